From an optimization exercise on the open Yosys and OpenROAD flow, aimed at small area and a short achievable clock period; shortcuts taken in it are not production practice.
At most, simulation tests tie the RTL to the original design; equivalence was not proved.
Runs are listed by start time; runs that overlapped did not see each other's results, and the first one shown may already differ from the original design.
The series may have gaps, and a smaller design here may also do less where the tests do not look.
Only the layout flow was run in runs 3 to 9, 25, 29, 30, 32, 36 and 37; the RTL was not checked for function there.

$ cat flow/design.v
module add(
input [15:0] dataA,
input [15:0] dataB,
input [1:0] bitnum,
output [15:0] sum
);
wire [3:0] d0,d1,d2,d3,d4,d5,d6,d7;
wire [4:0] c0,c1,c2,c3;
assign d0 = dataA[3:0];
assign d1 = dataA[7:4];
assign d2 = dataA[11:8];
assign d3 = dataA[15:12];
assign d4 = dataB[3:0];
assign d5 = dataB[7:4];
assign d6 = dataB[11:8];
assign d7 = dataB[15:12];
assign c0[4:0]= d0 + d4;
assign c1[4:0]= (bitnum==2'b00)? (d1+ d5)       : (d1+ d5+ c0[4]);
assign c2[4:0]= (bitnum==2'b10)? (d2+ d6+ c1[4]): (d2+ d6);
assign c3[4:0]= (bitnum==2'b00)? (d3+ d7)       : (d3+ d7+ c2[4]);
assign sum={c3[3:0],c2[3:0],c1[3:0],c0[3:0]};
endmodule
module sub(
input [15:0] dataA,
input [15:0] dataB,
input [1:0] bitnum,
output [15:0] sub
);
wire [4:0] c0,c1,c2,c3;
wire [3:0] d0,d1,d2,d3,d4,d5,d6,d7;
wire [15:0] negB;
assign negB = ~dataB;
assign d0 = dataA[3:0];
assign d1 = dataA[7:4];
assign d2 = dataA[11:8];
assign d3 = dataA[15:12];
assign d4 = negB[3:0];
assign d5 = negB[7:4];
assign d6 = negB[11:8];
assign d7 = negB[15:12];
assign c0[4:0]= d0 + d4 +2'b01;
assign c1[4:0]= (bitnum==2'b00)? (d1+ d5 +2'b01):(d1+ d5 + c0[4]);
assign c2[4:0]= (bitnum==2'b10)? (d2+ d6 +c1[4]):(d2+ d6 +2'b01);
assign c3[4:0]= (bitnum==2'b00)? (d3+ d7 +2'b01):(d3+ d7 + c2[4]);
assign sub = {c3[3:0],c2[3:0],c1[3:0],c0[3:0]};
endmodule
module multi(
input [15:0] A,
input [15:0] B,
input [15:0] dataC,
input [1:0] bitnum,
input select,
output [15:0] multi_H,
output [15:0] multi_L
);
wire [15:0] m0,m1,m2,m3,m4,m5,m6,m7,m8,m9,m10,m11,m12,m13,m14,m15;
wire [31:0] c0,c1,c2;
assign m0 = B[0]? A : 0;
assign m1 = B[1]? A : 0;
assign m2 = B[2]? A : 0;
assign m3 = B[3]? A : 0;
assign m4 = B[4]? A : 0;
assign m5 = B[5]? A : 0;
assign m6 = B[6]? A : 0;
assign m7 = B[7]? A : 0;
assign m8 = B[8]? A : 0;
assign m9 = B[9]? A : 0;
assign m10 = B[10]? A : 0;
assign m11 = B[11]? A : 0;
assign m12 = B[12]? A : 0;
assign m13 = B[13]? A : 0;
assign m14 = B[14]? A : 0;
assign m15 = B[15]? A : 0;
assign c0[7:0]  = {m0[3]  ,m0[3]  ,m0[3]  ,m0[3:0]}   + {m1[3],  m1[3],  m1[3:0],   1'b0}+ {m2[3],  m2[3:0],   2'b0}+ {B[3]? (~m3[3:0]+1):m3[3:0],      3'b0}+ {select? (dataC[3]?4'hf:4'b0):4'b0,select?dataC[3:0]:4'b0};
assign c0[15:8] = {m4[7]  ,m4[7]  ,m4[7]  ,m4[7:4]}   + {m5[7],  m5[7],  m5[7:4],   1'b0}+ {m6[7],  m6[7:4],   2'b0}+ {B[7]? (~m7[7:4]+1):m7[7:4],      3'b0}+ {select? (dataC[7]?4'hf:4'b0):4'b0,select?dataC[7:4]:4'b0};
assign c0[23:16]= {m8[11] ,m8[11] ,m8[11] ,m8[11:8]}  + {m9[11], m9[11], m9[11:8],  1'b0}+ {m10[11],m10[11:8], 2'b0}+ {B[11]?(~m11[11:8]+1):m11[11:8],  3'b0}+ {select? (dataC[11]?4'hf:4'b0):4'b0,select?dataC[11:8]:4'b0};
assign c0[31:24]= {m12[15],m12[15],m12[15],m12[15:12]}+ {m13[15],m13[15],m13[15:12],1'b0}+ {m14[15],m14[15:12],2'b0}+ {B[15]?(~m15[15:12]+1):m15[15:12],3'b0}+ {select? (dataC[15]?4'hf:4'b0):4'b0,select?dataC[15:12]:4'b0};
assign c1[15:0] = {m0[7]?7'h7f:7'h0,m0[7:0]}   +{m1[7]?6'h3F:6'h0,m1[7:0],1'b0}   + {m2[7]?5'h1f:5'h0,m2[7:0],2'b00}    + {m3[7]?4'hf:4'h0,m3[7:0],3'b0}+
				   {m4[7]?3'h7:3'h0, m4[7:0],4'b0}     +{m5[7]?2'h3:2'h0,m5[7:0],5'b0}     +{m6[7],m6[7:0],6'b0}     +{B[7]?(~m7[7:0]+1):m7[7:0],7'b0}      +{select? (dataC[7]?8'hff:8'b0):8'b0,select?dataC[7:0]:8'b0};
assign c1[31:16]= {m8[15]?7'h7f:7'h0,m8[15:8]} +{m9[15]?6'h3F:6'h0,m9[15:8],1'b0} + {m10[15]?5'h1f:5'h0,m10[15:8],2'b00}+ {m11[15]?4'hf:4'h0,m11[15:8],3'b0}+
				   {m12[15]?3'h7:3'h0, m12[15:8],4'b0} +{m13[15]?2'h3:2'h0,m13[15:8],5'b0} +{m14[15],m14[15:8],6'b0} +{B[15]?(~m15[15:8]+1):m15[15:8],7'b0} +{select? (dataC[15]?8'hff:8'b0):8'b0,select?dataC[15:8]:8'b0};
assign c2 = {m0[15]? 15'h7fff:15'h0,m0}       +{m1[15]? 14'h3fff:14'h0, m1,1'b0}  +{m2[15]? 13'h1fff:13'h0,m2 ,2'b0} +{m3[15]? 12'hfff:12'h0,m3,3'b0}
	       +{m4[15]? 11'h7ff :11'h0,m4 ,4'b0} +{m5[15]? 10'h3ff :10'h0, m5,5'b0}  +{m6[15]?  9'h1ff : 9'h0,m6 ,6'b0} +{m7[15]?  8'hff :8'h0, m7,7'b0}
           +{m8[15]?  7'h7f  : 7'h0,m8 ,8'b0} +{m9[15]?  6'h3f  : 6'h0, m9,9'b0}  +{m10[15]? 5'h1f  : 5'h0,m10,10'b0}+{m11[15]? 4'hf  :4'h0, m11,11'b0}
           +{m12[15]? 3'h7   : 3'h0,m12,12'b0}+{m13[15]? 2'h3   : 2'h0, m13,13'b0}+{m14[15]? 1'h1   : 1'h0,m14,14'b0}+{B[15]?(~m15+1):m15,15'b0}+{select? (dataC[15]?16'hffff:16'b0):16'b0,select?dataC:16'b0};
assign multi_H=bitnum[1]? c2[31:16]:(bitnum[0]? c1[31:16]:c0[31:16]);
assign multi_L=bitnum[1]? c2[15:0]:(bitnum[0]? c1[15:0]:c0[15:0]);
endmodule
module am_shifter(
input [15:0] datain,
input right,
input [1:0] bitnum,
output [15:0]dataout
);
wire [14:0]	right_temp = datain[15:1];
wire [14:0] left_temp = datain[14:0];
wire [15:0] data_temp = (right==1'b1)? {datain[15], right_temp} : {left_temp, 1'b0};
assign  dataout[3:0] = {(bitnum == 2'b00)? {(right==1'b1)?datain[3]:data_temp[3], data_temp[2:0]} :{data_temp[3:0]}};
assign  dataout[7:4] = {(bitnum == 2'b10)? {data_temp[7]} : {(right==1'b1)?datain[7]:
                         data_temp[7]},data_temp[6:5],(bitnum == 2'b00)? {right&data_temp[4]} : {data_temp[4]} };
assign  dataout[11:8] = {(bitnum == 2'b00)? {(right==1'b1)?datain[11]:data_temp[11]} :
                          data_temp[11],data_temp[10:9],(bitnum == 2'b10)? {data_temp[8]} : {right&data_temp[8]} };
assign  dataout[15:12]= {data_temp[15:13],(bitnum == 2'b00)? {right&data_temp[12]} : {data_temp[12]} };
endmodule
module lg_shifter(
input [15:0]datain,
input right,
input [1:0] bitnum,
output [15:0]dataout
);
wire [14:0]	right_temp = datain[15:1];
wire [14:0] left_temp = datain[14:0];
wire [15:0] data_temp = (right==1'b1)? {1'b0, right_temp} : {left_temp, 1'b0};
assign  dataout[3:0] = {(bitnum == 2'b00)? {(!right)&data_temp[3], data_temp[2:0]} : {data_temp[3:0]}};
assign  dataout[7:4] = {(bitnum == 2'b10)? {data_temp[7]} : {(!right)&data_temp[7]},
                        data_temp[6:5], (bitnum == 2'b00)? {right&data_temp[4]} : {data_temp[4]} };
assign  dataout[11:8] = {(bitnum == 2'b00)? {(!right)&data_temp[11]} : data_temp[11],
                        data_temp[10:9],(bitnum == 2'b10)? {data_temp[8]} : {right&data_temp[8]} };
assign  dataout[15:12]= {data_temp[15:13], (bitnum == 2'b00)? {right&data_temp[12]} : {data_temp[12]} };
endmodule										  
module AND(
input [15:0] dataA, dataB,
output [15:0] out
);
assign out[0]=dataA[0]&dataB[0];
assign out[1]=dataA[1]&dataB[1];
assign out[2]=dataA[2]&dataB[2];
assign out[3]=dataA[3]&dataB[3];
assign out[4]=dataA[4]&dataB[4];
assign out[5]=dataA[5]&dataB[5];
assign out[6]=dataA[6]&dataB[6];
assign out[7]=dataA[7]&dataB[7];
assign out[8]=dataA[8]&dataB[8];
assign out[9]=dataA[9]&dataB[9];
assign out[10]=dataA[10]&dataB[10];
assign out[11]=dataA[11]&dataB[11];
assign out[12]=dataA[12]&dataB[12];
assign out[13]=dataA[13]&dataB[13];
assign out[14]=dataA[14]&dataB[14];
assign out[15]=dataA[15]&dataB[15];
endmodule
module OR(
input [15:0] dataA, dataB,
output [15:0] out
);
assign out[0]=dataA[0]|dataB[0];
assign out[1]=dataA[1]|dataB[1];
assign out[2]=dataA[2]|dataB[2];
assign out[3]=dataA[3]|dataB[3];
assign out[4]=dataA[4]|dataB[4];
assign out[5]=dataA[5]|dataB[5];
assign out[6]=dataA[6]|dataB[6];
assign out[7]=dataA[7]|dataB[7];
assign out[8]=dataA[8]|dataB[8];
assign out[9]=dataA[9]|dataB[9];
assign out[10]=dataA[10]|dataB[10];
assign out[11]=dataA[11]|dataB[11];
assign out[12]=dataA[12]|dataB[12];
assign out[13]=dataA[13]|dataB[13];
assign out[14]=dataA[14]|dataB[14];
assign out[15]=dataA[15]|dataB[15];
endmodule
module XOR(
input [15:0] dataA, dataB,
output [15:0] out
);
assign out[0]=(dataA[0]==dataB[0])?1'b0:1'b1;
assign out[1]=(dataA[1]==dataB[1])?1'b0:1'b1;
assign out[2]=(dataA[2]==dataB[2])?1'b0:1'b1;
assign out[3]=(dataA[3]==dataB[3])?1'b0:1'b1;
assign out[4]=(dataA[4]==dataB[4])?1'b0:1'b1;
assign out[5]=(dataA[5]==dataB[5])?1'b0:1'b1;
assign out[6]=(dataA[6]==dataB[6])?1'b0:1'b1;
assign out[7]=(dataA[7]==dataB[7])?1'b0:1'b1;
assign out[8]=(dataA[8]==dataB[8])?1'b0:1'b1;
assign out[9]=(dataA[9]==dataB[9])?1'b0:1'b1;
assign out[10]=(dataA[10]==dataB[10])?1'b0:1'b1;
assign out[11]=(dataA[11]==dataB[11])?1'b0:1'b1;
assign out[12]=(dataA[12]==dataB[12])?1'b0:1'b1;
assign out[13]=(dataA[13]==dataB[13])?1'b0:1'b1;
assign out[14]=(dataA[14]==dataB[14])?1'b0:1'b1;
assign out[15]=(dataA[15]==dataB[15])?1'b0:1'b1;
endmodule
module NOT(
input [15:0] dataA,
output [15:0] out
);
assign out[0]=!dataA[0];
assign out[1]=!dataA[1];
assign out[2]=!dataA[2];
assign out[3]=!dataA[3];
assign out[4]=!dataA[4];
assign out[5]=!dataA[5];
assign out[6]=!dataA[6];
assign out[7]=!dataA[7];
assign out[8]=!dataA[8];
assign out[9]=!dataA[9];
assign out[10]=!dataA[10];
assign out[11]=!dataA[11];
assign out[12]=!dataA[12];
assign out[13]=!dataA[13];
assign out[14]=!dataA[14];
assign out[15]=!dataA[15];
endmodule
module SIMD(
input [11:0] instruction,
input clk,
input rst,
output [31:0] outputvalue
);
reg [15:0] register[0:15];
reg [11:0]command;  
reg [1:0]bitwidth;  
reg add_en,sub_en,mux_en,shiftlg_en,mac_en,shiftam_en,and_en,or_en,xor_en,not_en;  
reg [3:0]fa,fb,fc;  
reg [15:0]execute_H,execute,mux_H;  
reg [3:0]wbnum,wb;
wire [15:0] add_out,sub_out,mux_out_H,mux_out_L,and_out,or_out,xor_out,not_out,shifam_out,shiflg_out;  
always @(posedge clk)
begin
  if(rst) begin
            command<=12'b0;
            bitwidth<=2'b0;
            add_en<=0; sub_en<=0; mux_en<=0; mac_en<=0; shiftlg_en<=0; shiftam_en<=0; and_en<=0; or_en<=0; xor_en<=0; not_en<=0;
            fa<=4'b0; fb<=4'b0; fc<=4'b0;
            execute<=16'b0;
            wbnum<=4'b0;
            register[0]<=16'b0;  
            register[1]<=16'b0001_1000_1000_0100;   
            register[2]<=16'b1110_0110_0110_1100;
            register[3]<=16'b0;
            register[4]<=16'b0010_0111_0100_1100;
            register[5]<=16'b1101_1000_1000_0101;
            register[6]<=16'b0;
            register[7]<=16'b0;
            register[8]<=16'b0001_0110_0100_1010;
            register[9]<=16'b1111_1010_1010_0100;
            register[10]<=16'b0;
            register[11]<=16'b0;
            register[12]<=16'b0;
            register[13]<=16'b0001_1000_1000_0100;
            register[14]<=16'b0;
            register[15]<=16'b0;
          end
  else begin
        command<=instruction;
        bitwidth<=command[7:6];
        add_en<=((command[11:8]==4'd0)? 1'b1:1'b0);
        sub_en<=((command[11:8]==4'd1)? 1'b1:1'b0);
        mux_en<=((command[11:8]==4'd2)? 1'b1:1'b0);
        mac_en<=((command[11:8]==4'd3)? 1'b1:1'b0);
        shiftlg_en<=((command[11:8]==4'd4)? 1'b1:1'b0);
        shiftam_en<=((command[11:8]==4'd6)? 1'b1:1'b0);
        and_en<=((command[11:8]==4'd8)? 1'b1:1'b0);
        or_en<=((command[11:8]==4'd9)? 1'b1:1'b0);
        xor_en<=((command[11:8]==4'd10)? 1'b1:1'b0);
        not_en<=((command[11:8]==4'd11)? 1'b1:1'b0);
        fa<={command[7:6],command[1:0]};
        fb<={command[7:6],command[3:2]};
        fc<={command[7:6],command[5:4]};
        execute <= add_en? add_out:(sub_en? sub_out:(mux_en? mux_out_L:(mac_en? mux_out_L:(shiftlg_en? shiflg_out:(
                  shiftam_en? shifam_out:(and_en? and_out:(or_en? or_out:(xor_en? xor_out:(not_en? not_out:0)))))))));
        execute_H <=(mux_en|mac_en)? mux_out_H:16'b0;
        wbnum <= fc;
        register[wbnum] <=execute;
        mux_H<=execute_H;
        wb<=wbnum;
  end
end
add    a(.dataA(register[fa]),.dataB(register[fb]),.bitnum(bitwidth),.sum(add_out));
sub    b(.dataA(register[fa]),.dataB(register[fb]),.bitnum(bitwidth),.sub(sub_out));
multi mu(.A(register[fa]),.B(register[fb]),.dataC(register[fc]),.select(mac_en),.bitnum(bitwidth),.multi_H(mux_out_H),.multi_L(mux_out_L));
AND   an(.dataA(register[{fb[1:0],fa[1:0]}]),.dataB(register[fc]),.out(and_out));
OR     o(.dataA(register[{fb[1:0],fa[1:0]}]),.dataB(register[fc]),.out(or_out));
XOR   xo(.dataA(register[{fb[1:0],fa[1:0]}]),.dataB(register[fc]),.out(xor_out));
NOT   no(.dataA(register[{fb[1:0],fa[1:0]}]),.out(not_out));
am_shifter am(.datain(register[fa]),.right(fb[0]),.bitnum(bitwidth),.dataout(shifam_out));
lg_shifter lg(.datain(register[fa]),.right(fb[0]),.bitnum(bitwidth),.dataout(shiflg_out));
assign outputvalue = {mux_H,register[wb]};
endmodule
$ cat flow/constraint.sdc
create_clock -name core_clock -period 10.0 [get_ports {clk}]
set_input_delay 2.0000 -clock core_clock [delete_from_list [all_inputs] [get_ports {clk}]]
set_output_delay 2.0000 -clock core_clock [all_outputs]
set_load 0.01 [all_outputs]
$ cat flow/config.mk
export PLATFORM = sky130hd
export DESIGN_NAME = SIMD
export DESIGN_NICKNAME = SIMD
export VERILOG_FILES = /design/flow/design.v
export SDC_FILE = /design/flow/constraint.sdc
export NUM_CORES = 4
export LEC_CHECK = 0
export CAP_MARGIN = 20
export CORE_MARGIN = 2
export CORE_UTILIZATION = 40
export SLEW_MARGIN = 20
$ cat flow/run.sh
#!/bin/bash
# synth_recipe.tcl (not shown) runs the flow's synth.tcl, then flattens the netlist and writes it again
# the make line also repeats each setting of config.mk as NAME=value (left out here)
make -C /OpenROAD-flow-scripts/flow DESIGN_CONFIG=/design/flow/config.mk WORK_HOME=/design/flow/orfs CLKGATE_MAP_FILE= SYNTH_SCRIPT=/design/flow/synth_recipe.tcl finish
==> results.txt, run 1 <==
----------------------------------------------------
[Clock tree]
  Post-CTS Hold Buffers ... 0
  TritonCTS clock tree ... yes
  CTS H-tree lvls ... 2
  # resized after CTS ... 0
  CTS clock-pin slew for the worst setup and hold paths ... around 80 ps
  Clock tree sinks ... about 350
  Setup bufs post-CTS ... 0
  Cts bufs inserted ... 42
  Root buf cell ... clkbuf_16
  Clock network latency to the later pin of the worst-skew pair ... around 630 ps
  Buffers from clock root to sink, at most ... 3

[Min path]
  Endpoint of the worst hold path ... mux_H[3]$_DFFE_PN_
  Worst Min Path Start ... execute_H[3]$_SDFFCE_PN0N_
  Worst hold path cell count ... 0
  Hold Crit Class ... reg2reg

[Cells and area]
  Number of filler instances in the final layout ... 9174
  Antenna diodes ... 0
  Post-layout net count ... between 4000 and 5000
  Final core utilization ... between 40% and 50%
  Area of all placed cells without fillers ... 43400 um^2
  FF/Latch Area ... a little under 10000 um^2
  Growth of design area from synthesis to finish ... 9.27%
  Fraction of final layout cells with drive strength greater than 1 ... 16.5%
  Multi-input logic area ... approximately 27000 um^2

[Drt]
  Routed wire length ... 128000 um
  Avg WL per Cell ... between 20 and 30 um
  Drc violations ... 0
  Starting DRC count in detailed routing ... approximately 3400
  Post-route antenna net violation count ... 0
  Via density per instance ... 5.89
  Number of vias in the routed layout ... 28168
  DRT Pass-1 Iters ... 6

[Placed design]
  DPL Wire Length ... approximately 94000 um
  Dpl ws ... 776 ps
  Count of buffers inserted at the top-level ports ... 45
  Gpl congestion ... around 0.94
  Total cell area at the placement stage ... roughly 42000 um^2

[Global route]
  GRT overflow ... 0
  Met3 Track Usage GR ... 5.77%
  Pin count of the biggest net entering global routing ... 65
  Via count of the first global-routing pass ... about 29000
  Global-route wire length before repair ... 192000 um
  Overall Global Routing Usage ... between 20% and 30%
  Met2 capacity usage during global routing ... between 40% and 50%
  Global routing usage on met1 ... about a third
  Number of antenna violations at the first check in global routing ... 2
  GR peak layer ... met2

[Synthesis]
  Post-synth ARST share ... 0%
  Total nets after synthesis ... ~4100
  Gate Count Post-Synth ... 3466
  Number of warning messages in the yosys log ... 1
  Post-synth cell types ... 78
  Synth Flop Type ... edfxtp_1
  Post-Synthesis Mean Instance Area ... 11.4 um^2
  Sequential element share of the synthesized area ... 24.8%
  Netlist area before placement ... roughly 40000 um^2
  Post-synthesis sequential element count ... between 300 and 400
  Number of enable flip-flop cells after synthesis ... between 200 and 300

[Timing]
  Final Hold Viols ... 0
  Headroom to the max-slew limit ... about a fifth
  Final Critical Period ... 9200 ps
  Worst Tran Pin Value ... about 1200 ps
  Skew final ... around 47 ps
  Peak clock frequency supported by timing ... about 110 MHz
  Final setup vio count ... 0
  Final total negative setup slack ... 0 ps
  Final worst slack ... between 800 and 900 ps
  Pins over their slew limit ... 0
  Fraction of the cycle the final worst path needs ... approximately 90%
  Setup repair after global routing missed its margin ... no

[Worst setup path]
  Required arrival time at the worst endpoint ... 10420 ps
  R2r setup slk ... approximately 800 ps
  Cell depth of the worst flop-to-flop path ... 27
  Capture instance of the worst register-to-register path ... execute_H[14]$_SDFFCE_PN0N_
  Critical path class ... reg2reg
  Crit Path Max Fanout ... 41
  Origin of the critical flop-to-flop path ... fb[0]$_SDFF_PP0_
  Critical Path End Type ... register
  Kind of start point of the critical path ... register
  Crit path arrival time ... 9620 ps

[Die]
  Initial cell density of the core ... between 40% and 50%
  Rows ... around 120
  Floorplan die height ... 319 um
  Die X ... ~320 um
  Full die area ... approximately 100000 um^2
  Floorplan core area ... 98400 um^2
  Number of primary I/O pins ... 46

[Flow run]
  Number of max-capacitance violations reported ... 0

[Outcome]
  Run status ... finished clean

----------------------------------------------------
critical path: stages, from the launching register on:
cell	delay (ps)
dfxtp_4	890
buf_4	440
mux4_2	540
mux2_2	290
o21ai_2	500
clkinv_1	490
nand2_1	210
fa_1	490
fa_1	480
fa_1	500
inv_1	50
fa_1	470
inv_1	50
fa_1	480
inv_1	50
fa_1	430
ha_1	330
nand2_1	70
nand2_1	50
a21oi_1	220
o221ai_1	170
a2111oi_0	450
nor3_1	240
a311oi_1	340
buf_4	190
nor2b_1	60
o21ba_2	190
o41ai_1	310
layout make-up:
type	instances	area share (%)
clock inverter	26	0.805
clock buffer	52	2.58
tap	1287	3.71
timing repair buffer	150	2.96
sequential	346	22.8
inverter	541	4.69
multi-input combinational	2379	62.5
cells in the final DEF, fill, tap and decap left out, types with 98 or more instances in the layout:
master and instances:
inv_1 527, fa_1 451, mux4_2 316, edfxtp_1 292, nand2_1 244, nor2_1 227, and2_1 223, ha_1 192
xnor2_1 122, buf_4 101, a21oi_1 98
metal layers:
metal	routed length [um]	share of wire, %
met1	49700	39
met2	59400	46
met3	13200	10
met4	5730	4.5
met5	0	0
registers in the layout, indices dropped and copies added, names as in the netlist, named ones only:
signal	cells
register	256
execute	16
execute_H	16
mux_H	16
command	12
wb	4
wbnum	4
bitwidth	2
fb	2
fc	2
add_en	1
and_en	1
mac_en	1
mux_en	1
not_en	1
or_en	1
shiftam_en	1
shiftlg_en	1
sub_en	1
xor_en	1
worst max path at each step:
| stage | from | end | slack, ps |
|---|---|---|---|
| 2_1_floorplan | fb[0]$_SDFF_PP0_ | execute_H[14]$_SDFFCE_PN0N_ | 1540 |
| 4_1_cts | fb[0]$_SDFF_PP0_ | execute_H[14]$_SDFFCE_PN0N_ | 780 |
| 3_5_place_dp | fb[0]$_SDFF_PP0_ | execute_H[14]$_SDFFCE_PN0N_ | 780 |
| 3_3_place_gp | fb[0]$_SDFF_PP0_ | execute_H[14]$_SDFFCE_PN0N_ | 850 |
| 5_1_grt | fb[0]$_SDFF_PP0_ | execute_H[14]$_SDFFCE_PN0N_ | 230 |
| 6_report | fb[0]$_SDFF_PP0_ | execute_H[14]$_SDFFCE_PN0N_ | 800 |
cell families (layout without fill, tap and decap cells):
logic type	count (synthesis)	in the layout	share of synthesized area, %
flip-flops	346	346	24.8
AND/OR/NAND/NOR	897	897	11.0
adder cells (fa/ha/maj)	643	643	28.8
buffers and inverters	741	769	7.29
XOR/XNOR	150	150	3.31
multiplexers	357	357	19.0
AO/OA/AOI/OAI	332	332	5.77
synth_stat cells, types with 45 or more instances:
library cell / count / area, um^2
mux4_2: 316 / 7120
and2_1: 223 / 1400
xnor2_1: 122 / 1070
nand2_1: 248 / 931
a211oi_1: 45 / 338
nor2_1: 239 / 897
ha_1: 192 / 2400
fa_1: 451 / 9030
clkbuf_1: 128 / 480
edfxtp_1: 292 / 8770
inv_1: 528 / 1980
o21ai_0: 52 / 260
a21oi_1: 98 / 490
dfxtp_1: 54 / 1080
through the flow:
step	std cells	hold slack, ps
after floorplan	3466	400
after global placement	4703	402
after detailed placement	4703	408
after CTS	4781	422
after global routing	4781	422
final	4781	419
Power of run 1 is not shown: the default activity estimate is doubtful for this run.
==> run 2, diff against run 1 <==
==> flow/design.v (replaced) <==
module simd_addsub(
input  [15:0] a,
input  [15:0] b,
input  [1:0]  w,
input         sub,
output [15:0] s
);
wire [15:0] y = sub ? ~b : b;
wire p1 = (w != 2'd0);
wire p2 = (w == 2'd2);
wire [20:0] fx = {a[15:12], p1 | sub, a[11:8], p2 | sub, a[7:4], p1 | sub, a[3:0], sub};
wire [20:0] fy = {y[15:12], ~p1 & sub, y[11:8], ~p2 & sub, y[7:4], ~p1 & sub, y[3:0], sub};
wire [20:0] fs = fx + fy;
assign s = {fs[19:16], fs[14:11], fs[9:6], fs[4:1]};
endmodule
module simd_mul(
  input  [15:0] a,
  input  [15:0] b,
  input  [15:0] c,
  input         m4, m8, m16,
  output [31:0] p
);
  wire nm4 = ~m4, nm8 = ~m8, nm16 = ~m16;
  wire t0 = b[0] & nm4;
  wire t1 = b[0] & m16;
  wire t2 = b[1] & nm4;
  wire t3 = b[1] & m16;
  wire t4 = b[2] & nm4;
  wire t5 = b[2] & m16;
  wire t6 = b[3] & nm4;
  wire t7 = b[3] & m16;
  wire t8 = b[4] & nm4;
  wire t9 = b[4] & m16;
  wire t10 = b[5] & nm4;
  wire t11 = b[5] & m16;
  wire t12 = b[6] & nm4;
  wire t13 = b[6] & m16;
  wire t14 = b[7] & nm4;
  wire t15 = b[7] & m16;
  wire t16 = b[8] & nm4;
  wire t17 = b[8] & m16;
  wire t18 = b[9] & nm4;
  wire t19 = b[9] & m16;
  wire t20 = b[10] & nm4;
  wire t21 = b[10] & m16;
  wire t22 = b[11] & nm4;
  wire t23 = b[11] & m16;
  wire t24 = b[12] & nm4;
  wire t25 = b[12] & m16;
  wire t26 = b[13] & nm4;
  wire t27 = b[13] & m16;
  wire t28 = b[14] & nm4;
  wire t29 = b[14] & m16;
  wire t30 = b[15] & nm4;
  wire t31 = b[15] & m16;
  wire t32 = a[0] & b[0];
  wire t33 = a[0] & b[1];
  wire t34 = a[0] & b[2];
  wire t35 = (a[0] & b[3]) ^ m4;
  wire t36 = a[0] & t8;
  wire t37 = a[0] & t10;
  wire t38 = a[0] & t12;
  wire t39 = (a[0] & t14) ^ m8;
  wire t40 = a[0] & t17;
  wire t41 = a[0] & t19;
  wire t42 = a[0] & t21;
  wire t43 = a[0] & t23;
  wire t44 = a[0] & t25;
  wire t45 = a[0] & t27;
  wire t46 = a[0] & t29;
  wire t47 = (a[0] & t31) ^ m16;
  wire t48 = a[1] & b[0];
  wire t49 = a[1] & b[1];
  wire t50 = a[1] & b[2];
  wire t51 = (a[1] & b[3]) ^ m4;
  wire t52 = a[1] & t8;
  wire t53 = a[1] & t10;
  wire t54 = a[1] & t12;
  wire t55 = (a[1] & t14) ^ m8;
  wire t56 = a[1] & t17;
  wire t57 = a[1] & t19;
  wire t58 = a[1] & t21;
  wire t59 = a[1] & t23;
  wire t60 = a[1] & t25;
  wire t61 = a[1] & t27;
  wire t62 = a[1] & t29;
  wire t63 = (a[1] & t31) ^ m16;
  wire t64 = a[2] & b[0];
  wire t65 = a[2] & b[1];
  wire t66 = a[2] & b[2];
  wire t67 = (a[2] & b[3]) ^ m4;
  wire t68 = a[2] & t8;
  wire t69 = a[2] & t10;
  wire t70 = a[2] & t12;
  wire t71 = (a[2] & t14) ^ m8;
  wire t72 = a[2] & t17;
  wire t73 = a[2] & t19;
  wire t74 = a[2] & t21;
  wire t75 = a[2] & t23;
  wire t76 = a[2] & t25;
  wire t77 = a[2] & t27;
  wire t78 = a[2] & t29;
  wire t79 = (a[2] & t31) ^ m16;
  wire t80 = (a[3] & b[0]) ^ m4;
  wire t81 = (a[3] & b[1]) ^ m4;
  wire t82 = (a[3] & b[2]) ^ m4;
  wire t83 = a[3] & b[3];
  wire t84 = a[3] & t8;
  wire t85 = a[3] & t10;
  wire t86 = a[3] & t12;
  wire t87 = (a[3] & t14) ^ m8;
  wire t88 = a[3] & t17;
  wire t89 = a[3] & t19;
  wire t90 = a[3] & t21;
  wire t91 = a[3] & t23;
  wire t92 = a[3] & t25;
  wire t93 = a[3] & t27;
  wire t94 = a[3] & t29;
  wire t95 = (a[3] & t31) ^ m16;
  wire t96 = a[4] & t0;
  wire t97 = a[4] & t2;
  wire t98 = a[4] & t4;
  wire t99 = a[4] & t6;
  wire t100 = a[4] & b[4];
  wire t101 = a[4] & b[5];
  wire t102 = a[4] & b[6];
  wire t103 = (a[4] & b[7]) ^ nm16;
  wire t104 = a[4] & t17;
  wire t105 = a[4] & t19;
  wire t106 = a[4] & t21;
  wire t107 = a[4] & t23;
  wire t108 = a[4] & t25;
  wire t109 = a[4] & t27;
  wire t110 = a[4] & t29;
  wire t111 = (a[4] & t31) ^ m16;
  wire t112 = a[5] & t0;
  wire t113 = a[5] & t2;
  wire t114 = a[5] & t4;
  wire t115 = a[5] & t6;
  wire t116 = a[5] & b[4];
  wire t117 = a[5] & b[5];
  wire t118 = a[5] & b[6];
  wire t119 = (a[5] & b[7]) ^ nm16;
  wire t120 = a[5] & t17;
  wire t121 = a[5] & t19;
  wire t122 = a[5] & t21;
  wire t123 = a[5] & t23;
  wire t124 = a[5] & t25;
  wire t125 = a[5] & t27;
  wire t126 = a[5] & t29;
  wire t127 = (a[5] & t31) ^ m16;
  wire t128 = a[6] & t0;
  wire t129 = a[6] & t2;
  wire t130 = a[6] & t4;
  wire t131 = a[6] & t6;
  wire t132 = a[6] & b[4];
  wire t133 = a[6] & b[5];
  wire t134 = a[6] & b[6];
  wire t135 = (a[6] & b[7]) ^ nm16;
  wire t136 = a[6] & t17;
  wire t137 = a[6] & t19;
  wire t138 = a[6] & t21;
  wire t139 = a[6] & t23;
  wire t140 = a[6] & t25;
  wire t141 = a[6] & t27;
  wire t142 = a[6] & t29;
  wire t143 = (a[6] & t31) ^ m16;
  wire t144 = (a[7] & t0) ^ m8;
  wire t145 = (a[7] & t2) ^ m8;
  wire t146 = (a[7] & t4) ^ m8;
  wire t147 = (a[7] & t6) ^ m8;
  wire t148 = (a[7] & b[4]) ^ nm16;
  wire t149 = (a[7] & b[5]) ^ nm16;
  wire t150 = (a[7] & b[6]) ^ nm16;
  wire t151 = a[7] & b[7];
  wire t152 = a[7] & t17;
  wire t153 = a[7] & t19;
  wire t154 = a[7] & t21;
  wire t155 = a[7] & t23;
  wire t156 = a[7] & t25;
  wire t157 = a[7] & t27;
  wire t158 = a[7] & t29;
  wire t159 = (a[7] & t31) ^ m16;
  wire t160 = a[8] & t1;
  wire t161 = a[8] & t3;
  wire t162 = a[8] & t5;
  wire t163 = a[8] & t7;
  wire t164 = a[8] & t9;
  wire t165 = a[8] & t11;
  wire t166 = a[8] & t13;
  wire t167 = a[8] & t15;
  wire t168 = a[8] & b[8];
  wire t169 = a[8] & b[9];
  wire t170 = a[8] & b[10];
  wire t171 = (a[8] & b[11]) ^ m4;
  wire t172 = a[8] & t24;
  wire t173 = a[8] & t26;
  wire t174 = a[8] & t28;
  wire t175 = (a[8] & t30) ^ nm4;
  wire t176 = a[9] & t1;
  wire t177 = a[9] & t3;
  wire t178 = a[9] & t5;
  wire t179 = a[9] & t7;
  wire t180 = a[9] & t9;
  wire t181 = a[9] & t11;
  wire t182 = a[9] & t13;
  wire t183 = a[9] & t15;
  wire t184 = a[9] & b[8];
  wire t185 = a[9] & b[9];
  wire t186 = a[9] & b[10];
  wire t187 = (a[9] & b[11]) ^ m4;
  wire t188 = a[9] & t24;
  wire t189 = a[9] & t26;
  wire t190 = a[9] & t28;
  wire t191 = (a[9] & t30) ^ nm4;
  wire t192 = a[10] & t1;
  wire t193 = a[10] & t3;
  wire t194 = a[10] & t5;
  wire t195 = a[10] & t7;
  wire t196 = a[10] & t9;
  wire t197 = a[10] & t11;
  wire t198 = a[10] & t13;
  wire t199 = a[10] & t15;
  wire t200 = a[10] & b[8];
  wire t201 = a[10] & b[9];
  wire t202 = a[10] & b[10];
  wire t203 = (a[10] & b[11]) ^ m4;
  wire t204 = a[10] & t24;
  wire t205 = a[10] & t26;
  wire t206 = a[10] & t28;
  wire t207 = (a[10] & t30) ^ nm4;
  wire t208 = a[11] & t1;
  wire t209 = a[11] & t3;
  wire t210 = a[11] & t5;
  wire t211 = a[11] & t7;
  wire t212 = a[11] & t9;
  wire t213 = a[11] & t11;
  wire t214 = a[11] & t13;
  wire t215 = a[11] & t15;
  wire t216 = (a[11] & b[8]) ^ m4;
  wire t217 = (a[11] & b[9]) ^ m4;
  wire t218 = (a[11] & b[10]) ^ m4;
  wire t219 = a[11] & b[11];
  wire t220 = a[11] & t24;
  wire t221 = a[11] & t26;
  wire t222 = a[11] & t28;
  wire t223 = (a[11] & t30) ^ nm4;
  wire t224 = a[12] & t1;
  wire t225 = a[12] & t3;
  wire t226 = a[12] & t5;
  wire t227 = a[12] & t7;
  wire t228 = a[12] & t9;
  wire t229 = a[12] & t11;
  wire t230 = a[12] & t13;
  wire t231 = a[12] & t15;
  wire t232 = a[12] & t16;
  wire t233 = a[12] & t18;
  wire t234 = a[12] & t20;
  wire t235 = a[12] & t22;
  wire t236 = a[12] & b[12];
  wire t237 = a[12] & b[13];
  wire t238 = a[12] & b[14];
  wire t239 = ~(a[12] & b[15]);
  wire t240 = a[13] & t1;
  wire t241 = a[13] & t3;
  wire t242 = a[13] & t5;
  wire t243 = a[13] & t7;
  wire t244 = a[13] & t9;
  wire t245 = a[13] & t11;
  wire t246 = a[13] & t13;
  wire t247 = a[13] & t15;
  wire t248 = a[13] & t16;
  wire t249 = a[13] & t18;
  wire t250 = a[13] & t20;
  wire t251 = a[13] & t22;
  wire t252 = a[13] & b[12];
  wire t253 = a[13] & b[13];
  wire t254 = a[13] & b[14];
  wire t255 = ~(a[13] & b[15]);
  wire t256 = a[14] & t1;
  wire t257 = a[14] & t3;
  wire t258 = a[14] & t5;
  wire t259 = a[14] & t7;
  wire t260 = a[14] & t9;
  wire t261 = a[14] & t11;
  wire t262 = a[14] & t13;
  wire t263 = a[14] & t15;
  wire t264 = a[14] & t16;
  wire t265 = a[14] & t18;
  wire t266 = a[14] & t20;
  wire t267 = a[14] & t22;
  wire t268 = a[14] & b[12];
  wire t269 = a[14] & b[13];
  wire t270 = a[14] & b[14];
  wire t271 = ~(a[14] & b[15]);
  wire t272 = (a[15] & t1) ^ m16;
  wire t273 = (a[15] & t3) ^ m16;
  wire t274 = (a[15] & t5) ^ m16;
  wire t275 = (a[15] & t7) ^ m16;
  wire t276 = (a[15] & t9) ^ m16;
  wire t277 = (a[15] & t11) ^ m16;
  wire t278 = (a[15] & t13) ^ m16;
  wire t279 = (a[15] & t15) ^ m16;
  wire t280 = (a[15] & t16) ^ nm4;
  wire t281 = (a[15] & t18) ^ nm4;
  wire t282 = (a[15] & t20) ^ nm4;
  wire t283 = (a[15] & t22) ^ nm4;
  wire t284 = ~(a[15] & b[12]);
  wire t285 = ~(a[15] & b[13]);
  wire t286 = ~(a[15] & b[14]);
  wire t287 = a[15] & b[15];
  wire t288 = ^b[3:0];
  wire t289 = ^b[7:4];
  wire t290 = ^b[11:8];
  wire t291 = ^b[15:12];
  wire t292 = t288 ^ t289;
  wire t293 = t290 ^ t291;
  wire t294 = t292 ^ t293;
  wire t295 = (m4 & (c[0])) | (m8 & (c[0])) | (m16 & (c[0]));
  wire t296 = (m4 & (c[1])) | (m8 & (c[1])) | (m16 & (c[1]));
  wire t297 = (m4 & (c[2])) | (m8 & (c[2])) | (m16 & (c[2]));
  wire t298 = (m4 & (c[3])) | (m8 & (c[3])) | (m16 & (c[3]));
  wire t299 = (m4 & (~c[3])) | (m8 & (c[4])) | (m16 & (c[4]));
  wire t300 = (m8 & (c[5])) | (m16 & (c[5]));
  wire t301 = (m8 & (c[6])) | (m16 & (c[6]));
  wire t302 = (m4 & (~(a[3] & t288))) | (m8 & (c[7])) | (m16 & (c[7]));
  wire t303 = (m4 & (c[4])) | (m8 & (~c[7])) | (m16 & (c[8]));
  wire t304 = (m4 & (c[5])) | (m16 & (c[9]));
  wire t305 = (m4 & (c[6])) | (m16 & (c[10]));
  wire t306 = (m4 & (c[7])) | (m16 & (c[11]));
  wire t307 = (m4 & (~c[7])) | (m16 & (c[12]));
  wire t308 = (m16 & (c[13]));
  wire t309 = (m16 & (c[14]));
  wire t310 = (m4 & (~(a[7] & t289))) | (m8 & (~(a[7] & t292))) | (m16 & (c[15]));
  wire t311 = (m4 & (c[8])) | (m8 & (c[8])) | (m16 & (~c[15]));
  wire t312 = (m4 & (c[9])) | (m8 & (c[9]));
  wire t313 = (m4 & (c[10])) | (m8 & (c[10]));
  wire t314 = (m4 & (c[11])) | (m8 & (c[11]));
  wire t315 = (m4 & (~c[11])) | (m8 & (c[12]));
  wire t316 = (m8 & (c[13]));
  wire t317 = (m8 & (c[14]));
  wire t318 = (m4 & (~(a[11] & t290))) | (m8 & (c[15]));
  wire t319 = (m4 & (c[12])) | (m8 & (~c[15]));
  wire t320 = (m4 & (c[13]));
  wire t321 = (m4 & (c[14]));
  wire t322 = (m4 & (c[15]));
  wire t323 = (m4 & (~c[15]));
  wire t324 = (m4 & (~(a[15] & t291))) | (m8 & (~(a[15] & t293))) | (m16 & (~(a[15] & t294)));
  wire t325 = t33 ^ t48 ^ t296;
  wire t326 = (t33 & t48) | (t33 & t296) | (t48 & t296);
  wire t327 = t34 ^ t49 ^ t64;
  wire t328 = (t34 & t49) | (t34 & t64) | (t49 & t64);
  wire t329 = t297 ^ t327 ^ t326;
  wire t330 = (t297 & t327) | (t297 & t326) | (t327 & t326);
  wire t331 = t50 ^ t65 ^ t35;
  wire t332 = (t50 & t65) | (t50 & t35) | (t65 & t35);
  wire t333 = t80 ^ t298 ^ t328;
  wire t334 = (t80 & t298) | (t80 & t328) | (t298 & t328);
  wire t335 = t331 ^ t333 ^ t330;
  wire t336 = (t331 & t333) | (t331 & t330) | (t333 & t330);
  wire t337 = t36 ^ t66 ^ t96;
  wire t338 = (t36 & t66) | (t36 & t96) | (t66 & t96);
  wire t339 = t51 ^ t81 ^ t299;
  wire t340 = (t51 & t81) | (t51 & t299) | (t81 & t299);
  wire t341 = t337 ^ t332 ^ t339;
  wire t342 = (t337 & t332) | (t337 & t339) | (t332 & t339);
  wire t343 = t334 ^ t341 ^ t336;
  wire t344 = (t334 & t341) | (t334 & t336) | (t341 & t336);
  wire t345 = t37 ^ t52 ^ t97;
  wire t346 = (t37 & t52) | (t37 & t97) | (t52 & t97);
  wire t347 = t112 ^ t67 ^ t82;
  wire t348 = (t112 & t67) | (t112 & t82) | (t67 & t82);
  wire t349 = t300 ^ t338 ^ t345;
  wire t350 = (t300 & t338) | (t300 & t345) | (t338 & t345);
  wire t351 = t340 ^ t347 ^ t349;
  wire t352 = (t340 & t347) | (t340 & t349) | (t347 & t349);
  wire t353 = t342 ^ t351 ^ t344;
  wire t354 = (t342 & t351) | (t342 & t344) | (t351 & t344);
  wire t355 = t38 ^ t53 ^ t68;
  wire t356 = (t38 & t53) | (t38 & t68) | (t53 & t68);
  wire t357 = t83 ^ t98 ^ t113;
  wire t358 = (t83 & t98) | (t83 & t113) | (t98 & t113);
  wire t359 = t128 ^ t301 ^ t346;
  wire t360 = (t128 & t301) | (t128 & t346) | (t301 & t346);
  wire t361 = t355 ^ t357 ^ t348;
  wire t362 = (t355 & t357) | (t355 & t348) | (t357 & t348);
  wire t363 = t350 ^ t359 ^ t361;
  wire t364 = (t350 & t359) | (t350 & t361) | (t359 & t361);
  wire t365 = t352 ^ t363 ^ t354;
  wire t366 = (t352 & t363) | (t352 & t354) | (t363 & t354);
  wire t367 = t54 ^ t69 ^ t84;
  wire t368 = (t54 & t69) | (t54 & t84) | (t69 & t84);
  wire t369 = t368 & nm4;
  wire t370 = t99 ^ t114 ^ t129;
  wire t371 = (t99 & t114) | (t99 & t129) | (t114 & t129);
  wire t372 = t371 & nm4;
  wire t373 = t39 ^ t144 ^ t356;
  wire t374 = (t39 & t144) | (t39 & t356) | (t144 & t356);
  wire t375 = t374 & nm4;
  wire t376 = t358 ^ t367 ^ t370;
  wire t377 = (t358 & t367) | (t358 & t370) | (t367 & t370);
  wire t378 = t377 & nm4;
  wire t379 = t302 ^ t360 ^ t373;
  wire t380 = (t302 & t360) | (t302 & t373) | (t360 & t373);
  wire t381 = t380 & nm4;
  wire t382 = t376 ^ t362 ^ t379;
  wire t383 = (t376 & t362) | (t376 & t379) | (t362 & t379);
  wire t384 = t383 & nm4;
  wire t385 = t364 ^ t382 ^ t366;
  wire t386 = (t364 & t382) | (t364 & t366) | (t382 & t366);
  wire t387 = t386 & nm4;
  wire t388 = t40 ^ t70 ^ t85;
  wire t389 = (t40 & t70) | (t40 & t85) | (t70 & t85);
  wire t390 = t100 ^ t115 ^ t130;
  wire t391 = (t100 & t115) | (t100 & t130) | (t115 & t130);
  wire t392 = t160 ^ t55 ^ t145;
  wire t393 = (t160 & t55) | (t160 & t145) | (t55 & t145);
  wire t394 = t303 ^ t388 ^ t390;
  wire t395 = (t303 & t388) | (t303 & t390) | (t388 & t390);
  wire t396 = t369 ^ t372 ^ t392;
  wire t397 = (t369 & t372) | (t369 & t392) | (t372 & t392);
  wire t398 = t394 ^ t375 ^ t378;
  wire t399 = (t394 & t375) | (t394 & t378) | (t375 & t378);
  wire t400 = t396 ^ t381 ^ t398;
  wire t401 = (t396 & t381) | (t396 & t398) | (t381 & t398);
  wire t402 = t384 ^ t400 ^ t387;
  wire t403 = (t384 & t400) | (t384 & t387) | (t400 & t387);
  wire t404 = t41 ^ t56 ^ t86;
  wire t405 = (t41 & t56) | (t41 & t86) | (t56 & t86);
  wire t406 = t101 ^ t116 ^ t131;
  wire t407 = (t101 & t116) | (t101 & t131) | (t116 & t131);
  wire t408 = t161 ^ t176 ^ t71;
  wire t409 = (t161 & t176) | (t161 & t71) | (t176 & t71);
  wire t410 = t146 ^ t304 ^ t389;
  wire t411 = (t146 & t304) | (t146 & t389) | (t304 & t389);
  wire t412 = t391 ^ t404 ^ t406;
  wire t413 = (t391 & t404) | (t391 & t406) | (t404 & t406);
  wire t414 = t393 ^ t408 ^ t395;
  wire t415 = (t393 & t408) | (t393 & t395) | (t408 & t395);
  wire t416 = t410 ^ t412 ^ t397;
  wire t417 = (t410 & t412) | (t410 & t397) | (t412 & t397);
  wire t418 = t414 ^ t399 ^ t416;
  wire t419 = (t414 & t399) | (t414 & t416) | (t399 & t416);
  wire t420 = t401 ^ t418 ^ t403;
  wire t421 = (t401 & t418) | (t401 & t403) | (t418 & t403);
  wire t422 = t42 ^ t57 ^ t72;
  wire t423 = (t42 & t57) | (t42 & t72) | (t57 & t72);
  wire t424 = t102 ^ t117 ^ t132;
  wire t425 = (t102 & t117) | (t102 & t132) | (t117 & t132);
  wire t426 = t162 ^ t177 ^ t192;
  wire t427 = (t162 & t177) | (t162 & t192) | (t177 & t192);
  wire t428 = t87 ^ t147 ^ t305;
  wire t429 = (t87 & t147) | (t87 & t305) | (t147 & t305);
  wire t430 = t405 ^ t407 ^ t422;
  wire t431 = (t405 & t407) | (t405 & t422) | (t407 & t422);
  wire t432 = t424 ^ t426 ^ t409;
  wire t433 = (t424 & t426) | (t424 & t409) | (t426 & t409);
  wire t434 = t428 ^ t411 ^ t413;
  wire t435 = (t428 & t411) | (t428 & t413) | (t411 & t413);
  wire t436 = t430 ^ t432 ^ t415;
  wire t437 = (t430 & t432) | (t430 & t415) | (t432 & t415);
  wire t438 = t434 ^ t417 ^ t436;
  wire t439 = (t434 & t417) | (t434 & t436) | (t417 & t436);
  wire t440 = t419 ^ t438 ^ t421;
  wire t441 = (t419 & t438) | (t419 & t421) | (t438 & t421);
  wire t442 = t43 ^ t58 ^ t73;
  wire t443 = (t43 & t58) | (t43 & t73) | (t58 & t73);
  wire t444 = t88 ^ t118 ^ t133;
  wire t445 = (t88 & t118) | (t88 & t133) | (t118 & t133);
  wire t446 = t163 ^ t178 ^ t193;
  wire t447 = (t163 & t178) | (t163 & t193) | (t178 & t193);
  wire t448 = t208 ^ t103 ^ t148;
  wire t449 = (t208 & t103) | (t208 & t148) | (t103 & t148);
  wire t450 = t306 ^ t423 ^ t425;
  wire t451 = (t306 & t423) | (t306 & t425) | (t423 & t425);
  wire t452 = t427 ^ t442 ^ t444;
  wire t453 = (t427 & t442) | (t427 & t444) | (t442 & t444);
  wire t454 = t446 ^ t429 ^ t448;
  wire t455 = (t446 & t429) | (t446 & t448) | (t429 & t448);
  wire t456 = t431 ^ t450 ^ t452;
  wire t457 = (t431 & t450) | (t431 & t452) | (t450 & t452);
  wire t458 = t433 ^ t454 ^ t435;
  wire t459 = (t433 & t454) | (t433 & t435) | (t454 & t435);
  wire t460 = t456 ^ t437 ^ t458;
  wire t461 = (t456 & t437) | (t456 & t458) | (t437 & t458);
  wire t462 = t439 ^ t460 ^ t441;
  wire t463 = (t439 & t460) | (t439 & t441) | (t460 & t441);
  wire t464 = t44 ^ t59 ^ t74;
  wire t465 = (t44 & t59) | (t44 & t74) | (t59 & t74);
  wire t466 = t89 ^ t104 ^ t134;
  wire t467 = (t89 & t104) | (t89 & t134) | (t104 & t134);
  wire t468 = t164 ^ t179 ^ t194;
  wire t469 = (t164 & t179) | (t164 & t194) | (t179 & t194);
  wire t470 = t209 ^ t224 ^ t119;
  wire t471 = (t209 & t224) | (t209 & t119) | (t224 & t119);
  wire t472 = t149 ^ t307 ^ t443;
  wire t473 = (t149 & t307) | (t149 & t443) | (t307 & t443);
  wire t474 = t445 ^ t447 ^ t464;
  wire t475 = (t445 & t447) | (t445 & t464) | (t447 & t464);
  wire t476 = t466 ^ t468 ^ t449;
  wire t477 = (t466 & t468) | (t466 & t449) | (t468 & t449);
  wire t478 = t470 ^ t451 ^ t453;
  wire t479 = (t470 & t451) | (t470 & t453) | (t451 & t453);
  wire t480 = t472 ^ t474 ^ t455;
  wire t481 = (t472 & t474) | (t472 & t455) | (t474 & t455);
  wire t482 = t476 ^ t457 ^ t478;
  wire t483 = (t476 & t457) | (t476 & t478) | (t457 & t478);
  wire t484 = t480 ^ t459 ^ t482;
  wire t485 = (t480 & t459) | (t480 & t482) | (t459 & t482);
  wire t486 = t461 ^ t484 ^ t463;
  wire t487 = (t461 & t484) | (t461 & t463) | (t484 & t463);
  wire t488 = t45 ^ t60 ^ t75;
  wire t489 = (t45 & t60) | (t45 & t75) | (t60 & t75);
  wire t490 = t90 ^ t105 ^ t120;
  wire t491 = (t90 & t105) | (t90 & t120) | (t105 & t120);
  wire t492 = t165 ^ t180 ^ t195;
  wire t493 = (t165 & t180) | (t165 & t195) | (t180 & t195);
  wire t494 = t210 ^ t225 ^ t240;
  wire t495 = (t210 & t225) | (t210 & t240) | (t225 & t240);
  wire t496 = t135 ^ t150 ^ t308;
  wire t497 = (t135 & t150) | (t135 & t308) | (t150 & t308);
  wire t498 = t465 ^ t467 ^ t469;
  wire t499 = (t465 & t467) | (t465 & t469) | (t467 & t469);
  wire t500 = t488 ^ t490 ^ t492;
  wire t501 = (t488 & t490) | (t488 & t492) | (t490 & t492);
  wire t502 = t494 ^ t471 ^ t496;
  wire t503 = (t494 & t471) | (t494 & t496) | (t471 & t496);
  wire t504 = t473 ^ t475 ^ t498;
  wire t505 = (t473 & t475) | (t473 & t498) | (t475 & t498);
  wire t506 = t500 ^ t477 ^ t502;
  wire t507 = (t500 & t477) | (t500 & t502) | (t477 & t502);
  wire t508 = t479 ^ t504 ^ t481;
  wire t509 = (t479 & t504) | (t479 & t481) | (t504 & t481);
  wire t510 = t506 ^ t483 ^ t508;
  wire t511 = (t506 & t483) | (t506 & t508) | (t483 & t508);
  wire t512 = t485 ^ t510 ^ t487;
  wire t513 = (t485 & t510) | (t485 & t487) | (t510 & t487);
  wire t514 = t46 ^ t61 ^ t76;
  wire t515 = (t46 & t61) | (t46 & t76) | (t61 & t76);
  wire t516 = t91 ^ t106 ^ t121;
  wire t517 = (t91 & t106) | (t91 & t121) | (t106 & t121);
  wire t518 = t136 ^ t151 ^ t166;
  wire t519 = (t136 & t151) | (t136 & t166) | (t151 & t166);
  wire t520 = t181 ^ t196 ^ t211;
  wire t521 = (t181 & t196) | (t181 & t211) | (t196 & t211);
  wire t522 = t226 ^ t241 ^ t256;
  wire t523 = (t226 & t241) | (t226 & t256) | (t241 & t256);
  wire t524 = t309 ^ t489 ^ t491;
  wire t525 = (t309 & t489) | (t309 & t491) | (t489 & t491);
  wire t526 = t493 ^ t495 ^ t514;
  wire t527 = (t493 & t495) | (t493 & t514) | (t495 & t514);
  wire t528 = t516 ^ t518 ^ t520;
  wire t529 = (t516 & t518) | (t516 & t520) | (t518 & t520);
  wire t530 = t522 ^ t497 ^ t499;
  wire t531 = (t522 & t497) | (t522 & t499) | (t497 & t499);
  wire t532 = t501 ^ t524 ^ t526;
  wire t533 = (t501 & t524) | (t501 & t526) | (t524 & t526);
  wire t534 = t528 ^ t503 ^ t505;
  wire t535 = (t528 & t503) | (t528 & t505) | (t503 & t505);
  wire t536 = t530 ^ t532 ^ t507;
  wire t537 = (t530 & t532) | (t530 & t507) | (t532 & t507);
  wire t538 = t534 ^ t509 ^ t536;
  wire t539 = (t534 & t509) | (t534 & t536) | (t509 & t536);
  wire t540 = t511 ^ t538 ^ t513;
  wire t541 = (t511 & t538) | (t511 & t513) | (t538 & t513);
  wire t542 = t62 ^ t77 ^ t92;
  wire t543 = (t62 & t77) | (t62 & t92) | (t77 & t92);
  wire t544 = t543 & m16;
  wire t545 = t107 ^ t122 ^ t137;
  wire t546 = (t107 & t122) | (t107 & t137) | (t122 & t137);
  wire t547 = t546 & m16;
  wire t548 = t152 ^ t167 ^ t182;
  wire t549 = (t152 & t167) | (t152 & t182) | (t167 & t182);
  wire t550 = t549 & m16;
  wire t551 = t197 ^ t212 ^ t227;
  wire t552 = (t197 & t212) | (t197 & t227) | (t212 & t227);
  wire t553 = t552 & m16;
  wire t554 = t242 ^ t257 ^ t47;
  wire t555 = (t242 & t257) | (t242 & t47) | (t257 & t47);
  wire t556 = t555 & m16;
  wire t557 = t272 ^ t515 ^ t517;
  wire t558 = (t272 & t515) | (t272 & t517) | (t515 & t517);
  wire t559 = t558 & m16;
  wire t560 = t519 ^ t521 ^ t523;
  wire t561 = (t519 & t521) | (t519 & t523) | (t521 & t523);
  wire t562 = t561 & m16;
  wire t563 = t542 ^ t545 ^ t548;
  wire t564 = (t542 & t545) | (t542 & t548) | (t545 & t548);
  wire t565 = t564 & m16;
  wire t566 = t551 ^ t554 ^ t310;
  wire t567 = (t551 & t554) | (t551 & t310) | (t554 & t310);
  wire t568 = t567 & m16;
  wire t569 = t525 ^ t527 ^ t529;
  wire t570 = (t525 & t527) | (t525 & t529) | (t527 & t529);
  wire t571 = t570 & m16;
  wire t572 = t557 ^ t560 ^ t563;
  wire t573 = (t557 & t560) | (t557 & t563) | (t560 & t563);
  wire t574 = t573 & m16;
  wire t575 = t531 ^ t533 ^ t566;
  wire t576 = (t531 & t533) | (t531 & t566) | (t533 & t566);
  wire t577 = t576 & m16;
  wire t578 = t569 ^ t572 ^ t535;
  wire t579 = (t569 & t572) | (t569 & t535) | (t572 & t535);
  wire t580 = t579 & m16;
  wire t581 = t575 ^ t537 ^ t578;
  wire t582 = (t575 & t537) | (t575 & t578) | (t537 & t578);
  wire t583 = t582 & m16;
  wire t584 = t539 ^ t581 ^ t541;
  wire t585 = (t539 & t581) | (t539 & t541) | (t581 & t541);
  wire t586 = t585 & m16;
  wire t587 = t78 ^ t93 ^ t108;
  wire t588 = (t78 & t93) | (t78 & t108) | (t93 & t108);
  wire t589 = t123 ^ t138 ^ t153;
  wire t590 = (t123 & t138) | (t123 & t153) | (t138 & t153);
  wire t591 = t168 ^ t183 ^ t198;
  wire t592 = (t168 & t183) | (t168 & t198) | (t183 & t198);
  wire t593 = t213 ^ t228 ^ t243;
  wire t594 = (t213 & t228) | (t213 & t243) | (t228 & t243);
  wire t595 = t258 ^ t63 ^ t273;
  wire t596 = (t258 & t63) | (t258 & t273) | (t63 & t273);
  wire t597 = t311 ^ t587 ^ t589;
  wire t598 = (t311 & t587) | (t311 & t589) | (t587 & t589);
  wire t599 = t591 ^ t593 ^ t544;
  wire t600 = (t591 & t593) | (t591 & t544) | (t593 & t544);
  wire t601 = t547 ^ t550 ^ t553;
  wire t602 = (t547 & t550) | (t547 & t553) | (t550 & t553);
  wire t603 = t595 ^ t556 ^ t597;
  wire t604 = (t595 & t556) | (t595 & t597) | (t556 & t597);
  wire t605 = t559 ^ t562 ^ t565;
  wire t606 = (t559 & t562) | (t559 & t565) | (t562 & t565);
  wire t607 = t599 ^ t601 ^ t603;
  wire t608 = (t599 & t601) | (t599 & t603) | (t601 & t603);
  wire t609 = t568 ^ t571 ^ t574;
  wire t610 = (t568 & t571) | (t568 & t574) | (t571 & t574);
  wire t611 = t605 ^ t607 ^ t577;
  wire t612 = (t605 & t607) | (t605 & t577) | (t607 & t577);
  wire t613 = t609 ^ t580 ^ t611;
  wire t614 = (t609 & t580) | (t609 & t611) | (t580 & t611);
  wire t615 = t583 ^ t613 ^ t586;
  wire t616 = (t583 & t613) | (t583 & t586) | (t613 & t586);
  wire t617 = t94 ^ t109 ^ t124;
  wire t618 = (t94 & t109) | (t94 & t124) | (t109 & t124);
  wire t619 = t139 ^ t154 ^ t169;
  wire t620 = (t139 & t154) | (t139 & t169) | (t154 & t169);
  wire t621 = t184 ^ t199 ^ t214;
  wire t622 = (t184 & t199) | (t184 & t214) | (t199 & t214);
  wire t623 = t229 ^ t244 ^ t259;
  wire t624 = (t229 & t244) | (t229 & t259) | (t244 & t259);
  wire t625 = t79 ^ t274 ^ t312;
  wire t626 = (t79 & t274) | (t79 & t312) | (t274 & t312);
  wire t627 = t588 ^ t590 ^ t592;
  wire t628 = (t588 & t590) | (t588 & t592) | (t590 & t592);
  wire t629 = t594 ^ t617 ^ t619;
  wire t630 = (t594 & t617) | (t594 & t619) | (t617 & t619);
  wire t631 = t621 ^ t623 ^ t596;
  wire t632 = (t621 & t623) | (t621 & t596) | (t623 & t596);
  wire t633 = t625 ^ t598 ^ t627;
  wire t634 = (t625 & t598) | (t625 & t627) | (t598 & t627);
  wire t635 = t629 ^ t600 ^ t602;
  wire t636 = (t629 & t600) | (t629 & t602) | (t600 & t602);
  wire t637 = t631 ^ t604 ^ t633;
  wire t638 = (t631 & t604) | (t631 & t633) | (t604 & t633);
  wire t639 = t606 ^ t635 ^ t608;
  wire t640 = (t606 & t635) | (t606 & t608) | (t635 & t608);
  wire t641 = t637 ^ t610 ^ t639;
  wire t642 = (t637 & t610) | (t637 & t639) | (t610 & t639);
  wire t643 = t612 ^ t641 ^ t614;
  wire t644 = (t612 & t641) | (t612 & t614) | (t641 & t614);
  wire t645 = t110 ^ t125 ^ t140;
  wire t646 = (t110 & t125) | (t110 & t140) | (t125 & t140);
  wire t647 = t155 ^ t170 ^ t185;
  wire t648 = (t155 & t170) | (t155 & t185) | (t170 & t185);
  wire t649 = t200 ^ t215 ^ t230;
  wire t650 = (t200 & t215) | (t200 & t230) | (t215 & t230);
  wire t651 = t245 ^ t260 ^ t95;
  wire t652 = (t245 & t260) | (t245 & t95) | (t260 & t95);
  wire t653 = t275 ^ t313 ^ t618;
  wire t654 = (t275 & t313) | (t275 & t618) | (t313 & t618);
  wire t655 = t620 ^ t622 ^ t624;
  wire t656 = (t620 & t622) | (t620 & t624) | (t622 & t624);
  wire t657 = t645 ^ t647 ^ t649;
  wire t658 = (t645 & t647) | (t645 & t649) | (t647 & t649);
  wire t659 = t626 ^ t651 ^ t628;
  wire t660 = (t626 & t651) | (t626 & t628) | (t651 & t628);
  wire t661 = t630 ^ t653 ^ t655;
  wire t662 = (t630 & t653) | (t630 & t655) | (t653 & t655);
  wire t663 = t657 ^ t632 ^ t634;
  wire t664 = (t657 & t632) | (t657 & t634) | (t632 & t634);
  wire t665 = t659 ^ t661 ^ t636;
  wire t666 = (t659 & t661) | (t659 & t636) | (t661 & t636);
  wire t667 = t638 ^ t663 ^ t665;
  wire t668 = (t638 & t663) | (t638 & t665) | (t663 & t665);
  wire t669 = t640 ^ t667 ^ t642;
  wire t670 = (t640 & t667) | (t640 & t642) | (t667 & t642);
  wire t671 = t126 ^ t141 ^ t156;
  wire t672 = (t126 & t141) | (t126 & t156) | (t141 & t156);
  wire t673 = t186 ^ t201 ^ t231;
  wire t674 = (t186 & t201) | (t186 & t231) | (t201 & t231);
  wire t675 = t246 ^ t261 ^ t111;
  wire t676 = (t246 & t261) | (t246 & t111) | (t261 & t111);
  wire t677 = t171 ^ t216 ^ t276;
  wire t678 = (t171 & t216) | (t171 & t276) | (t216 & t276);
  wire t679 = t314 ^ t646 ^ t648;
  wire t680 = (t314 & t646) | (t314 & t648) | (t646 & t648);
  wire t681 = t650 ^ t671 ^ t673;
  wire t682 = (t650 & t671) | (t650 & t673) | (t671 & t673);
  wire t683 = t652 ^ t675 ^ t677;
  wire t684 = (t652 & t675) | (t652 & t677) | (t675 & t677);
  wire t685 = t654 ^ t656 ^ t658;
  wire t686 = (t654 & t656) | (t654 & t658) | (t656 & t658);
  wire t687 = t679 ^ t681 ^ t683;
  wire t688 = (t679 & t681) | (t679 & t683) | (t681 & t683);
  wire t689 = t660 ^ t662 ^ t685;
  wire t690 = (t660 & t662) | (t660 & t685) | (t662 & t685);
  wire t691 = t687 ^ t664 ^ t689;
  wire t692 = (t687 & t664) | (t687 & t689) | (t664 & t689);
  wire t693 = t666 ^ t691 ^ t668;
  wire t694 = (t666 & t691) | (t666 & t668) | (t691 & t668);
  wire t695 = t142 ^ t157 ^ t172;
  wire t696 = (t142 & t157) | (t142 & t172) | (t157 & t172);
  wire t697 = t202 ^ t232 ^ t247;
  wire t698 = (t202 & t232) | (t202 & t247) | (t232 & t247);
  wire t699 = t262 ^ t127 ^ t187;
  wire t700 = (t262 & t127) | (t262 & t187) | (t127 & t187);
  wire t701 = t217 ^ t277 ^ t315;
  wire t702 = (t217 & t277) | (t217 & t315) | (t277 & t315);
  wire t703 = t672 ^ t674 ^ t695;
  wire t704 = (t672 & t674) | (t672 & t695) | (t674 & t695);
  wire t705 = t697 ^ t676 ^ t678;
  wire t706 = (t697 & t676) | (t697 & t678) | (t676 & t678);
  wire t707 = t699 ^ t701 ^ t680;
  wire t708 = (t699 & t701) | (t699 & t680) | (t701 & t680);
  wire t709 = t682 ^ t703 ^ t684;
  wire t710 = (t682 & t703) | (t682 & t684) | (t703 & t684);
  wire t711 = t705 ^ t686 ^ t707;
  wire t712 = (t705 & t686) | (t705 & t707) | (t686 & t707);
  wire t713 = t688 ^ t709 ^ t690;
  wire t714 = (t688 & t709) | (t688 & t690) | (t709 & t690);
  wire t715 = t711 ^ t692 ^ t713;
  wire t716 = (t711 & t692) | (t711 & t713) | (t692 & t713);
  wire t717 = t158 ^ t173 ^ t188;
  wire t718 = (t158 & t173) | (t158 & t188) | (t173 & t188);
  wire t719 = t233 ^ t248 ^ t263;
  wire t720 = (t233 & t248) | (t233 & t263) | (t248 & t263);
  wire t721 = t143 ^ t203 ^ t218;
  wire t722 = (t143 & t203) | (t143 & t218) | (t203 & t218);
  wire t723 = t278 ^ t316 ^ t696;
  wire t724 = (t278 & t316) | (t278 & t696) | (t316 & t696);
  wire t725 = t698 ^ t717 ^ t719;
  wire t726 = (t698 & t717) | (t698 & t719) | (t717 & t719);
  wire t727 = t700 ^ t702 ^ t721;
  wire t728 = (t700 & t702) | (t700 & t721) | (t702 & t721);
  wire t729 = t704 ^ t723 ^ t725;
  wire t730 = (t704 & t723) | (t704 & t725) | (t723 & t725);
  wire t731 = t706 ^ t727 ^ t708;
  wire t732 = (t706 & t727) | (t706 & t708) | (t727 & t708);
  wire t733 = t729 ^ t710 ^ t712;
  wire t734 = (t729 & t710) | (t729 & t712) | (t710 & t712);
  wire t735 = t731 ^ t714 ^ t733;
  wire t736 = (t731 & t714) | (t731 & t733) | (t714 & t733);
  wire t737 = t174 ^ t189 ^ t204;
  wire t738 = (t174 & t189) | (t174 & t204) | (t189 & t204);
  wire t739 = t219 ^ t234 ^ t249;
  wire t740 = (t219 & t234) | (t219 & t249) | (t234 & t249);
  wire t741 = t264 ^ t159 ^ t279;
  wire t742 = (t264 & t159) | (t264 & t279) | (t159 & t279);
  wire t743 = t317 ^ t718 ^ t720;
  wire t744 = (t317 & t718) | (t317 & t720) | (t718 & t720);
  wire t745 = t737 ^ t739 ^ t722;
  wire t746 = (t737 & t739) | (t737 & t722) | (t739 & t722);
  wire t747 = t741 ^ t724 ^ t726;
  wire t748 = (t741 & t724) | (t741 & t726) | (t724 & t726);
  wire t749 = t743 ^ t728 ^ t745;
  wire t750 = (t743 & t728) | (t743 & t745) | (t728 & t745);
  wire t751 = t730 ^ t747 ^ t749;
  wire t752 = (t730 & t747) | (t730 & t749) | (t747 & t749);
  wire t753 = t732 ^ t751 ^ t734;
  wire t754 = (t732 & t751) | (t732 & t734) | (t751 & t734);
  wire t755 = t190 ^ t205 ^ t220;
  wire t756 = (t190 & t205) | (t190 & t220) | (t205 & t220);
  wire t757 = t756 & nm4;
  wire t758 = t235 ^ t250 ^ t265;
  wire t759 = (t235 & t250) | (t235 & t265) | (t250 & t265);
  wire t760 = t759 & nm4;
  wire t761 = t175 ^ t280 ^ t738;
  wire t762 = (t175 & t280) | (t175 & t738) | (t280 & t738);
  wire t763 = t762 & nm4;
  wire t764 = t740 ^ t755 ^ t758;
  wire t765 = (t740 & t755) | (t740 & t758) | (t755 & t758);
  wire t766 = t765 & nm4;
  wire t767 = t742 ^ t318 ^ t744;
  wire t768 = (t742 & t318) | (t742 & t744) | (t318 & t744);
  wire t769 = t768 & nm4;
  wire t770 = t761 ^ t764 ^ t746;
  wire t771 = (t761 & t764) | (t761 & t746) | (t764 & t746);
  wire t772 = t771 & nm4;
  wire t773 = t748 ^ t767 ^ t750;
  wire t774 = (t748 & t767) | (t748 & t750) | (t767 & t750);
  wire t775 = t774 & nm4;
  wire t776 = t770 ^ t752 ^ t773;
  wire t777 = (t770 & t752) | (t770 & t773) | (t752 & t773);
  wire t778 = t777 & nm4;
  wire t779 = t206 ^ t221 ^ t236;
  wire t780 = (t206 & t221) | (t206 & t236) | (t221 & t236);
  wire t781 = t251 ^ t266 ^ t191;
  wire t782 = (t251 & t266) | (t251 & t191) | (t266 & t191);
  wire t783 = t281 ^ t319 ^ t779;
  wire t784 = (t281 & t319) | (t281 & t779) | (t319 & t779);
  wire t785 = t757 ^ t760 ^ t781;
  wire t786 = (t757 & t760) | (t757 & t781) | (t760 & t781);
  wire t787 = t783 ^ t763 ^ t766;
  wire t788 = (t783 & t763) | (t783 & t766) | (t763 & t766);
  wire t789 = t785 ^ t769 ^ t787;
  wire t790 = (t785 & t769) | (t785 & t787) | (t769 & t787);
  wire t791 = t772 ^ t789 ^ t775;
  wire t792 = (t772 & t789) | (t772 & t775) | (t789 & t775);
  wire t793 = t222 ^ t237 ^ t252;
  wire t794 = (t222 & t237) | (t222 & t252) | (t237 & t252);
  wire t795 = t267 ^ t207 ^ t282;
  wire t796 = (t267 & t207) | (t267 & t282) | (t207 & t282);
  wire t797 = t320 ^ t780 ^ t793;
  wire t798 = (t320 & t780) | (t320 & t793) | (t780 & t793);
  wire t799 = t782 ^ t795 ^ t784;
  wire t800 = (t782 & t795) | (t782 & t784) | (t795 & t784);
  wire t801 = t797 ^ t786 ^ t799;
  wire t802 = (t797 & t786) | (t797 & t799) | (t786 & t799);
  wire t803 = t788 ^ t801 ^ t790;
  wire t804 = (t788 & t801) | (t788 & t790) | (t801 & t790);
  wire t805 = t238 ^ t253 ^ t268;
  wire t806 = (t238 & t253) | (t238 & t268) | (t253 & t268);
  wire t807 = t223 ^ t283 ^ t321;
  wire t808 = (t223 & t283) | (t223 & t321) | (t283 & t321);
  wire t809 = t794 ^ t805 ^ t796;
  wire t810 = (t794 & t805) | (t794 & t796) | (t805 & t796);
  wire t811 = t807 ^ t798 ^ t809;
  wire t812 = (t807 & t798) | (t807 & t809) | (t798 & t809);
  wire t813 = t800 ^ t811 ^ t802;
  wire t814 = (t800 & t811) | (t800 & t802) | (t811 & t802);
  wire t815 = t239 ^ t254 ^ t269;
  wire t816 = (t239 & t254) | (t239 & t269) | (t254 & t269);
  wire t817 = t284 ^ t322 ^ t806;
  wire t818 = (t284 & t322) | (t284 & t806) | (t322 & t806);
  wire t819 = t815 ^ t808 ^ t817;
  wire t820 = (t815 & t808) | (t815 & t817) | (t808 & t817);
  wire t821 = t810 ^ t819 ^ t812;
  wire t822 = (t810 & t819) | (t810 & t812) | (t819 & t812);
  wire t823 = t255 ^ t270 ^ t285;
  wire t824 = (t255 & t270) | (t255 & t285) | (t270 & t285);
  wire t825 = t323 ^ t816 ^ t823;
  wire t826 = (t323 & t816) | (t323 & t823) | (t816 & t823);
  wire t827 = t818 ^ t825 ^ t820;
  wire t828 = (t818 & t825) | (t818 & t820) | (t825 & t820);
  wire t829 = t271 ^ t286 ^ t824;
  wire t830 = (t271 & t286) | (t271 & t824) | (t286 & t824);
  wire t831 = t826 ^ t829 ^ t828;
  wire t832 = (t826 & t829) | (t826 & t828) | (t829 & t828);
  wire t833 = t287 ^ t830 ^ t832;
  wire t834 = (t287 & t830) | (t287 & t832) | (t830 & t832);
  wire [34:0] fx = {t324, t833, t831, t822, t814, t804, t792, t778, nm4, t754, t736, t716, t694, t670, t644, t616, t615, m16, t584, t540, t512, t486, t462, t440, t420, t402, nm4, t385, t365, t353, t343, t335, t329, t325, t32};
  wire [34:0] fy = {t834, 1'b0, 1'b0, t827, t821, t813, t803, t791, 1'b0, t776, t753, t735, t715, t693, t669, t643, 1'b0, 1'b0, 1'b0, 1'b0, 1'b0, 1'b0, 1'b0, 1'b0, 1'b0, 1'b0, 1'b0, 1'b0, 1'b0, 1'b0, 1'b0, 1'b0, 1'b0, 1'b0, t295};
  wire [34:0] fs = fx + fy;
  assign p = {fs[34:27], fs[25:18], fs[16:9], fs[7:0]};
endmodule
module simd_shift(
input  [15:0] d,
input  [1:0]  w,
input         right,
input         arith,
output [15:0] q
);
wire s4 = (w == 2'd0);
wire s16 = (w == 2'd2);
wire [15:0] tops = {1'b1, 3'b0, s4, 3'b0, ~s16, 3'b0, s4, 3'b0};
wire [15:0] bots = {3'b0, s4, 3'b0, ~s16, 3'b0, s4, 3'b0, 1'b1};
wire [15:0] rsh = ({1'b0, d[15:1]} & ~tops) | (d & tops & {16{arith}});
wire [15:0] lsh = {d[14:0], 1'b0} & ~bots;
assign q = right ? rsh : lsh;
endmodule
module SIMD(
input [11:0] instruction,
input clk,
input rst,
output [31:0] outputvalue
);
reg  [11:0] cmd;             
reg  [255:0] rf;             
reg  [15:0] ra, rb, rc;      
reg  e_as, e_sub, e_mul, e_mac, e_sh, e_arith, e_and, e_or, e_xor, e_not;
reg  [1:0] e_w;
reg  e_m4, e_m8, e_m16, e_right;
reg  [3:0] e_dst;
reg  [15:0] res_l, res_h, out_l, out_h;
wire [3:0] op = cmd[11:8];
wire [1:0] w  = cmd[7:6];
wire [1:0] fc = cmd[5:4];
wire [1:0] fb = cmd[3:2];
wire [1:0] fa = cmd[1:0];
wire is_logic = (op[3:2] == 2'b10);
wire [3:0] addr_a = is_logic ? {fb, fa} : {w, fa};
wire [15:0] bank0 = rf[16*{w,2'd0} +: 16];
wire [15:0] bank1 = rf[16*{w,2'd1} +: 16];
wire [15:0] bank2 = rf[16*{w,2'd2} +: 16];
wire [15:0] bank3 = rf[16*{w,2'd3} +: 16];
wire [15:0] rd_a = rf[16*addr_a +: 16];
wire [15:0] rd_b = fb[1] ? (fb[0] ? bank3 : bank2) : (fb[0] ? bank1 : bank0);
wire [15:0] rd_c = fc[1] ? (fc[0] ? bank3 : bank2) : (fc[0] ? bank1 : bank0);
always @(posedge clk) begin
  ra <= rd_a;
  rb <= rd_b;
  rc <= rd_c;
  e_w <= w;
  e_m4 <= (w == 2'd0);
  e_m8 <= (w == 2'd1);
  e_m16 <= w[1];
  e_right <= fb[0];
  if (rst) begin
    cmd <= 12'd0;
    {e_as, e_sub, e_mul, e_mac, e_sh, e_arith, e_and, e_or, e_xor, e_not} <= 10'd0;
    e_dst <= 4'd0;
  end else begin
    cmd <= instruction;
    e_as    <= (op[3:1] == 3'd0);
    e_sub   <= (op == 4'd1);
    e_mul   <= (op[3:1] == 3'd1);
    e_mac   <= (op == 4'd3);
    e_sh    <= (op == 4'd4) | (op == 4'd6);
    e_arith <= (op == 4'd6);
    e_and   <= (op == 4'd8);
    e_or    <= (op == 4'd9);
    e_xor   <= (op == 4'd10);
    e_not   <= (op == 4'd11);
    e_dst   <= {w, fc};
  end
end
wire [31:0] prod;
simd_mul mu(.a(ra), .b(rb), .c(e_mac ? rc : 16'd0), .m4(e_m4), .m8(e_m8), .m16(e_m16), .p(prod));
wire [15:0] as_out;
simd_addsub as(.a(ra), .b(rb), .w(e_w), .sub(e_sub), .s(as_out));
wire [15:0] sh_out;
simd_shift sh(.d(ra), .w(e_w), .right(e_right), .arith(e_arith), .q(sh_out));
wire [15:0] res = ({16{e_mul}} & prod[15:0])
                | ({16{e_as}}  & as_out)
                | ({16{e_sh}}  & sh_out)
                | ({16{e_and}} & (ra & rc))
                | ({16{e_or}}  & (ra | rc))
                | ({16{e_xor}} & (ra ^ rc))
                | ({16{e_not}} & ~ra);
integer i;
always @(posedge clk) begin
  res_l <= res;
  res_h <= {16{e_mul}} & prod[31:16];
  out_l <= res_l;
  out_h <= res_h;
  for (i = 0; i < 16; i = i + 1) begin
    if (rst)
      rf[16*i +: 16] <= rf_init(i);
    else if (e_dst == i)
      rf[16*i +: 16] <= res;
  end
end
function [15:0] rf_init(input integer r);
  case (r)
    1:  rf_init = 16'b0001_1000_1000_0100;
    2:  rf_init = 16'b1110_0110_0110_1100;
    4:  rf_init = 16'b0010_0111_0100_1100;
    5:  rf_init = 16'b1101_1000_1000_0101;
    8:  rf_init = 16'b0001_0110_0100_1010;
    9:  rf_init = 16'b1111_1010_1010_0100;
    13: rf_init = 16'b0001_1000_1000_0100;
    default: rf_init = 16'b0;
  endcase
endfunction
assign outputvalue = {out_h, out_l};
endmodule
==> run 2 against run 1 <==
Sequential share of layout area grew 3.1 points. Global-route usage shrank 1.0 points. Non-clock buffer count shrank 20. Synthesized cell count shrank 17%. Cell area shrank 29%. Count of clock-buffer cells in the layout grew 13. Worst setup slack lost 300 ps. Core utilization grew 0.44 points. First-iteration DRC count shrank 33%. Clock skew shrank 16 ps. Critical path depth grew 5. Critical path type unchanged.
==> results.txt, run 2 <==
----------------------------------------------------
[Synthesis]
  Number of enable flip-flop cells after synthesis ... 0 (-100%)
  Most repeated cell in the gate-level netlist after synthesis ... dfxtp_1
  Gate Count Post-Synth ... 2862 (-17%)
  Synth Flop Type ... dfxtp_1
  Area share of the largest cell type after synthesis ... 28.5% (+5.8 points)
  Netlist area before placement ... 28000 um^2 (-29%)
  Post-Synthesis Mean Instance Area ... 9.78 um^2 (-15%)
  Post-synthesis sequential element count ... 399 (+15%)
  Ranking of synthesized cells by area ... dfxtp_1 29%, fa_1 17%, mux4_2 13%, a211oi_1 5.3%, nor2_1 4.3%
  Post-synth cell types ... 79 (+1.3%)
  Post-synth top cells ... 399 x dfxtp_1, 318 x nor2_1, 264 x inv_1
  Number of warning messages in the yosys log ... 1 (unchanged)
  Sequential element share of the synthesized area ... 28.5% (+3.7 points)
  Total nets after synthesis ... 3177 (-23%)
  Post-synth top area cell ... dfxtp_1
  Post-synth ARST share ... 0% (unchanged)

[Global route]
  Pin count of the biggest net entering global routing ... 104 (+60%)
  Overall Global Routing Usage ... 24.5% (-1.0 points)
  GRT overflow ... 0 (unchanged)
  Global-route wire length before repair ... 135000 um (-30%)
  Via count of the first global-routing pass ... 22319 (-23%)
  Number of antenna violations at the first check in global routing ... 6 (+4)

[Clock tree]
  TritonCTS clock tree ... yes
  Cts bufs inserted ... 46 (+9.5%)
  Clock network latency to the later pin of the worst-skew pair ... 600 ps (-30 ps)
  Root buf cell ... clkbuf_16
  Post-CTS Hold Buffers ... 0 (unchanged)
  CTS H-tree lvls ... 2 (unchanged)
  CTS clock-pin slew for the worst setup and hold paths ... 60 ps (-20 ps)
  Buffers from clock root to sink, at most ... 3 (unchanged)
  Clock tree sinks ... 399 (+15%)

[Timing]
  Fraction of the cycle the final worst path needs ... 95.0% (+3.0 points)
  Worst Tran Pin Value ... 1140 ps (-48.8 ps)
  Skew final ... 30.7 ps (-16.4 ps)
  Final Critical Period ... 9500 ps (+304 ps)
  Pins over their slew limit ... 0 (unchanged)
  Peak clock frequency supported by timing ... 105 MHz (-3.2%)
  Final setup vio count ... 0 (unchanged)
  Final Hold Viols ... 0 (unchanged)
  Setup repair after global routing missed its margin ... no
  Headroom to the max-slew limit ... 24.0% (+3.3 points)
  Final total negative setup slack ... 0 ps (unchanged)

[Min path]
  Hold Crit Class ... reg2reg
  Worst hold path cell count ... 0 (unchanged)

[Cells and area]
  Most frequent standard cell in the layout excluding fill and tap cells ... dfxtp_1
  Area of all placed cells without fillers ... 31000 um^2 (-29%)
  Post-layout net count ... 3101 (-25%)
  Flip-flop count of the largest register, all copies and words added ... 256 (unchanged)
  Final non-filler cell total ... 3760 (-21%)
  Commonest cells after routing, fill and taps aside ... 391 x dfxtp_1, 309 x nor2_1, 264 x inv_1
  Fraction of final layout cells with drive strength greater than 1 ... 14.1% (-2.5 points)
  Growth of design area from synthesis to finish ... 10.7%
  Final core utilization ... 44.5% (+0.44 points)
  Largest reg by FF count ... rf

[Worst setup path]
  R2r setup slk ... 500 ps (-300 ps)
  First element of the critical path ... e_w[1]$_DFF_P_
  Critical path class ... reg2reg
  Capture instance of the worst register-to-register path ... res_h[11]$_DFF_P_
  Termination of the worst setup path ... res_h[11]$_DFF_P_
  Critical Path End Type ... register
  Origin of the critical flop-to-flop path ... e_w[1]$_DFF_P_
  Required arrival time at the worst endpoint ... 10500 ps (+80 ps)
  Master of the slowest instance on the critical path ... fa_1
  Worst stage delay on the critical path ... 470 ps (-420 ps)
  Crit Path Max Fanout ... 9 (-78%)
  Most used cell along the critical path ... fa_1
  Kind of start point of the critical path ... register
  Cell depth of the worst flop-to-flop path ... 32 (+19%)
  Crit path arrival time ... 10000 ps (+380 ps)

[Placed design]
  Count of buffers inserted at the top-level ports ... 45 (unchanged)
  DPL Wire Length ... 59400 um (-37%)
  Total cell area at the placement stage ... 29400 um^2 (-30%)
  Cell count after placement ... 3678 (-22%)
  Gpl congestion ... 0.923 (-1.4%)

[Die]
  Floorplan die height ... 269 um (-16%)
  Full die area ... 72100 um^2 (-29%)
  Initial cell density of the core ... 40.2% (-0.13 points)
  Number of primary I/O pins ... 46 (unchanged)
  Rows ... 97 (-16%)
  Floorplan core area ... 69700 um^2 (-29%)
  Die X ... 269 um (-16%)

[Flow run]
  Number of max-capacitance violations reported ... 0 (unchanged)

[Drt]
  Number of vias in the routed layout ... 21809 (-23%)
  Drc violations ... 0 (unchanged)
  Avg WL per Cell ... 23.2 um (-13%)
  Post-route antenna net violation count ... 0 (unchanged)
  Starting DRC count in detailed routing ... 2231 (-33%)
  Via density per instance ... 5.80 (-1.6%)
  DRT Pass-1 Iters ... 7 (+1)
  Routed wire length ... 87100 um (-32%)

[Outcome]
  Run status ... finished clean

----------------------------------------------------
[run 2: cell types whose count changed after synthesis, sizes merged, moves of 85 or more]
cell	delta
dfxtp	+345
clkbuf	+90
edfxtp	-292
and2	-125
mux4	-156
a211oi	+160
and3	+85
ha	-131
inv	-270
fa	-211
[run 2: metrics by stage]
step                      worst slack, ps  hold WS [ps]
after global routing                 12.4           327
after detailed placement              150           313
final                                 498           324
after floorplan                       263           310
after CTS                             160           326
after global placement                244           311
[run 2: routing by layer]
metal / GRT usage (%) / wire (um)
met1: 32.0 / 35800
met2: 40.8 / 41500
met3: 4.06 / 6660
met4: 9.22 / 3240
met5: 0 / 23
[run 2: worst min path at each step]
| stage | start | endpoint | slack, ps |
|---|---|---|---|
| floorplan | res_h[0]$_DFF_P_ | out_h[0]$_DFF_P_ | 310 |
| global placement | res_l[13]$_DFF_P_ | out_l[13]$_DFF_P_ | 310 |
| detailed placement | res_l[15]$_DFF_P_ | out_l[15]$_DFF_P_ | 310 |
| CTS | res_l[15]$_DFF_P_ | out_l[15]$_DFF_P_ | 330 |
| global route | res_l[15]$_DFF_P_ | out_l[15]$_DFF_P_ | 330 |
| finish | res_l[15]$_DFF_P_ | out_l[15]$_DFF_P_ | 320 |
[run 2: critical path: cells and delay by family (launching register included)]
kind	cells	cell delay, ps
DFF	1	370
adders and majority gates	17	6480
and+or+nand+nor	4	540
AOI/OAI and AO/OA	8	1790
buffers and inverters	3	230
[run 2: timing repair]
action	4_1_cts	5_1_grt
setup buffers	0	0
endpoints found under the setup margin	0	8
resized for setup	0	7
[run 2: kinds of logic (layout without fill, tap and decap cells)]
family	count (synthesis)	count (layout)	synth area share, %
xor+xnor	91	91	2.85
flops	399	399	28.5
other cells	0	1	0
mux	170	170	13.2
buf+inv	519	476	7.13
fa+ha+maj	301	301	19.9
compound gates	493	493	13.3
simple gates	889	889	15.1
[run 2: cell type report]
cell class / count / area (um^2)
antenna: 1 / 2.50
clock buffer: 65 / 1380
clock inverter: 16 / 220
fill: 6649 / 38700
inverter: 265 / 995
multi-input combinational: 1944 / 18100
sequential: 399 / 8010
tap: 940 / 1180
timing repair buffer: 130 / 1090
Power of run 2 is not shown: the default activity estimate is doubtful for this run.
==> run 3, diff against run 2 <==
--- a/flow/design.v
+++ b/flow/design.v
@@ -347,16 +347,16 @@
   wire t323 = (m4 & (~c[15]));
   wire t324 = (m4 & (~(a[15] & t291))) | (m8 & (~(a[15] & t293))) | (m16 & (~(a[15] & t294)));
-  wire t325 = t33 ^ t48 ^ t296;
-  wire t326 = (t33 & t48) | (t33 & t296) | (t48 & t296);
+  wire t325 = t33 ^ t48;
+  wire t326 = t33 & t48;
   wire t327 = t34 ^ t49 ^ t64;
   wire t328 = (t34 & t49) | (t34 & t64) | (t49 & t64);
-  wire t329 = t297 ^ t327 ^ t326;
-  wire t330 = (t297 & t327) | (t297 & t326) | (t327 & t326);
+  wire t329 = t297 ^ t326;
+  wire t330 = t297 & t326;
   wire t331 = t50 ^ t65 ^ t35;
   wire t332 = (t50 & t65) | (t50 & t35) | (t65 & t35);
   wire t333 = t80 ^ t298 ^ t328;
   wire t334 = (t80 & t298) | (t80 & t328) | (t298 & t328);
-  wire t335 = t331 ^ t333 ^ t330;
-  wire t336 = (t331 & t333) | (t331 & t330) | (t333 & t330);
+  wire t335 = t330 ^ t331;
+  wire t336 = t330 & t331;
   wire t337 = t36 ^ t66 ^ t96;
   wire t338 = (t36 & t66) | (t36 & t96) | (t66 & t96);
@@ -365,6 +365,6 @@
   wire t341 = t337 ^ t332 ^ t339;
   wire t342 = (t337 & t332) | (t337 & t339) | (t332 & t339);
-  wire t343 = t334 ^ t341 ^ t336;
-  wire t344 = (t334 & t341) | (t334 & t336) | (t341 & t336);
+  wire t343 = t334 ^ t336;
+  wire t344 = t334 & t336;
   wire t345 = t37 ^ t52 ^ t97;
   wire t346 = (t37 & t52) | (t37 & t97) | (t52 & t97);
@@ -375,6 +375,6 @@
   wire t351 = t340 ^ t347 ^ t349;
   wire t352 = (t340 & t347) | (t340 & t349) | (t347 & t349);
-  wire t353 = t342 ^ t351 ^ t344;
-  wire t354 = (t342 & t351) | (t342 & t344) | (t351 & t344);
+  wire t353 = t342 ^ t344;
+  wire t354 = t342 & t344;
   wire t355 = t38 ^ t53 ^ t68;
   wire t356 = (t38 & t53) | (t38 & t68) | (t53 & t68);
@@ -387,6 +387,6 @@
   wire t363 = t350 ^ t359 ^ t361;
   wire t364 = (t350 & t359) | (t350 & t361) | (t359 & t361);
-  wire t365 = t352 ^ t363 ^ t354;
-  wire t366 = (t352 & t363) | (t352 & t354) | (t363 & t354);
+  wire t365 = t352 ^ t354;
+  wire t366 = t352 & t354;
   wire t367 = t54 ^ t69 ^ t84;
   wire t368 = (t54 & t69) | (t54 & t84) | (t69 & t84);
@@ -407,6 +407,6 @@
   wire t383 = (t376 & t362) | (t376 & t379) | (t362 & t379);
   wire t384 = t383 & nm4;
-  wire t385 = t364 ^ t382 ^ t366;
-  wire t386 = (t364 & t382) | (t364 & t366) | (t382 & t366);
+  wire t385 = t364 ^ t366;
+  wire t386 = t364 & t366;
   wire t387 = t386 & nm4;
   wire t388 = t40 ^ t70 ^ t85;
@@ -424,6 +424,6 @@
   wire t400 = t396 ^ t381 ^ t398;
   wire t401 = (t396 & t381) | (t396 & t398) | (t381 & t398);
-  wire t402 = t384 ^ t400 ^ t387;
-  wire t403 = (t384 & t400) | (t384 & t387) | (t400 & t387);
+  wire t402 = t384 ^ t387;
+  wire t403 = t384 & t387;
   wire t404 = t41 ^ t56 ^ t86;
   wire t405 = (t41 & t56) | (t41 & t86) | (t56 & t86);
@@ -442,6 +442,6 @@
   wire t418 = t414 ^ t399 ^ t416;
   wire t419 = (t414 & t399) | (t414 & t416) | (t399 & t416);
-  wire t420 = t401 ^ t418 ^ t403;
-  wire t421 = (t401 & t418) | (t401 & t403) | (t418 & t403);
+  wire t420 = t401 ^ t418;
+  wire t421 = t401 & t418;
   wire t422 = t42 ^ t57 ^ t72;
   wire t423 = (t42 & t57) | (t42 & t72) | (t57 & t72);
@@ -462,6 +462,6 @@
   wire t438 = t434 ^ t417 ^ t436;
   wire t439 = (t434 & t417) | (t434 & t436) | (t417 & t436);
-  wire t440 = t419 ^ t438 ^ t421;
-  wire t441 = (t419 & t438) | (t419 & t421) | (t438 & t421);
+  wire t440 = t419 ^ t421;
+  wire t441 = t419 & t421;
   wire t442 = t43 ^ t58 ^ t73;
   wire t443 = (t43 & t58) | (t43 & t73) | (t58 & t73);
@@ -484,6 +484,6 @@
   wire t460 = t456 ^ t437 ^ t458;
   wire t461 = (t456 & t437) | (t456 & t458) | (t437 & t458);
-  wire t462 = t439 ^ t460 ^ t441;
-  wire t463 = (t439 & t460) | (t439 & t441) | (t460 & t441);
+  wire t462 = t439 ^ t460;
+  wire t463 = t439 & t460;
   wire t464 = t44 ^ t59 ^ t74;
   wire t465 = (t44 & t59) | (t44 & t74) | (t59 & t74);
@@ -508,6 +508,6 @@
   wire t484 = t480 ^ t459 ^ t482;
   wire t485 = (t480 & t459) | (t480 & t482) | (t459 & t482);
-  wire t486 = t461 ^ t484 ^ t463;
-  wire t487 = (t461 & t484) | (t461 & t463) | (t484 & t463);
+  wire t486 = t461 ^ t484;
+  wire t487 = t461 & t484;
   wire t488 = t45 ^ t60 ^ t75;
   wire t489 = (t45 & t60) | (t45 & t75) | (t60 & t75);
@@ -534,6 +534,6 @@
   wire t510 = t506 ^ t483 ^ t508;
   wire t511 = (t506 & t483) | (t506 & t508) | (t483 & t508);
-  wire t512 = t485 ^ t510 ^ t487;
-  wire t513 = (t485 & t510) | (t485 & t487) | (t510 & t487);
+  wire t512 = t485 ^ t487;
+  wire t513 = t485 & t487;
   wire t514 = t46 ^ t61 ^ t76;
   wire t515 = (t46 & t61) | (t46 & t76) | (t61 & t76);
@@ -562,6 +562,6 @@
   wire t538 = t534 ^ t509 ^ t536;
   wire t539 = (t534 & t509) | (t534 & t536) | (t509 & t536);
-  wire t540 = t511 ^ t538 ^ t513;
-  wire t541 = (t511 & t538) | (t511 & t513) | (t538 & t513);
+  wire t540 = t511 ^ t538;
+  wire t541 = t511 & t538;
   wire t542 = t62 ^ t77 ^ t92;
   wire t543 = (t62 & t77) | (t62 & t92) | (t77 & t92);
@@ -606,6 +606,6 @@
   wire t582 = (t575 & t537) | (t575 & t578) | (t537 & t578);
   wire t583 = t582 & m16;
-  wire t584 = t539 ^ t581 ^ t541;
-  wire t585 = (t539 & t581) | (t539 & t541) | (t581 & t541);
+  wire t584 = t539 ^ t541;
+  wire t585 = t539 & t541;
   wire t586 = t585 & m16;
   wire t587 = t78 ^ t93 ^ t108;
@@ -637,6 +637,6 @@
   wire t613 = t609 ^ t580 ^ t611;
   wire t614 = (t609 & t580) | (t609 & t611) | (t580 & t611);
-  wire t615 = t583 ^ t613 ^ t586;
-  wire t616 = (t583 & t613) | (t583 & t586) | (t613 & t586);
+  wire t615 = t583 ^ t613;
+  wire t616 = t583 & t613;
   wire t617 = t94 ^ t109 ^ t124;
   wire t618 = (t94 & t109) | (t94 & t124) | (t109 & t124);
@@ -853,10 +853,10 @@
   wire t829 = t271 ^ t286 ^ t824;
   wire t830 = (t271 & t286) | (t271 & t824) | (t286 & t824);
-  wire t831 = t826 ^ t829 ^ t828;
-  wire t832 = (t826 & t829) | (t826 & t828) | (t829 & t828);
-  wire t833 = t287 ^ t830 ^ t832;
-  wire t834 = (t287 & t830) | (t287 & t832) | (t830 & t832);
-  wire [34:0] fx = {t324, t833, t831, t822, t814, t804, t792, t778, nm4, t754, t736, t716, t694, t670, t644, t616, t615, m16, t584, t540, t512, t486, t462, t440, t420, t402, nm4, t385, t365, t353, t343, t335, t329, t325, t32};
-  wire [34:0] fy = {t834, 1'b0, 1'b0, t827, t821, t813, t803, t791, 1'b0, t776, t753, t735, t715, t693, t669, t643, 1'b0, 1'b0, 1'b0, 1'b0, 1'b0, 1'b0, 1'b0, 1'b0, 1'b0, 1'b0, 1'b0, 1'b0, 1'b0, 1'b0, 1'b0, 1'b0, 1'b0, 1'b0, t295};
+  wire t831 = t826 ^ t829;
+  wire t832 = t826 & t829;
+  wire t833 = t287 ^ t830;
+  wire t834 = t287 & t830;
+  wire [34:0] fx = {t324, t832, t828, t822, t814, t804, t792, t778, nm4, t754, t736, t716, t694, t670, t644, t616, t586, m16, t581, t513, t510, t463, t441, t438, t403, t400, nm4, t382, t363, t351, t341, t333, t327, t296, t32};
+  wire [34:0] fy = {t834, t833, t831, t827, t821, t813, t803, t791, 1'b0, t776, t753, t735, t715, t693, t669, t643, t615, 1'b0, t584, t540, t512, t486, t462, t440, t420, t402, 1'b0, t385, t365, t353, t343, t335, t329, t325, t295};
   wire [34:0] fs = fx + fy;
   assign p = {fs[34:27], fs[25:18], fs[16:9], fs[7:0]};
@@ -946,4 +946,6 @@
                 | ({16{e_xor}} & (ra ^ rc))
                 | ({16{e_not}} & ~ra);
+wire [15:0] wd0 = res & ~{16{rst}};
+wire [15:0] wd1 = res | {16{rst}};
 integer i;
 always @(posedge clk) begin
@@ -952,10 +954,7 @@
   out_l <= res_l;
   out_h <= res_h;
-  for (i = 0; i < 16; i = i + 1) begin
-    if (rst)
-      rf[16*i +: 16] <= rf_init(i);
-    else if (e_dst == i)
-      rf[16*i +: 16] <= res;
-  end
+  for (i = 0; i < 16; i = i + 1)
+    if (rst | (e_dst == i))
+      rf[16*i +: 16] <= (wd1 & rf_init(i)) | (wd0 & ~rf_init(i));
 end
 function [15:0] rf_init(input integer r);
==> run 3 against run 2 <==
Final cell count down 13%. Sequential cell count unchanged. Critical path depth down 13. Worst hold slack worse by 2.3 ps. Critical endpoint is now rf[14]$_DFFE_PP_. Largest cell class unchanged. Highest routed layer is now met4.
==> results.txt, run 3 <==
----------------------------------------------------
[Outcome]
  Run status ... finished clean

[Flow run]
  Number of max-capacitance violations reported ... 0 (unchanged)

[Timing]
  Peak clock frequency supported by timing ... 132 MHz (+25%)
  Pins over their slew limit ... 0 (unchanged)
  Worst Tran Pin Value ... 1170 ps (+34.1 ps)
  Fraction of the cycle the final worst path needs ... 75.8% (-19 points)
  Final setup vio count ... 0 (unchanged)
  Setup repair after global routing missed its margin ... no
  Final total negative setup slack ... 0 ps (unchanged)
  Skew final ... 26.5 ps (-4.16 ps)
  Hold_ws ... 321 ps (-2.32 ps)
  Headroom to the max-slew limit ... 21.7% (-2.3 points)
  Final Critical Period ... 7580 ps (-1920 ps)
  Final Hold Viols ... 0 (unchanged)

[Cells and area]
  Flip-flop count of the largest register, all copies and words added ... 256 (unchanged)
  Fraction of final layout cells with drive strength greater than 1 ... 14.0% (-0.037 points)
  Area of all placed cells without fillers ... 30400 um^2 (-1.8%)
  Largest reg by FF count ... rf
  Post-layout net count ... 2628 (-15%)
  Most frequent standard cell in the layout excluding fill and tap cells ... edfxtp_1
  Growth of design area from synthesis to finish ... 9.82%
  Commonest cells after routing, fill and taps aside ... 256 x edfxtp_1, 252 x inv_1, 223 x fa_1

[Synthesis]
  Share of synthesized cell area in full adder, half adder and majority cells ... 20.4% (+0.56 points)
  Parity-gate share of the synthesized area counting xor and xnor cells ... 2.72% (-0.13 points)
  Post-Synthesis Mean Instance Area ... 12.0 um^2 (+23%)
  Post-synth cell types ... 81 (+2.5%)
  Area fraction in compound gates after synthesis ... 7.86% (-5.4 points)
  Synth Flop Type ... edfxtp_1
  Ranking of synthesized cells by area ... edfxtp_1 28%, fa_1 16%, mux4_2 13%, dfxtp_1 10%, ha_1 4.3%
  Post-synthesis sequential element count ... 399 (unchanged)
  Area share of the largest cell type after synthesis ... 27.7% (-0.79 points)
  Total nets after synthesis ... 2644 (-17%)
  Number of enable flip-flop cells after synthesis ... 256 (+256)
  Most repeated cell in the gate-level netlist after synthesis ... edfxtp_1
  Post-synth ARST share ... 0% (unchanged)
  Portion of netlist area occupied by mux cells ... 13.6% (+0.38 points)
  Sequential element share of the synthesized area ... 38.1% (+9.5 points)
  Simple-Gate Fraction of Synth Area ... 11.5% (-3.6 points)
  Combinational family with the most area after synthesis ... adder cells
  Number of warning messages in the yosys log ... 1 (unchanged)
  Post-synth top cells ... 256 x edfxtp_1, 252 x inv_1, 223 x fa_1
  Post-synth top area cell ... edfxtp_1
  Netlist area before placement ... 27700 um^2 (-1.0%)
  Gate Count Post-Synth ... 2311 (-19%)

[Die]
  Rows ... 96 (-1.0%)
  Die X ... 267 um (-0.50%)
  Floorplan core area ... 68600 um^2 (-1.5%)
  Number of primary I/O pins ... 46 (unchanged)
  Floorplan die height ... 267 um (-0.50%)
  Initial cell density of the core ... 40.4% (+0.22 points)
  Full die area ... 71400 um^2 (-1.0%)

[Clock tree]
  Setup bufs post-CTS ... 0 (unchanged)
  Root buf cell ... clkbuf_16
  CTS H-tree lvls ... 2 (unchanged)
  # resized after CTS ... 0 (unchanged)
  CTS clock-pin slew for the worst setup and hold paths ... 60 ps (about the same)
  Post-CTS Hold Buffers ... 0 (unchanged)
  Buffers from clock root to sink, at most ... 3 (unchanged)
  Clock network latency to the later pin of the worst-skew pair ... 570 ps (-30 ps)
  TritonCTS clock tree ... yes
  Cts bufs inserted ... 42 (-8.7%)
  Clock tree sinks ... 399 (unchanged)

[Worst setup path]
  Worst stage delay on the critical path ... 910 ps (+440 ps)
  Critical path class ... reg2reg
  Cell chain of the critical path ... buf_4 -> nand3_1 -> fa_1 -> inv_1 -> fa_1 -> inv_1 -> fa_1 -> fa_1 -> inv_1 -> ha_1 -> ha_1 -> ha_1 -> a21oi_1 -> nand2_1 -> a2111oi_4 -> o311ai_0 -> o41ai_1 -> a211oi_1 -> nor2_1
  Kind of start point of the critical path ... register
  Crit path arrival time ... 7820 ps (-2180 ps)
  Crit path buf inv count ... 4 (+1)
  Master of the slowest instance on the critical path ... dfxtp_4
  Family with the most delay on the worst path ... adder cells
  Most used cell along the critical path ... fa_1
  Required arrival time at the worst endpoint ... 10250 ps (-250 ps)
  Crit Path Max Fanout ... 89 (+80)
  Critical Path End Type ... register

[Placed design]
  Count of buffers inserted at the top-level ports ... 45 (unchanged)
  Gpl congestion ... 0.928 (+0.50%)
  DPL Wire Length ... 52900 um (-11%)
  Total cell area at the placement stage ... 29100 um^2 (-0.89%)

[Min path]
  Hold Crit Class ... reg2reg

[Global route]
  Via count of the first global-routing pass ... 19763 (-11%)
  Global-route wire length before repair ... 119000 um (-12%)
  Pin count of the biggest net entering global routing ... 90 (-13%)
  GRT overflow ... 0 (unchanged)
  Overall Global Routing Usage ... 22.3% (-2.1 points)
  Number of antenna violations at the first check in global routing ... 1 (-5)

[Drt]
  Drc violations ... 0 (unchanged)
  DRT Pass-1 Iters ... 5 (-2)
  Avg WL per Cell ... 24.0 um (+3.4%)
  Number of vias in the routed layout ... 18703 (-14%)
  Post-route antenna net violation count ... 0 (unchanged)
  Via density per instance ... 5.74 (-1.1%)
  Routed wire length ... 78100 um (-10%)
  Starting DRC count in detailed routing ... 1692 (-24%)

----------------------------------------------------
## run 3: stage by stage
stage,worst slack (ps),utilization (%),instances
after global routing,2000,44.4,3259
final,2420,44.4,3260
after detailed placement,2630,42.5,3182
after global placement,2710,42.5,3182
after CTS,2570,44.4,3259
after floorplan,3150,-,2311
## run 3: final cells by class
cell class | instances | area [um^2]
antenna | 1 | 2.50
clock buffer | 52 | 1130
clock inverter | 25 | 180
fill | 6208 | 38100
inverter | 253 | 950
multi-input combinational | 1499 | 15600
sequential | 399 | 10600
tap | 931 | 1160
timing repair buffer | 100 | 858
## run 3: cell families after synthesis
| family | Yosys count |
|---|---|
| DFF | 399 |
| AOI/OAI and AO/OA | 295 |
| and+or+nand+nor | 623 |
| xor gates and xnor gates | 86 |
| adders and majority gates | 319 |
| buffers and inverters | 413 |
| muxes | 176 |
## run 3: path summary, 6_finish.rpt
check,startpoint,endpoint,slack [ps],depth (start not counted)
worst max-delay path,e_w[1]$_DFF_P_,rf[14]$_DFFE_PP_,2420,19
worst min-delay path,res_h[11]$_DFF_P_,out_h[11]$_DFF_P_,320,0
worst max register to register,e_w[1]$_DFF_P_,rf[14]$_DFFE_PP_,2420,19
worst min register to register,res_h[11]$_DFF_P_,out_h[11]$_DFF_P_,320,0
## run 3: worst register-to-register path, delay by kind of cell, from the launching register on
kind	cells	cell delay [ps]
adder cells (fa/ha/maj)	7	2900
AO/OA/AOI/OAI	5	1520
AND/OR/NAND/NOR	3	1040
buffers and inverters	4	910
flip-flops	1	910
## run 3: per-layer routing
| metal | global-route usage, % | part of all wire [%] |
|---|---|---|
| met5 | 0 | 0 |
| met4 | 9.20 | 4.3 |
| met3 | 3.79 | 7.8 |
| met2 | 38.0 | 49 |
| met1 | 28.2 | 39 |
Power of run 3 is not shown: the default activity estimate is doubtful for this run.
==> run 4, diff against run 3 <==
--- a/flow/config.mk
+++ b/flow/config.mk
@@ -6,4 +6,5 @@
 export NUM_CORES = 4
 export LEC_CHECK = 0
+export ABC_CLOCK_PERIOD_IN_PS = 5000
 export CAP_MARGIN = 20
 export CORE_MARGIN = 2
==> run 4 against run 3 <==
Register-to-register slack is essentially flat. Synthesized cell count is the same. Global-route usage is the same. Critical path type unchanged. Sequential share of layout area is the same. Count of clock-buffer cells in the layout is the same. Cell area is the same.
==> results.txt, run 4 <==
----------------------------------------------------
[Outcome]
  Run status ... finished clean

[Placed design]
  DPL Wire Length ... 52900 um (unchanged)
  Gpl congestion ... 0.928 (unchanged)
  Count of buffers inserted at the top-level ports ... 45 (unchanged)

[Timing]
  Pins over their slew limit ... 0 (unchanged)
  Final Critical Period ... 7580 ps (unchanged)
  Skew final ... 26.5 ps (unchanged)
  Final setup vio count ... 0 (unchanged)
  Peak clock frequency supported by timing ... 132 MHz (unchanged)
  Final Hold Viols ... 0 (unchanged)
  Fraction of the cycle the final worst path needs ... 75.8% (unchanged)
  Hold_ws ... 321 ps (unchanged)
  Final total negative setup slack ... 0 ps (unchanged)
  Worst Tran Pin Value ... 1170 ps (unchanged)
  Setup repair after global routing missed its margin ... no
  Headroom to the max-slew limit ... 21.7% (unchanged)

[Global route]
  Pin count of the biggest net entering global routing ... 90 (unchanged)
  Global-route wire length before repair ... 119000 um (unchanged)
  GRT overflow ... 0 (unchanged)
  Via count of the first global-routing pass ... 19763 (unchanged)
  Number of antenna violations at the first check in global routing ... 1 (unchanged)
  Overall Global Routing Usage ... 22.3% (unchanged)

[Synthesis]
  Total nets after synthesis ... 2644 (unchanged)
  Post-synthesis sequential element count ... 399 (unchanged)
  Sequential element share of the synthesized area ... 38.1% (unchanged)
  Most repeated cell in the gate-level netlist after synthesis ... edfxtp_1
  Number of enable flip-flop cells after synthesis ... 256 (unchanged)
  Gate Count Post-Synth ... 2311 (unchanged)
  Netlist area before placement ... 27700 um^2 (unchanged)
  Post-synth cell types ... 81 (unchanged)
  Post-synth top area cell ... edfxtp_1
  Post-synth ARST share ... 0% (unchanged)
  Area share of the largest cell type after synthesis ... 27.7% (unchanged)
  Post-Synthesis Mean Instance Area ... 12.0 um^2 (unchanged)
  Post-synth top cells ... 256 x edfxtp_1, 252 x inv_1, 223 x fa_1
  Synth Flop Type ... edfxtp_1
  Ranking of synthesized cells by area ... edfxtp_1 28%, fa_1 16%, mux4_2 13%, dfxtp_1 10%, ha_1 4.3%
  Number of warning messages in the yosys log ... 1 (unchanged)

[Cells and area]
  Growth of design area from synthesis to finish ... 9.82% (unchanged)
  Commonest cells after routing, fill and taps aside ... 256 x edfxtp_1, 252 x inv_1, 223 x fa_1
  Most frequent standard cell in the layout excluding fill and tap cells ... edfxtp_1
  Largest reg by FF count ... rf
  Flip-flop count of the largest register, all copies and words added ... 256 (unchanged)
  Post-layout net count ... 2628 (unchanged)
  Fraction of final layout cells with drive strength greater than 1 ... 14.0% (unchanged)

[Die]
  Rows ... 96 (unchanged)
  Number of primary I/O pins ... 46 (unchanged)
  Die X ... 267 um (unchanged)
  Initial cell density of the core ... 40.4% (unchanged)
  Floorplan core area ... 68600 um^2 (unchanged)
  Full die area ... 71400 um^2 (unchanged)
  Floorplan die height ... 267 um (unchanged)

[Drt]
  Post-route antenna net violation count ... 0 (unchanged)
  Via density per instance ... 5.74 (unchanged)
  Avg WL per Cell ... 24.0 um (unchanged)
  DRT Pass-1 Iters ... 5 (unchanged)
  Number of vias in the routed layout ... 18703 (unchanged)
  Routed wire length ... 78100 um (unchanged)
  Starting DRC count in detailed routing ... 1692 (unchanged)
  Drc violations ... 0 (unchanged)

[Worst setup path]
  Critical Path End Type ... register
  Crit Path Max Fanout ... 89 (unchanged)
  Crit path arrival time ... 7820 ps (about the same)
  Critical path class ... reg2reg
  Kind of start point of the critical path ... register
  Required arrival time at the worst endpoint ... 10250 ps (about the same)

[Clock tree]
  TritonCTS clock tree ... yes
  Setup bufs post-CTS ... 0 (unchanged)
  Post-CTS Hold Buffers ... 0 (unchanged)
  Clock tree sinks ... 399 (unchanged)
  CTS clock-pin slew for the worst setup and hold paths ... 60 ps (about the same)
  CTS H-tree lvls ... 2 (unchanged)
  # resized after CTS ... 0 (unchanged)
  Clock network latency to the later pin of the worst-skew pair ... 570 ps (about the same)
  Root buf cell ... clkbuf_16
  Cts bufs inserted ... 42 (unchanged)
  Buffers from clock root to sink, at most ... 3 (unchanged)

[Flow run]
  Number of max-capacitance violations reported ... 0 (unchanged)

[Min path]
  Hold Crit Class ... reg2reg

----------------------------------------------------
## run 4: cell counts in the layout (fill, tap and decap cells not counted)
No cell type changed its count.
## run 4: final cells by class
cell class,instances,area [um^2]
Timing Repair Buffer,100,858
Antenna cell,1,2.50
Multi-Input combinational cell,1499,15600
Fill cell,6208,38100
Clock inverter,25,180
Sequential cell,399,10600
Clock buffer,52,1130
Tap cell,931,1160
Inverter,253,950
## run 4: worst paths after layout
check	depth (start not counted)	slack (ps)	start	endpoint
setup / recovery	19	2420	e_w[1]$_DFF_P_	rf[14]$_DFFE_PP_
hold / removal	0	320	res_h[11]$_DFF_P_	out_h[11]$_DFF_P_
setup reg to reg	19	2420	e_w[1]$_DFF_P_	rf[14]$_DFFE_PP_
hold reg to reg	0	320	res_h[11]$_DFF_P_	out_h[11]$_DFF_P_
## run 4: cells by family (layout without fill, tap and decap cells)
| group | Yosys count | in the layout | share of synthesized area [%] |
|---|---|---|---|
| mux | 176 | 176 | 13.6 |
| xor+xnor | 86 | 86 | 2.72 |
| buf+inv | 413 | 430 | 5.78 |
| fa+ha+maj | 319 | 319 | 20.4 |
| compound gates | 295 | 295 | 7.86 |
| simple gates | 623 | 623 | 11.5 |
| flops | 399 | 399 | 38.1 |
| other cells | 0 | 1 | 0 |
## run 4: critical path: stages (launching register included)
cell	delay (ps)
dfxtp_4	910
buf_4	690
nand3_1	210
fa_1	590
inv_1	60
fa_1	520
inv_1	60
fa_1	480
fa_1	490
inv_1	50
ha_1	180
ha_1	270
ha_1	370
a21oi_1	210
nand2_1	170
a2111oi_4	630
o311ai_0	240
o41ai_1	180
a211oi_1	260
nor2_1	650
## run 4: routing by layer
layer  GRT usage, %  share of wire [%]
met1           28.2                 39
met2           38.0                 49
met3           3.79                7.8
met4           9.20                4.3
met5              0                  0
## run 4: stage by stage
| stage | setup slack [ps] | instances | utilization, % | area [um^2] |
|---|---|---|---|---|
| 4_1_cts | 2570 | 3259 | 44.4 | 30400 |
| 5_1_grt | 2000 | 3259 | 44.4 | 30400 |
| 2_1_floorplan | 3150 | 2311 | - | 27700 |
| 3_3_place_gp | 2710 | 3182 | 42.5 | 29100 |
| 3_5_place_dp | 2630 | 3182 | 42.5 | 29100 |
| 6_report | 2420 | 3260 | 44.4 | 30400 |
Power of run 4 is not shown: the default activity estimate is doubtful for this run.
==> run 5, diff against run 4 <==
--- a/flow/config.mk
+++ b/flow/config.mk
@@ -6,7 +6,7 @@
 export NUM_CORES = 4
 export LEC_CHECK = 0
-export ABC_CLOCK_PERIOD_IN_PS = 5000
 export CAP_MARGIN = 20
 export CORE_MARGIN = 2
 export CORE_UTILIZATION = 40
+export SETUP_SLACK_MARGIN = 3
 export SLEW_MARGIN = 20
==> run 5 against run 4 <==
Final cell count hardly changed. Sequential share of layout area is 0.12 points lower. Fmax is 12% higher. Via count is 0.27% higher. Wire length is 1.0% higher.
==> results.txt, run 5 <==
----------------------------------------------------
[Clock tree]
  CTS clock-pin slew for the worst setup and hold paths ... 60 ps (about the same)
  Cts bufs inserted ... 42 (unchanged)
  Root buf cell ... clkbuf_16
  Clock network latency to the later pin of the worst-skew pair ... 570 ps (about the same)
  Clock tree sinks ... 399 (unchanged)
  CTS H-tree lvls ... 2 (unchanged)
  TritonCTS clock tree ... yes
  Buffers from clock root to sink, at most ... 3 (unchanged)

[Worst setup path]
  Origin of the critical flop-to-flop path ... rb[10]$_DFF_P_
  Crit Path Max Fanout ... 18 (-80%)
  Worst stage delay on the critical path ... 550 ps (-360 ps)
  Critical path class ... reg2reg
  Master of the slowest instance on the critical path ... fa_1
  Cell chain of the critical path ... buf_4 -> and3_1 -> fa_1 -> fa_1 -> fa_1 -> inv_1 -> fa_1 -> fa_1 -> inv_1 -> fa_1 -> inv_1 -> fa_1 -> inv_1 -> ha_1 -> nand4_1 -> or4_1 -> o221ai_2 -> a21oi_1 -> o311ai_1 -> mux2i_1
  Required arrival time at the worst endpoint ... 10490 ps (+240 ps)
  First element of the critical path ... rb[10]$_DFF_P_
  Family with the most delay on the worst path ... adder cells
  Critical Path End Type ... register
  Crit path buf inv count ... 5 (+1)
  Most used cell along the critical path ... fa_1
  Kind of start point of the critical path ... register
  Crit path arrival time ... 7250 ps (-570 ps)

[Cells and area]
  Fraction of final layout cells with drive strength greater than 1 ... 14.4% (+0.37 points)
  Commonest cells after routing, fill and taps aside ... 256 x edfxtp_1, 252 x inv_1, 223 x fa_1
  Number of filler instances in the final layout ... 6200 (-0.13%)
  Final non-filler cell total ... 3263 (+0.092%)
  Largest reg by FF count ... rf
  Most frequent standard cell in the layout excluding fill and tap cells ... edfxtp_1
  Flip-flop count of the largest register, all copies and words added ... 256 (unchanged)
  Growth of design area from synthesis to finish ... 10.2%
  Post-layout net count ... 2631 (+0.11%)

[Timing]
  Final Hold Viols ... 0 (unchanged)
  Final Critical Period ... 6760 ps (-816 ps)
  Final setup vio count ... 0 (unchanged)
  Hold_ws ... 322 ps (+0.397 ps)
  Worst Tran Pin Value ... 1190 ps (+20.5 ps)
  Fraction of the cycle the final worst path needs ... 67.6% (-8.2 points)
  Setup repair after global routing missed its margin ... no
  Final total negative setup slack ... 0 ps (unchanged)
  Headroom to the max-slew limit ... 20.3% (-1.4 points)
  Skew final ... 26.1 ps (-0.449 ps)
  Peak clock frequency supported by timing ... 148 MHz (+12%)
  Pins over their slew limit ... 0 (unchanged)

[Drt]
  Post-route antenna net violation count ... 0 (unchanged)
  Drc violations ... 0 (unchanged)
  Starting DRC count in detailed routing ... 1642 (-3.0%)
  Avg WL per Cell ... 24.2 um (+0.95%)
  Routed wire length ... 78900 um (+1.0%)
  Via density per instance ... 5.75 (+0.18%)
  Number of vias in the routed layout ... 18753 (+0.27%)
  DRT Pass-1 Iters ... 7 (+2)

[Die]
  Floorplan core area ... 68600 um^2 (unchanged)
  Rows ... 96 (unchanged)
  Floorplan die height ... 267 um (unchanged)
  Initial cell density of the core ... 40.4% (unchanged)
  Full die area ... 71400 um^2 (unchanged)
  Die X ... 267 um (unchanged)
  Number of primary I/O pins ... 46 (unchanged)

[Synthesis]
  Post-Synthesis Mean Instance Area ... 12.0 um^2 (unchanged)
  Number of enable flip-flop cells after synthesis ... 256 (unchanged)
  Post-synthesis sequential element count ... 399 (unchanged)
  Number of warning messages in the yosys log ... 1 (unchanged)
  Post-synth top area cell ... edfxtp_1
  Post-synth top cells ... 256 x edfxtp_1, 252 x inv_1, 223 x fa_1
  Post-synth cell types ... 81 (unchanged)
  Area share of the largest cell type after synthesis ... 27.7% (unchanged)
  Sequential element share of the synthesized area ... 38.1% (unchanged)
  Netlist area before placement ... 27700 um^2 (unchanged)
  Gate Count Post-Synth ... 2311 (unchanged)
  Post-synth ARST share ... 0% (unchanged)
  Ranking of synthesized cells by area ... edfxtp_1 28%, fa_1 16%, mux4_2 13%, dfxtp_1 10%, ha_1 4.3%
  Total nets after synthesis ... 2644 (unchanged)
  Most repeated cell in the gate-level netlist after synthesis ... edfxtp_1
  Synth Flop Type ... edfxtp_1

[Global route]
  Overall Global Routing Usage ... 22.4% (+0.093 points)
  Pin count of the biggest net entering global routing ... 82 (-8.9%)
  GRT overflow ... 0 (unchanged)
  Global-route wire length before repair ... 120000 um (+0.35%)
  Via count of the first global-routing pass ... 19800 (+0.19%)
  Number of antenna violations at the first check in global routing ... 1 (unchanged)

[Min path]
  Worst Min Path Start ... res_h[11]$_DFF_P_
  Hold Crit Class ... reg2reg

[Placed design]
  Count of buffers inserted at the top-level ports ... 45 (unchanged)
  DPL Wire Length ... 52900 um (unchanged)
  Gpl congestion ... 0.928 (unchanged)
  Cell count after placement ... 3182 (unchanged)

[Flow run]
  Number of max-capacitance violations reported ... 0 (unchanged)

[Outcome]
  Run status ... finished clean

----------------------------------------------------
run 5: cell counts after synthesis:
Identical to the previous run, type by type.
run 5: path summary, 6_finish.rpt:
check | slack, ps | to | cells past startpoint
setup / recovery | 3240 | res_h[12]$_DFF_P_ | 20
hold / removal | 320 | out_h[11]$_DFF_P_ | 0
setup reg to reg | 3240 | res_h[12]$_DFF_P_ | 20
hold reg to reg | 320 | out_h[11]$_DFF_P_ | 0
run 5: layout make-up:
type | count | area, um^2 | area share (%)
Tap cell | 931 | 1160 | 3.81
Timing Repair Buffer | 103 | 950 | 3.11
Inverter | 253 | 950 | 3.11
Clock buffer | 52 | 1130 | 3.69
Multi-Input combinational cell | 1499 | 15600 | 51.1
Antenna cell | 1 | 2.50 | 0.00819
Sequential cell | 399 | 10600 | 34.6
Clock inverter | 25 | 180 | 0.590
run 5: routing by layer:
metal	wire length [um]	up-vias	global-route usage, %
met4	3300	0	9.25
met3	6330	206	3.81
met1	30800	9568	28.4
met2	38500	861	38.1
met5	0	-	0
li1	-	8118	-
run 5: stage by stage:
stage	setup slack, ps	area [um^2]	utilization [%]
detailed placement	2630	29100	42.5
CTS	3100	30500	44.4
global route	3010	30600	44.5
finish	3240	30600	44.5
global placement	2710	29100	42.5
floorplan	3150	27700	-
run 5: worst reg2reg max path, stage by stage (launching register included):
cell and delay, ps:
dfxtp_1 300, buf_4 320, and3_1 260, fa_1 450
fa_1 520, fa_1 540, inv_1 50, fa_1 440
fa_1 550, inv_1 60, fa_1 540, inv_1 60
fa_1 510, inv_1 40, ha_1 380, nand4_1 170
or4_1 520, o221ai_2 270, a21oi_1 150, o311ai_1 360
mux2i_1 210
run 5: what timing repair did:
action | in CTS | in global routing
resized for setup | 3 | 13
pin swaps | 0 | 0
buffers inserted | 1 | 2
hold buffers | 0 | 0
endpoints found under the setup margin | 83 | 66
run 5: logic make-up (layout without fill, tap and decap cells):
group	after synthesis	in the layout	share of synthesized area, %
and+or+nand+nor	623	623	11.5
buffers and inverters	413	433	5.78
DFF	399	399	38.1
adders and majority gates	319	319	20.4
AOI/OAI and AO/OA	295	295	7.86
muxes	176	176	13.6
xor gates and xnor gates	86	86	2.72
other	0	1	0
Power of run 5 is not shown: the default activity estimate is doubtful for this run.
==> run 6: too many edits to list; what changed since run 5 <==
flow/design.v: 973 -> 678 lines; modules unchanged: 3
  simd_mul: edited, 848 -> 553 lines, not shown
--- a/flow/config.mk
+++ b/flow/config.mk
@@ -9,4 +9,3 @@
 export CORE_MARGIN = 2
 export CORE_UTILIZATION = 40
-export SETUP_SLACK_MARGIN = 3
 export SLEW_MARGIN = 20
==> run 6 against run 5 <==
Still clean on timing, DRC and antenna. Fmax decreased by 13%. Non-clock buffer count grew 6. Count of clock-buffer cells in the layout grew 7. Final cell count down 5.4%. First-iteration DRC count rose by 26%. Register-to-register slack worse by 1000 ps. Largest cell class unchanged. Highest routed layer unchanged.
==> results.txt, run 6 <==
----------------------------------------------------
[Drt]
  Via density per instance ... 6.01 (+4.6%)
  Routed wire length ... 78200 um (-0.90%)
  Drc violations ... 0 (unchanged)
  DRT Pass-1 Iters ... 6 (-1)
  Starting DRC count in detailed routing ... 2076 (+26%)
  Avg WL per Cell ... 25.3 um (+4.7%)
  Post-route antenna net violation count ... 0 (unchanged)
  Number of vias in the routed layout ... 18549 (-1.1%)

[Clock tree]
  Clock tree sinks ... 399 (unchanged)
  Buffers from clock root to sink, at most ... 3 (unchanged)
  CTS H-tree lvls ... 2 (unchanged)
  Clock network latency to the later pin of the worst-skew pair ... 600 ps (+30 ps)
  TritonCTS clock tree ... yes
  # resized after CTS ... 0 (-3)
  CTS clock-pin slew for the worst setup and hold paths ... 60 ps (about the same)
  Root buf cell ... clkbuf_16
  Post-CTS Hold Buffers ... 0 (unchanged)
  Cts bufs inserted ... 44 (+4.8%)
  Setup bufs post-CTS ... 0 (-1)

[Worst setup path]
  Crit path arrival time ... 8060 ps (+810 ps)
  Critical path class ... reg2reg
  Cell chain of the critical path ... inv_2 -> ha_1 -> mux2_2 -> a22oi_1 -> xnor2_1 -> nand2b_1 -> fa_1 -> or2_2 -> fa_1 -> inv_1 -> fa_1 -> ha_1 -> ha_1 -> nand2b_1 -> a2111oi_0 -> nor4_1 -> a21oi_1 -> xor2_1 -> a211o_1 -> nor2b_1
  WP depth ... 20 (unchanged)
  Crit path buf inv count ... 2 (-3)
  Cell depth of the worst flop-to-flop path ... 20 (unchanged)
  Required arrival time at the worst endpoint ... 10300 ps (-190 ps)
  Master of the slowest instance on the critical path ... dfxtp_1
  Kind of start point of the critical path ... register
  Worst stage delay on the critical path ... 940 ps (+390 ps)
  Crit Path Max Fanout ... 18 (unchanged)
  Critical Path End Type ... register
  Family with the most delay on the worst path ... adder cells

[Timing]
  Fraction of the cycle the final worst path needs ... 77.6% (+10 points)
  Pins over their slew limit ... 0 (unchanged)
  Peak clock frequency supported by timing ... 129 MHz (-13%)
  Final Critical Period ... 7760 ps (+1000 ps)
  Final Hold Viols ... 0 (unchanged)
  Headroom to the max-slew limit ... 22.8% (+2.4 points)
  Final total negative setup slack ... 0 ps (unchanged)
  Final setup vio count ... 0 (unchanged)
  Skew final ... 37.3 ps (+11.2 ps)
  Setup repair after global routing missed its margin ... no
  Worst Tran Pin Value ... 1160 ps (-36.3 ps)

[Synthesis]
  Netlist area before placement ... 26300 um^2 (-5.1%)
  Number of enable flip-flop cells after synthesis ... 256 (unchanged)
  Area share of the largest cell type after synthesis ... 29.2% (+1.5 points)
  Ranking of synthesized cells by area ... edfxtp_1 29%, mux4_2 14%, dfxtp_1 11%, fa_1 8.9%, ha_1 5.4%
  Post-synth ARST share ... 0% (unchanged)
  Total nets after synthesis ... 2452 (-7.3%)
  Number of warning messages in the yosys log ... 1 (unchanged)
  Gate Count Post-Synth ... 2208 (-4.5%)
  Post-synth top cells ... 256 x edfxtp_1, 179 x nand2_1, 160 x mux4_2
  Synth Flop Type ... edfxtp_1
  Post-synthesis sequential element count ... 399 (unchanged)
  Most repeated cell in the gate-level netlist after synthesis ... edfxtp_1
  Post-synth top area cell ... edfxtp_1
  Post-synth cell types ... 73 (-9.9%)
  Post-Synthesis Mean Instance Area ... 11.9 um^2 (-0.67%)
  Sequential element share of the synthesized area ... 40.1% (+2.0 points)

[Cells and area]
  Final core utilization ... 44.8% (+0.22 points)
  Largest reg by FF count ... rf
  Flip-flop count of the largest register, all copies and words added ... 256 (unchanged)
  Commonest cells after routing, fill and taps aside ... 256 x edfxtp_1, 179 x nand2_1, 160 x mux4_2
  Fraction of final layout cells with drive strength greater than 1 ... 15.3% (+0.93 points)
  Antenna diodes ... 0 (-1)
  Growth of design area from synthesis to finish ... 11.3%
  Post-layout net count ... 2431 (-7.6%)
  Area of all placed cells without fillers ... 29300 um^2 (-4.2%)
  Number of filler instances in the final layout ... 5983 (-3.5%)
  Most frequent standard cell in the layout excluding fill and tap cells ... edfxtp_1

[Global route]
  Global-route wire length before repair ... 117000 um (-2.1%)
  Via count of the first global-routing pass ... 18790 (-5.1%)
  GRT overflow ... 0 (unchanged)
  Overall Global Routing Usage ... 23.1% (+0.63 points)
  Pin count of the biggest net entering global routing ... 71 (-13%)
  Number of antenna violations at the first check in global routing ... 2 (+1)

[Die]
  Floorplan core area ... 65400 um^2 (-4.7%)
  Initial cell density of the core ... 40.2% (-0.19 points)
  Floorplan die height ... 260 um (-2.5%)
  Rows ... 94 (-2.1%)
  Number of primary I/O pins ... 46 (unchanged)
  Die X ... 260 um (-2.5%)
  Full die area ... 67800 um^2 (-5.0%)

[Placed design]
  Total cell area at the placement stage ... 27700 um^2 (-5.0%)
  DPL Wire Length ... 52900 um (about the same)
  Count of buffers inserted at the top-level ports ... 45 (unchanged)
  Gpl congestion ... 0.932 (+0.45%)

[Min path]
  Hold Crit Class ... reg2reg
  Worst hold path cell count ... 0 (unchanged)

[Flow run]
  Number of max-capacitance violations reported ... 0 (unchanged)

[Outcome]
  Run status ... finished clean

----------------------------------------------------
-- run 6: cell count changes after synthesis, sizes merged, moves of 15 or more --
| cell | previous run | this run |
|---|---|---|
| a21oi | 48 | 65 |
| inv | 253 | 143 |
| xnor2 | 45 | 155 |
| a22oi | 7 | 123 |
| and2 | 100 | 30 |
| ha | 96 | 113 |
| nand2b | 24 | 54 |
| and3 | 82 | 13 |
| clkbuf | 113 | 133 |
| fa | 223 | 117 |
| a21o | 37 | 22 |
| nand3 | 59 | 31 |
-- run 6: cell type report --
| type | instances | area (um^2) | share of cell area [%] |
|---|---|---|---|
| Timing Repair Buffer | 109 | 926 | 3.16 |
| Sequential cell | 399 | 10600 | 36.1 |
| Inverter | 144 | 541 | 1.85 |
| Clock buffer | 59 | 1280 | 4.37 |
| Multi-Input combinational cell | 1489 | 14600 | 49.7 |
| Tap cell | 864 | 1080 | 3.69 |
| Clock inverter | 23 | 333 | 1.14 |
-- run 6: path summary, 6_finish.rpt --
path / slack [ps] / endpoint / startpoint
setup / recovery: 2240 / rf[14]$_DFFE_PP_ / rb[3]$_DFF_P_
hold / removal: 320 / out_l[3]$_DFF_P_ / res_l[3]$_DFF_P_
setup reg to reg: 2240 / rf[14]$_DFFE_PP_ / rb[3]$_DFF_P_
hold reg to reg: 320 / out_l[3]$_DFF_P_ / res_l[3]$_DFF_P_
-- run 6: kinds of logic (layout without fill, tap and decap cells) --
kind of cell,Yosys count,count (layout),synth area share (%)
XOR/XNOR,196,196,6.53
buffers and inverters,320,335,4.66
multiplexers,177,177,14.4
adder cells (fa/ha/maj),230,230,14.3
AND/OR/NAND/NOR,459,459,8.49
AO/OA/AOI/OAI,427,427,11.5
flip-flops,399,399,40.1
-- run 6: metal layers --
metal	GRT usage (%)	up-vias	part of all wire, %
met5	0	-	0
met4	10.3	0	4.3
met3	2.95	182	7.9
met2	37.1	910	47
met1	31.3	9394	41
li1	-	8063	-
-- run 6: stage by stage --
step                      hold slack (ps)  cells  setup WS (ps)
after floorplan                       310   2208           3730
after global placement                311   3005           2590
after detailed placement              312   3005           2360
after CTS                             324   3087           2330
after global routing                  331   3087           2070
final                                 323   3087           2240
-- run 6: worst reg2reg max path: stages, from the launching register on --
cell and delay (ps):
dfxtp_1 940, inv_2 260, ha_1 280, mux2_2 400
a22oi_1 250, xnor2_1 140, nand2b_1 90, fa_1 360
or2_2 300, fa_1 530, inv_1 60, fa_1 540
ha_1 230, ha_1 310, nand2b_1 100, a2111oi_0 810
nor4_1 290, a21oi_1 440, xor2_1 250, a211o_1 270
nor2b_1 640
Power of run 6 is not shown: default switching activity piles up to over one toggle a cycle in this logic, so the estimate is an artifact.
==> run 7, diff against run 6 <==
--- a/flow/config.mk
+++ b/flow/config.mk
@@ -9,3 +9,4 @@
 export CORE_MARGIN = 2
 export CORE_UTILIZATION = 40
+export SETUP_SLACK_MARGIN = 5
 export SLEW_MARGIN = 20
==> run 7 against run 6 <==
Count of clock-buffer cells in the layout rose by 1. Worst hold slack improved by 1.1 ps. Via count rose by 4.6%. Highest routed layer is now met5. Non-clock buffer count rose by 131. Critical endpoint is now rf[47]$_DFFE_PP_. Synthesized cell count did not move. Still clean. Fmax rose by 31%. Critical path type unchanged. Critical path depth rose by 4. Global-route usage rose by 0.35 points. Largest cell class unchanged. Core utilization rose by 4.1 points. First-iteration DRC count fell by 5.1%. Register-to-register slack improved by 1800 ps. Clock skew fell by 14 ps.
==> results.txt, run 7 <==
----------------------------------------------------
[Cells and area]
  Flip-flop count of the largest register, all copies and words added ... 256 (unchanged)
  Commonest cells after routing, fill and taps aside ... 256 x edfxtp_1, 173 x nand2_1, 160 x mux4_2
  Multi-input logic area ... 16000 um^2 (+10%)
  Area of all placed cells without fillers ... 32000 um^2 (+9.3%)
  Fraction of final layout cells with drive strength greater than 1 ... 29.2% (+14 points)
  Number of filler instances in the final layout ... 5697 (-4.8%)
  Antenna diodes ... 0 (unchanged)
  Largest reg by FF count ... rf
  FF/Latch Area ... 10600 um^2 (+0.49%)
  Post-layout net count ... 2568 (+5.6%)
  Final core utilization ... 48.9% (+4.1 points)
  Growth of design area from synthesis to finish ... 21.6%
  Most frequent standard cell in the layout excluding fill and tap cells ... edfxtp_1

[Placed design]
  DPL Wire Length ... 52100 um (-1.4%)
  Total cell area at the placement stage ... 28000 um^2 (+1.3%)
  Count of buffers inserted at the top-level ports ... 45 (unchanged)
  Gpl congestion ... 0.892 (-4.3%)

[Synthesis]
  Post-synth ARST share ... 0% (unchanged)
  Number of warning messages in the yosys log ... 1 (unchanged)
  Post-synth cell types ... 73 (unchanged)
  Post-synth top area cell ... edfxtp_1
  Netlist area before placement ... 26300 um^2 (unchanged)
  Total nets after synthesis ... 2452 (unchanged)
  Post-synth top cells ... 256 x edfxtp_1, 179 x nand2_1, 160 x mux4_2
  Synth Flop Type ... edfxtp_1
  Parity-gate share of the synthesized area counting xor and xnor cells ... 6.53% (unchanged)
  Sequential element share of the synthesized area ... 40.1% (unchanged)
  Number of enable flip-flop cells after synthesis ... 256 (unchanged)
  Simple-Gate Fraction of Synth Area ... 8.49% (unchanged)
  Post-synthesis sequential element count ... 399 (unchanged)
  Area share of the largest cell type after synthesis ... 29.2% (unchanged)
  Post-Synthesis Mean Instance Area ... 11.9 um^2 (unchanged)
  Ranking of synthesized cells by area ... edfxtp_1 29%, mux4_2 14%, dfxtp_1 11%, fa_1 8.9%, ha_1 5.4%
  Gate Count Post-Synth ... 2208 (unchanged)
  Portion of netlist area occupied by mux cells ... 14.4% (unchanged)
  Most repeated cell in the gate-level netlist after synthesis ... edfxtp_1
  Share of synthesized cell area in full adder, half adder and majority cells ... 14.3% (unchanged)
  Area fraction in compound gates after synthesis ... 11.5% (unchanged)
  Combinational family with the most area after synthesis ... multiplexers

[Global route]
  Via count of the first global-routing pass ... 19286 (+2.6%)
  Global-route wire length before repair ... 119000 um (+2.1%)
  Number of antenna violations at the first check in global routing ... 1 (-1)
  Overall Global Routing Usage ... 23.4% (+0.35 points)
  GRT overflow ... 0 (unchanged)
  Pin count of the biggest net entering global routing ... 71 (unchanged)

[Die]
  Die X ... 260 um (unchanged)
  Floorplan core area ... 65400 um^2 (unchanged)
  Rows ... 94 (unchanged)
  Floorplan die height ... 260 um (unchanged)
  Number of primary I/O pins ... 46 (unchanged)
  Initial cell density of the core ... 40.2% (unchanged)
  Full die area ... 67800 um^2 (unchanged)

[Worst setup path]
  Kind of start point of the critical path ... register
  Cell depth of the worst flop-to-flop path ... 24 (+20%)
  Critical path class ... reg2reg
  Required arrival time at the worst endpoint ... 10300 ps (about the same)
  Origin of the critical flop-to-flop path ... e_m4$_DFF_P_
  Crit path arrival time ... 6240 ps (-1820 ps)
  Crit Path Max Fanout ... 6 (-12)
  R2r setup slk ... 4060 ps (+1820 ps)
  Critical Path End Type ... register
  Capture instance of the worst register-to-register path ... rf[47]$_DFFE_PP_

[Timing]
  Pins over their slew limit ... 0 (unchanged)
  Hold_ws ... 324 ps (+1.10 ps)
  Final setup vio count ... 0 (unchanged)
  Worst Tran Pin Value ... 1130 ps (-27.7 ps)
  Final Critical Period ... 5940 ps (-1820 ps)
  Final Hold Viols ... 0 (unchanged)
  Peak clock frequency supported by timing ... 168 MHz (+31%)
  Final total negative setup slack ... 0 ps (unchanged)
  Skew final ... 23.0 ps (-14.3 ps)
  Headroom to the max-slew limit ... 24.6% (+1.8 points)
  Fraction of the cycle the final worst path needs ... 59.4% (-18 points)
  Setup repair after global routing missed its margin ... yes

[Drt]
  Drc violations ... 0 (unchanged)
  Routed wire length ... 80700 um (+3.2%)
  Via density per instance ... 6.02 (+0.24%)
  Post-route antenna net violation count ... 0 (unchanged)
  Starting DRC count in detailed routing ... 1971 (-5.1%)
  Avg WL per Cell ... 25.1 um (-1.0%)
  Number of vias in the routed layout ... 19395 (+4.6%)
  DRT Pass-1 Iters ... 6 (unchanged)

[Min path]
  Hold Crit Class ... reg2reg
  Worst hold path cell count ... 0 (unchanged)
  Worst Min Path Start ... res_l[2]$_DFF_P_
  Endpoint of the worst hold path ... out_l[2]$_DFF_P_

[Outcome]
  Run status ... finished clean

[Flow run]
  Number of max-capacitance violations reported ... 0 (unchanged)

[Clock tree]
  Post-CTS Hold Buffers ... 0 (unchanged)
  Cts bufs inserted ... 42 (-4.5%)
  Buffers from clock root to sink, at most ... 3 (unchanged)
  TritonCTS clock tree ... yes
  Clock network latency to the later pin of the worst-skew pair ... 580 ps (-20 ps)
  CTS H-tree lvls ... 2 (unchanged)
  CTS clock-pin slew for the worst setup and hold paths ... 60 ps (about the same)
  Root buf cell ... clkbuf_16
  Clock tree sinks ... 399 (unchanged)

----------------------------------------------------
## run 7: cell count changes in the layout (fill, tap and decap cells not counted), sizes merged
| cell | change |
|---|---|
| bufinv | -5 |
| bufbuf | +3 |
| nor2 | +5 |
| clkinv | -1 |
| inv | +2 |
| clkinvlp | -3 |
| clkbuf | +3 |
| buf | +126 |
| nor2b | +3 |
## run 7: critical path: stages, from the launching register on
cell and delay (ps):
dfxtp_4 350, buf_12 140, nand2b_4 140, buf_4 150, xnor2_4 240, buf_12 160, buf_4 110, o21ai_0 90
nor2_1 220, a21oi_2 80, xnor2_2 290, fa_1 480, fa_1 560, inv_1 50, fa_2 570, ha_4 210
ha_4 240, nand2_4 150, nor2_2 80, a211oi_4 290, nand3b_1 200, xor2_2 260, a21oi_2 190, o311ai_4 140
or2_1 280
## run 7: area by class of cell
cell class / instances / share of cell area (%)
clock inverters: 16 / 0.446
clock buffers: 60 / 3.88
repair buffers: 240 / 7.10
multi-input cells: 1497 / 50.2
inverters: 144 / 1.84
well taps: 864 / 3.38
flip-flops and latches: 399 / 33.2
## run 7: kinds of logic after synthesis
family	after synthesis
and+or+nand+nor	459
AOI/OAI and AO/OA	427
DFF	399
buffers and inverters	320
adders and majority gates	230
xor gates and xnor gates	196
muxes	177
## run 7: how the worst max path moves through the flow
stage | start | to | slack [ps] | cells past startpoint
after floorplan | rb[5]$_DFF_P_ | res_h[15]$_DFF_P_ | 4410 | 23
after global placement | rb[11]$_DFF_P_ | rf[63]$_DFFE_PP_ | 3080 | 20
after global routing | e_m4$_DFF_P_ | rf[47]$_DFFE_PP_ | 3980 | 24
after detailed placement | rb[11]$_DFF_P_ | rf[207]$_DFFE_PP_ | 2950 | 20
final | e_m4$_DFF_P_ | rf[47]$_DFFE_PP_ | 4060 | 24
after CTS | rb[5]$_DFF_P_ | res_h[15]$_DFF_P_ | 4130 | 24
## run 7: metrics by stage
stage	setup WS [ps]	std cells
after floorplan	4410	2208
after global placement	3080	2994
after detailed placement	2950	2994
after CTS	4130	3166
after global routing	3980	3220
final	4060	3220
## run 7: per-layer routing
layer / share of wire [%] / vias to the layer above / GRT usage (%)
li1: - / 8342 / -
met1: 39 / 9932 / 30.6
met2: 49 / 915 / 39.4
met3: 7.9 / 204 / 3.49
met4: 3.8 / 2 / 8.75
met5: 0.012 / - / 0
## run 7: timing repair
action / CTS / global route
resized for setup: 133 / 123
setup endpoints to repair: 216 / 199
gates cloned: 5 / 7
pin swaps: 71 / 103
buffers inserted: 91 / 47
Power of run 7 is left out for the same reason.
--- run 8: outline of the changes from run 7 ---
flow/design.v: 678 -> 700 lines; modules unchanged: 2
  simd_booth_enc: new, 38 lines, not shown
  simd_mul: edited, 553 -> 529 lines, shown in part
  SIMD: edited, 95 -> 103 lines, not shown
==> module simd_mul as of run 8, first 40 of 529 lines <==
module simd_mul(
  input  [15:0] a,
  input  [7:0]  one, two, neg,
  input  [15:0] c,
  input  [3:0]  q,
  input         m4, m8, m16,
  output [31:0] p
);
  wire nm4 = ~m4, nm8 = ~m8, nm16 = ~m16;
  wire t0 = (one[0] & a[0]) ^ neg[0];
  wire t1 = ((one[0] & a[1]) | (two[0] & a[0])) ^ neg[0];
  wire t2 = ((one[0] & a[2]) | (two[0] & a[1])) ^ neg[0];
  wire t3 = ((one[0] & a[3]) | (two[0] & a[2])) ^ neg[0];
  wire t4 = (m4 & (~(((one[0] | two[0]) & a[3]) ^ neg[0]))) | (nm4 & (((one[0] & a[4]) | (two[0] & a[3])) ^ neg[0]));
  wire t5 = one[0] & nm4;
  wire t6 = two[0] & nm4;
  wire t7 = neg[0] & nm4;
  wire t8 = ((t5 & a[5]) | (t6 & a[4])) ^ t7;
  wire t9 = ((t5 & a[6]) | (t6 & a[5])) ^ t7;
  wire t10 = ((t5 & a[7]) | (t6 & a[6])) ^ t7;
  wire t11 = (m8 & (~(((one[0] | two[0]) & a[7]) ^ neg[0]))) | (m16 & (((one[0] & a[8]) | (two[0] & a[7])) ^ neg[0]));
  wire t12 = one[0] & m16;
  wire t13 = two[0] & m16;
  wire t14 = neg[0] & m16;
  wire t15 = ((t12 & a[9]) | (t13 & a[8])) ^ t14;
  wire t16 = ((t12 & a[10]) | (t13 & a[9])) ^ t14;
  wire t17 = ((t12 & a[11]) | (t13 & a[10])) ^ t14;
  wire t18 = ((t12 & a[12]) | (t13 & a[11])) ^ t14;
  wire t19 = ((t12 & a[13]) | (t13 & a[12])) ^ t14;
  wire t20 = ((t12 & a[14]) | (t13 & a[13])) ^ t14;
  wire t21 = ((t12 & a[15]) | (t13 & a[14])) ^ t14;
  wire t22 = m16 & ~(((t12 | t13) & a[15]) ^ t14);
  wire t23 = (one[1] & a[0]) ^ neg[1];
  wire t24 = ((one[1] & a[1]) | (two[1] & a[0])) ^ neg[1];
  wire t25 = ((one[1] & a[2]) | (two[1] & a[1])) ^ neg[1];
  wire t26 = ((one[1] & a[3]) | (two[1] & a[2])) ^ neg[1];
  wire t27 = (m4 & (~(((one[1] | two[1]) & a[3]) ^ neg[1]))) | (nm4 & (((one[1] & a[4]) | (two[1] & a[3])) ^ neg[1]));
  wire t28 = one[1] & nm4;
  wire t29 = two[1] & nm4;
  wire t30 = neg[1] & nm4;
==> run 8 against run 7 <==
Synthesized area rose by 2.8%. Wire length up 6.1%. Cell area up 0.99%. Final cell count rose by 2.0%. Via count up 2.5%. Global-route usage rose by 0.60 points.
==> results.txt, run 8 <==
----------------------------------------------------
[Outcome]
  Run status ... finished clean

[Die]
  Floorplan core area ... 67000 um^2 (+2.5%)
  Die X ... 264 um (+1.4%)
  Full die area ... 69700 um^2 (+2.8%)
  Floorplan die height ... 264 um (+1.4%)
  Initial cell density of the core ... 40.3% (+0.12 points)
  Number of primary I/O pins ... 46 (unchanged)
  Rows ... 95 (+1.1%)

[Synthesis]
  Post-synthesis sequential element count ... 416 (+4.3%)
  Gate Count Post-Synth ... 2291 (+3.8%)
  Synth Flop Type ... edfxtp_1
  Number of enable flip-flop cells after synthesis ... 256 (unchanged)
  Number of warning messages in the yosys log ... 1 (unchanged)
  Sequential element share of the synthesized area ... 40.3% (+0.16 points)
  Netlist area before placement ... 27000 um^2 (+2.8%)
  Post-synth top area cell ... edfxtp_1
  Ranking of synthesized cells by area ... edfxtp_1 28%, mux4_2 13%, dfxtp_1 12%, fa_1 8.7%, ha_1 5.2%
  Post-synth top cells ... 256 x edfxtp_1, 178 x nand2_1, 160 x dfxtp_1
  Area share of the largest cell type after synthesis ... 28.4% (-0.80 points)
  Total nets after synthesis ... 2534 (+3.3%)
  Most repeated cell in the gate-level netlist after synthesis ... edfxtp_1
  Post-synth cell types ... 74 (+1.4%)
  Post-Synthesis Mean Instance Area ... 11.8 um^2 (-0.90%)
  Post-synth ARST share ... 0% (unchanged)

[Clock tree]
  CTS H-tree lvls ... 2 (unchanged)
  CTS clock-pin slew for the worst setup and hold paths ... 60 ps (about the same)
  Cts bufs inserted ... 45 (+7.1%)
  TritonCTS clock tree ... yes
  Root buf cell ... clkbuf_16
  Post-CTS Hold Buffers ... 0 (unchanged)
  Clock tree sinks ... 416 (+4.3%)
  Buffers from clock root to sink, at most ... 3 (unchanged)
  Clock network latency to the later pin of the worst-skew pair ... 590 ps (about the same)

[Global route]
  Number of antenna violations at the first check in global routing ... 0 (-1)
  Global-route wire length before repair ... 127000 um (+6.3%)
  Overall Global Routing Usage ... 24.0% (+0.60 points)
  Via count of the first global-routing pass ... 20226 (+4.9%)
  Pin count of the biggest net entering global routing ... 69 (-2.8%)
  GRT overflow ... 0 (unchanged)

[Cells and area]
  Post-layout net count ... 2619 (+2.0%)
  Antenna diodes ... 0 (unchanged)
  Fraction of final layout cells with drive strength greater than 1 ... 26.2% (-3.0 points)
  Flip-flop count of the largest register, all copies and words added ... 256 (unchanged)
  Final non-filler cell total ... 3286 (+2.0%)
  Commonest cells after routing, fill and taps aside ... 256 x edfxtp_1, 169 x nand2_1, 157 x mux4_2
  Most frequent standard cell in the layout excluding fill and tap cells ... edfxtp_1
  Growth of design area from synthesis to finish ... 19.4%
  Largest reg by FF count ... rf

[Drt]
  Routed wire length ... 85600 um (+6.1%)
  Post-route antenna net violation count ... 0 (unchanged)
  Avg WL per Cell ... 26.1 um (+3.9%)
  Number of vias in the routed layout ... 19871 (+2.5%)
  Via density per instance ... 6.05 (+0.40%)
  DRT Pass-1 Iters ... 9 (+3)
  Starting DRC count in detailed routing ... 2196 (+11%)
  Drc violations ... 0 (unchanged)

[Timing]
  Setup repair after global routing missed its margin ... yes
  Final Critical Period ... 5130 ps (-808 ps)
  Headroom to the max-slew limit ... 32.8% (+8.2 points)
  Worst Tran Pin Value ... 1010 ps (-123 ps)
  Peak clock frequency supported by timing ... 195 MHz (+16%)
  Skew final ... 30.3 ps (+7.30 ps)
  Final worst slack ... 4870 ps (+808 ps)
  Final total negative setup slack ... 0 ps (unchanged)
  Hold_ws ... 323 ps (-1.12 ps)
  Final Hold Viols ... 0 (unchanged)
  Fraction of the cycle the final worst path needs ... 51.3% (-8.1 points)
  Pins over their slew limit ... 0 (unchanged)
  Final setup vio count ... 0 (unchanged)

[Worst setup path]
  Origin of the critical flop-to-flop path ... ra[5]$_DFF_P_
  Cell chain of the critical path ... buf_12 -> a22oi_2 -> xnor2_1 -> nand2_1 -> fa_2 -> fa_1 -> fa_2 -> fa_2 -> nor2_2 -> fa_1 -> ha_4 -> and2_4 -> or3_1 -> o211ai_1 -> o21a_1 -> and2_4 -> o311ai_4 -> o31ai_2 -> mux2i_1
  Termination of the worst setup path ... res_h[13]$_DFF_P_
  First element of the critical path ... ra[5]$_DFF_P_
  Cell depth of the worst flop-to-flop path ... 19 (-21%)
  Crit Path Max Fanout ... 7 (+1)
  Master of the slowest instance on the critical path ... fa_1
  Most used cell along the critical path ... fa_2
  Worst stage delay on the critical path ... 580 ps (about the same)
  Kind of start point of the critical path ... register
  Required arrival time at the worst endpoint ... 10500 ps (+200 ps)
  Capture instance of the worst register-to-register path ... res_h[13]$_DFF_P_
  R2r setup slk ... 4870 ps (+810 ps)
  Crit path arrival time ... 5640 ps (-600 ps)
  Critical path class ... reg2reg
  Critical Path End Type ... register

[Placed design]
  Dpl ws ... 3380 ps (+424 ps)
  Cell count after placement ... 3080 (+2.9%)
  DPL Wire Length ... 56900 um (+9.2%)
  Count of buffers inserted at the top-level ports ... 45 (unchanged)
  Gpl congestion ... 0.965 (+8.3%)

[Min path]
  Worst Min Path Start ... res_l[10]$_DFF_P_
  Hold Crit Class ... reg2reg

[Flow run]
  Number of max-capacitance violations reported ... 0 (unchanged)

----------------------------------------------------
## run 8: changes by cell type after synthesis, sizes merged, moves of 12 or more
cell	change
mux2i	+28
nand2b	-18
dfxtp	+17
nor2b	+20
a21oi	+19
nor2	+37
o221ai	+12
xor2	+15
a31oi	-17
## run 8: routing by layer
metal,GRT usage [%],routed length (um),vias up
met5,0,0,-
met2,40.9,42100,1067
li1,-,-,8486
met1,29.7,32300,10043
met3,3.73,6640,275
met4,11.9,4600,0
## run 8: worst min-delay path by stage
stage / to / slack (ps) / cells past startpoint
floorplan: out_h[0]$_DFF_P_ / 310 / 0
global placement: out_h[2]$_DFF_P_ / 310 / 0
detailed placement: out_l[13]$_DFF_P_ / 310 / 0
CTS: out_l[2]$_DFF_P_ / 320 / 0
global route: out_l[2]$_DFF_P_ / 330 / 0
finish: out_l[10]$_DFF_P_ / 320 / 0
## run 8: logic make-up (layout without fill, tap and decap cells)
logic type	count (synthesis)	in the layout	share of synthesized area, %
AND/OR/NAND/NOR	478	483	8.43
AO/OA/AOI/OAI	419	419	10.7
flip-flops	416	416	40.3
buffers and inverters	336	453	4.87
adder cells (fa/ha/maj)	229	229	13.8
multiplexers	208	208	15.3
XOR/XNOR	205	205	6.64
## run 8: area by class of cell
| class | count | area (um^2) |
|---|---|---|
| Multi-Input combinational cell | 1544 | 15900 |
| Clock buffer | 48 | 1150 |
| Timing Repair Buffer | 223 | 2230 |
| Inverter | 146 | 552 |
| Tap cell | 873 | 1090 |
| Sequential cell | 416 | 11000 |
| Clock inverter | 36 | 357 |
| Fill cell | 5874 | 34700 |
## run 8: through the flow
stage                     area (um^2)  utilization [%]
final                           32300             48.2
after global routing            32300             48.2
after CTS                       31400             46.9
after detailed placement        28400             42.4
after global placement          28400             42.4
after floorplan                 27400                -
## run 8: critical path: cells and delay by family (launching register included)
kind                     cells  cell delay, ps
XOR/XNOR                     1             140
multiplexers                 1             210
adder cells (fa/ha/maj)      6            2500
buffers and inverters        1             150
AND/OR/NAND/NOR              5             880
flip-flops                   1             380
AO/OA/AOI/OAI                5             790
## run 8: what timing repair did
item	CTS	global route
pin swaps	56	52
setup endpoints to repair	173	161
buffers inserted	72	42
cloned	6	2
gates resized for setup	193	97
Power of run 8 is left out for the same reason.
--- run 9: outline of the changes from run 8 ---
flow/design.v: 700 -> 672 lines; modules unchanged: 3
  simd_mul: edited, 529 -> 500 lines, shown in part
  SIMD: edited, 103 -> 104 lines, not shown
==> module simd_mul, changes in run 9, first 35 of 685 lines <==
@@ -2,6 +2,6 @@
   input  [15:0] a,
   input  [7:0]  one, two, neg,
-  input  [15:0] c,
-  input  [3:0]  q,
+  input  [31:0] x,
+  input         en,
   input         m4, m8, m16,
   output [31:0] p
@@ -12,5 +12,5 @@
   wire t2 = ((one[0] & a[2]) | (two[0] & a[1])) ^ neg[0];
   wire t3 = ((one[0] & a[3]) | (two[0] & a[2])) ^ neg[0];
-  wire t4 = (m4 & (~(((one[0] | two[0]) & a[3]) ^ neg[0]))) | (nm4 & (((one[0] & a[4]) | (two[0] & a[3])) ^ neg[0]));
+  wire t4 = (m4 & (en & ~(((one[0] | two[0]) & a[3]) ^ neg[0]))) | (nm4 & (((one[0] & a[4]) | (two[0] & a[3])) ^ neg[0]));
   wire t5 = one[0] & nm4;
   wire t6 = two[0] & nm4;
@@ -19,5 +19,5 @@
   wire t9 = ((t5 & a[6]) | (t6 & a[5])) ^ t7;
   wire t10 = ((t5 & a[7]) | (t6 & a[6])) ^ t7;
-  wire t11 = (m8 & (~(((one[0] | two[0]) & a[7]) ^ neg[0]))) | (m16 & (((one[0] & a[8]) | (two[0] & a[7])) ^ neg[0]));
+  wire t11 = (m8 & (en & ~(((one[0] | two[0]) & a[7]) ^ neg[0]))) | (m16 & (((one[0] & a[8]) | (two[0] & a[7])) ^ neg[0]));
   wire t12 = one[0] & m16;
   wire t13 = two[0] & m16;
@@ -30,10 +30,10 @@
   wire t20 = ((t12 & a[14]) | (t13 & a[13])) ^ t14;
   wire t21 = ((t12 & a[15]) | (t13 & a[14])) ^ t14;
-  wire t22 = m16 & ~(((t12 | t13) & a[15]) ^ t14);
+  wire t22 = m16 & en & ~(((t12 | t13) & a[15]) ^ t14);
   wire t23 = (one[1] & a[0]) ^ neg[1];
   wire t24 = ((one[1] & a[1]) | (two[1] & a[0])) ^ neg[1];
   wire t25 = ((one[1] & a[2]) | (two[1] & a[1])) ^ neg[1];
   wire t26 = ((one[1] & a[3]) | (two[1] & a[2])) ^ neg[1];
-  wire t27 = (m4 & (~(((one[1] | two[1]) & a[3]) ^ neg[1]))) | (nm4 & (((one[1] & a[4]) | (two[1] & a[3])) ^ neg[1]));
+  wire t27 = (m4 & (en & ~(((one[1] | two[1]) & a[3]) ^ neg[1]))) | (nm4 & (((one[1] & a[4]) | (two[1] & a[3])) ^ neg[1]));
   wire t28 = one[1] & nm4;
==> run 9 against run 8 <==
Global-route usage shrank 0.61 points. Count of clock-buffer cells in the layout rose by 9. Sequential cell count down 4. Worst hold slack worse by 12 ps. Cell area fell by 2.1%. Core utilization decreased by 0.19 points. Wire length down 3.7%. Non-clock buffer count shrank 6. Fmax down 4.0%. Synthesized area down 1.4%. Worst setup slack lost 220 ps. Critical path type unchanged. Largest cell class unchanged.
==> results.txt, run 9 <==
----------------------------------------------------
[Min path]
  Hold Crit Class ... reg2reg

[Timing]
  Final setup vio count ... 0 (unchanged)
  Fraction of the cycle the final worst path needs ... 53.5% (+2.2 points)
  Final Hold Viols ... 0 (unchanged)
  Final total negative setup slack ... 0 ps (unchanged)
  Worst Tran Pin Value ... 1090 ps (+78.9 ps)
  Pins over their slew limit ... 0 (unchanged)
  Skew final ... 52.5 ps (+22.1 ps)
  Setup repair after global routing missed its margin ... yes
  Headroom to the max-slew limit ... 27.6% (-5.3 points)
  Final Critical Period ... 5350 ps (+216 ps)
  Peak clock frequency supported by timing ... 187 MHz (-4.0%)

[Die]
  Number of primary I/O pins ... 46 (unchanged)
  Floorplan die height ... 262 um (-0.67%)
  Die X ... 262 um (-0.67%)
  Initial cell density of the core ... 40.5% (+0.16 points)
  Floorplan core area ... 65900 um^2 (-1.8%)
  Full die area ... 68800 um^2 (-1.3%)
  Rows ... 94 (-1.1%)

[Worst setup path]
  Crit path arrival time ... 5840 ps (+200 ps)
  Required arrival time at the worst endpoint ... 10490 ps (about the same)
  Critical Path End Type ... register
  Kind of start point of the critical path ... register
  Crit Path Max Fanout ... 6 (-1)
  Critical path class ... reg2reg

[Global route]
  Pin count of the biggest net entering global routing ... 53 (-23%)
  Global-route wire length before repair ... 122000 um (-3.6%)
  Overall Global Routing Usage ... 23.4% (-0.61 points)
  Via count of the first global-routing pass ... 19206 (-5.0%)
  Number of antenna violations at the first check in global routing ... 1 (+1)
  GRT overflow ... 0 (unchanged)

[Clock tree]
  TritonCTS clock tree ... yes
  Root buf cell ... clkbuf_16
  Clock tree sinks ... 412 (-0.96%)
  CTS H-tree lvls ... 2 (unchanged)
  Clock network latency to the later pin of the worst-skew pair ... 610 ps (+20 ps)
  Cts bufs inserted ... 45 (unchanged)
  Buffers from clock root to sink, at most ... 3 (unchanged)
  CTS clock-pin slew for the worst setup and hold paths ... 60 ps (about the same)

[Drt]
  Starting DRC count in detailed routing ... 2214 (+0.82%)
  Routed wire length ... 82400 um (-3.7%)
  Via density per instance ... 5.95 (-1.7%)
  Drc violations ... 0 (unchanged)
  Number of vias in the routed layout ... 19042 (-4.2%)
  Post-route antenna net violation count ... 0 (unchanged)
  DRT Pass-1 Iters ... 7 (-2)
  Avg WL per Cell ... 25.7 um (-1.2%)

[Cells and area]
  Number of filler instances in the final layout ... 5803 (-1.2%)
  Commonest cells after routing, fill and taps aside ... 256 x edfxtp_1, 166 x mux4_2, 159 x inv_1
  Top Registers ... rf x256, e_x x31
  Final core utilization ... 48.0% (-0.19 points)
  Flip-flop count of the largest register, all copies and words added ... 256 (unchanged)
  Final non-filler cell total ... 3203 (-2.5%)
  Growth of design area from synthesis to finish ... 18.5%
  Post-layout net count ... 2546 (-2.8%)
  Fraction of final layout cells with drive strength greater than 1 ... 26.0% (-0.20 points)
  Largest reg by FF count ... rf
  Antenna diodes ... 0 (unchanged)
  Most frequent standard cell in the layout excluding fill and tap cells ... edfxtp_1
  Area of all placed cells without fillers ... 31600 um^2 (-2.1%)

[Synthesis]
  Post-synth top area cell ... edfxtp_1
  Synth Flop Type ... edfxtp_1
  Post-Synthesis Mean Instance Area ... 12.1 um^2 (+2.3%)
  Number of enable flip-flop cells after synthesis ... 256 (unchanged)
  Post-synth ARST share ... 0% (unchanged)
  Total nets after synthesis ... 2453 (-3.2%)
  Ranking of synthesized cells by area ... edfxtp_1 29%, mux4_2 14%, dfxtp_1 12%, fa_1 8.9%, ha_1 5.2%
  Most repeated cell in the gate-level netlist after synthesis ... edfxtp_1
  Post-synth top cells ... 256 x edfxtp_1, 166 x inv_1, 166 x mux4_2
  Gate Count Post-Synth ... 2210 (-3.5%)
  Netlist area before placement ... 26700 um^2 (-1.4%)
  Sequential element share of the synthesized area ... 40.5% (+0.25 points)
  Area share of the largest cell type after synthesis ... 28.8% (+0.39 points)
  Post-synthesis sequential element count ... 412 (-0.96%)
  Number of warning messages in the yosys log ... 1 (unchanged)
  Post-synth cell types ... 72 (-2.7%)

[Placed design]
  Cell count after placement ... 3000 (-2.6%)
  DPL Wire Length ... 54100 um (-5.0%)
  Total cell area at the placement stage ... 28100 um^2 (-1.1%)
  Count of buffers inserted at the top-level ports ... 45 (unchanged)
  Gpl congestion ... 0.926 (-4.1%)

[Outcome]
  Run status ... finished clean

[Flow run]
  Number of max-capacitance violations reported ... 0 (unchanged)

----------------------------------------------------
[run 9: cell types whose count changed in the layout (fill, tap and decap cells not counted), sizes merged, moves of 12 or more]
cell	previous run	this run
nand2	178	135
xor2	56	81
inv	148	172
nand2b	36	16
xnor2	149	129
and2	31	18
a31o	1	13
[run 9: worst max-delay path: stages (launching register included)]
cell and delay (ps):
dfxtp_4 380, o21ai_2 150, xnor2_1 150, nor2_1 80
fa_2 530, inv_2 40, fa_2 390, fa_1 500
fa_1 460, fa_1 520, inv_2 50, ha_4 250
a21o_1 200, a21oi_2 180, o21ai_2 90, a21oi_2 200
buf_4 150, buf_6 80, buf_6 80, buf_6 80
buf_6 80, buf_6 80, buf_6 80, buf_6 80
buf_6 80, buf_6 80, nand2b_4 40, xor2_1 130
[run 9: per-stage QoR]
step	setup slack (ps)	hold WS, ps
floorplan	4760	310
global placement	3780	311
detailed placement	3710	312
CTS	4730	306
global route	4540	316
finish	4650	311
[run 9: timing repair]
item                                    in CTS  in global routing
gates cloned                                 6                  1
endpoints found under the hold margin        0                  0
hold buffers                                 0                  0
pin swaps                                   64                 39
endpoints found under the setup margin     151                132
buffers inserted                            81                 32
resized for setup                          198                 39
[run 9: cells by family after synthesis]
kind of cell,count (synthesis),share of synthesized area [%]
buffers and inverters,343,5.21
AOI/OAI and AO/OA,409,10.6
adders and majority gates,229,14.1
xor gates and xnor gates,210,6.89
DFF,412,40.5
and+or+nand+nor,398,7.00
muxes,209,15.7
[run 9: final timing paths]
check	cells past startpoint	from	endpoint	slack, ps
worst max-delay path	27	e_one[0]$_DFF_P_	res_h[4]$_DFF_P_	4650
worst min-delay path	0	res_l[8]$_DFF_P_	out_l[8]$_DFF_P_	310
worst max register to register	27	e_one[0]$_DFF_P_	res_h[4]$_DFF_P_	4650
worst min register to register	0	res_l[8]$_DFF_P_	out_l[8]$_DFF_P_	310
[run 9: layout make-up]
cell class | instances | area [um^2] | share of cell area, %
clock buffers | 57 | 1240 | 3.94
clock inverters | 26 | 315 | 0.997
inverters | 168 | 636 | 2.01
multi-input cells | 1458 | 15300 | 48.5
flip-flops and latches | 412 | 10900 | 34.6
well taps | 864 | 1080 | 3.42
repair buffers | 217 | 2060 | 6.52
repair inverters | 1 | 5.00 | 0.0158
[run 9: layer usage]
metal  wire, um  vias up  GRT usage (%)
met5          0        -              0
met4       4330        0           11.6
met3       6210      214           3.43
met2      39900      955           38.9
met1      32000     9663           29.9
li1           -     8210              -
Power of run 9 is not shown: the default activity estimate is doubtful for this run.
==> run 10, diff against run 9 <==
--- a/flow/design.v
+++ b/flow/design.v
@@ -58,5 +58,7 @@
   input         en,
   input         m4, m8, m16,
-  output [31:0] p
+  output [15:0] pl,
+  output [15:0] hx, hy,
+  output        hc
 );
   wire nm4 = ~m4, nm8 = ~m8, nm16 = ~m16;
@@ -547,8 +549,11 @@
   wire t366 = x[30] ^ t183;
   wire t367 = x[30] & t183;
-  wire [34:0] fx = {x[31], fc365, t364, fc361, fc359, fc356, fc353, t349, nm4, fc341, fc336, fc331, fc325, fc319, fc312, fc305, t297, m16, t280, t271, t263, t255, fs253, t241, t235, t229, nm4, fs225, fs218, fs213, fs209, fs205, fs202, t199, t0};
-  wire [34:0] fy = {t367, t366, fs365, t363, fs361, fs359, fs356, fs353, 1'b0, fs348, fs341, fs336, fs331, fs325, fs319, fs312, fs305, 1'b0, t295, t279, t270, t262, t254, t247, t240, t234, 1'b0, t227, t219, t214, t210, t206, t203, t200, t198};
-  wire [34:0] fs = fx + fy;
-  assign p = {fs[34:27], fs[25:18], fs[16:9], fs[7:0]};
+  wire [17:0] fx = {1'b0, t280, t271, t263, t255, fs253, t241, t235, t229, nm4, fs225, fs218, fs213, fs209, fs205, fs202, t199, t0};
+  wire [17:0] fy = {1'b0, t295, t279, t270, t262, t254, t247, t240, t234, 1'b0, t227, t219, t214, t210, t206, t203, t200, t198};
+  wire [17:0] fs = fx + fy;
+  assign pl = {fs[16:9], fs[7:0]};
+  assign hc = fs[17] & m16;
+  assign hx = {x[31], fc365, t364, fc361, fc359, fc356, fc353, t349, fc341, fc336, fc331, fc325, fc319, fc312, fc305, t297};
+  assign hy = {t367, t366, fs365, t363, fs361, fs359, fs356, fs353, fs348, fs341, fs336, fs331, fs325, fs319, fs312, fs305};
 endmodule
 module simd_shift(
@@ -581,5 +586,7 @@
 reg  e_mul, e_m4, e_m8, e_m16;
 reg  [3:0] e_dst;
-reg  [15:0] res_l, res_h, out_l, out_h;
+reg  [15:0] res_l, out_l, out_h;
+reg  [15:0] w_hx, w_hy;      
+reg  w_hc, w_k24;            
 wire [3:0] op = cmd[11:8];
 wire [1:0] w  = cmd[7:6];
@@ -641,8 +648,9 @@
   cmd <= instruction;
 end
-wire [31:0] prod;
+wire [15:0] res, hx, hy;
+wire hc;
 simd_mul mu(.a(ra), .one(e_one), .two(e_two), .neg(e_neg), .x(e_x), .en(e_mul),
-            .m4(e_m4), .m8(e_m8), .m16(e_m16), .p(prod));
-wire [15:0] res = prod[15:0];
+            .m4(e_m4), .m8(e_m8), .m16(e_m16), .pl(res), .hx(hx), .hy(hy), .hc(hc));
+wire [17:0] hs = {w_hx[15:8], w_k24, w_hx[7:0], w_hc} + {w_hy[15:8], 1'b0, w_hy[7:0], w_hc};
 wire [15:0] wd0 = res & ~{16{rst}};
 wire [15:0] wd1 = res | {16{rst}};
@@ -650,7 +658,10 @@
 always @(posedge clk) begin
   res_l <= res;
-  res_h <= prod[31:16];
+  w_hx <= hx;
+  w_hy <= hy;
+  w_hc <= hc;
+  w_k24 <= ~e_m4;
   out_l <= res_l;
-  out_h <= res_h;
+  out_h <= {hs[17:10], hs[8:1]};
   for (i = 0; i < 16; i = i + 1)
     if (rst | (e_dst == i))
==> run 10 against run 9 <==
Via count decreased by 2.2%. Final cell count decreased by 1.3%. Non-clock buffer count decreased by 81. Fmax increased by 9.6%. Still clean. Wire length decreased by 2.2%. Sequential cell count increased by 17.
==> results.txt, run 10 <==
----------------------------------------------------
[Cells and area]
  Most frequent standard cell in the layout excluding fill and tap cells ... edfxtp_1
  Commonest cells after routing, fill and taps aside ... 256 x edfxtp_1, 162 x inv_1, 161 x mux4_2
  Top Registers ... rf x256, e_x x31
  Growth of design area from synthesis to finish ... 13.2%
  Post-layout net count ... 2495 (-2.0%)
  Antenna diodes ... 0 (unchanged)
  Area of all placed cells without fillers ... 30800 um^2 (-2.7%)
  Flip-flop count of the largest register, all copies and words added ... 256 (unchanged)
  Number of filler instances in the final layout ... 5944 (+2.4%)
  Fraction of final layout cells with drive strength greater than 1 ... 20.0% (-6.0 points)
  Largest reg by FF count ... rf

[Drt]
  Routed wire length ... 80600 um (-2.2%)
  Via density per instance ... 5.89 (-0.91%)
  DRT Pass-1 Iters ... 7 (unchanged)
  Drc violations ... 0 (unchanged)
  Starting DRC count in detailed routing ... 1853 (-16%)
  Post-route antenna net violation count ... 0 (unchanged)
  Number of vias in the routed layout ... 18627 (-2.2%)
  Avg WL per Cell ... 25.5 um (-0.96%)

[Synthesis]
  Post-synth ARST share ... 0% (unchanged)
  Area share of the largest cell type after synthesis ... 28.3% (-0.52 points)
  Netlist area before placement ... 27200 um^2 (+1.8%)
  Most repeated cell in the gate-level netlist after synthesis ... edfxtp_1
  Sequential element share of the synthesized area ... 41.0% (+0.52 points)
  Post-synth top area cell ... edfxtp_1
  Number of warning messages in the yosys log ... 1 (unchanged)
  Synth Flop Type ... edfxtp_1
  Post-synthesis sequential element count ... 429 (+4.1%)
  Post-synth cell types ... 82 (+14%)
  Number of enable flip-flop cells after synthesis ... 256 (unchanged)
  Gate Count Post-Synth ... 2236 (+1.2%)
  Post-synth top cells ... 256 x edfxtp_1, 173 x dfxtp_1, 162 x inv_1
  Total nets after synthesis ... 2480 (+1.1%)
  Ranking of synthesized cells by area ... edfxtp_1 28%, mux4_2 13%, dfxtp_1 13%, fa_1 8.8%, ha_1 5.1%
  Post-Synthesis Mean Instance Area ... 12.2 um^2 (+0.65%)

[Clock tree]
  Clock network latency to the later pin of the worst-skew pair ... 610 ps (about the same)
  Post-CTS Hold Buffers ... 0 (unchanged)
  Buffers from clock root to sink, at most ... 3 (unchanged)
  Root buf cell ... clkbuf_16
  Clock tree sinks ... 429 (+4.1%)
  CTS H-tree lvls ... 2 (unchanged)
  CTS clock-pin slew for the worst setup and hold paths ... 60 ps (about the same)
  Cts bufs inserted ... 47 (+4.4%)
  TritonCTS clock tree ... yes

[Worst setup path]
  Kind of start point of the critical path ... register
  Crit path buf inv count ... 1 (-11)
  Cell chain of the critical path ... a22oi_2 -> xnor2_1 -> nand2_1 -> fa_2 -> fa_2 -> fa_1 -> fa_1 -> inv_1 -> ha_1 -> ha_1 -> nand2_1 -> or2_2 -> nor3_4 -> o41a_1 -> a31oi_4 -> or2_2
  Family with the most delay on the worst path ... adder cells
  Crit path arrival time ... 5220 ps (-620 ps)
  Master of the slowest instance on the critical path ... fa_1
  Worst stage delay on the critical path ... 550 ps (+20 ps)
  Required arrival time at the worst endpoint ... 10340 ps (-150 ps)
  Crit Path Max Fanout ... 14 (+8)
  Critical path class ... reg2reg
  Critical Path End Type ... register

[Die]
  Floorplan core area ... 67200 um^2 (+2.0%)
  Full die area ... 70000 um^2 (+1.8%)
  Rows ... 95 (+1.1%)
  Initial cell density of the core ... 40.5% (-0.051 points)
  Floorplan die height ... 265 um (+0.90%)
  Number of primary I/O pins ... 46 (unchanged)
  Die X ... 265 um (+0.90%)

[Timing]
  Peak clock frequency supported by timing ... 205 MHz (+9.6%)
  Setup repair after global routing missed its margin ... no
  Worst Tran Pin Value ... 1120 ps (+37.7 ps)
  Skew final ... 38.2 ps (-14.3 ps)
  Final setup vio count ... 0 (unchanged)
  Pins over their slew limit ... 0 (unchanged)
  Fraction of the cycle the final worst path needs ... 48.8% (-4.7 points)
  Hold_ws ... 318 ps (+6.67 ps)
  Final Critical Period ... 4880 ps (-470 ps)
  Final Hold Viols ... 0 (unchanged)
  Final total negative setup slack ... 0 ps (unchanged)
  Headroom to the max-slew limit ... 24.4% (-3.2 points)

[Placed design]
  Gpl congestion ... 0.967 (+4.4%)
  DPL Wire Length ... 55900 um (+3.4%)
  Total cell area at the placement stage ... 28400 um^2 (+1.0%)
  Count of buffers inserted at the top-level ports ... 45 (unchanged)

[Min path]
  Hold Crit Class ... reg2reg

[Global route]
  Via count of the first global-routing pass ... 18987 (-1.1%)
  Pin count of the biggest net entering global routing ... 88 (+66%)
  Number of antenna violations at the first check in global routing ... 3 (+2)
  Overall Global Routing Usage ... 23.0% (-0.39 points)
  GRT overflow ... 0 (unchanged)
  Global-route wire length before repair ... 122000 um (-0.45%)

[Flow run]
  Number of max-capacitance violations reported ... 0 (unchanged)

[Outcome]
  Run status ... finished clean

----------------------------------------------------
[run 10: cell families after synthesis]
group	after synthesis	synth area share, %
adders and majority gates	230	13.9
and+or+nand+nor	403	7.14
AOI/OAI and AO/OA	402	10.3
buffers and inverters	346	5.31
DFF	429	41.0
xor gates and xnor gates	202	6.51
muxes	224	15.8
[run 10: cell type report]
| cell class | count | area, um^2 | share of cell area, % |
|---|---|---|---|
| flip-flops and latches | 429 | 11200 | 36.6 |
| inverters | 174 | 656 | 2.13 |
| clock inverters | 27 | 339 | 1.10 |
| repair buffers | 136 | 1280 | 4.18 |
| well taps | 873 | 1090 | 3.55 |
| clock buffers | 60 | 1310 | 4.25 |
| multi-input cells | 1463 | 14800 | 48.2 |
[run 10: through the flow]
step	setup WS [ps]	std cells	util, %
global placement	4450	3043	42.3
CTS	5000	3135	45.1
global route	4960	3162	45.8
detailed placement	4290	3043	42.3
finish	5120	3162	45.8
floorplan	4990	2236	-
[run 10: worst reg2reg max path, stage by stage (launching register included)]
cell and delay, ps:
dfxtp_4 410, a22oi_2 220, xnor2_1 130, nand2_1 100, fa_2 420, fa_2 410
fa_1 490, fa_1 550, inv_1 50, ha_1 270, ha_1 320, nand2_1 80
or2_2 320, nor3_4 220, o41a_1 260, a31oi_4 80, or2_2 330
[run 10: routing by layer]
metal	vias up	global-route usage, %	part of all wire (%)
met5	-	0	0.016
met1	9497	29.3	40
met4	2	9.49	4.5
li1	8150	-	-
met3	191	3.86	7.0
met2	787	39.0	49
[run 10: path summary, 6_finish.rpt]
check	slack (ps)	end	startpoint	depth (start not counted)
worst min-delay path	320	out_l[9]$_DFF_P_	res_l[9]$_DFF_P_	0
worst max-delay path	5120	rf[158]$_DFFE_PP_	e_two[4]$_DFF_P_	16
worst max register to register	5120	rf[158]$_DFFE_PP_	e_two[4]$_DFF_P_	16
worst min register to register	320	out_l[9]$_DFF_P_	res_l[9]$_DFF_P_	0
[run 10: what timing repair did]
action | 4_1_cts | 5_1_grt
resized for setup | 57 | 61
buffers inserted | 3 | 26
setup endpoints to repair | 117 | 125
cloned | 2 | 1
pin swaps | 3 | 8
Power of run 10 is not shown: the default activity estimate is doubtful for this run.
==> run 11, diff against run 10 <==
--- a/flow/config.mk
+++ b/flow/config.mk
@@ -11,2 +11,3 @@
 export SETUP_SLACK_MARGIN = 5
 export SLEW_MARGIN = 20
+export TNS_END_PERCENT = 5
==> run 11 against run 10 <==
Still clean on timing, DRC and antenna. Die area unchanged. Synthesized area unchanged. Worst setup slack worse by 130 ps. First-iteration DRC count down 3.5%. Synthesized cell count unchanged. Fmax down 2.6%. Critical path depth up 1. Global-route usage down 0.22 points. Clock skew down 11 ps. Worst hold slack better by 5.9 ps. Final cell count down 0.66%. Via count down 1.7%. Largest cell class unchanged.
==> results.txt, run 11 <==
----------------------------------------------------
[Synthesis]
  Post-synth top cells ... 256 x edfxtp_1, 173 x dfxtp_1, 162 x inv_1
  Post-synth top area cell ... edfxtp_1
  Post-synthesis sequential element count ... 429 (unchanged)
  Synth Flop Type ... edfxtp_1
  Sequential element share of the synthesized area ... 41.0% (unchanged)
  Number of warning messages in the yosys log ... 1 (unchanged)
  Netlist area before placement ... 27200 um^2 (unchanged)
  Total nets after synthesis ... 2480 (unchanged)
  Post-synth cell types ... 82 (unchanged)
  Gate Count Post-Synth ... 2236 (unchanged)
  Most repeated cell in the gate-level netlist after synthesis ... edfxtp_1
  Number of enable flip-flop cells after synthesis ... 256 (unchanged)
  Post-synth ARST share ... 0% (unchanged)
  Area share of the largest cell type after synthesis ... 28.3% (unchanged)
  Ranking of synthesized cells by area ... edfxtp_1 28%, mux4_2 13%, dfxtp_1 13%, fa_1 8.8%, ha_1 5.1%
  Post-Synthesis Mean Instance Area ... 12.2 um^2 (unchanged)

[Drt]
  Drc violations ... 0 (unchanged)
  Number of vias in the routed layout ... 18317 (-1.7%)
  Avg WL per Cell ... 25.3 um (-0.70%)
  DRT Pass-1 Iters ... 5 (-2)
  Via density per instance ... 5.83 (-1.0%)
  Starting DRC count in detailed routing ... 1788 (-3.5%)
  Routed wire length ... 79500 um (-1.4%)
  Post-route antenna net violation count ... 0 (unchanged)

[Worst setup path]
  Crit path arrival time ... 5430 ps (+210 ps)
  Critical path class ... reg2reg
  Required arrival time at the worst endpoint ... 10430 ps (+90 ps)
  Crit Path Max Fanout ... 18 (+4)
  Kind of start point of the critical path ... register
  Critical Path End Type ... register

[Timing]
  Headroom to the max-slew limit ... 19.7% (-4.7 points)
  Final Hold Viols ... 0 (unchanged)
  Pins over their slew limit ... 0 (unchanged)
  Final setup vio count ... 0 (unchanged)
  Worst Tran Pin Value ... 1200 ps (+77.7 ps)
  Final Critical Period ... 5010 ps (+128 ps)
  Fraction of the cycle the final worst path needs ... 50.1% (+1.3 points)
  Peak clock frequency supported by timing ... 200 MHz (-2.6%)
  Final total negative setup slack ... 0 ps (unchanged)
  Setup repair after global routing missed its margin ... yes
  Skew final ... 27.1 ps (-11.1 ps)
  Final worst slack ... 4990 ps (-128 ps)

[Die]
  Number of primary I/O pins ... 46 (unchanged)
  Full die area ... 70000 um^2 (unchanged)
  Floorplan die height ... 265 um (unchanged)
  Initial cell density of the core ... 40.5% (unchanged)
  Rows ... 95 (unchanged)
  Die X ... 265 um (unchanged)
  Floorplan core area ... 67200 um^2 (unchanged)

[Global route]
  GR peak layer ... met2
  Global routing usage on met1 ... 28.1% (-1.2 points)
  Met3 Track Usage GR ... 4.14% (+0.29 points)
  Met2 capacity usage during global routing ... 38.8% (-0.19 points)
  Overall Global Routing Usage ... 22.8% (-0.22 points)
  GRT overflow ... 0 (unchanged)
  Via count of the first global-routing pass ... 18819 (-0.88%)
  Global-route wire length before repair ... 120000 um (-1.3%)
  Number of antenna violations at the first check in global routing ... 1 (-2)
  Pin count of the biggest net entering global routing ... 88 (unchanged)

[Cells and area]
  Commonest cells after routing, fill and taps aside ... 256 x edfxtp_1, 162 x inv_1, 161 x mux4_2
  Most frequent standard cell in the layout excluding fill and tap cells ... edfxtp_1
  Antenna diodes ... 0 (unchanged)
  Largest reg by FF count ... rf
  Fraction of final layout cells with drive strength greater than 1 ... 18.0% (-1.9 points)
  Growth of design area from synthesis to finish ... 11.9%
  Top Registers ... rf x256, e_x x31
  Post-layout net count ... 2472 (-0.92%)
  Flip-flop count of the largest register, all copies and words added ... 256 (unchanged)
  Number of filler instances in the final layout ... 5959 (+0.25%)

[Placed design]
  Dpl ws ... 4070 ps (-218 ps)
  Count of buffers inserted at the top-level ports ... 45 (unchanged)
  DPL Wire Length ... 55800 um (-0.21%)
  Gpl congestion ... 0.969 (+0.29%)

[Clock tree]
  CTS H-tree lvls ... 2 (unchanged)
  Cts bufs inserted ... 49 (+4.3%)
  CTS clock-pin slew for the worst setup and hold paths ... 60 ps (about the same)
  Post-CTS Hold Buffers ... 0 (unchanged)
  Buffers from clock root to sink, at most ... 3 (unchanged)
  Clock tree sinks ... 429 (unchanged)
  Clock network latency to the later pin of the worst-skew pair ... 620 ps (about the same)
  Root buf cell ... clkbuf_16
  TritonCTS clock tree ... yes

[Outcome]
  Run status ... finished clean

[Min path]
  Hold Crit Class ... reg2reg

[Flow run]
  Number of max-capacitance violations reported ... 0 (unchanged)

----------------------------------------------------
## run 11: kinds of logic (layout without fill, tap and decap cells)
family	Yosys count	in the layout	share of synthesized area, %
flip-flops	429	429	41.0
AO/OA/AOI/OAI	402	402	10.3
XOR/XNOR	202	202	6.51
AND/OR/NAND/NOR	403	405	7.14
multiplexers	224	224	15.8
buffers and inverters	346	376	5.31
adder cells (fa/ha/maj)	230	230	13.9
## run 11: cell type report
type,count,area [um^2],area share [%]
Sequential cell,429,11200,37.0
Inverter,174,653,2.15
Timing Repair Buffer,111,1030,3.38
Clock buffer,69,1380,4.55
Multi-Input combinational cell,1463,14700,48.5
Tap cell,873,1090,3.59
Clock inverter,22,268,0.881
## run 11: path summary, 6_finish.rpt
kind | from | to | slack, ps | depth (start not counted)
worst min register to register | res_l[11]$_DFF_P_ | out_l[11]$_DFF_P_ | 320 | 0
worst max register to register | e_one[5]$_DFF_P_ | rf[222]$_DFFE_PP_ | 4990 | 17
worst max-delay path | e_one[5]$_DFF_P_ | rf[222]$_DFFE_PP_ | 4990 | 17
worst min-delay path | res_l[11]$_DFF_P_ | out_l[11]$_DFF_P_ | 320 | 0
## run 11: critical path, stage by stage, from the launching register on
cell     delay (ps)
dfxtp_1         350
buf_12          170
nand2_1          80
xnor2_1         140
nand2_1          90
fa_1            460
fa_1            440
fa_1            480
fa_1            560
inv_1            50
ha_1            280
ha_1            340
nand2_1         130
or2_4           160
nor3_4           50
o41a_1          480
a31oi_4         260
nor2b_4         300
## run 11: metrics by stage
stage | area, um^2 | util [%] | hold slack, ps | cells
floorplan | 27200 | - | 310 | 2236
global placement | 28400 | 42.3 | 311 | 3044
detailed placement | 28400 | 42.3 | 312 | 3044
CTS | 30200 | 45.0 | 324 | 3139
global route | 30400 | 45.3 | 326 | 3141
finish | 30400 | 45.3 | 324 | 3141
## run 11: repair_timing
action | 4_1_cts | 5_1_grt
buffers inserted | 2 | 2
pin swaps | 1 | 3
resized for setup | 41 | 37
cloned | 2 | 0
setup endpoints to repair | 127 | 126
## run 11: routing by layer
layer	vias up	part of all wire (%)	wire, um
li1	8078	-	-
met1	9246	39	31000
met2	790	49	39100
met3	203	6.8	5430
met4	0	5.1	4030
met5	-	0	0
Power of run 11 is not shown: the default activity estimate is doubtful for this run.
==> run 12, diff against run 11 <==
--- a/flow/config.mk
+++ b/flow/config.mk
@@ -8,6 +8,5 @@
 export CAP_MARGIN = 20
 export CORE_MARGIN = 2
-export CORE_UTILIZATION = 40
+export CORE_UTILIZATION = 60
 export SETUP_SLACK_MARGIN = 5
 export SLEW_MARGIN = 20
-export TNS_END_PERCENT = 5
==> run 12 against run 11 <==
Still clean on timing, DRC and antenna. Worst setup slack improved by 120 ps. Sequential cell count unchanged. Via count increased by 1.5%. Sequential share of layout area increased by 0.30 points. Count of clock-buffer cells in the layout decreased by 11. Critical path type unchanged. Largest cell class unchanged. Highest routed layer unchanged.
==> results.txt, run 12 <==
----------------------------------------------------
[Outcome]
  Run status ... finished clean

[Timing]
  Final Critical Period ... 4890 ps (-121 ps)
  Setup repair after global routing missed its margin ... no
  Peak clock frequency supported by timing ... 205 MHz (+2.5%)
  Final total negative setup slack ... 0 ps (unchanged)
  Final setup vio count ... 0 (unchanged)
  Worst Tran Pin Value ... 1160 ps (-38.1 ps)
  Pins over their slew limit ... 0 (unchanged)
  Fraction of the cycle the final worst path needs ... 48.9% (-1.2 points)
  Final worst slack ... 5110 ps (+121 ps)
  Skew final ... 25.8 ps (-1.29 ps)
  Headroom to the max-slew limit ... 21.7% (+2.0 points)
  Final Hold Viols ... 0 (unchanged)

[Placed design]
  Total cell area at the placement stage ... 28000 um^2 (-1.3%)
  Count of buffers inserted at the top-level ports ... 45 (unchanged)
  Gpl congestion ... 0.992 (+2.4%)
  Dpl ws ... 3960 ps (-112 ps)
  DPL Wire Length ... 54300 um (-2.7%)

[Clock tree]
  Buffers from clock root to sink, at most ... 3 (unchanged)
  Root buf cell ... clkbuf_16
  TritonCTS clock tree ... yes
  Clock network latency to the later pin of the worst-skew pair ... 610 ps (about the same)
  Clock tree sinks ... 429 (unchanged)
  CTS clock-pin slew for the worst setup and hold paths ... 60 ps (about the same)
  CTS H-tree lvls ... 2 (unchanged)
  Cts bufs inserted ... 45 (-8.2%)

[Synthesis]
  Ranking of synthesized cells by area ... edfxtp_1 28%, mux4_2 13%, dfxtp_1 13%, fa_1 8.8%, ha_1 5.1%
  Netlist area before placement ... 27200 um^2 (unchanged)
  Area share of the largest cell type after synthesis ... 28.3% (unchanged)
  Post-synth top area cell ... edfxtp_1
  Number of warning messages in the yosys log ... 1 (unchanged)
  Total nets after synthesis ... 2480 (unchanged)
  Post-synth ARST share ... 0% (unchanged)
  Most repeated cell in the gate-level netlist after synthesis ... edfxtp_1
  Gate Count Post-Synth ... 2236 (unchanged)
  Number of enable flip-flop cells after synthesis ... 256 (unchanged)
  Sequential element share of the synthesized area ... 41.0% (unchanged)
  Post-synth top cells ... 256 x edfxtp_1, 173 x dfxtp_1, 162 x inv_1
  Post-Synthesis Mean Instance Area ... 12.2 um^2 (unchanged)
  Post-synthesis sequential element count ... 429 (unchanged)
  Post-synth cell types ... 82 (unchanged)
  Synth Flop Type ... edfxtp_1

[Die]
  Die X ... 217 um (-18%)
  Full die area ... 47000 um^2 (-33%)
  Rows ... 77 (-19%)
  Initial cell density of the core ... 61.2% (+21 points)
  Floorplan die height ... 217 um (-18%)
  Floorplan core area ... 44400 um^2 (-34%)
  Number of primary I/O pins ... 46 (unchanged)

[Drt]
  DRT Pass-1 Iters ... 8 (+3)
  Avg WL per Cell ... 27.3 um (+7.8%)
  Via density per instance ... 6.48 (+11%)
  Drc violations ... 0 (unchanged)
  Post-route antenna net violation count ... 0 (unchanged)
  Starting DRC count in detailed routing ... 2004 (+12%)
  Routed wire length ... 78200 um (-1.6%)
  Number of vias in the routed layout ... 18588 (+1.5%)

[Global route]
  Global-route wire length before repair ... 116000 um (-3.2%)
  Pin count of the biggest net entering global routing ... 54 (-39%)
  Overall Global Routing Usage ... 33.5% (+11 points)
  Number of antenna violations at the first check in global routing ... 2 (+1)
  GRT overflow ... 0 (unchanged)
  Via count of the first global-routing pass ... 18446 (-2.0%)

[Worst setup path]
  Critical path class ... reg2reg
  Capture instance of the worst register-to-register path ... rf[63]$_DFFE_PP_
  Origin of the critical flop-to-flop path ... ra[12]$_DFF_P_
  Kind of start point of the critical path ... register
  Termination of the worst setup path ... rf[63]$_DFFE_PP_
  Crit Path Max Fanout ... 16 (-2)
  Crit path arrival time ... 5340 ps (-90 ps)
  First element of the critical path ... ra[12]$_DFF_P_
  R2r setup slk ... 5110 ps (+120 ps)
  Cell depth of the worst flop-to-flop path ... 16 (-1)
  Required arrival time at the worst endpoint ... 10450 ps (+20 ps)
  Critical Path End Type ... register

[Cells and area]
  Area of all placed cells without fillers ... 30200 um^2 (-0.65%)
  Commonest cells after routing, fill and taps aside ... 256 x edfxtp_1, 162 x inv_1, 161 x mux4_2
  Largest reg by FF count ... rf
  Most frequent standard cell in the layout excluding fill and tap cells ... edfxtp_1
  Antenna diodes ... 0 (unchanged)
  Top Registers ... rf x256, e_x x31
  Fraction of final layout cells with drive strength greater than 1 ... 19.5% (+1.4 points)
  Growth of design area from synthesis to finish ... 11.1%
  Post-layout net count ... 2482 (+0.40%)
  Flip-flop count of the largest register, all copies and words added ... 256 (unchanged)

[Min path]
  Hold Crit Class ... reg2reg
  Worst hold path cell count ... 0 (unchanged)

[Flow run]
  Number of max-capacitance violations reported ... 0 (unchanged)

----------------------------------------------------
-- run 12: cell counts after synthesis --
Identical to the previous run, type by type.
-- run 12: area by class of cell --
type,count,area (um^2)
Multi-Input combinational cell,1463,14800
Fill cell,3230,14200
Timing Repair Buffer,125,1160
Inverter,174,661
Clock inverter,26,304
Clock buffer,58,1220
Tap cell,592,741
Sequential cell,429,11300
-- run 12: cells by family (layout without fill, tap and decap cells) --
group,after synthesis,count (layout),share of synthesized area [%]
simple gates,403,405,7.14
xor+xnor,202,202,6.51
buf+inv,346,383,5.31
compound gates,402,402,10.3
flops,429,429,41.0
mux,224,224,15.8
fa+ha+maj,230,230,13.9
-- run 12: worst min path at each step --
stage / from / slack (ps) / to
6_report: res_l[4]$_DFF_P_ / 330 / out_l[4]$_DFF_P_
5_1_grt: res_l[4]$_DFF_P_ / 330 / out_l[4]$_DFF_P_
4_1_cts: res_l[4]$_DFF_P_ / 330 / out_l[4]$_DFF_P_
3_5_place_dp: res_l[7]$_DFF_P_ / 310 / out_l[7]$_DFF_P_
3_3_place_gp: res_l[7]$_DFF_P_ / 310 / out_l[7]$_DFF_P_
2_1_floorplan: res_l[0]$_DFF_P_ / 310 / out_l[0]$_DFF_P_
-- run 12: worst max-delay path, cell delays in order, from the launching register on --
cell and delay (ps):
dfxtp_4 420, a22oi_1 250, xnor2_1 150, nand2_1 90
fa_1 450, fa_1 530, fa_1 550, inv_1 50
fa_1 490, ha_1 360, ha_4 320, nor2_1 50
nor2_1 160, nor2_1 110, or3_4 410, a21oi_4 190
buf_12 160
-- run 12: timing repair --
item,CTS,global route
hold buffers,0,0
gates cloned,1,1
pin swaps,2,3
gates resized for setup,47,66
setup endpoints to repair,133,107
buffers inserted,1,20
-- run 12: through the flow --
stage	std cells	util (%)	hold WS, ps
after global routing	2867	68.0	332
final	2867	68.0	326
after floorplan	2236	-	310
after global placement	2758	63.1	310
after detailed placement	2759	63.1	312
after CTS	2845	66.9	326
-- run 12: metal layers --
metal	global-route usage [%]	wire (um)	up-vias
met5	0	0	-
met4	14.8	3860	0
met3	6.97	7240	192
met2	54.4	37400	1014
met1	43.8	29700	9279
li1	-	-	8103
Power of run 12 is not shown: the default activity estimate is doubtful for this run.
--- run 13: outline of the changes from run 12 ---
flow/design.v: 683 -> 665 lines; modules unchanged: 3
  simd_mul: edited, 505 -> 455 lines, not shown
  SIMD: edited, 110 -> 142 lines, not shown
--- a/flow/config.mk
+++ b/flow/config.mk
@@ -8,5 +8,5 @@
 export CAP_MARGIN = 20
 export CORE_MARGIN = 2
-export CORE_UTILIZATION = 60
+export CORE_UTILIZATION = 40
 export SETUP_SLACK_MARGIN = 5
 export SLEW_MARGIN = 20
==> run 13 against run 12 <==
Final cell count increased by 27%. Sequential cell count increased by 27. Critical path depth increased by 2. Synthesized area increased by 1.1%. First-iteration DRC count increased by 48%. Register-to-register slack improved by 60 ps. Clock skew increased by 24 ps. Sequential share of layout area increased by 0.12 points. Non-clock buffer count increased by 44.
==> results.txt, run 13 <==
----------------------------------------------------
[Cells and area]
  Fraction of final layout cells with drive strength greater than 1 ... 12.2% (-7.3 points)
  Post-layout net count ... 2969 (+20%)
  Largest reg by FF count ... rf
  Commonest cells after routing, fill and taps aside ... 331 x a22oi_1, 256 x edfxtp_1, 240 x nand2_1
  Number of filler instances in the final layout ... 6262 (+94%)
  Multi-input logic area ... 14600 um^2 (-1.8%)
  Antenna diodes ... 0 (unchanged)
  Growth of design area from synthesis to finish ... 14.6%
  Top Registers ... rf x256, e_x x32
  FF/Latch Area ... 11800 um^2 (+4.7%)
  Flip-flop count of the largest register, all copies and words added ... 256 (unchanged)
  Most frequent standard cell in the layout excluding fill and tap cells ... a22oi_1

[Drt]
  Starting DRC count in detailed routing ... 2959 (+48%)
  Number of vias in the routed layout ... 22675 (+22%)
  Via density per instance ... 6.21 (-4.2%)
  Drc violations ... 0 (unchanged)
  Avg WL per Cell ... 26.6 um (-2.6%)
  Routed wire length ... 97000 um (+24%)
  DRT Pass-1 Iters ... 9 (+1)
  Post-route antenna net violation count ... 0 (unchanged)

[Flow run]
  Number of max-capacitance violations reported ... 0 (unchanged)

[Placed design]
  Count of buffers inserted at the top-level ports ... 45 (unchanged)
  DPL Wire Length ... 64800 um (+19%)
  Gpl congestion ... 0.933 (-6.0%)

[Global route]
  Global-route wire length before repair ... 142000 um (+22%)
  Overall Global Routing Usage ... 26.8% (-6.7 points)
  Number of antenna violations at the first check in global routing ... 1 (-1)
  GRT overflow ... 0 (unchanged)
  Via count of the first global-routing pass ... 21928 (+19%)
  Pin count of the biggest net entering global routing ... 83 (+54%)

[Synthesis]
  Number of warning messages in the yosys log ... 2 (+1)
  Number of enable flip-flop cells after synthesis ... 256 (unchanged)
  Sequential element share of the synthesized area ... 42.5% (+1.5 points)
  Most repeated cell in the gate-level netlist after synthesis ... a22oi_1
  Area share of the largest cell type after synthesis ... 28.0% (-0.32 points)
  Post-synth top area cell ... edfxtp_1
  Netlist area before placement ... 27500 um^2 (+1.1%)
  Post-synth cell types ... 77 (-6.1%)
  Post-Synthesis Mean Instance Area ... 10.2 um^2 (-16%)
  Total nets after synthesis ... 2947 (+19%)
  Post-synthesis sequential element count ... 456 (+6.3%)
  Synth Flop Type ... edfxtp_1
  Post-synth ARST share ... 0% (unchanged)
  Gate Count Post-Synth ... 2704 (+21%)
  Ranking of synthesized cells by area ... edfxtp_1 28%, dfxtp_1 15%, a22oi_1 9.3%, fa_1 7.7%, ha_1 5.6%
  Post-synth top cells ... 339 x a22oi_1, 256 x edfxtp_1, 242 x nand2_1

[Worst setup path]
  Kind of start point of the critical path ... primary input
  Crit path buf inv count ... 4 (+2)
  Cell chain of the critical path ... buf_4 -> buf_12 -> nor3_4 -> nand2_4 -> buf_12 -> clkinvlp_4 -> nand2_2 -> nor2_1 -> ha_1 -> nand2_1 -> a41oi_2 -> o2111ai_4 -> o311ai_4 -> a31oi_4 -> o32a_1 -> o21bai_2 -> nor2b_2 -> mux2i_1
  Crit path arrival time ... 5460 ps (+120 ps)
  R2r setup slk ... 5170 ps (+60 ps)
  Required arrival time at the worst endpoint ... 10540 ps (+90 ps)
  Worst stage delay on the critical path ... 410 ps (-140 ps)
  Most used cell along the critical path ... buf_12
  Crit Path Max Fanout ... 14 (-2)
  Critical Path End Type ... register
  Critical path class ... in2reg
  Family with the most delay on the worst path ... compound AO/OA/AOI/OAI gates
  Master of the slowest instance on the critical path ... o311ai_4

[Clock tree]
  Cts bufs inserted ... 51 (+13%)
  CTS clock-pin slew for the worst setup and hold paths ... 60 ps (about the same)
  Clock tree sinks ... 456 (+6.3%)
  Root buf cell ... clkbuf_16
  Buffers from clock root to sink, at most ... 3 (unchanged)
  CTS H-tree lvls ... 2 (unchanged)
  Post-CTS Hold Buffers ... 0 (unchanged)
  Clock network latency to the later pin of the worst-skew pair ... 650 ps (+40 ps)
  TritonCTS clock tree ... yes

[Timing]
  Final setup vio count ... 0 (unchanged)
  Skew final ... 50.3 ps (+24.5 ps)
  Peak clock frequency supported by timing ... 203 MHz (-0.68%)
  Final total negative setup slack ... 0 ps (unchanged)
  Headroom to the max-slew limit ... 16.4% (-5.3 points)
  Fraction of the cycle the final worst path needs ... 49.2% (+0.33 points)
  Setup repair after global routing missed its margin ... yes
  Pins over their slew limit ... 0 (unchanged)
  Worst Tran Pin Value ... 1250 ps (+88.2 ps)
  Final Critical Period ... 4920 ps (+33.4 ps)
  Final Hold Viols ... 0 (unchanged)

[Outcome]
  Run status ... finished clean

[Die]
  Floorplan core area ... 68300 um^2 (+54%)
  Rows ... 96 (+25%)
  Die X ... 266 um (+23%)
  Number of primary I/O pins ... 46 (unchanged)
  Floorplan die height ... 266 um (+23%)
  Initial cell density of the core ... 40.2% (-21 points)
  Full die area ... 70800 um^2 (+51%)

[Min path]
  Hold Crit Class ... reg2reg

----------------------------------------------------
-- run 13: cell types whose count changed in the layout (fill, tap and decap cells not counted), sizes merged, moves of 18 or more --
cell    before  now
nor2        97  159
a21oi       77  105
mux4       161    0
dfxtp      173  200
buf         80  120
mux2i       60   22
xor2        51   69
a22oi      120  342
a22o         7   47
a221oi       5   41
nand2      132  242
-- run 13: layout make-up --
cell class,instances,share of cell area [%]
Multi-Input combinational cell,1869,46.3
Sequential cell,456,37.4
Timing Repair Buffer,169,4.91
Clock buffer,61,4.43
Tap cell,882,3.50
Inverter,178,2.14
Clock inverter,35,1.31
Timing Repair inverter,1,0.0159
-- run 13: worst paths after layout --
check,start,endpoint,cells past startpoint
setup / recovery,rst,e_x[22]$_SDFF_PN0_,18
hold / removal,res_l[7]$_DFF_P_,out_l[7]$_DFF_P_,0
setup reg to reg,e_one[1]$_DFF_P_,rf[47]$_DFFE_PP_,14
hold reg to reg,res_l[7]$_DFF_P_,out_l[7]$_DFF_P_,0
-- run 13: cells by family after synthesis --
logic type / count (synthesis) / share of synthesized area (%)
mux: 24 / 0.897
buf+inv: 379 / 5.38
xor+xnor: 227 / 7.24
fa+ha+maj: 229 / 13.3
simple gates: 623 / 10.4
flops: 456 / 42.5
compound gates: 765 / 20.2
other cells: 1 / 0.0136
-- run 13: worst register-to-register path: cells and delay by family (launching register included) --
| family | cells | cell delay, ps |
|---|---|---|
| xor+xnor | 1 | 220 |
| buf+inv | 2 | 240 |
| fa+ha+maj | 5 | 2320 |
| flops | 1 | 360 |
| compound gates | 3 | 920 |
| simple gates | 3 | 530 |
-- run 13: layer usage --
layer | global-route usage, % | wire, um | vias up
met4 | 10.7 | 4370 | 0
met3 | 6.98 | 11800 | 293
met2 | 41.1 | 42700 | 1512
met1 | 36.1 | 38300 | 11056
li1 | - | - | 9814
met5 | 0 | 0 | -
-- run 13: through the flow --
step / hold WS [ps] / setup slack [ps] / utilization [%] / cell area (um^2) / instances
finish: 327 / 5080 / 46.1 / 31500 / 3651
global route: 332 / 4910 / 46.1 / 31500 / 3651
detailed placement: 312 / 3150 / 42.1 / 28800 / 3500
global placement: 310 / 3320 / 42.1 / 28800 / 3500
floorplan: 310 / 4990 / - / 27500 / 2704
CTS: 327 / 4930 / 45.4 / 31000 / 3615
-- run 13: timing repair --
| item | CTS | global route |
|---|---|---|
| endpoints found under the setup margin | 127 | 104 |
| cloned | 4 | 1 |
| endpoints found under the hold margin | 0 | 0 |
| pin swaps | 10 | 12 |
| gates resized for setup | 79 | 40 |
| buffers inserted | 15 | 35 |
Power of run 13 is not shown: the default activity estimate is doubtful for this run.
==> run 14, diff against run 13 <==
==> flow/design.v: back to that of run 10 <==
==> flow/flow/run.sh (new file) <==
#!/bin/bash
set -euo pipefail
bash standard.sh SETUP_SLACK_MARGIN=7 finish > make_finish.log 2>&1
==> flow/standard.sh (new file) <==
#!/bin/bash
# synth_recipe.tcl (not shown) runs the flow's synth.tcl, then flattens the netlist and writes it again
# the make line also repeats each setting of config.mk as NAME=value (left out here)
make -C /OpenROAD-flow-scripts/flow DESIGN_CONFIG=/design/flow/config.mk WORK_HOME=/design/flow/orfs CLKGATE_MAP_FILE= SYNTH_SCRIPT=/design/flow/synth_recipe.tcl "${@:-finish}"
--- a/flow/config.mk
+++ b/flow/config.mk
@@ -9,4 +9,3 @@
 export CORE_MARGIN = 2
 export CORE_UTILIZATION = 40
-export SETUP_SLACK_MARGIN = 5
 export SLEW_MARGIN = 20
removed: flow/run.sh
==> run 14 against run 13 <==
Still clean. Synthesized cell count is 17% lower. Via count is 13% lower. Global-route usage is 2.5 points lower. Die area is 1.1% lower. Sequential cell count is 27 lower. Sequential share of layout area is 4.8 points lower. Register-to-register slack better by 230 ps. Final cell count is 9.0% lower. Count of clock-buffer cells in the layout is 4 lower.
==> results.txt, run 14 <==
----------------------------------------------------
[Worst setup path]
  Crit Path Max Fanout ... 12 (-2)
  Cell depth of the worst flop-to-flop path ... 19 (+5)
  Crit path arrival time ... 5080 ps (-380 ps)
  Master of the slowest instance on the critical path ... fa_2
  Worst stage delay on the critical path ... 550 ps (+140 ps)
  Kind of start point of the critical path ... register
  R2r setup slk ... 5400 ps (+230 ps)
  Crit path buf inv count ... 4 (unchanged)
  Origin of the critical flop-to-flop path ... e_one[0]$_DFF_P_
  Termination of the worst setup path ... rf[63]$_DFFE_PP_
  WP depth ... 19 (+1)
  Cell chain of the critical path ... buf_6 -> a22oi_2 -> xnor2_1 -> and2_1 -> fa_2 -> inv_2 -> fa_2 -> fa_1 -> inv_1 -> ha_2 -> ha_4 -> ha_4 -> nand2_4 -> or2_4 -> a21oi_4 -> nor3_2 -> or3_4 -> a21oi_4 -> buf_12
  Family with the most delay on the worst path ... adder cells
  Critical path class ... reg2reg
  First element of the critical path ... e_one[0]$_DFF_P_
  Required arrival time at the worst endpoint ... 10480 ps (-60 ps)
  Capture instance of the worst register-to-register path ... rf[63]$_DFFE_PP_
  Critical Path End Type ... register

[Clock tree]
  Clock tree sinks ... 429 (-5.9%)
  Buffers from clock root to sink, at most ... 3 (unchanged)
  TritonCTS clock tree ... yes
  Root buf cell ... clkbuf_16
  Cts bufs inserted ... 46 (-9.8%)
  Post-CTS Hold Buffers ... 0 (unchanged)
  Clock network latency to the later pin of the worst-skew pair ... 630 ps (-20 ps)
  CTS H-tree lvls ... 2 (unchanged)
  CTS clock-pin slew for the worst setup and hold paths ... 70 ps (about the same)

[Timing]
  Final worst slack ... 5400 ps (+320 ps)
  Setup repair after global routing missed its margin ... yes
  Skew final ... 19.5 ps (-30.7 ps)
  Worst Tran Pin Value ... 1190 ps (-59.7 ps)
  Final total negative setup slack ... 0 ps (unchanged)
  Headroom to the max-slew limit ... 18.2% (+1.8 points)
  Final setup vio count ... 0 (unchanged)
  Pins over their slew limit ... 0 (unchanged)
  Final Critical Period ... 4600 ps (-320 ps)
  Peak clock frequency supported by timing ... 217 MHz (+7.0%)
  Fraction of the cycle the final worst path needs ... 46.0% (-3.2 points)
  Final Hold Viols ... 0 (unchanged)

[Global route]
  Number of antenna violations at the first check in global routing ... 1 (unchanged)
  Via count of the first global-routing pass ... 20001 (-8.8%)
  Met3 Track Usage GR ... 4.19% (-2.8 points)
  Met2 capacity usage during global routing ... 41.0% (-0.053 points)
  Pin count of the biggest net entering global routing ... 65 (-22%)
  GRT overflow ... 0 (unchanged)
  Global-route wire length before repair ... 127000 um (-10%)
  Overall Global Routing Usage ... 24.3% (-2.5 points)
  Global routing usage on met1 ... 30.2% (-5.9 points)
  GR peak layer ... met2

[Placed design]
  Dpl ws ... 4700 ps (+1550 ps)
  DPL Wire Length ... 53700 um (-17%)
  Count of buffers inserted at the top-level ports ... 45 (unchanged)
  Total cell area at the placement stage ... 29000 um^2 (+0.93%)
  Gpl congestion ... 0.918 (-1.6%)
  Cell count after placement ... 3033 (-13%)

[Min path]
  Hold Crit Class ... reg2reg
  Worst hold path cell count ... 0 (unchanged)

[Cells and area]
  Most frequent standard cell in the layout excluding fill and tap cells ... edfxtp_1
  Post-layout net count ... 2652 (-11%)
  Final non-filler cell total ... 3321 (-9.0%)
  Top Registers ... rf x256, e_x x31
  Flip-flop count of the largest register, all copies and words added ... 256 (unchanged)
  Commonest cells after routing, fill and taps aside ... 256 x edfxtp_1, 161 x mux4_2, 138 x inv_1
  Area of all placed cells without fillers ... 34500 um^2 (+9.5%)
  Number of filler instances in the final layout ... 5581 (-11%)
  Fraction of final layout cells with drive strength greater than 1 ... 38.0% (+26 points)
  Growth of design area from synthesis to finish ... 27.0%
  Largest reg by FF count ... rf

[Drt]
  Routed wire length ... 87600 um (-9.7%)
  Drc violations ... 0 (unchanged)
  Avg WL per Cell ... 26.4 um (-0.74%)
  Starting DRC count in detailed routing ... 2181 (-26%)
  DRT Pass-1 Iters ... 6 (-3)
  Via density per instance ... 5.95 (-4.1%)
  Post-route antenna net violation count ... 0 (unchanged)
  Number of vias in the routed layout ... 19775 (-13%)

[Die]
  Initial cell density of the core ... 40.5% (+0.25 points)
  Floorplan core area ... 67200 um^2 (-1.7%)
  Rows ... 95 (-1.0%)
  Floorplan die height ... 265 um (-0.56%)
  Number of primary I/O pins ... 46 (unchanged)
  Full die area ... 70000 um^2 (-1.1%)
  Die X ... 265 um (-0.56%)

[Synthesis]
  Number of warning messages in the yosys log ... 1 (-1)
  Post-synth cell types ... 82 (+6.5%)
  Number of enable flip-flop cells after synthesis ... 256 (unchanged)
  Post-synth top cells ... 256 x edfxtp_1, 173 x dfxtp_1, 162 x inv_1
  Netlist area before placement ... 27200 um^2 (-1.1%)
  Area share of the largest cell type after synthesis ... 28.3% (+0.32 points)
  Post-Synthesis Mean Instance Area ... 12.2 um^2 (+20%)
  Post-synthesis sequential element count ... 429 (-5.9%)
  Synth Flop Type ... edfxtp_1
  Gate Count Post-Synth ... 2236 (-17%)
  Sequential element share of the synthesized area ... 41.0% (-1.5 points)
  Post-synth ARST share ... 0% (unchanged)
  Total nets after synthesis ... 2480 (-16%)
  Most repeated cell in the gate-level netlist after synthesis ... edfxtp_1
  Ranking of synthesized cells by area ... edfxtp_1 28%, mux4_2 13%, dfxtp_1 13%, fa_1 8.8%, ha_1 5.1%
  Post-synth top area cell ... edfxtp_1

[Outcome]
  Run status ... finished clean

[Flow run]
  Number of max-capacitance violations reported ... 0 (unchanged)

----------------------------------------------------
## run 14: cell type report
cell class	count	area, um^2	share of cell area, %
sequential	429	11300	32.6
clock inverter	28	350	1.02
antenna	3	7.51	0.0218
timing repair buffer	292	3170	9.19
multi-input combinational	1465	16700	48.5
tap	873	1090	3.17
clock buffer	57	1230	3.58
inverter	174	668	1.94
## run 14: per-layer routing
layer / vias to the layer above / part of all wire, %
li1: 8459 / -
met1: 9995 / 38
met2: 1063 / 48
met3: 258 / 8.1
met4: 0 / 5.4
met5: - / 0
## run 14: per-stage QoR
step | util [%] | hold WS (ps)
CTS | 49.4 | 326
finish | 51.4 | 322
floorplan | - | 310
detailed placement | 43.2 | 312
global route | 51.4 | 334
global placement | 43.2 | 313
## run 14: how the worst min path moves through the flow
stage / from / endpoint / slack [ps]
floorplan: res_l[0]$_DFF_P_ / out_l[0]$_DFF_P_ / 310
global placement: res_l[15]$_DFF_P_ / out_l[15]$_DFF_P_ / 310
detailed placement: res_l[3]$_DFF_P_ / out_l[3]$_DFF_P_ / 310
CTS: res_l[3]$_DFF_P_ / out_l[3]$_DFF_P_ / 330
global route: res_l[9]$_DFF_P_ / out_l[9]$_DFF_P_ / 330
finish: res_l[6]$_DFF_P_ / out_l[6]$_DFF_P_ / 320
## run 14: logic make-up after synthesis
kind of cell / synth area share, %
xor gates and xnor gates: 6.51
muxes: 15.8
AOI/OAI and AO/OA: 10.3
buffers and inverters: 5.31
adders and majority gates: 13.9
and+or+nand+nor: 7.14
DFF: 41.0
## run 14: repair_timing
action	CTS	global route
pin swaps	106	78
endpoints found under the setup margin	622	320
setup buffers	122	59
gates cloned	13	6
endpoints found under the hold margin	0	0
gates resized for setup	458	147
Power of run 14 is not shown: the default activity estimate is doubtful for this run.
==> run 15, diff against run 14 <==
--- a/flow/design.v
+++ b/flow/design.v
@@ -597,12 +597,33 @@
 wire nop = rst | rst_d;
 wire mul = ~nop & (op[3:1] == 3'd1);
-wire [3:0] addr_a = is_logic ? {fb, fa} : {w, fa};
-wire [15:0] bank0 = rf[16*{w,2'd0} +: 16];
-wire [15:0] bank1 = rf[16*{w,2'd1} +: 16];
-wire [15:0] bank2 = rf[16*{w,2'd2} +: 16];
-wire [15:0] bank3 = rf[16*{w,2'd3} +: 16];
-wire [15:0] rd_a = rf[16*addr_a +: 16];
-wire [15:0] rd_b = fb[1] ? (fb[0] ? bank3 : bank2) : (fb[0] ? bank1 : bank0);
-wire [15:0] rd_c = fc[1] ? (fc[0] ? bank3 : bank2) : (fc[0] ? bank1 : bank0);
+reg  [15:0] sel_a;
+reg  [3:0]  sel_w, sel_b, sel_c;
+wire [11:0] ins = instruction;
+wire [3:0] ins_a = (ins[11:10] == 2'b10) ? {ins[3:2], ins[1:0]} : {ins[7:6], ins[1:0]};
+always @(posedge clk) begin
+  sel_a <= 16'd1 << ins_a;
+  sel_w <= 4'd1 << ins[7:6];
+  sel_b <= 4'd1 << ins[3:2];
+  sel_c <= 4'd1 << ins[5:4];
+end
+reg [15:0] rd_a, rd_b, rd_c;
+reg [15:0] bank [0:3];
+integer r, k;
+always @* begin
+  rd_a = 16'd0;
+  for (r = 0; r < 16; r = r + 1)
+    rd_a = rd_a | ({16{sel_a[r]}} & rf[16*r +: 16]);
+  for (k = 0; k < 4; k = k + 1) begin
+    bank[k] = 16'd0;
+    for (r = 0; r < 4; r = r + 1)
+      bank[k] = bank[k] | ({16{sel_w[r]}} & rf[16*(4*r+k) +: 16]);
+  end
+  rd_b = 16'd0;
+  rd_c = 16'd0;
+  for (k = 0; k < 4; k = k + 1) begin
+    rd_b = rd_b | ({16{sel_b[k]}} & bank[k]);
+    rd_c = rd_c | ({16{sel_c[k]}} & bank[k]);
+  end
+end
 wire [15:0] as_out;
 simd_addsub as(.a(rd_a), .b(rd_b), .w(w), .sub(op == 4'd1), .s(as_out));
==> flow/run.sh (new file) <==
#!/bin/bash
# synth_recipe.tcl (not shown) runs the flow's synth.tcl, then flattens the netlist and writes it again
# the make line also repeats each setting of config.mk as NAME=value (left out here)
make -C /OpenROAD-flow-scripts/flow DESIGN_CONFIG=/design/flow/config.mk WORK_HOME=/design/flow/orfs CLKGATE_MAP_FILE= SYNTH_SCRIPT=/design/flow/synth_recipe.tcl finish
--- a/flow/config.mk
+++ b/flow/config.mk
@@ -9,3 +9,4 @@
 export CORE_MARGIN = 2
 export CORE_UTILIZATION = 40
+export SETUP_SLACK_MARGIN = 5
 export SLEW_MARGIN = 20
removed: flow/flow/run.sh
removed: flow/standard.sh
==> run 15 against run 14 <==
Final cell count increased by 4.0%. Synthesized area fell by 1.6%. Wire length is 3.7% higher. Sequential cell count rose by 25. Non-clock buffer count decreased by 143. Sequential share of layout area up 6.0 points. Worst hold slack improved by 2.4 ps. First-iteration DRC count increased by 35%. Still clean. Global-route usage up 1.1 points. Clock skew rose by 19 ps. Cell area is 12% lower. Via count up 8.6%. Critical endpoint is now rf[107]$_DFFE_PP_.
==> results.txt, run 15 <==
----------------------------------------------------
[Outcome]
  Run status ... finished clean

[Cells and area]
  Growth of design area from synthesis to finish ... 13.9%
  Post-layout net count ... 2789 (+5.2%)
  Area of all placed cells without fillers ... 30500 um^2 (-12%)
  Most frequent standard cell in the layout excluding fill and tap cells ... a22oi_1
  Commonest cells after routing, fill and taps aside ... 317 x a22oi_1, 256 x edfxtp_1, 221 x nand2_1
  Top Registers ... rf x256, e_x x31
  Largest reg by FF count ... rf
  Flip-flop count of the largest register, all copies and words added ... 256 (unchanged)
  Fraction of final layout cells with drive strength greater than 1 ... 11.6% (-26 points)

[Worst setup path]
  Critical path class ... reg2reg
  Crit Path Max Fanout ... 14 (+2)
  R2r setup slk ... 5020 ps (-380 ps)
  Crit path arrival time ... 5290 ps (+210 ps)
  Kind of start point of the critical path ... register
  Origin of the critical flop-to-flop path ... e_mul$_DFF_P_
  Capture instance of the worst register-to-register path ... rf[107]$_DFFE_PP_
  Cell depth of the worst flop-to-flop path ... 15 (-4)
  Required arrival time at the worst endpoint ... 10310 ps (-170 ps)
  First element of the critical path ... e_mul$_DFF_P_
  Critical Path End Type ... register

[Timing]
  Final worst slack ... 5020 ps (-381 ps)
  Worst Tran Pin Value ... 1260 ps (+66.3 ps)
  Hold_ws ... 324 ps (+2.43 ps)
  Setup repair after global routing missed its margin ... yes
  Headroom to the max-slew limit ... 16.0% (-2.3 points)
  Final setup vio count ... 0 (unchanged)
  Pins over their slew limit ... 0 (unchanged)
  Skew final ... 38.6 ps (+19.1 ps)
  Peak clock frequency supported by timing ... 201 MHz (-7.7%)
  Fraction of the cycle the final worst path needs ... 49.8% (+3.8 points)
  Final Hold Viols ... 0 (unchanged)
  Final Critical Period ... 4980 ps (+381 ps)
  Final total negative setup slack ... 0 ps (unchanged)

[Die]
  Rows ... 94 (-1.1%)
  Die X ... 263 um (-0.77%)
  Floorplan core area ... 66000 um^2 (-1.8%)
  Floorplan die height ... 263 um (-0.77%)
  Full die area ... 68900 um^2 (-1.5%)
  Number of primary I/O pins ... 46 (unchanged)
  Initial cell density of the core ... 40.5% (+0.079 points)

[Clock tree]
  CTS H-tree lvls ... 2 (unchanged)
  Buffers from clock root to sink, at most ... 3 (unchanged)
  Cts bufs inserted ... 48 (+4.3%)
  Root buf cell ... clkbuf_16
  Clock tree sinks ... 454 (+5.8%)
  TritonCTS clock tree ... yes
  Clock network latency to the later pin of the worst-skew pair ... 630 ps (about the same)
  CTS clock-pin slew for the worst setup and hold paths ... 60 ps (about the same)

[Drt]
  Drc violations ... 0 (unchanged)
  Starting DRC count in detailed routing ... 2944 (+35%)
  DRT Pass-1 Iters ... 7 (+1)
  Post-route antenna net violation count ... 0 (unchanged)
  Routed wire length ... 90900 um (+3.7%)
  Via density per instance ... 6.22 (+4.4%)
  Avg WL per Cell ... 26.3 um (-0.24%)
  Number of vias in the routed layout ... 21474 (+8.6%)

[Synthesis]
  Sequential element share of the synthesized area ... 43.6% (+2.5 points)
  Post-synth top cells ... 331 x a22oi_1, 256 x edfxtp_1, 221 x nand2_1
  Number of warning messages in the yosys log ... 2 (+1)
  Post-synth ARST share ... 0% (unchanged)
  Ranking of synthesized cells by area ... edfxtp_1 29%, dfxtp_1 15%, a22oi_1 9.3%, fa_1 9.0%, ha_1 5.1%
  Netlist area before placement ... 26700 um^2 (-1.6%)
  Most repeated cell in the gate-level netlist after synthesis ... a22oi_1
  Synth Flop Type ... edfxtp_1
  Gate Count Post-Synth ... 2547 (+14%)
  Post-synth cell types ... 76 (-7.3%)
  Total nets after synthesis ... 2791 (+13%)
  Area share of the largest cell type after synthesis ... 28.7% (+0.45 points)
  Post-Synthesis Mean Instance Area ... 10.5 um^2 (-14%)
  Number of enable flip-flop cells after synthesis ... 256 (unchanged)
  Post-synth top area cell ... edfxtp_1
  Post-synthesis sequential element count ... 454 (+5.8%)

[Global route]
  Via count of the first global-routing pass ... 20509 (+2.5%)
  Number of antenna violations at the first check in global routing ... 4 (+3)
  Overall Global Routing Usage ... 25.4% (+1.1 points)
  GRT overflow ... 0 (unchanged)
  Pin count of the biggest net entering global routing ... 65 (unchanged)
  Global-route wire length before repair ... 133000 um (+4.3%)

[Placed design]
  DPL Wire Length ... 58900 um (+9.5%)
  Dpl ws ... 3960 ps (-735 ps)
  Count of buffers inserted at the top-level ports ... 45 (unchanged)
  Gpl congestion ... 0.937 (+2.0%)
  Total cell area at the placement stage ... 28000 um^2 (-3.5%)

[Min path]
  Endpoint of the worst hold path ... w_hx[15]$_DFF_P_
  Hold Crit Class ... reg2reg
  Worst hold path cell count ... 0 (unchanged)
  Worst Min Path Start ... e_x[31]$_SDFF_PN0_

[Flow run]
  Number of max-capacitance violations reported ... 0 (unchanged)

----------------------------------------------------
## run 15: metrics by stage
stage	utilization, %	cells
final	46.2	3453
after global routing	46.2	3449
after CTS	45.3	3415
after detailed placement	42.5	3319
after global placement	42.4	3318
after floorplan	-	2547
## run 15: area by class of cell
cell class	instances	area, um^2
fillers	5947	35500
multi-input cells	1716	14000
flip-flops and latches	454	11800
clock buffers	65	1380
repair buffers	149	1350
well taps	864	1080
inverters	175	661
clock inverters	25	265
diodes	4	10.0
repair inverters	1	5.00
## run 15: logic make-up after synthesis
group | Yosys count | synth area share (%)
adders and majority gates | 230 | 14.1
muxes | 29 | 1.09
and+or+nand+nor | 540 | 9.39
AOI/OAI and AO/OA | 715 | 19.9
buffers and inverters | 379 | 5.39
DFF | 454 | 43.6
xor gates and xnor gates | 200 | 6.55
## run 15: worst max-delay path: stages, from the launching register on
cell and delay [ps]:
dfxtp_1 750, o2111ai_1 240, o211ai_1 140, o21ai_0 200
fa_1 550, inv_1 50, fa_1 460, ha_1 300
ha_2 330, o211a_1 170, and3_1 200, o31a_1 200
nor2_1 70, xnor2_1 210, buf_4 210, nor2b_1 610
## run 15: timing repair
item | CTS | global route
resized for setup | 57 | 67
setup endpoints to repair | 137 | 128
cloned | 4 | 1
buffers inserted | 2 | 33
hold buffers | 0 | 0
pin swaps | 2 | 22
## run 15: routing by layer
metal  GRT usage, %  wire length (um)  vias up
li1               -                 -     9243
met1           35.0             36800    10524
met2           38.2             39400     1426
met3           5.18              9970      279
met4           12.2              4750        2
met5              0                17        -
## run 15: worst max-delay path by stage
stage,end,slack (ps),cells after the start
detailed placement,rf[190]$_DFFE_PP_,3960,18
floorplan,rf[111]$_DFFE_PP_,5010,16
global route,rf[107]$_DFFE_PP_,4800,17
global placement,rf[190]$_DFFE_PP_,4120,16
CTS,rf[46]$_DFFE_PP_,4940,17
finish,rf[107]$_DFFE_PP_,5020,15
Power of run 15 is not shown: the default activity estimate is doubtful for this run.
==> run 16, diff against run 15 <==
--- a/flow/design.v
+++ b/flow/design.v
@@ -597,33 +597,12 @@
 wire nop = rst | rst_d;
 wire mul = ~nop & (op[3:1] == 3'd1);
-reg  [15:0] sel_a;
-reg  [3:0]  sel_w, sel_b, sel_c;
-wire [11:0] ins = instruction;
-wire [3:0] ins_a = (ins[11:10] == 2'b10) ? {ins[3:2], ins[1:0]} : {ins[7:6], ins[1:0]};
-always @(posedge clk) begin
-  sel_a <= 16'd1 << ins_a;
-  sel_w <= 4'd1 << ins[7:6];
-  sel_b <= 4'd1 << ins[3:2];
-  sel_c <= 4'd1 << ins[5:4];
-end
-reg [15:0] rd_a, rd_b, rd_c;
-reg [15:0] bank [0:3];
-integer r, k;
-always @* begin
-  rd_a = 16'd0;
-  for (r = 0; r < 16; r = r + 1)
-    rd_a = rd_a | ({16{sel_a[r]}} & rf[16*r +: 16]);
-  for (k = 0; k < 4; k = k + 1) begin
-    bank[k] = 16'd0;
-    for (r = 0; r < 4; r = r + 1)
-      bank[k] = bank[k] | ({16{sel_w[r]}} & rf[16*(4*r+k) +: 16]);
-  end
-  rd_b = 16'd0;
-  rd_c = 16'd0;
-  for (k = 0; k < 4; k = k + 1) begin
-    rd_b = rd_b | ({16{sel_b[k]}} & bank[k]);
-    rd_c = rd_c | ({16{sel_c[k]}} & bank[k]);
-  end
-end
+wire [3:0] addr_a = is_logic ? {fb, fa} : {w, fa};
+wire [15:0] bank0 = rf[16*{w,2'd0} +: 16];
+wire [15:0] bank1 = rf[16*{w,2'd1} +: 16];
+wire [15:0] bank2 = rf[16*{w,2'd2} +: 16];
+wire [15:0] bank3 = rf[16*{w,2'd3} +: 16];
+wire [15:0] rd_a = rf[16*addr_a +: 16];
+wire [15:0] rd_b = fb[1] ? (fb[0] ? bank3 : bank2) : (fb[0] ? bank1 : bank0);
+wire [15:0] rd_c = fc[1] ? (fc[0] ? bank3 : bank2) : (fc[0] ? bank1 : bank0);
 wire [15:0] as_out;
 simd_addsub as(.a(rd_a), .b(rd_b), .w(w), .sub(op == 4'd1), .s(as_out));
--- a/flow/config.mk
+++ b/flow/config.mk
@@ -9,4 +9,4 @@
 export CORE_MARGIN = 2
 export CORE_UTILIZATION = 40
-export SETUP_SLACK_MARGIN = 5
+export SETUP_SLACK_MARGIN = 4
 export SLEW_MARGIN = 20
==> run 16 against run 15 <==
Synthesized cell count is 12% lower. Critical path type unchanged. Still clean. Largest cell class unchanged. Via count is 15% lower. Fmax is 14% lower. Cell area is 0.68% lower. Non-clock buffer count is 44 lower. Critical path depth stayed put. Count of clock-buffer cells in the layout is 3 lower. Global-route usage is 2.7 points lower. Synthesized area is 1.6% higher.
==> results.txt, run 16 <==
----------------------------------------------------
[Cells and area]
  Final core utilization ... 45.1% (-1.1 points)
  Commonest cells after routing, fill and taps aside ... 256 x edfxtp_1, 166 x dfxtp_1, 163 x inv_1
  Fraction of final layout cells with drive strength greater than 1 ... 16.7% (+5.1 points)
  Top Registers ... rf x256, e_x x31
  Most frequent standard cell in the layout excluding fill and tap cells ... edfxtp_1
  Growth of design area from synthesis to finish ... 11.4%
  Flip-flop count of the largest register, all copies and words added ... 256 (unchanged)
  Area of all placed cells without fillers ... 30300 um^2 (-0.68%)
  Largest reg by FF count ... rf
  Number of filler instances in the final layout ... 6031 (+1.4%)
  Post-layout net count ... 2464 (-12%)

[Clock tree]
  Setup bufs post-CTS ... 0 (-2)
  Buffers from clock root to sink, at most ... 3 (unchanged)
  Root buf cell ... clkbuf_16
  Clock tree sinks ... 429 (-5.5%)
  CTS clock-pin slew for the worst setup and hold paths ... 60 ps (about the same)
  Clock network latency to the later pin of the worst-skew pair ... 620 ps (about the same)
  Cts bufs inserted ... 49 (+2.1%)
  CTS H-tree lvls ... 2 (unchanged)
  TritonCTS clock tree ... yes

[Global route]
  Number of antenna violations at the first check in global routing ... 2 (-2)
  GRT overflow ... 0 (unchanged)
  Via count of the first global-routing pass ... 19049 (-7.1%)
  Pin count of the biggest net entering global routing ... 88 (+35%)
  Global-route wire length before repair ... 120000 um (-9.8%)
  Overall Global Routing Usage ... 22.7% (-2.7 points)

[Placed design]
  DPL Wire Length ... 56400 um (-4.2%)
  Dpl ws ... 4090 ps (+121 ps)
  Gpl congestion ... 0.962 (+2.7%)
  Total cell area at the placement stage ... 28400 um^2 (+1.3%)
  Count of buffers inserted at the top-level ports ... 45 (unchanged)

[Worst setup path]
  Worst stage delay on the critical path ... 780 ps (+30 ps)
  Crit path arrival time ... 6120 ps (+830 ps)
  Critical path class ... reg2reg
  Crit Path Max Fanout ... 17 (+3)
  Kind of start point of the critical path ... register
  Critical Path End Type ... register
  Master of the slowest instance on the critical path ... dfxtp_1
  Most used cell along the critical path ... fa_1
  Required arrival time at the worst endpoint ... 10350 ps (+40 ps)
  Cell chain of the critical path ... a22oi_1 -> xor2_1 -> fa_1 -> fa_1 -> fa_1 -> fa_1 -> inv_1 -> ha_1 -> ha_1 -> nand2_1 -> or2_2 -> nor3_1 -> o31ai_1 -> a31oi_1 -> nor2b_2

[Timing]
  Pins over their slew limit ... 0 (unchanged)
  Setup repair after global routing missed its margin ... yes
  Final worst slack ... 4230 ps (-788 ps)
  Final Critical Period ... 5770 ps (+788 ps)
  Fraction of the cycle the final worst path needs ... 57.7% (+7.9 points)
  Final total negative setup slack ... 0 ps (unchanged)
  Final Hold Viols ... 0 (unchanged)
  Skew final ... 37.6 ps (-0.995 ps)
  Headroom to the max-slew limit ... 29.8% (+14 points)
  Peak clock frequency supported by timing ... 173 MHz (-14%)
  Final setup vio count ... 0 (unchanged)
  Worst Tran Pin Value ... 1050 ps (-208 ps)

[Drt]
  DRT Pass-1 Iters ... 6 (-1)
  Routed wire length ... 78600 um (-13%)
  Avg WL per Cell ... 25.1 um (-4.7%)
  Number of vias in the routed layout ... 18278 (-15%)
  Post-route antenna net violation count ... 0 (unchanged)
  Total met3 wirelength after detailed routing ... 5340 um (-46%)
  Routed met2 length ... 39000 um (-0.94%)
  Highest Signal Layer ... met4
  Detailed-routing wirelength on met1 ... 30700 um (-16%)
  Via density per instance ... 5.83 (-6.2%)
  Starting DRC count in detailed routing ... 1893 (-36%)
  Drc violations ... 0 (unchanged)

[Die]
  Initial cell density of the core ... 40.5% (-0.079 points)
  Rows ... 95 (+1.1%)
  Floorplan die height ... 265 um (+0.78%)
  Full die area ... 70000 um^2 (+1.6%)
  Number of primary I/O pins ... 46 (unchanged)
  Die X ... 265 um (+0.78%)
  Floorplan core area ... 67200 um^2 (+1.8%)

[Synthesis]
  Sequential element share of the synthesized area ... 41.0% (-2.5 points)
  Most repeated cell in the gate-level netlist after synthesis ... edfxtp_1
  Share of synthesized cell area in full adder, half adder and majority cells ... 13.9% (-0.22 points)
  Netlist area before placement ... 27200 um^2 (+1.6%)
  Post-synth top cells ... 256 x edfxtp_1, 173 x dfxtp_1, 162 x inv_1
  Simple-Gate Fraction of Synth Area ... 7.14% (-2.3 points)
  Post-synth ARST share ... 0% (unchanged)
  Total nets after synthesis ... 2480 (-11%)
  Post-synth cell types ... 82 (+7.9%)
  Parity-gate share of the synthesized area counting xor and xnor cells ... 6.51% (-0.038 points)
  Gate Count Post-Synth ... 2236 (-12%)
  Area share of the largest cell type after synthesis ... 28.3% (-0.45 points)
  Synth Flop Type ... edfxtp_1
  Post-synthesis sequential element count ... 429 (-5.5%)
  Number of enable flip-flop cells after synthesis ... 256 (unchanged)
  Ranking of synthesized cells by area ... edfxtp_1 28%, mux4_2 13%, dfxtp_1 13%, fa_1 8.8%, ha_1 5.1%
  Number of warning messages in the yosys log ... 1 (-1)
  Area fraction in compound gates after synthesis ... 10.3% (-9.6 points)
  Portion of netlist area occupied by mux cells ... 15.8% (+15 points)
  Post-synth top area cell ... edfxtp_1
  Combinational family with the most area after synthesis ... multiplexers
  Post-Synthesis Mean Instance Area ... 12.2 um^2 (+16%)

[Flow run]
  Number of max-capacitance violations reported ... 0 (unchanged)

[Outcome]
  Run status ... finished clean

[Min path]
  Hold Crit Class ... reg2reg

----------------------------------------------------
==> run 16: cell count changes after synthesis, sizes merged, moves of 23 or more <==
| cell | delta |
|---|---|
| mux4 | +161 |
| a221oi | -51 |
| buf | +27 |
| nor2 | -23 |
| clkbuf | -59 |
| a22o | -48 |
| dfxtp | -25 |
| nand2 | -90 |
| a22oi | -215 |
| mux2i | +32 |
==> run 16: critical path, delay by kind of cell, from the launching register on <==
family                   cells  cell delay (ps)
adder cells (fa/ha/maj)      6             2550
AND/OR/NAND/NOR              4             1210
flip-flops                   1              780
AO/OA/AOI/OAI                3              700
XOR/XNOR                     1              200
buffers and inverters        1               50
==> run 16: kinds of logic (layout without fill, tap and decap cells) <==
family / Yosys count / after routing
compound gates: 402 / 402
xor+xnor: 202 / 202
fa+ha+maj: 230 / 230
buf+inv: 346 / 370
flops: 429 / 429
mux: 224 / 224
other cells: 0 / 1
simple gates: 403 / 403
==> run 16: what timing repair did <==
item                                    4_1_cts  5_1_grt
gates resized for setup                       0        4
hold buffers                                  0        0
endpoints found under the setup margin        0       50
endpoints found under the hold margin         0        0
==> run 16: final cells by class <==
class                      count  area (um^2)  area share [%]
antenna                        1         2.50         0.00827
clock buffer                  62         1490            4.91
multi-input combinational   1461        14600            48.2
sequential                   429        11200            36.9
inverter                     174          653            2.16
timing repair buffer         105          893            2.95
tap                          873         1090            3.61
clock inverter                29          379            1.25
==> run 16: path summary, 6_finish.rpt <==
path | from | to | slack [ps] | depth (start not counted)
min | res_l[0]$_DFF_P_ | out_l[0]$_DFF_P_ | 330 | 0
max reg2reg | e_two[2]$_DFF_P_ | rf[222]$_DFFE_PP_ | 4230 | 15
max | e_two[2]$_DFF_P_ | rf[222]$_DFFE_PP_ | 4230 | 15
min reg2reg | res_l[0]$_DFF_P_ | out_l[0]$_DFF_P_ | 330 | 0
==> run 16: per-stage QoR <==
stage	hold slack, ps	std cells
6_report	325	3134
5_1_grt	329	3133
4_1_cts	327	3133
3_5_place_dp	312	3042
3_3_place_gp	311	3041
2_1_floorplan	310	2236
==> run 16: per-layer routing <==
metal | vias up | track usage [%]
met4 | 0 | 9.78
met1 | 9226 | 28.0
met5 | - | 0
met2 | 787 | 39.4
met3 | 198 | 3.60
li1 | 8067 | -
Power of run 16 is not shown: the default activity estimate is doubtful for this run.
==> run 17, diff against run 16 <==
--- a/flow/config.mk
+++ b/flow/config.mk
@@ -9,4 +9,5 @@
 export CORE_MARGIN = 2
 export CORE_UTILIZATION = 40
-export SETUP_SLACK_MARGIN = 4
+export CTS_BUF_LIST = sky130_fd_sc_hd__clkbuf_4 sky130_fd_sc_hd__clkbuf_8
+export SETUP_SLACK_MARGIN = 5
 export SLEW_MARGIN = 20
==> run 17 against run 16 <==
Still clean. Worst setup slack better by 890 ps. Register-to-register slack better by 890 ps. Worst hold slack worse by 1.5 ps. Fmax up 18%. Global-route usage up 0.57 points. Wire length up 2.6%. Non-clock buffer count up 19. Final cell count up 2.2%. Die area unchanged. Synthesized area unchanged. Largest cell class unchanged.
==> results.txt, run 17 <==
----------------------------------------------------
[Synthesis]
  Synth Flop Type ... edfxtp_1
  Area share of the largest cell type after synthesis ... 28.3% (unchanged)
  Number of enable flip-flop cells after synthesis ... 256 (unchanged)
  Post-synth top cells ... 256 x edfxtp_1, 173 x dfxtp_1, 162 x inv_1
  Number of warning messages in the yosys log ... 1 (unchanged)
  Post-synth cell types ... 82 (unchanged)
  Gate Count Post-Synth ... 2236 (unchanged)
  Sequential element share of the synthesized area ... 41.0% (unchanged)
  Ranking of synthesized cells by area ... edfxtp_1 28%, mux4_2 13%, dfxtp_1 13%, fa_1 8.8%, ha_1 5.1%
  Post-Synthesis Mean Instance Area ... 12.2 um^2 (unchanged)
  Most repeated cell in the gate-level netlist after synthesis ... edfxtp_1
  Total nets after synthesis ... 2480 (unchanged)
  Post-synth top area cell ... edfxtp_1
  Post-synth ARST share ... 0% (unchanged)
  Netlist area before placement ... 27200 um^2 (unchanged)
  Post-synthesis sequential element count ... 429 (unchanged)

[Placed design]
  Cell count after placement ... 3043 (+0.033%)
  Count of buffers inserted at the top-level ports ... 45 (unchanged)
  Gpl congestion ... 0.967 (+0.45%)
  DPL Wire Length ... 55900 um (-0.91%)

[Clock tree]
  Clock tree sinks ... 429 (unchanged)
  Cts bufs inserted ... 76 (+55%)
  Buffers from clock root to sink, at most ... 3 (unchanged)
  CTS clock-pin slew for the worst setup and hold paths ... 70 ps (about the same)
  Clock network latency to the later pin of the worst-skew pair ... 710 ps (+90 ps)
  Post-CTS Hold Buffers ... 0 (unchanged)
  Root buf cell ... clkbuf_8
  CTS H-tree lvls ... 3 (+1)
  TritonCTS clock tree ... yes

[Cells and area]
  Post-layout net count ... 2511 (+1.9%)
  Fraction of final layout cells with drive strength greater than 1 ... 21.4% (+4.7 points)
  Largest reg by FF count ... rf
  Flip-flop count of the largest register, all copies and words added ... 256 (unchanged)
  Number of filler instances in the final layout ... 5968 (-1.0%)
  Most frequent standard cell in the layout excluding fill and tap cells ... edfxtp_1
  Commonest cells after routing, fill and taps aside ... 256 x edfxtp_1, 162 x inv_1, 161 x mux4_2
  Final non-filler cell total ... 3203 (+2.2%)
  Growth of design area from synthesis to finish ... 12.9%
  Top Registers ... rf x256, e_x x31

[Die]
  Floorplan die height ... 265 um (unchanged)
  Floorplan core area ... 67200 um^2 (unchanged)
  Initial cell density of the core ... 40.5% (unchanged)
  Full die area ... 70000 um^2 (unchanged)
  Rows ... 95 (unchanged)
  Number of primary I/O pins ... 46 (unchanged)
  Die X ... 265 um (unchanged)

[Drt]
  DRT Pass-1 Iters ... 5 (-1)
  Starting DRC count in detailed routing ... 1795 (-5.2%)
  Drc violations ... 0 (unchanged)
  Routed wire length ... 80700 um (+2.6%)
  Avg WL per Cell ... 25.2 um (+0.35%)
  Post-route antenna net violation count ... 0 (unchanged)
  Number of vias in the routed layout ... 18804 (+2.9%)
  Via density per instance ... 5.87 (+0.66%)

[Global route]
  Pin count of the biggest net entering global routing ... 88 (unchanged)
  GRT overflow ... 0 (unchanged)
  Met2 capacity usage during global routing ... 39.1% (-0.30 points)
  Overall Global Routing Usage ... 23.2% (+0.57 points)
  Via count of the first global-routing pass ... 19214 (+0.87%)
  Number of antenna violations at the first check in global routing ... 5 (+3)
  GR peak layer ... met2
  Global routing usage on met1 ... 28.9% (+0.91 points)
  Global-route wire length before repair ... 123000 um (+2.4%)
  Met3 Track Usage GR ... 4.46% (+0.85 points)

[Worst setup path]
  Required arrival time at the worst endpoint ... 10500 ps (+150 ps)
  Family with the most delay on the worst path ... adder cells
  Cell chain of the critical path ... a22oi_2 -> xnor2_1 -> nand2_1 -> fa_2 -> fa_2 -> fa_1 -> fa_1 -> inv_1 -> ha_1 -> ha_4 -> nand2_1 -> or2_2 -> a21oi_4 -> nor3_4 -> or3_4 -> a21oi_4
  Master of the slowest instance on the critical path ... fa_1
  First element of the critical path ... ra[1]$_DFF_P_
  Kind of start point of the critical path ... register
  Crit path arrival time ... 5380 ps (-740 ps)
  Critical Path End Type ... register
  Origin of the critical flop-to-flop path ... ra[1]$_DFF_P_
  Crit path buf inv count ... 1 (unchanged)
  Worst stage delay on the critical path ... 550 ps (-230 ps)
  Critical path class ... reg2reg
  Crit Path Max Fanout ... 16 (-1)

[Timing]
  Skew final ... 45.6 ps (+7.99 ps)
  Pins over their slew limit ... 0 (unchanged)
  Worst Tran Pin Value ... 1100 ps (+44.9 ps)
  Final Critical Period ... 4880 ps (-892 ps)
  Final setup vio count ... 0 (unchanged)
  Headroom to the max-slew limit ... 26.3% (-3.5 points)
  Final Hold Viols ... 0 (unchanged)
  Final total negative setup slack ... 0 ps (unchanged)
  Fraction of the cycle the final worst path needs ... 48.8% (-8.9 points)
  Peak clock frequency supported by timing ... 205 MHz (+18%)
  Setup repair after global routing missed its margin ... yes

[Min path]
  Hold Crit Class ... reg2reg
  Worst Min Path Start ... res_l[3]$_DFF_P_

[Outcome]
  Run status ... finished clean

[Flow run]
  Number of max-capacitance violations reported ... 0 (unchanged)

----------------------------------------------------
[run 17: worst paths after layout]
path              slack (ps)  cells past startpoint                end
setup / recovery        5120                     16  rf[207]$_DFFE_PP_
hold / removal           320                      0   out_l[3]$_DFF_P_
hold reg to reg          320                      0   out_l[3]$_DFF_P_
setup reg to reg        5120                     16  rf[207]$_DFFE_PP_
[run 17: timing repair]
item,in CTS,in global routing
cloned,1,0
setup buffers,4,14
pin swaps,2,7
endpoints found under the setup margin,112,120
gates resized for setup,51,61
[run 17: layout make-up]
| cell class | instances | area, um^2 | area share, % |
|---|---|---|---|
| well taps | 873 | 1090 | 3.56 |
| clock inverters | 35 | 362 | 1.18 |
| inverters | 174 | 656 | 2.14 |
| diodes | 1 | 2.50 | 0.00816 |
| multi-input cells | 1462 | 14800 | 48.4 |
| flip-flops and latches | 429 | 11200 | 36.7 |
| clock buffers | 105 | 1320 | 4.30 |
| repair buffers | 124 | 1150 | 3.76 |
[run 17: logic make-up after synthesis]
logic type,share of synthesized area [%]
XOR/XNOR,6.51
AND/OR/NAND/NOR,7.14
flip-flops,41.0
adder cells (fa/ha/maj),13.9
buffers and inverters,5.31
AO/OA/AOI/OAI,10.3
multiplexers,15.8
[run 17: worst reg2reg max path: cells and delay by family (launching register included)]
family | cells | cell delay [ps]
DFF | 1 | 410
buffers and inverters | 1 | 50
AOI/OAI and AO/OA | 3 | 590
and+or+nand+nor | 5 | 1030
xor gates and xnor gates | 1 | 130
adders and majority gates | 6 | 2480
[run 17: metrics by stage]
step                      setup slack (ps)  hold WS, ps  instance area (um^2)  util (%)
after detailed placement              4290          312                 28400      42.3
after CTS                             5000          321                 30300      45.1
after global placement                4450          312                 28400      42.3
after global routing                  4960          324                 30700      45.7
after floorplan                       4990          310                 27200         -
final                                 5120          324                 30700      45.7
[run 17: routing by layer]
| metal | routed length [um] | up-vias | part of all wire (%) |
|---|---|---|---|
| met3 | 5930 | 235 | 7.3 |
| met2 | 39300 | 859 | 49 |
| met5 | 29 | - | 0.036 |
| met4 | 4120 | 4 | 5.1 |
| li1 | - | 8179 | - |
| met1 | 31300 | 9527 | 39 |
Power of run 17 is not shown: the default activity estimate is doubtful for this run.
==> run 18, diff against run 17 <==
--- a/flow/config.mk
+++ b/flow/config.mk
@@ -9,5 +9,5 @@
 export CORE_MARGIN = 2
 export CORE_UTILIZATION = 40
-export CTS_BUF_LIST = sky130_fd_sc_hd__clkbuf_4 sky130_fd_sc_hd__clkbuf_8
+export CTS_CLUSTER_SIZE = 30
 export SETUP_SLACK_MARGIN = 5
 export SLEW_MARGIN = 20
==> run 18 against run 17 <==
Via count shrank 0.94%. Synthesized area is the same. Worst setup slack got worse by 2.3 ps. Still clean. Final cell count is 1.3% lower. Non-clock buffer count grew 12. Clock skew down 7.4 ps. Register-to-register slack about the same. Worst hold slack worse by 6.2 ps. First-iteration DRC count rose by 3.2%.
==> results.txt, run 18 <==
----------------------------------------------------
[Outcome]
  Run status ... finished clean

[Synthesis]
  Simple-Gate Fraction of Synth Area ... 7.14% (unchanged)
  Area fraction in compound gates after synthesis ... 10.3% (unchanged)
  Post-synth cell types ... 82 (unchanged)
  Combinational family with the most area after synthesis ... multiplexers
  Share of synthesized cell area in full adder, half adder and majority cells ... 13.9% (unchanged)
  Ranking of synthesized cells by area ... edfxtp_1 28%, mux4_2 13%, dfxtp_1 13%, fa_1 8.8%, ha_1 5.1%
  Area share of the largest cell type after synthesis ... 28.3% (unchanged)
  Gate Count Post-Synth ... 2236 (unchanged)
  Post-synthesis sequential element count ... 429 (unchanged)
  Number of enable flip-flop cells after synthesis ... 256 (unchanged)
  Post-synth top area cell ... edfxtp_1
  Parity-gate share of the synthesized area counting xor and xnor cells ... 6.51% (unchanged)
  Portion of netlist area occupied by mux cells ... 15.8% (unchanged)
  Post-Synthesis Mean Instance Area ... 12.2 um^2 (unchanged)
  Netlist area before placement ... 27200 um^2 (unchanged)
  Synth Flop Type ... edfxtp_1
  Total nets after synthesis ... 2480 (unchanged)
  Most repeated cell in the gate-level netlist after synthesis ... edfxtp_1
  Post-synth top cells ... 256 x edfxtp_1, 173 x dfxtp_1, 162 x inv_1
  Post-synth ARST share ... 0% (unchanged)
  Sequential element share of the synthesized area ... 41.0% (unchanged)
  Number of warning messages in the yosys log ... 1 (unchanged)

[Worst setup path]
  Kind of start point of the critical path ... register
  Worst stage delay on the critical path ... 550 ps (about the same)
  Master of the slowest instance on the critical path ... fa_1
  Required arrival time at the worst endpoint ... 10340 ps (-160 ps)
  Capture instance of the worst register-to-register path ... rf[158]$_DFFE_PP_
  Origin of the critical flop-to-flop path ... e_two[4]$_DFF_P_
  Critical Path End Type ... register
  Critical path class ... reg2reg
  Cell depth of the worst flop-to-flop path ... 16 (unchanged)
  Cell chain of the critical path ... a22oi_2 -> xnor2_1 -> nand2_1 -> fa_2 -> fa_2 -> fa_1 -> fa_1 -> inv_1 -> ha_1 -> ha_1 -> nand2_1 -> or2_2 -> nor3_4 -> o41a_1 -> a31oi_4 -> or2_2
  Crit Path Max Fanout ... 14 (-2)
  Crit path arrival time ... 5220 ps (-160 ps)
  R2r setup slk ... 5120 ps (about the same)

[Global route]
  GRT overflow ... 0 (unchanged)
  Overall Global Routing Usage ... 23.0% (-0.24 points)
  Pin count of the biggest net entering global routing ... 88 (unchanged)
  Number of antenna violations at the first check in global routing ... 3 (-2)
  Via count of the first global-routing pass ... 18987 (-1.2%)
  Global-route wire length before repair ... 122000 um (-0.59%)

[Die]
  Full die area ... 70000 um^2 (unchanged)
  Number of primary I/O pins ... 46 (unchanged)
  Die X ... 265 um (unchanged)
  Floorplan core area ... 67200 um^2 (unchanged)
  Rows ... 95 (unchanged)
  Initial cell density of the core ... 40.5% (unchanged)
  Floorplan die height ... 265 um (unchanged)

[Drt]
  Post-route antenna net violation count ... 0 (unchanged)
  Via density per instance ... 5.89 (+0.34%)
  Starting DRC count in detailed routing ... 1853 (+3.2%)
  DRT Pass-1 Iters ... 7 (+2)
  Avg WL per Cell ... 25.5 um (+1.2%)
  Routed wire length ... 80600 um (about the same)
  Drc violations ... 0 (unchanged)
  Number of vias in the routed layout ... 18627 (-0.94%)

[Cells and area]
  Flip-flop count of the largest register, all copies and words added ... 256 (unchanged)
  Final core utilization ... 45.8% (+0.14 points)
  Growth of design area from synthesis to finish ... 13.2%
  Most frequent standard cell in the layout excluding fill and tap cells ... edfxtp_1
  Fraction of final layout cells with drive strength greater than 1 ... 20.0% (-1.4 points)
  Top Registers ... rf x256, e_x x31
  Commonest cells after routing, fill and taps aside ... 256 x edfxtp_1, 162 x inv_1, 161 x mux4_2
  FF/Latch Area ... 11200 um^2 (unchanged)
  Antenna diodes ... 0 (-1)
  Number of filler instances in the final layout ... 5944 (-0.40%)
  Largest reg by FF count ... rf
  Post-layout net count ... 2495 (-0.64%)
  Area of all placed cells without fillers ... 30800 um^2 (+0.31%)
  Multi-input logic area ... 14800 um^2 (about the same)

[Timing]
  Final setup vio count ... 0 (unchanged)
  Peak clock frequency supported by timing ... 205 MHz (about the same)
  Skew final ... 38.2 ps (-7.44 ps)
  Final Hold Viols ... 0 (unchanged)
  Worst Tran Pin Value ... 1120 ps (+28.7 ps)
  Pins over their slew limit ... 0 (unchanged)
  Hold_ws ... 318 ps (-6.22 ps)
  Headroom to the max-slew limit ... 24.4% (-1.9 points)
  Setup repair after global routing missed its margin ... no
  Final Critical Period ... 4880 ps (+2.25 ps)
  Fraction of the cycle the final worst path needs ... 48.8% (about the same)
  Final total negative setup slack ... 0 ps (unchanged)

[Clock tree]
  Cts bufs inserted ... 47 (-38%)
  CTS H-tree lvls ... 2 (-1)
  Root buf cell ... clkbuf_16
  Post-CTS Hold Buffers ... 0 (unchanged)
  Clock network latency to the later pin of the worst-skew pair ... 610 ps (-100 ps)
  Buffers from clock root to sink, at most ... 3 (unchanged)
  TritonCTS clock tree ... yes
  Clock tree sinks ... 429 (unchanged)
  CTS clock-pin slew for the worst setup and hold paths ... 60 ps (about the same)

[Placed design]
  Gpl congestion ... 0.967 (unchanged)
  Count of buffers inserted at the top-level ports ... 45 (unchanged)
  DPL Wire Length ... 55900 um (unchanged)
  Total cell area at the placement stage ... 28400 um^2 (unchanged)

[Min path]
  Worst Min Path Start ... res_l[9]$_DFF_P_
  Endpoint of the worst hold path ... out_l[9]$_DFF_P_
  Worst hold path cell count ... 0 (unchanged)
  Hold Crit Class ... reg2reg

[Flow run]
  Number of max-capacitance violations reported ... 0 (unchanged)

----------------------------------------------------
run 18: cell counts after synthesis:
Identical to the previous run, type by type.
run 18: layout make-up:
type / instances / share of cell area [%]
Clock buffer: 60 / 4.25
Clock inverter: 27 / 1.10
Inverter: 174 / 2.13
Multi-Input combinational cell: 1463 / 48.2
Sequential cell: 429 / 36.6
Tap cell: 873 / 3.55
Timing Repair Buffer: 136 / 4.18
run 18: worst max path at each step:
stage / startpoint / endpoint / slack, ps / depth (start not counted)
global placement: e_neg[0]$_DFF_P_ / rf[111]$_DFFE_PP_ / 4450 / 16
floorplan: ra[0]$_DFF_P_ / rf[110]$_DFFE_PP_ / 4990 / 18
global route: ra[10]$_DFF_P_ / rf[62]$_DFFE_PP_ / 4960 / 19
CTS: e_one[5]$_DFF_P_ / rf[207]$_DFFE_PP_ / 5000 / 17
finish: e_two[4]$_DFF_P_ / rf[158]$_DFFE_PP_ / 5120 / 16
detailed placement: e_neg[0]$_DFF_P_ / rf[254]$_DFFE_PP_ / 4290 / 16
run 18: cells by family after synthesis:
kind of cell    after synthesis
compound gates              402
xor+xnor                    202
fa+ha+maj                   230
buf+inv                     346
flops                       429
mux                         224
simple gates                403
run 18: through the flow:
step / setup WS [ps] / std cells
floorplan: 4990 / 2236
global placement: 4450 / 3043
detailed placement: 4290 / 3043
CTS: 5000 / 3135
global route: 4960 / 3162
finish: 5120 / 3162
run 18: per-layer routing:
metal	vias up	GRT usage (%)	share of wire (%)
li1	8150	-	-
met1	9497	29.3	40
met2	787	39.0	49
met3	191	3.86	7.0
met4	2	9.49	4.5
met5	-	0	0.016
run 18: worst max-delay path, delay by kind of cell (launching register included):
family,cells,cell delay (ps)
and+or+nand+nor,5,1050
DFF,1,410
adders and majority gates,6,2450
buffers and inverters,1,50
xor gates and xnor gates,1,130
AOI/OAI and AO/OA,3,550
run 18: timing repair:
item,in CTS,in global routing
gates cloned,2,1
resized for setup,57,61
endpoints found under the setup margin,117,125
pin swaps,3,8
setup buffers,3,26
Power of run 18 is not shown: the default activity estimate is doubtful for this run.
==> run 19, diff against run 18 <==
--- a/flow/config.mk
+++ b/flow/config.mk
@@ -8,6 +8,7 @@
 export CAP_MARGIN = 20
 export CORE_MARGIN = 2
-export CORE_UTILIZATION = 40
-export CTS_CLUSTER_SIZE = 30
+export CORE_UTILIZATION = 60
+export CTS_BUF_LIST = sky130_fd_sc_hd__clkbuf_8 sky130_fd_sc_hd__clkbuf_16
+export CTS_CLUSTER_SIZE = 40
 export SETUP_SLACK_MARGIN = 5
 export SLEW_MARGIN = 20
==> run 19 against run 18 <==
Die area decreased by 33%. Highest routed layer is now met4. Synthesized area unchanged. Still clean on timing, DRC and antenna. Sequential cell count unchanged. Clock skew decreased by 7.1 ps. Wire length decreased by 3.5%. Final cell count decreased by 9.6%. Register-to-register slack about the same. Cell area decreased by 2.1%. Global-route usage increased by 10 points. Count of clock-buffer cells in the layout decreased by 12.
==> results.txt, run 19 <==
----------------------------------------------------
[Outcome]
  Run status ... finished clean

[Die]
  Number of primary I/O pins ... 46 (unchanged)
  Floorplan die height ... 217 um (-18%)
  Rows ... 77 (-19%)
  Floorplan core area ... 44400 um^2 (-34%)
  Initial cell density of the core ... 61.2% (+21 points)
  Full die area ... 47000 um^2 (-33%)
  Die X ... 217 um (-18%)

[Drt]
  Avg WL per Cell ... 27.2 um (+6.7%)
  DRT Pass-1 Iters ... 5 (-2)
  Via density per instance ... 6.49 (+10%)
  Post-route antenna net violation count ... 0 (unchanged)
  Routed wire length ... 77800 um (-3.5%)
  Number of vias in the routed layout ... 18556 (-0.38%)
  Starting DRC count in detailed routing ... 1853 (unchanged)
  Drc violations ... 0 (unchanged)

[Worst setup path]
  Crit Path Max Fanout ... 16 (+2)
  Kind of start point of the critical path ... register
  Critical path class ... reg2reg
  Required arrival time at the worst endpoint ... 10340 ps (about the same)
  Crit path arrival time ... 5220 ps (about the same)
  Critical Path End Type ... register

[Timing]
  Setup repair after global routing missed its margin ... yes
  Skew final ... 31.1 ps (-7.08 ps)
  Worst Tran Pin Value ... 1210 ps (+85.7 ps)
  Final Hold Viols ... 0 (unchanged)
  Headroom to the max-slew limit ... 19.3% (-5.0 points)
  Fraction of the cycle the final worst path needs ... 48.8% (about the same)
  Final Critical Period ... 4880 ps (+2.29 ps)
  Final setup vio count ... 0 (unchanged)
  Pins over their slew limit ... 0 (unchanged)
  Final total negative setup slack ... 0 ps (unchanged)
  Peak clock frequency supported by timing ... 205 MHz (about the same)

[Synthesis]
  Area share of the largest cell type after synthesis ... 28.3% (unchanged)
  Post-synth ARST share ... 0% (unchanged)
  Post-synthesis sequential element count ... 429 (unchanged)
  Netlist area before placement ... 27200 um^2 (unchanged)
  Post-synth top area cell ... edfxtp_1
  Total nets after synthesis ... 2480 (unchanged)
  Ranking of synthesized cells by area ... edfxtp_1 28%, mux4_2 13%, dfxtp_1 13%, fa_1 8.8%, ha_1 5.1%
  Post-synth top cells ... 256 x edfxtp_1, 173 x dfxtp_1, 162 x inv_1
  Synth Flop Type ... edfxtp_1
  Gate Count Post-Synth ... 2236 (unchanged)
  Most repeated cell in the gate-level netlist after synthesis ... edfxtp_1
  Number of enable flip-flop cells after synthesis ... 256 (unchanged)
  Sequential element share of the synthesized area ... 41.0% (unchanged)
  Post-Synthesis Mean Instance Area ... 12.2 um^2 (unchanged)
  Post-synth cell types ... 82 (unchanged)
  Number of warning messages in the yosys log ... 1 (unchanged)

[Global route]
  Overall Global Routing Usage ... 33.4% (+10 points)
  Number of antenna violations at the first check in global routing ... 0 (-3)
  Via count of the first global-routing pass ... 18427 (-2.9%)
  GRT overflow ... 0 (unchanged)
  Pin count of the biggest net entering global routing ... 54 (-39%)
  Global-route wire length before repair ... 116000 um (-4.5%)

[Cells and area]
  Multi-input logic area ... 14800 um^2 (about the same)
  FF/Latch Area ... 11300 um^2 (about the same)
  Largest reg by FF count ... rf
  Top Registers ... rf x256, e_x x31
  Most frequent standard cell in the layout excluding fill and tap cells ... edfxtp_1
  Antenna diodes ... 0 (unchanged)
  Number of filler instances in the final layout ... 3225 (-46%)
  Commonest cells after routing, fill and taps aside ... 256 x edfxtp_1, 171 x inv_1, 161 x mux4_2
  Post-layout net count ... 2475 (-0.80%)
  Fraction of final layout cells with drive strength greater than 1 ... 19.1% (-0.82 points)
  Final non-filler cell total ... 2859 (-9.6%)
  Flip-flop count of the largest register, all copies and words added ... 256 (unchanged)
  Growth of design area from synthesis to finish ... 10.9%

[Clock tree]
  Clock tree sinks ... 429 (unchanged)
  CTS H-tree lvls ... 2 (unchanged)
  CTS clock-pin slew for the worst setup and hold paths ... 60 ps (about the same)
  TritonCTS clock tree ... yes
  Clock network latency to the later pin of the worst-skew pair ... 610 ps (about the same)
  Buffers from clock root to sink, at most ... 3 (unchanged)
  Cts bufs inserted ... 45 (-4.3%)
  Root buf cell ... clkbuf_16

[Placed design]
  DPL Wire Length ... 54300 um (-2.9%)
  Count of buffers inserted at the top-level ports ... 45 (unchanged)
  Gpl congestion ... 0.992 (+2.7%)
  Cell count after placement ... 2759 (-9.3%)

[Min path]
  Hold Crit Class ... reg2reg

[Flow run]
  Number of max-capacitance violations reported ... 0 (unchanged)

----------------------------------------------------
==> run 19: cell counts after synthesis <==
No cell type changed its count.
==> run 19: final timing paths <==
path                         start          endpoint  slack, ps  depth (start not counted)
setup / recovery    ra[13]$_DFF_P_  rf[63]$_DFFE_PP_       5120                         17
hold / removal    res_l[1]$_DFF_P_  out_l[1]$_DFF_P_        330                          0
setup reg to reg    ra[13]$_DFF_P_  rf[63]$_DFFE_PP_       5120                         17
hold reg to reg   res_l[1]$_DFF_P_  out_l[1]$_DFF_P_        330                          0
==> run 19: critical path: stages (launching register included) <==
cell and delay, ps:
dfxtp_1 310, buf_4 230, a22oi_1 140, xnor2_1 140, and2_1 170, fa_1 510
inv_1 70, fa_1 380, fa_1 480, fa_1 570, inv_1 50, ha_1 270
ha_2 220, or3_4 410, nor3_4 230, or3_4 190, a21oi_4 60, buf_12 190
==> run 19: what timing repair did <==
item | CTS | global route
gates cloned | 1 | 1
endpoints found under the setup margin | 133 | 108
setup buffers | 1 | 14
resized for setup | 47 | 64
pin swaps | 2 | 5
hold buffers | 0 | 0
==> run 19: kinds of logic after synthesis <==
family,Yosys count,synth area share [%]
compound gates,402,10.3
xor+xnor,202,6.51
fa+ha+maj,230,13.9
buf+inv,346,5.31
flops,429,41.0
mux,224,15.8
simple gates,403,7.14
==> run 19: final cells by class <==
type / instances / share of cell area, %
tap: 592 / 2.46
clock buffer: 48 / 3.91
sequential: 429 / 37.3
clock inverter: 35 / 1.13
inverter: 174 / 2.19
timing repair buffer: 118 / 3.68
multi-input combinational: 1463 / 49.3
==> run 19: layer usage <==
metal,global-route usage [%],vias up,wire length [um]
met5,0,-,0
li1,-,8097,-
met2,54.5,961,37300
met3,6.53,202,6990
met1,44.0,9296,29700
met4,14.4,0,3830
==> run 19: stage by stage <==
stage	area, um^2	hold WS, ps	worst slack (ps)	utilization (%)
after floorplan	27200	310	4990	-
after global placement	28000	310	4100	63.1
after detailed placement	28000	312	3960	63.1
after CTS	29700	326	4900	66.9
after global routing	30100	332	4940	67.8
final	30100	326	5120	67.8
Power of run 19 is not shown: the default activity estimate is doubtful for this run.
==> run 20, diff against run 19 <==
--- a/flow/config.mk
+++ b/flow/config.mk
@@ -9,6 +9,6 @@
 export CORE_MARGIN = 2
 export CORE_UTILIZATION = 60
-export CTS_BUF_LIST = sky130_fd_sc_hd__clkbuf_8 sky130_fd_sc_hd__clkbuf_16
-export CTS_CLUSTER_SIZE = 40
+export CTS_CLUSTER_DIAMETER = 150
+export CTS_CLUSTER_SIZE = 20
 export SETUP_SLACK_MARGIN = 5
 export SLEW_MARGIN = 20
==> run 20 against run 19 <==
Wire length decreased by 1.0%. Global-route usage decreased by 0.39 points. Via count increased by 0.19%. Fmax decreased by 1.8%. Critical path depth unchanged. Sequential cell count unchanged. Core utilization decreased by 2.1 points. Synthesized cell count unchanged. Final cell count decreased by 1.6%. Critical endpoint is now rf[31]$_DFFE_PP_. Highest routed layer is now met5.
==> results.txt, run 20 <==
----------------------------------------------------
[Drt]
  Via density per instance ... 6.61 (+1.8%)
  Starting DRC count in detailed routing ... 2073 (+12%)
  DRT Pass-1 Iters ... 6 (+1)
  Avg WL per Cell ... 27.4 um (+0.60%)
  Routed wire length ... 77000 um (-1.0%)
  Post-route antenna net violation count ... 0 (unchanged)
  Number of vias in the routed layout ... 18592 (+0.19%)
  Drc violations ... 0 (unchanged)

[Worst setup path]
  Crit path arrival time ... 5310 ps (+90 ps)
  Critical path class ... reg2reg
  Cell chain of the critical path ... buf_4 -> a22oi_1 -> xnor2_1 -> and2_1 -> fa_1 -> inv_1 -> fa_1 -> fa_1 -> fa_1 -> inv_1 -> ha_1 -> ha_1 -> or3_1 -> nor3_4 -> or3_4 -> a21oi_4 -> buf_12
  Most used cell along the critical path ... fa_1
  Kind of start point of the critical path ... register
  Required arrival time at the worst endpoint ... 10340 ps (about the same)
  Critical Path End Type ... register
  Crit path buf inv count ... 4 (unchanged)
  R2r setup slk ... 5030 ps (-90 ps)
  Crit Path Max Fanout ... 16 (unchanged)
  Family with the most delay on the worst path ... adder cells
  First element of the critical path ... ra[13]$_DFF_P_
  Master of the slowest instance on the critical path ... fa_1
  Capture instance of the worst register-to-register path ... rf[31]$_DFFE_PP_
  Cell depth of the worst flop-to-flop path ... 17 (unchanged)
  WP depth ... 17 (unchanged)
  Origin of the critical flop-to-flop path ... ra[13]$_DFF_P_
  Worst stage delay on the critical path ... 570 ps (about the same)
  Termination of the worst setup path ... rf[31]$_DFFE_PP_

[Timing]
  Skew final ... 36.7 ps (+5.56 ps)
  Final setup vio count ... 0 (unchanged)
  Fraction of the cycle the final worst path needs ... 49.7% (+0.87 points)
  Pins over their slew limit ... 0 (unchanged)
  Final Critical Period ... 4970 ps (+87.1 ps)
  Peak clock frequency supported by timing ... 201 MHz (-1.8%)
  Headroom to the max-slew limit ... 19.5% (+0.14 points)
  Worst Tran Pin Value ... 1200 ps (-13.1 ps)
  Setup repair after global routing missed its margin ... yes
  Final Hold Viols ... 0 (unchanged)
  Final total negative setup slack ... 0 ps (unchanged)

[Global route]
  Number of antenna violations at the first check in global routing ... 5 (+5)
  GRT overflow ... 0 (unchanged)
  Met2 capacity usage during global routing ... 54.3% (-0.15 points)
  Pin count of the biggest net entering global routing ... 54 (unchanged)
  Via count of the first global-routing pass ... 18208 (-1.2%)
  GR peak layer ... met2
  Overall Global Routing Usage ... 33.0% (-0.39 points)
  Met3 Track Usage GR ... 5.26% (-1.3 points)
  Global routing usage on met1 ... 44.5% (+0.49 points)
  Global-route wire length before repair ... 116000 um (-0.48%)

[Synthesis]
  Ranking of synthesized cells by area ... edfxtp_1 28%, mux4_2 13%, dfxtp_1 13%, fa_1 8.8%, ha_1 5.1%
  Synth Flop Type ... edfxtp_1
  Post-synthesis sequential element count ... 429 (unchanged)
  Post-Synthesis Mean Instance Area ... 12.2 um^2 (unchanged)
  Number of enable flip-flop cells after synthesis ... 256 (unchanged)
  Post-synth top cells ... 256 x edfxtp_1, 173 x dfxtp_1, 162 x inv_1
  Netlist area before placement ... 27200 um^2 (unchanged)
  Post-synth ARST share ... 0% (unchanged)
  Post-synth top area cell ... edfxtp_1
  Gate Count Post-Synth ... 2236 (unchanged)
  Sequential element share of the synthesized area ... 41.0% (unchanged)
  Post-synth cell types ... 82 (unchanged)
  Total nets after synthesis ... 2480 (unchanged)
  Area share of the largest cell type after synthesis ... 28.3% (unchanged)
  Most repeated cell in the gate-level netlist after synthesis ... edfxtp_1
  Number of warning messages in the yosys log ... 1 (unchanged)

[Outcome]
  Run status ... finished clean

[Cells and area]
  Largest reg by FF count ... rf
  Flip-flop count of the largest register, all copies and words added ... 256 (unchanged)
  Antenna diodes ... 0 (unchanged)
  Top Registers ... rf x256, e_x x31
  Post-layout net count ... 2449 (-1.1%)
  Commonest cells after routing, fill and taps aside ... 256 x edfxtp_1, 162 x inv_1, 161 x mux4_2
  Growth of design area from synthesis to finish ... 7.44%
  Number of filler instances in the final layout ... 3346 (+3.8%)
  Most frequent standard cell in the layout excluding fill and tap cells ... edfxtp_1
  Fraction of final layout cells with drive strength greater than 1 ... 17.1% (-2.1 points)

[Clock tree]
  Cts bufs inserted ... 25 (-44%)
  Root buf cell ... clkbuf_16
  Clock network latency to the later pin of the worst-skew pair ... 610 ps (about the same)
  CTS clock-pin slew for the worst setup and hold paths ... 90 ps (+30 ps)
  Clock tree sinks ... 429 (unchanged)
  CTS H-tree lvls ... 1 (-1)
  Buffers from clock root to sink, at most ... 3 (unchanged)
  TritonCTS clock tree ... yes
  Post-CTS Hold Buffers ... 0 (unchanged)

[Placed design]
  Count of buffers inserted at the top-level ports ... 45 (unchanged)
  DPL Wire Length ... 54300 um (unchanged)
  Gpl congestion ... 0.992 (unchanged)

[Die]
  Floorplan core area ... 44400 um^2 (unchanged)
  Full die area ... 47000 um^2 (unchanged)
  Initial cell density of the core ... 61.2% (unchanged)
  Rows ... 77 (unchanged)
  Floorplan die height ... 217 um (unchanged)
  Die X ... 217 um (unchanged)
  Number of primary I/O pins ... 46 (unchanged)

[Flow run]
  Number of max-capacitance violations reported ... 0 (unchanged)

[Min path]
  Hold Crit Class ... reg2reg

----------------------------------------------------
==> run 20: cell types whose count changed in the layout (fill, tap and decap cells not counted), sizes merged <==
| cell | delta |
|---|---|
| nor2b | -1 |
| clkbuf | -7 |
| buf | -6 |
| bufinv | -4 |
| inv | -12 |
| clkinv | -14 |
| clkinvlp | -2 |
==> run 20: per-stage QoR <==
stage                     setup WS [ps]  util (%)  cell area (um^2)  cells  hold WS (ps)
after floorplan                    4990         -             27200   2236           310
after global placement             4100      63.1             28000   2758           310
after detailed placement           3960      63.1             28000   2759           312
after CTS                          4930      65.1             28900   2804           330
after global routing               4930      65.7             29200   2813           336
final                              5030      65.7             29200   2813           330
==> run 20: layout make-up <==
type,instances,area (um^2),area share [%]
clock buffers,40,682,2.34
flip-flops and latches,429,11300,38.6
multi-input cells,1462,14800,50.6
clock inverters,3,36.3,0.124
repair buffers,113,1050,3.59
well taps,592,741,2.54
inverters,174,661,2.26
==> run 20: worst min-delay path by stage <==
stage / startpoint / endpoint / slack (ps) / depth (start not counted)
final: res_l[7]$_DFF_P_ / out_l[7]$_DFF_P_ / 330 / 0
after global routing: res_l[7]$_DFF_P_ / out_l[7]$_DFF_P_ / 340 / 0
after CTS: res_l[7]$_DFF_P_ / out_l[7]$_DFF_P_ / 330 / 0
after global placement: res_l[7]$_DFF_P_ / out_l[7]$_DFF_P_ / 310 / 0
after floorplan: res_l[0]$_DFF_P_ / out_l[0]$_DFF_P_ / 310 / 0
after detailed placement: res_l[7]$_DFF_P_ / out_l[7]$_DFF_P_ / 310 / 0
==> run 20: metal layers <==
layer,vias to the layer above,share of wire (%)
met3,181,9.3
met2,994,48
met4,4,4.9
li1,8020,-
met1,9393,38
met5,-,0.040
==> run 20: cell families after synthesis <==
group           after synthesis  synth area share, %
flops                       429                 41.0
simple gates                403                 7.14
compound gates              402                 10.3
buf+inv                     346                 5.31
fa+ha+maj                   230                 13.9
mux                         224                 15.8
xor+xnor                    202                 6.51
==> run 20: timing repair <==
item | CTS | global route
pin swaps | 2 | 4
setup endpoints to repair | 133 | 106
resized for setup | 48 | 56
cloned | 1 | 0
buffers inserted | 1 | 8
Power of run 20 is not shown: the default activity estimate is doubtful for this run.
==> run 21, diff against run 20 <==
--- a/flow/config.mk
+++ b/flow/config.mk
@@ -10,5 +10,5 @@
 export CORE_UTILIZATION = 60
 export CTS_CLUSTER_DIAMETER = 150
-export CTS_CLUSTER_SIZE = 20
+export CTS_CLUSTER_SIZE = 26
 export SETUP_SLACK_MARGIN = 5
 export SLEW_MARGIN = 20
==> run 21 against run 20 <==
Cell area down 0.18%. Die area did not move. Critical path depth is 1 lower. Sequential share of layout area up 0.076 points. Wire length rose by 0.59%. Register-to-register slack about the same. Critical path type unchanged.
==> results.txt, run 21 <==
----------------------------------------------------
[Outcome]
  Run status ... finished clean

[Cells and area]
  Largest reg by FF count ... rf
  Flip-flop count of the largest register, all copies and words added ... 256 (unchanged)
  Growth of design area from synthesis to finish ... 7.25%
  Number of filler instances in the final layout ... 3353 (+0.21%)
  Final non-filler cell total ... 2814 (+0.036%)
  Commonest cells after routing, fill and taps aside ... 256 x edfxtp_1, 162 x inv_1, 161 x mux4_2
  Area of all placed cells without fillers ... 29100 um^2 (-0.18%)
  Post-layout net count ... 2453 (+0.16%)
  Multi-input logic area ... 14800 um^2 (+0.19%)
  Fraction of final layout cells with drive strength greater than 1 ... 17.3% (+0.22 points)
  Antenna diodes ... 0 (unchanged)
  Most frequent standard cell in the layout excluding fill and tap cells ... edfxtp_1
  Top Registers ... rf x256, e_x x31
  FF/Latch Area ... 11300 um^2 (about the same)

[Clock tree]
  CTS clock-pin slew for the worst setup and hold paths ... 100 ps (about the same)
  Clock tree sinks ... 429 (unchanged)
  TritonCTS clock tree ... yes
  Cts bufs inserted ... 20 (-20%)
  Clock network latency to the later pin of the worst-skew pair ... 590 ps (-20 ps)
  Buffers from clock root to sink, at most ... 3 (unchanged)
  Post-CTS Hold Buffers ... 0 (unchanged)
  Root buf cell ... clkbuf_16
  CTS H-tree lvls ... 1 (unchanged)

[Worst setup path]
  First element of the critical path ... ra[8]$_DFF_P_
  Master of the slowest instance on the critical path ... fa_1
  Required arrival time at the worst endpoint ... 10320 ps (-20 ps)
  Cell chain of the critical path ... buf_6 -> a22oi_1 -> xnor2_1 -> nand2_1 -> fa_1 -> fa_1 -> fa_1 -> fa_1 -> inv_1 -> ha_1 -> ha_1 -> or3_1 -> nor3_4 -> or3_4 -> a21oi_4 -> buf_12
  Kind of start point of the critical path ... register
  Crit Path Max Fanout ... 18 (+2)
  Critical path class ... reg2reg
  Origin of the critical flop-to-flop path ... ra[8]$_DFF_P_
  Termination of the worst setup path ... rf[79]$_DFFE_PP_
  Family with the most delay on the worst path ... adder cells
  WP depth ... 16 (-1)
  Crit path arrival time ... 5280 ps (-30 ps)
  Crit path buf inv count ... 3 (-1)
  Worst stage delay on the critical path ... 570 ps (about the same)
  Critical Path End Type ... register
  Capture instance of the worst register-to-register path ... rf[79]$_DFFE_PP_
  Cell depth of the worst flop-to-flop path ... 16 (-1)
  Most used cell along the critical path ... fa_1
  R2r setup slk ... 5050 ps (about the same)

[Placed design]
  Count of buffers inserted at the top-level ports ... 45 (unchanged)
  Gpl congestion ... 0.992 (unchanged)
  Total cell area at the placement stage ... 28000 um^2 (unchanged)
  Cell count after placement ... 2759 (unchanged)
  DPL Wire Length ... 54300 um (unchanged)

[Die]
  Floorplan die height ... 217 um (unchanged)
  Die X ... 217 um (unchanged)
  Full die area ... 47000 um^2 (unchanged)
  Initial cell density of the core ... 61.2% (unchanged)
  Floorplan core area ... 44400 um^2 (unchanged)
  Rows ... 77 (unchanged)
  Number of primary I/O pins ... 46 (unchanged)

[Global route]
  Via count of the first global-routing pass ... 18202 (-0.033%)
  Pin count of the biggest net entering global routing ... 54 (unchanged)
  Overall Global Routing Usage ... 32.9% (-0.077 points)
  Number of antenna violations at the first check in global routing ... 2 (-3)
  Global-route wire length before repair ... 116000 um (-0.16%)
  GRT overflow ... 0 (unchanged)

[Synthesis]
  Most repeated cell in the gate-level netlist after synthesis ... edfxtp_1
  Post-synth top area cell ... edfxtp_1
  Post-Synthesis Mean Instance Area ... 12.2 um^2 (unchanged)
  Total nets after synthesis ... 2480 (unchanged)
  Post-synthesis sequential element count ... 429 (unchanged)
  Post-synth ARST share ... 0% (unchanged)
  Sequential element share of the synthesized area ... 41.0% (unchanged)
  Netlist area before placement ... 27200 um^2 (unchanged)
  Post-synth top cells ... 256 x edfxtp_1, 173 x dfxtp_1, 162 x inv_1
  Ranking of synthesized cells by area ... edfxtp_1 28%, mux4_2 13%, dfxtp_1 13%, fa_1 8.8%, ha_1 5.1%
  Number of enable flip-flop cells after synthesis ... 256 (unchanged)
  Synth Flop Type ... edfxtp_1
  Number of warning messages in the yosys log ... 1 (unchanged)
  Gate Count Post-Synth ... 2236 (unchanged)
  Area share of the largest cell type after synthesis ... 28.3% (unchanged)
  Post-synth cell types ... 82 (unchanged)

[Drt]
  Drc violations ... 0 (unchanged)
  DRT Pass-1 Iters ... 6 (unchanged)
  Routed wire length ... 77400 um (+0.59%)
  Starting DRC count in detailed routing ... 1923 (-7.2%)
  Via density per instance ... 6.58 (-0.42%)
  Avg WL per Cell ... 27.5 um (+0.55%)
  Post-route antenna net violation count ... 0 (unchanged)
  Number of vias in the routed layout ... 18521 (-0.38%)

[Flow run]
  Number of max-capacitance violations reported ... 0 (unchanged)

[Timing]
  Final Hold Viols ... 0 (unchanged)
  Final setup vio count ... 0 (unchanged)
  Pins over their slew limit ... 0 (unchanged)
  Skew final ... 40.7 ps (+4.01 ps)
  Headroom to the max-slew limit ... 20.1% (+0.60 points)
  Fraction of the cycle the final worst path needs ... 49.5% (-0.15 points)
  Peak clock frequency supported by timing ... 202 MHz (+0.29%)
  Final total negative setup slack ... 0 ps (unchanged)
  Final Critical Period ... 4950 ps (-14.6 ps)
  Setup repair after global routing missed its margin ... yes
  Worst Tran Pin Value ... 1190 ps (-8.88 ps)

[Min path]
  Hold Crit Class ... reg2reg
  Worst Min Path Start ... e_x[31]$_SDFF_PN0_

----------------------------------------------------
[run 21: cells by family after synthesis]
family	Yosys count	share of synthesized area, %
buffers and inverters	346	5.31
flip-flops	429	41.0
adder cells (fa/ha/maj)	230	13.9
AND/OR/NAND/NOR	403	7.14
multiplexers	224	15.8
XOR/XNOR	202	6.51
AO/OA/AOI/OAI	402	10.3
[run 21: area by class of cell]
type | instances | share of cell area [%]
clock inverters | 3 | 0.107
flip-flops and latches | 429 | 38.6
repair buffers | 121 | 3.80
inverters | 174 | 2.27
clock buffers | 32 | 1.87
multi-input cells | 1463 | 50.8
well taps | 592 | 2.54
[run 21: worst register-to-register path: cells and delay by family (launching register included)]
| family | cells | cell delay [ps] |
|---|---|---|
| xor gates and xnor gates | 1 | 160 |
| DFF | 1 | 320 |
| adders and majority gates | 6 | 2590 |
| and+or+nand+nor | 4 | 920 |
| AOI/OAI and AO/OA | 2 | 330 |
| buffers and inverters | 3 | 410 |
[run 21: routing by layer]
layer | global-route usage [%] | up-vias | routed length (um)
li1 | - | 8021 | -
met1 | 44.0 | 9354 | 29600
met2 | 54.6 | 964 | 37400
met3 | 5.35 | 182 | 6910
met4 | 12.6 | 0 | 3480
met5 | 0 | - | 0
[run 21: worst min-delay path by stage]
stage | end | slack (ps) | depth (start not counted)
final | w_hx[15]$_DFF_P_ | 340 | 0
after global routing | out_l[7]$_DFF_P_ | 340 | 0
after CTS | out_l[7]$_DFF_P_ | 340 | 0
after detailed placement | out_l[7]$_DFF_P_ | 310 | 0
after global placement | out_l[7]$_DFF_P_ | 310 | 0
after floorplan | out_l[0]$_DFF_P_ | 310 | 0
[run 21: metrics by stage]
step / util, % / hold slack [ps] / setup WS, ps
2_1_floorplan: - / 310 / 4990
3_3_place_gp: 63.1 / 310 / 4100
3_5_place_dp: 63.1 / 312 / 3960
4_1_cts: 64.8 / 336 / 4940
5_1_grt: 65.6 / 343 / 4920
6_report: 65.6 / 337 / 5050
[run 21: what timing repair did]
action                                  in CTS  in global routing
pin swaps                                    2                  3
endpoints found under the setup margin     133                106
cloned                                       1                  1
resized for setup                           49                 51
buffers inserted                             1                 17
Power of run 21 is not shown: the default activity estimate is doubtful for this run.
==> run 22, diff against run 21 <==
--- a/flow/design.v
+++ b/flow/design.v
@@ -597,12 +597,33 @@
 wire nop = rst | rst_d;
 wire mul = ~nop & (op[3:1] == 3'd1);
-wire [3:0] addr_a = is_logic ? {fb, fa} : {w, fa};
-wire [15:0] bank0 = rf[16*{w,2'd0} +: 16];
-wire [15:0] bank1 = rf[16*{w,2'd1} +: 16];
-wire [15:0] bank2 = rf[16*{w,2'd2} +: 16];
-wire [15:0] bank3 = rf[16*{w,2'd3} +: 16];
-wire [15:0] rd_a = rf[16*addr_a +: 16];
-wire [15:0] rd_b = fb[1] ? (fb[0] ? bank3 : bank2) : (fb[0] ? bank1 : bank0);
-wire [15:0] rd_c = fc[1] ? (fc[0] ? bank3 : bank2) : (fc[0] ? bank1 : bank0);
+reg  [15:0] sel_a;
+reg  [3:0]  sel_w, sel_b, sel_c;
+wire [11:0] ins = instruction;
+wire [3:0] ins_a = (ins[11:10] == 2'b10) ? {ins[3:2], ins[1:0]} : {ins[7:6], ins[1:0]};
+always @(posedge clk) begin
+  sel_a <= 16'd1 << ins_a;
+  sel_w <= 4'd1 << ins[7:6];
+  sel_b <= 4'd1 << ins[3:2];
+  sel_c <= 4'd1 << ins[5:4];
+end
+reg [15:0] rd_a, rd_b, rd_c;
+reg [15:0] bank [0:3];
+integer r, k;
+always @* begin
+  rd_a = 16'd0;
+  for (r = 0; r < 16; r = r + 1)
+    rd_a = rd_a | ({16{sel_a[r]}} & rf[16*r +: 16]);
+  for (k = 0; k < 4; k = k + 1) begin
+    bank[k] = 16'd0;
+    for (r = 0; r < 4; r = r + 1)
+      bank[k] = bank[k] | ({16{sel_w[r]}} & rf[16*(4*r+k) +: 16]);
+  end
+  rd_b = 16'd0;
+  rd_c = 16'd0;
+  for (k = 0; k < 4; k = k + 1) begin
+    rd_b = rd_b | ({16{sel_b[k]}} & bank[k]);
+    rd_c = rd_c | ({16{sel_c[k]}} & bank[k]);
+  end
+end
 wire [15:0] as_out;
 simd_addsub as(.a(rd_a), .b(rd_b), .w(w), .sub(op == 4'd1), .s(as_out));
--- a/flow/config.mk
+++ b/flow/config.mk
@@ -10,5 +10,5 @@
 export CORE_UTILIZATION = 60
 export CTS_CLUSTER_DIAMETER = 150
-export CTS_CLUSTER_SIZE = 26
+export CTS_CLUSTER_SIZE = 20
 export SETUP_SLACK_MARGIN = 5
 export SLEW_MARGIN = 20
==> run 22 against run 21 <==
Wire length up 17%. Core utilization up 0.66 points. Non-clock buffer count up 27. Worst hold slack worse by 6.2 ps. Register-to-register slack worse by 140 ps. First-iteration DRC count up 84%. Sequential share of layout area up 1.6 points. Critical path depth down 3. Fmax down 2.7%. Cell area up 0.35%. Via count up 16%. Count of clock-buffer cells in the layout up 10. Critical path type unchanged.
==> results.txt, run 22 <==
----------------------------------------------------
[Synthesis]
  Sequential element share of the synthesized area ... 43.6% (+2.5 points)
  Post-synth top area cell ... edfxtp_1
  Post-synth top cells ... 331 x a22oi_1, 256 x edfxtp_1, 221 x nand2_1
  Post-synthesis sequential element count ... 454 (+5.8%)
  Most repeated cell in the gate-level netlist after synthesis ... a22oi_1
  Gate Count Post-Synth ... 2547 (+14%)
  Post-synth cell types ... 76 (-7.3%)
  Number of enable flip-flop cells after synthesis ... 256 (unchanged)
  Total nets after synthesis ... 2791 (+13%)
  Area share of the largest cell type after synthesis ... 28.7% (+0.45 points)
  Post-Synthesis Mean Instance Area ... 10.5 um^2 (-14%)
  Netlist area before placement ... 26700 um^2 (-1.6%)
  Synth Flop Type ... edfxtp_1
  Number of warning messages in the yosys log ... 2 (+1)
  Ranking of synthesized cells by area ... edfxtp_1 29%, dfxtp_1 15%, a22oi_1 9.3%, fa_1 9.0%, ha_1 5.1%
  Post-synth ARST share ... 0% (unchanged)

[Clock tree]
  Buffers from clock root to sink, at most ... 3 (unchanged)
  Root buf cell ... clkbuf_16
  TritonCTS clock tree ... yes
  Clock tree sinks ... 454 (+5.8%)
  Clock network latency to the later pin of the worst-skew pair ... 620 ps (+30 ps)
  CTS H-tree lvls ... 1 (unchanged)
  Cts bufs inserted ... 26 (+30%)
  CTS clock-pin slew for the worst setup and hold paths ... 90 ps (about the same)

[Min path]
  Hold Crit Class ... reg2reg

[Global route]
  Overall Global Routing Usage ... 38.4% (+5.5 points)
  Number of antenna violations at the first check in global routing ... 3 (+1)
  GRT overflow ... 0 (unchanged)
  Global routing usage on met1 ... 54.1% (+10 points)
  Via count of the first global-routing pass ... 20477 (+12%)
  Met2 capacity usage during global routing ... 55.6% (+1.0 points)
  GR peak layer ... met2
  Met3 Track Usage GR ... 9.47% (+4.1 points)
  Global-route wire length before repair ... 133000 um (+15%)
  Pin count of the biggest net entering global routing ... 71 (+31%)

[Worst setup path]
  Crit Path Max Fanout ... 15 (-3)
  Cell chain of the critical path ... nand2_1 -> a2bb2oi_1 -> fa_1 -> fa_1 -> inv_1 -> ha_1 -> a21o_1 -> nor3_1 -> o21ai_0 -> a31oi_1 -> nor2_1 -> xnor2_1 -> nor2_2
  Crit path buf inv count ... 1 (-2)
  Most used cell along the critical path ... fa_1
  Critical Path End Type ... register
  Critical path class ... reg2reg
  Termination of the worst setup path ... rf[248]$_DFFE_PP_
  Worst stage delay on the critical path ... 740 ps (+170 ps)
  Crit path arrival time ... 5360 ps (+80 ps)
  Capture instance of the worst register-to-register path ... rf[248]$_DFFE_PP_
  Kind of start point of the critical path ... register
  Required arrival time at the worst endpoint ... 10270 ps (-50 ps)
  WP depth ... 13 (-3)
  Cell depth of the worst flop-to-flop path ... 13 (-3)
  Family with the most delay on the worst path ... adder cells
  First element of the critical path ... e_mul$_DFF_P_
  Master of the slowest instance on the critical path ... dfxtp_1
  Origin of the critical flop-to-flop path ... e_mul$_DFF_P_
  R2r setup slk ... 4910 ps (-140 ps)

[Timing]
  Fraction of the cycle the final worst path needs ... 50.9% (+1.4 points)
  Worst Tran Pin Value ... 1170 ps (-17.8 ps)
  Final Critical Period ... 5090 ps (+140 ps)
  Final total negative setup slack ... 0 ps (unchanged)
  Final setup vio count ... 0 (unchanged)
  Setup repair after global routing missed its margin ... yes
  Skew final ... 41.4 ps (+0.713 ps)
  Final Hold Viols ... 0 (unchanged)
  Final worst slack ... 4910 ps (-140 ps)
  Peak clock frequency supported by timing ... 196 MHz (-2.7%)
  Pins over their slew limit ... 0 (unchanged)
  Headroom to the max-slew limit ... 22.0% (+1.9 points)

[Cells and area]
  Growth of design area from synthesis to finish ... 9.33%
  Flip-flop count of the largest register, all copies and words added ... 256 (unchanged)
  Commonest cells after routing, fill and taps aside ... 315 x a22oi_1, 256 x edfxtp_1, 221 x nand2_1
  Multi-input logic area ... 14000 um^2 (-5.7%)
  FF/Latch Area ... 11800 um^2 (+4.4%)
  Fraction of final layout cells with drive strength greater than 1 ... 9.96% (-7.3 points)
  Post-layout net count ... 2767 (+13%)
  Top Registers ... rf x256, e_x x31
  Final core utilization ... 66.3% (+0.66 points)
  Number of filler instances in the final layout ... 3545 (+5.7%)
  Most frequent standard cell in the layout excluding fill and tap cells ... a22oi_1
  Largest reg by FF count ... rf

[Placed design]
  Gpl congestion ... 0.949 (-4.4%)
  Count of buffers inserted at the top-level ports ... 45 (unchanged)
  Dpl ws ... 4000 ps (+46.6 ps)
  DPL Wire Length ... 61200 um (+13%)

[Die]
  Die X ... 215 um (-0.77%)
  Rows ... 77 (unchanged)
  Initial cell density of the core ... 60.6% (-0.56 points)
  Full die area ... 46300 um^2 (-1.5%)
  Floorplan core area ... 44100 um^2 (-0.65%)
  Floorplan die height ... 215 um (-0.77%)
  Number of primary I/O pins ... 46 (unchanged)

[Drt]
  Number of vias in the routed layout ... 21402 (+16%)
  Routed wire length ... 90600 um (+17%)
  DRT Pass-1 Iters ... 6 (unchanged)
  Via density per instance ... 6.83 (+3.8%)
  Starting DRC count in detailed routing ... 3535 (+84%)
  Post-route antenna net violation count ... 0 (unchanged)
  Avg WL per Cell ... 28.9 um (+5.1%)
  Drc violations ... 0 (unchanged)

[Flow run]
  Number of max-capacitance violations reported ... 0 (unchanged)

[Outcome]
  Run status ... finished clean

----------------------------------------------------
==> run 22: cell types whose count changed in the layout (fill, tap and decap cells not counted), sizes merged, moves of 21 or more <==
cell	delta
buf	+21
nand2	+90
dfxtp	+25
nor2	+23
a221oi	+51
a22oi	+215
a22o	+48
mux4	-161
mux2i	-32
==> run 22: metal layers <==
metal  vias to the layer above  share of wire, %
li1                       9156                 -
met1                     10389                39
met2                      1547                42
met3                       308                13
met4                         2               6.1
met5                         -             0.014
==> run 22: metrics by stage <==
step / cell area [um^2] / hold slack [ps] / instances
5_1_grt: 29200 / 338 / 3131
3_5_place_dp: 27600 / 312 / 3042
2_1_floorplan: 26800 / 310 / 2547
4_1_cts: 28600 / 332 / 3090
3_3_place_gp: 27600 / 310 / 3042
6_report: 29200 / 330 / 3134
==> run 22: worst min path at each step <==
stage	cells after the start	end	slack (ps)	from
after CTS	0	w_hx[15]$_DFF_P_	330	e_x[31]$_SDFF_PN0_
after detailed placement	0	out_l[0]$_DFF_P_	310	res_l[0]$_DFF_P_
final	0	out_l[6]$_DFF_P_	330	res_l[6]$_DFF_P_
after global routing	0	out_l[8]$_DFF_P_	340	res_l[8]$_DFF_P_
after global placement	0	out_l[6]$_DFF_P_	310	res_l[6]$_DFF_P_
after floorplan	0	out_l[0]$_DFF_P_	310	res_l[0]$_DFF_P_
==> run 22: timing repair <==
action | in CTS | in global routing
buffers inserted | 1 | 36
gates cloned | 3 | 3
hold buffers | 0 | 0
pin swaps | 3 | 29
resized for setup | 60 | 73
endpoints found under the setup margin | 141 | 104
==> run 22: logic make-up after synthesis <==
logic type      Yosys count  share of synthesized area [%]
compound gates          715                           19.9
simple gates            540                           9.39
flops                   454                           43.6
buf+inv                 379                           5.39
fa+ha+maj               230                           14.1
xor+xnor                200                           6.55
mux                      29                           1.09
==> run 22: area by class of cell <==
type / instances / area share [%]
antenna: 3 / 0.0257
clock buffer: 42 / 2.43
clock inverter: 2 / 0.0856
inverter: 175 / 2.30
multi-input combinational: 1717 / 47.7
sequential: 454 / 40.2
tap: 592 / 2.53
timing repair buffer: 148 / 4.69
timing repair inverter: 1 / 0.0171
==> run 22: worst register-to-register path: cells and delay by family, from the launching register on <==
kind,cells,cell delay (ps)
buffers and inverters,1,40
AO/OA/AOI/OAI,4,1080
AND/OR/NAND/NOR,4,840
XOR/XNOR,1,720
flip-flops,1,740
adder cells (fa/ha/maj),3,1350
Power of run 22 is not shown: the default activity estimate is doubtful for this run.
==> run 23, diff against run 22 <==
==> flow/flow/run.sh (new file) <==
#!/bin/bash
set -euo pipefail
bash standard.sh SETUP_SLACK_MARGIN=6.0 finish > make_finish.log 2>&1
==> flow/standard.sh (new file) <==
#!/bin/bash
# synth_recipe.tcl (not shown) runs the flow's synth.tcl, then flattens the netlist and writes it again
# the make line also repeats each setting of config.mk as NAME=value (left out here)
make -C /OpenROAD-flow-scripts/flow DESIGN_CONFIG=/design/flow/config.mk WORK_HOME=/design/flow/orfs CLKGATE_MAP_FILE= SYNTH_SCRIPT=/design/flow/synth_recipe.tcl "${@:-finish}"
--- a/flow/config.mk
+++ b/flow/config.mk
@@ -11,4 +11,3 @@
 export CTS_CLUSTER_DIAMETER = 150
 export CTS_CLUSTER_SIZE = 20
-export SETUP_SLACK_MARGIN = 5
 export SLEW_MARGIN = 20
removed: flow/run.sh
==> run 23 against run 22 <==
Synthesized area unchanged. Final cell count rose by 1.3%. First-iteration DRC count fell by 0.68%. Fmax up 6.3%. Worst hold slack gained 0.99 ps. Clock skew fell by 24 ps. Sequential cell count is the same. Worst setup slack improved by 300 ps. Wire length increased by 2.3%. Die area is the same. Critical endpoint is now rf[94]$_DFFE_PP_. Largest cell class unchanged.
==> results.txt, run 23 <==
----------------------------------------------------
[Global route]
  Number of antenna violations at the first check in global routing ... 8 (+5)
  Global-route wire length before repair ... 135000 um (+1.9%)
  GRT overflow ... 0 (unchanged)
  Overall Global Routing Usage ... 39.3% (+0.89 points)
  Via count of the first global-routing pass ... 20831 (+1.7%)
  Pin count of the biggest net entering global routing ... 69 (-2.8%)

[Outcome]
  Run status ... finished clean

[Min path]
  Hold Crit Class ... reg2reg

[Timing]
  Headroom to the max-slew limit ... 20.1% (-1.9 points)
  Final setup vio count ... 0 (unchanged)
  Worst Tran Pin Value ... 1200 ps (+28.3 ps)
  Peak clock frequency supported by timing ... 209 MHz (+6.3%)
  Final Critical Period ... 4790 ps (-301 ps)
  Fraction of the cycle the final worst path needs ... 47.9% (-3.0 points)
  Final total negative setup slack ... 0 ps (unchanged)
  Skew final ... 17.3 ps (-24.1 ps)
  Final Hold Viols ... 0 (unchanged)
  Setup repair after global routing missed its margin ... yes
  Pins over their slew limit ... 0 (unchanged)

[Drt]
  Routed wire length ... 92700 um (+2.3%)
  Avg WL per Cell ... 29.2 um (+0.94%)
  Starting DRC count in detailed routing ... 3511 (-0.68%)
  Post-route antenna net violation count ... 0 (unchanged)
  Number of vias in the routed layout ... 21849 (+2.1%)
  Via density per instance ... 6.88 (+0.77%)
  DRT Pass-1 Iters ... 6 (unchanged)
  Drc violations ... 0 (unchanged)

[Cells and area]
  Post-layout net count ... 2804 (+1.3%)
  Commonest cells after routing, fill and taps aside ... 301 x a22oi_1, 256 x edfxtp_1, 216 x nand2_1
  Flip-flop count of the largest register, all copies and words added ... 256 (unchanged)
  Top Registers ... rf x256, e_x x31
  Most frequent standard cell in the layout excluding fill and tap cells ... a22oi_1
  Growth of design area from synthesis to finish ... 13.1%
  Largest reg by FF count ... rf
  Fraction of final layout cells with drive strength greater than 1 ... 15.2% (+5.2 points)

[Worst setup path]
  Crit path arrival time ... 5150 ps (-210 ps)
  Critical path class ... reg2reg
  Kind of start point of the critical path ... register
  Critical Path End Type ... register
  Crit Path Max Fanout ... 6 (-9)
  Required arrival time at the worst endpoint ... 10360 ps (+90 ps)

[Synthesis]
  Synth Flop Type ... edfxtp_1
  Netlist area before placement ... 26700 um^2 (unchanged)
  Post-synth cell types ... 76 (unchanged)
  Number of warning messages in the yosys log ... 2 (unchanged)
  Most repeated cell in the gate-level netlist after synthesis ... a22oi_1
  Gate Count Post-Synth ... 2547 (unchanged)
  Post-Synthesis Mean Instance Area ... 10.5 um^2 (unchanged)
  Ranking of synthesized cells by area ... edfxtp_1 29%, dfxtp_1 15%, a22oi_1 9.3%, fa_1 9.0%, ha_1 5.1%
  Post-synth top area cell ... edfxtp_1
  Area share of the largest cell type after synthesis ... 28.7% (unchanged)
  Post-synthesis sequential element count ... 454 (unchanged)
  Total nets after synthesis ... 2791 (unchanged)
  Post-synth top cells ... 331 x a22oi_1, 256 x edfxtp_1, 221 x nand2_1
  Post-synth ARST share ... 0% (unchanged)
  Number of enable flip-flop cells after synthesis ... 256 (unchanged)
  Sequential element share of the synthesized area ... 43.6% (unchanged)

[Die]
  Full die area ... 46300 um^2 (unchanged)
  Rows ... 77 (unchanged)
  Floorplan die height ... 215 um (unchanged)
  Floorplan core area ... 44100 um^2 (unchanged)
  Initial cell density of the core ... 60.6% (unchanged)
  Number of primary I/O pins ... 46 (unchanged)
  Die X ... 215 um (unchanged)

[Placed design]
  DPL Wire Length ... 60700 um (-0.75%)
  Count of buffers inserted at the top-level ports ... 45 (unchanged)
  Gpl congestion ... 0.948 (-0.16%)

[Clock tree]
  TritonCTS clock tree ... yes
  CTS clock-pin slew for the worst setup and hold paths ... 90 ps (about the same)
  Clock network latency to the later pin of the worst-skew pair ... 600 ps (-20 ps)
  Buffers from clock root to sink, at most ... 3 (unchanged)
  CTS H-tree lvls ... 1 (unchanged)
  Post-CTS Hold Buffers ... 0 (unchanged)
  Cts bufs inserted ... 26 (unchanged)
  Root buf cell ... clkbuf_16
  Clock tree sinks ... 454 (unchanged)

[Flow run]
  Number of max-capacitance violations reported ... 0 (unchanged)

----------------------------------------------------
[run 23: cell counts after synthesis]
No cell type changed its count.
[run 23: final timing paths]
path / from / endpoint / slack (ps) / cells after the start
setup / recovery: e_one[0]$_DFF_P_ / rf[94]$_DFFE_PP_ / 5210 / 18
hold / removal: res_l[3]$_DFF_P_ / out_l[3]$_DFF_P_ / 330 / 0
setup reg to reg: e_one[0]$_DFF_P_ / rf[94]$_DFFE_PP_ / 5210 / 18
hold reg to reg: res_l[3]$_DFF_P_ / out_l[3]$_DFF_P_ / 330 / 0
[run 23: area by class of cell]
class	instances	area, um^2
repair inverters	1	5.00
well taps	592	741
multi-input cells	1718	14600
fillers	3401	13900
inverters	175	676
diodes	7	17.5
clock inverters	2	25.0
flip-flops and latches	454	11800
clock buffers	42	711
repair buffers	184	1750
[run 23: timing repair]
item	in CTS	in global routing
cloned	3	3
setup endpoints to repair	209	201
resized for setup	131	92
setup buffers	44	28
pin swaps	27	45
[run 23: critical path, stage by stage, from the launching register on]
cell and delay (ps):
dfxtp_4 400, a22oi_2 190, xor2_1 170, nor2_1 80
fa_1 530, inv_2 40, fa_1 460, fa_1 530
inv_2 50, ha_4 260, ha_4 190, a21o_1 180
a21o_1 200, or3_4 350, a21oi_4 140, o41ai_2 90
a21oi_2 260, xnor2_4 160, or2_4 260
[run 23: logic make-up after synthesis]
logic type / Yosys count / share of synthesized area (%)
compound gates: 715 / 19.9
simple gates: 540 / 9.39
flops: 454 / 43.6
buf+inv: 379 / 5.39
fa+ha+maj: 230 / 14.1
xor+xnor: 200 / 6.55
mux: 29 / 1.09
[run 23: layer usage]
| layer | vias to the layer above | track usage, % | share of wire [%] |
|---|---|---|---|
| met1 | 10557 | 54.2 | 38 |
| met5 | - | 0 | 0.042 |
| met2 | 1685 | 56.9 | 42 |
| met4 | 6 | 19.3 | 6.3 |
| li1 | 9255 | - | - |
| met3 | 346 | 11.5 | 14 |
[run 23: stage by stage]
step	area (um^2)	utilization, %	hold WS [ps]	setup slack, ps	instances
global route	30300	68.6	342	5070	3175
floorplan	27300	-	310	5380	2547
CTS	29500	67.0	334	5280	3136
detailed placement	27900	63.3	312	4370	3045
global placement	27900	63.3	311	4440	3045
finish	30300	68.6	331	5210	3175
Power of run 23 is not shown: the default activity estimate is doubtful for this run.
==> run 24, diff against run 23 <==
==> flow/flow/run.sh (replaced) <==
#!/bin/bash
set -euo pipefail
bash standard.sh SETUP_SLACK_MARGIN=5.5 finish > make_finish.log 2>&1
==> run 24 against run 23 <==
Sequential share of layout area increased by 0.77 points. Fmax increased by 0.15%. Via count rose by 0.27%. Non-clock buffer count fell by 18. Still clean on timing, DRC and antenna. Cell area shrank 2.0%. Wire length is 0.24% higher. Worst setup slack better by 7.2 ps. Count of clock-buffer cells in the layout increased by 1. Synthesized area did not move. Critical path type unchanged. Die area unchanged. First-iteration DRC count grew 1.8%. Final cell count fell by 0.72%. Critical endpoint is now rf[46]$_DFFE_PP_.
==> results.txt, run 24 <==
----------------------------------------------------
[Clock tree]
  Root buf cell ... clkbuf_16
  Buffers from clock root to sink, at most ... 3 (unchanged)
  Clock network latency to the later pin of the worst-skew pair ... 620 ps (+20 ps)
  Clock tree sinks ... 454 (unchanged)
  CTS H-tree lvls ... 1 (unchanged)
  Cts bufs inserted ... 26 (unchanged)
  TritonCTS clock tree ... yes
  CTS clock-pin slew for the worst setup and hold paths ... 90 ps (about the same)

[Worst setup path]
  Origin of the critical flop-to-flop path ... e_one[1]$_DFF_P_
  Kind of start point of the critical path ... register
  R2r setup slk ... 5210 ps (about the same)
  Capture instance of the worst register-to-register path ... rf[46]$_DFFE_PP_
  Critical Path End Type ... register
  Crit path arrival time ... 5130 ps (-20 ps)
  Crit Path Max Fanout ... 11 (+5)
  Required arrival time at the worst endpoint ... 10350 ps (about the same)
  Critical path class ... reg2reg
  Cell depth of the worst flop-to-flop path ... 19 (+1)

[Synthesis]
  Post-Synthesis Mean Instance Area ... 10.5 um^2 (unchanged)
  Sequential element share of the synthesized area ... 43.6% (unchanged)
  Post-synth top area cell ... edfxtp_1
  Post-synth ARST share ... 0% (unchanged)
  Ranking of synthesized cells by area ... edfxtp_1 29%, dfxtp_1 15%, a22oi_1 9.3%, fa_1 9.0%, ha_1 5.1%
  Number of warning messages in the yosys log ... 2 (unchanged)
  Post-synth top cells ... 331 x a22oi_1, 256 x edfxtp_1, 221 x nand2_1
  Area share of the largest cell type after synthesis ... 28.7% (unchanged)
  Total nets after synthesis ... 2791 (unchanged)
  Synth Flop Type ... edfxtp_1
  Post-synth cell types ... 76 (unchanged)
  Post-synthesis sequential element count ... 454 (unchanged)
  Number of enable flip-flop cells after synthesis ... 256 (unchanged)
  Gate Count Post-Synth ... 2547 (unchanged)
  Netlist area before placement ... 26700 um^2 (unchanged)
  Most repeated cell in the gate-level netlist after synthesis ... a22oi_1

[Cells and area]
  Growth of design area from synthesis to finish ... 10.9%
  Flip-flop count of the largest register, all copies and words added ... 256 (unchanged)
  Top Registers ... rf x256, e_x x31
  Number of filler instances in the final layout ... 3471 (+2.1%)
  Post-layout net count ... 2785 (-0.68%)
  Multi-input logic area ... 14100 um^2 (-3.0%)
  FF/Latch Area ... 11700 um^2 (about the same)
  Most frequent standard cell in the layout excluding fill and tap cells ... a22oi_1
  Fraction of final layout cells with drive strength greater than 1 ... 11.8% (-3.3 points)
  Commonest cells after routing, fill and taps aside ... 312 x a22oi_1, 256 x edfxtp_1, 220 x nand2_1
  Largest reg by FF count ... rf

[Placed design]
  Count of buffers inserted at the top-level ports ... 45 (unchanged)
  DPL Wire Length ... 61800 um (+1.7%)
  Gpl congestion ... 0.948 (about the same)

[Timing]
  Fraction of the cycle the final worst path needs ... 47.9% (-0.072 points)
  Pins over their slew limit ... 0 (unchanged)
  Peak clock frequency supported by timing ... 209 MHz (+0.15%)
  Final setup vio count ... 0 (unchanged)
  Final total negative setup slack ... 0 ps (unchanged)
  Final Critical Period ... 4790 ps (-7.24 ps)
  Worst Tran Pin Value ... 1160 ps (-42.6 ps)
  Skew final ... 46.0 ps (+28.7 ps)
  Headroom to the max-slew limit ... 23.0% (+2.8 points)
  Hold_ws ... 334 ps (+3.03 ps)
  Setup repair after global routing missed its margin ... yes
  Final Hold Viols ... 0 (unchanged)

[Global route]
  Met2 capacity usage during global routing ... 58.2% (+1.4 points)
  Number of antenna violations at the first check in global routing ... 3 (-5)
  GR peak layer ... met2
  GRT overflow ... 0 (unchanged)
  Global-route wire length before repair ... 136000 um (+0.46%)
  Via count of the first global-routing pass ... 20858 (+0.13%)
  Pin count of the biggest net entering global routing ... 65 (-5.8%)
  Global routing usage on met1 ... 55.9% (+1.7 points)
  Met3 Track Usage GR ... 8.49% (-3.0 points)
  Overall Global Routing Usage ... 39.5% (+0.19 points)

[Flow run]
  Number of max-capacitance violations reported ... 0 (unchanged)

[Min path]
  Hold Crit Class ... reg2reg
  Endpoint of the worst hold path ... out_l[2]$_DFF_P_
  Worst Min Path Start ... res_l[2]$_DFF_P_
  Worst hold path cell count ... 0 (unchanged)

[Outcome]
  Run status ... finished clean

[Die]
  Floorplan die height ... 215 um (unchanged)
  Die X ... 215 um (unchanged)
  Number of primary I/O pins ... 46 (unchanged)
  Rows ... 77 (unchanged)
  Initial cell density of the core ... 60.6% (unchanged)
  Full die area ... 46300 um^2 (unchanged)
  Floorplan core area ... 44100 um^2 (unchanged)

[Drt]
  Post-route antenna net violation count ... 0 (unchanged)
  Drc violations ... 0 (unchanged)
  Starting DRC count in detailed routing ... 3573 (+1.8%)
  Via density per instance ... 6.95 (+1.0%)
  Avg WL per Cell ... 29.5 um (+0.98%)
  Routed wire length ... 92900 um (+0.24%)
  Number of vias in the routed layout ... 21908 (+0.27%)
  DRT Pass-1 Iters ... 6 (unchanged)

----------------------------------------------------
==> run 24: changes by cell type in the layout (fill, tap and decap cells not counted), sizes merged <==
cell / change
clkbuf: +1
inv: +1
buf: -20
diode: -5
bufbuf: +2
nor2b: -1
clkinv: -1
==> run 24: kinds of logic (layout without fill, tap and decap cells) <==
kind of cell               after synthesis  count (layout)  synth area share, %
buffers and inverters                  379             387                 5.39
xor gates and xnor gates               200             200                 6.55
AOI/OAI and AO/OA                      715             715                 19.9
other                                    0               2                    0
DFF                                    454             454                 43.6
adders and majority gates              230             230                 14.1
and+or+nand+nor                        540             543                 9.39
muxes                                   29              29                 1.09
==> run 24: metal layers <==
metal | vias up | part of all wire, %
met3 | 363 | 14
met4 | 4 | 6.2
met5 | - | 0.034
met2 | 1732 | 42
met1 | 10612 | 38
li1 | 9197 | -
==> run 24: area by class of cell <==
type                    instances  area share [%]
diodes                          2          0.0169
clock buffers                  43            2.41
clock inverters                 2          0.0844
inverters                     175            2.25
multi-input cells            1717            47.7
flip-flops and latches        454            39.6
well taps                     592            2.50
repair buffers                166            5.41
repair inverters                1          0.0169
==> run 24: worst max path at each step <==
| stage | cells past startpoint | startpoint | endpoint | slack, ps |
|---|---|---|---|---|
| after global routing | 19 | e_one[4]$_DFF_P_ | rf[46]$_DFFE_PP_ | 5090 |
| after CTS | 19 | e_one[4]$_DFF_P_ | rf[46]$_DFFE_PP_ | 5320 |
| final | 19 | e_one[1]$_DFF_P_ | rf[46]$_DFFE_PP_ | 5210 |
| after detailed placement | 16 | e_m16$_DFF_P_ | rf[238]$_DFFE_PP_ | 4400 |
| after floorplan | 20 | e_two[0]$_DFF_P_ | rf[158]$_DFFE_PP_ | 5380 |
| after global placement | 18 | e_m16$_DFF_P_ | rf[174]$_DFFE_PP_ | 4500 |
==> run 24: critical path, stage by stage, from the launching register on <==
cell and delay, ps:
dfxtp_4 410, a22oi_1 220, xor2_1 170, nor2_1 70
fa_1 510, inv_1 60, fa_1 480, fa_1 500
inv_2 50, ha_4 260, ha_4 190, a21o_1 170
a21o_1 180, or3_1 330, a21oi_2 150, o41ai_2 110
a21oi_1 150, buf_4 170, xnor2_4 110, or2_4 250
==> run 24: timing repair <==
item | 4_1_cts | 5_1_grt
endpoints found under the setup margin | 168 | 145
hold buffers | 0 | 0
setup buffers | 34 | 20
pin swaps | 20 | 14
resized for setup | 112 | 30
cloned | 6 | 0
==> run 24: metrics by stage <==
stage | std cells | setup WS, ps | cell area (um^2) | utilization, %
6_report | 3152 | 5210 | 29600 | 67.2
5_1_grt | 3150 | 5090 | 29600 | 67.2
4_1_cts | 3129 | 5320 | 29300 | 66.5
3_5_place_dp | 3044 | 4400 | 27800 | 63.1
3_3_place_gp | 3043 | 4500 | 27800 | 63.1
2_1_floorplan | 2547 | 5380 | 27200 | -
Power of run 24 is not shown: the default activity estimate is doubtful for this run.
==> run 25, diff against run 24 <==
--- a/flow/design.v
+++ b/flow/design.v
@@ -549,9 +549,310 @@
   wire t366 = x[30] ^ t183;
   wire t367 = x[30] & t183;
-  wire [17:0] fx = {1'b0, t280, t271, t263, t255, fs253, t241, t235, t229, nm4, fs225, fs218, fs213, fs209, fs205, fs202, t199, t0};
-  wire [17:0] fy = {1'b0, t295, t279, t270, t262, t254, t247, t240, t234, 1'b0, t227, t219, t214, t210, t206, t203, t200, t198};
-  wire [17:0] fs = fx + fy;
-  assign pl = {fs[16:9], fs[7:0]};
-  assign hc = fs[17] & m16;
+  wire t368 = t0 & t198;
+  wire t369 = t0 ^ t198;
+  wire t370 = t199 & t200;
+  wire t371 = t199 ^ t200;
+  wire t372 = fs202 & t203;
+  wire t373 = fs202 ^ t203;
+  wire t374 = fs205 & t206;
+  wire t375 = fs205 ^ t206;
+  wire t376 = fs209 & t210;
+  wire t377 = fs209 ^ t210;
+  wire t378 = fs213 & t214;
+  wire t379 = fs213 ^ t214;
+  wire t380 = fs218 & t219;
+  wire t381 = fs218 ^ t219;
+  wire t382 = fs225 & t227;
+  wire t383 = fs225 ^ t227;
+  wire t384 = t229 & t234;
+  wire t385 = t229 ^ t234;
+  wire t386 = t235 & t240;
+  wire t387 = t235 ^ t240;
+  wire t388 = t241 & t247;
+  wire t389 = t241 ^ t247;
+  wire t390 = fs253 & t254;
+  wire t391 = fs253 ^ t254;
+  wire t392 = t255 & t262;
+  wire t393 = t255 ^ t262;
+  wire t394 = t263 & t270;
+  wire t395 = t263 ^ t270;
+  wire t396 = t271 & t279;
+  wire t397 = t271 ^ t279;
+  wire t398 = t280 & t295;
+  wire t399 = t280 ^ t295;
+  wire t400 = t371 ^ t368;
+  wire t401 = t370 | (t371 & t368);
+  wire t402 = t373 ^ t401;
+  wire t403 = t372 | (t373 & t370);
+  wire t404 = t373 & t371;
+  wire t405 = t372 | (t373 & t401);
+  wire t406 = t375 ^ t405;
+  wire t407 = t374 | (t375 & t372);
+  wire t408 = t375 & t373;
+  wire t409 = t374 | (t375 & t403);
+  wire t410 = t375 & t404;
+  wire t411 = t374 | (t375 & t405);
+  wire t412 = t377 ^ t411;
+  wire t413 = t376 | (t377 & t374);
+  wire t414 = t377 & t375;
+  wire t415 = t376 | (t377 & t407);
+  wire t416 = t377 & t408;
+  wire t417 = t376 | (t377 & t409);
+  wire t418 = t377 & t410;
+  wire t419 = t376 | (t377 & t411);
+  wire t420 = t379 ^ t419;
+  wire t421 = t378 | (t379 & t376);
+  wire t422 = t379 & t377;
+  wire t423 = t378 | (t379 & t413);
+  wire t424 = t379 & t414;
+  wire t425 = t378 | (t379 & t415);
+  wire t426 = t379 & t416;
+  wire t427 = t378 | (t379 & t417);
+  wire t428 = t379 & t418;
+  wire t429 = t378 | (t379 & t419);
+  wire t430 = t381 ^ t429;
+  wire t431 = t380 | (t381 & t378);
+  wire t432 = t381 & t379;
+  wire t433 = t380 | (t381 & t421);
+  wire t434 = t381 & t422;
+  wire t435 = t380 | (t381 & t423);
+  wire t436 = t381 & t424;
+  wire t437 = t380 | (t381 & t425);
+  wire t438 = t381 & t426;
+  wire t439 = t380 | (t381 & t427);
+  wire t440 = t381 & t428;
+  wire t441 = t380 | (t381 & t429);
+  wire t442 = t383 ^ t441;
+  wire t443 = t382 | (t383 & t380);
+  wire t444 = t383 & t381;
+  wire t445 = t382 | (t383 & t431);
+  wire t446 = t383 & t432;
+  wire t447 = t382 | (t383 & t433);
+  wire t448 = t383 & t434;
+  wire t449 = t382 | (t383 & t435);
+  wire t450 = t383 & t436;
+  wire t451 = t382 | (t383 & t437);
+  wire t452 = t383 & t438;
+  wire t453 = t382 | (t383 & t439);
+  wire t454 = t383 & t440;
+  wire t455 = t382 | (t383 & t441);
+  wire t456 = nm4 ^ t455;
+  wire t457 = 1'b0 | (nm4 & t382);
+  wire t458 = nm4 & t383;
+  wire t459 = t457 | (t458 & t380);
+  wire t460 = t458 & t381;
+  wire t461 = t457 | (t458 & t431);
+  wire t462 = t458 & t432;
+  wire t463 = t457 | (t458 & t433);
+  wire t464 = t458 & t434;
+  wire t465 = t457 | (t458 & t435);
+  wire t466 = t458 & t436;
+  wire t467 = t457 | (t458 & t437);
+  wire t468 = t458 & t438;
+  wire t469 = t457 | (t458 & t439);
+  wire t470 = t458 & t440;
+  wire t471 = t457 | (t458 & t441);
+  wire t472 = t385 ^ t471;
+  wire t473 = t384 | (t385 & 1'b0);
+  wire t474 = t385 & nm4;
+  wire t475 = t384 | (t385 & t457);
+  wire t476 = t385 & t458;
+  wire t477 = t475 | (t476 & t380);
+  wire t478 = t476 & t381;
+  wire t479 = t475 | (t476 & t431);
+  wire t480 = t476 & t432;
+  wire t481 = t475 | (t476 & t433);
+  wire t482 = t476 & t434;
+  wire t483 = t475 | (t476 & t435);
+  wire t484 = t476 & t436;
+  wire t485 = t475 | (t476 & t437);
+  wire t486 = t476 & t438;
+  wire t487 = t475 | (t476 & t439);
+  wire t488 = t476 & t440;
+  wire t489 = t475 | (t476 & t441);
+  wire t490 = t387 ^ t489;
+  wire t491 = t386 | (t387 & t384);
+  wire t492 = t387 & t385;
+  wire t493 = t491 | (t492 & 1'b0);
+  wire t494 = t492 & nm4;
+  wire t495 = t491 | (t492 & t457);
+  wire t496 = t492 & t458;
+  wire t497 = t491 | (t492 & t459);
+  wire t498 = t492 & t460;
+  wire t499 = t491 | (t492 & t461);
+  wire t500 = t492 & t462;
+  wire t501 = t491 | (t492 & t463);
+  wire t502 = t492 & t464;
+  wire t503 = t491 | (t492 & t465);
+  wire t504 = t492 & t466;
+  wire t505 = t491 | (t492 & t467);
+  wire t506 = t492 & t468;
+  wire t507 = t491 | (t492 & t469);
+  wire t508 = t492 & t470;
+  wire t509 = t491 | (t492 & t471);
+  wire t510 = t389 ^ t509;
+  wire t511 = t388 | (t389 & t386);
+  wire t512 = t389 & t387;
+  wire t513 = t511 | (t512 & t384);
+  wire t514 = t512 & t385;
+  wire t515 = t511 | (t512 & t473);
+  wire t516 = t512 & t474;
+  wire t517 = t511 | (t512 & t475);
+  wire t518 = t512 & t476;
+  wire t519 = t517 | (t518 & t380);
+  wire t520 = t518 & t381;
+  wire t521 = t517 | (t518 & t431);
+  wire t522 = t518 & t432;
+  wire t523 = t517 | (t518 & t433);
+  wire t524 = t518 & t434;
+  wire t525 = t517 | (t518 & t435);
+  wire t526 = t518 & t436;
+  wire t527 = t517 | (t518 & t437);
+  wire t528 = t518 & t438;
+  wire t529 = t517 | (t518 & t439);
+  wire t530 = t518 & t440;
+  wire t531 = t517 | (t518 & t441);
+  wire t532 = t391 ^ t531;
+  wire t533 = t390 | (t391 & t388);
+  wire t534 = t391 & t389;
+  wire t535 = t390 | (t391 & t511);
+  wire t536 = t391 & t512;
+  wire t537 = t535 | (t536 & t384);
+  wire t538 = t536 & t385;
+  wire t539 = t535 | (t536 & t473);
+  wire t540 = t536 & t474;
+  wire t541 = t535 | (t536 & t475);
+  wire t542 = t536 & t476;
+  wire t543 = t535 | (t536 & t477);
+  wire t544 = t536 & t478;
+  wire t545 = t535 | (t536 & t479);
+  wire t546 = t536 & t480;
+  wire t547 = t535 | (t536 & t481);
+  wire t548 = t536 & t482;
+  wire t549 = t535 | (t536 & t483);
+  wire t550 = t536 & t484;
+  wire t551 = t535 | (t536 & t485);
+  wire t552 = t536 & t486;
+  wire t553 = t535 | (t536 & t487);
+  wire t554 = t536 & t488;
+  wire t555 = t535 | (t536 & t489);
+  wire t556 = t393 ^ t555;
+  wire t557 = t392 | (t393 & t390);
+  wire t558 = t393 & t391;
+  wire t559 = t557 | (t558 & t388);
+  wire t560 = t558 & t389;
+  wire t561 = t557 | (t558 & t511);
+  wire t562 = t558 & t512;
+  wire t563 = t557 | (t558 & t513);
+  wire t564 = t558 & t514;
+  wire t565 = t557 | (t558 & t515);
+  wire t566 = t558 & t516;
+  wire t567 = t557 | (t558 & t517);
+  wire t568 = t558 & t518;
+  wire t569 = t567 | (t568 & t380);
+  wire t570 = t568 & t381;
+  wire t571 = t567 | (t568 & t431);
+  wire t572 = t568 & t432;
+  wire t573 = t567 | (t568 & t433);
+  wire t574 = t568 & t434;
+  wire t575 = t567 | (t568 & t435);
+  wire t576 = t568 & t436;
+  wire t577 = t567 | (t568 & t437);
+  wire t578 = t568 & t438;
+  wire t579 = t567 | (t568 & t439);
+  wire t580 = t568 & t440;
+  wire t581 = t567 | (t568 & t441);
+  wire t582 = t395 ^ t581;
+  wire t583 = t394 | (t395 & t392);
+  wire t584 = t395 & t393;
+  wire t585 = t583 | (t584 & t390);
+  wire t586 = t584 & t391;
+  wire t587 = t583 | (t584 & t533);
+  wire t588 = t584 & t534;
+  wire t589 = t583 | (t584 & t535);
+  wire t590 = t584 & t536;
+  wire t591 = t589 | (t590 & t384);
+  wire t592 = t590 & t385;
+  wire t593 = t589 | (t590 & t473);
+  wire t594 = t590 & t474;
+  wire t595 = t589 | (t590 & t475);
+  wire t596 = t590 & t476;
+  wire t597 = t589 | (t590 & t477);
+  wire t598 = t590 & t478;
+  wire t599 = t589 | (t590 & t479);
+  wire t600 = t590 & t480;
+  wire t601 = t589 | (t590 & t481);
+  wire t602 = t590 & t482;
+  wire t603 = t589 | (t590 & t483);
+  wire t604 = t590 & t484;
+  wire t605 = t589 | (t590 & t485);
+  wire t606 = t590 & t486;
+  wire t607 = t589 | (t590 & t487);
+  wire t608 = t590 & t488;
+  wire t609 = t589 | (t590 & t489);
+  wire t610 = t397 ^ t609;
+  wire t611 = t396 | (t397 & t394);
+  wire t612 = t397 & t395;
+  wire t613 = t611 | (t612 & t392);
+  wire t614 = t612 & t393;
+  wire t615 = t611 | (t612 & t557);
+  wire t616 = t612 & t558;
+  wire t617 = t615 | (t616 & t388);
+  wire t618 = t616 & t389;
+  wire t619 = t615 | (t616 & t511);
+  wire t620 = t616 & t512;
+  wire t621 = t615 | (t616 & t513);
+  wire t622 = t616 & t514;
+  wire t623 = t615 | (t616 & t515);
+  wire t624 = t616 & t516;
+  wire t625 = t615 | (t616 & t517);
+  wire t626 = t616 & t518;
+  wire t627 = t615 | (t616 & t519);
+  wire t628 = t616 & t520;
+  wire t629 = t615 | (t616 & t521);
+  wire t630 = t616 & t522;
+  wire t631 = t615 | (t616 & t523);
+  wire t632 = t616 & t524;
+  wire t633 = t615 | (t616 & t525);
+  wire t634 = t616 & t526;
+  wire t635 = t615 | (t616 & t527);
+  wire t636 = t616 & t528;
+  wire t637 = t615 | (t616 & t529);
+  wire t638 = t616 & t530;
+  wire t639 = t615 | (t616 & t531);
+  wire t640 = t399 ^ t639;
+  wire t641 = t398 | (t399 & t396);
+  wire t642 = t399 & t397;
+  wire t643 = t641 | (t642 & t394);
+  wire t644 = t642 & t395;
+  wire t645 = t641 | (t642 & t583);
+  wire t646 = t642 & t584;
+  wire t647 = t645 | (t646 & t390);
+  wire t648 = t646 & t391;
+  wire t649 = t645 | (t646 & t533);
+  wire t650 = t646 & t534;
+  wire t651 = t645 | (t646 & t535);
+  wire t652 = t646 & t536;
+  wire t653 = t645 | (t646 & t537);
+  wire t654 = t646 & t538;
+  wire t655 = t645 | (t646 & t539);
+  wire t656 = t646 & t540;
+  wire t657 = t645 | (t646 & t541);
+  wire t658 = t646 & t542;
+  wire t659 = t645 | (t646 & t543);
+  wire t660 = t646 & t544;
+  wire t661 = t645 | (t646 & t545);
+  wire t662 = t646 & t546;
+  wire t663 = t645 | (t646 & t547);
+  wire t664 = t646 & t548;
+  wire t665 = t645 | (t646 & t549);
+  wire t666 = t646 & t550;
+  wire t667 = t645 | (t646 & t551);
+  wire t668 = t646 & t552;
+  wire t669 = t645 | (t646 & t553);
+  wire t670 = t646 & t554;
+  wire t671 = t645 | (t646 & t555);
+  assign pl = {t640, t610, t582, t556, t532, t510, t490, t472, t442, t430, t420, t412, t406, t402, t400, t369};
+  assign hc = t671 & m16;
   assign hx = {x[31], fc365, t364, fc361, fc359, fc356, fc353, t349, fc341, fc336, fc331, fc325, fc319, fc312, fc305, t297};
   assign hy = {t367, t366, fs365, t363, fs361, fs359, fs356, fs353, fs348, fs341, fs336, fs331, fs325, fs319, fs312, fs305};
==> run 25 against run 24 <==
Final cell count fell by 1.8%. Largest cell class unchanged. Count of clock-buffer cells in the layout fell by 2. Synthesized area fell by 1.1%. Die area fell by 1.0%. Still clean. Fmax fell by 6.8%. Critical endpoint is now rf[79]$_DFFE_PP_. Register-to-register slack got worse by 350 ps. Core utilization rose by 0.098 points. Worst setup slack got worse by 350 ps. Worst hold slack got worse by 2.4 ps. Sequential share of layout area rose by 0.64 points. Sequential cell count did not move. Highest routed layer is now met4. Critical path type unchanged.
==> results.txt, run 25 <==
----------------------------------------------------
[Die]
  Rows ... 76 (-1.3%)
  Full die area ... 45800 um^2 (-1.0%)
  Die X ... 214 um (-0.52%)
  Floorplan die height ... 214 um (-0.52%)
  Initial cell density of the core ... 61.2% (+0.55 points)
  Number of primary I/O pins ... 46 (unchanged)
  Floorplan core area ... 43300 um^2 (-1.9%)

[Worst setup path]
  Master of the slowest instance on the critical path ... fa_2
  Kind of start point of the critical path ... register
  Cell chain of the critical path ... buf_12 -> nor3_4 -> nor2b_1 -> ha_1 -> ha_1 -> inv_1 -> fa_2 -> fa_2 -> fa_2 -> fa_2 -> fa_2 -> fa_2 -> nor2b_4 -> o211a_1 -> o21a_1 -> o21a_1 -> o21a_2 -> o21ai_2 -> a21oi_2 -> xor2_2 -> nor2b_4
  Most used cell along the critical path ... fa_2
  Family with the most delay on the worst path ... adder cells
  Critical Path End Type ... register
  Worst stage delay on the critical path ... 380 ps (-130 ps)
  Capture instance of the worst register-to-register path ... rf[79]$_DFFE_PP_
  Crit path buf inv count ... 2 (-1)
  Crit path arrival time ... 5570 ps (+440 ps)
  Required arrival time at the worst endpoint ... 10440 ps (+90 ps)
  Cell depth of the worst flop-to-flop path ... 21 (+2)
  Crit Path Max Fanout ... 7 (-4)
  R2r setup slk ... 4870 ps (-350 ps)
  Critical path class ... reg2reg
  Origin of the critical flop-to-flop path ... e_m16$_DFF_P_

[Cells and area]
  Growth of design area from synthesis to finish ... 10.0%
  Multi-input logic area ... 13700 um^2 (-3.3%)
  Flip-flop count of the largest register, all copies and words added ... 256 (unchanged)
  Number of filler instances in the final layout ... 3345 (-3.6%)
  Commonest cells after routing, fill and taps aside ... 352 x a22oi_1, 256 x edfxtp_1, 220 x nand2_1
  Post-layout net count ... 2736 (-1.8%)
  Fraction of final layout cells with drive strength greater than 1 ... 10.7% (-1.1 points)
  Most frequent standard cell in the layout excluding fill and tap cells ... a22oi_1
  Top Registers ... rf x256, e_x x31
  FF/Latch Area ... 11700 um^2 (-0.22%)
  Largest reg by FF count ... rf

[Min path]
  Worst hold path cell count ... 0 (unchanged)
  Worst Min Path Start ... res_l[6]$_DFF_P_
  Endpoint of the worst hold path ... out_l[6]$_DFF_P_
  Hold Crit Class ... reg2reg

[Global route]
  Via count of the first global-routing pass ... 20411 (-2.1%)
  GRT overflow ... 0 (unchanged)
  Overall Global Routing Usage ... 37.4% (-2.1 points)
  Global-route wire length before repair ... 129000 um (-5.1%)
  Pin count of the biggest net entering global routing ... 65 (unchanged)
  Number of antenna violations at the first check in global routing ... 0 (-3)

[Timing]
  Peak clock frequency supported by timing ... 195 MHz (-6.8%)
  Fraction of the cycle the final worst path needs ... 51.3% (+3.5 points)
  Pins over their slew limit ... 0 (unchanged)
  Skew final ... 40.5 ps (-5.52 ps)
  Final Critical Period ... 5130 ps (+348 ps)
  Final total negative setup slack ... 0 ps (unchanged)
  Setup repair after global routing missed its margin ... yes
  Worst Tran Pin Value ... 1180 ps (+19.4 ps)
  Headroom to the max-slew limit ... 21.7% (-1.3 points)
  Final setup vio count ... 0 (unchanged)
  Final Hold Viols ... 0 (unchanged)

[Placed design]
  DPL Wire Length ... 57200 um (-7.3%)
  Gpl congestion ... 0.975 (+2.8%)
  Count of buffers inserted at the top-level ports ... 45 (unchanged)

[Clock tree]
  Clock network latency to the later pin of the worst-skew pair ... 640 ps (+20 ps)
  CTS H-tree lvls ... 1 (unchanged)
  Clock tree sinks ... 454 (unchanged)
  Root buf cell ... clkbuf_16
  Buffers from clock root to sink, at most ... 3 (unchanged)
  Cts bufs inserted ... 26 (unchanged)
  TritonCTS clock tree ... yes
  CTS clock-pin slew for the worst setup and hold paths ... 90 ps (about the same)

[Synthesis]
  Area fraction in compound gates after synthesis ... 18.9% (-1.0 points)
  Post-synthesis sequential element count ... 454 (unchanged)
  Portion of netlist area occupied by mux cells ... 1.25% (+0.16 points)
  Area share of the largest cell type after synthesis ... 29.1% (+0.31 points)
  Netlist area before placement ... 26500 um^2 (-1.1%)
  Sequential element share of the synthesized area ... 44.0% (+0.47 points)
  Total nets after synthesis ... 2746 (-1.6%)
  Number of warning messages in the yosys log ... 2 (unchanged)
  Post-synth cell types ... 77 (+1.3%)
  Post-synth ARST share ... 0% (unchanged)
  Share of synthesized cell area in full adder, half adder and majority cells ... 14.4% (+0.25 points)
  Parity-gate share of the synthesized area counting xor and xnor cells ... 6.65% (+0.10 points)
  Number of enable flip-flop cells after synthesis ... 256 (unchanged)
  Gate Count Post-Synth ... 2503 (-1.7%)
  Most repeated cell in the gate-level netlist after synthesis ... a22oi_1
  Synth Flop Type ... edfxtp_1
  Post-synth top cells ... 358 x a22oi_1, 256 x edfxtp_1, 220 x nand2_1
  Simple-Gate Fraction of Synth Area ... 9.24% (-0.15 points)
  Combinational family with the most area after synthesis ... compound AO/OA/AOI/OAI gates
  Post-synth top area cell ... edfxtp_1
  Ranking of synthesized cells by area ... edfxtp_1 29%, dfxtp_1 15%, a22oi_1 10%, fa_1 9.5%, ha_1 4.9%
  Post-Synthesis Mean Instance Area ... 10.6 um^2 (+0.68%)

[Drt]
  Number of vias in the routed layout ... 21006 (-4.1%)
  Starting DRC count in detailed routing ... 2871 (-20%)
  Routed wire length ... 87500 um (-5.8%)
  Drc violations ... 0 (unchanged)
  Post-route antenna net violation count ... 0 (unchanged)
  Via density per instance ... 6.79 (-2.3%)
  DRT Pass-1 Iters ... 7 (+1)
  Avg WL per Cell ... 28.3 um (-4.0%)

[Outcome]
  Run status ... finished clean

[Flow run]
  Number of max-capacitance violations reported ... 0 (unchanged)

----------------------------------------------------
==> run 25: cell types whose count changed after synthesis, sizes merged, moves of 9 or more <==
cell / previous run / this run
mux2i: 28 / 18
a221oi: 56 / 43
a22oi: 335 / 358
buf: 27 / 39
and3: 18 / 7
clkbuf: 177 / 168
==> run 25: final cells by class <==
| cell class | instances | share of cell area [%] |
|---|---|---|
| Inverter | 179 | 2.32 |
| Clock buffer | 41 | 2.54 |
| Antenna cell | 2 | 0.0172 |
| Tap cell | 585 | 2.51 |
| Timing Repair Buffer | 165 | 5.31 |
| Sequential cell | 454 | 40.3 |
| Multi-Input combinational cell | 1667 | 46.9 |
| Clock inverter | 1 | 0.103 |
==> run 25: repair_timing <==
action | CTS | global route
cloned | 7 | 2
hold buffers | 0 | 0
buffers inserted | 15 | 26
endpoints found under the setup margin | 168 | 165
resized for setup | 56 | 47
pin swaps | 10 | 13
==> run 25: logic make-up after synthesis <==
family | count (synthesis)
AOI/OAI and AO/OA | 680
and+or+nand+nor | 528
DFF | 454
buffers and inverters | 386
adders and majority gates | 229
xor gates and xnor gates | 201
muxes | 25
==> run 25: worst max-delay path by stage <==
stage	start	to	slack, ps	depth (start not counted)
5_1_grt	e_m16$_DFF_P_	rf[79]$_DFFE_PP_	4700	21
3_3_place_gp	e_neg[0]$_DFF_P_	rf[125]$_DFFE_PP_	4280	18
6_report	e_m16$_DFF_P_	rf[79]$_DFFE_PP_	4870	21
2_1_floorplan	e_two[1]$_DFF_P_	rf[110]$_DFFE_PP_	5070	20
4_1_cts	e_m16$_DFF_P_	rf[79]$_DFFE_PP_	4920	21
3_5_place_dp	e_neg[0]$_DFF_P_	rf[15]$_DFFE_PP_	4160	17
==> run 25: through the flow <==
| step | utilization (%) | cell area [um^2] | hold WS [ps] | instances | setup slack (ps) |
|---|---|---|---|---|---|
| detailed placement | 63.5 | 27500 | 315 | 3000 | 4160 |
| finish | 67.3 | 29100 | 332 | 3094 | 4870 |
| global route | 67.3 | 29100 | 336 | 3092 | 4700 |
| floorplan | - | 26600 | 310 | 2503 | 5070 |
| CTS | 66.3 | 28700 | 333 | 3064 | 4920 |
| global placement | 63.5 | 27500 | 310 | 2999 | 4280 |
==> run 25: worst reg2reg max path: stages, from the launching register on <==
cell	delay, ps
dfxtp_4	370
buf_12	130
nor3_4	180
nor2b_1	70
ha_1	270
ha_1	130
inv_1	50
fa_2	330
fa_2	350
fa_2	360
fa_2	350
fa_2	350
fa_2	380
nor2b_4	130
o211a_1	160
o21a_1	130
o21a_1	150
o21a_2	180
o21ai_2	70
a21oi_2	210
xor2_2	310
nor2b_4	300
==> run 25: layer usage <==
metal	track usage, %	vias to the layer above	routed length [um]
met1	46.2	10156	30900
met4	23.1	0	6790
met5	0	-	0
li1	-	8935	-
met3	6.52	426	9180
met2	61.6	1489	40600
Power of run 25 is not shown: the default activity estimate is doubtful for this run.
==> run 26, diff against run 25 <==
==> flow/design.v: back to that of run 15 <==
--- a/flow/config.mk
+++ b/flow/config.mk
@@ -8,5 +8,5 @@
 export CAP_MARGIN = 20
 export CORE_MARGIN = 2
-export CORE_UTILIZATION = 60
+export CORE_UTILIZATION = 70
 export CTS_CLUSTER_DIAMETER = 150
 export CTS_CLUSTER_SIZE = 20
==> run 26 against run 25 <==
Still clean. Cell area rose by 0.77%. Critical path depth shrank 4. Critical path type unchanged. Worst setup slack improved by 310 ps.
==> results.txt, run 26 <==
----------------------------------------------------
[Outcome]
  Run status ... finished clean

[Placed design]
  Count of buffers inserted at the top-level ports ... 45 (unchanged)
  Gpl congestion ... 0.993 (+1.9%)
  Cell count after placement ... 2956 (-1.5%)
  DPL Wire Length ... 58900 um (+2.9%)
  Total cell area at the placement stage ... 27700 um^2 (+0.71%)

[Worst setup path]
  Cell chain of the critical path ... buf_6 -> xnor2_1 -> nand2_1 -> fa_1 -> fa_1 -> fa_1 -> inv_2 -> ha_4 -> ha_4 -> a21o_1 -> a21o_1 -> or3_1 -> a21oi_2 -> o41ai_2 -> a21oi_2 -> xnor2_4 -> nor2b_4
  Master of the slowest instance on the critical path ... fa_1
  Crit path arrival time ... 5230 ps (-340 ps)
  Origin of the critical flop-to-flop path ... e_neg[4]$_DFF_P_
  Worst stage delay on the critical path ... 570 ps (+190 ps)
  Kind of start point of the critical path ... register
  Capture instance of the worst register-to-register path ... rf[222]$_DFFE_PP_
  Crit Path Max Fanout ... 20 (+13)
  Critical Path End Type ... register
  First element of the critical path ... e_neg[4]$_DFF_P_
  Critical path class ... reg2reg
  Most used cell along the critical path ... fa_1
  Required arrival time at the worst endpoint ... 10400 ps (-40 ps)
  Cell depth of the worst flop-to-flop path ... 17 (-19%)
  R2r setup slk ... 5170 ps (+310 ps)

[Timing]
  Headroom to the max-slew limit ... 17.9% (-3.8 points)
  Final setup vio count ... 0 (unchanged)
  Pins over their slew limit ... 0 (unchanged)
  Worst Tran Pin Value ... 1230 ps (+56.6 ps)
  Final Hold Viols ... 0 (unchanged)
  Skew final ... 43.5 ps (+2.95 ps)
  Final Critical Period ... 4830 ps (-307 ps)
  Setup repair after global routing missed its margin ... yes
  Fraction of the cycle the final worst path needs ... 48.3% (-3.1 points)
  Final total negative setup slack ... 0 ps (unchanged)
  Peak clock frequency supported by timing ... 207 MHz (+6.4%)
  Hold_ws ... 331 ps (-1.25 ps)

[Cells and area]
  Flip-flop count of the largest register, all copies and words added ... 256 (unchanged)
  Fraction of final layout cells with drive strength greater than 1 ... 11.1% (+0.39 points)
  Post-layout net count ... 2765 (+1.1%)
  Number of filler instances in the final layout ... 2460 (-26%)
  Area of all placed cells without fillers ... 29300 um^2 (+0.77%)
  Final non-filler cell total ... 3051 (-1.4%)
  Largest reg by FF count ... rf
  Top Registers ... rf x256, e_x x31
  Growth of design area from synthesis to finish ... 9.70%
  Commonest cells after routing, fill and taps aside ... 313 x a22oi_1, 256 x edfxtp_1, 220 x nand2_1
  Most frequent standard cell in the layout excluding fill and tap cells ... a22oi_1

[Synthesis]
  Post-synth top cells ... 331 x a22oi_1, 256 x edfxtp_1, 221 x nand2_1
  Post-synth ARST share ... 0% (unchanged)
  Netlist area before placement ... 26700 um^2 (+1.1%)
  Number of warning messages in the yosys log ... 2 (unchanged)
  Gate Count Post-Synth ... 2547 (+1.8%)
  Synth Flop Type ... edfxtp_1
  Area share of the largest cell type after synthesis ... 28.7% (-0.31 points)
  Total nets after synthesis ... 2791 (+1.6%)
  Number of enable flip-flop cells after synthesis ... 256 (unchanged)
  Sequential element share of the synthesized area ... 43.6% (-0.47 points)
  Post-Synthesis Mean Instance Area ... 10.5 um^2 (-0.67%)
  Post-synthesis sequential element count ... 454 (unchanged)
  Ranking of synthesized cells by area ... edfxtp_1 29%, dfxtp_1 15%, a22oi_1 9.3%, fa_1 9.0%, ha_1 5.1%
  Post-synth top area cell ... edfxtp_1
  Most repeated cell in the gate-level netlist after synthesis ... a22oi_1
  Post-synth cell types ... 76 (-1.3%)

[Min path]
  Endpoint of the worst hold path ... out_l[1]$_DFF_P_
  Hold Crit Class ... reg2reg
  Worst hold path cell count ... 0 (unchanged)
  Worst Min Path Start ... res_l[1]$_DFF_P_

[Drt]
  Detailed-routing wirelength on met1 ... 30800 um (-0.42%)
  Drc violations ... 0 (unchanged)
  Starting DRC count in detailed routing ... 4435 (+54%)
  Highest Signal Layer ... met5
  Post-route antenna net violation count ... 0 (unchanged)
  Routed wire length ... 89700 um (+2.5%)
  Total met3 wirelength after detailed routing ... 15500 um (+68%)
  Avg WL per Cell ... 29.4 um (+4.0%)
  Via density per instance ... 7.26 (+7.0%)
  DRT Pass-1 Iters ... 8 (+1)
  Number of vias in the routed layout ... 22158 (+5.5%)
  Routed met2 length ... 36800 um (-9.6%)

[Clock tree]
  Cts bufs inserted ... 26 (unchanged)
  Root buf cell ... clkbuf_16
  CTS clock-pin slew for the worst setup and hold paths ... 80 ps (about the same)
  Clock network latency to the later pin of the worst-skew pair ... 620 ps (-20 ps)
  CTS H-tree lvls ... 1 (unchanged)
  TritonCTS clock tree ... yes
  Post-CTS Hold Buffers ... 0 (unchanged)
  Clock tree sinks ... 454 (unchanged)
  Buffers from clock root to sink, at most ... 3 (unchanged)

[Global route]
  Overall Global Routing Usage ... 45.1% (+7.6 points)
  GRT overflow ... 0 (unchanged)
  Global-route wire length before repair ... 130000 um (+1.1%)
  Via count of the first global-routing pass ... 20782 (+1.8%)
  Pin count of the biggest net entering global routing ... 65 (unchanged)
  Number of antenna violations at the first check in global routing ... 3 (+3)

[Die]
  Initial cell density of the core ... 71.0% (+9.8 points)
  Rows ... 71 (-6.6%)
  Floorplan core area ... 37700 um^2 (-13%)
  Full die area ... 39800 um^2 (-13%)
  Number of primary I/O pins ... 46 (unchanged)
  Die X ... 199 um (-6.8%)
  Floorplan die height ... 199 um (-6.8%)

[Flow run]
  Number of max-capacitance violations reported ... 0 (unchanged)

----------------------------------------------------
## run 26: how the worst max path moves through the flow
stage	depth (start not counted)	endpoint
floorplan	20	rf[158]$_DFFE_PP_
global placement	16	rf[127]$_DFFE_PP_
detailed placement	16	rf[175]$_DFFE_PP_
CTS	16	rf[222]$_DFFE_PP_
global route	18	rf[222]$_DFFE_PP_
finish	17	rf[222]$_DFFE_PP_
## run 26: layer usage
layer,up-vias,GRT usage (%)
met4,10,26.6
met5,-,0
met3,492,16.6
met2,2087,63.9
li1,9157,-
met1,10412,59.5
## run 26: critical path, delay by kind of cell, from the launching register on
kind / cells / cell delay [ps]
xor+xnor: 2 / 370
fa+ha+maj: 5 / 1960
compound gates: 5 / 890
simple gates: 3 / 730
flops: 1 / 330
buf+inv: 2 / 320
## run 26: stage by stage
| step | util, % | setup WS, ps |
|---|---|---|
| global placement | 73.5 | 4460 |
| floorplan | - | 5380 |
| CTS | 77.2 | 5230 |
| global route | 77.9 | 5030 |
| finish | 77.9 | 5170 |
| detailed placement | 73.5 | 4390 |
## run 26: what timing repair did
item / 4_1_cts / 5_1_grt
buffers inserted: 26 / 13
gates cloned: 5 / 2
gates resized for setup: 109 / 20
pin swaps: 31 / 13
endpoints found under the setup margin: 149 / 144
## run 26: area by class of cell
type | count | area (um^2) | area share, %
inverters | 175 | 662 | 2.26
well taps | 511 | 639 | 2.18
flip-flops and latches | 454 | 11800 | 40.0
repair buffers | 145 | 1370 | 4.65
diodes | 3 | 7.51 | 0.0256
clock buffers | 42 | 711 | 2.42
multi-input cells | 1718 | 14200 | 48.3
clock inverters | 2 | 25.0 | 0.0853
repair inverters | 1 | 5.00 | 0.0171
## run 26: kinds of logic after synthesis
| kind of cell | Yosys count | share of synthesized area (%) |
|---|---|---|
| compound gates | 715 | 19.9 |
| xor+xnor | 200 | 6.55 |
| fa+ha+maj | 230 | 14.1 |
| buf+inv | 379 | 5.39 |
| flops | 454 | 43.6 |
| mux | 29 | 1.09 |
| simple gates | 540 | 9.39 |
Power of run 26 is not shown: the default activity estimate is doubtful for this run.
==> run 27, diff against run 26 <==
==> flow/flow/run.sh (replaced) <==
#!/bin/bash
set -euo pipefail
bash standard.sh SETUP_SLACK_MARGIN=5.25 finish > make_finish.log 2>&1
==> run 27 against run 26 <==
Fmax decreased by 2.7%. Critical endpoint is now rf[15]$_DFFE_PP_. Still clean. Sequential share of layout area shrank 0.18 points. First-iteration DRC count is 8.8% lower. Critical path type unchanged. Non-clock buffer count rose by 11. Synthesized cell count unchanged.
==> results.txt, run 27 <==
----------------------------------------------------
[Worst setup path]
  Master of the slowest instance on the critical path ... fa_1
  Cell depth of the worst flop-to-flop path ... 17 (unchanged)
  Worst stage delay on the critical path ... 530 ps (-40 ps)
  Critical path class ... reg2reg
  R2r setup slk ... 5040 ps (-130 ps)
  Cell chain of the critical path ... a22oi_2 -> xor2_2 -> nor2_2 -> fa_1 -> inv_1 -> fa_1 -> fa_1 -> inv_2 -> ha_4 -> ha_4 -> a21o_1 -> a21o_1 -> buf_4 -> or3_4 -> o21a_4 -> o311ai_4 -> nor2b_4
  Required arrival time at the worst endpoint ... 10420 ps (+20 ps)
  Most used cell along the critical path ... fa_1
  Kind of start point of the critical path ... register
  Critical Path End Type ... register
  Crit path arrival time ... 5390 ps (+160 ps)
  Crit Path Max Fanout ... 7 (-65%)
  Origin of the critical flop-to-flop path ... ra[6]$_DFF_P_
  Capture instance of the worst register-to-register path ... rf[15]$_DFFE_PP_

[Cells and area]
  Growth of design area from synthesis to finish ... 10.2%
  Most frequent standard cell in the layout excluding fill and tap cells ... a22oi_1
  Area of all placed cells without fillers ... 29500 um^2 (+0.43%)
  Top Registers ... rf x256, e_x x31
  Largest reg by FF count ... rf
  Commonest cells after routing, fill and taps aside ... 316 x a22oi_1, 256 x edfxtp_1, 220 x nand2_1
  Fraction of final layout cells with drive strength greater than 1 ... 11.6% (+0.46 points)
  Flip-flop count of the largest register, all copies and words added ... 256 (unchanged)
  Post-layout net count ... 2775 (+0.36%)

[Global route]
  GRT overflow ... 0 (unchanged)
  Pin count of the biggest net entering global routing ... 65 (unchanged)
  Number of antenna violations at the first check in global routing ... 3 (unchanged)
  Global-route wire length before repair ... 133000 um (+1.7%)
  Overall Global Routing Usage ... 45.5% (+0.45 points)
  Via count of the first global-routing pass ... 21380 (+2.9%)

[Timing]
  Pins over their slew limit ... 0 (unchanged)
  Final Hold Viols ... 0 (unchanged)
  Worst Tran Pin Value ... 1200 ps (-27.6 ps)
  Final Critical Period ... 4960 ps (+135 ps)
  Fraction of the cycle the final worst path needs ... 49.6% (+1.3 points)
  Setup repair after global routing missed its margin ... yes
  Peak clock frequency supported by timing ... 202 MHz (-2.7%)
  Headroom to the max-slew limit ... 19.7% (+1.8 points)
  Final setup vio count ... 0 (unchanged)
  Final total negative setup slack ... 0 ps (unchanged)
  Skew final ... 17.8 ps (-25.7 ps)

[Synthesis]
  Post-synth cell types ... 76 (unchanged)
  Number of warning messages in the yosys log ... 2 (unchanged)
  Gate Count Post-Synth ... 2547 (unchanged)
  Synth Flop Type ... edfxtp_1
  Number of enable flip-flop cells after synthesis ... 256 (unchanged)
  Post-synth top cells ... 331 x a22oi_1, 256 x edfxtp_1, 221 x nand2_1
  Total nets after synthesis ... 2791 (unchanged)
  Post-synth top area cell ... edfxtp_1
  Post-synthesis sequential element count ... 454 (unchanged)
  Netlist area before placement ... 26700 um^2 (unchanged)
  Ranking of synthesized cells by area ... edfxtp_1 29%, dfxtp_1 15%, a22oi_1 9.3%, fa_1 9.0%, ha_1 5.1%
  Post-synth ARST share ... 0% (unchanged)
  Sequential element share of the synthesized area ... 43.6% (unchanged)
  Most repeated cell in the gate-level netlist after synthesis ... a22oi_1
  Area share of the largest cell type after synthesis ... 28.7% (unchanged)
  Post-Synthesis Mean Instance Area ... 10.5 um^2 (unchanged)

[Drt]
  Highest Signal Layer ... met5
  Detailed-routing wirelength on met1 ... 31400 um (+2.1%)
  Routed met2 length ... 37400 um (+1.7%)
  Starting DRC count in detailed routing ... 4044 (-8.8%)
  Avg WL per Cell ... 29.6 um (+0.49%)
  DRT Pass-1 Iters ... 9 (+1)
  Number of vias in the routed layout ... 22257 (+0.45%)
  Routed wire length ... 90600 um (+0.99%)
  Drc violations ... 0 (unchanged)
  Total met3 wirelength after detailed routing ... 15100 um (-2.3%)
  Via density per instance ... 7.26 (about the same)
  Post-route antenna net violation count ... 0 (unchanged)

[Min path]
  Worst hold path cell count ... 0 (unchanged)
  Hold Crit Class ... reg2reg
  Endpoint of the worst hold path ... out_l[5]$_DFF_P_
  Worst Min Path Start ... res_l[5]$_DFF_P_

[Die]
  Floorplan die height ... 199 um (unchanged)
  Initial cell density of the core ... 71.0% (unchanged)
  Full die area ... 39800 um^2 (unchanged)
  Rows ... 71 (unchanged)
  Floorplan core area ... 37700 um^2 (unchanged)
  Die X ... 199 um (unchanged)
  Number of primary I/O pins ... 46 (unchanged)

[Placed design]
  DPL Wire Length ... 58500 um (-0.61%)
  Total cell area at the placement stage ... 27600 um^2 (-0.42%)
  Gpl congestion ... 0.979 (-1.4%)
  Count of buffers inserted at the top-level ports ... 45 (unchanged)

[Clock tree]
  Clock network latency to the later pin of the worst-skew pair ... 600 ps (-20 ps)
  Buffers from clock root to sink, at most ... 3 (unchanged)
  Root buf cell ... clkbuf_16
  CTS clock-pin slew for the worst setup and hold paths ... 90 ps (about the same)
  TritonCTS clock tree ... yes
  CTS H-tree lvls ... 1 (unchanged)
  Cts bufs inserted ... 26 (unchanged)
  Clock tree sinks ... 454 (unchanged)

[Flow run]
  Number of max-capacitance violations reported ... 0 (unchanged)

[Outcome]
  Run status ... finished clean

----------------------------------------------------
==> run 27: cell count changes in the layout (fill, tap and decap cells not counted), sizes merged <==
cell | previous run | this run
buf | 97 | 109
diode | 3 | 7
bufinv | 0 | 1
clkbuf | 44 | 43
clkinv | 3 | 2
inv | 173 | 174
nor2b | 41 | 40
==> run 27: metrics by stage <==
step	cells	util (%)	setup slack [ps]	hold WS, ps
after floorplan	2547	-	5260	310
after global placement	2960	73.1	4190	311
after detailed placement	2961	73.2	4020	314
after CTS	3051	77.5	5200	330
after global routing	3059	78.2	4990	332
final	3066	78.2	5040	329
==> run 27: cells by family (layout without fill, tap and decap cells) <==
| logic type | count (synthesis) | after routing | synth area share, % |
|---|---|---|---|
| buffers and inverters | 379 | 377 | 5.39 |
| adder cells (fa/ha/maj) | 230 | 230 | 14.1 |
| AO/OA/AOI/OAI | 715 | 715 | 19.9 |
| AND/OR/NAND/NOR | 540 | 543 | 9.39 |
| other | 0 | 7 | 0 |
| XOR/XNOR | 200 | 200 | 6.55 |
| flip-flops | 454 | 454 | 43.6 |
| multiplexers | 29 | 29 | 1.09 |
==> run 27: critical path, delay by kind of cell (launching register included) <==
| family | cells | cell delay [ps] |
|---|---|---|
| AO/OA/AOI/OAI | 5 | 1260 |
| XOR/XNOR | 1 | 200 |
| adder cells (fa/ha/maj) | 5 | 1950 |
| buffers and inverters | 3 | 270 |
| flip-flops | 1 | 380 |
| AND/OR/NAND/NOR | 3 | 720 |
==> run 27: worst max-delay path by stage <==
| stage | end | from | depth (start not counted) |
|---|---|---|---|
| after floorplan | rf[159]$_DFFE_PP_ | e_m16$_DFF_P_ | 16 |
| after global placement | rf[207]$_DFFE_PP_ | e_m16$_DFF_P_ | 15 |
| after detailed placement | rf[127]$_DFFE_PP_ | e_m16$_DFF_P_ | 15 |
| after CTS | rf[90]$_DFFE_PP_ | e_two[1]$_DFF_P_ | 17 |
| after global routing | rf[15]$_DFFE_PP_ | e_one[4]$_DFF_P_ | 16 |
| final | rf[15]$_DFFE_PP_ | ra[6]$_DFF_P_ | 17 |
==> run 27: cell type report <==
cell class,instances,area [um^2]
diodes,7,17.5
clock buffers,42,711
clock inverters,3,50.0
fillers,2441,8200
inverters,175,673
multi-input cells,1717,14200
flip-flops and latches,454,11700
well taps,511,639
repair buffers,156,1450
repair inverters,1,5.00
==> run 27: timing repair <==
| item | in CTS | in global routing |
|---|---|---|
| buffers inserted | 40 | 5 |
| resized for setup | 126 | 41 |
| endpoints found under the setup margin | 158 | 137 |
| pin swaps | 13 | 19 |
| endpoints found under the hold margin | 0 | 0 |
| cloned | 5 | 2 |
| hold buffers | 0 | 0 |
==> run 27: layer usage <==
metal  track usage (%)  up-vias
met1              60.5    10513
met3              15.3      468
met5                 0        -
met2              65.5     2103
li1                  -     9171
met4              26.2        2
Power of run 27 is not shown: the default activity estimate is doubtful for this run.
==> run 28, diff against run 27 <==
==> flow/flow/run.sh (replaced) <==
#!/bin/bash
set -euo pipefail
bash standard.sh SETUP_SLACK_MARGIN=5.75 finish > make_finish.log 2>&1
==> run 28 against run 27 <==
Global-route usage shrank 0.64 points. Via count shrank 0.45%. First-iteration DRC count grew 1.4%. Worst setup slack gained 83 ps. Synthesized cell count is the same. Wire length shrank 1.3%. Fmax grew 1.7%. Die area is the same. Register-to-register slack gained 80 ps. Core utilization grew 0.51 points. Count of clock-buffer cells in the layout grew 2. Critical endpoint is now rf[94]$_DFFE_PP_.
==> results.txt, run 28 <==
----------------------------------------------------
[Die]
  Initial cell density of the core ... 71.0% (unchanged)
  Floorplan die height ... 199 um (unchanged)
  Number of primary I/O pins ... 46 (unchanged)
  Rows ... 71 (unchanged)
  Full die area ... 39800 um^2 (unchanged)
  Floorplan core area ... 37700 um^2 (unchanged)
  Die X ... 199 um (unchanged)

[Worst setup path]
  Critical path class ... reg2reg
  Crit path arrival time ... 5230 ps (-160 ps)
  Cell chain of the critical path ... buf_8 -> a22oi_2 -> xnor2_1 -> nand2_1 -> fa_1 -> fa_1 -> fa_1 -> inv_2 -> ha_4 -> ha_4 -> a21o_1 -> a21o_1 -> or3_4 -> a21oi_4 -> o41ai_2 -> a21oi_2 -> xnor2_4 -> or2_4
  Kind of start point of the critical path ... register
  Master of the slowest instance on the critical path ... fa_1
  Crit Path Max Fanout ... 18 (+11)
  Worst stage delay on the critical path ... 510 ps (-20 ps)
  Critical Path End Type ... register
  Most used cell along the critical path ... fa_1
  Required arrival time at the worst endpoint ... 10360 ps (-60 ps)

[Cells and area]
  Number of filler instances in the final layout ... 2392 (-2.0%)
  Most frequent standard cell in the layout excluding fill and tap cells ... a22oi_1
  Flip-flop count of the largest register, all copies and words added ... 256 (unchanged)
  Growth of design area from synthesis to finish ... 10.9%
  FF/Latch Area ... 11700 um^2 (about the same)
  Final core utilization ... 78.7% (+0.51 points)
  Largest reg by FF count ... rf
  Top Registers ... rf x256, e_x x31
  Multi-input logic area ... 14400 um^2 (+1.3%)
  Post-layout net count ... 2788 (+0.47%)
  Fraction of final layout cells with drive strength greater than 1 ... 12.6% (+0.99 points)
  Final non-filler cell total ... 3075 (+0.29%)
  Commonest cells after routing, fill and taps aside ... 310 x a22oi_1, 256 x edfxtp_1, 219 x nand2_1

[Clock tree]
  Post-CTS Hold Buffers ... 0 (unchanged)
  TritonCTS clock tree ... yes
  CTS H-tree lvls ... 1 (unchanged)
  Cts bufs inserted ... 26 (unchanged)
  Clock tree sinks ... 454 (unchanged)
  Buffers from clock root to sink, at most ... 3 (unchanged)
  Clock network latency to the later pin of the worst-skew pair ... 610 ps (about the same)
  Root buf cell ... clkbuf_16
  CTS clock-pin slew for the worst setup and hold paths ... 90 ps (about the same)

[Outcome]
  Run status ... finished clean

[Synthesis]
  Area share of the largest cell type after synthesis ... 28.7% (unchanged)
  Synth Flop Type ... edfxtp_1
  Share of synthesized cell area in full adder, half adder and majority cells ... 14.1% (unchanged)
  Post-synthesis sequential element count ... 454 (unchanged)
  Ranking of synthesized cells by area ... edfxtp_1 29%, dfxtp_1 15%, a22oi_1 9.3%, fa_1 9.0%, ha_1 5.1%
  Most repeated cell in the gate-level netlist after synthesis ... a22oi_1
  Parity-gate share of the synthesized area counting xor and xnor cells ... 6.55% (unchanged)
  Number of enable flip-flop cells after synthesis ... 256 (unchanged)
  Total nets after synthesis ... 2791 (unchanged)
  Portion of netlist area occupied by mux cells ... 1.09% (unchanged)
  Gate Count Post-Synth ... 2547 (unchanged)
  Number of warning messages in the yosys log ... 2 (unchanged)
  Simple-Gate Fraction of Synth Area ... 9.39% (unchanged)
  Post-synth cell types ... 76 (unchanged)
  Post-synth top cells ... 331 x a22oi_1, 256 x edfxtp_1, 221 x nand2_1
  Post-synth ARST share ... 0% (unchanged)
  Post-synth top area cell ... edfxtp_1
  Sequential element share of the synthesized area ... 43.6% (unchanged)
  Combinational family with the most area after synthesis ... compound AO/OA/AOI/OAI gates
  Area fraction in compound gates after synthesis ... 19.9% (unchanged)
  Post-Synthesis Mean Instance Area ... 10.5 um^2 (unchanged)
  Netlist area before placement ... 26700 um^2 (unchanged)

[Timing]
  Worst Tran Pin Value ... 1250 ps (+47.7 ps)
  Skew final ... 36.8 ps (+19.1 ps)
  Pins over their slew limit ... 0 (unchanged)
  Final setup vio count ... 0 (unchanged)
  Peak clock frequency supported by timing ... 205 MHz (+1.7%)
  Final total negative setup slack ... 0 ps (unchanged)
  Final Critical Period ... 4880 ps (-83.0 ps)
  Headroom to the max-slew limit ... 16.5% (-3.2 points)
  Final Hold Viols ... 0 (unchanged)
  Setup repair after global routing missed its margin ... yes
  Hold_ws ... 330 ps (+0.316 ps)
  Fraction of the cycle the final worst path needs ... 48.8% (-0.83 points)

[Global route]
  Number of antenna violations at the first check in global routing ... 5 (+2)
  Pin count of the biggest net entering global routing ... 65 (unchanged)
  GRT overflow ... 0 (unchanged)
  Overall Global Routing Usage ... 44.9% (-0.64 points)
  Global-route wire length before repair ... 130000 um (-1.8%)
  Via count of the first global-routing pass ... 21019 (-1.7%)

[Drt]
  Drc violations ... 0 (unchanged)
  Via density per instance ... 7.21 (-0.75%)
  Routed wire length ... 89500 um (-1.3%)
  Starting DRC count in detailed routing ... 4100 (+1.4%)
  DRT Pass-1 Iters ... 7 (-2)
  Post-route antenna net violation count ... 0 (unchanged)
  Number of vias in the routed layout ... 22156 (-0.45%)
  Avg WL per Cell ... 29.1 um (-1.6%)

[Placed design]
  Count of buffers inserted at the top-level ports ... 45 (unchanged)
  DPL Wire Length ... 59400 um (+1.6%)
  Cell count after placement ... 2962 (+0.034%)
  Gpl congestion ... 1.02 (+4.1%)

[Flow run]
  Number of max-capacitance violations reported ... 0 (unchanged)

[Min path]
  Hold Crit Class ... reg2reg

----------------------------------------------------
==> run 28: layout make-up <==
class,count,share of cell area [%]
inverter,175,2.27
multi-input combinational,1722,48.4
timing repair inverter,1,0.0169
timing repair buffer,164,5.01
tap,511,2.16
antenna,2,0.0169
clock buffer,44,2.42
clock inverter,2,0.0844
sequential,454,39.6
==> run 28: kinds of logic (layout without fill, tap and decap cells) <==
kind of cell / Yosys count / in the layout
other: 0 / 2
flip-flops: 454 / 454
XOR/XNOR: 200 / 200
AO/OA/AOI/OAI: 715 / 715
AND/OR/NAND/NOR: 540 / 548
multiplexers: 29 / 29
adder cells (fa/ha/maj): 230 / 230
buffers and inverters: 379 / 386
==> run 28: metrics by stage <==
stage | instance area, um^2 | setup slack [ps]
2_1_floorplan | 27200 | 5380
3_3_place_gp | 27800 | 4370
3_5_place_dp | 27800 | 4260
4_1_cts | 29400 | 5200
5_1_grt | 29700 | 4950
6_report | 29700 | 5120
==> run 28: timing repair <==
action | CTS | global route
cloned | 8 | 3
setup endpoints to repair | 185 | 185
setup buffers | 47 | 7
resized for setup | 116 | 35
pin swaps | 35 | 11
==> run 28: final timing paths <==
path              depth (start not counted)  slack (ps)             start          endpoint
setup / recovery                         18        5120  e_one[3]$_DFF_P_  rf[94]$_DFFE_PP_
hold / removal                            0         330  res_l[3]$_DFF_P_  out_l[3]$_DFF_P_
setup reg to reg                         18        5120  e_one[3]$_DFF_P_  rf[94]$_DFFE_PP_
hold reg to reg                           0         330  res_l[3]$_DFF_P_  out_l[3]$_DFF_P_
==> run 28: per-layer routing <==
metal | vias up | part of all wire [%] | wire (um) | GRT usage (%)
li1 | 9209 | - | - | -
met1 | 10421 | 35 | 30900 | 59.7
met2 | 2065 | 42 | 37600 | 65.9
met3 | 457 | 17 | 14900 | 14.1
met4 | 4 | 6.8 | 6060 | 24.5
met5 | - | 0.036 | 32 | 0
==> run 28: critical path, delay by kind of cell (launching register included) <==
family | cells | cell delay (ps)
adder cells (fa/ha/maj) | 5 | 1930
buffers and inverters | 2 | 210
AND/OR/NAND/NOR | 3 | 730
XOR/XNOR | 2 | 310
flip-flops | 1 | 330
AO/OA/AOI/OAI | 6 | 1150
Power of run 28 is not shown: the default activity estimate is doubtful for this run.
==> run 29, diff against run 28 <==
--- a/flow/design.v
+++ b/flow/design.v
@@ -56,5 +56,4 @@
   input  [7:0]  one, two, neg,
   input  [31:0] x,
-  input         en,
   input         m4, m8, m16,
   output [15:0] pl,
@@ -67,5 +66,5 @@
   wire t2 = ((one[0] & a[2]) | (two[0] & a[1])) ^ neg[0];
   wire t3 = ((one[0] & a[3]) | (two[0] & a[2])) ^ neg[0];
-  wire t4 = (m4 & (en & ~(((one[0] | two[0]) & a[3]) ^ neg[0]))) | (nm4 & (((one[0] & a[4]) | (two[0] & a[3])) ^ neg[0]));
+  wire t4 = (m4 & (~(((one[0] | two[0]) & a[3]) ^ neg[0]))) | (nm4 & (((one[0] & a[4]) | (two[0] & a[3])) ^ neg[0]));
   wire t5 = one[0] & nm4;
   wire t6 = two[0] & nm4;
@@ -74,5 +73,5 @@
   wire t9 = ((t5 & a[6]) | (t6 & a[5])) ^ t7;
   wire t10 = ((t5 & a[7]) | (t6 & a[6])) ^ t7;
-  wire t11 = (m8 & (en & ~(((one[0] | two[0]) & a[7]) ^ neg[0]))) | (m16 & (((one[0] & a[8]) | (two[0] & a[7])) ^ neg[0]));
+  wire t11 = (m8 & (~(((one[0] | two[0]) & a[7]) ^ neg[0]))) | (m16 & (((one[0] & a[8]) | (two[0] & a[7])) ^ neg[0]));
   wire t12 = one[0] & m16;
   wire t13 = two[0] & m16;
@@ -85,10 +84,10 @@
   wire t20 = ((t12 & a[14]) | (t13 & a[13])) ^ t14;
   wire t21 = ((t12 & a[15]) | (t13 & a[14])) ^ t14;
-  wire t22 = m16 & en & ~(((t12 | t13) & a[15]) ^ t14);
+  wire t22 = m16 & ~(((t12 | t13) & a[15]) ^ t14);
   wire t23 = (one[1] & a[0]) ^ neg[1];
   wire t24 = ((one[1] & a[1]) | (two[1] & a[0])) ^ neg[1];
   wire t25 = ((one[1] & a[2]) | (two[1] & a[1])) ^ neg[1];
   wire t26 = ((one[1] & a[3]) | (two[1] & a[2])) ^ neg[1];
-  wire t27 = (m4 & (en & ~(((one[1] | two[1]) & a[3]) ^ neg[1]))) | (nm4 & (((one[1] & a[4]) | (two[1] & a[3])) ^ neg[1]));
+  wire t27 = (m4 & (~(((one[1] | two[1]) & a[3]) ^ neg[1]))) | (nm4 & (((one[1] & a[4]) | (two[1] & a[3])) ^ neg[1]));
   wire t28 = one[1] & nm4;
   wire t29 = two[1] & nm4;
@@ -97,5 +96,5 @@
   wire t32 = ((t28 & a[6]) | (t29 & a[5])) ^ t30;
   wire t33 = ((t28 & a[7]) | (t29 & a[6])) ^ t30;
-  wire t34 = (m8 & (en & ~(((one[1] | two[1]) & a[7]) ^ neg[1]))) | (m16 & (((one[1] & a[8]) | (two[1] & a[7])) ^ neg[1]));
+  wire t34 = (m8 & (~(((one[1] | two[1]) & a[7]) ^ neg[1]))) | (m16 & (((one[1] & a[8]) | (two[1] & a[7])) ^ neg[1]));
   wire t35 = one[1] & m16;
   wire t36 = two[1] & m16;
@@ -108,5 +107,5 @@
   wire t43 = ((t35 & a[14]) | (t36 & a[13])) ^ t37;
   wire t44 = ((t35 & a[15]) | (t36 & a[14])) ^ t37;
-  wire t45 = m16 & en & ~(((t35 | t36) & a[15]) ^ t37);
+  wire t45 = m16 & ~(((t35 | t36) & a[15]) ^ t37);
   wire t46 = one[2] & nm4;
   wire t47 = two[2] & nm4;
@@ -120,5 +119,5 @@
   wire t55 = ((one[2] & a[6]) | (two[2] & a[5])) ^ neg[2];
   wire t56 = ((one[2] & a[7]) | (two[2] & a[6])) ^ neg[2];
-  wire t57 = (nm16 & (en & ~(((one[2] | two[2]) & a[7]) ^ neg[2]))) | (m16 & (((one[2] & a[8]) | (two[2] & a[7])) ^ neg[2]));
+  wire t57 = (nm16 & (~(((one[2] | two[2]) & a[7]) ^ neg[2]))) | (m16 & (((one[2] & a[8]) | (two[2] & a[7])) ^ neg[2]));
   wire t58 = one[2] & m16;
   wire t59 = two[2] & m16;
@@ -131,5 +130,5 @@
   wire t66 = ((t58 & a[14]) | (t59 & a[13])) ^ t60;
   wire t67 = ((t58 & a[15]) | (t59 & a[14])) ^ t60;
-  wire t68 = m16 & en & ~(((t58 | t59) & a[15]) ^ t60);
+  wire t68 = m16 & ~(((t58 | t59) & a[15]) ^ t60);
   wire t69 = one[3] & nm4;
   wire t70 = two[3] & nm4;
@@ -143,5 +142,5 @@
   wire t78 = ((one[3] & a[6]) | (two[3] & a[5])) ^ neg[3];
   wire t79 = ((one[3] & a[7]) | (two[3] & a[6])) ^ neg[3];
-  wire t80 = (nm16 & (en & ~(((one[3] | two[3]) & a[7]) ^ neg[3]))) | (m16 & (((one[3] & a[8]) | (two[3] & a[7])) ^ neg[3]));
+  wire t80 = (nm16 & (~(((one[3] | two[3]) & a[7]) ^ neg[3]))) | (m16 & (((one[3] & a[8]) | (two[3] & a[7])) ^ neg[3]));
   wire t81 = one[3] & m16;
   wire t82 = two[3] & m16;
@@ -154,5 +153,5 @@
   wire t89 = ((t81 & a[14]) | (t82 & a[13])) ^ t83;
   wire t90 = ((t81 & a[15]) | (t82 & a[14])) ^ t83;
-  wire t91 = m16 & en & ~(((t81 | t82) & a[15]) ^ t83);
+  wire t91 = m16 & ~(((t81 | t82) & a[15]) ^ t83);
   wire t92 = one[4] & m16;
   wire t93 = two[4] & m16;
@@ -170,5 +169,5 @@
   wire t105 = ((one[4] & a[10]) | (two[4] & a[9])) ^ neg[4];
   wire t106 = ((one[4] & a[11]) | (two[4] & a[10])) ^ neg[4];
-  wire t107 = (m4 & (en & ~(((one[4] | two[4]) & a[11]) ^ neg[4]))) | (nm4 & (((one[4] & a[12]) | (two[4] & a[11])) ^ neg[4]));
+  wire t107 = (m4 & (~(((one[4] | two[4]) & a[11]) ^ neg[4]))) | (nm4 & (((one[4] & a[12]) | (two[4] & a[11])) ^ neg[4]));
   wire t108 = one[4] & nm4;
   wire t109 = two[4] & nm4;
@@ -177,5 +176,5 @@
   wire t112 = ((t108 & a[14]) | (t109 & a[13])) ^ t110;
   wire t113 = ((t108 & a[15]) | (t109 & a[14])) ^ t110;
-  wire t114 = nm4 & en & ~(((t108 | t109) & a[15]) ^ t110);
+  wire t114 = nm4 & ~(((t108 | t109) & a[15]) ^ t110);
   wire t115 = one[5] & m16;
   wire t116 = two[5] & m16;
@@ -193,5 +192,5 @@
   wire t128 = ((one[5] & a[10]) | (two[5] & a[9])) ^ neg[5];
   wire t129 = ((one[5] & a[11]) | (two[5] & a[10])) ^ neg[5];
-  wire t130 = (m4 & (en & ~(((one[5] | two[5]) & a[11]) ^ neg[5]))) | (nm4 & (((one[5] & a[12]) | (two[5] & a[11])) ^ neg[5]));
+  wire t130 = (m4 & (~(((one[5] | two[5]) & a[11]) ^ neg[5]))) | (nm4 & (((one[5] & a[12]) | (two[5] & a[11])) ^ neg[5]));
   wire t131 = one[5] & nm4;
   wire t132 = two[5] & nm4;
@@ -200,5 +199,5 @@
   wire t135 = ((t131 & a[14]) | (t132 & a[13])) ^ t133;
   wire t136 = ((t131 & a[15]) | (t132 & a[14])) ^ t133;
-  wire t137 = nm4 & en & ~(((t131 | t132) & a[15]) ^ t133);
+  wire t137 = nm4 & ~(((t131 | t132) & a[15]) ^ t133);
   wire t138 = one[6] & m16;
   wire t139 = two[6] & m16;
@@ -223,5 +222,5 @@
   wire t158 = ((one[6] & a[14]) | (two[6] & a[13])) ^ neg[6];
   wire t159 = ((one[6] & a[15]) | (two[6] & a[14])) ^ neg[6];
-  wire t160 = en & ~(((one[6] | two[6]) & a[15]) ^ neg[6]);
+  wire t160 = ~(((one[6] | two[6]) & a[15]) ^ neg[6]);
   wire t161 = one[7] & m16;
   wire t162 = two[7] & m16;
@@ -246,5 +245,5 @@
   wire t181 = ((one[7] & a[14]) | (two[7] & a[13])) ^ neg[7];
   wire t182 = ((one[7] & a[15]) | (two[7] & a[14])) ^ neg[7];
-  wire t183 = en & ~(((one[7] | two[7]) & a[15]) ^ neg[7]);
+  wire t183 = ~(((one[7] | two[7]) & a[15]) ^ neg[7]);
   wire t184 = (m4 & neg[0]) | (m8 & neg[0]) | (m16 & neg[0]);
   wire t185 = (m4 & neg[1]) | (m8 & neg[1]) | (m16 & neg[1]);
@@ -584,5 +583,5 @@
 reg  [7:0]  e_one, e_two, e_neg;    
 reg  [31:0] e_x;             
-reg  e_mul, e_m4, e_m8, e_m16;
+reg  e_m4, e_m8, e_m16;       
 reg  [3:0] e_dst;
 reg  [15:0] res_l, out_l, out_h;
@@ -654,5 +653,5 @@
 wire [31:0] x16 = {q[3], 1'b0, 1'b1, 1'b0, 1'b1, 1'b0, 1'b1, 1'b0, 1'b1, 1'b0, 1'b1,
                    1'b0, 1'b1, 1'b0, 1'b1, ~c[15], c[15:0]};
-wire [31:0] x = ~mul ? {16'd0, pre} : m4 ? x4 : m8 ? x8 : x16;
+wire [31:0] x = ~mul ? {16'hAAAB, pre} : m4 ? x4 : m8 ? x8 : x16;
 always @(posedge clk) begin
   ra <= rd_a;
@@ -661,8 +660,7 @@
   e_neg <= neg & {8{mul}};
   e_x <= x;
-  e_mul <= mul;
-  e_m4 <= m4;
-  e_m8 <= m8;
-  e_m16 <= m16;
+  e_m4 <= mul & m4;
+  e_m8 <= mul & m8;
+  e_m16 <= ~mul | m16;
   e_dst <= nop ? 4'd0 : {w, fc};
   rst_d <= rst;
@@ -671,5 +669,5 @@
 wire [15:0] res, hx, hy;
 wire hc;
-simd_mul mu(.a(ra), .one(e_one), .two(e_two), .neg(e_neg), .x(e_x), .en(e_mul),
+simd_mul mu(.a(ra), .one(e_one), .two(e_two), .neg(e_neg), .x(e_x),
             .m4(e_m4), .m8(e_m8), .m16(e_m16), .pl(res), .hx(hx), .hy(hy), .hc(hc));
 wire [17:0] hs = {w_hx[15:8], w_k24, w_hx[7:0], w_hc} + {w_hy[15:8], 1'b0, w_hy[7:0], w_hc};
==> flow/flow/run.sh (replaced) <==
#!/bin/bash
set -euo pipefail
bash standard.sh SETUP_SLACK_MARGIN=5.5 finish > make_finish.log 2>&1
--- a/flow/config.mk
+++ b/flow/config.mk
@@ -8,5 +8,5 @@
 export CAP_MARGIN = 20
 export CORE_MARGIN = 2
-export CORE_UTILIZATION = 70
+export CORE_UTILIZATION = 60
 export CTS_CLUSTER_DIAMETER = 150
 export CTS_CLUSTER_SIZE = 20
==> run 29 against run 28 <==
Sequential cell count shrank 2. Global-route usage shrank 6.6 points. Count of clock-buffer cells in the layout shrank 1. Core utilization shrank 10 points. Worst hold slack gained 1.8 ps. Fmax grew 5.2%. Critical path depth shrank 1. Die area grew 15%. First-iteration DRC count shrank 25%. Register-to-register slack gained 240 ps. Still clean. Synthesized cell count shrank 1.1%.
==> results.txt, run 29 <==
----------------------------------------------------
[Timing]
  Peak clock frequency supported by timing ... 216 MHz (+5.2%)
  Final Hold Viols ... 0 (unchanged)
  Final Critical Period ... 4640 ps (-241 ps)
  Hold_ws ... 331 ps (+1.81 ps)
  Headroom to the max-slew limit ... 13.9% (-2.6 points)
  Fraction of the cycle the final worst path needs ... 46.4% (-2.4 points)
  Setup repair after global routing missed its margin ... yes
  Skew final ... 41.1 ps (+4.23 ps)
  Final total negative setup slack ... 0 ps (unchanged)
  Final setup vio count ... 0 (unchanged)
  Worst Tran Pin Value ... 1290 ps (+37.7 ps)
  Pins over their slew limit ... 0 (unchanged)

[Cells and area]
  Final core utilization ... 68.3% (-10 points)
  Most frequent standard cell in the layout excluding fill and tap cells ... a22oi_1
  Flip-flop count of the largest register, all copies and words added ... 256 (unchanged)
  Fraction of final layout cells with drive strength greater than 1 ... 13.1% (+0.57 points)
  Commonest cells after routing, fill and taps aside ... 354 x a22oi_1, 256 x edfxtp_1, 234 x nand2_1
  Post-layout net count ... 2776 (-0.43%)
  Top Registers ... rf x256, e_x x30
  Growth of design area from synthesis to finish ... 11.7%
  Largest reg by FF count ... rf

[Die]
  Number of primary I/O pins ... 46 (unchanged)
  Floorplan die height ... 214 um (+7.3%)
  Initial cell density of the core ... 61.2% (-9.8 points)
  Floorplan core area ... 43300 um^2 (+15%)
  Die X ... 214 um (+7.3%)
  Rows ... 76 (+7.0%)
  Full die area ... 45800 um^2 (+15%)

[Drt]
  Avg WL per Cell ... 28.5 um (-2.0%)
  Post-route antenna net violation count ... 0 (unchanged)
  Routed wire length ... 89400 um (about the same)
  Drc violations ... 0 (unchanged)
  Number of vias in the routed layout ... 21126 (-4.6%)
  Starting DRC count in detailed routing ... 3068 (-25%)
  DRT Pass-1 Iters ... 7 (unchanged)
  Via density per instance ... 6.74 (-6.5%)

[Synthesis]
  Share of synthesized cell area in full adder, half adder and majority cells ... 14.3% (+0.12 points)
  Area fraction in compound gates after synthesis ... 18.6% (-1.3 points)
  Post-synth top area cell ... edfxtp_1
  Simple-Gate Fraction of Synth Area ... 10.0% (+0.62 points)
  Number of warning messages in the yosys log ... 2 (unchanged)
  Ranking of synthesized cells by area ... edfxtp_1 29%, dfxtp_1 15%, a22oi_1 11%, fa_1 9.0%, ha_1 5.2%
  Combinational family with the most area after synthesis ... compound AO/OA/AOI/OAI gates
  Total nets after synthesis ... 2763 (-1.0%)
  Area share of the largest cell type after synthesis ... 29.1% (+0.31 points)
  Most repeated cell in the gate-level netlist after synthesis ... a22oi_1
  Post-Synthesis Mean Instance Area ... 10.5 um^2 (about the same)
  Synth Flop Type ... edfxtp_1
  Post-synth cell types ... 64 (-16%)
  Number of enable flip-flop cells after synthesis ... 256 (unchanged)
  Sequential element share of the synthesized area ... 43.9% (+0.32 points)
  Post-synth ARST share ... 0% (unchanged)
  Netlist area before placement ... 26500 um^2 (-1.1%)
  Portion of netlist area occupied by mux cells ... 1.42% (+0.33 points)
  Parity-gate share of the synthesized area counting xor and xnor cells ... 6.55% (about the same)
  Gate Count Post-Synth ... 2519 (-1.1%)
  Post-synth top cells ... 374 x a22oi_1, 256 x edfxtp_1, 234 x nand2_1
  Post-synthesis sequential element count ... 452 (-0.44%)

[Worst setup path]
  Kind of start point of the critical path ... register
  Cell chain of the critical path ... buf_4 -> a22oi_2 -> xor2_1 -> nor2_2 -> fa_2 -> inv_2 -> fa_1 -> fa_2 -> nor2_2 -> ha_4 -> ha_4 -> nor2b_4 -> nand4_1 -> nand3b_1 -> nand2_1 -> xor2_4 -> or2_2
  Required arrival time at the worst endpoint ... 10340 ps (-20 ps)
  Critical Path End Type ... register
  Crit Path Max Fanout ... 8 (-10)
  Master of the slowest instance on the critical path ... fa_1
  Crit path arrival time ... 4980 ps (-250 ps)
  Worst stage delay on the critical path ... 450 ps (-60 ps)
  Critical path class ... reg2reg

[Global route]
  Overall Global Routing Usage ... 38.3% (-6.6 points)
  Met3 Track Usage GR ... 7.81% (-6.3 points)
  Global routing usage on met1 ... 45.3% (-14 points)
  Met2 capacity usage during global routing ... 63.4% (-2.5 points)
  GRT overflow ... 0 (unchanged)
  GR peak layer ... met2
  Global-route wire length before repair ... 132000 um (+1.0%)
  Pin count of the biggest net entering global routing ... 65 (unchanged)
  Via count of the first global-routing pass ... 21164 (+0.69%)
  Number of antenna violations at the first check in global routing ... 4 (-1)

[Clock tree]
  Post-CTS Hold Buffers ... 0 (unchanged)
  Clock network latency to the later pin of the worst-skew pair ... 630 ps (+20 ps)
  CTS H-tree lvls ... 1 (unchanged)
  Root buf cell ... clkbuf_16
  Clock tree sinks ... 452 (-0.44%)
  CTS clock-pin slew for the worst setup and hold paths ... 100 ps (about the same)
  Buffers from clock root to sink, at most ... 3 (unchanged)
  Cts bufs inserted ... 26 (unchanged)
  TritonCTS clock tree ... yes

[Placed design]
  DPL Wire Length ... 58900 um (-0.92%)
  Gpl congestion ... 0.977 (-4.1%)
  Count of buffers inserted at the top-level ports ... 45 (unchanged)

[Flow run]
  Number of max-capacitance violations reported ... 0 (unchanged)

[Min path]
  Hold Crit Class ... reg2reg

[Outcome]
  Run status ... finished clean

----------------------------------------------------
[run 29: cell count changes after synthesis, sizes merged, moves of 13 or more]
cell    previous run  this run
a221oi            56        42
a22o              55        36
a22oi            335       374
and2              20        38
and3              18         5
buf               27        43
clkbuf           177       152
mux2i             28        15
[run 29: cell type report]
| class | count | area [um^2] |
|---|---|---|
| fillers | 3294 | 13700 |
| clock buffers | 43 | 736 |
| repair buffers | 177 | 1620 |
| multi-input cells | 1698 | 14100 |
| well taps | 585 | 732 |
| inverters | 177 | 667 |
| diodes | 2 | 5.00 |
| flip-flops and latches | 452 | 11700 |
| clock inverters | 2 | 35.0 |
[run 29: layer usage]
layer,routed length (um),part of all wire [%]
met1,30600,34
met2,41600,46
met3,9560,11
met4,7680,8.6
met5,0,0
[run 29: final timing paths]
| path | start | to | slack [ps] | depth (start not counted) |
|---|---|---|---|---|
| worst max-delay path | e_two[0]$_DFF_P_ | rf[92]$_DFFE_PP_ | 5360 | 17 |
| worst min-delay path | res_l[6]$_DFF_P_ | out_l[6]$_DFF_P_ | 330 | 0 |
| worst max register to register | e_two[0]$_DFF_P_ | rf[92]$_DFFE_PP_ | 5360 | 17 |
| worst min register to register | res_l[6]$_DFF_P_ | out_l[6]$_DFF_P_ | 330 | 0 |
[run 29: timing repair]
| action | CTS | global route |
|---|---|---|
| buffers inserted | 53 | 7 |
| gates resized for setup | 110 | 42 |
| cloned | 4 | 0 |
| pin swaps | 25 | 48 |
| endpoints found under the setup margin | 147 | 144 |
[run 29: cell families after synthesis]
logic type / count (synthesis)
buffers and inverters: 372
flip-flops: 452
AND/OR/NAND/NOR: 572
XOR/XNOR: 198
multiplexers: 26
AO/OA/AOI/OAI: 669
adder cells (fa/ha/maj): 230
[run 29: critical path: cells and delay by family (launching register included)]
| family | cells | cell delay (ps) |
|---|---|---|
| xor gates and xnor gates | 2 | 360 |
| buffers and inverters | 2 | 240 |
| DFF | 1 | 380 |
| AOI/OAI and AO/OA | 1 | 200 |
| adders and majority gates | 5 | 1700 |
| and+or+nand+nor | 7 | 1490 |
[run 29: per-stage QoR]
| stage | worst slack (ps) | cells | instance area, um^2 |
|---|---|---|---|
| floorplan | 5490 | 2519 | 26900 |
| global placement | 4640 | 3024 | 27700 |
| detailed placement | 4510 | 3025 | 27700 |
| CTS | 5390 | 3127 | 29300 |
| global route | 5240 | 3134 | 29600 |
| finish | 5360 | 3136 | 29600 |
Power of run 29 is not shown: the default activity estimate is doubtful for this run.
==> run 30, diff against run 29 <==
==> flow/flow/run.sh (replaced) <==
#!/bin/bash
set -euo pipefail
bash standard.sh SETUP_SLACK_MARGIN=6 finish > make_finish.log 2>&1
==> run 30 against run 29 <==
Synthesized area unchanged. Still clean. Clock skew up 2.2 ps. Synthesized cell count unchanged. Highest routed layer unchanged. Final cell count up 1.1%. Worst setup slack worse by 6.9 ps. Core utilization up 1.8 points. Sequential cell count unchanged. Sequential share of layout area down 1.0 points. Die area unchanged.
==> results.txt, run 30 <==
----------------------------------------------------
[Outcome]
  Run status ... finished clean

[Drt]
  Highest Signal Layer ... met4
  Starting DRC count in detailed routing ... 2876 (-6.3%)
  Routed wire length ... 91900 um (+2.8%)
  Number of vias in the routed layout ... 21597 (+2.2%)
  Avg WL per Cell ... 29.0 um (+1.7%)
  Via density per instance ... 6.81 (+1.1%)
  Detailed-routing wirelength on met1 ... 31100 um (+1.7%)
  Post-route antenna net violation count ... 0 (unchanged)
  DRT Pass-1 Iters ... 7 (unchanged)
  Routed met2 length ... 42500 um (+2.1%)
  Total met3 wirelength after detailed routing ... 10000 um (+4.7%)
  Drc violations ... 0 (unchanged)

[Timing]
  Setup repair after global routing missed its margin ... yes
  Final setup vio count ... 0 (unchanged)
  Skew final ... 43.3 ps (+2.25 ps)
  Pins over their slew limit ... 0 (unchanged)
  Final Hold Viols ... 0 (unchanged)
  Worst Tran Pin Value ... 1220 ps (-68.5 ps)
  Fraction of the cycle the final worst path needs ... 46.4% (+0.069 points)
  Final total negative setup slack ... 0 ps (unchanged)
  Peak clock frequency supported by timing ... 215 MHz (-0.15%)
  Headroom to the max-slew limit ... 18.6% (+4.7 points)
  Final Critical Period ... 4640 ps (+6.86 ps)

[Die]
  Floorplan core area ... 43300 um^2 (unchanged)
  Die X ... 214 um (unchanged)
  Number of primary I/O pins ... 46 (unchanged)
  Floorplan die height ... 214 um (unchanged)
  Initial cell density of the core ... 61.2% (unchanged)
  Full die area ... 45800 um^2 (unchanged)
  Rows ... 76 (unchanged)

[Synthesis]
  Most repeated cell in the gate-level netlist after synthesis ... a22oi_1
  Post-synth top cells ... 374 x a22oi_1, 256 x edfxtp_1, 234 x nand2_1
  Number of warning messages in the yosys log ... 2 (unchanged)
  Number of enable flip-flop cells after synthesis ... 256 (unchanged)
  Post-synth top area cell ... edfxtp_1
  Ranking of synthesized cells by area ... edfxtp_1 29%, dfxtp_1 15%, a22oi_1 11%, fa_1 9.0%, ha_1 5.2%
  Gate Count Post-Synth ... 2519 (unchanged)
  Total nets after synthesis ... 2763 (unchanged)
  Netlist area before placement ... 26500 um^2 (unchanged)
  Post-synth ARST share ... 0% (unchanged)
  Synth Flop Type ... edfxtp_1
  Area share of the largest cell type after synthesis ... 29.1% (unchanged)
  Post-Synthesis Mean Instance Area ... 10.5 um^2 (unchanged)
  Post-synthesis sequential element count ... 452 (unchanged)
  Post-synth cell types ... 64 (unchanged)
  Sequential element share of the synthesized area ... 43.9% (unchanged)

[Worst setup path]
  Critical path class ... reg2reg
  Origin of the critical flop-to-flop path ... ra[0]$_DFF_P_
  Crit Path Max Fanout ... 6 (-2)
  Kind of start point of the critical path ... register
  Required arrival time at the worst endpoint ... 10350 ps (about the same)
  Critical Path End Type ... register
  Capture instance of the worst register-to-register path ... rf[47]$_DFFE_PP_
  Crit path arrival time ... 4990 ps (about the same)
  Cell depth of the worst flop-to-flop path ... 18 (+1)
  R2r setup slk ... 5360 ps (about the same)

[Min path]
  Endpoint of the worst hold path ... out_l[2]$_DFF_P_
  Worst Min Path Start ... res_l[2]$_DFF_P_
  Hold Crit Class ... reg2reg
  Worst hold path cell count ... 0 (unchanged)

[Clock tree]
  TritonCTS clock tree ... yes
  Cts bufs inserted ... 26 (unchanged)
  CTS clock-pin slew for the worst setup and hold paths ... 90 ps (about the same)
  Buffers from clock root to sink, at most ... 3 (unchanged)
  CTS H-tree lvls ... 1 (unchanged)
  Root buf cell ... clkbuf_16
  Clock tree sinks ... 452 (unchanged)
  Clock network latency to the later pin of the worst-skew pair ... 620 ps (about the same)

[Placed design]
  Gpl congestion ... 0.964 (-1.4%)
  DPL Wire Length ... 58700 um (-0.35%)
  Count of buffers inserted at the top-level ports ... 45 (unchanged)

[Cells and area]
  Largest reg by FF count ... rf
  Number of filler instances in the final layout ... 3140 (-4.7%)
  Fraction of final layout cells with drive strength greater than 1 ... 16.8% (+3.7 points)
  Flip-flop count of the largest register, all copies and words added ... 256 (unchanged)
  Antenna diodes ... 0 (-2)
  Multi-input logic area ... 14500 um^2 (+2.8%)
  Top Registers ... rf x256, e_x x30
  Commonest cells after routing, fill and taps aside ... 339 x a22oi_1, 256 x edfxtp_1, 228 x nand2_1
  Post-layout net count ... 2812 (+1.3%)
  Growth of design area from synthesis to finish ... 14.7%
  FF/Latch Area ... 11700 um^2 (about the same)
  Most frequent standard cell in the layout excluding fill and tap cells ... a22oi_1

[Global route]
  Overall Global Routing Usage ... 38.7% (+0.39 points)
  Global-route wire length before repair ... 133000 um (+1.2%)
  GRT overflow ... 0 (unchanged)
  Number of antenna violations at the first check in global routing ... 1 (-3)
  Pin count of the biggest net entering global routing ... 65 (unchanged)
  Via count of the first global-routing pass ... 21211 (+0.22%)

[Flow run]
  Number of max-capacitance violations reported ... 0 (unchanged)

----------------------------------------------------
run 30: cell counts after synthesis:
Identical to the previous run, type by type.
run 30: cell families (layout without fill, tap and decap cells):
group / Yosys count / after routing / share of synthesized area, %
buffers and inverters: 372 / 435 / 5.31
multiplexers: 26 / 26 / 1.42
adder cells (fa/ha/maj): 230 / 230 / 14.3
AND/OR/NAND/NOR: 572 / 575 / 10.0
AO/OA/AOI/OAI: 669 / 669 / 18.6
flip-flops: 452 / 452 / 43.9
XOR/XNOR: 198 / 198 / 6.55
run 30: metal layers:
metal / up-vias / track usage [%]
met5: - / 0
met4: 0 / 28.0
met3: 515 / 7.30
met2: 1672 / 63.0
met1: 10279 / 46.3
li1: 9131 / -
run 30: repair_timing:
action,CTS,global route
setup buffers,64,39
pin swaps,43,44
hold buffers,0,0
gates cloned,3,1
resized for setup,138,103
endpoints found under the setup margin,205,198
run 30: critical path: stages, from the launching register on:
cell	delay (ps)
dfxtp_4	390
buf_6	120
a22oi_2	120
xnor2_1	160
nand2_1	120
fa_1	500
fa_1	520
fa_1	540
inv_2	60
ha_4	240
ha_4	240
a21o_1	160
a21o_1	190
a21oi_4	200
nor2_2	60
a21oi_2	180
a211o_1	240
nand3_2	100
or2_4	250
run 30: how the worst max path moves through the flow:
stage               depth (start not counted)  slack, ps           endpoint              from
floorplan                                  20       5550  rf[159]$_DFFE_PP_  e_one[1]$_DFF_P_
global placement                           11       4660     e_x[8]$_DFF_P_               rst
detailed placement                         11       4530     e_x[8]$_DFF_P_               rst
CTS                                        18       5410   rf[47]$_DFFE_PP_     ra[8]$_DFF_P_
global route                               18       5210   rf[95]$_DFFE_PP_     ra[6]$_DFF_P_
finish                                     18       5360   rf[47]$_DFFE_PP_     ra[0]$_DFF_P_
run 30: layout make-up:
type	count	area share, %
Clock buffer	45	2.59
Tap cell	585	2.41
Inverter	177	2.20
Multi-Input combinational cell	1698	47.6
Sequential cell	452	38.6
Timing Repair Buffer	213	6.54
run 30: metrics by stage:
step / worst slack (ps) / std cells / util (%) / cell area (um^2) / hold slack, ps
after floorplan: 5550 / 2519 / - / 27100 / 310
after global placement: 4660 / 3016 / 64.1 / 27700 / 311
after detailed placement: 4530 / 3018 / 64.1 / 27700 / 312
after CTS: 5410 / 3130 / 68.4 / 29600 / 325
after global routing: 5210 / 3170 / 70.1 / 30400 / 340
final: 5360 / 3170 / 70.1 / 30400 / 321
Power of run 30 is not shown: the default activity estimate is doubtful for this run.
==> run 31, diff against run 30 <==
--- a/flow/design.v
+++ b/flow/design.v
@@ -577,5 +577,5 @@
 output [31:0] outputvalue
 );
-reg  [11:0] cmd;             
+reg  [11:8] cmd;             
 reg  rst_d;                  
 reg  [255:0] rf;             
@@ -588,12 +588,4 @@
 reg  [15:0] w_hx, w_hy;      
 reg  w_hc, w_k24;            
-wire [3:0] op = cmd[11:8];
-wire [1:0] w  = cmd[7:6];
-wire [1:0] fc = cmd[5:4];
-wire [1:0] fb = cmd[3:2];
-wire [1:0] fa = cmd[1:0];
-wire is_logic = (op[3:2] == 2'b10);
-wire nop = rst | rst_d;
-wire mul = ~nop & (op[3:1] == 3'd1);
 reg  [15:0] sel_a;
 reg  [3:0]  sel_w, sel_b, sel_c;
@@ -606,4 +598,10 @@
   sel_c <= 4'd1 << ins[5:4];
 end
+wire [3:0] op = cmd[11:8];
+wire [1:0] w  = {sel_w[2] | sel_w[3], sel_w[1] | sel_w[3]};
+wire [1:0] fc = {sel_c[2] | sel_c[3], sel_c[1] | sel_c[3]};
+wire       fb0 = sel_b[1] | sel_b[3];
+wire nop = rst | rst_d;
+wire mul = ~nop & (op[3:1] == 3'd1);
 reg [15:0] rd_a, rd_b, rd_c;
 reg [15:0] bank [0:3];
@@ -628,5 +626,5 @@
 simd_addsub as(.a(rd_a), .b(rd_b), .w(w), .sub(op == 4'd1), .s(as_out));
 wire [15:0] sh_out;
-simd_shift sh(.d(rd_a), .w(w), .right(fb[0]), .arith(op == 4'd6), .q(sh_out));
+simd_shift sh(.d(rd_a), .w(w), .right(fb0), .arith(op == 4'd6), .q(sh_out));
 wire [15:0] pre = ({16{~nop & (op[3:1] == 3'd0)}} & as_out)
                 | ({16{~nop & ((op == 4'd4) | (op == 4'd6))}} & sh_out)
@@ -635,5 +633,5 @@
                 | ({16{~nop & (op == 4'd10)}} & (rd_a ^ rd_c))
                 | ({16{~nop & (op == 4'd11)}} & ~rd_a);
-wire m4 = (w == 2'd0), m8 = (w == 2'd1), m16 = w[1];
+wire m4 = sel_w[0], m8 = sel_w[1], m16 = sel_w[2] | sel_w[3];
 wire [7:0] one, two, neg;
 simd_booth_enc be(.b(rd_b), .m4(m4), .m8(m8), .m16(m16), .one(one), .two(two), .neg(neg));
@@ -665,5 +663,5 @@
   e_dst <= nop ? 4'd0 : {w, fc};
   rst_d <= rst;
-  cmd <= instruction;
+  cmd <= instruction[11:8];
 end
 wire [15:0] res, hx, hy;
==> flow/flow/run.sh (replaced) <==
#!/bin/bash
set -euo pipefail
bash standard.sh SETUP_SLACK_MARGIN=5.5 finish > make_finish.log 2>&1
==> run 31 against run 30 <==
Register-to-register slack gained 30 ps. Critical path depth shrank 3. Wire length decreased by 2.3%. Critical path type unchanged. Critical endpoint is now rf[143]$_DFFE_PP_.
==> results.txt, run 31 <==
----------------------------------------------------
[Synthesis]
  Area share of the largest cell type after synthesis ... 29.0% (-0.078 points)
  Post-synth top area cell ... edfxtp_1
  Portion of netlist area occupied by mux cells ... 1.42% (+0.0056 points)
  Post-synth top cells ... 359 x a22oi_1, 256 x edfxtp_1, 228 x nand2_1
  Ranking of synthesized cells by area ... edfxtp_1 29%, dfxtp_1 14%, a22oi_1 10%, fa_1 9.0%, ha_1 5.2%
  Most repeated cell in the gate-level netlist after synthesis ... a22oi_1
  Post-synth ARST share ... 0% (unchanged)
  Post-synthesis sequential element count ... 447 (-1.1%)
  Post-synth cell types ... 86 (+34%)
  Synth Flop Type ... edfxtp_1
  Parity-gate share of the synthesized area counting xor and xnor cells ... 6.60% (+0.048 points)
  Total nets after synthesis ... 2749 (-0.51%)
  Gate Count Post-Synth ... 2505 (-0.56%)
  Number of enable flip-flop cells after synthesis ... 256 (unchanged)
  Post-Synthesis Mean Instance Area ... 10.6 um^2 (+0.83%)
  Combinational family with the most area after synthesis ... compound AO/OA/AOI/OAI gates
  Number of warning messages in the yosys log ... 2 (unchanged)
  Area fraction in compound gates after synthesis ... 18.8% (+0.21 points)
  Sequential element share of the synthesized area ... 43.4% (-0.50 points)
  Simple-Gate Fraction of Synth Area ... 9.87% (-0.14 points)
  Share of synthesized cell area in full adder, half adder and majority cells ... 14.2% (-0.038 points)
  Netlist area before placement ... 26500 um^2 (+0.27%)

[Drt]
  DRT Pass-1 Iters ... 6 (-1)
  Number of vias in the routed layout ... 21040 (-2.6%)
  Routed wire length ... 89800 um (-2.3%)
  Starting DRC count in detailed routing ... 2814 (-2.2%)
  Drc violations ... 0 (unchanged)
  Post-route antenna net violation count ... 0 (unchanged)
  Avg WL per Cell ... 28.7 um (-0.90%)
  Via density per instance ... 6.73 (-1.2%)

[Worst setup path]
  Critical Path End Type ... register
  Termination of the worst setup path ... rf[143]$_DFFE_PP_
  R2r setup slk ... 5380 ps (+30 ps)
  Most used cell along the critical path ... fa_1
  Required arrival time at the worst endpoint ... 10430 ps (+80 ps)
  Crit Path Max Fanout ... 7 (+1)
  Kind of start point of the critical path ... register
  Cell depth of the worst flop-to-flop path ... 15 (-3)
  Capture instance of the worst register-to-register path ... rf[143]$_DFFE_PP_
  Master of the slowest instance on the critical path ... fa_1
  Critical path class ... reg2reg
  Origin of the critical flop-to-flop path ... ra[12]$_DFF_P_
  Cell chain of the critical path ... a22oi_2 -> xnor2_1 -> nand2_1 -> fa_2 -> fa_1 -> fa_1 -> fa_1 -> inv_2 -> ha_4 -> ha_4 -> or2_4 -> a21oi_4 -> a31oi_4 -> xor2_4 -> nor2b_4
  Worst stage delay on the critical path ... 590 ps (+50 ps)
  Crit path arrival time ... 5050 ps (+60 ps)
  First element of the critical path ... ra[12]$_DFF_P_

[Cells and area]
  Top Registers ... rf x256, e_x x30
  Antenna diodes ... 0 (unchanged)
  Area of all placed cells without fillers ... 29500 um^2 (-2.8%)
  Fraction of final layout cells with drive strength greater than 1 ... 13.4% (-3.4 points)
  Post-layout net count ... 2762 (-1.8%)
  Growth of design area from synthesis to finish ... 11.2%
  Largest reg by FF count ... rf
  Flip-flop count of the largest register, all copies and words added ... 256 (unchanged)
  Commonest cells after routing, fill and taps aside ... 341 x a22oi_1, 256 x edfxtp_1, 227 x nand2_1
  Most frequent standard cell in the layout excluding fill and tap cells ... a22oi_1

[Min path]
  Worst hold path cell count ... 0 (unchanged)
  Hold Crit Class ... reg2reg

[Clock tree]
  Root buf cell ... clkbuf_16
  Post-CTS Hold Buffers ... 0 (unchanged)
  CTS clock-pin slew for the worst setup and hold paths ... 80 ps (about the same)
  Clock tree sinks ... 447 (-1.1%)
  Cts bufs inserted ... 26 (unchanged)
  Buffers from clock root to sink, at most ... 3 (unchanged)
  CTS H-tree lvls ... 1 (unchanged)
  Clock network latency to the later pin of the worst-skew pair ... 620 ps (about the same)
  TritonCTS clock tree ... yes

[Timing]
  Final Hold Viols ... 0 (unchanged)
  Setup repair after global routing missed its margin ... yes
  Final Critical Period ... 4620 ps (-25.2 ps)
  Skew final ... 48.8 ps (+5.49 ps)
  Worst Tran Pin Value ... 1070 ps (-146 ps)
  Final setup vio count ... 0 (unchanged)
  Final total negative setup slack ... 0 ps (unchanged)
  Peak clock frequency supported by timing ... 217 MHz (+0.54%)
  Fraction of the cycle the final worst path needs ... 46.2% (-0.25 points)
  Hold_ws ... 332 ps (+10.9 ps)
  Headroom to the max-slew limit ... 28.4% (+9.8 points)
  Pins over their slew limit ... 0 (unchanged)

[Placed design]
  Total cell area at the placement stage ... 27600 um^2 (-0.65%)
  DPL Wire Length ... 59200 um (+0.87%)
  Count of buffers inserted at the top-level ports ... 45 (unchanged)
  Gpl congestion ... 1.01 (+4.9%)

[Die]
  Rows ... 77 (+1.3%)
  Die X ... 214 um (+0.13%)
  Full die area ... 45900 um^2 (+0.27%)
  Floorplan core area ... 43900 um^2 (+1.5%)
  Floorplan die height ... 214 um (+0.13%)
  Number of primary I/O pins ... 46 (unchanged)
  Initial cell density of the core ... 60.4% (-0.76 points)

[Flow run]
  Number of max-capacitance violations reported ... 0 (unchanged)

[Global route]
  Via count of the first global-routing pass ... 20946 (-1.2%)
  Pin count of the biggest net entering global routing ... 74 (+14%)
  Global-route wire length before repair ... 133000 um (-0.21%)
  GRT overflow ... 0 (unchanged)
  Number of antenna violations at the first check in global routing ... 3 (+2)
  Overall Global Routing Usage ... 38.7% (about the same)

[Outcome]
  Run status ... finished clean

----------------------------------------------------
-- run 31: cell types whose count changed after synthesis, moves of 6 or more --
cell,before,now
nand4_1,22,13
a22oi_1,374,359
buf_1,35,21
xor2_1,62,49
clkbuf_2,0,8
xnor2_1,136,151
buf_2,8,16
clkbuf_1,152,137
nor3_1,30,18
nand2_1,234,228
buf_4,0,7
a21oi_1,59,45
a221oi_2,0,8
-- run 31: layer usage --
layer / GRT usage [%] / part of all wire, %
met1: 47.3 / 36
met2: 63.0 / 46
met3: 8.11 / 11
met4: 24.2 / 7.7
met5: 0 / 0.027
-- run 31: timing repair --
item | CTS | global route
cloned | 6 | 1
endpoints found under the hold margin | 0 | 0
setup buffers | 45 | 18
endpoints found under the setup margin | 155 | 138
gates resized for setup | 118 | 27
pin swaps | 34 | 19
-- run 31: how the worst min path moves through the flow --
stage,start,to
global placement,res_l[0]$_DFF_P_,out_l[0]$_DFF_P_
detailed placement,res_l[0]$_DFF_P_,out_l[0]$_DFF_P_
CTS,res_l[9]$_DFF_P_,out_l[9]$_DFF_P_
global route,res_l[4]$_DFF_P_,out_l[4]$_DFF_P_
floorplan,res_l[0]$_DFF_P_,out_l[0]$_DFF_P_
finish,res_l[8]$_DFF_P_,out_l[8]$_DFF_P_
-- run 31: layout make-up --
type                       instances  area, um^2
timing repair buffer             175        1590
multi-input combinational       1686       14100
clock buffer                      42         711
sequential                       447       11600
inverter                         181         683
timing repair inverter             1        5.00
tap                              592         741
fill                            3404       14400
clock inverter                     2        46.3
-- run 31: logic make-up (layout without fill, tap and decap cells) --
| family | after synthesis | in the layout |
|---|---|---|
| adders and majority gates | 230 | 230 |
| xor gates and xnor gates | 200 | 200 |
| AOI/OAI and AO/OA | 666 | 666 |
| DFF | 447 | 447 |
| buffers and inverters | 376 | 401 |
| and+or+nand+nor | 559 | 563 |
| muxes | 27 | 27 |
-- run 31: through the flow --
stage / cells / utilization, % / setup WS [ps]
after floorplan: 2505 / - / 5500
after global placement: 3012 / 62.7 / 4620
after detailed placement: 3012 / 62.7 / 4470
after CTS: 3107 / 66.5 / 5350
after global routing: 3126 / 67.1 / 5280
final: 3126 / 67.1 / 5380
-- run 31: worst max-delay path: cells and delay by family, from the launching register on --
family          cells  cell delay (ps)
compound gates      3              440
flops               1              380
xor+xnor            2              470
fa+ha+maj           6             2440
simple gates        3              650
buf+inv             1               50
Power of run 31 is not shown: the default activity estimate is doubtful for this run.
==> run 32, diff against run 31 <==
--- a/flow/design.v
+++ b/flow/design.v
@@ -56,6 +56,7 @@
   input  [7:0]  one, two, neg,
   input  [31:0] x,
+  input         r,
   input         m4, m8, m16,
-  output [15:0] pl,
+  output [15:0] pl, pl1,
   output [15:0] hx, hy,
   output        hc
@@ -299,5 +300,5 @@
   wire t224 = fc223 & nm4;
   wire fs225, fc225;
-  assign {fc225, fs225} = {1'b0, fs221} + {1'b0, fc217} + {1'b0, fs223};
+  assign {fc225, fs225} = {1'b0, fc217} + {1'b0, fs221} + {1'b0, fs223};
   wire t226 = fc225 & nm4;
   wire t227 = fc218 ^ t220;
@@ -312,6 +313,6 @@
   wire fs233, fc233;
   assign {fc233, fs233} = {1'b0, fs231} + {1'b0, t224} + {1'b0, fs232};
-  wire t234 = t226 ^ fs233;
-  wire t235 = t226 & fs233;
+  wire t234 = t226 ^ t229;
+  wire t235 = t226 & t229;
   wire fs236, fc236;
   assign {fc236, fs236} = {1'b0, x[9]} + {1'b0, t15} + {1'b0, t33};
@@ -319,7 +320,7 @@
   assign {fc237, fs237} = {1'b0, t54} + {1'b0, t75} + {1'b0, t96};
   wire fs238, fc238;
-  assign {fc238, fs238} = {1'b0, fc230} + {1'b0, fs236} + {1'b0, fs237};
+  assign {fc238, fs238} = {1'b0, fc230} + {1'b0, fc231} + {1'b0, fs236};
   wire fs239, fc239;
-  assign {fc239, fs239} = {1'b0, fc231} + {1'b0, fs238} + {1'b0, fc232};
+  assign {fc239, fs239} = {1'b0, fs237} + {1'b0, fc232} + {1'b0, fs238};
   wire t240 = fc233 ^ fs239;
   wire t241 = fc233 & fs239;
@@ -334,6 +335,6 @@
   wire fs246, fc246;
   assign {fc246, fs246} = {1'b0, fc238} + {1'b0, fs244} + {1'b0, fs245};
-  wire t247 = fs246 ^ fc239;
-  wire t248 = fs246 & fc239;
+  wire t247 = fc239 ^ fs246;
+  wire t248 = fc239 & fs246;
   wire fs249, fc249;
   assign {fc249, fs249} = {1'b0, x[11]} + {1'b0, t17} + {1'b0, t38};
@@ -345,7 +346,7 @@
   assign {fc252, fs252} = {1'b0, fs249} + {1'b0, fs250} + {1'b0, fc244};
   wire fs253, fc253;
-  assign {fc253, fs253} = {1'b0, fc245} + {1'b0, fs251} + {1'b0, fc246};
-  wire t254 = fs252 ^ t248;
-  wire t255 = fs252 & t248;
+  assign {fc253, fs253} = {1'b0, fc245} + {1'b0, fs251} + {1'b0, fs252};
+  wire t254 = fc246 ^ t248;
+  wire t255 = fc246 & t248;
   wire fs256, fc256;
   assign {fc256, fs256} = {1'b0, x[12]} + {1'b0, t190} + {1'b0, t18};
@@ -369,7 +370,7 @@
   assign {fc266, fs266} = {1'b0, t121} + {1'b0, t142} + {1'b0, fc256};
   wire fs267, fc267;
-  assign {fc267, fs267} = {1'b0, fc257} + {1'b0, fs264} + {1'b0, fs265};
+  assign {fc267, fs267} = {1'b0, fc257} + {1'b0, fc258} + {1'b0, fs264};
   wire fs268, fc268;
-  assign {fc268, fs268} = {1'b0, fc258} + {1'b0, fc259} + {1'b0, fs266};
+  assign {fc268, fs268} = {1'b0, fs265} + {1'b0, fc259} + {1'b0, fs266};
   wire fs269, fc269;
   assign {fc269, fs269} = {1'b0, fs267} + {1'b0, fc260} + {1'b0, fs268};
@@ -427,5 +428,5 @@
   assign {fc302, fs302} = {1'b0, fs300} + {1'b0, t282} + {1'b0, t284};
   wire fs303, fc303;
-  assign {fc303, fs303} = {1'b0, t286} + {1'b0, fs301} + {1'b0, t288};
+  assign {fc303, fs303} = {1'b0, t286} + {1'b0, t288} + {1'b0, fs301};
   wire fs304, fc304;
   assign {fc304, fs304} = {1'b0, t290} + {1'b0, fs302} + {1'b0, t292};
@@ -443,7 +444,7 @@
   assign {fc310, fs310} = {1'b0, fs307} + {1'b0, fc301} + {1'b0, fs308};
   wire fs311, fc311;
-  assign {fc311, fs311} = {1'b0, fs309} + {1'b0, fc302} + {1'b0, fs310};
+  assign {fc311, fs311} = {1'b0, fc302} + {1'b0, fs309} + {1'b0, fc303};
   wire fs312, fc312;
-  assign {fc312, fs312} = {1'b0, fc303} + {1'b0, fs311} + {1'b0, fc304};
+  assign {fc312, fs312} = {1'b0, fs310} + {1'b0, fc304} + {1'b0, fs311};
   wire fs313, fc313;
   assign {fc313, fs313} = {1'b0, x[18]} + {1'b0, t193} + {1'b0, t45};
@@ -467,5 +468,5 @@
   assign {fc322, fs322} = {1'b0, t169} + {1'b0, fc313} + {1'b0, fc314};
   wire fs323, fc323;
-  assign {fc323, fs323} = {1'b0, fs320} + {1'b0, fs321} + {1'b0, fc315};
+  assign {fc323, fs323} = {1'b0, fc315} + {1'b0, fs320} + {1'b0, fs321};
   wire fs324, fc324;
   assign {fc324, fs324} = {1'b0, fc316} + {1'b0, fs322} + {1'b0, fs323};
@@ -481,7 +482,7 @@
   assign {fc329, fs329} = {1'b0, fc321} + {1'b0, fs326} + {1'b0, fs327};
   wire fs330, fc330;
-  assign {fc330, fs330} = {1'b0, fc322} + {1'b0, fs328} + {1'b0, fs329};
+  assign {fc330, fs330} = {1'b0, fc322} + {1'b0, fc323} + {1'b0, fs328};
   wire fs331, fc331;
-  assign {fc331, fs331} = {1'b0, fc323} + {1'b0, fs330} + {1'b0, fc324};
+  assign {fc331, fs331} = {1'b0, fs329} + {1'b0, fc324} + {1'b0, fs330};
   wire fs332, fc332;
   assign {fc332, fs332} = {1'b0, x[21]} + {1'b0, t90} + {1'b0, t111};
@@ -511,5 +512,5 @@
   wire t345 = fc344 & nm4;
   wire fs346, fc346;
-  assign {fc346, fs346} = {1'b0, fs342} + {1'b0, fc338} + {1'b0, fc339};
+  assign {fc346, fs346} = {1'b0, fc338} + {1'b0, fs342} + {1'b0, fc339};
   wire t347 = fc346 & nm4;
   wire fs348, fc348;
@@ -527,7 +528,7 @@
   assign {fc354, fs354} = {1'b0, x[25]} + {1'b0, t136} + {1'b0, t157};
   wire fs355, fc355;
-  assign {fc355, fs355} = {1'b0, t178} + {1'b0, fc350} + {1'b0, fs354};
+  assign {fc355, fs355} = {1'b0, t178} + {1'b0, fc350} + {1'b0, fc351};
   wire fs356, fc356;
-  assign {fc356, fs356} = {1'b0, fc351} + {1'b0, fs355} + {1'b0, fc352};
+  assign {fc356, fs356} = {1'b0, fs354} + {1'b0, fc352} + {1'b0, fs355};
   wire fs357, fc357;
   assign {fc357, fs357} = {1'b0, x[26]} + {1'b0, t197} + {1'b0, t137};
@@ -548,9 +549,165 @@
   wire t366 = x[30] ^ t183;
   wire t367 = x[30] & t183;
-  wire [17:0] fx = {1'b0, t280, t271, t263, t255, fs253, t241, t235, t229, nm4, fs225, fs218, fs213, fs209, fs205, fs202, t199, t0};
-  wire [17:0] fy = {1'b0, t295, t279, t270, t262, t254, t247, t240, t234, 1'b0, t227, t219, t214, t210, t206, t203, t200, t198};
-  wire [17:0] fs = fx + fy;
-  assign pl = {fs[16:9], fs[7:0]};
-  assign hc = fs[17] & m16;
+  wire t368 = t0 & t198;
+  wire t369 = t199 & t200;
+  wire t370 = fs202 & t203;
+  wire t371 = fs205 & t206;
+  wire t372 = fs209 & t210;
+  wire t373 = fs213 & t214;
+  wire t374 = fs218 & t219;
+  wire t375 = fs225 & t227;
+  wire t376 = fs233 & t234;
+  wire t377 = t235 & t240;
+  wire t378 = t241 & t247;
+  wire t379 = fs253 & t254;
+  wire t380 = t255 & t262;
+  wire t381 = t263 & t270;
+  wire t382 = t271 & t279;
+  wire t383 = t280 & t295;
+  wire t384 = t0 ^ t198;
+  wire t385 = t199 ^ t200;
+  wire t386 = fs202 ^ t203;
+  wire t387 = fs205 ^ t206;
+  wire t388 = fs209 ^ t210;
+  wire t389 = fs213 ^ t214;
+  wire t390 = fs218 ^ t219;
+  wire t391 = fs225 ^ t227;
+  wire t392 = fs233 ^ t234;
+  wire t393 = t235 ^ t240;
+  wire t394 = t241 ^ t247;
+  wire t395 = fs253 ^ t254;
+  wire t396 = t255 ^ t262;
+  wire t397 = t263 ^ t270;
+  wire t398 = t271 ^ t279;
+  wire t399 = t280 ^ t295;
+  wire t400 = t369 | (t385 & t368);
+  wire t401 = t370 | (t386 & t369);
+  wire t402 = t386 & t385;
+  wire t403 = t371 | (t387 & t370);
+  wire t404 = t387 & t386;
+  wire t405 = t372 | (t388 & t371);
+  wire t406 = t388 & t387;
+  wire t407 = t373 | (t389 & t372);
+  wire t408 = t389 & t388;
+  wire t409 = t374 | (t390 & t373);
+  wire t410 = t390 & t389;
+  wire t411 = t375 | (t391 & t374);
+  wire t412 = t391 & t390;
+  wire t413 = 1'b0 | (nm4 & t375);
+  wire t414 = nm4 & t391;
+  wire t415 = t376 | (t392 & 1'b0);
+  wire t416 = t392 & nm4;
+  wire t417 = t377 | (t393 & t376);
+  wire t418 = t393 & t392;
+  wire t419 = t378 | (t394 & t377);
+  wire t420 = t394 & t393;
+  wire t421 = t379 | (t395 & t378);
+  wire t422 = t395 & t394;
+  wire t423 = t380 | (t396 & t379);
+  wire t424 = t396 & t395;
+  wire t425 = t381 | (t397 & t380);
+  wire t426 = t397 & t396;
+  wire t427 = t382 | (t398 & t381);
+  wire t428 = t398 & t397;
+  wire t429 = t383 | (t399 & t382);
+  wire t430 = t399 & t398;
+  wire t431 = t401 | (t402 & t368);
+  wire t432 = t403 | (t404 & t400);
+  wire t433 = t405 | (t406 & t401);
+  wire t434 = t406 & t402;
+  wire t435 = t407 | (t408 & t403);
+  wire t436 = t408 & t404;
+  wire t437 = t409 | (t410 & t405);
+  wire t438 = t410 & t406;
+  wire t439 = t411 | (t412 & t407);
+  wire t440 = t412 & t408;
+  wire t441 = t413 | (t414 & t409);
+  wire t442 = t414 & t410;
+  wire t443 = t415 | (t416 & t411);
+  wire t444 = t416 & t412;
+  wire t445 = t417 | (t418 & t413);
+  wire t446 = t418 & t414;
+  wire t447 = t419 | (t420 & t415);
+  wire t448 = t420 & t416;
+  wire t449 = t421 | (t422 & t417);
+  wire t450 = t422 & t418;
+  wire t451 = t423 | (t424 & t419);
+  wire t452 = t424 & t420;
+  wire t453 = t425 | (t426 & t421);
+  wire t454 = t426 & t422;
+  wire t455 = t427 | (t428 & t423);
+  wire t456 = t428 & t424;
+  wire t457 = t429 | (t430 & t425);
+  wire t458 = t430 & t426;
+  wire t459 = t433 | (t434 & t368);
+  wire t460 = t435 | (t436 & t400);
+  wire t461 = t437 | (t438 & t431);
+  wire t462 = t439 | (t440 & t432);
+  wire t463 = t441 | (t442 & t433);
+  wire t464 = t442 & t434;
+  wire t465 = t443 | (t444 & t435);
+  wire t466 = t444 & t436;
+  wire t467 = t445 | (t446 & t437);
+  wire t468 = t446 & t438;
+  wire t469 = t447 | (t448 & t439);
+  wire t470 = t448 & t440;
+  wire t471 = t449 | (t450 & t441);
+  wire t472 = t450 & t442;
+  wire t473 = t451 | (t452 & t443);
+  wire t474 = t452 & t444;
+  wire t475 = t453 | (t454 & t445);
+  wire t476 = t454 & t446;
+  wire t477 = t455 | (t456 & t447);
+  wire t478 = t456 & t448;
+  wire t479 = t457 | (t458 & t449);
+  wire t480 = t458 & t450;
+  wire t481 = t463 | (t464 & t368);
+  wire t482 = t465 | (t466 & t400);
+  wire t483 = t467 | (t468 & t431);
+  wire t484 = t469 | (t470 & t432);
+  wire t485 = t471 | (t472 & t459);
+  wire t486 = t473 | (t474 & t460);
+  wire t487 = t475 | (t476 & t461);
+  wire t488 = t477 | (t478 & t462);
+  wire t489 = t479 | (t480 & t463);
+  wire t490 = t480 & t464;
+  wire t491 = t489 | (t490 & t368);
+  wire t492 = t384 ^ 1'b0;
+  wire t493 = t385 ^ t368;
+  wire t494 = t386 ^ t400;
+  wire t495 = t387 ^ t431;
+  wire t496 = t388 ^ t432;
+  wire t497 = t389 ^ t459;
+  wire t498 = t390 ^ t460;
+  wire t499 = t391 ^ t461;
+  wire t500 = nm4 ^ t462;
+  wire t501 = t392 ^ t481;
+  wire t502 = t393 ^ t482;
+  wire t503 = t394 ^ t483;
+  wire t504 = t395 ^ t484;
+  wire t505 = t396 ^ t485;
+  wire t506 = t397 ^ t486;
+  wire t507 = t398 ^ t487;
+  wire t508 = t399 ^ t488;
+  wire t509 = (t384 | r) ^ 1'b0;
+  wire t510 = (t385 | r) ^ t368;
+  wire t511 = (t386 | r) ^ t400;
+  wire t512 = (t387 | r) ^ t431;
+  wire t513 = (t388 | r) ^ t432;
+  wire t514 = (t389 | r) ^ t459;
+  wire t515 = (t390 | r) ^ t460;
+  wire t516 = (t391 | r) ^ t461;
+  wire t517 = (nm4 | r) ^ t462;
+  wire t518 = (t392 | r) ^ t481;
+  wire t519 = (t393 | r) ^ t482;
+  wire t520 = (t394 | r) ^ t483;
+  wire t521 = (t395 | r) ^ t484;
+  wire t522 = (t396 | r) ^ t485;
+  wire t523 = (t397 | r) ^ t486;
+  wire t524 = (t398 | r) ^ t487;
+  wire t525 = (t399 | r) ^ t488;
+  assign pl = {t508, t507, t506, t505, t504, t503, t502, t501, t499, t498, t497, t496, t495, t494, t493, t492};
+  assign pl1 = {t525, t524, t523, t522, t521, t520, t519, t518, t516, t515, t514, t513, t512, t511, t510, t509};
+  assign hc = t491 & m16;
   assign hx = {x[31], fc365, t364, fc361, fc359, fc356, fc353, t349, fc341, fc336, fc331, fc325, fc319, fc312, fc305, t297};
   assign hy = {t367, t366, fs365, t363, fs361, fs359, fs356, fs353, fs348, fs341, fs336, fs331, fs325, fs319, fs312, fs305};
@@ -665,11 +822,9 @@
   cmd <= instruction[11:8];
 end
-wire [15:0] res, hx, hy;
+wire [15:0] res, res1, hx, hy;
 wire hc;
-simd_mul mu(.a(ra), .one(e_one), .two(e_two), .neg(e_neg), .x(e_x),
-            .m4(e_m4), .m8(e_m8), .m16(e_m16), .pl(res), .hx(hx), .hy(hy), .hc(hc));
+simd_mul mu(.a(ra), .one(e_one), .two(e_two), .neg(e_neg), .x(e_x), .r(rst_d),
+            .m4(e_m4), .m8(e_m8), .m16(e_m16), .pl(res), .pl1(res1), .hx(hx), .hy(hy), .hc(hc));
 wire [17:0] hs = {w_hx[15:8], w_k24, w_hx[7:0], w_hc} + {w_hy[15:8], 1'b0, w_hy[7:0], w_hc};
-wire [15:0] wd0 = res & ~{16{rst}};
-wire [15:0] wd1 = res | {16{rst}};
 integer i;
 always @(posedge clk) begin
@@ -682,6 +837,6 @@
   out_h <= {hs[17:10], hs[8:1]};
   for (i = 0; i < 16; i = i + 1)
-    if (rst | (e_dst == i))
-      rf[16*i +: 16] <= (wd1 & rf_init(i)) | (wd0 & ~rf_init(i));
+    if (rst_d | (e_dst == i))
+      rf[16*i +: 16] <= (res1 & rf_init(i)) | (res & ~rf_init(i));
 end
 function [15:0] rf_init(input integer r);
==> run 32 against run 31 <==
Still clean on timing, DRC and antenna. Register-to-register slack worse by 50 ps. Fmax down 1.0%. Wire length up 0.43%. Critical path depth up 3. Die area about the same. Critical endpoint is now rf[255]$_DFFE_PP_. Critical path type unchanged. Via count up 0.96%. Non-clock buffer count down 16. Count of clock-buffer cells in the layout up 3. Cell area about the same.
==> results.txt, run 32 <==
----------------------------------------------------
[Cells and area]
  Fraction of final layout cells with drive strength greater than 1 ... 12.5% (-0.91 points)
  Number of filler instances in the final layout ... 3462 (+1.7%)
  Multi-input logic area ... 14200 um^2 (+0.43%)
  Largest reg by FF count ... rf
  Top Registers ... rf x256, e_x x30
  FF/Latch Area ... 11600 um^2 (about the same)
  Commonest cells after routing, fill and taps aside ... 316 x a22oi_1, 256 x edfxtp_1, 233 x nand2_1
  Most frequent standard cell in the layout excluding fill and tap cells ... a22oi_1
  Post-layout net count ... 2736 (-0.94%)
  Flip-flop count of the largest register, all copies and words added ... 256 (unchanged)
  Growth of design area from synthesis to finish ... 11.1% (about the same)

[Global route]
  Overall Global Routing Usage ... 38.6% (-0.069 points)
  Via count of the first global-routing pass ... 20638 (-1.5%)
  GRT overflow ... 0 (unchanged)
  Number of antenna violations at the first check in global routing ... 3 (unchanged)
  Pin count of the biggest net entering global routing ... 93 (+26%)
  Global-route wire length before repair ... 132000 um (-0.40%)

[Clock tree]
  Clock tree sinks ... 447 (unchanged)
  TritonCTS clock tree ... yes
  Clock network latency to the later pin of the worst-skew pair ... 620 ps (about the same)
  Buffers from clock root to sink, at most ... 3 (unchanged)
  Root buf cell ... clkbuf_16
  Cts bufs inserted ... 26 (unchanged)
  CTS clock-pin slew for the worst setup and hold paths ... 120 ps (+40 ps)
  Post-CTS Hold Buffers ... 0 (unchanged)
  CTS H-tree lvls ... 1 (unchanged)

[Timing]
  Fraction of the cycle the final worst path needs ... 46.7% (+0.47 points)
  Pins over their slew limit ... 0 (unchanged)
  Final setup vio count ... 0 (unchanged)
  Final Hold Viols ... 0 (unchanged)
  Final Critical Period ... 4670 ps (+47.2 ps)
  Worst Tran Pin Value ... 1230 ps (+154 ps)
  Peak clock frequency supported by timing ... 214 MHz (-1.0%)
  Setup repair after global routing missed its margin ... yes
  Headroom to the max-slew limit ... 18.0% (-10 points)
  Final total negative setup slack ... 0 ps (unchanged)
  Skew final ... 48.1 ps (-0.754 ps)

[Placed design]
  Count of buffers inserted at the top-level ports ... 45 (unchanged)
  Gpl congestion ... 0.965 (-4.5%)
  DPL Wire Length ... 59700 um (+0.90%)

[Die]
  Die X ... 214 um (about the same)
  Initial cell density of the core ... 60.4% (about the same)
  Number of primary I/O pins ... 46 (unchanged)
  Floorplan core area ... 43900 um^2 (unchanged)
  Full die area ... 45900 um^2 (about the same)
  Rows ... 77 (unchanged)
  Floorplan die height ... 214 um (about the same)

[Synthesis]
  Netlist area before placement ... 26500 um^2 (about the same)
  Number of enable flip-flop cells after synthesis ... 256 (unchanged)
  Post-synth cell types ... 74 (-14%)
  Area share of the largest cell type after synthesis ... 29.0% (about the same)
  Number of warning messages in the yosys log ... 2 (unchanged)
  Total nets after synthesis ... 2752 (+0.11%)
  Post-synth top area cell ... edfxtp_1
  Synth Flop Type ... edfxtp_1
  Gate Count Post-Synth ... 2508 (+0.12%)
  Post-Synthesis Mean Instance Area ... 10.6 um^2 (-0.11%)
  Post-synth top cells ... 329 x a22oi_1, 256 x edfxtp_1, 234 x nand2_1
  Post-synthesis sequential element count ... 447 (unchanged)
  Most repeated cell in the gate-level netlist after synthesis ... a22oi_1
  Post-synth ARST share ... 0% (unchanged)
  Sequential element share of the synthesized area ... 43.4% (about the same)
  Ranking of synthesized cells by area ... edfxtp_1 29%, dfxtp_1 14%, a22oi_1 9.3%, fa_1 9.0%, xnor2_1 5.3%

[Drt]
  DRT Pass-1 Iters ... 8 (+2)
  Number of vias in the routed layout ... 21242 (+0.96%)
  Via density per instance ... 6.85 (+1.7%)
  Avg WL per Cell ... 29.1 um (+1.2%)
  Post-route antenna net violation count ... 0 (unchanged)
  Starting DRC count in detailed routing ... 3225 (+15%)
  Routed wire length ... 90200 um (+0.43%)
  Drc violations ... 0 (unchanged)

[Flow run]
  Number of max-capacitance violations reported ... 0 (unchanged)

[Min path]
  Hold Crit Class ... reg2reg

[Worst setup path]
  Worst stage delay on the critical path ... 590 ps (about the same)
  Master of the slowest instance on the critical path ... fa_2
  Cell chain of the critical path ... a22oi_2 -> xor2_1 -> nor2_1 -> fa_1 -> inv_2 -> fa_2 -> inv_2 -> fa_1 -> ha_4 -> ha_4 -> nand3_4 -> o22ai_4 -> a211oi_4 -> o41ai_2 -> a21oi_2 -> buf_6 -> xnor2_4 -> buf_12
  Required arrival time at the worst endpoint ... 10350 ps (-80 ps)
  Critical Path End Type ... register
  Crit Path Max Fanout ... 14 (+7)
  Critical path class ... reg2reg
  Kind of start point of the critical path ... register
  Crit path arrival time ... 5020 ps (-30 ps)

[Outcome]
  Run status ... finished clean

----------------------------------------------------
run 32: layer usage:
layer | up-vias | wire length [um] | part of all wire, % | GRT usage (%)
li1 | 8987 | - | - | -
met1 | 10291 | 32400 | 36 | 50.6
met2 | 1609 | 41200 | 46 | 61.1
met3 | 351 | 11400 | 13 | 8.21
met4 | 4 | 5280 | 5.9 | 19.4
met5 | - | 25 | 0.028 | 0
run 32: worst paths after layout:
path	startpoint	end	slack [ps]	cells past startpoint
worst max register to register	e_two[1]$_DFF_P_	rf[255]$_DFFE_PP_	5330	18
worst min-delay path	res_l[0]$_DFF_P_	out_l[0]$_DFF_P_	310	0
worst min register to register	res_l[0]$_DFF_P_	out_l[0]$_DFF_P_	310	0
worst max-delay path	e_two[1]$_DFF_P_	rf[255]$_DFFE_PP_	5330	18
run 32: final cells by class:
| type | instances | share of cell area [%] |
|---|---|---|
| Clock buffer | 45 | 2.52 |
| Multi-Input combinational cell | 1673 | 48.0 |
| Timing Repair inverter | 1 | 0.0170 |
| Antenna cell | 1 | 0.00849 |
| Sequential cell | 447 | 39.4 |
| Tap cell | 592 | 2.51 |
| Timing Repair Buffer | 159 | 5.08 |
| Inverter | 184 | 2.35 |
| Clock inverter | 1 | 0.0552 |
run 32: logic make-up after synthesis:
family,after synthesis,synth area share (%)
buffers and inverters,389,5.67
DFF,447,43.4
adders and majority gates,230,14.2
xor gates and xnor gates,217,7.16
and+or+nand+nor,533,9.09
muxes,25,1.58
AOI/OAI and AO/OA,667,18.9
run 32: repair_timing:
item	CTS	global route
endpoints found under the setup margin	156	130
cloned	1	3
buffers inserted	15	37
gates resized for setup	81	85
pin swaps	16	30
run 32: metrics by stage:
step	cell area [um^2]	setup slack (ps)	utilization (%)	instances	hold slack, ps
final	29500	5330	67.1	3103	305
after global routing	29500	5240	67.1	3102	337
after CTS	28700	5310	65.3	3062	316
after detailed placement	27500	4610	62.6	3000	313
after global placement	27500	4680	62.6	3000	310
after floorplan	26800	5500	-	2508	310
run 32: critical path: cells and delay by family (launching register included):
family	cells	cell delay [ps]
AO/OA/AOI/OAI	5	960
adder cells (fa/ha/maj)	5	2180
AND/OR/NAND/NOR	2	200
flip-flops	1	400
XOR/XNOR	2	300
buffers and inverters	4	400
Power of run 32 is not shown: the default activity estimate is doubtful for this run.
==> run 33, diff against run 32 <==
--- a/flow/design.v
+++ b/flow/design.v
@@ -300,5 +300,5 @@
   wire t224 = fc223 & nm4;
   wire fs225, fc225;
-  assign {fc225, fs225} = {1'b0, fc217} + {1'b0, fs221} + {1'b0, fs223};
+  assign {fc225, fs225} = {1'b0, fs221} + {1'b0, fc217} + {1'b0, fs223};
   wire t226 = fc225 & nm4;
   wire t227 = fc218 ^ t220;
@@ -313,6 +313,6 @@
   wire fs233, fc233;
   assign {fc233, fs233} = {1'b0, fs231} + {1'b0, t224} + {1'b0, fs232};
-  wire t234 = t226 ^ t229;
-  wire t235 = t226 & t229;
+  wire t234 = t226 ^ fs233;
+  wire t235 = t226 & fs233;
   wire fs236, fc236;
   assign {fc236, fs236} = {1'b0, x[9]} + {1'b0, t15} + {1'b0, t33};
@@ -320,7 +320,7 @@
   assign {fc237, fs237} = {1'b0, t54} + {1'b0, t75} + {1'b0, t96};
   wire fs238, fc238;
-  assign {fc238, fs238} = {1'b0, fc230} + {1'b0, fc231} + {1'b0, fs236};
+  assign {fc238, fs238} = {1'b0, fc230} + {1'b0, fs236} + {1'b0, fs237};
   wire fs239, fc239;
-  assign {fc239, fs239} = {1'b0, fs237} + {1'b0, fc232} + {1'b0, fs238};
+  assign {fc239, fs239} = {1'b0, fc231} + {1'b0, fs238} + {1'b0, fc232};
   wire t240 = fc233 ^ fs239;
   wire t241 = fc233 & fs239;
@@ -335,6 +335,6 @@
   wire fs246, fc246;
   assign {fc246, fs246} = {1'b0, fc238} + {1'b0, fs244} + {1'b0, fs245};
-  wire t247 = fc239 ^ fs246;
-  wire t248 = fc239 & fs246;
+  wire t247 = fs246 ^ fc239;
+  wire t248 = fs246 & fc239;
   wire fs249, fc249;
   assign {fc249, fs249} = {1'b0, x[11]} + {1'b0, t17} + {1'b0, t38};
@@ -346,7 +346,7 @@
   assign {fc252, fs252} = {1'b0, fs249} + {1'b0, fs250} + {1'b0, fc244};
   wire fs253, fc253;
-  assign {fc253, fs253} = {1'b0, fc245} + {1'b0, fs251} + {1'b0, fs252};
-  wire t254 = fc246 ^ t248;
-  wire t255 = fc246 & t248;
+  assign {fc253, fs253} = {1'b0, fc245} + {1'b0, fs251} + {1'b0, fc246};
+  wire t254 = fs252 ^ t248;
+  wire t255 = fs252 & t248;
   wire fs256, fc256;
   assign {fc256, fs256} = {1'b0, x[12]} + {1'b0, t190} + {1'b0, t18};
@@ -370,7 +370,7 @@
   assign {fc266, fs266} = {1'b0, t121} + {1'b0, t142} + {1'b0, fc256};
   wire fs267, fc267;
-  assign {fc267, fs267} = {1'b0, fc257} + {1'b0, fc258} + {1'b0, fs264};
+  assign {fc267, fs267} = {1'b0, fc257} + {1'b0, fs264} + {1'b0, fs265};
   wire fs268, fc268;
-  assign {fc268, fs268} = {1'b0, fs265} + {1'b0, fc259} + {1'b0, fs266};
+  assign {fc268, fs268} = {1'b0, fc258} + {1'b0, fc259} + {1'b0, fs266};
   wire fs269, fc269;
   assign {fc269, fs269} = {1'b0, fs267} + {1'b0, fc260} + {1'b0, fs268};
@@ -428,5 +428,5 @@
   assign {fc302, fs302} = {1'b0, fs300} + {1'b0, t282} + {1'b0, t284};
   wire fs303, fc303;
-  assign {fc303, fs303} = {1'b0, t286} + {1'b0, t288} + {1'b0, fs301};
+  assign {fc303, fs303} = {1'b0, t286} + {1'b0, fs301} + {1'b0, t288};
   wire fs304, fc304;
   assign {fc304, fs304} = {1'b0, t290} + {1'b0, fs302} + {1'b0, t292};
@@ -444,7 +444,7 @@
   assign {fc310, fs310} = {1'b0, fs307} + {1'b0, fc301} + {1'b0, fs308};
   wire fs311, fc311;
-  assign {fc311, fs311} = {1'b0, fc302} + {1'b0, fs309} + {1'b0, fc303};
+  assign {fc311, fs311} = {1'b0, fs309} + {1'b0, fc302} + {1'b0, fs310};
   wire fs312, fc312;
-  assign {fc312, fs312} = {1'b0, fs310} + {1'b0, fc304} + {1'b0, fs311};
+  assign {fc312, fs312} = {1'b0, fc303} + {1'b0, fs311} + {1'b0, fc304};
   wire fs313, fc313;
   assign {fc313, fs313} = {1'b0, x[18]} + {1'b0, t193} + {1'b0, t45};
@@ -468,5 +468,5 @@
   assign {fc322, fs322} = {1'b0, t169} + {1'b0, fc313} + {1'b0, fc314};
   wire fs323, fc323;
-  assign {fc323, fs323} = {1'b0, fc315} + {1'b0, fs320} + {1'b0, fs321};
+  assign {fc323, fs323} = {1'b0, fs320} + {1'b0, fs321} + {1'b0, fc315};
   wire fs324, fc324;
   assign {fc324, fs324} = {1'b0, fc316} + {1'b0, fs322} + {1'b0, fs323};
@@ -482,7 +482,7 @@
   assign {fc329, fs329} = {1'b0, fc321} + {1'b0, fs326} + {1'b0, fs327};
   wire fs330, fc330;
-  assign {fc330, fs330} = {1'b0, fc322} + {1'b0, fc323} + {1'b0, fs328};
+  assign {fc330, fs330} = {1'b0, fc322} + {1'b0, fs328} + {1'b0, fs329};
   wire fs331, fc331;
-  assign {fc331, fs331} = {1'b0, fs329} + {1'b0, fc324} + {1'b0, fs330};
+  assign {fc331, fs331} = {1'b0, fc323} + {1'b0, fs330} + {1'b0, fc324};
   wire fs332, fc332;
   assign {fc332, fs332} = {1'b0, x[21]} + {1'b0, t90} + {1'b0, t111};
@@ -512,5 +512,5 @@
   wire t345 = fc344 & nm4;
   wire fs346, fc346;
-  assign {fc346, fs346} = {1'b0, fc338} + {1'b0, fs342} + {1'b0, fc339};
+  assign {fc346, fs346} = {1'b0, fs342} + {1'b0, fc338} + {1'b0, fc339};
   wire t347 = fc346 & nm4;
   wire fs348, fc348;
@@ -528,7 +528,7 @@
   assign {fc354, fs354} = {1'b0, x[25]} + {1'b0, t136} + {1'b0, t157};
   wire fs355, fc355;
-  assign {fc355, fs355} = {1'b0, t178} + {1'b0, fc350} + {1'b0, fc351};
+  assign {fc355, fs355} = {1'b0, t178} + {1'b0, fc350} + {1'b0, fs354};
   wire fs356, fc356;
-  assign {fc356, fs356} = {1'b0, fs354} + {1'b0, fc352} + {1'b0, fs355};
+  assign {fc356, fs356} = {1'b0, fc351} + {1'b0, fs355} + {1'b0, fc352};
   wire fs357, fc357;
   assign {fc357, fs357} = {1'b0, x[26]} + {1'b0, t197} + {1'b0, t137};
@@ -557,5 +557,5 @@
   wire t374 = fs218 & t219;
   wire t375 = fs225 & t227;
-  wire t376 = fs233 & t234;
+  wire t376 = t229 & t234;
   wire t377 = t235 & t240;
   wire t378 = t241 & t247;
@@ -573,5 +573,5 @@
   wire t390 = fs218 ^ t219;
   wire t391 = fs225 ^ t227;
-  wire t392 = fs233 ^ t234;
+  wire t392 = t229 ^ t234;
   wire t393 = t235 ^ t240;
   wire t394 = t241 ^ t247;
==> run 33 against run 32 <==
Sequential share of layout area up 0.16 points. Worst hold slack better by 27 ps. Count of clock-buffer cells in the layout down 3. Synthesized cell count down 0.84%. First-iteration DRC count down 4.2%. Register-to-register slack better by 110 ps. Critical endpoint is now rf[143]$_DFFE_PP_.
==> results.txt, run 33 <==
----------------------------------------------------
[Outcome]
  Run status ... finished clean

[Timing]
  Final total negative setup slack ... 0 ps (unchanged)
  Final Hold Viols ... 0 (unchanged)
  Fraction of the cycle the final worst path needs ... 45.6% (-1.1 points)
  Final setup vio count ... 0 (unchanged)
  Pins over their slew limit ... 0 (unchanged)
  Worst Tran Pin Value ... 1250 ps (+19.3 ps)
  Peak clock frequency supported by timing ... 220 MHz (+2.4%)
  Headroom to the max-slew limit ... 16.8% (-1.2 points)
  Skew final ... 25.0 ps (-23.0 ps)
  Final Critical Period ... 4560 ps (-110 ps)
  Setup repair after global routing missed its margin ... yes

[Synthesis]
  Synth Flop Type ... edfxtp_1
  Post-synthesis sequential element count ... 447 (unchanged)
  Number of enable flip-flop cells after synthesis ... 256 (unchanged)
  Area share of the largest cell type after synthesis ... 29.2% (+0.19 points)
  Total nets after synthesis ... 2731 (-0.76%)
  Post-synth cell types ... 69 (-6.8%)
  Number of warning messages in the yosys log ... 2 (unchanged)
  Post-synth top area cell ... edfxtp_1
  Ranking of synthesized cells by area ... edfxtp_1 29%, dfxtp_1 15%, a22oi_1 9.8%, fa_1 9.0%, ha_1 5.3%
  Post-synth top cells ... 344 x a22oi_1, 256 x edfxtp_1, 223 x nand2_1
  Gate Count Post-Synth ... 2487 (-0.84%)
  Sequential element share of the synthesized area ... 43.7% (+0.29 points)
  Post-Synthesis Mean Instance Area ... 10.6 um^2 (+0.18%)
  Post-synth ARST share ... 0% (unchanged)
  Most repeated cell in the gate-level netlist after synthesis ... a22oi_1
  Netlist area before placement ... 26400 um^2 (-0.66%)

[Worst setup path]
  Cell chain of the critical path ... buf_4 -> a22oi_2 -> xor2_1 -> fa_2 -> fa_1 -> fa_1 -> inv_1 -> ha_1 -> ha_4 -> ha_4 -> or3_4 -> a211oi_4 -> o31ai_2 -> a21oi_2 -> buf_6 -> xnor2_4 -> buf_12
  Worst stage delay on the critical path ... 520 ps (-70 ps)
  Required arrival time at the worst endpoint ... 10370 ps (+20 ps)
  Critical Path End Type ... register
  Crit path buf inv count ... 4 (unchanged)
  R2r setup slk ... 5440 ps (+110 ps)
  Master of the slowest instance on the critical path ... fa_1
  Kind of start point of the critical path ... register
  Family with the most delay on the worst path ... adder cells
  Crit path arrival time ... 4920 ps (-100 ps)
  Crit Path Max Fanout ... 14 (unchanged)
  Critical path class ... reg2reg

[Flow run]
  Number of max-capacitance violations reported ... 0 (unchanged)

[Cells and area]
  Commonest cells after routing, fill and taps aside ... 332 x a22oi_1, 256 x edfxtp_1, 221 x nand2_1
  Antenna diodes ... 0 (-1)
  Flip-flop count of the largest register, all copies and words added ... 256 (unchanged)
  Top Registers ... rf x256, e_x x30
  Post-layout net count ... 2737 (+0.037%)
  Most frequent standard cell in the layout excluding fill and tap cells ... a22oi_1
  Largest reg by FF count ... rf
  Number of filler instances in the final layout ... 3365 (-2.8%)
  Growth of design area from synthesis to finish ... 11.5%
  Fraction of final layout cells with drive strength greater than 1 ... 12.5% (-0.035 points)

[Global route]
  Number of antenna violations at the first check in global routing ... 0 (-3)
  Global-route wire length before repair ... 131000 um (-1.1%)
  GRT overflow ... 0 (unchanged)
  Pin count of the biggest net entering global routing ... 69 (-26%)
  Overall Global Routing Usage ... 39.5% (+0.84 points)
  Via count of the first global-routing pass ... 20217 (-2.0%)

[Placed design]
  DPL Wire Length ... 58800 um (-1.6%)
  Gpl congestion ... 0.947 (-1.9%)
  Count of buffers inserted at the top-level ports ... 45 (unchanged)

[Die]
  Number of primary I/O pins ... 46 (unchanged)
  Die X ... 214 um (-0.32%)
  Rows ... 76 (-1.3%)
  Floorplan core area ... 43300 um^2 (-1.5%)
  Full die area ... 45600 um^2 (-0.65%)
  Initial cell density of the core ... 60.9% (+0.52 points)
  Floorplan die height ... 214 um (-0.32%)

[Drt]
  Via density per instance ... 6.81 (-0.55%)
  Post-route antenna net violation count ... 0 (unchanged)
  Number of vias in the routed layout ... 21064 (-0.84%)
  Avg WL per Cell ... 29.0 um (-0.27%)
  Total met3 wirelength after detailed routing ... 11900 um (+4.7%)
  Detailed-routing wirelength on met1 ... 32200 um (-0.35%)
  Routed met2 length ... 39600 um (-3.8%)
  Routed wire length ... 89700 um (-0.56%)
  Highest Signal Layer ... met4
  DRT Pass-1 Iters ... 8 (unchanged)
  Drc violations ... 0 (unchanged)
  Starting DRC count in detailed routing ... 3089 (-4.2%)

[Min path]
  Hold Crit Class ... reg2reg

[Clock tree]
  Clock tree sinks ... 447 (unchanged)
  TritonCTS clock tree ... yes
  Post-CTS Hold Buffers ... 0 (unchanged)
  Clock network latency to the later pin of the worst-skew pair ... 610 ps (about the same)
  Cts bufs inserted ... 26 (unchanged)
  CTS clock-pin slew for the worst setup and hold paths ... 90 ps (-30 ps)
  Root buf cell ... clkbuf_16
  CTS H-tree lvls ... 1 (unchanged)
  Buffers from clock root to sink, at most ... 3 (unchanged)

----------------------------------------------------
==> run 33: area by class of cell <==
cell class | instances | area (um^2) | area share [%]
Clock buffer | 42 | 711 | 2.42
Clock inverter | 2 | 46.3 | 0.158
Inverter | 169 | 638 | 2.17
Multi-Input combinational cell | 1671 | 14000 | 47.6
Sequential cell | 447 | 11600 | 39.6
Tap cell | 585 | 732 | 2.49
Timing Repair Buffer | 177 | 1630 | 5.56
Timing Repair inverter | 1 | 5.00 | 0.0170
==> run 33: path summary, 6_finish.rpt <==
kind,startpoint,to,depth (start not counted)
worst min-delay path,res_l[11]$_DFF_P_,out_l[11]$_DFF_P_,0
worst min register to register,res_l[11]$_DFF_P_,out_l[11]$_DFF_P_,0
worst max-delay path,ra[5]$_DFF_P_,rf[143]$_DFFE_PP_,17
worst max register to register,ra[5]$_DFF_P_,rf[143]$_DFFE_PP_,17
==> run 33: timing repair <==
item | in CTS | in global routing
pin swaps | 18 | 34
setup endpoints to repair | 156 | 140
gates resized for setup | 106 | 45
setup buffers | 48 | 15
hold endpoints to repair | 0 | 0
gates cloned | 3 | 1
==> run 33: layer usage <==
layer | up-vias | global-route usage, %
met4 | 0 | 21.3
li1 | 8954 | -
met5 | - | 0
met1 | 10243 | 51.6
met2 | 1515 | 59.9
met3 | 352 | 11.0
==> run 33: kinds of logic after synthesis <==
| kind of cell | share of synthesized area, % |
|---|---|
| xor gates and xnor gates | 7.28 |
| DFF | 43.7 |
| buffers and inverters | 5.35 |
| and+or+nand+nor | 9.16 |
| AOI/OAI and AO/OA | 18.8 |
| adders and majority gates | 14.3 |
| muxes | 1.43 |
==> run 33: stage by stage <==
step / utilization (%) / worst slack, ps / hold WS [ps] / instance area [um^2] / instances
2_1_floorplan: - / 5500 / 310 / 26600 / 2487
3_3_place_gp: 63.3 / 4760 / 310 / 27400 / 2983
3_5_place_dp: 63.3 / 4680 / 314 / 27400 / 2983
4_1_cts: 67.0 / 5500 / 335 / 29000 / 3078
5_1_grt: 67.9 / 5260 / 337 / 29400 / 3094
6_report: 67.9 / 5440 / 332 / 29400 / 3094
Power of run 33 is not shown: the default activity estimate is doubtful for this run.
==> run 34, diff against run 33 <==
==> flow/flow/run.sh (replaced) <==
#!/bin/bash
set -euo pipefail
bash standard.sh SETUP_SLACK_MARGIN=5.75 finish > make_finish.log 2>&1
==> run 34 against run 33 <==
Count of clock-buffer cells in the layout unchanged. Critical path depth did not move. Cell area rose by 3.2%. Synthesized area is the same. Via count grew 1.8%. Worst hold slack better by 2.5 ps. Final cell count grew 1.6%. Die area stayed put. Core utilization up 2.1 points.
==> results.txt, run 34 <==
----------------------------------------------------
[Outcome]
  Run status ... finished clean

[Cells and area]
  Most frequent standard cell in the layout excluding fill and tap cells ... a22oi_1
  Growth of design area from synthesis to finish ... 15.0%
  Final core utilization ... 70.1% (+2.1 points)
  Post-layout net count ... 2787 (+1.8%)
  Commonest cells after routing, fill and taps aside ... 326 x a22oi_1, 256 x edfxtp_1, 217 x nand2_1
  Antenna diodes ... 0 (unchanged)
  Top Registers ... rf x256, e_x x30
  Final non-filler cell total ... 3145 (+1.6%)
  Flip-flop count of the largest register, all copies and words added ... 256 (unchanged)
  Largest reg by FF count ... rf
  Fraction of final layout cells with drive strength greater than 1 ... 16.7% (+4.2 points)
  Area of all placed cells without fillers ... 30300 um^2 (+3.2%)

[Clock tree]
  Clock tree sinks ... 447 (unchanged)
  Post-CTS Hold Buffers ... 0 (unchanged)
  Cts bufs inserted ... 26 (unchanged)
  Clock network latency to the later pin of the worst-skew pair ... 630 ps (+20 ps)
  CTS H-tree lvls ... 1 (unchanged)
  Buffers from clock root to sink, at most ... 3 (unchanged)
  TritonCTS clock tree ... yes
  Root buf cell ... clkbuf_16
  CTS clock-pin slew for the worst setup and hold paths ... 100 ps (about the same)

[Worst setup path]
  Origin of the critical flop-to-flop path ... ra[10]$_DFF_P_
  Critical Path End Type ... register
  Kind of start point of the critical path ... register
  Capture instance of the worst register-to-register path ... rf[109]$_DFFE_PP_
  Critical path class ... reg2reg
  Cell depth of the worst flop-to-flop path ... 17 (unchanged)
  Required arrival time at the worst endpoint ... 10360 ps (about the same)
  Crit path arrival time ... 4870 ps (-50 ps)
  Crit Path Max Fanout ... 14 (unchanged)
  R2r setup slk ... 5490 ps (+40 ps)

[Min path]
  Worst hold path cell count ... 0 (unchanged)
  Hold Crit Class ... reg2reg
  Endpoint of the worst hold path ... out_l[0]$_DFF_P_
  Worst Min Path Start ... res_l[0]$_DFF_P_

[Drt]
  Avg WL per Cell ... 29.6 um (+2.2%)
  DRT Pass-1 Iters ... 9 (+1)
  Post-route antenna net violation count ... 0 (unchanged)
  Routed wire length ... 93200 um (+3.9%)
  Starting DRC count in detailed routing ... 3259 (+5.5%)
  Number of vias in the routed layout ... 21440 (+1.8%)
  Via density per instance ... 6.82 (+0.13%)
  Drc violations ... 0 (unchanged)

[Global route]
  Via count of the first global-routing pass ... 20659 (+2.2%)
  GRT overflow ... 0 (unchanged)
  Overall Global Routing Usage ... 40.7% (+1.2 points)
  Pin count of the biggest net entering global routing ... 75 (+8.7%)
  Global-route wire length before repair ... 134000 um (+2.5%)
  Number of antenna violations at the first check in global routing ... 0 (unchanged)

[Timing]
  Final Hold Viols ... 0 (unchanged)
  Final setup vio count ... 0 (unchanged)
  Fraction of the cycle the final worst path needs ... 45.1% (-0.44 points)
  Headroom to the max-slew limit ... 18.6% (+1.7 points)
  Setup repair after global routing missed its margin ... yes
  Worst Tran Pin Value ... 1220 ps (-26.2 ps)
  Skew final ... 39.5 ps (+14.5 ps)
  Final Critical Period ... 4510 ps (-44.4 ps)
  Peak clock frequency supported by timing ... 222 MHz (+0.98%)
  Final total negative setup slack ... 0 ps (unchanged)
  Pins over their slew limit ... 0 (unchanged)

[Placed design]
  Cell count after placement ... 2978 (-0.17%)
  Total cell area at the placement stage ... 27500 um^2 (+0.43%)
  DPL Wire Length ... 59400 um (+1.1%)
  Count of buffers inserted at the top-level ports ... 45 (unchanged)
  Gpl congestion ... 0.948 (about the same)

[Synthesis]
  Post-synth ARST share ... 0% (unchanged)
  Post-Synthesis Mean Instance Area ... 10.6 um^2 (unchanged)
  Most repeated cell in the gate-level netlist after synthesis ... a22oi_1
  Post-synthesis sequential element count ... 447 (unchanged)
  Number of warning messages in the yosys log ... 2 (unchanged)
  Post-synth cell types ... 69 (unchanged)
  Gate Count Post-Synth ... 2487 (unchanged)
  Post-synth top area cell ... edfxtp_1
  Post-synth top cells ... 344 x a22oi_1, 256 x edfxtp_1, 223 x nand2_1
  Area share of the largest cell type after synthesis ... 29.2% (unchanged)
  Total nets after synthesis ... 2731 (unchanged)
  Netlist area before placement ... 26400 um^2 (unchanged)
  Synth Flop Type ... edfxtp_1
  Ranking of synthesized cells by area ... edfxtp_1 29%, dfxtp_1 15%, a22oi_1 9.8%, fa_1 9.0%, ha_1 5.3%
  Sequential element share of the synthesized area ... 43.7% (unchanged)
  Number of enable flip-flop cells after synthesis ... 256 (unchanged)

[Die]
  Rows ... 76 (unchanged)
  Full die area ... 45600 um^2 (unchanged)
  Floorplan core area ... 43300 um^2 (unchanged)
  Floorplan die height ... 214 um (unchanged)
  Die X ... 214 um (unchanged)
  Initial cell density of the core ... 60.9% (unchanged)
  Number of primary I/O pins ... 46 (unchanged)

[Flow run]
  Number of max-capacitance violations reported ... 0 (unchanged)

----------------------------------------------------
==> run 34: layer usage <==
metal  track usage [%]  vias up  share of wire [%]
li1                  -     9057                  -
met1              51.3    10290                 35
met2              63.2     1662                 44
met3              11.0      431                 13
met4              24.1        0                7.6
met5                 0        -                  0
==> run 34: logic make-up (layout without fill, tap and decap cells) <==
group                      Yosys count  in the layout  share of synthesized area (%)
DFF                                447            447                           43.7
xor gates and xnor gates           219            219                           7.28
muxes                               24             24                           1.43
buffers and inverters              369            442                           5.35
AOI/OAI and AO/OA                  663            663                           18.8
adders and majority gates          230            230                           14.3
and+or+nand+nor                    535            535                           9.16
==> run 34: critical path: stages, from the launching register on <==
cell	delay, ps
dfxtp_4	370
a22oi_2	190
xnor2_1	100
and2_4	170
fa_1	520
inv_2	40
fa_1	500
fa_2	570
inv_2	50
ha_4	160
ha_4	210
ha_4	160
or3_4	390
a211oi_4	290
buf_4	160
nor2_2	70
xnor2_4	140
buf_12	150
==> run 34: timing repair <==
| action | 4_1_cts | 5_1_grt |
|---|---|---|
| setup buffers | 79 | 37 |
| pin swaps | 26 | 36 |
| gates resized for setup | 150 | 77 |
| endpoints found under the setup margin | 178 | 153 |
| cloned | 4 | 2 |
==> run 34: through the flow <==
stage / hold slack, ps / worst slack, ps
finish: 335 / 5490
global route: 343 / 5350
CTS: 335 / 5530
detailed placement: 313 / 4690
global placement: 310 / 4740
floorplan: 310 / 5620
==> run 34: final cells by class <==
cell class	count	area [um^2]
multi-input cells	1671	14400
fillers	3232	12900
flip-flops and latches	447	11600
repair buffers	227	2150
well taps	585	732
clock buffers	42	711
inverters	169	642
clock inverters	3	71.3
repair inverters	1	5.00
==> run 34: worst max path at each step <==
stage | end | cells after the start | startpoint
floorplan | rf[111]$_DFFE_PP_ | 17 | e_two[4]$_DFF_P_
global placement | rf[15]$_DFFE_PP_ | 14 | e_neg[0]$_DFF_P_
detailed placement | rf[223]$_DFFE_PP_ | 14 | e_neg[0]$_DFF_P_
CTS | rf[127]$_DFFE_PP_ | 16 | ra[9]$_DFF_P_
global route | rf[127]$_DFFE_PP_ | 16 | ra[0]$_DFF_P_
finish | rf[109]$_DFFE_PP_ | 17 | ra[10]$_DFF_P_
Power of run 34 is not shown: the default activity estimate is doubtful for this run.
==> run 35, diff against run 34 <==
==> flow/flow/run.sh (replaced) <==
#!/bin/bash
set -euo pipefail
bash standard.sh SETUP_SLACK_MARGIN=5.5 finish > make_finish.log 2>&1
--- a/flow/config.mk
+++ b/flow/config.mk
@@ -10,4 +10,4 @@
 export CORE_UTILIZATION = 60
 export CTS_CLUSTER_DIAMETER = 150
-export CTS_CLUSTER_SIZE = 20
+export CTS_CLUSTER_SIZE = 16
 export SLEW_MARGIN = 20
==> run 35 against run 34 <==
Still clean on timing, DRC and antenna. Synthesized area unchanged. Register-to-register slack worse by 60 ps. Global-route usage shrank 1.2 points. Via count shrank 1.1%. Sequential cell count is the same. Fmax fell by 1.3%. Count of clock-buffer cells in the layout is 10 higher. Synthesized cell count unchanged. Die area stayed put. Critical endpoint is now rf[159]$_DFFE_PP_.
==> results.txt, run 35 <==
----------------------------------------------------
[Synthesis]
  Most repeated cell in the gate-level netlist after synthesis ... a22oi_1
  Post-Synthesis Mean Instance Area ... 10.6 um^2 (unchanged)
  Post-synth top area cell ... edfxtp_1
  Gate Count Post-Synth ... 2487 (unchanged)
  Post-synth ARST share ... 0% (unchanged)
  Total nets after synthesis ... 2731 (unchanged)
  Post-synth top cells ... 344 x a22oi_1, 256 x edfxtp_1, 223 x nand2_1
  Sequential element share of the synthesized area ... 43.7% (unchanged)
  Post-synthesis sequential element count ... 447 (unchanged)
  Number of warning messages in the yosys log ... 2 (unchanged)
  Synth Flop Type ... edfxtp_1
  Ranking of synthesized cells by area ... edfxtp_1 29%, dfxtp_1 15%, a22oi_1 9.8%, fa_1 9.0%, ha_1 5.3%
  Number of enable flip-flop cells after synthesis ... 256 (unchanged)
  Area share of the largest cell type after synthesis ... 29.2% (unchanged)
  Netlist area before placement ... 26400 um^2 (unchanged)
  Post-synth cell types ... 69 (unchanged)

[Worst setup path]
  Worst stage delay on the critical path ... 610 ps (+40 ps)
  Crit Path Max Fanout ... 6 (-8)
  Crit path arrival time ... 4940 ps (+70 ps)
  Family with the most delay on the worst path ... adder cells
  Origin of the critical flop-to-flop path ... e_two[4]$_DFF_P_
  Kind of start point of the critical path ... register
  Master of the slowest instance on the critical path ... fa_1
  Critical path class ... reg2reg
  First element of the critical path ... e_two[4]$_DFF_P_
  Crit path buf inv count ... 4 (unchanged)
  Required arrival time at the worst endpoint ... 10370 ps (about the same)
  Critical Path End Type ... register
  Cell chain of the critical path ... buf_4 -> a22oi_1 -> xnor2_1 -> nand2_1 -> fa_1 -> fa_1 -> fa_1 -> fa_1 -> inv_1 -> ha_1 -> ha_4 -> a21oi_2 -> buf_6 -> buf_4 -> xor2_2
  Cell depth of the worst flop-to-flop path ... 15 (-2)
  R2r setup slk ... 5430 ps (-60 ps)
  Capture instance of the worst register-to-register path ... rf[159]$_DFFE_PP_
  Most used cell along the critical path ... fa_1

[Cells and area]
  Commonest cells after routing, fill and taps aside ... 333 x a22oi_1, 256 x edfxtp_1, 221 x nand2_1
  Post-layout net count ... 2743 (-1.6%)
  Largest reg by FF count ... rf
  Top Registers ... rf x256, e_x x30
  Final non-filler cell total ... 3104 (-1.3%)
  Most frequent standard cell in the layout excluding fill and tap cells ... a22oi_1
  Fraction of final layout cells with drive strength greater than 1 ... 12.4% (-4.3 points)
  Growth of design area from synthesis to finish ... 11.8%
  Antenna diodes ... 0 (unchanged)
  Flip-flop count of the largest register, all copies and words added ... 256 (unchanged)
  Number of filler instances in the final layout ... 3355 (+3.8%)

[Global route]
  Global-route wire length before repair ... 131000 um (-2.4%)
  Number of antenna violations at the first check in global routing ... 2 (+2)
  Met2 capacity usage during global routing ... 59.7% (-3.5 points)
  GR peak layer ... met2
  Overall Global Routing Usage ... 39.5% (-1.2 points)
  Pin count of the biggest net entering global routing ... 69 (-8.0%)
  Via count of the first global-routing pass ... 20260 (-1.9%)
  Global routing usage on met1 ... 51.6% (+0.33 points)
  Met3 Track Usage GR ... 11.1% (+0.088 points)
  GRT overflow ... 0 (unchanged)

[Die]
  Die X ... 214 um (unchanged)
  Floorplan core area ... 43300 um^2 (unchanged)
  Full die area ... 45600 um^2 (unchanged)
  Initial cell density of the core ... 60.9% (unchanged)
  Floorplan die height ... 214 um (unchanged)
  Rows ... 76 (unchanged)
  Number of primary I/O pins ... 46 (unchanged)

[Drt]
  Avg WL per Cell ... 29.0 um (-2.3%)
  Starting DRC count in detailed routing ... 3079 (-5.5%)
  Drc violations ... 0 (unchanged)
  Via density per instance ... 6.83 (+0.18%)
  Number of vias in the routed layout ... 21199 (-1.1%)
  Post-route antenna net violation count ... 0 (unchanged)
  DRT Pass-1 Iters ... 8 (-1)
  Routed wire length ... 89900 um (-3.6%)

[Timing]
  Pins over their slew limit ... 0 (unchanged)
  Final setup vio count ... 0 (unchanged)
  Headroom to the max-slew limit ... 16.3% (-2.3 points)
  Peak clock frequency supported by timing ... 219 MHz (-1.3%)
  Setup repair after global routing missed its margin ... yes
  Skew final ... 38.3 ps (-1.26 ps)
  Hold_ws ... 328 ps (-6.61 ps)
  Final Hold Viols ... 0 (unchanged)
  Fraction of the cycle the final worst path needs ... 45.7% (+0.61 points)
  Final total negative setup slack ... 0 ps (unchanged)
  Worst Tran Pin Value ... 1260 ps (+34.0 ps)
  Final Critical Period ... 4570 ps (+60.9 ps)

[Min path]
  Worst hold path cell count ... 0 (unchanged)
  Worst Min Path Start ... res_l[13]$_DFF_P_
  Endpoint of the worst hold path ... out_l[13]$_DFF_P_
  Hold Crit Class ... reg2reg

[Placed design]
  Count of buffers inserted at the top-level ports ... 45 (unchanged)
  Cell count after placement ... 2983 (+0.17%)
  Gpl congestion ... 0.947 (about the same)
  DPL Wire Length ... 58800 um (-1.1%)

[Clock tree]
  Clock tree sinks ... 447 (unchanged)
  Post-CTS Hold Buffers ... 0 (unchanged)
  TritonCTS clock tree ... yes
  Clock network latency to the later pin of the worst-skew pair ... 650 ps (+20 ps)
  Cts bufs inserted ... 31 (+19%)
  Root buf cell ... clkbuf_16
  Buffers from clock root to sink, at most ... 3 (unchanged)
  CTS H-tree lvls ... 1 (unchanged)
  CTS clock-pin slew for the worst setup and hold paths ... 80 ps (-20 ps)

[Outcome]
  Run status ... finished clean

[Flow run]
  Number of max-capacitance violations reported ... 0 (unchanged)

----------------------------------------------------
==> run 35: cell count changes in the layout (fill, tap and decap cells not counted), sizes merged <==
cell	change
buf	-48
clkbuf	+9
bufinv	-1
clkinv	-1
clkinvlp	-1
inv	+1
==> run 35: worst max path at each step <==
stage	cells past startpoint	to
final	15	rf[159]$_DFFE_PP_
after global routing	17	rf[15]$_DFFE_PP_
after CTS	18	rf[143]$_DFFE_PP_
after detailed placement	12	rf[11]$_DFFE_PP_
after global placement	14	rf[109]$_DFFE_PP_
after floorplan	17	rf[111]$_DFFE_PP_
==> run 35: what timing repair did <==
item | 4_1_cts | 5_1_grt
cloned | 3 | 0
buffers inserted | 55 | 10
gates resized for setup | 112 | 38
pin swaps | 22 | 31
setup endpoints to repair | 168 | 124
==> run 35: cells by family after synthesis <==
| kind of cell | Yosys count | share of synthesized area (%) |
|---|---|---|
| buffers and inverters | 369 | 5.35 |
| AND/OR/NAND/NOR | 535 | 9.16 |
| adder cells (fa/ha/maj) | 230 | 14.3 |
| XOR/XNOR | 219 | 7.28 |
| AO/OA/AOI/OAI | 663 | 18.8 |
| multiplexers | 24 | 1.43 |
| flip-flops | 447 | 43.7 |
==> run 35: worst register-to-register path: stages (launching register included) <==
cell     delay [ps]
dfxtp_4         380
buf_4           150
a22oi_1         200
xnor2_1         140
nand2_1         100
fa_1            470
fa_1            520
fa_1            500
fa_1            610
inv_1            70
ha_1            310
ha_4            340
a21oi_2          80
buf_6           140
buf_4           140
xor2_2          180
==> run 35: layout make-up <==
class                   count  area [um^2]  area share, %
clock buffers              52          855           2.90
clock inverters             1         20.0         0.0679
inverters                 169          638           2.16
multi-input cells        1671        14000           47.4
flip-flops and latches    447        11600           39.5
well taps                 585          732           2.48
repair buffers            178         1620           5.49
repair inverters            1         5.00         0.0170
==> run 35: per-stage QoR <==
stage               setup slack (ps)  cell area [um^2]  utilization [%]
detailed placement              4680             27400             63.3
global placement                4760             27400             63.3
finish                          5430             29500             68.1
global route                    5250             29500             68.1
floorplan                       5500             26600                -
CTS                             5490             29200             67.4
==> run 35: layer usage <==
metal  part of all wire [%]  vias up
li1                       -     8975
met4                    6.7        2
met3                     13      368
met1                     36    10241
met2                     44     1613
met5                  0.014        -
Power of run 35 is not shown: the default activity estimate is doubtful for this run.
--- run 36: outline of the changes from run 35 ---
flow/design.v: 855 -> 853 lines; modules unchanged: 4
  simd_mul: edited, 661 -> 659 lines, shown in part
==> module simd_mul, changes in run 36, first 42 of 818 lines <==
@@ -208,425 +208,426 @@
   wire t196 = (m4 & neg[6]);
   wire t197 = (m4 & neg[7]);
-  wire t198 = x[0] ^ t184;
-  wire t199 = x[0] & t184;
-  wire t200 = x[1] ^ t1;
-  wire t201 = x[1] & t1;
+  wire fs198, fc198;
+  assign {fc198, fs198} = {1'b0, x[2]} + {1'b0, t185} + {1'b0, t2};
+  wire fs199, fc199;
+  assign {fc199, fs199} = {1'b0, x[3]} + {1'b0, t3} + {1'b0, t24};
+  wire fs200, fc200;
+  assign {fc200, fs200} = {1'b0, x[4]} + {1'b0, t186} + {1'b0, t25};
+  wire fs201, fc201;
+  assign {fc201, fs201} = {1'b0, t49} + {1'b0, t4} + {1'b0, fc199};
   wire fs202, fc202;
-  assign {fc202, fs202} = {1'b0, x[2]} + {1'b0, t185} + {1'b0, t2};
-  wire t203 = t23 ^ t201;
-  wire t204 = t23 & t201;
+  assign {fc202, fs202} = {1'b0, x[5]} + {1'b0, t8} + {1'b0, t26};
+  wire fs203, fc203;
+  assign {fc203, fs203} = {1'b0, t50} + {1'b0, fc200} + {1'b0, fs202};
+  wire fs204, fc204;
+  assign {fc204, fs204} = {1'b0, x[6]} + {1'b0, t187} + {1'b0, t9};
   wire fs205, fc205;
-  assign {fc205, fs205} = {1'b0, x[3]} + {1'b0, t3} + {1'b0, t24};
-  wire t206 = fc202 ^ t204;
-  wire t207 = fc202 & t204;
-  wire fs208, fc208;
-  assign {fc208, fs208} = {1'b0, x[4]} + {1'b0, t186} + {1'b0, t25};
+  assign {fc205, fs205} = {1'b0, t51} + {1'b0, t72} + {1'b0, t27};
+  wire fs206, fc206;
+  assign {fc206, fs206} = {1'b0, fc202} + {1'b0, fs204} + {1'b0, fs205};
+  wire fs207, fc207;
+  assign {fc207, fs207} = {1'b0, x[7]} + {1'b0, t10} + {1'b0, t31};
+  wire t208 = fc207 & nm4;
   wire fs209, fc209;
-  assign {fc209, fs209} = {1'b0, t49} + {1'b0, t4} + {1'b0, fc205};
-  wire t210 = fs208 ^ t207;
-  wire t211 = fs208 & t207;
-  wire fs212, fc212;
-  assign {fc212, fs212} = {1'b0, x[5]} + {1'b0, t8} + {1'b0, t26};
--- a/flow/config.mk
+++ b/flow/config.mk
@@ -10,4 +10,4 @@
 export CORE_UTILIZATION = 60
 export CTS_CLUSTER_DIAMETER = 150
-export CTS_CLUSTER_SIZE = 16
+export CTS_CLUSTER_SIZE = 20
 export SLEW_MARGIN = 20
==> run 36 against run 35 <==
Still clean on timing, DRC and antenna. Wire length grew 0.26%. Count of clock-buffer cells in the layout decreased by 8. Die area fell by 0.25%. Critical endpoint is now rf[63]$_DFFE_PP_.
==> results.txt, run 36 <==
----------------------------------------------------
[Outcome]
  Run status ... finished clean

[Worst setup path]
  Most used cell along the critical path ... fa_1
  R2r setup slk ... 5390 ps (-40 ps)
  Crit Path Max Fanout ... 14 (+8)
  WP depth ... 14 (-1)
  Master of the slowest instance on the critical path ... fa_1
  Worst stage delay on the critical path ... 560 ps (-50 ps)
  Family with the most delay on the worst path ... adder cells
  Origin of the critical flop-to-flop path ... ra[9]$_DFF_P_
  Capture instance of the worst register-to-register path ... rf[63]$_DFFE_PP_
  Cell chain of the critical path ... buf_4 -> a22oi_1 -> xnor2_1 -> nand2_1 -> fa_1 -> fa_1 -> fa_1 -> fa_1 -> inv_1 -> ha_1 -> ha_4 -> a21o_4 -> xor2_4 -> buf_12
  Critical path class ... reg2reg
  Cell depth of the worst flop-to-flop path ... 14 (-1)
  Required arrival time at the worst endpoint ... 10350 ps (-20 ps)
  Critical Path End Type ... register
  Crit path buf inv count ... 3 (-1)
  Kind of start point of the critical path ... register
  Crit path arrival time ... 4960 ps (+20 ps)

[Synthesis]
  Ranking of synthesized cells by area ... edfxtp_1 29%, dfxtp_1 15%, a22oi_1 10%, fa_1 9.1%, xnor2_1 5.2%
  Synth Flop Type ... edfxtp_1
  Post-synth ARST share ... 0% (unchanged)
  Gate Count Post-Synth ... 2480 (-0.28%)
  Most repeated cell in the gate-level netlist after synthesis ... a22oi_1
  Post-Synthesis Mean Instance Area ... 10.6 um^2 (about the same)
  Netlist area before placement ... 26300 um^2 (-0.25%)
  Post-synth top cells ... 357 x a22oi_1, 256 x edfxtp_1, 222 x nand2_1
  Area share of the largest cell type after synthesis ... 29.2% (+0.074 points)
  Post-synthesis sequential element count ... 447 (unchanged)
  Sequential element share of the synthesized area ... 43.8% (+0.11 points)
  Post-synth cell types ... 71 (+2.9%)
  Number of warning messages in the yosys log ... 2 (unchanged)
  Post-synth top area cell ... edfxtp_1
  Total nets after synthesis ... 2723 (-0.29%)
  Number of enable flip-flop cells after synthesis ... 256 (unchanged)

[Clock tree]
  Root buf cell ... clkbuf_16
  CTS H-tree lvls ... 1 (unchanged)
  Buffers from clock root to sink, at most ... 3 (unchanged)
  TritonCTS clock tree ... yes
  CTS clock-pin slew for the worst setup and hold paths ... 100 ps (+20 ps)
  Clock tree sinks ... 447 (unchanged)
  Cts bufs inserted ... 26 (-16%)
  Clock network latency to the later pin of the worst-skew pair ... 610 ps (-40 ps)

[Min path]
  Worst hold path cell count ... 0 (unchanged)
  Endpoint of the worst hold path ... w_hy[15]$_DFF_P_
  Worst Min Path Start ... e_x[31]$_SDFF_PN1_
  Hold Crit Class ... reg2reg

[Flow run]
  Number of max-capacitance violations reported ... 0 (unchanged)

[Global route]
  Via count of the first global-routing pass ... 20453 (+0.95%)
  Overall Global Routing Usage ... 39.8% (+0.30 points)
  Number of antenna violations at the first check in global routing ... 2 (unchanged)
  GRT overflow ... 0 (unchanged)
  Pin count of the biggest net entering global routing ... 74 (+7.2%)
  Global-route wire length before repair ... 131000 um (+0.46%)

[Timing]
  Peak clock frequency supported by timing ... 217 MHz (-0.86%)
  Headroom to the max-slew limit ... 12.1% (-4.1 points)
  Final Hold Viols ... 0 (unchanged)
  Worst Tran Pin Value ... 1320 ps (+60.4 ps)
  Setup repair after global routing missed its margin ... yes
  Fraction of the cycle the final worst path needs ... 46.1% (+0.40 points)
  Final Critical Period ... 4610 ps (+39.7 ps)
  Skew final ... 41.5 ps (+3.25 ps)
  Final total negative setup slack ... 0 ps (unchanged)
  Final setup vio count ... 0 (unchanged)
  Pins over their slew limit ... 0 (unchanged)

[Drt]
  Starting DRC count in detailed routing ... 3425 (+11%)
  Avg WL per Cell ... 29.2 um (+0.75%)
  Drc violations ... 0 (unchanged)
  Number of vias in the routed layout ... 21176 (-0.11%)
  DRT Pass-1 Iters ... 7 (-1)
  Post-route antenna net violation count ... 0 (unchanged)
  Via density per instance ... 6.86 (+0.38%)
  Routed wire length ... 90200 um (+0.26%)

[Die]
  Floorplan die height ... 213 um (-0.12%)
  Full die area ... 45500 um^2 (-0.25%)
  Rows ... 76 (unchanged)
  Number of primary I/O pins ... 46 (unchanged)
  Initial cell density of the core ... 60.9% (about the same)
  Die X ... 213 um (-0.12%)
  Floorplan core area ... 43200 um^2 (-0.22%)

[Cells and area]
  Number of filler instances in the final layout ... 3317 (-1.1%)
  Fraction of final layout cells with drive strength greater than 1 ... 13.4% (+0.95 points)
  FF/Latch Area ... 11600 um^2 (about the same)
  Flip-flop count of the largest register, all copies and words added ... 256 (unchanged)
  Most frequent standard cell in the layout excluding fill and tap cells ... a22oi_1
  Multi-input logic area ... 14000 um^2 (+0.33%)
  Antenna diodes ... 0 (unchanged)
  Commonest cells after routing, fill and taps aside ... 347 x a22oi_1, 256 x edfxtp_1, 220 x nand2_1
  Largest reg by FF count ... rf
  Post-layout net count ... 2730 (-0.47%)
  Top Registers ... rf x256, e_x x30
  Growth of design area from synthesis to finish ... 12.2%

[Placed design]
  DPL Wire Length ... 57900 um (-1.5%)
  Gpl congestion ... 0.965 (+1.8%)
  Count of buffers inserted at the top-level ports ... 45 (unchanged)

----------------------------------------------------
[run 36: routing by layer]
| metal | track usage (%) | part of all wire [%] |
|---|---|---|
| met5 | 0 | 0.014 |
| met4 | 23.8 | 7.2 |
| met1 | 52.2 | 36 |
| met2 | 60.2 | 44 |
| met3 | 9.70 | 13 |
[run 36: worst register-to-register path, delay by kind of cell, from the launching register on]
| kind | cells | cell delay (ps) |
|---|---|---|
| adder cells (fa/ha/maj) | 6 | 2640 |
| AND/OR/NAND/NOR | 1 | 90 |
| AO/OA/AOI/OAI | 2 | 520 |
| XOR/XNOR | 2 | 320 |
| buffers and inverters | 3 | 410 |
| flip-flops | 1 | 380 |
[run 36: final cells by class]
type	count	share of cell area [%]
multi-input combinational	1663	47.5
sequential	447	39.4
timing repair buffer	179	5.83
clock buffer	44	2.51
tap	585	2.48
inverter	170	2.18
clock inverter	1	0.0551
[run 36: kinds of logic (layout without fill, tap and decap cells)]
group	count (synthesis)	after routing	share of synthesized area (%)
AOI/OAI and AO/OA	651	651	18.4
buffers and inverters	371	394	5.36
adders and majority gates	229	229	14.3
and+or+nand+nor	536	536	9.18
muxes	26	26	1.67
DFF	447	447	43.8
xor gates and xnor gates	220	221	7.33
[run 36: worst max path at each step]
stage	startpoint	end	slack (ps)
after detailed placement	e_m4$_DFF_P_	rf[78]$_DFFE_PP_	4640
after global placement	e_m4$_DFF_P_	rf[14]$_DFFE_PP_	4790
after CTS	ra[10]$_DFF_P_	rf[63]$_DFFE_PP_	5400
final	ra[9]$_DFF_P_	rf[63]$_DFFE_PP_	5390
after floorplan	ra[12]$_DFF_P_	rf[110]$_DFFE_PP_	5500
after global routing	e_two[1]$_DFF_P_	rf[63]$_DFFE_PP_	5270
[run 36: through the flow]
| step | instances | utilization, % | worst slack, ps | hold slack (ps) | area, um^2 |
|---|---|---|---|---|---|
| 2_1_floorplan | 2480 | - | 5500 | 310 | 26700 |
| 4_1_cts | 3058 | 67.0 | 5400 | 335 | 28900 |
| 6_report | 3089 | 68.3 | 5390 | 329 | 29500 |
| 3_5_place_dp | 2969 | 63.4 | 4640 | 315 | 27400 |
| 3_3_place_gp | 2968 | 63.4 | 4790 | 312 | 27400 |
| 5_1_grt | 3089 | 68.3 | 5270 | 339 | 29500 |
[run 36: timing repair]
item | 4_1_cts | 5_1_grt
gates cloned | 2 | 3
resized for setup | 108 | 56
pin swaps | 11 | 20
setup buffers | 42 | 27
hold buffers | 0 | 0
setup endpoints to repair | 160 | 139
Power of run 36 is not shown: the default activity estimate is doubtful for this run.
==> run 37, diff against run 36 <==
==> flow/flow/run.sh (replaced) <==
#!/bin/bash
set -euo pipefail
bash standard.sh SETUP_SLACK_MARGIN=5.25 finish > make_finish.log 2>&1
==> run 37 against run 36 <==
First-iteration DRC count fell by 6.9%. Sequential cell count unchanged. Still clean. Global-route usage decreased by 0.31 points. Non-clock buffer count decreased by 16. Wire length fell by 0.70%. Cell area is 1.2% lower. Critical endpoint is now e_x[15]$_DFF_P_.
==> results.txt, run 37 <==
----------------------------------------------------
[Worst setup path]
  Crit Path Max Fanout ... 59 (+45)
  Kind of start point of the critical path ... register
  Crit path buf inv count ... 1 (-2)
  Required arrival time at the worst endpoint ... 10460 ps (+110 ps)
  Critical path class ... reg2reg
  Critical Path End Type ... register
  Master of the slowest instance on the critical path ... dfxtp_2
  Crit path arrival time ... 5210 ps (+250 ps)
  Family with the most delay on the worst path ... compound AO/OA/AOI/OAI gates
  Worst stage delay on the critical path ... 730 ps (+170 ps)
  Cell chain of the critical path ... buf_8 -> a22oi_1 -> nand2_1 -> a22oi_1 -> nand2_1 -> xnor2_1 -> ha_1 -> a211o_1 -> a31oi_1 -> o21ai_0 -> a211o_1 -> a31o_2 -> a21oi_1 -> xnor2_1 -> o2111ai_1

[Synthesis]
  Most repeated cell in the gate-level netlist after synthesis ... a22oi_1
  Number of enable flip-flop cells after synthesis ... 256 (unchanged)
  Post-synth top area cell ... edfxtp_1
  Post-synth top cells ... 357 x a22oi_1, 256 x edfxtp_1, 222 x nand2_1
  Number of warning messages in the yosys log ... 2 (unchanged)
  Ranking of synthesized cells by area ... edfxtp_1 29%, dfxtp_1 15%, a22oi_1 10%, fa_1 9.1%, xnor2_1 5.2%
  Gate Count Post-Synth ... 2480 (unchanged)
  Post-synth cell types ... 71 (unchanged)
  Area share of the largest cell type after synthesis ... 29.2% (unchanged)
  Total nets after synthesis ... 2723 (unchanged)
  Post-synth ARST share ... 0% (unchanged)
  Netlist area before placement ... 26300 um^2 (unchanged)
  Post-synthesis sequential element count ... 447 (unchanged)
  Sequential element share of the synthesized area ... 43.8% (unchanged)
  Synth Flop Type ... edfxtp_1
  Post-Synthesis Mean Instance Area ... 10.6 um^2 (unchanged)

[Timing]
  Final Critical Period ... 4750 ps (+141 ps)
  Final setup vio count ... 0 (unchanged)
  Worst Tran Pin Value ... 1230 ps (-88.8 ps)
  Fraction of the cycle the final worst path needs ... 47.5% (+1.4 points)
  Final Hold Viols ... 0 (unchanged)
  Skew final ... 36.5 ps (-4.97 ps)
  Headroom to the max-slew limit ... 18.2% (+6.0 points)
  Pins over their slew limit ... 0 (unchanged)
  Final worst slack ... 5250 ps (-141 ps)
  Final total negative setup slack ... 0 ps (unchanged)
  Peak clock frequency supported by timing ... 210 MHz (-3.0%)
  Setup repair after global routing missed its margin ... no

[Global route]
  Overall Global Routing Usage ... 39.5% (-0.31 points)
  Number of antenna violations at the first check in global routing ... 2 (unchanged)
  Pin count of the biggest net entering global routing ... 70 (-5.4%)
  GRT overflow ... 0 (unchanged)
  Global-route wire length before repair ... 130000 um (-0.74%)
  Via count of the first global-routing pass ... 20119 (-1.6%)

[Drt]
  Via density per instance ... 6.82 (-0.52%)
  Starting DRC count in detailed routing ... 3189 (-6.9%)
  Post-route antenna net violation count ... 0 (unchanged)
  Routed wire length ... 89500 um (-0.70%)
  Number of vias in the routed layout ... 20949 (-1.1%)
  Avg WL per Cell ... 29.1 um (-0.15%)
  DRT Pass-1 Iters ... 6 (-1)
  Drc violations ... 0 (unchanged)

[Cells and area]
  Growth of design area from synthesis to finish ... 10.8%
  Flip-flop count of the largest register, all copies and words added ... 256 (unchanged)
  Number of filler instances in the final layout ... 3379 (+1.9%)
  Largest reg by FF count ... rf
  Most frequent standard cell in the layout excluding fill and tap cells ... a22oi_1
  Fraction of final layout cells with drive strength greater than 1 ... 12.0% (-1.4 points)
  Commonest cells after routing, fill and taps aside ... 343 x a22oi_1, 256 x edfxtp_1, 220 x nand2_1
  Final non-filler cell total ... 3072 (-0.55%)
  Final core utilization ... 67.5% (-0.83 points)
  FF/Latch Area ... 11600 um^2 (about the same)
  Antenna diodes ... 0 (unchanged)
  Post-layout net count ... 2714 (-0.59%)
  Multi-input logic area ... 13900 um^2 (-0.88%)
  Top Registers ... rf x256, e_x x30

[Die]
  Rows ... 76 (unchanged)
  Floorplan core area ... 43200 um^2 (unchanged)
  Floorplan die height ... 213 um (unchanged)
  Initial cell density of the core ... 60.9% (unchanged)
  Full die area ... 45500 um^2 (unchanged)
  Die X ... 213 um (unchanged)
  Number of primary I/O pins ... 46 (unchanged)

[Min path]
  Hold Crit Class ... reg2reg

[Outcome]
  Run status ... finished clean

[Flow run]
  Number of max-capacitance violations reported ... 0 (unchanged)

[Placed design]
  Count of buffers inserted at the top-level ports ... 45 (unchanged)
  Gpl congestion ... 1.03 (+7.3%)
  Cell count after placement ... 2969 (unchanged)
  Dpl ws ... 4280 ps (-356 ps)
  DPL Wire Length ... 59700 um (+3.0%)

[Clock tree]
  Root buf cell ... clkbuf_16
  Clock tree sinks ... 447 (unchanged)
  Buffers from clock root to sink, at most ... 3 (unchanged)
  CTS clock-pin slew for the worst setup and hold paths ... 100 ps (about the same)
  TritonCTS clock tree ... yes
  CTS H-tree lvls ... 1 (unchanged)
  Cts bufs inserted ... 26 (unchanged)
  Clock network latency to the later pin of the worst-skew pair ... 600 ps (about the same)
  Post-CTS Hold Buffers ... 0 (unchanged)

----------------------------------------------------
[run 37: changes by cell type in the layout (fill, tap and decap cells not counted), sizes merged]
cell,delta
inv,+1
xor2,-1
clkbuf,-4
bufbuf,-1
clkinv,-1
buf,-12
xnor2,+1
[run 37: per-stage QoR]
step           hold WS, ps  instance area [um^2]
6_report               331                 29100
3_3_place_gp           311                 27200
3_5_place_dp           314                 27200
5_1_grt                342                 29100
4_1_cts                335                 28600
2_1_floorplan          310                 26400
[run 37: metal layers]
layer | track usage, % | vias up | wire, um | part of all wire (%)
li1 | - | 8855 | - | -
met1 | 52.6 | 10238 | 32900 | 37
met2 | 60.5 | 1524 | 39500 | 44
met3 | 8.63 | 332 | 11000 | 12
met4 | 21.5 | 0 | 6070 | 6.8
met5 | 0 | - | 0 | 0
[run 37: path summary, 6_finish.rpt]
kind	cells past startpoint	startpoint	to	slack (ps)
min reg2reg	0	res_l[8]$_DFF_P_	out_l[8]$_DFF_P_	330
max	15	sel_w[0]$_SDFF_PP0_	e_x[15]$_DFF_P_	5250
min	0	res_l[8]$_DFF_P_	out_l[8]$_DFF_P_	330
max reg2reg	15	sel_w[0]$_SDFF_PP0_	e_x[15]$_DFF_P_	5250
[run 37: timing repair]
action,4_1_cts,5_1_grt
buffers inserted,37,17
gates cloned,1,2
endpoints found under the hold margin,0,0
gates resized for setup,88,65
pin swaps,2,20
endpoints found under the setup margin,149,120
[run 37: worst reg2reg max path, delay by kind of cell, from the launching register on]
family	cells	cell delay (ps)
AOI/OAI and AO/OA	9	2420
DFF	1	730
and+or+nand+nor	2	530
buffers and inverters	1	480
xor gates and xnor gates	2	260
adders and majority gates	1	210
[run 37: cell families after synthesis]
family / share of synthesized area (%)
muxes: 1.67
xor gates and xnor gates: 7.33
AOI/OAI and AO/OA: 18.4
buffers and inverters: 5.36
DFF: 43.8
adders and majority gates: 14.3
and+or+nand+nor: 9.18
[run 37: cell type report]
class	instances	area share [%]
clock inverters	1	0.0558
flip-flops and latches	447	39.9
inverters	170	2.21
multi-input cells	1663	47.7
repair buffers	163	5.09
well taps	585	2.51
clock buffers	43	2.52
Power of run 37 is not shown: the default activity estimate is doubtful for this run.
==> run 38, diff against run 37 <==
==> flow/design.v: back to that of run 33 <==
==> flow/flow/run.sh (replaced) <==
#!/bin/bash
set -euo pipefail
bash standard.sh SETUP_SLACK_MARGIN=5.5 finish > make_finish.log 2>&1
--- a/flow/config.mk
+++ b/flow/config.mk
@@ -8,5 +8,5 @@
 export CAP_MARGIN = 20
 export CORE_MARGIN = 2
-export CORE_UTILIZATION = 60
+export CORE_UTILIZATION = 65
 export CTS_CLUSTER_DIAMETER = 150
 export CTS_CLUSTER_SIZE = 20
==> run 38 against run 37 <==
Via count is 2.0% higher. Clock skew is 6.4 ps higher. Final cell count is 1.0% lower. Sequential cell count stayed put. Worst hold slack hardly changed. Fmax is 3.3% higher. Worst setup slack better by 150 ps. Critical endpoint is now rf[110]$_DFFE_PP_.
==> results.txt, run 38 <==
----------------------------------------------------
[Worst setup path]
  Most used cell along the critical path ... fa_1
  Critical Path End Type ... register
  R2r setup slk ... 5400 ps (+150 ps)
  Crit path arrival time ... 4940 ps (-270 ps)
  Cell chain of the critical path ... a22oi_2 -> xor2_1 -> nor2_1 -> fa_1 -> inv_2 -> fa_1 -> fa_1 -> inv_2 -> ha_4 -> ha_4 -> nor2b_4 -> nand3_2 -> o2111ai_4 -> o311ai_4 -> o21a_4 -> xnor2_4 -> clkbuf_16
  Worst stage delay on the critical path ... 550 ps (-180 ps)
  Required arrival time at the worst endpoint ... 10340 ps (-120 ps)
  Origin of the critical flop-to-flop path ... e_two[1]$_DFF_P_
  Critical path class ... reg2reg
  Cell depth of the worst flop-to-flop path ... 17 (+2)
  Master of the slowest instance on the critical path ... fa_1
  Kind of start point of the critical path ... register
  Capture instance of the worst register-to-register path ... rf[110]$_DFFE_PP_
  Crit Path Max Fanout ... 7 (-88%)

[Global route]
  Global-route wire length before repair ... 130000 um (-0.29%)
  Pin count of the biggest net entering global routing ... 69 (-1.4%)
  Number of antenna violations at the first check in global routing ... 1 (-1)
  Overall Global Routing Usage ... 42.3% (+2.8 points)
  Via count of the first global-routing pass ... 20719 (+3.0%)
  GRT overflow ... 0 (unchanged)

[Cells and area]
  Most frequent standard cell in the layout excluding fill and tap cells ... a22oi_1
  Commonest cells after routing, fill and taps aside ... 327 x a22oi_1, 256 x edfxtp_1, 222 x nand2_1
  Antenna diodes ... 0 (unchanged)
  Growth of design area from synthesis to finish ... 11.9%
  Fraction of final layout cells with drive strength greater than 1 ... 13.2% (+1.3 points)
  Flip-flop count of the largest register, all copies and words added ... 256 (unchanged)
  Top Registers ... rf x256, e_x x30
  Largest reg by FF count ... rf
  Final core utilization ... 73.9% (+6.4 points)
  Post-layout net count ... 2742 (+1.0%)

[Synthesis]
  Total nets after synthesis ... 2731 (+0.29%)
  Most repeated cell in the gate-level netlist after synthesis ... a22oi_1
  Post-synth cell types ... 69 (-2.8%)
  Post-synth top cells ... 344 x a22oi_1, 256 x edfxtp_1, 223 x nand2_1
  Number of enable flip-flop cells after synthesis ... 256 (unchanged)
  Gate Count Post-Synth ... 2487 (+0.28%)
  Post-Synthesis Mean Instance Area ... 10.6 um^2 (about the same)
  Ranking of synthesized cells by area ... edfxtp_1 29%, dfxtp_1 15%, a22oi_1 9.8%, fa_1 9.0%, ha_1 5.3%
  Netlist area before placement ... 26400 um^2 (+0.25%)
  Synth Flop Type ... edfxtp_1
  Area share of the largest cell type after synthesis ... 29.2% (-0.074 points)
  Sequential element share of the synthesized area ... 43.7% (-0.11 points)
  Number of warning messages in the yosys log ... 2 (unchanged)
  Post-synth ARST share ... 0% (unchanged)
  Post-synth top area cell ... edfxtp_1
  Post-synthesis sequential element count ... 447 (unchanged)

[Die]
  Floorplan die height ... 205 um (-3.7%)
  Initial cell density of the core ... 66.0% (+5.1 points)
  Floorplan core area ... 39900 um^2 (-7.5%)
  Number of primary I/O pins ... 46 (unchanged)
  Rows ... 73 (-3.9%)
  Full die area ... 42200 um^2 (-7.3%)
  Die X ... 205 um (-3.7%)

[Min path]
  Worst Min Path Start ... res_l[8]$_DFF_P_
  Endpoint of the worst hold path ... out_l[8]$_DFF_P_
  Worst hold path cell count ... 0 (unchanged)
  Hold Crit Class ... reg2reg

[Timing]
  Pins over their slew limit ... 0 (unchanged)
  Setup repair after global routing missed its margin ... yes
  Final Critical Period ... 4600 ps (-151 ps)
  Headroom to the max-slew limit ... 20.1% (+1.9 points)
  Hold_ws ... 331 ps (-0.0800 ps)
  Final setup vio count ... 0 (unchanged)
  Final Hold Viols ... 0 (unchanged)
  Final total negative setup slack ... 0 ps (unchanged)
  Fraction of the cycle the final worst path needs ... 46.0% (-1.5 points)
  Worst Tran Pin Value ... 1200 ps (-29.9 ps)
  Peak clock frequency supported by timing ... 217 MHz (+3.3%)
  Skew final ... 43.0 ps (+6.43 ps)

[Clock tree]
  Buffers from clock root to sink, at most ... 3 (unchanged)
  Root buf cell ... clkbuf_16
  CTS clock-pin slew for the worst setup and hold paths ... 80 ps (-20 ps)
  Clock tree sinks ... 447 (unchanged)
  Post-CTS Hold Buffers ... 0 (unchanged)
  TritonCTS clock tree ... yes
  Clock network latency to the later pin of the worst-skew pair ... 620 ps (+20 ps)
  Cts bufs inserted ... 26 (unchanged)
  CTS H-tree lvls ... 1 (unchanged)

[Drt]
  Avg WL per Cell ... 29.3 um (+0.57%)
  Routed wire length ... 89100 um (-0.47%)
  Starting DRC count in detailed routing ... 3493 (+9.5%)
  Post-route antenna net violation count ... 0 (unchanged)
  Via density per instance ... 7.03 (+3.1%)
  Drc violations ... 0 (unchanged)
  DRT Pass-1 Iters ... 6 (unchanged)
  Number of vias in the routed layout ... 21371 (+2.0%)

[Placed design]
  Gpl congestion ... 0.969 (-6.4%)
  DPL Wire Length ... 57800 um (-3.0%)
  Count of buffers inserted at the top-level ports ... 45 (unchanged)

[Outcome]
  Run status ... finished clean

[Flow run]
  Number of max-capacitance violations reported ... 0 (unchanged)

----------------------------------------------------
[run 38: layer usage]
layer,vias to the layer above,global-route usage [%],wire length (um)
met5,-,0.357,9
met4,2,25.1,6390
met3,408,12.3,12700
met2,1733,65.5,39200
met1,10263,52.7,30900
li1,8965,-,-
[run 38: how the worst max path moves through the flow]
stage	slack, ps	end	start	depth (start not counted)
after floorplan	5500	rf[111]$_DFFE_PP_	ra[10]$_DFF_P_	17
after global placement	4790	rf[141]$_DFFE_PP_	e_neg[0]$_DFF_P_	14
after detailed placement	4630	rf[139]$_DFFE_PP_	e_neg[0]$_DFF_P_	12
after CTS	5480	rf[111]$_DFFE_PP_	ra[5]$_DFF_P_	15
after global routing	5300	rf[110]$_DFFE_PP_	e_two[1]$_DFF_P_	17
final	5400	rf[110]$_DFFE_PP_	e_two[1]$_DFF_P_	17
[run 38: cell type report]
| type | count | area [um^2] |
|---|---|---|
| inverters | 169 | 638 |
| fillers | 2737 | 10400 |
| multi-input cells | 1671 | 14000 |
| clock inverters | 1 | 16.3 |
| well taps | 525 | 657 |
| clock buffers | 44 | 739 |
| repair buffers | 182 | 1740 |
| flip-flops and latches | 447 | 11600 |
| repair inverters | 1 | 5.00 |
[run 38: metrics by stage]
step	cell area (um^2)	cells	setup slack, ps
final	29500	3040	5400
after global routing	29500	3040	5300
after CTS	29000	3025	5480
after detailed placement	27300	2919	4630
after global placement	27300	2917	4790
after floorplan	26600	2487	5500
[run 38: repair_timing]
action	in CTS	in global routing
pin swaps	19	36
cloned	3	1
gates resized for setup	117	64
setup endpoints to repair	141	139
buffers inserted	58	13
[run 38: critical path, delay by kind of cell (launching register included)]
| kind | cells | cell delay (ps) |
|---|---|---|
| AND/OR/NAND/NOR | 3 | 370 |
| AO/OA/AOI/OAI | 4 | 970 |
| XOR/XNOR | 2 | 340 |
| adder cells (fa/ha/maj) | 5 | 1980 |
| buffers and inverters | 3 | 270 |
| flip-flops | 1 | 390 |
[run 38: cells by family (layout without fill, tap and decap cells)]
group	after synthesis	count (layout)	synth area share (%)
buffers and inverters	369	397	5.35
AOI/OAI and AO/OA	663	663	18.8
adders and majority gates	230	230	14.3
and+or+nand+nor	535	535	9.16
muxes	24	24	1.43
DFF	447	447	43.7
xor gates and xnor gates	219	219	7.28
Power of run 38 is not shown: the default activity estimate is doubtful for this run.
==> run 39, diff against run 38 <==
--- a/flow/config.mk
+++ b/flow/config.mk
@@ -8,6 +8,7 @@
 export CAP_MARGIN = 20
 export CORE_MARGIN = 2
-export CORE_UTILIZATION = 65
+export CORE_UTILIZATION = 60
 export CTS_CLUSTER_DIAMETER = 150
 export CTS_CLUSTER_SIZE = 20
+export PLACE_DENSITY = 0.75
 export SLEW_MARGIN = 20
==> run 39 against run 38 <==
Critical path depth down 3. Highest routed layer unchanged. Wire length up 0.29%. Cell area up 1.2%.
==> results.txt, run 39 <==
----------------------------------------------------
[Die]
  Floorplan core area ... 43300 um^2 (+8.4%)
  Number of primary I/O pins ... 46 (unchanged)
  Rows ... 76 (+4.1%)
  Die X ... 214 um (+4.0%)
  Full die area ... 45600 um^2 (+8.2%)
  Initial cell density of the core ... 60.9% (-5.1 points)
  Floorplan die height ... 214 um (+4.0%)

[Clock tree]
  Post-CTS Hold Buffers ... 0 (unchanged)
  TritonCTS clock tree ... yes
  Clock network latency to the later pin of the worst-skew pair ... 620 ps (about the same)
  Clock tree sinks ... 447 (unchanged)
  Root buf cell ... clkbuf_16
  CTS H-tree lvls ... 1 (unchanged)
  CTS clock-pin slew for the worst setup and hold paths ... 90 ps (about the same)
  Cts bufs inserted ... 26 (unchanged)
  Buffers from clock root to sink, at most ... 3 (unchanged)

[Synthesis]
  Most repeated cell in the gate-level netlist after synthesis ... a22oi_1
  Ranking of synthesized cells by area ... edfxtp_1 29%, dfxtp_1 15%, a22oi_1 9.8%, fa_1 9.0%, ha_1 5.3%
  Synth Flop Type ... edfxtp_1
  Gate Count Post-Synth ... 2487 (unchanged)
  Netlist area before placement ... 26400 um^2 (unchanged)
  Post-synth cell types ... 69 (unchanged)
  Post-synth top cells ... 344 x a22oi_1, 256 x edfxtp_1, 223 x nand2_1
  Sequential element share of the synthesized area ... 43.7% (unchanged)
  Post-synth top area cell ... edfxtp_1
  Number of warning messages in the yosys log ... 2 (unchanged)
  Total nets after synthesis ... 2731 (unchanged)
  Number of enable flip-flop cells after synthesis ... 256 (unchanged)
  Post-synth ARST share ... 0% (unchanged)
  Post-Synthesis Mean Instance Area ... 10.6 um^2 (unchanged)
  Post-synthesis sequential element count ... 447 (unchanged)
  Area share of the largest cell type after synthesis ... 29.2% (unchanged)

[Worst setup path]
  Kind of start point of the critical path ... register
  Critical path class ... reg2reg
  Critical Path End Type ... register
  Crit Path Max Fanout ... 7 (unchanged)
  R2r setup slk ... 5370 ps (-20 ps)
  Crit path arrival time ... 5100 ps (+160 ps)
  Origin of the critical flop-to-flop path ... ra[5]$_DFF_P_
  Required arrival time at the worst endpoint ... 10470 ps (+130 ps)
  Cell depth of the worst flop-to-flop path ... 14 (-3)
  Capture instance of the worst register-to-register path ... rf[110]$_DFFE_PP_

[Timing]
  Final Hold Viols ... 0 (unchanged)
  Final setup vio count ... 0 (unchanged)
  Fraction of the cycle the final worst path needs ... 46.3% (+0.24 points)
  Skew final ... 33.7 ps (-9.31 ps)
  Setup repair after global routing missed its margin ... yes
  Headroom to the max-slew limit ... 12.9% (-7.2 points)
  Hold_ws ... 331 ps (-0.204 ps)
  Worst Tran Pin Value ... 1310 ps (+108 ps)
  Final Critical Period ... 4630 ps (+23.8 ps)
  Final total negative setup slack ... 0 ps (unchanged)
  Pins over their slew limit ... 0 (unchanged)
  Peak clock frequency supported by timing ... 216 MHz (-0.51%)

[Min path]
  Worst hold path cell count ... 0 (unchanged)
  Worst Min Path Start ... res_l[8]$_DFF_P_
  Hold Crit Class ... reg2reg
  Endpoint of the worst hold path ... out_l[8]$_DFF_P_

[Placed design]
  Gpl congestion ... 1.00 (+3.3%)
  DPL Wire Length ... 57400 um (-0.80%)
  Count of buffers inserted at the top-level ports ... 45 (unchanged)
  Total cell area at the placement stage ... 27300 um^2 (+0.17%)
  Cell count after placement ... 2975 (+1.9%)

[Cells and area]
  Fraction of final layout cells with drive strength greater than 1 ... 14.7% (+1.5 points)
  Area of all placed cells without fillers ... 29900 um^2 (+1.2%)
  Growth of design area from synthesis to finish ... 13.3%
  Final non-filler cell total ... 3124 (+2.8%)
  Commonest cells after routing, fill and taps aside ... 327 x a22oi_1, 256 x edfxtp_1, 219 x nand2_1
  Flip-flop count of the largest register, all copies and words added ... 256 (unchanged)
  Largest reg by FF count ... rf
  Top Registers ... rf x256, e_x x30
  Antenna diodes ... 0 (unchanged)
  Post-layout net count ... 2768 (+0.95%)
  Most frequent standard cell in the layout excluding fill and tap cells ... a22oi_1

[Drt]
  Post-route antenna net violation count ... 0 (unchanged)
  Number of vias in the routed layout ... 21557 (+0.87%)
  Routed wire length ... 89300 um (+0.29%)
  Starting DRC count in detailed routing ... 3426 (-1.9%)
  DRT Pass-1 Iters ... 6 (unchanged)
  Via density per instance ... 6.90 (-1.8%)
  Drc violations ... 0 (unchanged)
  Avg WL per Cell ... 28.6 um (-2.4%)

[Global route]
  Overall Global Routing Usage ... 39.2% (-3.0 points)
  Global-route wire length before repair ... 131000 um (+0.56%)
  Via count of the first global-routing pass ... 20618 (-0.49%)
  GRT overflow ... 0 (unchanged)
  Number of antenna violations at the first check in global routing ... 2 (+1)
  Pin count of the biggest net entering global routing ... 69 (unchanged)

[Flow run]
  Number of max-capacitance violations reported ... 0 (unchanged)

[Outcome]
  Run status ... finished clean

----------------------------------------------------
run 39: cell type report:
class,count,area (um^2)
multi-input combinational,1672,14100
fill,3154,13400
sequential,447,11600
timing repair buffer,207,1940
tap,585,732
clock buffer,41,707
inverter,169,642
clock inverter,2,46.3
timing repair inverter,1,5.00
run 39: metal layers:
metal	vias up	global-route usage, %	share of wire [%]
li1	9008	-	-
met1	10310	50.8	35
met2	1797	60.4	44
met3	438	9.94	14
met4	4	22.4	7.3
met5	-	0	0.022
run 39: logic make-up after synthesis:
logic type	Yosys count	share of synthesized area [%]
and+or+nand+nor	535	9.16
DFF	447	43.7
buffers and inverters	369	5.35
adders and majority gates	230	14.3
AOI/OAI and AO/OA	663	18.8
xor gates and xnor gates	219	7.28
muxes	24	1.43
run 39: critical path: stages, from the launching register on:
cell and delay, ps:
dfxtp_4 370, buf_6 140, a22oi_1 240, xnor2_1 180
nand2_1 100, fa_1 460, fa_1 570, fa_1 450
fa_1 640, inv_1 80, ha_1 310, ha_4 280
buf_4 160, xnor2_4 290, clkbuf_16 210
run 39: worst max-delay path by stage:
stage                startpoint                 to  slack (ps)  cells after the start
6_report          ra[5]$_DFF_P_  rf[110]$_DFFE_PP_        5370                     14
5_1_grt        e_two[1]$_DFF_P_   rf[15]$_DFFE_PP_        5310                     17
4_1_cts        e_two[1]$_DFF_P_   rf[95]$_DFFE_PP_        5470                     17
3_5_place_dp   e_neg[1]$_DFF_P_  rf[139]$_DFFE_PP_        4670                     13
3_3_place_gp   e_neg[4]$_DFF_P_   rf[15]$_DFFE_PP_        4800                     14
2_1_floorplan    ra[10]$_DFF_P_  rf[111]$_DFFE_PP_        5500                     17
run 39: metrics by stage:
step	setup WS, ps	utilization, %
5_1_grt	5310	69.0
6_report	5370	69.0
3_3_place_gp	4800	63.1
2_1_floorplan	5500	-
4_1_cts	5470	67.5
3_5_place_dp	4670	63.2
run 39: timing repair:
item                                    in CTS  in global routing
cloned                                       4                  1
setup buffers                               70                 29
endpoints found under the setup margin     140                141
hold endpoints to repair                     0                  0
pin swaps                                   17                 62
gates resized for setup                    119                 82
Power of run 39 is not shown: the default activity estimate is doubtful for this run.
==> run 40, diff against run 39 <==
--- a/flow/config.mk
+++ b/flow/config.mk
@@ -11,4 +11,4 @@
 export CTS_CLUSTER_DIAMETER = 150
 export CTS_CLUSTER_SIZE = 20
-export PLACE_DENSITY = 0.75
 export SLEW_MARGIN = 20
+export TNS_END_PERCENT = 30
==> run 40 against run 39 <==
Critical path type unchanged. Register-to-register slack improved by 90 ps. Synthesized cell count did not move. Count of clock-buffer cells in the layout is 1 higher. Final cell count is 0.16% lower.
==> results.txt, run 40 <==
----------------------------------------------------
[Outcome]
  Run status ... finished clean

[Timing]
  Headroom to the max-slew limit ... 20.1% (+7.2 points)
  Final total negative setup slack ... 0 ps (unchanged)
  Worst Tran Pin Value ... 1200 ps (-107 ps)
  Peak clock frequency supported by timing ... 221 MHz (+2.1%)
  Pins over their slew limit ... 0 (unchanged)
  Final setup vio count ... 0 (unchanged)
  Setup repair after global routing missed its margin ... yes
  Fraction of the cycle the final worst path needs ... 45.3% (-0.95 points)
  Skew final ... 28.0 ps (-5.62 ps)
  Final Hold Viols ... 0 (unchanged)
  Final Critical Period ... 4530 ps (-95.0 ps)
  Final worst slack ... 5470 ps (+95.0 ps)

[Worst setup path]
  Family with the most delay on the worst path ... adder cells
  Kind of start point of the critical path ... register
  Master of the slowest instance on the critical path ... fa_1
  Critical path class ... reg2reg
  Crit Path Max Fanout ... 11 (+4)
  Required arrival time at the worst endpoint ... 10350 ps (-120 ps)
  Cell chain of the critical path ... buf_4 -> buf_4 -> a22oi_1 -> xnor2_1 -> nand2_1 -> fa_1 -> fa_1 -> fa_1 -> fa_1 -> inv_1 -> ha_1 -> ha_4 -> nor2_2 -> xor2_4
  Worst stage delay on the critical path ... 550 ps (-90 ps)
  Crit path buf inv count ... 3 (-1)
  Crit path arrival time ... 4880 ps (-220 ps)
  Most used cell along the critical path ... fa_1
  Critical Path End Type ... register

[Global route]
  Number of antenna violations at the first check in global routing ... 0 (-2)
  Via count of the first global-routing pass ... 20509 (-0.53%)
  Pin count of the biggest net entering global routing ... 75 (+8.7%)
  GR peak layer ... met2
  Global-route wire length before repair ... 133000 um (+1.7%)
  Overall Global Routing Usage ... 40.3% (+1.0 points)
  Met2 capacity usage during global routing ... 61.7% (+1.3 points)
  Global routing usage on met1 ... 52.2% (+1.4 points)
  Met3 Track Usage GR ... 11.1% (+1.1 points)
  GRT overflow ... 0 (unchanged)

[Synthesis]
  Post-Synthesis Mean Instance Area ... 10.6 um^2 (unchanged)
  Number of warning messages in the yosys log ... 2 (unchanged)
  Netlist area before placement ... 26400 um^2 (unchanged)
  Post-synth ARST share ... 0% (unchanged)
  Area share of the largest cell type after synthesis ... 29.2% (unchanged)
  Post-synth top area cell ... edfxtp_1
  Gate Count Post-Synth ... 2487 (unchanged)
  Total nets after synthesis ... 2731 (unchanged)
  Ranking of synthesized cells by area ... edfxtp_1 29%, dfxtp_1 15%, a22oi_1 9.8%, fa_1 9.0%, ha_1 5.3%
  Most repeated cell in the gate-level netlist after synthesis ... a22oi_1
  Synth Flop Type ... edfxtp_1
  Post-synthesis sequential element count ... 447 (unchanged)
  Post-synth top cells ... 344 x a22oi_1, 256 x edfxtp_1, 223 x nand2_1
  Sequential element share of the synthesized area ... 43.7% (unchanged)
  Number of enable flip-flop cells after synthesis ... 256 (unchanged)
  Post-synth cell types ... 69 (unchanged)

[Cells and area]
  Most frequent standard cell in the layout excluding fill and tap cells ... a22oi_1
  Fraction of final layout cells with drive strength greater than 1 ... 13.1% (-1.6 points)
  Top Registers ... rf x256, e_x x30
  Flip-flop count of the largest register, all copies and words added ... 256 (unchanged)
  Growth of design area from synthesis to finish ... 12.4%
  Final non-filler cell total ... 3119 (-0.16%)
  FF/Latch Area ... 11600 um^2 (about the same)
  Largest reg by FF count ... rf
  Post-layout net count ... 2760 (-0.29%)
  Multi-input logic area ... 14000 um^2 (-1.0%)
  Commonest cells after routing, fill and taps aside ... 338 x a22oi_1, 256 x edfxtp_1, 223 x nand2_1
  Number of filler instances in the final layout ... 3309 (+4.9%)

[Placed design]
  Count of buffers inserted at the top-level ports ... 45 (unchanged)
  Gpl congestion ... 0.961 (-4.0%)
  Cell count after placement ... 2985 (+0.34%)
  Dpl ws ... 4630 ps (-39.4 ps)
  DPL Wire Length ... 58700 um (+2.2%)

[Die]
  Full die area ... 45600 um^2 (unchanged)
  Floorplan die height ... 214 um (unchanged)
  Number of primary I/O pins ... 46 (unchanged)
  Initial cell density of the core ... 60.9% (unchanged)
  Floorplan core area ... 43300 um^2 (unchanged)
  Die X ... 214 um (unchanged)
  Rows ... 76 (unchanged)

[Drt]
  Via density per instance ... 6.86 (-0.53%)
  Avg WL per Cell ... 29.4 um (+2.9%)
  Drc violations ... 0 (unchanged)
  Number of vias in the routed layout ... 21408 (-0.69%)
  DRT Pass-1 Iters ... 10 (+4)
  Post-route antenna net violation count ... 0 (unchanged)
  Routed wire length ... 91800 um (+2.7%)
  Starting DRC count in detailed routing ... 3559 (+3.9%)

[Clock tree]
  Clock tree sinks ... 447 (unchanged)
  Buffers from clock root to sink, at most ... 3 (unchanged)
  TritonCTS clock tree ... yes
  Post-CTS Hold Buffers ... 0 (unchanged)
  Clock network latency to the later pin of the worst-skew pair ... 620 ps (about the same)
  CTS H-tree lvls ... 1 (unchanged)
  Cts bufs inserted ... 26 (unchanged)
  CTS clock-pin slew for the worst setup and hold paths ... 90 ps (about the same)
  Root buf cell ... clkbuf_16

[Flow run]
  Number of max-capacitance violations reported ... 0 (unchanged)

[Min path]
  Hold Crit Class ... reg2reg

----------------------------------------------------
run 40: cell counts after synthesis:
Identical to the previous run, type by type.
run 40: path summary, 6_finish.rpt:
kind | from | to | slack, ps | cells after the start
worst max-delay path | ra[10]$_DFF_P_ | rf[47]$_DFFE_PP_ | 5470 | 14
worst min-delay path | res_l[8]$_DFF_P_ | out_l[8]$_DFF_P_ | 330 | 0
worst max register to register | ra[10]$_DFF_P_ | rf[47]$_DFFE_PP_ | 5470 | 14
worst min register to register | res_l[8]$_DFF_P_ | out_l[8]$_DFF_P_ | 330 | 0
run 40: per-stage QoR:
stage / cell area, um^2 / hold slack [ps] / utilization [%]
2_1_floorplan: 26600 / 310 / -
3_3_place_gp: 27400 / 312 / 63.2
3_5_place_dp: 27400 / 314 / 63.3
4_1_cts: 29200 / 335 / 67.4
5_1_grt: 29600 / 340 / 68.5
6_report: 29600 / 333 / 68.5
run 40: layout make-up:
| cell class | instances | share of cell area [%] |
|---|---|---|
| sequential | 447 | 39.3 |
| multi-input combinational | 1672 | 47.2 |
| antenna | 1 | 0.00844 |
| tap | 585 | 2.47 |
| timing repair buffer | 199 | 6.18 |
| clock inverter | 3 | 0.241 |
| clock buffer | 42 | 2.40 |
| inverter | 169 | 2.15 |
| timing repair inverter | 1 | 0.0169 |
run 40: cells by family after synthesis:
group,Yosys count,synth area share [%]
and+or+nand+nor,535,9.16
adders and majority gates,230,14.3
muxes,24,1.43
buffers and inverters,369,5.35
DFF,447,43.7
xor gates and xnor gates,219,7.28
AOI/OAI and AO/OA,663,18.8
run 40: metal layers:
layer / wire length [um] / vias to the layer above
li1: - / 9000
met1: 32600 / 10379
met5: 0 / -
met4: 5940 / 0
met3: 12700 / 351
met2: 40600 / 1678
run 40: repair_timing:
action / 4_1_cts / 5_1_grt
cloned: 4 / 3
gates resized for setup: 106 / 44
endpoints found under the setup margin: 138 / 140
pin swaps: 14 / 18
buffers inserted: 67 / 13
run 40: worst reg2reg max path, delay by kind of cell (launching register included):
kind,cells,cell delay (ps)
adders and majority gates,6,2740
buffers and inverters,3,380
DFF,1,370
xor gates and xnor gates,2,340
AOI/OAI and AO/OA,1,250
and+or+nand+nor,2,200
Power of run 40 is not shown: the default activity estimate is doubtful for this run.
==> run 41, diff against run 40 <==
==> flow/flow/run.sh (replaced) <==
#!/bin/bash
set -euo pipefail
bash standard.sh SETUP_SLACK_MARGIN=5.4 finish > make_finish.log 2>&1
--- a/flow/config.mk
+++ b/flow/config.mk
@@ -12,3 +12,2 @@
 export CTS_CLUSTER_SIZE = 20
 export SLEW_MARGIN = 20
-export TNS_END_PERCENT = 30
==> run 41 against run 40 <==
Critical path depth is 3 higher. Sequential share of layout area is 0.15 points lower. Worst hold slack worse by 1.4 ps. Largest cell class unchanged. Synthesized area stayed put. First-iteration DRC count is 7.8% lower. Global-route usage is 0.062 points higher. Wire length is 0.37% lower. Core utilization is 0.23 points higher. Fmax is 0.80% lower. Cell area is 0.33% higher. Final cell count is 0.29% higher.
==> results.txt, run 41 <==
----------------------------------------------------
[Outcome]
  Run status ... finished clean

[Timing]
  Peak clock frequency supported by timing ... 219 MHz (-0.80%)
  Setup repair after global routing missed its margin ... yes
  Worst Tran Pin Value ... 1150 ps (-46.7 ps)
  Headroom to the max-slew limit ... 23.2% (+3.1 points)
  Final total negative setup slack ... 0 ps (unchanged)
  Fraction of the cycle the final worst path needs ... 45.7% (+0.37 points)
  Skew final ... 22.8 ps (-5.27 ps)
  Final Hold Viols ... 0 (unchanged)
  Pins over their slew limit ... 0 (unchanged)
  Final Critical Period ... 4570 ps (+36.6 ps)
  Final setup vio count ... 0 (unchanged)

[Clock tree]
  Cts bufs inserted ... 26 (unchanged)
  TritonCTS clock tree ... yes
  Clock tree sinks ... 447 (unchanged)
  Buffers from clock root to sink, at most ... 3 (unchanged)
  Root buf cell ... clkbuf_16
  Clock network latency to the later pin of the worst-skew pair ... 620 ps (about the same)
  Post-CTS Hold Buffers ... 0 (unchanged)
  CTS H-tree lvls ... 1 (unchanged)
  CTS clock-pin slew for the worst setup and hold paths ... 100 ps (about the same)

[Synthesis]
  Number of enable flip-flop cells after synthesis ... 256 (unchanged)
  Sequential element share of the synthesized area ... 43.7% (unchanged)
  Post-synth top area cell ... edfxtp_1
  Post-synth top cells ... 344 x a22oi_1, 256 x edfxtp_1, 223 x nand2_1
  Post-synthesis sequential element count ... 447 (unchanged)
  Synth Flop Type ... edfxtp_1
  Ranking of synthesized cells by area ... edfxtp_1 29%, dfxtp_1 15%, a22oi_1 9.8%, fa_1 9.0%, ha_1 5.3%
  Post-Synthesis Mean Instance Area ... 10.6 um^2 (unchanged)
  Netlist area before placement ... 26400 um^2 (unchanged)
  Total nets after synthesis ... 2731 (unchanged)
  Number of warning messages in the yosys log ... 2 (unchanged)
  Post-synth ARST share ... 0% (unchanged)
  Most repeated cell in the gate-level netlist after synthesis ... a22oi_1
  Area share of the largest cell type after synthesis ... 29.2% (unchanged)
  Post-synth cell types ... 69 (unchanged)
  Gate Count Post-Synth ... 2487 (unchanged)

[Cells and area]
  Area of all placed cells without fillers ... 29700 um^2 (+0.33%)
  Most frequent standard cell in the layout excluding fill and tap cells ... a22oi_1
  Largest reg by FF count ... rf
  Commonest cells after routing, fill and taps aside ... 328 x a22oi_1, 256 x edfxtp_1, 223 x nand2_1
  Post-layout net count ... 2770 (+0.36%)
  Fraction of final layout cells with drive strength greater than 1 ... 14.2% (+1.0 points)
  Top Registers ... rf x256, e_x x30
  Growth of design area from synthesis to finish ... 12.8%
  Final non-filler cell total ... 3128 (+0.29%)
  Flip-flop count of the largest register, all copies and words added ... 256 (unchanged)

[Drt]
  Highest Signal Layer ... met4
  Avg WL per Cell ... 29.2 um (-0.66%)
  Routed met2 length ... 40500 um (-0.17%)
  Routed wire length ... 91400 um (-0.37%)
  Detailed-routing wirelength on met1 ... 32700 um (+0.15%)
  Via density per instance ... 6.84 (-0.37%)
  DRT Pass-1 Iters ... 7 (-3)
  Post-route antenna net violation count ... 0 (unchanged)
  Drc violations ... 0 (unchanged)
  Number of vias in the routed layout ... 21390 (-0.084%)
  Starting DRC count in detailed routing ... 3280 (-7.8%)
  Total met3 wirelength after detailed routing ... 11900 um (-5.7%)

[Worst setup path]
  Kind of start point of the critical path ... register
  Critical path class ... reg2reg
  Cell chain of the critical path ... buf_6 -> a22oi_2 -> a21oi_2 -> xnor2_2 -> fa_1 -> fa_1 -> inv_1 -> fa_2 -> ha_4 -> ha_4 -> or3_4 -> a211oi_4 -> o31ai_4 -> a21oi_2 -> buf_6 -> xnor2_4 -> clkbuf_16
  Critical Path End Type ... register
  Required arrival time at the worst endpoint ... 10390 ps (+40 ps)
  Crit path buf inv count ... 4 (+1)
  Worst stage delay on the critical path ... 560 ps (about the same)
  Crit path arrival time ... 4950 ps (+70 ps)
  Crit Path Max Fanout ... 7 (-4)
  Master of the slowest instance on the critical path ... fa_2
  Family with the most delay on the worst path ... adder cells

[Die]
  Rows ... 76 (unchanged)
  Full die area ... 45600 um^2 (unchanged)
  Floorplan die height ... 214 um (unchanged)
  Initial cell density of the core ... 60.9% (unchanged)
  Die X ... 214 um (unchanged)
  Number of primary I/O pins ... 46 (unchanged)
  Floorplan core area ... 43300 um^2 (unchanged)

[Global route]
  Number of antenna violations at the first check in global routing ... 1 (+1)
  Via count of the first global-routing pass ... 20559 (+0.24%)
  GRT overflow ... 0 (unchanged)
  Global-route wire length before repair ... 133000 um (+0.12%)
  Overall Global Routing Usage ... 40.3% (+0.062 points)
  Pin count of the biggest net entering global routing ... 75 (unchanged)

[Placed design]
  Count of buffers inserted at the top-level ports ... 45 (unchanged)
  DPL Wire Length ... 58700 um (about the same)
  Cell count after placement ... 2985 (unchanged)
  Gpl congestion ... 0.965 (+0.40%)
  Total cell area at the placement stage ... 27400 um^2 (about the same)

[Min path]
  Hold Crit Class ... reg2reg

[Flow run]
  Number of max-capacitance violations reported ... 0 (unchanged)

----------------------------------------------------
run 41: through the flow:
step                setup WS, ps  util [%]  hold slack [ps]
detailed placement          4670      63.3              312
global placement            4720      63.2              310
floorplan                   5420         -              310
CTS                         5390      66.9              332
global route                5310      68.7              329
finish                      5430      68.7              331
run 41: path summary, 6_finish.rpt:
kind / slack [ps] / from / end / cells past startpoint
max: 5430 / e_two[2]$_DFF_P_ / rf[111]$_DFFE_PP_ / 17
min: 330 / res_l[7]$_DFF_P_ / out_l[7]$_DFF_P_ / 0
min reg2reg: 330 / res_l[7]$_DFF_P_ / out_l[7]$_DFF_P_ / 0
max reg2reg: 5430 / e_two[2]$_DFF_P_ / rf[111]$_DFFE_PP_ / 17
run 41: cell type report:
cell class                 instances  area [um^2]
clock buffer                      42          711
antenna                            1         2.50
timing repair inverter             1         5.00
sequential                       447        11600
clock inverter                     2         46.3
timing repair buffer             210         1920
inverter                         169          638
fill                            3237        13500
tap                              585          732
multi-input combinational       1671        14000
run 41: per-layer routing:
metal | track usage, % | up-vias
met1 | 52.4 | 10342
met4 | 22.1 | 0
met2 | 62.0 | 1638
met3 | 10.5 | 382
met5 | 0 | -
li1 | - | 9028
run 41: worst register-to-register path: stages (launching register included):
cell and delay (ps):
dfxtp_4 400, buf_6 140, a22oi_2 210, a21oi_2 110, xnor2_2 220, fa_1 470, fa_1 520, inv_1 50
fa_2 560, ha_4 220, ha_4 160, or3_4 390, a211oi_4 230, o31ai_4 110, a21oi_2 150, buf_6 130
xnor2_4 90, clkbuf_16 170
run 41: kinds of logic (layout without fill, tap and decap cells):
family / Yosys count / after routing / synth area share (%)
multiplexers: 24 / 24 / 1.43
AND/OR/NAND/NOR: 535 / 535 / 9.16
AO/OA/AOI/OAI: 663 / 663 / 18.8
flip-flops: 447 / 447 / 43.7
XOR/XNOR: 219 / 219 / 7.28
other: 0 / 1 / 0
buffers and inverters: 369 / 424 / 5.35
adder cells (fa/ha/maj): 230 / 230 / 14.3
run 41: repair_timing:
item,CTS,global route
pin swaps,12,38
endpoints found under the setup margin,139,123
cloned,3,2
setup buffers,54,36
resized for setup,100,76
Power of run 41 is not shown: the default activity estimate is doubtful for this run.

what the ideal ports hide:
How much do the figures lean on ideal ports? The routed layouts below were timed once more, with nothing changed but the port constraints. Step 1 (the two cells are an assumption about what drives the block):
set clk [get_ports {clk}]
set_driving_cell -lib_cell sky130_fd_sc_hd__clkbuf_16 $clk
set_driving_cell -lib_cell sky130_fd_sc_hd__buf_2 [delete_from_list [all_inputs] $clk]
Step 2 times the ports against the registers' clock, not the clock port: input delays grow and output delays shrink by t, the midpoint of the rising clock arrivals with the driver on. Three values: ideal ports, drivers, drivers and shift; two values: the first two.
run	t, ns	slack for setup (ns)	hold WS [ns]
run 1	0.676	0.802 / 0.802 / 0.802	0.419 / 0.419 / 0.419
run 2	0.645	0.498 / 0.498 / 0.498	0.324 / 0.324 / 0.324
run 3	0.615	2.422 / 2.422 / 2.422	0.321 / 0.321 / 0.321
run 4	0.615	2.422 / 2.422 / 2.422	0.321 / 0.321 / 0.321
run 5	0.614	3.237 / 3.237 / 3.237	0.322 / 0.322 / 0.322
run 6	0.636	2.236 / 2.236 / 2.236	0.323 / 0.323 / 0.323
run 7	0.629	4.059 / 4.059 / 4.059	0.324 / 0.324 / 0.324
run 8	0.641	4.867 / 4.867 / 4.867	0.323 / 0.323 / 0.323
run 9	0.652	4.651 / 4.651 / 4.651	0.311 / 0.311 / 0.311
run 10	0.652	5.120 / 5.120 / 4.542	0.318 / 0.318 / 0.318
run 11	0.668	4.992 / 4.992 / 4.931	0.324 / 0.324 / 0.324
run 12	0.655	5.113 / 5.113 / 5.113	0.326 / 0.326 / 0.326
run 13	0.686	5.080 / 5.117 / 4.430	0.327 / 0.327 / 0.327
run 14	0.680	5.400 / 5.400 / 5.400	0.322 / 0.322 / 0.322
run 15	0.670	5.019 / 5.019 / 4.596	0.324 / 0.324 / 0.324
run 16	0.669	4.230 / 4.230 / 4.230	0.325 / 0.325 / 0.325
run 17	0.740	5.123 / 5.123 / 4.554	0.324 / 0.324 / 0.324
run 18	0.652	5.120 / 5.120 / 4.542	0.318 / 0.318 / 0.318
run 19	0.655	5.118 / 5.118 / 5.118	0.326 / 0.326 / 0.326
run 20	0.649	5.031 / 5.031 / 5.031	0.330 / 0.330 / 0.330
run 21	0.623	5.046 / 5.046 / 5.046	0.337 / 0.337 / 0.337
run 22	0.656	4.906 / 4.906 / 4.776	0.330 / 0.330 / 0.330
run 23	0.653	5.207 / 5.207 / 5.207	0.331 / 0.331 / 0.331
run 24	0.659	5.214 / 5.214 / 4.856	0.334 / 0.334 / 0.334
run 25	0.675	4.867 / 4.867 / 4.867	0.332 / 0.332 / 0.332
run 26	0.650	5.174 / 5.174 / 4.641	0.331 / 0.331 / 0.331
run 27	0.651	5.039 / 5.039 / 4.885	0.329 / 0.329 / 0.329
run 28	0.649	5.122 / 5.122 / 5.122	0.330 / 0.330 / 0.330
run 29	0.670	5.363 / 5.363 / 5.184	0.331 / 0.331 / 0.331
run 30	0.653	5.356 / 5.356 / 5.356	0.321 / 0.321 / 0.321
run 31	0.658	5.382 / 5.382 / 5.035	0.332 / 0.332 / 0.332
run 32	0.654	5.334 / 5.334 / 5.334	0.305 / 0.305 / 0.305
run 33	0.656	5.444 / 5.444 / 5.444	0.332 / 0.332 / 0.332
run 34	0.671	5.489 / 5.489 / 5.489	0.335 / 0.335 / 0.335
run 35	0.685	5.428 / 5.428 / 5.428	0.328 / 0.328 / 0.328
run 36	0.645	5.388 / 5.388 / 5.173	0.329 / 0.329 / 0.329
run 37	0.641	5.248 / 5.248 / 4.972	0.331 / 0.331 / 0.331
run 38	0.654	5.398 / 5.398 / 5.398	0.331 / 0.331 / 0.331
run 39	0.659	5.375 / 5.375 / 5.375	0.331 / 0.331 / 0.331
run 40	0.661	5.470 / 5.470 / 5.367	0.333 / 0.333 / 0.333
run 41	0.671	5.433 / 5.433 / 5.433	0.331 / 0.331 / 0.331
After both steps setup and hold are still met in every run listed. For run 13, which loses most, drivers alone change the setup slack by +0.037 ns; drivers and shift together by -0.650 ns.
